Background: an optimization exercise with open tools, aiming at small area, a short achievable clock period and few clock cycles. Do not read the settings as production practice. Where RTL was checked, it was by simulation tests only, not by an equivalence proof against the original. The runs stand in the order in which they began. Some may have run side by side, so a run need not build on the results above it, and the first need not be the original design. Some runs may be left out. An edit can pass the tests and still lose a function that they never use. Only the layout flow was run in runs 2, 3, 7 to 14 and 19; the RTL was not checked for function there.

==> flow/design.v <==
module PE(
    clk,
    rst_n,
    state,
    in_west,  
    in_north,  
    out_east,  
    out_south,
    psum  
);  
    input clk , rst_n;
    input [1:0] state;
    input signed [7:0]  in_west , in_north;
    output reg [7:0] out_east , out_south;
    output wire [31:0] psum;
    reg [31:0] maccout;
    reg [31:0] west_c , north_c;  
    wire signed [31:0] product;
    localparam IDLE = 2'd0;
    localparam READ = 2'd1;
    assign psum = maccout;
    assign product = in_west * in_north;
    always @(posedge clk or negedge rst_n) begin
        if (!rst_n) begin
            maccout <= 0;
            out_east <= 0;
            out_south <= 0;
        end else if (state == READ) begin
            maccout <= maccout + product;
            out_east <= in_west;
            out_south <= in_north;
        end else if (state == IDLE) begin
            maccout <= 0;
        end
    end
endmodule
module systolic_array(
    clk,
    rst_n,
    state,
    datain_h,
    datain_v,
    psum_1,
    psum_2,
    psum_3,
    psum_4
);
    input clk;
    input rst_n;
    input [1:0] state;
    input [31:0] datain_h;
    input [31:0] datain_v;
    output wire [127:0] psum_1;
    output wire [127:0] psum_2;
    output wire [127:0] psum_3;
    output wire [127:0] psum_4;
    wire [31:0] psum [0:15];  
    wire [95:0] dataout_h;
    wire [95:0] dataout_v;
    parameter WRITE = 2'd2;
    assign psum_1 = (state == WRITE)?{psum[0], psum[1], psum[2], psum[3]} : 128'b0;
    assign psum_2 = (state == WRITE)?{psum[4], psum[5], psum[6], psum[7]} : 128'b0;
    assign psum_3 = (state == WRITE)?{psum[8], psum[9], psum[10], psum[11]} : 128'b0;
    assign psum_4 = (state == WRITE)?{psum[12], psum[13], psum[14], psum[15]} : 128'b0;
    PE pe1(
        .clk (clk),
        .rst_n (rst_n),
        .state (state),
        .in_west (datain_h[31:24]),
        .in_north (datain_v[31:24]),
        .out_east (dataout_h[7:0]),
        .out_south (dataout_v[7:0]),
        .psum (psum[0])
    );
    PE pe2(
        .clk (clk),
        .rst_n (rst_n),
        .state (state),
        .in_west (dataout_h[7:0]),
        .in_north (datain_v[23:16]),
        .out_east (dataout_h[15:8]),
        .out_south (dataout_v[15:8]),
        .psum (psum[1])
    );
    PE pe3(
        .clk (clk),
        .rst_n (rst_n),
        .state (state),
        .in_west (dataout_h[15:8]),
        .in_north (datain_v[15:8]),
        .out_east (dataout_h[23:16]),
        .out_south (dataout_v[23:16]),
        .psum (psum[2])
    );
    PE pe4(
        .clk (clk),
        .rst_n (rst_n),
        .state (state),
        .in_west (dataout_h[23:16]),
        .in_north (datain_v[7:0]),
        .out_east (),  
        .out_south (dataout_v[31:24]),
        .psum (psum[3])
    );
    PE pe5(
        .clk (clk),
        .rst_n (rst_n),
        .state (state),
        .in_west (datain_h[23:16]),
        .in_north (dataout_v[7:0]),
        .out_east (dataout_h[31:24]),
        .out_south (dataout_v[39:32]),
        .psum (psum[4])
    );
    PE pe6(
        .clk (clk),
        .rst_n (rst_n),
        .state (state),
        .in_west (dataout_h[31:24]),
        .in_north (dataout_v[15:8]),
        .out_east (dataout_h[39:32]),
        .out_south (dataout_v[47:40]),
        .psum (psum[5])
    );
    PE pe7(
        .clk (clk),
        .rst_n (rst_n),
        .state (state),
        .in_west (dataout_h[39:32]),
        .in_north (dataout_v[23:16]),
        .out_east (dataout_h[47:40]),
        .out_south (dataout_v[55:48]),
        .psum (psum[6])
    );
    PE pe8(
        .clk (clk),
        .rst_n (rst_n),
        .state (state),
        .in_west (dataout_h[47:40]),
        .in_north (dataout_v[31:24]),
        .out_east (),
        .out_south (dataout_v[63:56]),
        .psum (psum[7])
    );
    PE pe9(
        .clk (clk),
        .rst_n (rst_n),
        .state (state),
        .in_west (datain_h[15:8]),
        .in_north (dataout_v[39:32]),
        .out_east (dataout_h[55:48]),
        .out_south (dataout_v[71:64]),
        .psum (psum[8])
    );
    PE pe10(
        .clk (clk),
        .rst_n (rst_n),
        .state (state),
        .in_west (dataout_h[55:48]),
        .in_north (dataout_v[47:40]),
        .out_east (dataout_h[63:56]),
        .out_south (dataout_v[79:72]),
        .psum (psum[9])
    );
    PE pe11(
        .clk (clk),
        .rst_n (rst_n),
        .state (state),
        .in_west (dataout_h[63:56]),
        .in_north (dataout_v[55:48]),
        .out_east (dataout_h[71:64]),
        .out_south (dataout_v[87:80]),
        .psum (psum[10])
    );
    PE pe12(
        .clk (clk),
        .rst_n (rst_n),
        .state (state),
        .in_west (dataout_h[71:64]),
        .in_north (dataout_v[63:56]),
        .out_east (),
        .out_south (dataout_v[95:88]),
        .psum (psum[11])
    );
    PE pe13(
        .clk (clk),
        .rst_n (rst_n),
        .state (state),
        .in_west (datain_h[7:0]),
        .in_north (dataout_v[71:64]),
        .out_east (dataout_h[79:72]),
        .out_south (),
        .psum (psum[12])
    );
    PE pe14(
        .clk (clk),
        .rst_n (rst_n),
        .state (state),
        .in_west (dataout_h[79:72]),
        .in_north (dataout_v[79:72]),
        .out_east (dataout_h[87:80]),
        .out_south (),
        .psum (psum[13])
    );
    PE pe15(
        .clk (clk),
        .rst_n (rst_n),
        .state (state),
        .in_west (dataout_h[87:80]),
        .in_north (dataout_v[87:80]),
        .out_east (dataout_h[95:88]),
        .out_south (),
        .psum (psum[14])
    );
    PE pe16(
        .clk (clk),
        .rst_n (rst_n),
        .state (state),
        .in_west (dataout_h[95:88]),
        .in_north (dataout_v[95:88]),
        .out_east (),
        .out_south (),
        .psum (psum[15])
    );
endmodule
module TPU 
#(
    parameter ADDR_BITS=12
)
(
    clk,
    rst_n,
    in_valid,
    K,
    M,
    N,
    busy,
    A_wr_en,
    A_index,
    A_data_in,
    A_data_out,
    B_wr_en,
    B_index,
    B_data_in,
    B_data_out,
    C_wr_en,
    C_index,
    C_data_in,
    C_data_out
);
input clk;
input rst_n;
input            in_valid;
input [7:0]      K;
input [7:0]      M;
input [7:0]      N;
output  reg      busy;
output           A_wr_en;
output [ADDR_BITS-1:0]    A_index;
output [31:0]    A_data_in;
input  [31:0]    A_data_out;
output           B_wr_en;
output [ADDR_BITS-1:0]    B_index;
output [31:0]    B_data_in;
input  [31:0]    B_data_out;
output           C_wr_en;
output [ADDR_BITS-1:0]    C_index;
output [127:0]   C_data_in;
input  [127:0]   C_data_out;
reg [7:0] K_reg, M_reg, N_reg;
wire [1:0] state, n_state;
wire [31:0] counter;
wire [31:0] datain_h, datain_v;
wire [127:0] psum_1, psum_2, psum_3, psum_4;
parameter IDLE = 2'd0;
parameter READ = 2'd1;
parameter WRITE = 2'd2;
parameter FINISH = 2'd3;
always @(posedge clk or negedge rst_n) begin
    if (!rst_n) begin
        busy <= 0;
    end else if (in_valid) begin
        busy <= 1;
    end else if (n_state == FINISH) begin
        busy <= 0;
    end
end
always @(posedge clk) begin
    if(K > 0) begin  
        K_reg <= K;
        M_reg <= M;
        N_reg <= N;
    end
end
data_loader A_loader(
    .clk(clk),
    .rst_n(rst_n),
    .state(state),
    .in_data(A_data_out),
    .K_reg(K_reg), 
    .counter(counter),
    .out_wire(datain_h)
);
data_loader B_loader(
    .clk(clk),
    .rst_n(rst_n),
    .state(state),
    .in_data(B_data_out),
    .K_reg(K_reg),
    .counter(counter),
    .out_wire(datain_v)
);
systolic_array systolic(
    .clk(clk),
    .rst_n(rst_n),
    .state(state),
    .datain_h(datain_h),  
    .datain_v(datain_v),  
    .psum_1(psum_1),
    .psum_2(psum_2),
    .psum_3(psum_3),
    .psum_4(psum_4)
);
controller ctrl(
    .clk(clk),
    .rst_n(rst_n),
    .in_valid(in_valid),
    .busy(busy),
    .K_reg(K_reg),
    .M_reg(M_reg),
    .N_reg(N_reg),
    .psum_1(psum_1),
    .psum_2(psum_2),
    .psum_3(psum_3),
    .psum_4(psum_4),
    .state_wire(state),
    .n_state_wire(n_state),
    .A_wr_en(A_wr_en),
    .B_wr_en(B_wr_en),
    .C_wr_en(C_wr_en),
    .A_data_in(A_data_in),
    .B_data_in(B_data_in),
    .C_data_in(C_data_in),
    .A_index(A_index),
    .B_index(B_index),
    .C_index(C_index),
    .counter_wire(counter)
);
endmodule
module data_loader(
    clk,
    rst_n,
    state,
    in_data,
    K_reg, 
    counter, 
    out_wire
);
    input clk;
    input rst_n;
    input [1:0] state;
    input [31:0] in_data;
    input [7:0] K_reg;
    input [31:0] counter;
    output wire [31:0] out_wire;
    localparam IDLE = 2'b0;
    localparam READ = 2'b1;
    reg [31:0] out;
    reg [7:0] temp_out1;
    reg [15:0] temp_out2;
    reg [23:0] temp_out3;
    reg [31:0] temp_out4;
    assign out_wire = (state==READ)? out : 32'b0;
    always @(posedge clk or negedge rst_n) begin
        if(!rst_n) begin
            temp_out1 <= 0;
            temp_out2 <= 0;
            temp_out3 <= 0;
            temp_out4 <= 0;
            out <= 0;
        end else if(state == IDLE) begin
            temp_out1 <= 0;
            temp_out2 <= 0;
            temp_out3 <= 0;
            temp_out4 <= 0;
            out <= 0;
        end  else if(state == READ) begin
            if(counter < K_reg) begin
                temp_out1 <= in_data[31:24];
                temp_out2 <= {temp_out2[7:0] , in_data[23:16]};  
                temp_out3 <= {temp_out3[15:0] , in_data[15:8]};
                temp_out4 <= {temp_out4[23:0] , in_data[7:0]};
                out <= {in_data[31:24], temp_out2[7:0], temp_out3[15:8], temp_out4[23:16]};  
            end
            else begin
                temp_out1 <= temp_out1 << 8;
                temp_out2 <= temp_out2 << 8;
                temp_out3 <= temp_out3 << 8;
                temp_out4 <= temp_out4 << 8;
                out <= {8'b0, temp_out2[7:0], temp_out3[15:8], temp_out4[23:16]}; 
            end
        end
    end
endmodule
module controller
#(
    parameter ADDR_BITS=12
)
(
    clk,
    rst_n,
    in_valid,
    busy,
    K_reg,
    M_reg,
    N_reg,
    psum_1,
    psum_2,
    psum_3,
    psum_4,
    state_wire,
    n_state_wire,
    A_wr_en,
    B_wr_en,
    C_wr_en,
    A_data_in,
    B_data_in,
    C_data_in,
    A_index,
    B_index,
    C_index,
    counter_wire
);
    input clk;
    input rst_n;
    input in_valid;
    input [7:0] K_reg;
    input [7:0] M_reg;
    input [7:0] N_reg;
    input [127:0] psum_1;
    input [127:0] psum_2;
    input [127:0] psum_3;
    input [127:0] psum_4;
    input busy;
    output wire [1:0] state_wire;
    output wire [1:0] n_state_wire;
    output A_wr_en;
    output B_wr_en;
    output C_wr_en;
    output [31:0] A_data_in;
    output [31:0] B_data_in;
    output [127:0] C_data_in;
    output [ADDR_BITS-1:0] A_index;
    output [ADDR_BITS-1:0] B_index;
    output [ADDR_BITS-1:0] C_index;
    output wire [31:0] counter_wire;
    reg [1:0] state;
    reg [1:0] n_state;
    reg [2:0] out_cycle;  
    reg [7:0] a_offset;
    reg [7:0] b_offset;
    reg [7:0] counter_a;
    reg [7:0] counter_b;
    reg [31:0] counter;
    reg [31:0] counter_out;  
    reg [15:0] idx_a;
    reg [15:0] idx_b;
    reg [15:0] idx_c;
    parameter IDLE = 2'd0;
    parameter READ = 2'd1;
    parameter WRITE = 2'd2;
    parameter FINISH = 2'd3;
    assign state_wire = state;
    assign n_state_wire = n_state;
    assign counter_wire = counter;
    assign A_index = (state==READ)? idx_a : 0;
    assign B_index = (state==READ)?idx_b : 0;
    assign C_index = idx_c;
    always @(posedge clk or negedge rst_n) begin
        if(!rst_n) 
            state <= IDLE;
        else 
            state <= n_state;
    end
    always @(*) begin
        case (state)
            IDLE: 
                n_state = (in_valid || busy) ? READ : IDLE;
            READ: 
                n_state = (counter <= (K_reg + 6)) ? READ : WRITE; 
            WRITE: 
                n_state = (counter_out < out_cycle) ? WRITE : (counter_b == b_offset) ? FINISH : IDLE;
            FINISH: 
                n_state = IDLE;
            default: 
                n_state = IDLE;
        endcase
    end
    always @(*) begin
        a_offset = ((M_reg+3)/4);  
        b_offset = ((N_reg+3)/4);  
    end
    assign A_wr_en = 0;
    assign B_wr_en = 0;
    assign C_wr_en = (n_state == WRITE) ? 1 : 0;
    always @(posedge clk or negedge rst_n) begin
        if(!rst_n) out_cycle <= 0;
        else if(state == busy)
            out_cycle <= ((counter_a == (a_offset - 1) || a_offset == 8'd1) && M_reg[1:0] != 2'b00 ) ? M_reg[1:0] : 4;  
        else
            out_cycle <= out_cycle;
    end
    always @(posedge clk or negedge rst_n) begin
        if(!rst_n) counter <= 0;
        else begin
            if(state == READ)
                counter <= counter + 1;
            else
                counter <= 0;
        end
    end
    always @(posedge clk or negedge rst_n) begin
        if(!rst_n) counter_a <= 0;
        else begin
            if(counter_out == out_cycle-1 && state == WRITE) begin
                if(counter_a < a_offset)
                    counter_a <= counter_a + 1;
                else
                    counter_a <= 1;
            end
        else if(state == FINISH)
            counter_a <= 0;
        end
    end
    always @(posedge clk or negedge rst_n) begin
        if(!rst_n) counter_b <= 0;
        else begin
            if(n_state == IDLE && counter_a == a_offset && busy)
                counter_b <= counter_b + 1;
            else if(state == FINISH)
                counter_b <= 0;
        end
    end
    always @(posedge clk or negedge rst_n) begin
        if(!rst_n) counter_out <= 0;
        else if(state == WRITE)
            counter_out <= counter_out + 1;
        else
            counter_out <= 0;
    end
    always @(posedge clk or negedge rst_n) begin
        if(!rst_n) idx_a <= 15'd0;
        else begin
        if(state == WRITE) begin
            if(n_state==IDLE) begin  
                idx_a <= idx_a + 15'd1;
            end
            else
              idx_a <= idx_a;
        end
        else if(state == IDLE && counter_a == a_offset)begin
            idx_a <= 0;
        end
        else if(state == FINISH)begin
            idx_a <= 15'd0;
        end
        else if(state == READ) begin
            if(counter < K_reg - 1)  
            idx_a <= idx_a + 15'd1;
        end
        else begin
            idx_a <= idx_a;
        end
        end
    end
    always @(posedge clk or negedge rst_n) begin
        if(!rst_n) idx_b <= 0;
        else begin
            if(state == IDLE && busy) begin
                idx_b <= K_reg * counter_b;  
            end
            else if(state == FINISH)begin
                idx_b <= 15'd0;
            end
            else if(state == READ) begin
                if(counter < K_reg )  
                    idx_b <= idx_b + 1;
            end
        end
    end
    always @(posedge clk or negedge rst_n) begin
        if(!rst_n) idx_c <= 0;
        else begin
            if(state == FINISH)
                idx_c <= 0;
            else if(state == WRITE && n_state == WRITE)
                idx_c <= idx_c + 1;
            else
                idx_c <= idx_c;
        end
    end
    assign A_data_in = 0;
    assign B_data_in = 0;
    assign C_data_in = (!rst_n) ? 0 :
                   (counter_out == 2'd0) ? psum_1 :
                   (counter_out == 2'd1) ? psum_2 :
                   (counter_out == 2'd2) ? psum_3 :
                   (counter_out == 2'd3) ? psum_4 : 0;
endmodule
==> flow/run.sh <==
#!/bin/bash
# synth_recipe.tcl (not shown) runs the flow's synth.tcl, then flattens the netlist and writes it again
# the make line also repeats each setting of config.mk as NAME=value (left out here)
make -C /OpenROAD-flow-scripts/flow DESIGN_CONFIG=/design/flow/config.mk WORK_HOME=/design/flow/orfs CLKGATE_MAP_FILE= SYNTH_SCRIPT=/design/flow/synth_recipe.tcl finish
==> flow/config.mk <==
export PLATFORM = sky130hd
export DESIGN_NAME = TPU
export DESIGN_NICKNAME = TPU
export VERILOG_FILES = /design/flow/design.v
export SDC_FILE = /design/flow/constraint.sdc
export NUM_CORES = 4
export LEC_CHECK = 0
export CAP_MARGIN = 20
export CORE_MARGIN = 2
export CORE_UTILIZATION = 40
export SLEW_MARGIN = 20
==> flow/constraint.sdc <==
create_clock -name core_clock -period 10.0 [get_ports {clk}]
set_input_delay 2.0000 -clock core_clock [delete_from_list [all_inputs] [get_ports {clk}]]
set_output_delay 2.0000 -clock core_clock [all_outputs]
set_load 0.01 [all_outputs]
==> metrics.log, run 1 <==
INFO  metric run_status = no timing/DRC/antenna violations
INFO  metric dp_hpwl = 224.1 mm
INFO  metric rows = 191
INFO  metric floorplan.initialDensity = 40.23%
INFO  metric worstRegToRegCells = 30
INFO  metric layout_net_count = 14.62k
INFO  metric timing.reg2reg.setup_slack = 1.29 ns
INFO  metric slew_headroom = 25.94%
INFO  metric worst_path_max_delay_cell = xnor2_1
INFO  metric synth-edff-count = 24
INFO  metric clkSlewWorstSetupHoldPaths = 0.06 ns
INFO  metric grt_max_degree = 180
INFO  metric drt_iter0_drc = 5341
INFO  metric fp.dieW = 526.0 um
INFO  metric ys_ff_latch = 1010
INFO  metric num-fill-cells = 26.62k
INFO  metric cts.path.max_buffers = 4
INFO  metric timing.critical_path.required = 10.73 ns
INFO  metric fmax = 114.8 MHz
INFO  metric ctsResizeCount = 0
INFO  metric crit_buf_inv = 3
INFO  metric synth_top_area_share = 22.63%
INFO  metric grt_pass1_wl = 480.2 mm
INFO  metric cap_viol_max_count = 0
INFO  metric synth_top_flop_cell = dfrtp_1
INFO  metric core = 271000 sq um
INFO  metric worst_setup_path_end_kind = flop
INFO  metric postPlaceCellArea = 114800 sq um
INFO  metric timing.critical_path.from_type = flop
INFO  metric path_class = reg2reg
INFO  metric ioPinCount = 451
INFO  metric post-synth-top-count-cell = nand2_1
INFO  metric post_synth_num_cell_types = 91
INFO  metric grt_use_total = 21.50%
INFO  metric synth_async_sr_flop_share = 97.62%
INFO  metric crit_arrival = 9.44 ns
INFO  metric syn-instance-count = 12.45k
INFO  metric vias = 85.40k
INFO  metric global_route.overflow_total = 0
INFO  metric grt_pass1_vias = 84.66k
INFO  metric hold_violations = 0
INFO  metric areaGrowthSynthToFinish = 9.675%
INFO  metric path_delay_family = compound AO/OA/AOI/OAI gates
INFO  metric tns = 0 ns
INFO  metric netlist_top_cells_count = nand2_1 (1581), inv_1 (1523), ha_1 (1071)
INFO  metric worstHoldPathCells = 1
INFO  metric viasPerCell = 5.314
INFO  metric report.final.slew_viol_count = 0
INFO  metric synth.largest_area_cell = dfrtp_1
INFO  metric postCtsSetupRepairBufs = 0
INFO  metric layout-drive-gt1-share = 3.097%
INFO  metric route.antenna.remaining_nets = 0
INFO  metric cts.sinks = 1010
INFO  metric ctsHoldBuffers = 0
INFO  metric clock-root-buffer = clkbuf_16
INFO  metric finalCriticalPeriod = 8.712 ns
INFO  metric finClkSkew = 0.06512 ns
INFO  metric syn_area = 109000 sq um
INFO  metric routed_wirelength = 299.3 mm
INFO  metric critPathMaxStageDelay = 0.74 ns
INFO  metric grt_antenna_before_repair = 10
INFO  metric remaining_drc_errors = 0
INFO  metric design.die.area = 276700 sq um
INFO  metric hold_path_end = A_loader.out[16]
INFO  metric worst_r2r_endpoint = systolic.pe2.maccout[29]
INFO  metric dp.cells = 15.83k
INFO  metric setup_repair_after_global_routing_missed_its_margin = no
INFO  metric startpoint = ctrl.state[1]
INFO  metric max_slew.worst_pin.slew = 1.111 ns
INFO  metric hold_sp = A_loader.temp_out2[0]
INFO  metric final_cell_area = 119600 sq um
INFO  metric port-buffer-count = 256
INFO  metric finish.cell_count_without_fillers = 16.07k
INFO  metric critical_path.max_fanout = 12
INFO  metric finalSetupViolations = 0
INFO  metric cts_tree = done
INFO  metric clock_insertion_delay_worst_skew = 0.84 ns
INFO  metric dieHeight = 526.0 um
INFO  metric syn_area_per_cell = 8.759 sq um
INFO  metric part_of_the_yosys_area_used_for_sequential_elements = 23.29%
INFO  metric wl_per_cell = 18.63 um
INFO  metric drt-pass1-iter-count = 5
INFO  metric synth.area.top_cells = dfrtp_1 (23%), fa_1 (17%), ha_1 (12%)
INFO  metric multi_input_comb_area = 75700 sq um
INFO  metric min-delay-path-class = reg2reg
INFO  metric portion_of_the_clock_cycle_consumed_by_the_worst_path_in_the_final_layout = 87.12%
INFO  metric post-route-util = 44.12%
INFO  metric synth.yosys.warnings = 5
INFO  metric rr_startpoint = ctrl.state[1]
INFO  metric numCtsBuffers = 140
INFO  metric gpl.final_weighted_congestion = 0.8869
INFO  metric total_area_of_sequential_cells = 25400 sq um
INFO  metric cts_h_tree_lvls = 4
-- worst max path at each step --
stage / to / slack [ns] / cells past startpoint
after floorplan: systolic.pe5.maccout[30] / 1.54 / 30
after global placement: systolic.pe1.maccout[30] / 1.29 / 27
after detailed placement: systolic.pe2.maccout[29] / 1.30 / 30
after CTS: systolic.pe2.maccout[29] / 1.22 / 30
after global routing: systolic.pe4.maccout[31] / 0.77 / 29
final: systolic.pe2.maccout[29] / 1.29 / 30
-- layout make-up --
class | instances | area share [%]
Antenna cell | 6 | 0.01256
Clock buffer | 192 | 3.406
Clock inverter | 46 | 0.5777
Inverter | 1524 | 4.786
Multi-Input combinational cell | 9375 | 63.31
Sequential cell | 1010 | 21.24
Tap cell | 3570 | 3.736
Timing Repair Buffer | 349 | 2.923
-- per-layer routing --
metal  track usage, %  routed length (um)
met2            35.28              140000
met5                0                   0
met4            5.859                8502
met1            30.05              138400
met3            2.229               12500
-- placed cells by master, fill, tap and decap left out, types with 23 or more instances in the layout --
master and n:
o21ai_0 768, nand3_1 229, xnor2_1 498, a21o_1 309, and4_1 23, a221o_1 70
edfxtp_1 24, nand2b_1 122, or2_2 25, nor3_1 84, a31oi_1 60, or3_1 43
ha_1 1071, clkdlybuf4s50_1 255, o31ai_1 119, nor2_1 402, o211ai_1 96, a21boi_0 77
a211oi_1 56, and3_1 372, and2_1 484, nor2b_1 170, a22o_1 201, conb_1 66
nand2_1 1579, buf_4 74, a22oi_1 136, nor4_1 26, clkbuf_8 31, xor2_1 266
clkbuf_16 143, nand4_1 65, dfrtp_1 984, o21a_1 75, fa_1 927, inv_1 1522
a21oi_1 580, o21bai_1 112
-- metrics by stage --
step | hold slack [ns] | setup slack, ns
global route | 0.5049 | 0.7703
detailed placement | 0.4717 | 1.301
global placement | 0.4758 | 1.294
floorplan | 0.4472 | 1.538
finish | 0.4811 | 1.288
CTS | 0.4833 | 1.223
-- logic make-up (layout without fill, tap and decap cells) --
| kind of cell | count (synthesis) | count (layout) | synth area share, % |
|---|---|---|---|
| xor gates and xnor gates | 779 | 779 | 6.259 |
| other | 1 | 72 | 0.003440 |
| adders and majority gates | 1998 | 1998 | 29.32 |
| and+or+nand+nor | 3682 | 3682 | 16.35 |
| DFF | 1010 | 1010 | 23.29 |
| AOI/OAI and AO/OA | 2840 | 2840 | 17.03 |
| buffers and inverters | 2126 | 2111 | 7.647 |
| muxes | 10 | 10 | 0.1010 |
Testbench counts, summed over its fixed seeds: cycles 102,343.
Power of run 1 is not shown: default switching activity piles up to over one toggle a cycle in this logic, so the estimate is an artifact.
==> run 2, diff against run 1 <==
==> flow/design.v (replaced) <==
module PE (
    input  wire               clk,
    input  wire signed [7:0]  a,
    input  wire signed [7:0]  b,
    input  wire               acc_en,    
    input  wire               first,     
    output wire [22:0]        acc_out
);
    reg signed [15:0] prod;
    reg signed [22:0] acc;
    always @(posedge clk) begin
        prod <= a * b;
        if (acc_en)
            acc <= (first ? 23'sd0 : acc) + prod;
    end
    assign acc_out = acc;
endmodule
module systolic_array (
    input  wire         clk,
    input  wire [31:0]  a_word,     
    input  wire [31:0]  b_word,     
    input  wire         acc_en,
    input  wire         first,
    input  wire [1:0]   row_sel,    
    output wire [127:0] row_out     
);
    wire [22:0] acc [0:15];
    genvar r, c;
    generate
        for (r = 0; r < 4; r = r + 1) begin : g_row
            for (c = 0; c < 4; c = c + 1) begin : g_col
                PE pe (
                    .clk    (clk),
                    .a      (a_word[31-8*r -: 8]),
                    .b      (b_word[31-8*c -: 8]),
                    .acc_en (acc_en),
                    .first  (first),
                    .acc_out(acc[4*r+c])
                );
            end
        end
        for (c = 0; c < 4; c = c + 1) begin : g_out
            wire [22:0] v = acc[4*row_sel+c];
            assign row_out[127-32*c -: 32] = {{9{v[22]}}, v};
        end
    endgenerate
endmodule
module TPU
#(
    parameter ADDR_BITS = 12
)
(
    input  wire                  clk,
    input  wire                  rst_n,
    input  wire                  in_valid,
    input  wire [7:0]            K,
    input  wire [7:0]            M,
    input  wire [7:0]            N,
    output reg                   busy,
    output wire                  A_wr_en,
    output reg  [ADDR_BITS-1:0]  A_index,
    output wire [31:0]           A_data_in,
    input  wire [31:0]           A_data_out,
    output wire                  B_wr_en,
    output reg  [ADDR_BITS-1:0]  B_index,
    output wire [31:0]           B_data_in,
    input  wire [31:0]           B_data_out,
    output reg                   C_wr_en,
    output reg  [ADDR_BITS-1:0]  C_index,
    output wire [127:0]          C_data_in,
    input  wire [127:0]          C_data_out
);
    assign A_wr_en   = 1'b0;
    assign B_wr_en   = 1'b0;
    assign A_data_in = 32'd0;
    assign B_data_in = 32'd0;
    reg [7:0] k_m1;      
    reg [5:0] ab_m1;     
    reg [1:0] mrow_m1;   
    reg        issuing;      
    reg [1:0]  gap;          
    reg        draining;     
    reg [7:0]  krem;         
    reg [5:0]  arem;         
    reg [5:0]  brem;         
    reg [ADDR_BITS-1:0] bbase;   
    wire start = in_valid & ~busy;
    wire issue = start | (busy & issuing);
    wire [7:0] cur_krem = busy ? krem : K - 8'd1;
    wire [5:0] cur_arem = busy ? arem : (M - 8'd1) >> 2;
    wire [5:0] cur_brem = busy ? brem : (N - 8'd1) >> 2;
    wire [1:0] cur_mrow = busy ? mrow_m1 : (M[1:0] - 2'd1);
    wire last_k = (cur_krem == 8'd0);
    wire last_a = (cur_arem == 6'd0);
    wire last_b = (cur_brem == 6'd0);
    wire fin    = last_k & last_a & last_b;
    wire [1:0] rows_m1 = last_a ? cur_mrow : 2'd3;
    wire first_k = start | (krem == k_m1);
    always @(posedge clk or negedge rst_n) begin
        if (!rst_n) begin
            k_m1     <= 8'd0;
            ab_m1    <= 6'd0;
            mrow_m1  <= 2'd0;
            issuing  <= 1'b0;
            gap      <= 2'd0;
            draining <= 1'b0;
            krem     <= 8'd0;
            arem     <= 6'd0;
            brem     <= 6'd0;
            bbase    <= {ADDR_BITS{1'b0}};
            A_index  <= {ADDR_BITS{1'b0}};
            B_index  <= {ADDR_BITS{1'b0}};
        end else begin
            if (start) begin
                k_m1    <= K - 8'd1;
                ab_m1   <= (M - 8'd1) >> 2;
                mrow_m1 <= M[1:0] - 2'd1;
                arem    <= cur_arem;
                brem    <= cur_brem;
                issuing <= 1'b1;
            end
            if (issue) begin
                if (!last_k) begin
                    krem    <= cur_krem - 8'd1;
                    A_index <= A_index + 1'b1;
                    B_index <= B_index + 1'b1;
                end else begin
                    krem <= start ? K - 8'd1 : k_m1;
                    if (fin) begin
                        issuing  <= 1'b0;
                        draining <= 1'b1;
                        A_index  <= {ADDR_BITS{1'b0}};
                        B_index  <= {ADDR_BITS{1'b0}};
                        bbase    <= {ADDR_BITS{1'b0}};
                    end else begin
                        issuing <= (rows_m1 == 2'd0);
                        gap     <= rows_m1;
                        if (last_a) begin
                            arem    <= start ? (M - 8'd1) >> 2 : ab_m1;
                            brem    <= cur_brem - 6'd1;
                            A_index <= {ADDR_BITS{1'b0}};
                            B_index <= B_index + 1'b1;
                            bbase   <= B_index + 1'b1;
                        end else begin
                            arem    <= cur_arem - 6'd1;
                            brem    <= cur_brem;
                            A_index <= A_index + 1'b1;
                            B_index <= bbase;
                        end
                    end
                end
            end else if (gap != 2'd0) begin
                gap <= gap - 2'd1;
                if (gap == 2'd1)
                    issuing <= 1'b1;
            end
            if (draining & ~busy)
                draining <= 1'b0;
        end
    end
    reg [31:0] a_word, b_word;
    always @(posedge clk) begin
        a_word <= A_data_out;
        b_word <= B_data_out;
    end
    reg       v0, f0, l0, z0;
    reg [1:0] r0;
    reg       v1, f1, l1, z1;
    reg [1:0] r1;
    always @(posedge clk or negedge rst_n) begin
        if (!rst_n) begin
            v0 <= 1'b0; f0 <= 1'b0; l0 <= 1'b0; z0 <= 1'b0; r0 <= 2'd0;
            v1 <= 1'b0; f1 <= 1'b0; l1 <= 1'b0; z1 <= 1'b0; r1 <= 2'd0;
        end else begin
            v0 <= issue; f0 <= first_k; l0 <= last_k; z0 <= fin; r0 <= rows_m1;
            v1 <= v0;    f1 <= f0;      l1 <= l0;     z1 <= z0;  r1 <= r0;
        end
    end
    reg [1:0] wrow;      
    reg [1:0] wlast;     
    reg       wfin;      
    systolic_array array (
        .clk    (clk),
        .a_word (a_word),
        .b_word (b_word),
        .acc_en (v1),
        .first  (f1),
        .row_sel(wrow),
        .row_out(C_data_in)
    );
    always @(posedge clk or negedge rst_n) begin
        if (!rst_n) begin
            busy    <= 1'b0;
            C_wr_en <= 1'b0;
            C_index <= {ADDR_BITS{1'b0}};
            wrow    <= 2'd0;
            wlast   <= 2'd0;
            wfin    <= 1'b0;
        end else begin
            if (start)
                busy <= 1'b1;
            if (C_wr_en) begin
                C_index <= C_index + 1'b1;
                wrow    <= wrow + 2'd1;
                if (wrow == wlast) begin
                    C_wr_en <= 1'b0;
                    if (wfin) begin
                        busy    <= 1'b0;
                        C_index <= {ADDR_BITS{1'b0}};
                    end
                end
            end
            if (v1 & l1) begin
                C_wr_en <= 1'b1;
                wrow    <= 2'd0;
                wlast   <= r1;
                wfin    <= z1;
            end
        end
    end
endmodule
==> run 2 against run 1 <==
  * Hold slack got worse by 0.14 ns
  * Global-route usage is essentially flat
  * Sequential share of layout area grew 0.21 points
  * Still clean
==> metrics.log, run 2 <==
INFO  metric run_status = no timing/DRC/antenna violations
INFO  metric cts_tree = done
INFO  metric fp.dieW = 465.4 um
INFO  metric grt_pass1_wl = 366.0 mm
INFO  metric postCtsSetupRepairBufs = 0
INFO  metric areaGrowthSynthToFinish = 10.13%
INFO  metric grt_max_degree = 153
INFO  metric layout_common_cells = inv_1 (1523), fa_1 (896), ha_1 (825)
INFO  metric part_of_the_yosys_area_used_for_sequential_elements = 23.62%
INFO  metric timing.critical_path.from_type = flop
INFO  metric netlist_top_cells_count = inv_1 (1523), fa_1 (896), ha_1 (829)
INFO  metric slew_headroom = 27.39%
INFO  metric numCtsBuffers = 102
INFO  metric viasPerCell = 5.212
INFO  metric finalCriticalPeriod = 6.625 ns
INFO  metric synth-edff-count = 368
INFO  metric syn_area = 85150 sq um
INFO  metric report.final.slew_viol_count = 0
INFO  metric layout.cells.most_common = inv_1
INFO  metric crit_arrival = 4.63 ns
INFO  metric max_slew.worst_pin.slew = 1.075 ns
INFO  metric post-synth-top-count-cell = inv_1
INFO  metric largest_register = array.g_row.g_col.pe.acc
INFO  metric top_regs = array.g_row.g_col.pe.acc x368, array.g_row.g_col.pe.prod x256
INFO  metric synth_top_flop_cell = edfxtp_1
INFO  metric clkSlewWorstSetupHoldPaths = 0.06 ns
INFO  metric route.antenna.remaining_nets = 0
INFO  metric grt_antenna_before_repair = 40
INFO  metric ctsHoldBuffers = 0
INFO  metric finClkSkew = 0.02838 ns
INFO  metric vias = 63.44k
INFO  metric remaining_drc_errors = 0
INFO  metric post_synth_num_cell_types = 88
INFO  metric dp_hpwl = 176.2 mm
INFO  metric setup_repair_after_global_routing_missed_its_margin = no
INFO  metric drt-pass1-iter-count = 9
INFO  metric port-buffer-count = 256
INFO  metric floorplan.initialDensity = 40.19%
INFO  metric cts.path.max_buffers = 3
INFO  metric tns = 0 ns
INFO  metric layout-drive-gt1-share = 3.689%
INFO  metric cts.sinks = 794
INFO  metric synth.largest_area_cell = fa_1
INFO  metric grt_pass1_vias = 64.72k
INFO  metric routed_wirelength = 232.6 mm
INFO  metric design.die.area = 216600 sq um
INFO  metric ctsResizeCount = 0
INFO  metric ys_ff_latch = 794
INFO  metric layout_net_count = 11.21k
INFO  metric drt_iter0_drc = 4684
INFO  metric syn-instance-count = 9158
INFO  metric dieHeight = 465.4 um
INFO  metric synth.yosys.warnings = 3
INFO  metric synth.area.top_cells = fa_1 (21%), edfxtp_1 (13%), ha_1 (12%)
INFO  metric critical_path.max_fanout = 38
INFO  metric hold_violations = 0
INFO  metric path_class = reg2out
INFO  metric global_route.overflow_total = 0
INFO  metric grt_use_total = 21.55%
INFO  metric largest_register_ffs = 368
INFO  metric synth_async_sr_flop_share = 13.35%
INFO  metric worst_setup_path_end_kind = output pin
INFO  metric cap_viol_max_count = 0
INFO  metric wl_per_cell = 19.11 um
INFO  metric fmax = 150.9 MHz
INFO  metric finalSetupViolations = 0
INFO  metric ioPinCount = 451
INFO  metric timing.critical_path.required = 8.00 ns
INFO  metric cts_h_tree_lvls = 3
INFO  metric core = 211900 sq um
INFO  metric portion_of_the_clock_cycle_consumed_by_the_worst_path_in_the_final_layout = 66.25%
INFO  metric clock-root-buffer = clkbuf_16
INFO  metric clock_insertion_delay_worst_skew = 0.77 ns
INFO  metric min-delay-path-class = reg2reg
INFO  metric syn_area_per_cell = 9.298 sq um
INFO  metric rows = 169
INFO  metric gpl.final_weighted_congestion = 0.8781
INFO  metric synth_top_area_share = 21.07%
-- run 2: cell types whose count changed after synthesis, moves of 205 or more --
cell	delta
nor2b_1	+252
o21ai_0	-481
dfxtp_1	+320
ha_1	-242
dfrtp_1	-880
a21oi_1	-242
and3_1	-323
edfxtp_1	+344
and2_1	+205
nand2_1	-1022
-- run 2: metrics by stage --
stage                     hold slack, ns  std cells  util (%)  setup WS [ns]  instance area (sq um)
after floorplan                   0.3312       9223         -         0.4375                  85390
after global placement            0.3322      11979     42.63          4.143                  90320
after detailed placement          0.3347      11979     42.63          4.102                  90320
after CTS                         0.3451      12171     44.25          3.252                  93750
after global routing              0.3490      12172     44.26          3.137                  93770
final                             0.3388      12173     44.26          3.375                  93770
-- run 2: cell type report --
class | instances | area [sq um]
multi-input cells | 6492 | 57690
clock buffers | 133 | 2840
flip-flops and latches | 794 | 20120
inverters | 1524 | 5720
diodes | 1 | 2.502
fillers | 20444 | 118100
repair buffers | 349 | 3283
clock inverters | 59 | 584.3
well taps | 2821 | 3530
-- run 2: cells by family (layout without fill, tap and decap cells) --
| kind of cell | count (synthesis) | after routing | synth area share (%) |
|---|---|---|---|
| AOI/OAI and AO/OA | 1421 | 1421 | 11.04 |
| DFF | 794 | 794 | 23.62 |
| and+or+nand+nor | 2642 | 2642 | 16.42 |
| adders and majority gates | 1725 | 1725 | 33.25 |
| other | 1 | 67 | 0.004404 |
| xor gates and xnor gates | 583 | 583 | 5.997 |
| muxes | 55 | 55 | 0.6657 |
| buffers and inverters | 1937 | 2065 | 9.011 |
-- run 2: critical path, cell delays in order, from the launching register on --
cell and delay, ns:
dfrtp_1 0.57, inv_1 0.25, ha_4 0.56, buf_4 0.42, buf_4 0.48, a222oi_1 0.22
mux2i_1 0.58, clkdlybuf4s50_1 0.67
-- run 2: routing by layer --
metal / vias up / part of all wire, % / track usage, %
li1: 29916 / - / -
met3: 319 / 7.8 / 4.550
met5: - / 0.12 / 0
met4: 44 / 2.8 / 6.169
met1: 31379 / 47 / 31.28
met2: 1785 / 42 / 32.16
-- run 2: worst paths after layout --
path	startpoint	endpoint	slack, ns	cells after the start
max	wrow[0]	C_data_in[121]	3.37	7
min	v0	v1	0.34	0
max reg2reg	b_word[23]	array.g_row[1].g_col[1].pe.prod[15]	4.28	15
min reg2reg	v0	v1	0.34	0
max in group asynchronous	rst_n	f1	7.41	2
min in group asynchronous	rst_n	brem[5]	1.18	1
Power of run 2 is not shown: the default activity estimate is doubtful for this run.
==> run 3, diff against run 2 <==
==> flow/design.v (replaced) <==
module PE (
    input  wire        clk,
    input  wire [7:0]  a,
    input  wire [7:0]  b,
    input  wire        first,
    input  wire [7:0]  kc,
    output wire [22:0] acc_out
);
    reg  [22:0] acc;
    wire [22:0] acc_g = first ? {kc, 15'd0} : acc;
    wire pp0_0;
    wire pp0_1;
    wire pp0_2;
    wire pp0_3;
    wire pp0_4;
    wire pp0_5;
    wire pp0_6;
    wire pp0_7;
    wire pp1_0;
    wire pp1_1;
    wire pp1_2;
    wire pp1_3;
    wire pp1_4;
    wire pp1_5;
    wire pp1_6;
    wire pp1_7;
    wire pp2_0;
    wire pp2_1;
    wire pp2_2;
    wire pp2_3;
    wire pp2_4;
    wire pp2_5;
    wire pp2_6;
    wire pp2_7;
    wire pp3_0;
    wire pp3_1;
    wire pp3_2;
    wire pp3_3;
    wire pp3_4;
    wire pp3_5;
    wire pp3_6;
    wire pp3_7;
    wire pp4_0;
    wire pp4_1;
    wire pp4_2;
    wire pp4_3;
    wire pp4_4;
    wire pp4_5;
    wire pp4_6;
    wire pp4_7;
    wire pp5_0;
    wire pp5_1;
    wire pp5_2;
    wire pp5_3;
    wire pp5_4;
    wire pp5_5;
    wire pp5_6;
    wire pp5_7;
    wire pp6_0;
    wire pp6_1;
    wire pp6_2;
    wire pp6_3;
    wire pp6_4;
    wire pp6_5;
    wire pp6_6;
    wire pp6_7;
    wire pp7_0;
    wire pp7_1;
    wire pp7_2;
    wire pp7_3;
    wire pp7_4;
    wire pp7_5;
    wire pp7_6;
    wire pp7_7;
    wire s1;
    wire c2;
    wire s3;
    wire c4;
    wire s5;
    wire c6;
    wire s7;
    wire c8;
    wire s9;
    wire c10;
    wire s11;
    wire c12;
    wire s13;
    wire c14;
    wire s15;
    wire c16;
    wire s17;
    wire c18;
    wire s19;
    wire c20;
    wire s21;
    wire c22;
    wire s23;
    wire c24;
    wire s25;
    wire c26;
    wire s27;
    wire c28;
    wire s29;
    wire c30;
    wire s31;
    wire c32;
    wire s33;
    wire c34;
    wire s35;
    wire c36;
    wire s37;
    wire c38;
    wire s39;
    wire c40;
    wire s41;
    wire c42;
    wire s43;
    wire c44;
    wire s45;
    wire c46;
    wire s47;
    wire c48;
    wire s49;
    wire c50;
    wire s51;
    wire c52;
    wire s53;
    wire c54;
    wire s55;
    wire c56;
    wire s57;
    wire c58;
    wire s59;
    wire c60;
    wire s61;
    wire c62;
    wire s63;
    wire c64;
    wire s65;
    wire c66;
    wire s67;
    wire c68;
    wire s69;
    wire c70;
    wire s71;
    wire c72;
    wire s73;
    wire c74;
    wire s75;
    wire c76;
    wire s77;
    wire c78;
    wire s79;
    wire c80;
    wire s81;
    wire c82;
    wire s83;
    wire c84;
    wire s85;
    wire c86;
    wire s87;
    wire c88;
    wire s89;
    wire c90;
    wire s91;
    wire c92;
    wire s93;
    wire c94;
    wire s95;
    wire c96;
    wire s97;
    wire c98;
    wire s99;
    wire c100;
    wire s101;
    wire c102;
    wire s103;
    wire c104;
    wire s105;
    wire c106;
    wire s107;
    wire c108;
    wire s109;
    wire c110;
    wire s111;
    wire c112;
    assign pp0_0 = a[0] & b[0];
    assign pp0_1 = a[0] & b[1];
    assign pp0_2 = a[0] & b[2];
    assign pp0_3 = a[0] & b[3];
    assign pp0_4 = a[0] & b[4];
    assign pp0_5 = a[0] & b[5];
    assign pp0_6 = a[0] & b[6];
    assign pp0_7 = ~(a[0] & b[7]);
    assign pp1_0 = a[1] & b[0];
    assign pp1_1 = a[1] & b[1];
    assign pp1_2 = a[1] & b[2];
    assign pp1_3 = a[1] & b[3];
    assign pp1_4 = a[1] & b[4];
    assign pp1_5 = a[1] & b[5];
    assign pp1_6 = a[1] & b[6];
    assign pp1_7 = ~(a[1] & b[7]);
    assign pp2_0 = a[2] & b[0];
    assign pp2_1 = a[2] & b[1];
    assign pp2_2 = a[2] & b[2];
    assign pp2_3 = a[2] & b[3];
    assign pp2_4 = a[2] & b[4];
    assign pp2_5 = a[2] & b[5];
    assign pp2_6 = a[2] & b[6];
    assign pp2_7 = ~(a[2] & b[7]);
    assign pp3_0 = a[3] & b[0];
    assign pp3_1 = a[3] & b[1];
    assign pp3_2 = a[3] & b[2];
    assign pp3_3 = a[3] & b[3];
    assign pp3_4 = a[3] & b[4];
    assign pp3_5 = a[3] & b[5];
    assign pp3_6 = a[3] & b[6];
    assign pp3_7 = ~(a[3] & b[7]);
    assign pp4_0 = a[4] & b[0];
    assign pp4_1 = a[4] & b[1];
    assign pp4_2 = a[4] & b[2];
    assign pp4_3 = a[4] & b[3];
    assign pp4_4 = a[4] & b[4];
    assign pp4_5 = a[4] & b[5];
    assign pp4_6 = a[4] & b[6];
    assign pp4_7 = ~(a[4] & b[7]);
    assign pp5_0 = a[5] & b[0];
    assign pp5_1 = a[5] & b[1];
    assign pp5_2 = a[5] & b[2];
    assign pp5_3 = a[5] & b[3];
    assign pp5_4 = a[5] & b[4];
    assign pp5_5 = a[5] & b[5];
    assign pp5_6 = a[5] & b[6];
    assign pp5_7 = ~(a[5] & b[7]);
    assign pp6_0 = a[6] & b[0];
    assign pp6_1 = a[6] & b[1];
    assign pp6_2 = a[6] & b[2];
    assign pp6_3 = a[6] & b[3];
    assign pp6_4 = a[6] & b[4];
    assign pp6_5 = a[6] & b[5];
    assign pp6_6 = a[6] & b[6];
    assign pp6_7 = ~(a[6] & b[7]);
    assign pp7_0 = ~(a[7] & b[0]);
    assign pp7_1 = ~(a[7] & b[1]);
    assign pp7_2 = ~(a[7] & b[2]);
    assign pp7_3 = ~(a[7] & b[3]);
    assign pp7_4 = ~(a[7] & b[4]);
    assign pp7_5 = ~(a[7] & b[5]);
    assign pp7_6 = ~(a[7] & b[6]);
    assign pp7_7 = a[7] & b[7];
    HA ha1 (.a(pp0_6), .b(pp1_5), .s(s1), .co(c2));
    FA fa1 (.a(pp0_7), .b(pp1_6), .ci(pp2_5), .s(s3), .co(c4));
    HA ha2 (.a(pp3_4), .b(pp4_3), .s(s5), .co(c6));
    FA fa2 (.a(pp1_7), .b(pp2_6), .ci(pp3_5), .s(s7), .co(c8));
    FA fa3 (.a(pp4_4), .b(pp5_3), .ci(pp6_2), .s(s9), .co(c10));
    FA fa4 (.a(pp2_7), .b(pp3_6), .ci(pp4_5), .s(s11), .co(c12));
    HA ha3 (.a(pp0_4), .b(pp1_3), .s(s13), .co(c14));
    FA fa5 (.a(pp0_5), .b(pp1_4), .ci(pp2_3), .s(s15), .co(c16));
    HA ha4 (.a(pp3_2), .b(pp4_1), .s(s17), .co(c18));
    FA fa6 (.a(s1), .b(pp2_4), .ci(pp3_3), .s(s19), .co(c20));
    FA fa7 (.a(pp4_2), .b(pp5_1), .ci(pp6_0), .s(s21), .co(c22));
    FA fa8 (.a(s3), .b(s5), .ci(pp5_2), .s(s23), .co(c24));
    FA fa9 (.a(pp6_1), .b(pp7_0), .ci(c2), .s(s25), .co(c26));
    FA fa10 (.a(s7), .b(s9), .ci(pp7_1), .s(s27), .co(c28));
    assign s29 = ~(c6 ^ c4);
    assign c30 = c6 | c4;
    FA fa11 (.a(s11), .b(pp5_4), .ci(pp6_3), .s(s31), .co(c32));
    FA fa12 (.a(pp7_2), .b(c8), .ci(c10), .s(s33), .co(c34));
    FA fa13 (.a(pp3_7), .b(pp4_6), .ci(pp5_5), .s(s35), .co(c36));
    FA fa14 (.a(pp6_4), .b(pp7_3), .ci(c12), .s(s37), .co(c38));
    FA fa15 (.a(pp4_7), .b(pp5_6), .ci(pp6_5), .s(s39), .co(c40));
    HA ha5 (.a(pp0_3), .b(pp1_2), .s(s41), .co(c42));
    FA fa16 (.a(s13), .b(pp2_2), .ci(pp3_1), .s(s43), .co(c44));
    FA fa17 (.a(s15), .b(s17), .ci(pp5_0), .s(s45), .co(c46));
    FA fa18 (.a(s19), .b(s21), .ci(c16), .s(s47), .co(c48));
    FA fa19 (.a(s23), .b(s25), .ci(c20), .s(s49), .co(c50));
    FA fa20 (.a(s27), .b(s29), .ci(c24), .s(s51), .co(c52));
    FA fa21 (.a(s31), .b(s33), .ci(c28), .s(s53), .co(c54));
    FA fa22 (.a(s35), .b(s37), .ci(c32), .s(s55), .co(c56));
    FA fa23 (.a(s39), .b(pp7_4), .ci(c36), .s(s57), .co(c58));
    FA fa24 (.a(pp5_7), .b(pp6_6), .ci(pp7_5), .s(s59), .co(c60));
    HA ha6 (.a(pp0_2), .b(pp1_1), .s(s61), .co(c62));
    FA fa25 (.a(s41), .b(pp2_1), .ci(pp3_0), .s(s63), .co(c64));
    FA fa26 (.a(s43), .b(pp4_0), .ci(c42), .s(s65), .co(c66));
    FA fa27 (.a(s45), .b(c14), .ci(c44), .s(s67), .co(c68));
    FA fa28 (.a(s47), .b(c18), .ci(c46), .s(s69), .co(c70));
    FA fa29 (.a(s49), .b(c22), .ci(c48), .s(s71), .co(c72));
    FA fa30 (.a(s51), .b(c26), .ci(c50), .s(s73), .co(c74));
    FA fa31 (.a(s53), .b(c30), .ci(c52), .s(s75), .co(c76));
    FA fa32 (.a(s55), .b(c34), .ci(c54), .s(s77), .co(c78));
    FA fa33 (.a(s57), .b(c38), .ci(c56), .s(s79), .co(c80));
    FA fa34 (.a(s59), .b(c40), .ci(c58), .s(s81), .co(c82));
    FA fa35 (.a(pp6_7), .b(pp7_6), .ci(c60), .s(s83), .co(c84));
    HA ha7 (.a(acc_g[1]), .b(x0[1]), .s(s85), .co(c86));
    FA fa36 (.a(acc_g[2]), .b(x0[2]), .ci(x1[2]), .s(s87), .co(c88));
    FA fa37 (.a(acc_g[3]), .b(x0[3]), .ci(x1[3]), .s(s89), .co(c90));
    FA fa38 (.a(acc_g[4]), .b(x0[4]), .ci(x1[4]), .s(s91), .co(c92));
    FA fa39 (.a(acc_g[5]), .b(x0[5]), .ci(x1[5]), .s(s93), .co(c94));
    FA fa40 (.a(acc_g[6]), .b(x0[6]), .ci(x1[6]), .s(s95), .co(c96));
    FA fa41 (.a(acc_g[7]), .b(x0[7]), .ci(x1[7]), .s(s97), .co(c98));
    FA fa42 (.a(acc_g[8]), .b(x0[8]), .ci(x1[8]), .s(s99), .co(c100));
    FA fa43 (.a(acc_g[9]), .b(x0[9]), .ci(x1[9]), .s(s101), .co(c102));
    FA fa44 (.a(acc_g[10]), .b(x0[10]), .ci(x1[10]), .s(s103), .co(c104));
    FA fa45 (.a(acc_g[11]), .b(x0[11]), .ci(x1[11]), .s(s105), .co(c106));
    FA fa46 (.a(acc_g[12]), .b(x0[12]), .ci(x1[12]), .s(s107), .co(c108));
    FA fa47 (.a(acc_g[13]), .b(x0[13]), .ci(x1[13]), .s(s109), .co(c110));
    FA fa48 (.a(acc_g[14]), .b(x0[14]), .ci(x1[14]), .s(s111), .co(c112));
    reg [14:0] x0, x1;
    always @(posedge clk) begin
        x0 <= {pp7_7, s83, s81, s79, s77, s75, s73, s71, s69, s67, s65, s63, s61, pp0_1, pp0_0};
        x1 <= {c84, c82, c80, c78, c76, c74, c72, c70, c68, c66, c64, c62, pp2_0, pp1_0, 1'b0};
    end
    wire [22:0] sa = {acc_g[22], acc_g[21], acc_g[20], acc_g[19], acc_g[18], acc_g[17], acc_g[16], acc_g[15], s111, s109, s107, s105, s103, s101, s99, s97, s95, s93, s91, s89, s87, s85, acc_g[0]};
    wire [22:0] sb = {1'b0, 1'b0, 1'b0, 1'b0, 1'b0, 1'b0, 1'b0, c112, c110, c108, c106, c104, c102, c100, c98, c96, c94, c92, c90, c88, c86, x1[1], x0[0]};
    always @(posedge clk)
        acc <= sa + sb;
    assign acc_out = acc;
endmodule
module FA (input wire a, input wire b, input wire ci, output wire s, output wire co);
    assign s  = a ^ b ^ ci;
    assign co = (a & b) | (ci & (a ^ b));
endmodule
module HA (input wire a, input wire b, output wire s, output wire co);
    assign s  = a ^ b;
    assign co = a & b;
endmodule
module systolic_array (
    input  wire         clk,
    input  wire [31:0]  a_word,     
    input  wire [31:0]  b_word,     
    input  wire         first,      
    input  wire [31:0]  kc,         
    input  wire [1:0]   row_sel,    
    output wire [91:0]  row_out     
);
    wire [22:0] acc [0:15];
    genvar r, c;
    generate
        for (r = 0; r < 4; r = r + 1) begin : g_row
            for (c = 0; c < 4; c = c + 1) begin : g_col
                PE pe (
                    .clk    (clk),
                    .a      (a_word[31-8*r -: 8]),
                    .b      (b_word[31-8*c -: 8]),
                    .first  (first),
                    .kc     (kc[31-8*r -: 8]),
                    .acc_out(acc[4*r+c])
                );
            end
        end
        for (c = 0; c < 4; c = c + 1) begin : g_out
            assign row_out[91-23*c -: 23] = acc[4*row_sel+c];
        end
    endgenerate
endmodule
module TPU
#(
    parameter ADDR_BITS = 12
)
(
    input  wire                  clk,
    input  wire                  rst_n,
    input  wire                  in_valid,
    input  wire [7:0]            K,
    input  wire [7:0]            M,
    input  wire [7:0]            N,
    output reg                   busy,
    output wire                  A_wr_en,
    output reg  [ADDR_BITS-1:0]  A_index,
    output wire [31:0]           A_data_in,
    input  wire [31:0]           A_data_out,
    output wire                  B_wr_en,
    output reg  [ADDR_BITS-1:0]  B_index,
    output wire [31:0]           B_data_in,
    input  wire [31:0]           B_data_out,
    output reg                   C_wr_en,
    output reg  [ADDR_BITS-1:0]  C_index,
    output wire [127:0]          C_data_in,
    input  wire [127:0]          C_data_out
);
    assign A_wr_en   = 1'b0;
    assign B_wr_en   = 1'b0;
    assign A_data_in = 32'd0;
    assign B_data_in = 32'd0;
    reg [7:0] k_reg, m_reg;
    reg [31:0] kc;           
    reg        issuing;      
    reg [1:0]  gap;          
    reg [7:0]  kp1;          
    reg [7:0]  mrem;         
    reg [7:0]  nrem;         
    reg [ADDR_BITS-1:0] bbase;   
    wire start = in_valid & ~busy;
    wire issue = start | (busy & issuing);
    wire [7:0] cur_m = busy ? mrem : M;
    wire [7:0] cur_n = busy ? nrem : N;
    wire last_k = busy ? (kp1 == k_reg) : (K == 8'd1);
    wire last_a = (cur_m <= 8'd4);
    wire last_b = (cur_n <= 8'd4);
    wire fin    = last_k & last_a & last_b;
    wire [1:0] rows_m1 = last_a ? cur_m[1:0] - 2'd1 : 2'd3;
    wire first_k = start | (kp1 == 8'd1);
    always @(posedge clk or negedge rst_n) begin
        if (!rst_n) begin
            k_reg    <= 8'd0;
            m_reg    <= 8'd0;
            issuing  <= 1'b0;
            gap      <= 2'd0;
            kp1      <= 8'd0;
            mrem     <= 8'd0;
            nrem     <= 8'd0;
            bbase    <= {ADDR_BITS{1'b0}};
            A_index  <= {ADDR_BITS{1'b0}};
            B_index  <= {ADDR_BITS{1'b0}};
        end else begin
            if (start) begin
                k_reg   <= K;
                m_reg   <= M;
                mrem    <= M;
                nrem    <= N;
                issuing <= 1'b1;
            end
            if (issue) begin
                if (!last_k) begin
                    kp1     <= (start ? 8'd1 : kp1) + 8'd1;
                    A_index <= A_index + 1'b1;
                    B_index <= B_index + 1'b1;
                end else begin
                    kp1 <= 8'd1;
                    if (fin) begin
                        issuing  <= 1'b0;
                        A_index  <= {ADDR_BITS{1'b0}};
                        B_index  <= {ADDR_BITS{1'b0}};
                        bbase    <= {ADDR_BITS{1'b0}};
                    end else begin
                        issuing <= (rows_m1 == 2'd0);
                        gap     <= rows_m1;
                        if (last_a) begin
                            mrem    <= start ? M : m_reg;
                            nrem    <= cur_n - 8'd4;
                            A_index <= {ADDR_BITS{1'b0}};
                            B_index <= B_index + 1'b1;
                            bbase   <= B_index + 1'b1;
                        end else begin
                            mrem    <= cur_m - 8'd4;
                            A_index <= A_index + 1'b1;
                            B_index <= bbase;
                        end
                    end
                end
            end else if (gap != 2'd0) begin
                gap <= gap - 2'd1;
                if (gap == 2'd1)
                    issuing <= 1'b1;
            end
        end
    end
    always @(posedge clk) begin
        kc[31:24] <= 8'd0 - k_reg;
        kc[23:16] <= 8'd255 - k_reg;
        kc[15:8]  <= 8'd254 - k_reg;
        kc[7:0]   <= 8'd253 - k_reg;
    end
    reg [31:0] a_word, b_word;
    always @(posedge clk) begin
        a_word <= issue ? A_data_out : 32'd0;
        b_word <= B_data_out;
    end
    reg       v0, f0, l0, z0;
    reg [1:0] r0;
    reg       v1, f1, l1, z1;
    reg [1:0] r1;
    always @(posedge clk or negedge rst_n) begin
        if (!rst_n) begin
            v0 <= 1'b0; f0 <= 1'b0; l0 <= 1'b0; z0 <= 1'b0; r0 <= 2'd0;
            v1 <= 1'b0; f1 <= 1'b0; l1 <= 1'b0; z1 <= 1'b0; r1 <= 2'd0;
        end else begin
            v0 <= issue;    f0 <= issue & first_k;
            l0 <= last_k;   z0 <= fin;  r0 <= rows_m1;
            v1 <= v0;       f1 <= f0;   l1 <= v0 & l0;  z1 <= z0;  r1 <= r0;
        end
    end
    reg        ld;         
    reg [1:0]  ld_row;     
    reg [1:0]  ld_last;    
    reg        ld_fin;     
    reg        c_fin;      
    reg [91:0] c_data;
    wire [91:0] row_out;
    systolic_array array (
        .clk    (clk),
        .a_word (a_word),
        .b_word (b_word),
        .first  (f1),
        .kc     (kc),
        .row_sel(ld_row),
        .row_out(row_out)
    );
    always @(posedge clk)
        c_data <= row_out;
    genvar c;
    generate
        for (c = 0; c < 4; c = c + 1) begin : g_lane
            assign C_data_in[127-32*c -: 32] = {{9{c_data[91-23*c]}}, c_data[91-23*c -: 23]};
        end
    endgenerate
    always @(posedge clk or negedge rst_n) begin
        if (!rst_n) begin
            busy    <= 1'b0;
            ld      <= 1'b0;
            ld_row  <= 2'd0;
            ld_last <= 2'd0;
            ld_fin  <= 1'b0;
            c_fin   <= 1'b0;
            C_wr_en <= 1'b0;
            C_index <= {ADDR_BITS{1'b0}};
        end else begin
            if (start)
                busy <= 1'b1;
            if (C_wr_en) begin
                C_index <= C_index + 1'b1;
                if (c_fin) begin
                    busy    <= 1'b0;
                    C_index <= {ADDR_BITS{1'b0}};
                end
            end
            C_wr_en <= ld;
            c_fin   <= ld & ld_fin & (ld_row == ld_last);
            if (ld) begin
                ld_row <= ld_row + 2'd1;
                if (ld_row == ld_last)
                    ld <= 1'b0;
            end
            if (l1) begin
                ld      <= 1'b1;
                ld_row  <= 2'd0;
                ld_last <= r1;
                ld_fin  <= z1;
            end
        end
    end
endmodule
--- a/flow/config.mk
+++ b/flow/config.mk
@@ -9,3 +9,4 @@
 export CORE_MARGIN = 2
 export CORE_UTILIZATION = 40
 export SLEW_MARGIN = 20
+export SYNTH_HIERARCHICAL = 1
==> run 3 against run 2 <==
  * Utilization grew 1.5 points
  * Critical endpoint is now array.g_row[2].g_col[1].pe.acc[19]
  * Still clean
  * Via count shrank 23%
  * Clock skew grew 0.0029 ns
==> metrics.log, run 3 <==
INFO  metric vias = 48.68k
INFO  metric run_status = no timing/DRC/antenna violations
INFO  metric wl_per_cell = 20.44 um
INFO  metric hold_violations = 0
INFO  metric min-delay-path-class = reg2reg
INFO  metric timing.critical_path.from_type = flop
INFO  metric post-synth-top-count-cell = dfxtp_1
INFO  metric floorplan.initialDensity = 40.26%
INFO  metric gpl.final_weighted_congestion = 0.8869
INFO  metric synth_async_sr_flop_share = 9.832%
INFO  metric grt_pass1_vias = 50.52k
INFO  metric clock-root-buffer = clkbuf_16
INFO  metric synth_top_area_share = 28.71%
INFO  metric cts.sinks = 1129
INFO  metric routed_wirelength = 187.7 mm
INFO  metric setup_repair_after_global_routing_missed_its_margin = no
INFO  metric cts_h_tree_lvls = 4
INFO  metric worst_setup_path_end_kind = flop
INFO  metric synth-edff-count = 0
INFO  metric rows = 154
INFO  metric synth.area.top_cells = dfxtp_1 (29%), fa_1 (22%), and2_1 (7.4%)
INFO  metric cts_tree = done
INFO  metric finClkSkew = 0.03127 ns
INFO  metric ioPinCount = 451
INFO  metric layout.cells.most_common = dfxtp_1
INFO  metric grt_antenna_before_repair = 11
INFO  metric clkSlewWorstSetupHoldPaths = 0.06 ns
INFO  metric syn_area_per_cell = 11.01 sq um
INFO  metric port-buffer-count = 256
INFO  metric crit_arrival = 5.51 ns
INFO  metric largest_register_ffs = 368
INFO  metric top_regs = array.g_row.g_col.pe.acc x368, array.g_row.g_col.pe.x0 x240, array.g_row.g_col.pe.x1 x224
INFO  metric core = 176300 sq um
INFO  metric part_of_the_yosys_area_used_for_sequential_elements = 32.62%
INFO  metric critical_path.max_fanout = 116
INFO  metric syn_area = 70980 sq um
INFO  metric timing.critical_path.required = 10.66 ns
INFO  metric ys_ff_latch = 1129
INFO  metric areaGrowthSynthToFinish = 13.67%
INFO  metric largest_register = array.g_row.g_col.pe.acc
INFO  metric portion_of_the_clock_cycle_consumed_by_the_worst_path_in_the_final_layout = 48.55%
INFO  metric clock_insertion_delay_worst_skew = 0.79 ns
INFO  metric grt_use_total = 20.92%
INFO  metric post-route-util = 45.76%
INFO  metric max_slew.worst_pin.slew = 1.201 ns
INFO  metric drt_iter0_drc = 3282
INFO  metric path_class = reg2reg
INFO  metric finalCriticalPeriod = 4.855 ns
INFO  metric route.antenna.remaining_nets = 0
INFO  metric layout_common_cells = dfxtp_1 (1006), and2_1 (839), fa_1 (784)
INFO  metric fmax = 206.0 MHz
INFO  metric design.die.area = 180800 sq um
INFO  metric grt_max_degree = 122
INFO  metric finalSetupViolations = 0
INFO  metric drt-pass1-iter-count = 5
INFO  metric dieHeight = 425.3 um
INFO  metric netlist_top_cells_count = dfxtp_1 (1018), and2_1 (839), fa_1 (784)
INFO  metric fp.dieW = 425.3 um
INFO  metric synth.largest_area_cell = dfxtp_1
INFO  metric syn-instance-count = 6449
INFO  metric postCtsSetupRepairBufs = 0
INFO  metric ctsResizeCount = 0
INFO  metric post_synth_num_cell_types = 84
INFO  metric cts.path.max_buffers = 3
INFO  metric cap_viol_max_count = 0
INFO  metric global_route.overflow_total = 0
INFO  metric tns = 0 ns
INFO  metric layout_net_count = 8125
INFO  metric report.final.slew_viol_count = 0
INFO  metric slew_headroom = 19.93%
INFO  metric synth_top_flop_cell = dfxtp_1
INFO  metric remaining_drc_errors = 0
INFO  metric dp_hpwl = 131.9 mm
INFO  metric numCtsBuffers = 138
INFO  metric viasPerCell = 5.301
INFO  metric synth.yosys.warnings = 9
INFO  metric layout-drive-gt1-share = 8.516%
INFO  metric ctsHoldBuffers = 0
INFO  metric grt_pass1_wl = 293.2 mm
[run 3: changes by cell type after synthesis, moves of 142 or more]
cell	before	now
o21ai_0	287	120
dfxtp_1	320	1018
ha_1	829	399
xnor2_1	476	185
clkbuf_1	301	97
a22oi_1	144	2
and2_1	691	839
inv_1	1523	85
edfxtp_1	368	0
nor2_1	381	133
[run 3: metrics by stage]
step	instance area [sq um]	std cells	hold WS (ns)	worst slack [ns]
floorplan	71220	6514	0.3312	6.001
global placement	75830	8922	0.3347	5.140
detailed placement	75830	8922	0.3393	5.099
CTS	80630	9173	0.3545	5.214
global route	80660	9174	0.3570	4.989
finish	80680	9183	0.3450	5.145
[run 3: path summary, 6_finish.rpt]
path	startpoint	endpoint	slack [ns]	cells past startpoint
hold / removal	f0	f1	0.34	0
max in group asynchronous	rst_n	ld_row[1]	7.34	2
setup reg to reg	f1	array.g_row[2].g_col[1].pe.acc[19]	5.14	11
hold reg to reg	f0	f1	0.34	0
setup / recovery	f1	array.g_row[2].g_col[1].pe.acc[19]	5.14	11
min in group asynchronous	rst_n	A_index[11]	1.31	1
[run 3: area by class of cell]
| cell class | count | area (sq um) |
|---|---|---|
| antenna | 9 | 22.52 |
| clock buffer | 197 | 4094 |
| clock inverter | 54 | 710.7 |
| fill | 16173 | 95620 |
| inverter | 88 | 330.3 |
| multi-input combinational | 5026 | 46170 |
| sequential | 1129 | 23190 |
| tap | 2340 | 2928 |
| timing repair buffer | 340 | 3248 |
[run 3: layer usage]
metal | routed length, um | part of all wire, % | vias to the layer above | track usage (%)
met3 | 10520 | 5.6 | 297 | 3.080
met5 | 0 | 0 | - | 0
met4 | 7413 | 4.0 | 0 | 8.209
met1 | 81850 | 44 | 24675 | 28.01
li1 | - | - | 22398 | -
met2 | 87870 | 47 | 1306 | 34.09
[run 3: cell families (layout without fill, tap and decap cells)]
| group | count (synthesis) | count (layout) | synth area share [%] |
|---|---|---|---|
| buffers and inverters | 359 | 679 | 2.688 |
| muxes | 260 | 260 | 5.385 |
| and+or+nand+nor | 2283 | 2283 | 17.74 |
| DFF | 1129 | 1129 | 32.62 |
| adders and majority gates | 1183 | 1183 | 29.15 |
| other | 1 | 75 | 0.005283 |
| xor gates and xnor gates | 380 | 380 | 4.699 |
| AOI/OAI and AO/OA | 854 | 854 | 7.714 |
[run 3: worst max-delay path, cell delays in order, from the launching register on]
cell	delay (ns)
dfrtp_4	0.93
buf_12	0.56
nor2b_1	0.15
fa_1	0.51
ha_1	0.40
a21o_1	0.14
a21oi_1	0.09
a21oi_1	0.30
nor4_1	0.16
o31ai_1	0.96
nand2_1	0.17
xor2_1	0.22
[run 3: modules after synthesis (local to each module, per instance)]
| module | cells inside | times used | flip-flops and latches | area (sq um) |
|---|---|---|---|---|
| PE | 280 | 16 | 52 | 2549 |
| TPU | 977 | 1 | 297 | 11180 |
| FA | 1 | 768 | 0 | 20.02 |
| systolic_array | 112 | 1 | 0 | 2241 |
| HA | 1 | 112 | 0 | 12.51 |
Power of run 3 is not shown: the default activity estimate is doubtful for this run.
==> run 4, diff against run 3 <==
--- a/flow/design.v
+++ b/flow/design.v
@@ -2,11 +2,12 @@
     input  wire        clk,
     input  wire [7:0]  a,
     input  wire [7:0]  b,
-    input  wire        first,
+    input  wire        first_in,  
     input  wire [7:0]  kc,
     output wire [22:0] acc_out
 );
     reg  [22:0] acc;
+    reg         first;
     wire [22:0] acc_g = first ? {kc, 15'd0} : acc;
     wire pp0_0;
     wire pp0_1;
@@ -307,6 +308,7 @@
     FA fa48 (.a(acc_g[14]), .b(x0[14]), .ci(x1[14]), .s(s111), .co(c112));
     reg [14:0] x0, x1;
     always @(posedge clk) begin
+        first <= first_in;
         x0 <= {pp7_7, s83, s81, s79, s77, s75, s73, s71, s69, s67, s65, s63, s61, pp0_1, pp0_0};
         x1 <= {c84, c82, c80, c78, c76, c74, c72, c70, c68, c66, c64, c62, pp2_0, pp1_0, 1'b0};
     end
@@ -342,7 +344,7 @@
                     .clk    (clk),
                     .a      (a_word[31-8*r -: 8]),
                     .b      (b_word[31-8*c -: 8]),
-                    .first  (first),
+                    .first_in(first),
                     .kc     (kc[31-8*r -: 8]),
                     .acc_out(acc[4*r+c])
                 );
@@ -391,15 +393,13 @@
     reg [7:0]  nrem;         
     reg [ADDR_BITS-1:0] bbase;   
     wire start = in_valid & ~busy;
-    wire issue = start | (busy & issuing);
-    wire [7:0] cur_m = busy ? mrem : M;
-    wire [7:0] cur_n = busy ? nrem : N;
-    wire last_k = busy ? (kp1 == k_reg) : (K == 8'd1);
-    wire last_a = (cur_m <= 8'd4);
-    wire last_b = (cur_n <= 8'd4);
+    wire issue = busy & issuing;
+    wire last_k = (kp1 == k_reg);
+    wire last_a = (mrem <= 8'd4);
+    wire last_b = (nrem <= 8'd4);
     wire fin    = last_k & last_a & last_b;
-    wire [1:0] rows_m1 = last_a ? cur_m[1:0] - 2'd1 : 2'd3;
-    wire first_k = start | (kp1 == 8'd1);
+    wire [1:0] rows_m1 = last_a ? mrem[1:0] - 2'd1 : 2'd3;
+    wire first_k = (kp1 == 8'd1);
     always @(posedge clk or negedge rst_n) begin
         if (!rst_n) begin
             k_reg    <= 8'd0;
@@ -412,47 +412,45 @@
             bbase    <= {ADDR_BITS{1'b0}};
             A_index  <= {ADDR_BITS{1'b0}};
             B_index  <= {ADDR_BITS{1'b0}};
-        end else begin
-            if (start) begin
-                k_reg   <= K;
-                m_reg   <= M;
-                mrem    <= M;
-                nrem    <= N;
-                issuing <= 1'b1;
-            end
-            if (issue) begin
-                if (!last_k) begin
-                    kp1     <= (start ? 8'd1 : kp1) + 8'd1;
-                    A_index <= A_index + 1'b1;
-                    B_index <= B_index + 1'b1;
+        end else if (start) begin
+            k_reg   <= K;
+            m_reg   <= M;
+            mrem    <= M;
+            nrem    <= N;
+            kp1     <= 8'd1;
+            issuing <= 1'b1;
+        end else if (issue) begin
+            if (!last_k) begin
+                kp1     <= kp1 + 8'd1;
+                A_index <= A_index + 1'b1;
+                B_index <= B_index + 1'b1;
+            end else begin
+                kp1 <= 8'd1;
+                if (fin) begin
+                    issuing  <= 1'b0;
+                    A_index  <= {ADDR_BITS{1'b0}};
+                    B_index  <= {ADDR_BITS{1'b0}};
+                    bbase    <= {ADDR_BITS{1'b0}};
                 end else begin
-                    kp1 <= 8'd1;
-                    if (fin) begin
-                        issuing  <= 1'b0;
-                        A_index  <= {ADDR_BITS{1'b0}};
-                        B_index  <= {ADDR_BITS{1'b0}};
-                        bbase    <= {ADDR_BITS{1'b0}};
+                    issuing <= (rows_m1 == 2'd0);
+                    gap     <= rows_m1;
+                    if (last_a) begin
+                        mrem    <= m_reg;
+                        nrem    <= nrem - 8'd4;
+                        A_index <= {ADDR_BITS{1'b0}};
+                        B_index <= B_index + 1'b1;
+                        bbase   <= B_index + 1'b1;
                     end else begin
-                        issuing <= (rows_m1 == 2'd0);
-                        gap     <= rows_m1;
-                        if (last_a) begin
-                            mrem    <= start ? M : m_reg;
-                            nrem    <= cur_n - 8'd4;
-                            A_index <= {ADDR_BITS{1'b0}};
-                            B_index <= B_index + 1'b1;
-                            bbase   <= B_index + 1'b1;
-                        end else begin
-                            mrem    <= cur_m - 8'd4;
-                            A_index <= A_index + 1'b1;
-                            B_index <= bbase;
-                        end
+                        mrem    <= mrem - 8'd4;
+                        A_index <= A_index + 1'b1;
+                        B_index <= bbase;
                     end
                 end
-            end else if (gap != 2'd0) begin
-                gap <= gap - 2'd1;
-                if (gap == 2'd1)
-                    issuing <= 1'b1;
             end
+        end else if (gap != 2'd0) begin
+            gap <= gap - 2'd1;
+            if (gap == 2'd1)
+                issuing <= 1'b1;
         end
     end
     always @(posedge clk) begin
@@ -466,18 +464,18 @@
         a_word <= issue ? A_data_out : 32'd0;
         b_word <= B_data_out;
     end
-    reg       v0, f0, l0, z0;
+    reg       f0, l0, z0;
     reg [1:0] r0;
-    reg       v1, f1, l1, z1;
+    reg       l1, z1;
     reg [1:0] r1;
     always @(posedge clk or negedge rst_n) begin
         if (!rst_n) begin
-            v0 <= 1'b0; f0 <= 1'b0; l0 <= 1'b0; z0 <= 1'b0; r0 <= 2'd0;
-            v1 <= 1'b0; f1 <= 1'b0; l1 <= 1'b0; z1 <= 1'b0; r1 <= 2'd0;
+            f0 <= 1'b0; l0 <= 1'b0; z0 <= 1'b0; r0 <= 2'd0;
+            l1 <= 1'b0; z1 <= 1'b0; r1 <= 2'd0;
         end else begin
-            v0 <= issue;    f0 <= issue & first_k;
-            l0 <= last_k;   z0 <= fin;  r0 <= rows_m1;
-            v1 <= v0;       f1 <= f0;   l1 <= v0 & l0;  z1 <= z0;  r1 <= r0;
+            f0 <= issue & first_k;
+            l0 <= issue & last_k;   z0 <= fin;  r0 <= rows_m1;
+            l1 <= l0;               z1 <= z0;   r1 <= r0;
         end
     end
     reg        ld;         
@@ -491,7 +489,7 @@
         .clk    (clk),
         .a_word (a_word),
         .b_word (b_word),
-        .first  (f1),
+        .first  (f0),
         .kc     (kc),
         .row_sel(ld_row),
         .row_out(row_out)
==> run 4 against run 3 <==
  * Area after synthesis decreased by 0.45%
  * First-iteration DRC count rose by 4.8%
  * Sequential cell count increased by 14
  * Critical path depth is 10 lower
  * Utilization fell by 0.11 points
  * Count of clock-buffer cells in the layout up 5
  * Worst setup slack improved by 0.49 ns
  * Largest cell class unchanged
  * Global-route usage up 0.23 points
==> metrics.log, run 4 <==
INFO  metric run_status = no timing/DRC/antenna violations
INFO  metric muxShareOfSynthArea = 4.700%
INFO  metric largest_register = array.g_row.g_col.pe.acc
INFO  metric cap_viol_max_count = 0
INFO  metric clock-root-buffer = clkbuf_16
INFO  metric tns = 0 ns
INFO  metric ctsHoldBuffers = 0
INFO  metric drt-pass1-iter-count = 6
INFO  metric cts.sinks = 1143
INFO  metric syn_area = 70660 sq um
INFO  metric grt_use_total = 21.15%
INFO  metric critical_path.max_fanout = 10
INFO  metric min-delay-path-class = reg2reg
INFO  metric fmax = 228.8 MHz
INFO  metric cts_tree = done
INFO  metric synth_async_sr_flop_share = 9.536%
INFO  metric grt_pass1_wl = 295.2 mm
INFO  metric ioPinCount = 451
INFO  metric wl_per_cell = 20.55 um
INFO  metric design.die.area = 180000 sq um
INFO  metric timing.critical_path.required = 8.00 ns
INFO  metric worst_setup_path_end_kind = output pin
INFO  metric part_of_the_yosys_area_used_for_sequential_elements = 33.16%
INFO  metric layout-drive-gt1-share = 8.230%
INFO  metric post_synth_num_cell_types = 73
INFO  metric viasPerCell = 5.311
INFO  metric synth-compound-area-share = 7.811%
INFO  metric finalCriticalPeriod = 4.370 ns
INFO  metric layout_common_cells = dfxtp_1 (1025), and2_1 (802), fa_1 (784)
INFO  metric areaGrowthSynthToFinish = 13.65%
INFO  metric grt_pass1_vias = 50.47k
INFO  metric clkSlewWorstSetupHoldPaths = 0.06 ns
INFO  metric syn_area_per_cell = 10.95 sq um
INFO  metric final.hold.worst_slack = 0.3452 ns
INFO  metric layout.cells.most_common = dfxtp_1
INFO  metric dp_hpwl = 134.4 mm
INFO  metric critPathMaxStageDelay = 0.87 ns
INFO  metric cts.path.max_buffers = 3
INFO  metric largest_register_ffs = 368
INFO  metric global_route.overflow_total = 0
INFO  metric crit_path_cell_trace = clkdlybuf4s50_1
INFO  metric synth_xor_xnor_area_share = 4.549%
INFO  metric finClkSkew = 0.03324 ns
INFO  metric path_class = reg2out
INFO  metric grt_max_degree = 76
INFO  metric crit_buf_inv = 1
INFO  metric max_slew.worst_pin.slew = 1.147 ns
INFO  metric netlist_top_cells_count = dfxtp_1 (1034), and2_1 (802), fa_1 (784)
INFO  metric slew_headroom = 23.53%
INFO  metric vias = 48.79k
INFO  metric floorplan.initialDensity = 40.17%
INFO  metric path_delay_family = flip-flops
INFO  metric ys_ff_latch = 1143
INFO  metric drt_iter0_drc = 3438
INFO  metric hold_violations = 0
INFO  metric portion_of_the_clock_cycle_consumed_by_the_worst_path_in_the_final_layout = 43.70%
INFO  metric remaining_drc_errors = 0
INFO  metric post-synth-top-count-cell = dfxtp_1
INFO  metric port-buffer-count = 256
INFO  metric cts_h_tree_lvls = 4
INFO  metric route.antenna.remaining_nets = 0
INFO  metric syn-instance-count = 6450
INFO  metric timing.critical_path.from_type = flop
INFO  metric finalSetupViolations = 0
INFO  metric routed_wirelength = 188.8 mm
INFO  metric crit_arrival = 2.37 ns
INFO  metric top_regs = array.g_row.g_col.pe.acc x368, array.g_row.g_col.pe.x0 x240, array.g_row.g_col.pe.x1 x224
INFO  metric post_synthesis_adder_cell_area_fraction = 29.31%
INFO  metric synth_top_family_by_area = adder cells
INFO  metric clock_insertion_delay_worst_skew = 0.81 ns
INFO  metric synth.yosys.warnings = 9
INFO  metric gpl.final_weighted_congestion = 0.9048
INFO  metric synth_top_area_share = 29.30%
INFO  metric rows = 154
INFO  metric ctsResizeCount = 0
INFO  metric yosys.area_share.simple = 17.74%
INFO  metric core = 175900 sq um
INFO  metric fp.dieW = 424.3 um
INFO  metric synth_top_flop_cell = dfxtp_1
INFO  metric synth-edff-count = 0
INFO  metric numCtsBuffers = 140
INFO  metric postCtsSetupRepairBufs = 0
INFO  metric worst_path_max_delay_cell = dfxtp_1
INFO  metric setup_repair_after_global_routing_missed_its_margin = no
INFO  metric synth.largest_area_cell = dfxtp_1
INFO  metric synth.area.top_cells = dfxtp_1 (29%), fa_1 (22%), and2_1 (7.1%)
INFO  metric layout_net_count = 8132
INFO  metric dieHeight = 424.3 um
INFO  metric report.final.slew_viol_count = 0
INFO  metric grt_antenna_before_repair = 21
## run 4: kinds of logic (layout without fill, tap and decap cells)
group	after synthesis	count (layout)
muxes	212	212
other	1	72
DFF	1143	1143
adders and majority gates	1185	1185
xor gates and xnor gates	367	367
AOI/OAI and AO/OA	871	871
buffers and inverters	376	702
and+or+nand+nor	2295	2295
## run 4: stage by stage
step | instance area (sq um) | util [%] | instances | setup WS [ns]
2_1_floorplan | 70900 | - | 6515 | 6.752
3_3_place_gp | 75530 | 42.94 | 8926 | 6.091
3_5_place_dp | 75530 | 42.94 | 8926 | 6.118
4_1_cts | 80290 | 45.64 | 9181 | 5.536
5_1_grt | 80290 | 45.64 | 9181 | 5.604
6_report | 80310 | 45.65 | 9187 | 5.630
## run 4: path summary, 6_finish.rpt
path / start / endpoint / slack, ns / depth (start not counted)
max reg2reg: array.g_row[3].g_col[1].pe.first / array.g_row[3].g_col[1].pe.acc[19] / 6.18 / 11
max in group asynchronous: rst_n / ld_row[1] / 7.39 / 2
max: c_data[68] / C_data_in[90] / 5.63 / 1
min: l0 / l1 / 0.35 / 0
min reg2reg: l0 / l1 / 0.35 / 0
min in group asynchronous: rst_n / A_index[1] / 1.13 / 1
## run 4: final cells by class
class                   count  area (sq um)
diodes                      6         15.01
clock buffers             202          4111
clock inverters            53         641.9
fillers                 16207         95610
inverters                 103         386.6
multi-input cells        4996         45550
flip-flops and latches   1143         23450
well taps                2340          2928
repair buffers            344          3224
## run 4: routing by layer
layer / global-route usage (%) / part of all wire [%] / routed length [um]
met3: 3.437 / 5.3 / 10020
met1: 28.14 / 44 / 82690
met4: 8.304 / 4.1 / 7822
met2: 34.46 / 47 / 88160
met5: 0 / 0.042 / 80
## run 4: per-module statistics from Yosys (local to each module, per instance)
module          copies in the design  cell area, sq um
TPU                                1             10540
PE                                16              2569
systolic_array                     1              2241
FA                               768             20.02
HA                               112             12.51
Testbench counts for the RTL of run 4, summed over its fixed seeds: cycles 76,170.
Power of run 4 is not shown: the default activity estimate is doubtful for this run.
==> run 5, diff against run 4 <==
==> flow/flow/run.sh (new file) <==
#!/bin/bash
# Layout: the standard ORFS flow, with timing repair asked to aim for a
# shorter period than the clock the design is constrained and signed off at,
# and the ports buffered with plain buffers.
set -euo pipefail
bash standard.sh \
    SETUP_SLACK_MARGIN=6.5 \
    "BUFFER_PORTS_ARGS=-buffer_cell sky130_fd_sc_hd__buf_4" \
    finish > standard_flow.log 2>&1
==> flow/standard.sh (new file) <==
#!/bin/bash
# synth_recipe.tcl (not shown) runs the flow's synth.tcl, then flattens the netlist and writes it again
# the make line also repeats each setting of config.mk as NAME=value (left out here)
make -C /OpenROAD-flow-scripts/flow DESIGN_CONFIG=/design/flow/config.mk WORK_HOME=/design/flow/orfs CLKGATE_MAP_FILE= SYNTH_SCRIPT=/design/flow/synth_recipe.tcl "${@:-finish}"
removed: flow/run.sh
==> run 5 against run 4 <==
  * Utilization about the same
  * Critical path depth up 1
  * Global-route usage up 0.086 points
  * Still clean
  * Highest routed layer unchanged
==> metrics.log, run 5 <==
INFO  metric post_synth_num_cell_types = 73
INFO  metric postPlaceCellArea = 74920 sq um
INFO  metric fp.dieW = 424.3 um
INFO  metric yosys.area_share.simple = 17.74%
INFO  metric muxShareOfSynthArea = 4.700%
INFO  metric finalCriticalPeriod = 3.453 ns
INFO  metric crit_arrival = 1.45 ns
INFO  metric layout.cells.most_common = dfxtp_1
INFO  metric cap_viol_max_count = 0
INFO  metric cts.sinks = 1143
INFO  metric synth-compound-area-share = 7.811%
INFO  metric path_class = reg2out
INFO  metric critical_path.max_fanout = 5
INFO  metric dp_hpwl = 134.9 mm
INFO  metric ctsHoldBuffers = 0
INFO  metric worst_path_max_delay_cell = dfxtp_4
INFO  metric grt_pass1_wl = 295.6 mm
INFO  metric gpl.final_weighted_congestion = 0.9131
INFO  metric design.die.area = 180000 sq um
INFO  metric synth.area.top_cells = dfxtp_1 (29%), fa_1 (22%), and2_1 (7.1%)
INFO  metric final.hold.worst_slack = 0.3468 ns
INFO  metric slew_headroom = 23.97%
INFO  metric post_synthesis_adder_cell_area_fraction = 29.31%
INFO  metric post-synth-top-count-cell = dfxtp_1
INFO  metric cts.path.max_buffers = 3
INFO  metric vias = 49.12k
INFO  metric rows = 154
INFO  metric synth-edff-count = 0
INFO  metric max_slew.worst_pin.slew = 1.140 ns
INFO  metric port-buffer-count = 256
INFO  metric routed_wirelength = 190.8 mm
INFO  metric floorplan.initialDensity = 40.17%
INFO  metric cts_tree = done
INFO  metric final_cell_area = 80360 sq um
INFO  metric clock_insertion_delay_worst_skew = 0.81 ns
INFO  metric fin_ws = 6.547 ns
INFO  metric crit_path_cell_trace = buf_12, buf_6
INFO  metric grt_antenna_before_repair = 21
INFO  metric min-delay-path-class = reg2reg
INFO  metric synth_xor_xnor_area_share = 4.549%
INFO  metric dieHeight = 424.3 um
INFO  metric areaGrowthSynthToFinish = 13.73%
INFO  metric clock-root-buffer = clkbuf_16
INFO  metric ioPinCount = 451
INFO  metric remaining_drc_errors = 0
INFO  metric layout_net_count = 8150
INFO  metric wl_per_cell = 20.72 um
INFO  metric place_ws = 6.201 ns
INFO  metric worst_setup_path_end_kind = output pin
INFO  metric syn_area_per_cell = 10.95 sq um
INFO  metric timing.critical_path.from_type = flop
INFO  metric netlist_top_cells_count = dfxtp_1 (1034), and2_1 (802), fa_1 (784)
INFO  metric layout_common_cells = dfxtp_1 (1015), and2_1 (802), fa_1 (784)
INFO  metric ys_ff_latch = 1143
INFO  metric drt_iter0_drc = 3253
INFO  metric viasPerCell = 5.336
INFO  metric synth.yosys.warnings = 9
INFO  metric grt_max_degree = 78
INFO  metric synth_async_sr_flop_share = 9.536%
INFO  metric hold_violations = 0
INFO  metric core = 175900 sq um
INFO  metric grt_use_total = 21.24%
INFO  metric grt_pass1_vias = 50.80k
INFO  metric report.final.slew_viol_count = 0
INFO  metric global_route.overflow_total = 0
INFO  metric synth_top_area_share = 29.30%
INFO  metric syn_area = 70660 sq um
INFO  metric tns = 0 ns
INFO  metric drt-pass1-iter-count = 6
INFO  metric setup_repair_after_global_routing_missed_its_margin = yes
INFO  metric finalSetupViolations = 0
INFO  metric syn-instance-count = 6450
INFO  metric finClkSkew = 0.03236 ns
INFO  metric timing.reg2reg.setup_slack = 6.62 ns
INFO  metric route.antenna.remaining_nets = 0
INFO  metric critPathMaxStageDelay = 0.38 ns
INFO  metric largest_register = array.g_row.g_col.pe.acc
INFO  metric synth_top_family_by_area = adder cells
INFO  metric fmax = 289.6 MHz
INFO  metric top_regs = array.g_row.g_col.pe.acc x368, array.g_row.g_col.pe.x0 x240, array.g_row.g_col.pe.x1 x224
INFO  metric timing.critical_path.required = 8.00 ns
INFO  metric numCtsBuffers = 138
INFO  metric cts_h_tree_lvls = 4
INFO  metric run_status = no timing/DRC/antenna violations
INFO  metric clkSlewWorstSetupHoldPaths = 0.06 ns
INFO  metric synth.largest_area_cell = dfxtp_1
INFO  metric synth_top_flop_cell = dfxtp_1
INFO  metric largest_register_ffs = 368
INFO  metric part_of_the_yosys_area_used_for_sequential_elements = 33.16%
INFO  metric portion_of_the_clock_cycle_consumed_by_the_worst_path_in_the_final_layout = 34.53%
INFO  metric layout-drive-gt1-share = 13.11%
run 5: cell types whose count changed in the layout (fill, tap and decap cells not counted), moves of 11 or more:
cell             change
nor4_1              -13
buf_4              +249
clkdlybuf4s50_1    -255
a211oi_4            +11
a211oi_2            -11
buf_6               +11
run 5: routing by layer:
| metal | global-route usage [%] | up-vias | share of wire, % |
|---|---|---|---|
| met1 | 27.71 | 24860 | 43 |
| met4 | 9.603 | 16 | 5.0 |
| li1 | - | 22432 | - |
| met2 | 34.54 | 1431 | 47 |
| met3 | 3.612 | 376 | 5.7 |
| met5 | 0 | - | 0.049 |
run 5: critical path: cells and delay by family, from the launching register on:
family | cells | cell delay, ns
flops | 1 | 0.38
buf+inv | 2 | 0.29
run 5: modules after synthesis (local to each module, per instance):
module | copies in the design | area [sq um] | flip-flops and latches
systolic_array | 1 | 2241 | 0
HA | 112 | 12.51 | 0
TPU | 1 | 10540 | 295
FA | 768 | 20.02 | 0
PE | 16 | 2569 | 53
run 5: final timing paths:
check                                                      start                                  to  cells after the start
worst max-delay path                                  c_data[68]                       C_data_in[93]                      2
worst min-delay path                                       r0[1]                               r1[1]                      0
worst max register to register  array.g_row[2].g_col[1].pe.first  array.g_row[2].g_col[1].pe.acc[20]                     11
worst min register to register                             r0[1]                               r1[1]                      0
max in group asynchronous                                  rst_n                           ld_row[0]                      2
min in group asynchronous                                  rst_n                            bbase[9]                      1
run 5: area by class of cell:
cell class / count / area, sq um
fill: 16204 / 95560
multi-input combinational: 4996 / 45960
sequential: 1143 / 23480
clock buffer: 207 / 4124
timing repair buffer: 364 / 2955
tap: 2340 / 2928
clock inverter: 43 / 501.7
inverter: 103 / 386.6
antenna: 9 / 22.52
run 5: per-stage QoR:
| stage | util (%) | std cells |
|---|---|---|
| after global routing | 45.67 | 9198 |
| after floorplan | - | 6515 |
| after CTS | 45.35 | 9188 |
| final | 45.68 | 9205 |
| after detailed placement | 42.59 | 8929 |
| after global placement | 42.59 | 8929 |
run 5: cells by family after synthesis:
| kind of cell | after synthesis |
|---|---|
| AOI/OAI and AO/OA | 871 |
| xor gates and xnor gates | 367 |
| adders and majority gates | 1185 |
| buffers and inverters | 376 |
| DFF | 1143 |
| muxes | 212 |
| other | 1 |
| and+or+nand+nor | 2295 |
run 5: repair_timing:
| action | 4_1_cts | 5_1_grt |
|---|---|---|
| setup buffers | 9 | 6 |
| setup endpoints to repair | 78 | 99 |
| cloned | 0 | 2 |
| pin swaps | 0 | 6 |
| gates resized for setup | 38 | 89 |
Power of run 5 is not shown: the default activity estimate is doubtful for this run.
==> run 6, diff against run 5 <==
--- a/flow/flow/run.sh
+++ b/flow/flow/run.sh
@@ -4,6 +4,6 @@
 # and the ports buffered with plain buffers.
 set -euo pipefail
 bash standard.sh \
-    SETUP_SLACK_MARGIN=6.5 \
+    SETUP_SLACK_MARGIN=7.5 \
     "BUFFER_PORTS_ARGS=-buffer_cell sky130_fd_sc_hd__buf_4" \
     finish > standard_flow.log 2>&1
--- a/flow/config.mk
+++ b/flow/config.mk
@@ -7,6 +7,7 @@
 export LEC_CHECK = 0
 export CAP_MARGIN = 20
 export CORE_MARGIN = 2
-export CORE_UTILIZATION = 40
+export CORE_UTILIZATION = 60
+export PLACE_DENSITY = 0.72
 export SLEW_MARGIN = 20
 export SYNTH_HIERARCHICAL = 1
==> run 6 against run 5 <==
  * Still clean on timing, DRC and antenna
  * Clock skew fell by 0.0028 ns
  * Die area fell by 33%
  * Hold slack improved by 0.00060 ns
  * Sequential cell count did not move
  * Global-route usage rose by 19 points
  * Via count rose by 17%
  * Utilization rose by 37 points
  * Cell count fell by 0.76%
  * Final area rose by 20%
==> metrics.log, run 6 <==
INFO  metric run_status = no timing/DRC/antenna violations
INFO  metric design.die.area = 120500 sq um
INFO  metric met3WireLength = 31.66 mm
INFO  metric wl_per_cell = 28.00 um
INFO  metric cap_viol_max_count = 0
INFO  metric timing.critical_path.required = 8.00 ns
INFO  metric hold_violations = 0
INFO  metric crit_arrival = 1.42 ns
INFO  metric floorplan.initialDensity = 60.64%
INFO  metric layout-drive-gt1-share = 40.83%
INFO  metric timing.critical_path.from_type = flop
INFO  metric remaining_drc_errors = 0
INFO  metric global_route.overflow_total = 0
INFO  metric finalCriticalPeriod = 3.421 ns
INFO  metric critical_path.max_fanout = 2
INFO  metric max_slew.worst_pin.slew = 1.106 ns
INFO  metric met2_wirelength = 112.7 mm
INFO  metric syn_area_per_cell = 10.95 sq um
INFO  metric cts_h_tree_lvls = 4
INFO  metric drt_iter0_drc = 6385
INFO  metric post-synth-top-count-cell = dfxtp_1
INFO  metric grt_pass1_vias = 58.13k
INFO  metric clock_insertion_delay_worst_skew = 0.77 ns
INFO  metric gpl.final_weighted_congestion = 0.9432
INFO  metric clock-root-buffer = clkbuf_16
INFO  metric finClkSkew = 0.02955 ns
INFO  metric fin_ws = 6.579 ns
INFO  metric place_ws = 6.546 ns
INFO  metric grt_antenna_before_repair = 37
INFO  metric postPlaceCellArea = 75700 sq um
INFO  metric core = 116500 sq um
INFO  metric vias = 57.69k
INFO  metric dr.max_layer_used = met5
INFO  metric layout_net_count = 8886
INFO  metric worst_setup_path_end_kind = output pin
INFO  metric routed_wirelength = 255.8 mm
INFO  metric wirelength_met1 = 91.71 mm
INFO  metric portion_of_the_clock_cycle_consumed_by_the_worst_path_in_the_final_layout = 34.21%
INFO  metric grt_max_degree = 71
INFO  metric drt-pass1-iter-count = 9
INFO  metric ctsHoldBuffers = 0
INFO  metric cts_tree = done
INFO  metric clkSlewWorstSetupHoldPaths = 0.06 ns
INFO  metric grt_use_total = 40.36%
INFO  metric path_class = reg2out
INFO  metric hold_sp = z0
INFO  metric dieHeight = 347.2 um
INFO  metric final_cell_area = 96280 sq um
INFO  metric viasPerCell = 6.315
INFO  metric largest_register_ffs = 368
INFO  metric synth_async_sr_flop_share = 9.536%
INFO  metric num-fill-cells = 5982
INFO  metric min-delay-path-class = reg2reg
INFO  metric port-buffer-count = 256
INFO  metric grt_pass1_wl = 360.4 mm
INFO  metric startpoint = busy
INFO  metric post_synth_num_cell_types = 73
INFO  metric report.final.slew_viol_count = 0
INFO  metric rows = 125
INFO  metric finalSetupViolations = 0
INFO  metric cts.path.max_buffers = 3
INFO  metric layout.cells.most_common = dfxtp_1
INFO  metric layout_common_cells = dfxtp_1 (869), and2_1 (611), buf_4 (593)
INFO  metric netlist_top_cells_count = dfxtp_1 (1034), and2_1 (802), fa_1 (784)
INFO  metric ioPinCount = 451
INFO  metric rr_startpoint = array.g_row[3].g_col[0].pe.first
INFO  metric syn-instance-count = 6450
INFO  metric synth_top_flop_cell = dfxtp_1
INFO  metric setup_repair_after_global_routing_missed_its_margin = yes
INFO  metric part_of_the_yosys_area_used_for_sequential_elements = 33.16%
INFO  metric dp_hpwl = 130.2 mm
INFO  metric tns = 0 ns
INFO  metric synth.area.top_cells = dfxtp_1 (29%), fa_1 (22%), and2_1 (7.1%)
INFO  metric final.hold.worst_slack = 0.3474 ns
INFO  metric syn_area = 70660 sq um
INFO  metric synth.yosys.warnings = 9
INFO  metric areaGrowthSynthToFinish = 36.26%
INFO  metric synth_top_area_share = 29.30%
INFO  metric ys_ff_latch = 1143
INFO  metric largest_register = array.g_row.g_col.pe.acc
INFO  metric cts.sinks = 1143
INFO  metric slew_headroom = 26.14%
INFO  metric synth-edff-count = 0
INFO  metric top_regs = array.g_row.g_col.pe.acc x368, array.g_row.g_col.pe.x0 x240, array.g_row.g_col.pe.x1 x224
INFO  metric numCtsBuffers = 133
INFO  metric route.antenna.remaining_nets = 0
INFO  metric fmax = 292.3 MHz
INFO  metric synth.largest_area_cell = dfxtp_1
INFO  metric fp.dieW = 347.2 um
==> run 6: worst max-delay path, stage by stage (launching register included) <==
cell	delay, ns
dfrtp_2	0.43
buf_8	0.12
buf_6	0.11
==> run 6: cell families (layout without fill, tap and decap cells) <==
kind of cell / Yosys count / after routing / synth area share [%]
AND/OR/NAND/NOR: 2295 / 2295 / 17.74
adder cells (fa/ha/maj): 1185 / 1185 / 29.31
flip-flops: 1143 / 1143 / 33.16
AO/OA/AOI/OAI: 871 / 871 / 7.811
buffers and inverters: 376 / 1448 / 2.729
XOR/XNOR: 367 / 367 / 4.549
multiplexers: 212 / 212 / 4.700
other: 1 / 90 / 0.005307
==> run 6: final timing paths <==
| kind | endpoint | slack [ns] | cells after the start |
|---|---|---|---|
| worst max-delay path | busy | 6.58 | 2 |
| worst min-delay path | z1 | 0.35 | 0 |
| worst max register to register | array.g_row[3].g_col[0].pe.acc[20] | 6.93 | 11 |
| worst min register to register | z1 | 0.35 | 0 |
| max in group asynchronous | C_wr_en | 7.70 | 2 |
| min in group asynchronous | A_index[7] | 1.21 | 1 |
==> run 6: modules after synthesis, one instance, submodules excluded <==
module | area (sq um) | times used | flip-flops and latches
FA | 20.02 | 768 | 0
TPU | 10540 | 1 | 295
PE | 2569 | 16 | 53
HA | 12.51 | 112 | 0
systolic_array | 2241 | 1 | 0
==> run 6: final cells by class <==
type                       instances  area [sq um]  area share [%]
clock inverter                    49         544.3          0.5653
tap                             1524          1907           1.980
antenna                           24         60.06         0.06238
sequential                      1143         23860           24.78
inverter                         103         386.6          0.4015
clock buffer                     191          3914           4.065
timing repair buffer            1105         11720           12.18
multi-input combinational       4996         53890           55.97
==> run 6: per-layer routing <==
metal / vias to the layer above / global-route usage (%)
li1: 23983 / -
met1: 28892 / 50.70
met2: 3725 / 61.03
met3: 1069 / 12.39
met4: 16 / 25.12
met5: - / 0
==> run 6: per-stage QoR <==
stage	std cells	util, %
after floorplan	6515	-
after global placement	8051	64.97
after detailed placement	8051	64.97
after CTS	8920	79.23
after global routing	9114	82.59
final	9135	82.63
==> run 6: repair_timing <==
action,4_1_cts,5_1_grt
gates cloned,9,2
gates resized for setup,1371,569
hold endpoints to repair,0,0
buffers inserted,620,189
endpoints found under the setup margin,819,661
pin swaps,596,422
Power of run 6 is not shown: default switching activity piles up to over one toggle a cycle in this logic, so the estimate is an artifact.
==> run 7, diff against run 6 <==
--- a/flow/design.v
+++ b/flow/design.v
@@ -4,11 +4,13 @@
     input  wire [7:0]  b,
     input  wire        first_in,  
     input  wire [7:0]  kc,
-    output wire [22:0] acc_out
+    output wire [22:0] acc_s_out,
+    output wire [22:0] acc_c_out
 );
-    reg  [22:0] acc;
-    reg         first;
-    wire [22:0] acc_g = first ? {kc, 15'd0} : acc;
+    reg  [22:0] acc_s, acc_c;
+    reg         first;           
+    wire [22:0] s_g = first ? {kc, 15'd0} : acc_s;
+    wire [22:0] c_g = first ? 23'd0 : acc_c;
     wire pp0_0;
     wire pp0_1;
     wire pp0_2;
@@ -185,6 +187,52 @@
     wire c110;
     wire s111;
     wire c112;
+    wire s113;
+    wire c114;
+    wire s115;
+    wire c116;
+    wire s117;
+    wire c118;
+    wire s119;
+    wire c120;
+    wire s121;
+    wire c122;
+    wire s123;
+    wire c124;
+    wire s125;
+    wire c126;
+    wire s127;
+    wire c128;
+    wire s129;
+    wire c130;
+    wire s131;
+    wire c132;
+    wire s133;
+    wire c134;
+    wire s135;
+    wire c136;
+    wire s137;
+    wire c138;
+    wire s139;
+    wire c140;
+    wire s141;
+    wire c142;
+    wire s143;
+    wire c144;
+    wire s145;
+    wire c146;
+    wire s147;
+    wire c148;
+    wire s149;
+    wire c150;
+    wire s151;
+    wire c152;
+    wire s153;
+    wire c154;
+    wire s155;
+    wire c156;
+    wire s157;
+    wire c158;
     assign pp0_0 = a[0] & b[0];
     assign pp0_1 = a[0] & b[1];
     assign pp0_2 = a[0] & b[2];
@@ -249,74 +297,93 @@
     assign pp7_5 = ~(a[7] & b[5]);
     assign pp7_6 = ~(a[7] & b[6]);
     assign pp7_7 = a[7] & b[7];
-    HA ha1 (.a(pp0_6), .b(pp1_5), .s(s1), .co(c2));
-    FA fa1 (.a(pp0_7), .b(pp1_6), .ci(pp2_5), .s(s3), .co(c4));
-    HA ha2 (.a(pp3_4), .b(pp4_3), .s(s5), .co(c6));
-    FA fa2 (.a(pp1_7), .b(pp2_6), .ci(pp3_5), .s(s7), .co(c8));
-    FA fa3 (.a(pp4_4), .b(pp5_3), .ci(pp6_2), .s(s9), .co(c10));
-    FA fa4 (.a(pp2_7), .b(pp3_6), .ci(pp4_5), .s(s11), .co(c12));
-    HA ha3 (.a(pp0_4), .b(pp1_3), .s(s13), .co(c14));
-    FA fa5 (.a(pp0_5), .b(pp1_4), .ci(pp2_3), .s(s15), .co(c16));
-    HA ha4 (.a(pp3_2), .b(pp4_1), .s(s17), .co(c18));
-    FA fa6 (.a(s1), .b(pp2_4), .ci(pp3_3), .s(s19), .co(c20));
-    FA fa7 (.a(pp4_2), .b(pp5_1), .ci(pp6_0), .s(s21), .co(c22));
-    FA fa8 (.a(s3), .b(s5), .ci(pp5_2), .s(s23), .co(c24));
-    FA fa9 (.a(pp6_1), .b(pp7_0), .ci(c2), .s(s25), .co(c26));
-    FA fa10 (.a(s7), .b(s9), .ci(pp7_1), .s(s27), .co(c28));
-    assign s29 = ~(c6 ^ c4);
-    assign c30 = c6 | c4;
-    FA fa11 (.a(s11), .b(pp5_4), .ci(pp6_3), .s(s31), .co(c32));
-    FA fa12 (.a(pp7_2), .b(c8), .ci(c10), .s(s33), .co(c34));
-    FA fa13 (.a(pp3_7), .b(pp4_6), .ci(pp5_5), .s(s35), .co(c36));
-    FA fa14 (.a(pp6_4), .b(pp7_3), .ci(c12), .s(s37), .co(c38));
-    FA fa15 (.a(pp4_7), .b(pp5_6), .ci(pp6_5), .s(s39), .co(c40));
-    HA ha5 (.a(pp0_3), .b(pp1_2), .s(s41), .co(c42));
-    FA fa16 (.a(s13), .b(pp2_2), .ci(pp3_1), .s(s43), .co(c44));
-    FA fa17 (.a(s15), .b(s17), .ci(pp5_0), .s(s45), .co(c46));
-    FA fa18 (.a(s19), .b(s21), .ci(c16), .s(s47), .co(c48));
-    FA fa19 (.a(s23), .b(s25), .ci(c20), .s(s49), .co(c50));
-    FA fa20 (.a(s27), .b(s29), .ci(c24), .s(s51), .co(c52));
-    FA fa21 (.a(s31), .b(s33), .ci(c28), .s(s53), .co(c54));
-    FA fa22 (.a(s35), .b(s37), .ci(c32), .s(s55), .co(c56));
-    FA fa23 (.a(s39), .b(pp7_4), .ci(c36), .s(s57), .co(c58));
-    FA fa24 (.a(pp5_7), .b(pp6_6), .ci(pp7_5), .s(s59), .co(c60));
-    HA ha6 (.a(pp0_2), .b(pp1_1), .s(s61), .co(c62));
-    FA fa25 (.a(s41), .b(pp2_1), .ci(pp3_0), .s(s63), .co(c64));
-    FA fa26 (.a(s43), .b(pp4_0), .ci(c42), .s(s65), .co(c66));
-    FA fa27 (.a(s45), .b(c14), .ci(c44), .s(s67), .co(c68));
-    FA fa28 (.a(s47), .b(c18), .ci(c46), .s(s69), .co(c70));
-    FA fa29 (.a(s49), .b(c22), .ci(c48), .s(s71), .co(c72));
-    FA fa30 (.a(s51), .b(c26), .ci(c50), .s(s73), .co(c74));
-    FA fa31 (.a(s53), .b(c30), .ci(c52), .s(s75), .co(c76));
-    FA fa32 (.a(s55), .b(c34), .ci(c54), .s(s77), .co(c78));
-    FA fa33 (.a(s57), .b(c38), .ci(c56), .s(s79), .co(c80));
-    FA fa34 (.a(s59), .b(c40), .ci(c58), .s(s81), .co(c82));
-    FA fa35 (.a(pp6_7), .b(pp7_6), .ci(c60), .s(s83), .co(c84));
-    HA ha7 (.a(acc_g[1]), .b(x0[1]), .s(s85), .co(c86));
-    FA fa36 (.a(acc_g[2]), .b(x0[2]), .ci(x1[2]), .s(s87), .co(c88));
-    FA fa37 (.a(acc_g[3]), .b(x0[3]), .ci(x1[3]), .s(s89), .co(c90));
-    FA fa38 (.a(acc_g[4]), .b(x0[4]), .ci(x1[4]), .s(s91), .co(c92));
-    FA fa39 (.a(acc_g[5]), .b(x0[5]), .ci(x1[5]), .s(s93), .co(c94));
-    FA fa40 (.a(acc_g[6]), .b(x0[6]), .ci(x1[6]), .s(s95), .co(c96));
-    FA fa41 (.a(acc_g[7]), .b(x0[7]), .ci(x1[7]), .s(s97), .co(c98));
-    FA fa42 (.a(acc_g[8]), .b(x0[8]), .ci(x1[8]), .s(s99), .co(c100));
-    FA fa43 (.a(acc_g[9]), .b(x0[9]), .ci(x1[9]), .s(s101), .co(c102));
-    FA fa44 (.a(acc_g[10]), .b(x0[10]), .ci(x1[10]), .s(s103), .co(c104));
-    FA fa45 (.a(acc_g[11]), .b(x0[11]), .ci(x1[11]), .s(s105), .co(c106));
-    FA fa46 (.a(acc_g[12]), .b(x0[12]), .ci(x1[12]), .s(s107), .co(c108));
-    FA fa47 (.a(acc_g[13]), .b(x0[13]), .ci(x1[13]), .s(s109), .co(c110));
-    FA fa48 (.a(acc_g[14]), .b(x0[14]), .ci(x1[14]), .s(s111), .co(c112));
-    reg [14:0] x0, x1;
+    HA ha1 (.a(s_g[7]), .b(c_g[7]), .s(s1), .co(c2));
+    FA fa1 (.a(s_g[8]), .b(c_g[8]), .ci(pp1_7), .s(s3), .co(c4));
+    HA ha2 (.a(s_g[4]), .b(c_g[4]), .s(s5), .co(c6));
+    FA fa2 (.a(s_g[5]), .b(c_g[5]), .ci(pp0_5), .s(s7), .co(c8));
+    HA ha3 (.a(pp1_4), .b(pp2_3), .s(s9), .co(c10));
+    FA fa3 (.a(s_g[6]), .b(c_g[6]), .ci(pp0_6), .s(s11), .co(c12));
+    FA fa4 (.a(pp1_5), .b(pp2_4), .ci(pp3_3), .s(s13), .co(c14));
+    HA ha4 (.a(pp4_2), .b(pp5_1), .s(s15), .co(c16));
+    FA fa5 (.a(pp0_7), .b(pp1_6), .ci(pp2_5), .s(s17), .co(c18));
+    FA fa6 (.a(pp3_4), .b(pp4_3), .ci(pp5_2), .s(s19), .co(c20));
+    FA fa7 (.a(pp6_1), .b(pp7_0), .ci(s1), .s(s21), .co(c22));
+    FA fa8 (.a(pp2_6), .b(pp3_5), .ci(pp4_4), .s(s23), .co(c24));
+    FA fa9 (.a(pp5_3), .b(pp6_2), .ci(pp7_1), .s(s25), .co(c26));
+    assign s27 = ~(c2 ^ s3);
+    assign c28 = c2 | s3;
+    FA fa10 (.a(s_g[9]), .b(c_g[9]), .ci(pp2_7), .s(s29), .co(c30));
+    FA fa11 (.a(pp3_6), .b(pp4_5), .ci(pp5_4), .s(s31), .co(c32));
+    FA fa12 (.a(pp6_3), .b(pp7_2), .ci(c4), .s(s33), .co(c34));
+    FA fa13 (.a(s_g[10]), .b(c_g[10]), .ci(pp3_7), .s(s35), .co(c36));
+    FA fa14 (.a(pp4_6), .b(pp5_5), .ci(pp6_4), .s(s37), .co(c38));
+    FA fa15 (.a(s_g[11]), .b(c_g[11]), .ci(pp4_7), .s(s39), .co(c40));
+    HA ha5 (.a(s_g[2]), .b(c_g[2]), .s(s41), .co(c42));
+    FA fa16 (.a(s_g[3]), .b(c_g[3]), .ci(pp0_3), .s(s43), .co(c44));
+    HA ha6 (.a(pp1_2), .b(pp2_1), .s(s45), .co(c46));
+    FA fa17 (.a(pp0_4), .b(pp1_3), .ci(pp2_2), .s(s47), .co(c48));
+    FA fa18 (.a(pp3_1), .b(pp4_0), .ci(s5), .s(s49), .co(c50));
+    FA fa19 (.a(pp3_2), .b(pp4_1), .ci(pp5_0), .s(s51), .co(c52));
+    FA fa20 (.a(s7), .b(s9), .ci(c6), .s(s53), .co(c54));
+    FA fa21 (.a(pp6_0), .b(s11), .ci(s13), .s(s55), .co(c56));
+    FA fa22 (.a(s15), .b(c8), .ci(c10), .s(s57), .co(c58));
+    FA fa23 (.a(s17), .b(s19), .ci(s21), .s(s59), .co(c60));
+    FA fa24 (.a(c12), .b(c14), .ci(c16), .s(s61), .co(c62));
+    FA fa25 (.a(s23), .b(s25), .ci(s27), .s(s63), .co(c64));
+    FA fa26 (.a(c18), .b(c20), .ci(c22), .s(s65), .co(c66));
+    FA fa27 (.a(s29), .b(s31), .ci(s33), .s(s67), .co(c68));
+    FA fa28 (.a(c24), .b(c26), .ci(c28), .s(s69), .co(c70));
+    FA fa29 (.a(pp7_3), .b(s35), .ci(s37), .s(s71), .co(c72));
+    FA fa30 (.a(c30), .b(c32), .ci(c34), .s(s73), .co(c74));
+    FA fa31 (.a(pp5_6), .b(pp6_5), .ci(pp7_4), .s(s75), .co(c76));
+    FA fa32 (.a(s39), .b(c36), .ci(c38), .s(s77), .co(c78));
+    FA fa33 (.a(s_g[12]), .b(c_g[12]), .ci(pp5_7), .s(s79), .co(c80));
+    FA fa34 (.a(pp6_6), .b(pp7_5), .ci(c40), .s(s81), .co(c82));
+    FA fa35 (.a(s_g[13]), .b(c_g[13]), .ci(pp6_7), .s(s83), .co(c84));
+    HA ha7 (.a(s_g[1]), .b(c_g[1]), .s(s85), .co(c86));
+    FA fa36 (.a(pp0_2), .b(pp1_1), .ci(pp2_0), .s(s87), .co(c88));
+    FA fa37 (.a(pp3_0), .b(s43), .ci(s45), .s(s89), .co(c90));
+    FA fa38 (.a(s47), .b(s49), .ci(c44), .s(s91), .co(c92));
+    FA fa39 (.a(s51), .b(s53), .ci(c48), .s(s93), .co(c94));
+    FA fa40 (.a(s55), .b(s57), .ci(c52), .s(s95), .co(c96));
+    FA fa41 (.a(s59), .b(s61), .ci(c56), .s(s97), .co(c98));
+    FA fa42 (.a(s63), .b(s65), .ci(c60), .s(s99), .co(c100));
+    FA fa43 (.a(s67), .b(s69), .ci(c64), .s(s101), .co(c102));
+    FA fa44 (.a(s71), .b(s73), .ci(c68), .s(s103), .co(c104));
+    FA fa45 (.a(s75), .b(s77), .ci(c72), .s(s105), .co(c106));
+    FA fa46 (.a(s79), .b(s81), .ci(c76), .s(s107), .co(c108));
+    FA fa47 (.a(pp7_6), .b(s83), .ci(c80), .s(s109), .co(c110));
+    FA fa48 (.a(s_g[14]), .b(c_g[14]), .ci(pp7_7), .s(s111), .co(c112));
+    HA ha8 (.a(s_g[0]), .b(c_g[0]), .s(s113), .co(c114));
+    FA fa49 (.a(pp0_1), .b(pp1_0), .ci(s85), .s(s115), .co(c116));
+    FA fa50 (.a(s41), .b(s87), .ci(c86), .s(s117), .co(c118));
+    FA fa51 (.a(c42), .b(s89), .ci(c88), .s(s119), .co(c120));
+    FA fa52 (.a(c46), .b(s91), .ci(c90), .s(s121), .co(c122));
+    FA fa53 (.a(c50), .b(s93), .ci(c92), .s(s123), .co(c124));
+    FA fa54 (.a(c54), .b(s95), .ci(c94), .s(s125), .co(c126));
+    FA fa55 (.a(c58), .b(s97), .ci(c96), .s(s127), .co(c128));
+    FA fa56 (.a(c62), .b(s99), .ci(c98), .s(s129), .co(c130));
+    FA fa57 (.a(c66), .b(s101), .ci(c100), .s(s131), .co(c132));
+    FA fa58 (.a(c70), .b(s103), .ci(c102), .s(s133), .co(c134));
+    FA fa59 (.a(c74), .b(s105), .ci(c104), .s(s135), .co(c136));
+    FA fa60 (.a(c78), .b(s107), .ci(c106), .s(s137), .co(c138));
+    FA fa61 (.a(c82), .b(s109), .ci(c108), .s(s139), .co(c140));
+    FA fa62 (.a(c84), .b(s111), .ci(c110), .s(s141), .co(c142));
+    FA fa63 (.a(s_g[15]), .b(c_g[15]), .ci(c112), .s(s143), .co(c144));
+    HA ha9 (.a(s_g[16]), .b(c_g[16]), .s(s145), .co(c146));
+    HA ha10 (.a(s_g[17]), .b(c_g[17]), .s(s147), .co(c148));
+    HA ha11 (.a(s_g[18]), .b(c_g[18]), .s(s149), .co(c150));
+    HA ha12 (.a(s_g[19]), .b(c_g[19]), .s(s151), .co(c152));
+    HA ha13 (.a(s_g[20]), .b(c_g[20]), .s(s153), .co(c154));
+    HA ha14 (.a(s_g[21]), .b(c_g[21]), .s(s155), .co(c156));
+    HA ha15 (.a(s_g[22]), .b(c_g[22]), .s(s157), .co(c158));
     always @(posedge clk) begin
         first <= first_in;
-        x0 <= {pp7_7, s83, s81, s79, s77, s75, s73, s71, s69, s67, s65, s63, s61, pp0_1, pp0_0};
-        x1 <= {c84, c82, c80, c78, c76, c74, c72, c70, c68, c66, c64, c62, pp2_0, pp1_0, 1'b0};
+        acc_s <= {s157, s155, s153, s151, s149, s147, s145, s143, s141, s139, s137, s135, s133, s131, s129, s127, s125, s123, s121, s119, s117, s115, pp0_0};
+        acc_c <= {c156, c154, c152, c150, c148, c146, c144, c142, c140, c138, c136, c134, c132, c130, c128, c126, c124, c122, c120, c118, c116, c114, s113};
     end
-    wire [22:0] sa = {acc_g[22], acc_g[21], acc_g[20], acc_g[19], acc_g[18], acc_g[17], acc_g[16], acc_g[15], s111, s109, s107, s105, s103, s101, s99, s97, s95, s93, s91, s89, s87, s85, acc_g[0]};
-    wire [22:0] sb = {1'b0, 1'b0, 1'b0, 1'b0, 1'b0, 1'b0, 1'b0, c112, c110, c108, c106, c104, c102, c100, c98, c96, c94, c92, c90, c88, c86, x1[1], x0[0]};
-    always @(posedge clk)
-        acc <= sa + sb;
-    assign acc_out = acc;
+    assign acc_s_out = acc_s;
+    assign acc_c_out = acc_c;
 endmodule
 module FA (input wire a, input wire b, input wire ci, output wire s, output wire co);
     assign s  = a ^ b ^ ci;
@@ -333,25 +400,27 @@
     input  wire         first,      
     input  wire [31:0]  kc,         
     input  wire [1:0]   row_sel,    
-    output wire [91:0]  row_out     
+    output wire [183:0] row_out     
 );
-    wire [22:0] acc [0:15];
+    wire [22:0] acc_s [0:15];
+    wire [22:0] acc_c [0:15];
     genvar r, c;
     generate
         for (r = 0; r < 4; r = r + 1) begin : g_row
             for (c = 0; c < 4; c = c + 1) begin : g_col
                 PE pe (
-                    .clk    (clk),
-                    .a      (a_word[31-8*r -: 8]),
-                    .b      (b_word[31-8*c -: 8]),
-                    .first_in(first),
-                    .kc     (kc[31-8*r -: 8]),
-                    .acc_out(acc[4*r+c])
+                    .clk      (clk),
+                    .a        (a_word[31-8*r -: 8]),
+                    .b        (b_word[31-8*c -: 8]),
+                    .first_in (first),
+                    .kc       (kc[31-8*r -: 8]),
+                    .acc_s_out(acc_s[4*r+c]),
+                    .acc_c_out(acc_c[4*r+c])
                 );
             end
         end
         for (c = 0; c < 4; c = c + 1) begin : g_out
-            assign row_out[91-23*c -: 23] = acc[4*row_sel+c];
+            assign row_out[183-46*c -: 46] = {acc_s[4*row_sel+c], acc_c[4*row_sel+c]};
         end
     endgenerate
 endmodule
@@ -464,18 +533,13 @@
         a_word <= issue ? A_data_out : 32'd0;
         b_word <= B_data_out;
     end
-    reg       f0, l0, z0;
+    reg       l0, z0;
     reg [1:0] r0;
-    reg       l1, z1;
-    reg [1:0] r1;
     always @(posedge clk or negedge rst_n) begin
         if (!rst_n) begin
-            f0 <= 1'b0; l0 <= 1'b0; z0 <= 1'b0; r0 <= 2'd0;
-            l1 <= 1'b0; z1 <= 1'b0; r1 <= 2'd0;
+            l0 <= 1'b0; z0 <= 1'b0; r0 <= 2'd0;
         end else begin
-            f0 <= issue & first_k;
             l0 <= issue & last_k;   z0 <= fin;  r0 <= rows_m1;
-            l1 <= l0;               z1 <= z0;   r1 <= r0;
         end
     end
     reg        ld;         
@@ -484,20 +548,24 @@
     reg        ld_fin;     
     reg        c_fin;      
     reg [91:0] c_data;
-    wire [91:0] row_out;
+    wire [183:0] row_out;
     systolic_array array (
         .clk    (clk),
         .a_word (a_word),
         .b_word (b_word),
-        .first  (f0),
+        .first  (issue & first_k),
         .kc     (kc),
         .row_sel(ld_row),
         .row_out(row_out)
     );
-    always @(posedge clk)
-        c_data <= row_out;
     genvar c;
     generate
+        for (c = 0; c < 4; c = c + 1) begin : g_sum
+            always @(posedge clk)
+                c_data[91-23*c -: 23] <= row_out[183-46*c -: 23] + row_out[160-46*c -: 23];
+        end
+    endgenerate
+    generate
         for (c = 0; c < 4; c = c + 1) begin : g_lane
             assign C_data_in[127-32*c -: 32] = {{9{c_data[91-23*c]}}, c_data[91-23*c -: 23]};
         end
@@ -529,11 +597,11 @@
                 if (ld_row == ld_last)
                     ld <= 1'b0;
             end
-            if (l1) begin
+            if (l0) begin
                 ld      <= 1'b1;
                 ld_row  <= 2'd0;
-                ld_last <= r1;
-                ld_fin  <= z1;
+                ld_last <= r0;
+                ld_fin  <= z0;
             end
         end
     end
--- a/flow/flow/run.sh
+++ b/flow/flow/run.sh
@@ -4,6 +4,6 @@
 # and the ports buffered with plain buffers.
 set -euo pipefail
 bash standard.sh \
-    SETUP_SLACK_MARGIN=7.5 \
+    SETUP_SLACK_MARGIN=6.5 \
     "BUFFER_PORTS_ARGS=-buffer_cell sky130_fd_sc_hd__buf_4" \
     finish > standard_flow.log 2>&1
--- a/flow/config.mk
+++ b/flow/config.mk
@@ -7,7 +7,6 @@
 export LEC_CHECK = 0
 export CAP_MARGIN = 20
 export CORE_MARGIN = 2
-export CORE_UTILIZATION = 60
-export PLACE_DENSITY = 0.72
+export CORE_UTILIZATION = 40
 export SLEW_MARGIN = 20
 export SYNTH_HIERARCHICAL = 1
==> run 7 against run 6 <==
  * Critical path type is now reg2reg
  * Final area decreased by 18%
  * Still clean
  * Fmax shrank 1.7%
  * Highest routed layer unchanged
  * Global-route usage decreased by 18 points
  * Clock skew increased by 0.015 ns
  * Worst setup slack got worse by 0.059 ns
  * Register-to-register slack worse by 0.41 ns
==> metrics.log, run 7 <==
INFO  metric final.hold.worst_slack = 0.4673 ns
INFO  metric grt_antenna_before_repair = 23
INFO  metric place_ws = 5.037 ns
INFO  metric synth_top_flop_cell = dfxtp_1
INFO  metric timing.reg2reg.setup_slack = 6.52 ns
INFO  metric synth.area.top_cells = fa_1 (29%), dfxtp_1 (27%), and2_1 (7.2%)
INFO  metric grt_pass1_wl = 300.6 mm
INFO  metric areaGrowthSynthToFinish = 13.35%
INFO  metric layout_net_count = 7582
INFO  metric clock-root-buffer = clkbuf_16
INFO  metric grtUsageMet2 = 36.01%
INFO  metric design.die.area = 177800 sq um
INFO  metric routed_wirelength = 193.1 mm
INFO  metric global_route.overflow_total = 0
INFO  metric synth-edff-count = 0
INFO  metric layout-drive-gt1-share = 16.99%
INFO  metric syn-instance-count = 5712
INFO  metric drt-pass1-iter-count = 6
INFO  metric critPathMaxStageDelay = 0.49 ns
INFO  metric portion_of_the_clock_cycle_consumed_by_the_worst_path_in_the_final_layout = 34.80%
INFO  metric crit_path_cell_trace = buf_12, buf_4, buf_12, buf_4, mux4_2, ha_2, nand2_1, a211oi_4, buf_4, o21ai_1, nor2b_1, xnor2_2
INFO  metric grt-busiest-layer = met2
INFO  metric path_class = reg2reg
INFO  metric ys_ff_latch = 1042
INFO  metric synth_async_sr_flop_share = 9.981%
INFO  metric fp.dieW = 421.7 um
INFO  metric post_synth_num_cell_types = 77
INFO  metric setup_repair_after_global_routing_missed_its_margin = yes
INFO  metric grt_use_total = 22.22%
INFO  metric netlist_top_cells_count = fa_1 (1012), dfxtp_1 (938), and2_1 (804)
INFO  metric run_status = no timing/DRC/antenna violations
INFO  metric worst_path_max_delay_cell = mux4_2
INFO  metric timing.critical_path.required = 10.63 ns
INFO  metric remaining_drc_errors = 0
INFO  metric dp_hpwl = 131.4 mm
INFO  metric gpl.final_weighted_congestion = 0.8547
INFO  metric cts_h_tree_lvls = 3
INFO  metric tns = 0 ns
INFO  metric dieHeight = 421.7 um
INFO  metric grt_met1_usage = 30.25%
INFO  metric clkSlewWorstSetupHoldPaths = 0.06 ns
INFO  metric post-route-util = 45.55%
INFO  metric cts.sinks = 1042
INFO  metric port-buffer-count = 256
INFO  metric synth.largest_area_cell = fa_1
INFO  metric rows = 153
INFO  metric clock_insertion_delay_worst_skew = 0.76 ns
INFO  metric ioPinCount = 451
INFO  metric syn_area = 69780 sq um
INFO  metric cpMostUsedCell = buf_4
INFO  metric grt_max_degree = 81
INFO  metric vias = 43.50k
INFO  metric grt_util_met3 = 3.550%
INFO  metric crit_arrival = 4.11 ns
INFO  metric wl_per_cell = 22.91 um
INFO  metric syn_area_per_cell = 12.22 sq um
INFO  metric drt_iter0_drc = 3013
INFO  metric report.final.slew_viol_count = 0
INFO  metric timing.critical_path.from_type = flop
INFO  metric top_regs = array.g_row.g_col.pe.acc_c x368, array.g_row.g_col.pe.acc_s x368, c_data x92
INFO  metric worst_setup_path_end_kind = flop
INFO  metric slew_headroom = 46.48%
INFO  metric max_slew.worst_pin.slew = 0.8028 ns
INFO  metric finClkSkew = 0.04502 ns
INFO  metric post-synth-top-count-cell = fa_1
INFO  metric fmax = 287.4 MHz
INFO  metric numCtsBuffers = 121
INFO  metric critical_path.max_fanout = 15
INFO  metric cts.path.max_buffers = 3
INFO  metric core = 173600 sq um
INFO  metric route.antenna.remaining_nets = 0
INFO  metric viasPerCell = 5.162
INFO  metric hold_violations = 0
INFO  metric cap_viol_max_count = 0
INFO  metric finalSetupViolations = 0
INFO  metric synth_top_area_share = 29.03%
INFO  metric layout.cells.most_common = fa_1
INFO  metric min-delay-path-class = reg2reg
INFO  metric floorplan.initialDensity = 40.19%
INFO  metric layout_common_cells = fa_1 (1008), dfxtp_1 (888), and2_1 (804)
INFO  metric synth.yosys.warnings = 9
INFO  metric fin_ws = 6.521 ns
INFO  metric finalCriticalPeriod = 3.480 ns
INFO  metric grt_pass1_vias = 48.46k
INFO  metric part_of_the_yosys_area_used_for_sequential_elements = 30.64%
INFO  metric cts_tree = done
[run 7: cell count changes after synthesis, sizes merged, moves of 73 or more]
cell	previous run	this run
nand3	141	32
and2b	0	128
mux4	92	184
nor2b	291	497
mux2	38	134
xor2	187	49
dfxtp	1034	938
nor3	102	29
fa	784	1012
xnor2	180	86
a21oi	384	103
nand2	533	372
mux2i	82	2
[run 7: layout make-up]
class                   instances  area (sq um)
diodes                          6         15.01
clock buffers                 183          3665
clock inverters                46         646.9
fillers                     15848         94540
inverters                     127         476.7
multi-input cells            4326         46690
flip-flops and latches       1042         21490
well taps                    2325          2909
repair buffers                372          3202
[run 7: cells by family after synthesis]
kind of cell	Yosys count	share of synthesized area (%)
xor gates and xnor gates	135	1.695
DFF	1042	30.64
and+or+nand+nor	2078	17.19
buffers and inverters	409	3.518
AOI/OAI and AO/OA	354	3.145
muxes	320	8.302
other	1	0.005374
adders and majority gates	1373	35.51
[run 7: final timing paths]
| path | from | endpoint | cells after the start |
|---|---|---|---|
| worst max-delay path | ld_row[0] | c_data[10] | 12 |
| worst min-delay path | m_reg[4] | m_reg[4] | 2 |
| worst max register to register | ld_row[0] | c_data[10] | 12 |
| worst min register to register | m_reg[4] | m_reg[4] | 2 |
| max in group asynchronous | rst_n | C_wr_en | 2 |
| min in group asynchronous | rst_n | A_index[5] | 1 |
[run 7: worst max-delay path, delay by kind of cell, from the launching register on]
kind,cells,cell delay [ns]
buf+inv,5,0.91
fa+ha+maj,1,0.40
xor+xnor,1,0.31
flops,1,0.42
mux,1,0.49
compound gates,2,0.41
simple gates,2,0.35
[run 7: modules after synthesis (local to each module, per instance)]
module          cells  area, sq um
FA                  1        20.02
HA                  1        12.51
PE                168         1724
TPU              1550        14550
systolic_array    226         4461
[run 7: layer usage]
metal  share of wire [%]  up-vias
met5               0.050        -
met4                 3.5       14
met3                 5.8      317
met2                  48     1323
met1                  43    22673
li1                    -    19175
[run 7: metrics by stage]
stage               area, sq um  instances
finish                    79090       8427
global route              79070       8421
CTS                       78590       8408
detailed placement        73600       8161
global placement          73600       8161
floorplan                 70020       5777
[run 7: what timing repair did]
item,4_1_cts,5_1_grt
gates resized for setup,106,92
gates cloned,2,3
setup endpoints to repair,155,85
hold buffers,0,0
buffers inserted,16,10
pin swaps,6,18
Power of run 7 is not shown: the default activity estimate is doubtful for this run.
==> run 8, diff against run 7 <==
--- a/flow/design.v
+++ b/flow/design.v
@@ -399,7 +399,7 @@
     input  wire [31:0]  b_word,     
     input  wire         first,      
     input  wire [31:0]  kc,         
-    input  wire [1:0]   row_sel,    
+    input  wire [1:0]   row_sel_nx,  
     output wire [183:0] row_out     
 );
     wire [22:0] acc_s [0:15];
@@ -420,6 +420,8 @@
             end
         end
         for (c = 0; c < 4; c = c + 1) begin : g_out
+            wire [1:0] row_sel;
+            OREG #(.W(2)) sel (.clk(clk), .d(row_sel_nx), .q(row_sel));
             assign row_out[183-46*c -: 46] = {acc_s[4*row_sel+c], acc_c[4*row_sel+c]};
         end
     endgenerate
@@ -435,17 +437,17 @@
     input  wire [7:0]            K,
     input  wire [7:0]            M,
     input  wire [7:0]            N,
-    output reg                   busy,
+    output wire                  busy,
     output wire                  A_wr_en,
-    output reg  [ADDR_BITS-1:0]  A_index,
+    output wire [ADDR_BITS-1:0]  A_index,
     output wire [31:0]           A_data_in,
     input  wire [31:0]           A_data_out,
     output wire                  B_wr_en,
-    output reg  [ADDR_BITS-1:0]  B_index,
+    output wire [ADDR_BITS-1:0]  B_index,
     output wire [31:0]           B_data_in,
     input  wire [31:0]           B_data_out,
-    output reg                   C_wr_en,
-    output reg  [ADDR_BITS-1:0]  C_index,
+    output wire                  C_wr_en,
+    output wire [ADDR_BITS-1:0]  C_index,
     output wire [127:0]          C_data_in,
     input  wire [127:0]          C_data_out
 );
@@ -453,73 +455,86 @@
     assign B_wr_en   = 1'b0;
     assign A_data_in = 32'd0;
     assign B_data_in = 32'd0;
-    reg [7:0] k_reg, m_reg;
-    reg [31:0] kc;           
+    reg        busy_q;
     reg        issuing;      
     reg [1:0]  gap;          
+    reg [7:0]  k_reg, m_reg;
     reg [7:0]  kp1;          
     reg [7:0]  mrem;         
     reg [7:0]  nrem;         
-    reg [ADDR_BITS-1:0] bbase;   
-    wire start = in_valid & ~busy;
-    wire issue = busy & issuing;
+    reg [ADDR_BITS-1:0] a_idx, b_idx, bbase, c_idx;
+    reg [31:0] kc;           
+    wire start = in_valid & ~busy_q;
+    wire issue = busy_q & issuing;
     wire last_k = (kp1 == k_reg);
     wire last_a = (mrem <= 8'd4);
     wire last_b = (nrem <= 8'd4);
     wire fin    = last_k & last_a & last_b;
     wire [1:0] rows_m1 = last_a ? mrem[1:0] - 2'd1 : 2'd3;
     wire first_k = (kp1 == 8'd1);
+    reg [ADDR_BITS-1:0] a_nx, b_nx;
+    always @(*) begin
+        a_nx = a_idx;
+        b_nx = b_idx;
+        if (start) begin
+            a_nx = {ADDR_BITS{1'b0}};
+            b_nx = {ADDR_BITS{1'b0}};
+        end else if (issue) begin
+            if (!last_k || (!fin && !last_a))
+                a_nx = a_idx + 1'b1;
+            else
+                a_nx = {ADDR_BITS{1'b0}};
+            if (!last_k || (!fin && last_a))
+                b_nx = b_idx + 1'b1;
+            else if (!fin)
+                b_nx = bbase;
+            else
+                b_nx = {ADDR_BITS{1'b0}};
+        end
+    end
     always @(posedge clk or negedge rst_n) begin
         if (!rst_n) begin
-            k_reg    <= 8'd0;
-            m_reg    <= 8'd0;
-            issuing  <= 1'b0;
-            gap      <= 2'd0;
-            kp1      <= 8'd0;
-            mrem     <= 8'd0;
-            nrem     <= 8'd0;
-            bbase    <= {ADDR_BITS{1'b0}};
-            A_index  <= {ADDR_BITS{1'b0}};
-            B_index  <= {ADDR_BITS{1'b0}};
+            busy_q  <= 1'b0;
+            issuing <= 1'b0;
         end else if (start) begin
-            k_reg   <= K;
-            m_reg   <= M;
-            mrem    <= M;
-            nrem    <= N;
-            kp1     <= 8'd1;
+            busy_q  <= 1'b1;
             issuing <= 1'b1;
+        end else begin
+            if (C_wr_en_q & c_fin)
+                busy_q <= 1'b0;
+            if (issue & last_k)
+                issuing <= ~fin & (rows_m1 == 2'd0);
+            else if (~issue & (gap == 2'd1))
+                issuing <= 1'b1;
+        end
+    end
+    always @(posedge clk) begin
+        a_idx <= a_nx;
+        b_idx <= b_nx;
+        if (start) begin
+            k_reg <= K;
+            m_reg <= M;
+            mrem  <= M;
+            nrem  <= N;
+            kp1   <= 8'd1;
+            gap   <= 2'd0;
+            bbase <= {ADDR_BITS{1'b0}};
         end else if (issue) begin
             if (!last_k) begin
-                kp1     <= kp1 + 8'd1;
-                A_index <= A_index + 1'b1;
-                B_index <= B_index + 1'b1;
+                kp1 <= kp1 + 8'd1;
             end else begin
                 kp1 <= 8'd1;
-                if (fin) begin
-                    issuing  <= 1'b0;
-                    A_index  <= {ADDR_BITS{1'b0}};
-                    B_index  <= {ADDR_BITS{1'b0}};
-                    bbase    <= {ADDR_BITS{1'b0}};
+                gap <= fin ? 2'd0 : rows_m1;
+                if (last_a) begin
+                    mrem  <= m_reg;
+                    nrem  <= nrem - 8'd4;
+                    bbase <= b_idx + 1'b1;
                 end else begin
-                    issuing <= (rows_m1 == 2'd0);
-                    gap     <= rows_m1;
-                    if (last_a) begin
-                        mrem    <= m_reg;
-                        nrem    <= nrem - 8'd4;
-                        A_index <= {ADDR_BITS{1'b0}};
-                        B_index <= B_index + 1'b1;
-                        bbase   <= B_index + 1'b1;
-                    end else begin
-                        mrem    <= mrem - 8'd4;
-                        A_index <= A_index + 1'b1;
-                        B_index <= bbase;
-                    end
+                    mrem  <= mrem - 8'd4;
                 end
             end
         end else if (gap != 2'd0) begin
             gap <= gap - 2'd1;
-            if (gap == 2'd1)
-                issuing <= 1'b1;
         end
     end
     always @(posedge clk) begin
@@ -536,73 +551,93 @@
     reg       l0, z0;
     reg [1:0] r0;
     always @(posedge clk or negedge rst_n) begin
-        if (!rst_n) begin
-            l0 <= 1'b0; z0 <= 1'b0; r0 <= 2'd0;
-        end else begin
-            l0 <= issue & last_k;   z0 <= fin;  r0 <= rows_m1;
-        end
+        if (!rst_n)
+            l0 <= 1'b0;
+        else
+            l0 <= issue & last_k;
+    end
+    always @(posedge clk) begin
+        z0 <= fin;
+        r0 <= rows_m1;
     end
     reg        ld;         
     reg [1:0]  ld_row;     
     reg [1:0]  ld_last;    
     reg        ld_fin;     
     reg        c_fin;      
-    reg [91:0] c_data;
+    reg        C_wr_en_q;
     wire [183:0] row_out;
+    wire [1:0]   ld_row_nx;
     systolic_array array (
         .clk    (clk),
         .a_word (a_word),
         .b_word (b_word),
         .first  (issue & first_k),
         .kc     (kc),
-        .row_sel(ld_row),
+        .row_sel_nx(ld_row_nx),
         .row_out(row_out)
     );
-    genvar c;
-    generate
-        for (c = 0; c < 4; c = c + 1) begin : g_sum
-            always @(posedge clk)
-                c_data[91-23*c -: 23] <= row_out[183-46*c -: 23] + row_out[160-46*c -: 23];
-        end
-    endgenerate
-    generate
-        for (c = 0; c < 4; c = c + 1) begin : g_lane
-            assign C_data_in[127-32*c -: 32] = {{9{c_data[91-23*c]}}, c_data[91-23*c -: 23]};
-        end
-    endgenerate
     always @(posedge clk or negedge rst_n) begin
         if (!rst_n) begin
-            busy    <= 1'b0;
-            ld      <= 1'b0;
-            ld_row  <= 2'd0;
-            ld_last <= 2'd0;
-            ld_fin  <= 1'b0;
-            c_fin   <= 1'b0;
-            C_wr_en <= 1'b0;
-            C_index <= {ADDR_BITS{1'b0}};
+            ld        <= 1'b0;
+            C_wr_en_q <= 1'b0;
         end else begin
-            if (start)
-                busy <= 1'b1;
-            if (C_wr_en) begin
-                C_index <= C_index + 1'b1;
-                if (c_fin) begin
-                    busy    <= 1'b0;
-                    C_index <= {ADDR_BITS{1'b0}};
-                end
-            end
-            C_wr_en <= ld;
-            c_fin   <= ld & ld_fin & (ld_row == ld_last);
-            if (ld) begin
-                ld_row <= ld_row + 2'd1;
-                if (ld_row == ld_last)
-                    ld <= 1'b0;
-            end
-            if (l0) begin
-                ld      <= 1'b1;
-                ld_row  <= 2'd0;
-                ld_last <= r0;
-                ld_fin  <= z0;
-            end
+            C_wr_en_q <= ld;
+            if (l0)
+                ld <= 1'b1;
+            else if (ld_row == ld_last)
+                ld <= 1'b0;
+        end
+    end
+    assign ld_row_nx = l0 ? 2'd0 : ld ? ld_row + 2'd1 : ld_row;
+    always @(posedge clk) begin
+        c_fin  <= ld & ld_fin & (ld_row == ld_last);
+        ld_row <= ld_row_nx;
+        if (l0) begin
+            ld_last <= r0;
+            ld_fin  <= z0;
         end
     end
+    wire [ADDR_BITS-1:0] c_nx = start ? {ADDR_BITS{1'b0}} :
+                                C_wr_en_q ? c_idx + 1'b1 : c_idx;
+    always @(posedge clk)
+        c_idx <= c_nx;
+    OREG_R o_busy (.clk(clk), .rst_n(rst_n),
+                   .d(start | (busy_q & ~(C_wr_en_q & c_fin))), .q(busy));
+    OREG_R o_cwe  (.clk(clk), .rst_n(rst_n), .d(ld), .q(C_wr_en));
+    OREG #(.W(ADDR_BITS)) o_a (.clk(clk), .d(a_nx), .q(A_index));
+    OREG #(.W(ADDR_BITS)) o_b (.clk(clk), .d(b_nx), .q(B_index));
+    OREG #(.W(ADDR_BITS)) o_c (.clk(clk), .d(c_nx), .q(C_index));
+    genvar c, i;
+    generate
+        for (c = 0; c < 4; c = c + 1) begin : g_lane
+            wire [22:0] sum = row_out[183-46*c -: 23] + row_out[160-46*c -: 23];
+            OREG #(.W(23)) o_lo (.clk(clk), .d(sum), .q(C_data_in[127-32*c-9 -: 23]));
+            for (i = 0; i < 9; i = i + 1) begin : g_sign
+                OREG #(.W(1)) o_s (.clk(clk), .d(sum[22]), .q(C_data_in[127-32*c-i]));
+            end
+        end
+    endgenerate
+endmodule
+module OREG #(
+    parameter W = 1
+) (
+    input  wire         clk,
+    input  wire [W-1:0] d,
+    output reg  [W-1:0] q
+);
+    always @(posedge clk)
+        q <= d;
+endmodule
+module OREG_R (
+    input  wire clk,
+    input  wire rst_n,
+    input  wire d,
+    output reg  q
+);
+    always @(posedge clk or negedge rst_n)
+        if (!rst_n)
+            q <= 1'b0;
+        else
+            q <= d;
 endmodule
--- a/flow/flow/run.sh
+++ b/flow/flow/run.sh
@@ -4,6 +4,6 @@
 # and the ports buffered with plain buffers.
 set -euo pipefail
 bash standard.sh \
-    SETUP_SLACK_MARGIN=6.5 \
+    SETUP_SLACK_MARGIN=6.7 \
     "BUFFER_PORTS_ARGS=-buffer_cell sky130_fd_sc_hd__buf_4" \
     finish > standard_flow.log 2>&1
==> run 8 against run 7 <==
  * Die area increased by 1.5%
  * Cell count increased by 1.6%
  * Clock skew decreased by 0.012 ns
  * Critical path type unchanged
  * Critical endpoint is now g_lane[1].g_sign[2].o_s.q
==> metrics.log, run 8 <==
INFO  metric drt_iter0_drc = 2456
INFO  metric synth.area.top_cells = dfxtp_1 (31%), fa_1 (29%), and2_1 (7.1%)
INFO  metric portion_of_the_clock_cycle_consumed_by_the_worst_path_in_the_final_layout = 33.97%
INFO  metric clock-root-buffer = clkbuf_16
INFO  metric tns = 0 ns
INFO  metric critPathMaxStageDelay = 0.54 ns
INFO  metric netlist_top_cells_count = dfxtp_1 (1082), fa_1 (1012), and2_1 (807)
INFO  metric hold_violations = 0
INFO  metric cap_viol_max_count = 0
INFO  metric viasPerCell = 5.125
INFO  metric syn-instance-count = 5657
INFO  metric finalCriticalPeriod = 3.397 ns
INFO  metric grt_max_degree = 60
INFO  metric setup_repair_after_global_routing_missed_its_margin = yes
INFO  metric synth_top_area_share = 30.59%
INFO  metric wl_per_cell = 23.34 um
INFO  metric crit_path_cell_trace = buf_12, mux4_2, ha_4, inv_2, fa_2, nor2b_2, o31a_1, nor3_2, o21ai_2, a311o_2, a21oi_4, o311ai_4, xnor2_4, buf_12
INFO  metric synth.yosys.warnings = 14
INFO  metric core = 176100 sq um
INFO  metric report.final.slew_viol_count = 0
INFO  metric areaGrowthSynthToFinish = 17.69%
INFO  metric worst_setup_path_end_kind = flop
INFO  metric min-delay-path-class = reg2reg
INFO  metric layout_net_count = 7702
INFO  metric dp_hpwl = 128.8 mm
INFO  metric layout.cells.most_common = fa_1
INFO  metric cts_tree = done
INFO  metric floorplan.initialDensity = 40.21%
INFO  metric layout-drive-gt1-share = 19.85%
INFO  metric ioPinCount = 451
INFO  metric max_slew.worst_pin.slew = 1.017 ns
INFO  metric numCtsBuffers = 137
INFO  metric cts.sinks = 1124
INFO  metric worst_path_max_delay_cell = mux4_2
INFO  metric critical_path.max_fanout = 10
INFO  metric synth_top_flop_cell = dfxtp_1
INFO  metric port-buffer-count = 256
INFO  metric cts.path.max_buffers = 3
INFO  metric top_regs = array.g_row.g_col.pe.acc_c x368, array.g_row.g_col.pe.acc_s x368, g_lane.o_lo.q x92
INFO  metric rows = 154
INFO  metric gpl.final_weighted_congestion = 0.8436
INFO  metric grt_antenna_before_repair = 16
INFO  metric part_of_the_yosys_area_used_for_sequential_elements = 32.32%
INFO  metric route.antenna.remaining_nets = 0
INFO  metric run_status = no timing/DRC/antenna violations
INFO  metric finalSetupViolations = 0
INFO  metric layout_common_cells = fa_1 (1008), dfxtp_1 (994), and2_1 (807)
INFO  metric synth_async_sr_flop_share = 0.6228%
INFO  metric fmax = 294.4 MHz
INFO  metric clock_insertion_delay_worst_skew = 0.80 ns
INFO  metric path_class = reg2reg
INFO  metric global_route.overflow_total = 0
INFO  metric post-synth-top-count-cell = dfxtp_1
INFO  metric finClkSkew = 0.03285 ns
INFO  metric timing.critical_path.required = 10.69 ns
INFO  metric clkSlewWorstSetupHoldPaths = 0.06 ns
INFO  metric crit_arrival = 4.09 ns
INFO  metric syn_area_per_cell = 12.52 sq um
INFO  metric syn_area = 70810 sq um
INFO  metric vias = 43.90k
INFO  metric grt_use_total = 22.09%
INFO  metric timing.critical_path.from_type = flop
INFO  metric routed_wirelength = 200.0 mm
INFO  metric grt_pass1_wl = 300.5 mm
INFO  metric design.die.area = 180400 sq um
INFO  metric grt_pass1_vias = 48.69k
INFO  metric slew_headroom = 31.80%
INFO  metric ys_ff_latch = 1124
INFO  metric drt-pass1-iter-count = 5
INFO  metric cpMostUsedCell = buf_12
INFO  metric remaining_drc_errors = 0
INFO  metric fp.dieW = 424.8 um
INFO  metric post_synth_num_cell_types = 81
INFO  metric synth-edff-count = 35
INFO  metric dieHeight = 424.8 um
INFO  metric synth.largest_area_cell = dfxtp_1
INFO  metric cts_h_tree_lvls = 4
-- run 8: path summary, 6_finish.rpt --
path,start,end,slack [ns],depth (start not counted)
min,r0[1],ld_last[1],0.40,0
max reg2reg,array.g_out[1].sel.q[0],g_lane[1].g_sign[2].o_s.q,6.60,14
max in group asynchronous,rst_n,issuing,8.85,1
min reg2reg,r0[1],ld_last[1],0.40,0
max,array.g_out[1].sel.q[0],g_lane[1].g_sign[2].o_s.q,6.60,14
min in group asynchronous,rst_n,ld,1.01,1
-- run 8: worst max-delay path, delay by kind of cell, from the launching register on --
| kind | cells | cell delay [ns] |
|---|---|---|
| XOR/XNOR | 1 | 0.18 |
| multiplexers | 1 | 0.54 |
| adder cells (fa/ha/maj) | 2 | 0.41 |
| buffers and inverters | 3 | 0.34 |
| AO/OA/AOI/OAI | 5 | 1.23 |
| AND/OR/NAND/NOR | 2 | 0.20 |
| flip-flops | 1 | 0.37 |
-- run 8: Yosys stat by module (local to each module, per instance), a selection --
module,flip-flops and latches,area (sq um)
FA,0,20.02
HA,0,12.51
OREG_R,1,25.02
PE,47,1724
TPU,198,11860
systolic_array,0,4688
-- run 8: routing by layer --
metal | up-vias | global-route usage [%] | part of all wire, %
met4 | 6 | 8.144 | 3.8
met5 | - | 0 | 0.020
li1 | 19426 | - | -
met3 | 342 | 3.552 | 6.1
met1 | 22896 | 28.97 | 42
met2 | 1231 | 36.83 | 48
-- run 8: cell families after synthesis --
family	synth area share, %
simple gates	16.56
flops	32.32
compound gates	2.817
other cells	0.005296
mux	8.227
buf+inv	3.211
xor+xnor	1.868
fa+ha+maj	34.99
-- run 8: area by class of cell --
| cell class | count | area, sq um |
|---|---|---|
| fill | 15749 | 92780 |
| multi-input combinational | 4238 | 46840 |
| tap | 2340 | 2928 |
| antenna | 3 | 7.507 |
| sequential | 1124 | 23100 |
| timing repair buffer | 489 | 5151 |
| clock buffer | 190 | 3961 |
| clock inverter | 62 | 904.6 |
| inverter | 120 | 450.4 |
-- run 8: what timing repair did --
| item | 4_1_cts | 5_1_grt |
|---|---|---|
| resized for setup | 285 | 138 |
| cloned | 13 | 18 |
| pin swaps | 27 | 41 |
| setup endpoints to repair | 291 | 153 |
| buffers inserted | 65 | 51 |
| hold buffers | 0 | 0 |
-- run 8: stage by stage --
step / std cells / setup WS [ns] / hold slack (ns) / instance area [sq um] / utilization [%]
global placement: 8164 / 4.910 / 0.3904 / 74830 / 42.49
global route: 8563 / 6.480 / 0.4090 / 83330 / 47.32
finish: 8566 / 6.603 / 0.3965 / 83340 / 47.32
floorplan: 5722 / 6.714 / 0.3855 / 71080 / -
detailed placement: 8164 / 4.851 / 0.3921 / 74830 / 42.49
CTS: 8494 / 6.477 / 0.4108 / 81890 / 46.50
Power of run 8 is not shown: the default activity estimate is doubtful for this run.
==> run 9, diff against run 8 <==
--- a/flow/config.mk
+++ b/flow/config.mk
@@ -7,6 +7,8 @@
 export LEC_CHECK = 0
 export CAP_MARGIN = 20
 export CORE_MARGIN = 2
-export CORE_UTILIZATION = 40
+export CORE_UTILIZATION = 50
+export CTS_CLUSTER_DIAMETER = 80
+export CTS_CLUSTER_SIZE = 40
 export SLEW_MARGIN = 20
 export SYNTH_HIERARCHICAL = 1
==> run 9 against run 8 <==
  * Utilization grew 9.5 points
  * Register-to-register slack improved by 0.02 ns
  * Die area decreased by 20%
  * Final area decreased by 3.8%
  * Critical endpoint is now g_lane[1].g_sign[3].o_s.q
  * Worst setup slack better by 0.018 ns
  * Clock skew is 0.015 ns higher
==> metrics.log, run 9 <==
INFO  metric run_status = no timing/DRC/antenna violations
INFO  metric cts_tree = done
INFO  metric post_synth_num_cell_types = 81
INFO  metric synth.area.top_cells = dfxtp_1 (31%), fa_1 (29%), and2_1 (7.1%)
INFO  metric syn-instance-count = 5657
INFO  metric floorplan.initialDensity = 50.20%
INFO  metric synth-edff-count = 35
INFO  metric crit_arrival = 3.99 ns
INFO  metric slew_headroom = 27.18%
INFO  metric max_slew.worst_pin.slew = 1.086 ns
INFO  metric global_route.overflow_total = 0
INFO  metric remaining_drc_errors = 0
INFO  metric core = 141100 sq um
INFO  metric ctsHoldBuffers = 0
INFO  metric tns = 0 ns
INFO  metric grt_use_total = 27.21%
INFO  metric clock_insertion_delay_worst_skew = 0.73 ns
INFO  metric drt-pass1-iter-count = 5
INFO  metric rows = 138
INFO  metric synth.yosys.warnings = 14
INFO  metric drt_iter0_drc = 2569
INFO  metric grt_pass1_wl = 296.6 mm
INFO  metric netlist_top_cells_count = dfxtp_1 (1082), fa_1 (1012), and2_1 (807)
INFO  metric vias = 43.70k
INFO  metric place_ws = 5.087 ns
INFO  metric critical_path.max_fanout = 10
INFO  metric dp_hpwl = 128.4 mm
INFO  metric dieHeight = 380.3 um
INFO  metric layout-drive-gt1-share = 17.71%
INFO  metric timing.critical_path.from_type = flop
INFO  metric synth_async_sr_flop_share = 0.6228%
INFO  metric ys_ff_latch = 1124
INFO  metric design.die.area = 144700 sq um
INFO  metric cts_h_tree_lvls = 3
INFO  metric report.final.slew_viol_count = 0
INFO  metric min-delay-path-class = reg2reg
INFO  metric portion_of_the_clock_cycle_consumed_by_the_worst_path_in_the_final_layout = 33.79%
INFO  metric fp.dieW = 380.3 um
INFO  metric grt_antenna_before_repair = 19
INFO  metric viasPerCell = 5.478
INFO  metric syn_area_per_cell = 12.52 sq um
INFO  metric clock-root-buffer = clkbuf_16
INFO  metric finClkSkew = 0.04811 ns
INFO  metric wl_per_cell = 24.41 um
INFO  metric areaGrowthSynthToFinish = 13.23%
INFO  metric cts.sinks = 1124
INFO  metric top_regs = array.g_row.g_col.pe.acc_c x368, array.g_row.g_col.pe.acc_s x368, g_lane.o_lo.q x92
INFO  metric clkSlewWorstSetupHoldPaths = 0.11 ns
INFO  metric path_class = reg2reg
INFO  metric synth_top_area_share = 30.59%
INFO  metric finish.cell_count_without_fillers = 7978
INFO  metric cap_viol_max_count = 0
INFO  metric finalSetupViolations = 0
INFO  metric dp.cells = 7720
INFO  metric fmax = 295.9 MHz
INFO  metric layout.cells.most_common = dfxtp_1
INFO  metric synth.largest_area_cell = dfxtp_1
INFO  metric synth_top_flop_cell = dfxtp_1
INFO  metric finalCriticalPeriod = 3.379 ns
INFO  metric part_of_the_yosys_area_used_for_sequential_elements = 32.32%
INFO  metric cts.path.max_buffers = 3
INFO  metric hold_violations = 0
INFO  metric routed_wirelength = 194.8 mm
INFO  metric port-buffer-count = 256
INFO  metric gpl.final_weighted_congestion = 0.8491
INFO  metric numCtsBuffers = 78
INFO  metric post-synth-top-count-cell = dfxtp_1
INFO  metric syn_area = 70810 sq um
INFO  metric grt_pass1_vias = 48.02k
INFO  metric layout_net_count = 7610
INFO  metric fin_ws = 6.621 ns
INFO  metric layout_common_cells = dfxtp_1 (1025), fa_1 (1007), and2_1 (807)
INFO  metric grt_max_degree = 47
INFO  metric route.antenna.remaining_nets = 0
INFO  metric worst_setup_path_end_kind = flop
INFO  metric num-fill-cells = 11.81k
INFO  metric setup_repair_after_global_routing_missed_its_margin = yes
INFO  metric timing.critical_path.required = 10.61 ns
INFO  metric ioPinCount = 451
run 9: cells by family (layout without fill, tap and decap cells):
kind of cell	Yosys count	count (layout)	synth area share, %
AND/OR/NAND/NOR	2015	2015	16.56
adder cells (fa/ha/maj)	1373	1373	34.99
flip-flops	1124	1124	32.32
buffers and inverters	361	721	3.211
AO/OA/AOI/OAI	317	317	2.817
multiplexers	315	315	8.227
XOR/XNOR	151	152	1.868
other	1	71	0.005296
run 9: per-layer routing:
layer,vias to the layer above,global-route usage (%),share of wire (%)
li1,19190,-,-
met1,22925,36.53,42
met2,1311,46.20,49
met3,274,3.828,5.8
met4,4,7.496,3.1
met5,-,0,0.014
run 9: layout make-up:
cell class / instances / area [sq um] / share of cell area [%]
Antenna cell: 5 / 12.51 / 0.01560
Clock buffer: 85 / 2082 / 2.597
Clock inverter: 60 / 1002 / 1.250
Inverter: 120 / 452.9 / 0.5649
Multi-Input combinational cell: 4238 / 46630 / 58.16
Sequential cell: 1124 / 23040 / 28.73
Tap cell: 1890 / 2365 / 2.949
Timing Repair Buffer: 456 / 4593 / 5.729
run 9: final timing paths:
| path | start | endpoint | slack [ns] | cells past startpoint |
|---|---|---|---|---|
| worst min-delay path | r0[0] | ld_last[0] | 0.42 | 0 |
| worst min register to register | r0[0] | ld_last[0] | 0.42 | 0 |
| worst max-delay path | array.g_out[1].sel.q[0] | g_lane[1].g_sign[3].o_s.q | 6.62 | 12 |
| max in group asynchronous | rst_n | issuing | 8.76 | 1 |
| worst max register to register | array.g_out[1].sel.q[0] | g_lane[1].g_sign[3].o_s.q | 6.62 | 12 |
| min in group asynchronous | rst_n | busy_q | 1.08 | 1 |
run 9: modules after synthesis, one instance, submodules excluded, a selection:
module	cells	flops+latches	times used
PE	168	47	16
OREG_R	1	1	2
systolic_array	224	0	1
HA	1	0	240
TPU	1323	198	1
FA	1	0	1008
run 9: what timing repair did:
item | CTS | global route
resized for setup | 211 | 106
endpoints found under the hold margin | 0 | 0
pin swaps | 22 | 39
gates cloned | 17 | 12
buffers inserted | 50 | 28
endpoints found under the setup margin | 314 | 148
run 9: worst max-delay path, cell delays in order, from the launching register on:
cell	delay (ns)
dfxtp_4	0.40
buf_12	0.15
mux4_1	0.60
ha_4	0.32
o21a_1	0.11
o31a_1	0.25
nor3_2	0.08
o21ai_2	0.22
a311o_1	0.32
a21oi_4	0.10
o311ai_4	0.41
xnor2_4	0.13
buf_12	0.15
run 9: metrics by stage:
stage / util (%) / cell area [sq um] / hold slack (ns)
after floorplan: - / 71080 / 0.3855
after global placement: 52.68 / 74320 / 0.3889
after detailed placement: 52.69 / 74330 / 0.3911
after CTS: 56.13 / 79170 / 0.4188
after global routing: 56.83 / 80170 / 0.4299
final: 56.84 / 80180 / 0.4157
Power of run 9 is not shown: the default activity estimate is doubtful for this run.
==> run 10, diff against run 9 <==
==> flow/config.mk (replaced) <==
export PLATFORM = sky130hd
export DESIGN_NAME = TPU
export DESIGN_NICKNAME = TPU
export VERILOG_FILES = /design/flow/design.v
export SDC_FILE = /design/flow/constraint.sdc
export NUM_CORES = 4
export LEC_CHECK = 0
export ABC_CLOCK_PERIOD_IN_PS = 2500
export CAP_MARGIN = 20
export CORE_MARGIN = 2
export CORE_UTILIZATION = 50
export SLEW_MARGIN = 20
export SYNTH_HIERARCHICAL = 1
==> run 10 against run 9 <==
  * Critical path type unchanged
  * Cell count rose by 1.6%
  * Highest routed layer unchanged
  * Final area rose by 2.6%
  * Worst setup slack worse by 0.034 ns
  * Non-clock buffer count rose by 27
  * Critical path depth unchanged
  * First-iteration DRC count shrank 4.7%
==> metrics.log, run 10 <==
INFO  metric timing.critical_path.required = 10.70 ns
INFO  metric crit_arrival = 4.12 ns
INFO  metric max_slew.worst_pin.slew = 1.116 ns
INFO  metric hold_violations = 0
INFO  metric grt_pass1_vias = 48.96k
INFO  metric clock_insertion_delay_worst_skew = 0.77 ns
INFO  metric synth_async_sr_flop_share = 0.6228%
INFO  metric critPathMaxStageDelay = 0.54 ns
INFO  metric drt-pass1-iter-count = 7
INFO  metric portion_of_the_clock_cycle_consumed_by_the_worst_path_in_the_final_layout = 34.13%
INFO  metric fmax = 293.0 MHz
INFO  metric cts.path.max_buffers = 3
INFO  metric global_route.overflow_total = 0
INFO  metric grt_pass1_wl = 299.5 mm
INFO  metric route.antenna.remaining_nets = 0
INFO  metric tns = 0 ns
INFO  metric grt_use_total = 27.50%
INFO  metric synth_top_flop_cell = dfxtp_1
INFO  metric hold_path_end = ld_last[0]
INFO  metric netlist_top_cells_count = dfxtp_1 (1082), fa_1 (1012), and2_1 (807)
INFO  metric ys_ff_latch = 1124
INFO  metric syn_area_per_cell = 12.52 sq um
INFO  metric worstHoldPathCells = 0
INFO  metric post_synthesis_adder_cell_area_fraction = 34.99%
INFO  metric hold_sp = r0[0]
INFO  metric yosys.area_share.simple = 16.56%
INFO  metric port-buffer-count = 256
INFO  metric drt_iter0_drc = 2448
INFO  metric ctsHoldBuffers = 0
INFO  metric min-delay-path-class = reg2reg
INFO  metric layout_net_count = 7693
INFO  metric synth-compound-area-share = 2.817%
INFO  metric viasPerCell = 5.444
INFO  metric worstRegToRegCells = 12
INFO  metric finalCriticalPeriod = 3.413 ns
INFO  metric wl_per_cell = 24.47 um
INFO  metric synth_xor_xnor_area_share = 1.868%
INFO  metric dieHeight = 380.3 um
INFO  metric clock-root-buffer = clkbuf_16
INFO  metric finClkSkew = 0.01982 ns
INFO  metric syn-instance-count = 5657
INFO  metric layout_common_cells = dfxtp_1 (1017), fa_1 (1005), and2_1 (807)
INFO  metric fp.dieW = 380.3 um
INFO  metric run_status = no timing/DRC/antenna violations
INFO  metric numCtsBuffers = 134
INFO  metric synth_top_area_share = 30.59%
INFO  metric post_synth_num_cell_types = 81
INFO  metric synth_top_family_by_area = adder cells
INFO  metric dp_hpwl = 128.4 mm
INFO  metric post-synth-top-count-cell = dfxtp_1
INFO  metric grt_antenna_before_repair = 15
INFO  metric clkSlewWorstSetupHoldPaths = 0.06 ns
INFO  metric muxShareOfSynthArea = 8.227%
INFO  metric synth.area.top_cells = dfxtp_1 (31%), fa_1 (29%), and2_1 (7.1%)
INFO  metric areaGrowthSynthToFinish = 16.19%
INFO  metric timing.reg2reg.setup_slack = 6.59 ns
INFO  metric gpl.final_weighted_congestion = 0.8491
INFO  metric vias = 44.14k
INFO  metric rows = 138
INFO  metric cts_tree = done
INFO  metric cts.sinks = 1124
INFO  metric routed_wirelength = 198.5 mm
INFO  metric setup_repair_after_global_routing_missed_its_margin = yes
INFO  metric remaining_drc_errors = 0
INFO  metric synth-edff-count = 35
INFO  metric worst_setup_path_end_kind = flop
INFO  metric syn_area = 70810 sq um
INFO  metric floorplan.initialDensity = 50.20%
INFO  metric part_of_the_yosys_area_used_for_sequential_elements = 32.32%
INFO  metric core = 141100 sq um
INFO  metric slew_headroom = 25.21%
INFO  metric worst_path_max_delay_cell = mux4_2
INFO  metric critical_path.max_fanout = 10
INFO  metric timing.critical_path.from_type = flop
INFO  metric worst_r2r_endpoint = g_lane[1].g_sign[5].o_s.q
INFO  metric synth.yosys.warnings = 14
INFO  metric layout.cells.most_common = dfxtp_1
INFO  metric finalSetupViolations = 0
INFO  metric top_regs = array.g_row.g_col.pe.acc_c x368, array.g_row.g_col.pe.acc_s x368, g_lane.o_lo.q x92
INFO  metric layout-drive-gt1-share = 19.02%
INFO  metric cts_h_tree_lvls = 4
INFO  metric path_class = reg2reg
INFO  metric ioPinCount = 451
INFO  metric design.die.area = 144700 sq um
INFO  metric report.final.slew_viol_count = 0
INFO  metric rr_startpoint = array.g_out[1].sel.q[0]
INFO  metric synth.largest_area_cell = dfxtp_1
INFO  metric cap_viol_max_count = 0
INFO  metric grt_max_degree = 47
INFO  metric crit_path_cell_trace = bufbuf_16, mux4_2, ha_4, o21a_1, o31a_1, nor3_2, o21ai_2, a311o_1, a21oi_4, o311ai_4, xnor2_4, buf_12
==> run 10: worst max-delay path: cells and delay by family, from the launching register on <==
family                   cells  cell delay [ns]
AO/OA/AOI/OAI                6             1.41
multiplexers                 1             0.54
buffers and inverters        2             0.43
AND/OR/NAND/NOR              1             0.07
XOR/XNOR                     1             0.17
flip-flops                   1             0.41
adder cells (fa/ha/maj)      1             0.31
==> run 10: worst max path at each step <==
stage | start | end | slack [ns] | depth (start not counted)
2_1_floorplan | in_valid | k_reg[0] | 6.71 | 3
3_3_place_gp | array.g_out[1].sel.q[0] | g_lane[1].g_sign[0].o_s.q | 5.17 | 10
3_5_place_dp | array.g_out[1].sel.q[0] | g_lane[1].g_sign[0].o_s.q | 5.09 | 10
4_1_cts | array.g_out[3].sel.q[0] | g_lane[3].g_sign[0].o_s.q | 6.52 | 14
5_1_grt | array.g_out[3].sel.q[0] | g_lane[3].g_sign[2].o_s.q | 6.53 | 14
6_report | array.g_out[1].sel.q[0] | g_lane[1].g_sign[5].o_s.q | 6.59 | 12
==> run 10: routing by layer <==
metal  GRT usage, %  routed length (um)  vias up
met3          4.232               11300      330
met2          46.00               96850     1268
met1          36.52               83370    23116
met5              0                  53        -
li1               -                   -    19420
met4          9.509                6875        8
==> run 10: stage by stage <==
step / cells / setup WS, ns / area, sq um / util [%] / hold WS, ns
floorplan: 5722 / 6.714 / 71080 / - / 0.3855
global placement: 7720 / 5.174 / 74320 / 52.68 / 0.3889
finish: 8109 / 6.587 / 82270 / 58.32 / 0.4028
global route: 8098 / 6.527 / 82250 / 58.30 / 0.4174
detailed placement: 7720 / 5.087 / 74330 / 52.69 / 0.3911
CTS: 8035 / 6.516 / 81010 / 57.43 / 0.4053
==> run 10: final cells by class <==
| type | count | area, sq um |
|---|---|---|
| fillers | 11555 | 58800 |
| flip-flops and latches | 1124 | 23070 |
| diodes | 11 | 27.53 |
| clock inverters | 62 | 924.6 |
| well taps | 1890 | 2365 |
| repair buffers | 483 | 4931 |
| multi-input cells | 4238 | 46650 |
| clock buffers | 181 | 3855 |
| inverters | 120 | 452.9 |
==> run 10: cell families after synthesis <==
| logic type | count (synthesis) |
|---|---|
| compound gates | 317 |
| xor+xnor | 151 |
| fa+ha+maj | 1373 |
| buf+inv | 361 |
| flops | 1124 |
| mux | 315 |
| other cells | 1 |
| simple gates | 2015 |
==> run 10: Yosys stat by module (local to each module, per instance), a selection <==
module | area (sq um) | cells inside | flops+latches | times used
FA | 20.02 | 1 | 0 | 1008
OREG_R | 25.02 | 1 | 1 | 2
TPU | 11860 | 1323 | 198 | 1
HA | 12.51 | 1 | 0 | 240
systolic_array | 4688 | 224 | 0 | 1
PE | 1724 | 168 | 47 | 16
==> run 10: what timing repair did <==
item | in CTS | in global routing
endpoints found under the setup margin | 320 | 146
pin swaps | 26 | 50
setup buffers | 57 | 50
resized for setup | 233 | 114
cloned | 15 | 13
Power of run 10 is not shown: the default activity estimate is doubtful for this run.
==> run 11, diff against run 10 <==
==> flow/design.v (replaced) <==
module PE (
    input  wire        clk,
    input  wire [7:0]  a,
    input  wire [3:0]  bo,        
    input  wire [3:0]  bt,        
    input  wire [3:0]  bn,        
    input  wire        first_in,  
    input  wire [7:0]  kc,
    output wire [22:0] acc_s_out,
    output wire [22:0] acc_c_out
);
    reg  [22:0] acc_s, acc_c;
    reg         first;           
    wire [22:0] s_g = first ? {kc, 15'd0} : acc_s;
    wire [22:0] c_g = first ? 23'd0 : acc_c;
    wire pp0_0;
    wire pp0_1;
    wire pp0_2;
    wire pp0_3;
    wire pp0_4;
    wire pp0_5;
    wire pp0_6;
    wire pp0_7;
    wire pp0_8;
    wire pp1_0;
    wire pp1_1;
    wire pp1_2;
    wire pp1_3;
    wire pp1_4;
    wire pp1_5;
    wire pp1_6;
    wire pp1_7;
    wire pp1_8;
    wire pp2_0;
    wire pp2_1;
    wire pp2_2;
    wire pp2_3;
    wire pp2_4;
    wire pp2_5;
    wire pp2_6;
    wire pp2_7;
    wire pp2_8;
    wire pp3_0;
    wire pp3_1;
    wire pp3_2;
    wire pp3_3;
    wire pp3_4;
    wire pp3_5;
    wire pp3_6;
    wire pp3_7;
    wire pp3_8;
    wire s1;
    wire c2;
    wire s3;
    wire c4;
    wire s5;
    wire c6;
    wire s7;
    wire c8;
    wire s9;
    wire c10;
    wire s11;
    wire c12;
    wire s13;
    wire c14;
    wire s15;
    wire c16;
    wire s17;
    wire c18;
    wire s19;
    wire c20;
    wire s21;
    wire c22;
    wire s23;
    wire c24;
    wire s25;
    wire c26;
    wire s27;
    wire c28;
    wire s29;
    wire c30;
    wire s31;
    wire c32;
    wire s33;
    wire c34;
    wire s35;
    wire c36;
    wire s37;
    wire c38;
    wire s39;
    wire c40;
    wire s41;
    wire c42;
    wire s43;
    wire s44;
    wire c45;
    wire s46;
    wire c47;
    wire s48;
    wire c49;
    wire s50;
    wire c51;
    wire s52;
    wire c53;
    wire s54;
    wire c55;
    wire s56;
    wire c57;
    wire s58;
    wire c59;
    wire s60;
    wire c61;
    wire s62;
    wire c63;
    wire s64;
    wire c65;
    wire s66;
    wire c67;
    wire s68;
    wire c69;
    wire s70;
    wire c71;
    wire s72;
    wire c73;
    wire s74;
    wire c75;
    wire s76;
    wire c77;
    wire s78;
    wire c79;
    wire s80;
    wire c81;
    wire s82;
    wire c83;
    wire s84;
    wire c85;
    wire s86;
    wire c87;
    wire s88;
    wire c89;
    wire s90;
    wire c91;
    wire s92;
    wire c93;
    wire s94;
    wire c95;
    wire s96;
    wire c97;
    wire s98;
    wire c99;
    wire s100;
    wire c101;
    wire s102;
    wire c103;
    wire s104;
    wire c105;
    wire s106;
    wire c107;
    wire s108;
    wire c109;
    wire s110;
    wire c111;
    wire s112;
    wire c113;
    wire s114;
    wire c115;
    wire s116;
    wire c117;
    wire s118;
    wire c119;
    wire s120;
    wire c121;
    wire s122;
    wire c123;
    assign pp0_0 = (bo[0] & a[0]) ^ bn[0];
    assign pp0_1 = ((bo[0] & a[1]) | (bt[0] & a[0])) ^ bn[0];
    assign pp0_2 = ((bo[0] & a[2]) | (bt[0] & a[1])) ^ bn[0];
    assign pp0_3 = ((bo[0] & a[3]) | (bt[0] & a[2])) ^ bn[0];
    assign pp0_4 = ((bo[0] & a[4]) | (bt[0] & a[3])) ^ bn[0];
    assign pp0_5 = ((bo[0] & a[5]) | (bt[0] & a[4])) ^ bn[0];
    assign pp0_6 = ((bo[0] & a[6]) | (bt[0] & a[5])) ^ bn[0];
    assign pp0_7 = ((bo[0] & a[7]) | (bt[0] & a[6])) ^ bn[0];
    assign pp0_8 = ~(((bo[0] & a[7]) | (bt[0] & a[7])) ^ bn[0]);
    assign pp1_0 = (bo[1] & a[0]) ^ bn[1];
    assign pp1_1 = ((bo[1] & a[1]) | (bt[1] & a[0])) ^ bn[1];
    assign pp1_2 = ((bo[1] & a[2]) | (bt[1] & a[1])) ^ bn[1];
    assign pp1_3 = ((bo[1] & a[3]) | (bt[1] & a[2])) ^ bn[1];
    assign pp1_4 = ((bo[1] & a[4]) | (bt[1] & a[3])) ^ bn[1];
    assign pp1_5 = ((bo[1] & a[5]) | (bt[1] & a[4])) ^ bn[1];
    assign pp1_6 = ((bo[1] & a[6]) | (bt[1] & a[5])) ^ bn[1];
    assign pp1_7 = ((bo[1] & a[7]) | (bt[1] & a[6])) ^ bn[1];
    assign pp1_8 = ~(((bo[1] & a[7]) | (bt[1] & a[7])) ^ bn[1]);
    assign pp2_0 = (bo[2] & a[0]) ^ bn[2];
    assign pp2_1 = ((bo[2] & a[1]) | (bt[2] & a[0])) ^ bn[2];
    assign pp2_2 = ((bo[2] & a[2]) | (bt[2] & a[1])) ^ bn[2];
    assign pp2_3 = ((bo[2] & a[3]) | (bt[2] & a[2])) ^ bn[2];
    assign pp2_4 = ((bo[2] & a[4]) | (bt[2] & a[3])) ^ bn[2];
    assign pp2_5 = ((bo[2] & a[5]) | (bt[2] & a[4])) ^ bn[2];
    assign pp2_6 = ((bo[2] & a[6]) | (bt[2] & a[5])) ^ bn[2];
    assign pp2_7 = ((bo[2] & a[7]) | (bt[2] & a[6])) ^ bn[2];
    assign pp2_8 = ~(((bo[2] & a[7]) | (bt[2] & a[7])) ^ bn[2]);
    assign pp3_0 = (bo[3] & a[0]) ^ bn[3];
    assign pp3_1 = ((bo[3] & a[1]) | (bt[3] & a[0])) ^ bn[3];
    assign pp3_2 = ((bo[3] & a[2]) | (bt[3] & a[1])) ^ bn[3];
    assign pp3_3 = ((bo[3] & a[3]) | (bt[3] & a[2])) ^ bn[3];
    assign pp3_4 = ((bo[3] & a[4]) | (bt[3] & a[3])) ^ bn[3];
    assign pp3_5 = ((bo[3] & a[5]) | (bt[3] & a[4])) ^ bn[3];
    assign pp3_6 = ((bo[3] & a[6]) | (bt[3] & a[5])) ^ bn[3];
    assign pp3_7 = ((bo[3] & a[7]) | (bt[3] & a[6])) ^ bn[3];
    assign pp3_8 = ~(((bo[3] & a[7]) | (bt[3] & a[7])) ^ bn[3]);
    HA ha1 (.a(s_g[6]), .b(c_g[6]), .s(s1), .co(c2));
    HA ha2 (.a(s_g[7]), .b(c_g[7]), .s(s3), .co(c4));
    FA fa1 (.a(s_g[8]), .b(c_g[8]), .ci(pp0_8), .s(s5), .co(c6));
    HA ha3 (.a(s_g[9]), .b(c_g[9]), .s(s7), .co(c8));
    HA ha4 (.a(s_g[2]), .b(c_g[2]), .s(s9), .co(c10));
    HA ha5 (.a(s_g[3]), .b(c_g[3]), .s(s11), .co(c12));
    FA fa2 (.a(s_g[4]), .b(c_g[4]), .ci(pp0_4), .s(s13), .co(c14));
    HA ha6 (.a(pp1_2), .b(pp2_0), .s(s15), .co(c16));
    FA fa3 (.a(s_g[5]), .b(c_g[5]), .ci(pp0_5), .s(s17), .co(c18));
    HA ha7 (.a(pp1_3), .b(pp2_1), .s(s19), .co(c20));
    FA fa4 (.a(pp0_6), .b(pp1_4), .ci(pp2_2), .s(s21), .co(c22));
    FA fa5 (.a(pp3_0), .b(bn[3]), .ci(s1), .s(s23), .co(c24));
    FA fa6 (.a(pp0_7), .b(pp1_5), .ci(pp2_3), .s(s25), .co(c26));
    FA fa7 (.a(pp3_1), .b(s3), .ci(c2), .s(s27), .co(c28));
    FA fa8 (.a(pp1_6), .b(pp2_4), .ci(pp3_2), .s(s29), .co(c30));
    assign s31 = ~(c4 ^ s5);
    assign c32 = c4 | s5;
    FA fa9 (.a(pp1_7), .b(pp2_5), .ci(pp3_3), .s(s33), .co(c34));
    assign s35 = ~(c6 ^ s7);
    assign c36 = c6 | s7;
    FA fa10 (.a(s_g[10]), .b(c_g[10]), .ci(pp1_8), .s(s37), .co(c38));
    FA fa11 (.a(pp2_6), .b(pp3_4), .ci(c8), .s(s39), .co(c40));
    FA fa12 (.a(s_g[11]), .b(c_g[11]), .ci(pp2_7), .s(s41), .co(c42));
    assign s43 = ~pp3_5;
    FA fa13 (.a(s_g[12]), .b(c_g[12]), .ci(pp2_8), .s(s44), .co(c45));
    HA ha8 (.a(s_g[13]), .b(c_g[13]), .s(s46), .co(c47));
    HA ha9 (.a(s_g[0]), .b(c_g[0]), .s(s48), .co(c49));
    HA ha10 (.a(s_g[1]), .b(c_g[1]), .s(s50), .co(c51));
    FA fa14 (.a(pp0_2), .b(pp1_0), .ci(bn[1]), .s(s52), .co(c53));
    FA fa15 (.a(pp0_3), .b(pp1_1), .ci(s11), .s(s54), .co(c55));
    FA fa16 (.a(bn[2]), .b(s13), .ci(s15), .s(s56), .co(c57));
    FA fa17 (.a(s17), .b(s19), .ci(c14), .s(s58), .co(c59));
    FA fa18 (.a(s21), .b(s23), .ci(c18), .s(s60), .co(c61));
    FA fa19 (.a(s25), .b(s27), .ci(c22), .s(s62), .co(c63));
    FA fa20 (.a(s29), .b(s31), .ci(c26), .s(s64), .co(c65));
    FA fa21 (.a(s33), .b(s35), .ci(c30), .s(s66), .co(c67));
    FA fa22 (.a(s37), .b(s39), .ci(c34), .s(s68), .co(c69));
    FA fa23 (.a(s41), .b(s43), .ci(c38), .s(s70), .co(c71));
    FA fa24 (.a(pp3_6), .b(s44), .ci(c42), .s(s72), .co(c73));
    assign s74 = ~(s46 ^ pp3_7);
    assign c75 = s46 | pp3_7;
    FA fa25 (.a(s_g[14]), .b(c_g[14]), .ci(pp3_8), .s(s76), .co(c77));
    HA ha11 (.a(pp0_0), .b(bn[0]), .s(s78), .co(c79));
    FA fa26 (.a(pp0_1), .b(s50), .ci(c49), .s(s80), .co(c81));
    FA fa27 (.a(s9), .b(s52), .ci(c51), .s(s82), .co(c83));
    FA fa28 (.a(c10), .b(s54), .ci(c53), .s(s84), .co(c85));
    FA fa29 (.a(c12), .b(s56), .ci(c55), .s(s86), .co(c87));
    FA fa30 (.a(c16), .b(s58), .ci(c57), .s(s88), .co(c89));
    FA fa31 (.a(c20), .b(s60), .ci(c59), .s(s90), .co(c91));
    FA fa32 (.a(c24), .b(s62), .ci(c61), .s(s92), .co(c93));
    FA fa33 (.a(c28), .b(s64), .ci(c63), .s(s94), .co(c95));
    FA fa34 (.a(c32), .b(s66), .ci(c65), .s(s96), .co(c97));
    FA fa35 (.a(c36), .b(s68), .ci(c67), .s(s98), .co(c99));
    FA fa36 (.a(c40), .b(s70), .ci(c69), .s(s100), .co(c101));
    FA fa37 (.a(pp3_5), .b(s72), .ci(c71), .s(s102), .co(c103));
    FA fa38 (.a(c45), .b(s74), .ci(c73), .s(s104), .co(c105));
    FA fa39 (.a(c47), .b(s76), .ci(c75), .s(s106), .co(c107));
    FA fa40 (.a(s_g[15]), .b(c_g[15]), .ci(c77), .s(s108), .co(c109));
    HA ha12 (.a(s_g[16]), .b(c_g[16]), .s(s110), .co(c111));
    HA ha13 (.a(s_g[17]), .b(c_g[17]), .s(s112), .co(c113));
    HA ha14 (.a(s_g[18]), .b(c_g[18]), .s(s114), .co(c115));
    HA ha15 (.a(s_g[19]), .b(c_g[19]), .s(s116), .co(c117));
    HA ha16 (.a(s_g[20]), .b(c_g[20]), .s(s118), .co(c119));
    HA ha17 (.a(s_g[21]), .b(c_g[21]), .s(s120), .co(c121));
    HA ha18 (.a(s_g[22]), .b(c_g[22]), .s(s122), .co(c123));
    always @(posedge clk) begin
        first <= first_in;
        acc_s <= {s122, s120, s118, s116, s114, s112, s110, s108, s106, s104, s102, s100, s98, s96, s94, s92, s90, s88, s86, s84, s82, s80, s48};
        acc_c <= {c121, c119, c117, c115, c113, c111, c109, c107, c105, c103, c101, c99, c97, c95, c93, c91, c89, c87, c85, c83, c81, c79, s78};
    end
    assign acc_s_out = acc_s;
    assign acc_c_out = acc_c;
endmodule
module FA (input wire a, input wire b, input wire ci, output wire s, output wire co);
    assign s  = a ^ b ^ ci;
    assign co = (a & b) | (ci & (a ^ b));
endmodule
module HA (input wire a, input wire b, output wire s, output wire co);
    assign s  = a ^ b;
    assign co = a & b;
endmodule
module systolic_array (
    input  wire         clk,
    input  wire [31:0]  a_word,     
    input  wire [15:0]  b_one,      
    input  wire [15:0]  b_two,      
    input  wire [15:0]  b_neg,      
    input  wire         first,      
    input  wire [31:0]  kc,         
    input  wire [1:0]   row_sel_nx,  
    output wire [183:0] row_out     
);
    wire [22:0] acc_s [0:15];
    wire [22:0] acc_c [0:15];
    genvar r, c;
    generate
        for (r = 0; r < 4; r = r + 1) begin : g_row
            for (c = 0; c < 4; c = c + 1) begin : g_col
                PE pe (
                    .clk      (clk),
                    .a        (a_word[31-8*r -: 8]),
                    .bo       (b_one[15-4*c -: 4]),
                    .bt       (b_two[15-4*c -: 4]),
                    .bn       (b_neg[15-4*c -: 4]),
                    .first_in (first),
                    .kc       (kc[31-8*r -: 8]),
                    .acc_s_out(acc_s[4*r+c]),
                    .acc_c_out(acc_c[4*r+c])
                );
            end
        end
        for (c = 0; c < 4; c = c + 1) begin : g_out
            wire [1:0] row_sel;
            OREG #(.W(2)) sel (.clk(clk), .d(row_sel_nx), .q(row_sel));
            assign row_out[183-46*c -: 46] = {acc_s[4*row_sel+c], acc_c[4*row_sel+c]};
        end
    endgenerate
endmodule
module TPU
#(
    parameter ADDR_BITS = 12
)
(
    input  wire                  clk,
    input  wire                  rst_n,
    input  wire                  in_valid,
    input  wire [7:0]            K,
    input  wire [7:0]            M,
    input  wire [7:0]            N,
    output wire                  busy,
    output wire                  A_wr_en,
    output wire [ADDR_BITS-1:0]  A_index,
    output wire [31:0]           A_data_in,
    input  wire [31:0]           A_data_out,
    output wire                  B_wr_en,
    output wire [ADDR_BITS-1:0]  B_index,
    output wire [31:0]           B_data_in,
    input  wire [31:0]           B_data_out,
    output wire                  C_wr_en,
    output wire [ADDR_BITS-1:0]  C_index,
    output wire [127:0]          C_data_in,
    input  wire [127:0]          C_data_out
);
    assign A_wr_en   = 1'b0;
    assign B_wr_en   = 1'b0;
    assign A_data_in = 32'd0;
    assign B_data_in = 32'd0;
    reg        busy_q;
    reg        issuing;      
    reg [1:0]  gap;          
    reg [7:0]  k_reg, m_reg;
    reg [7:0]  kp1;          
    reg [7:0]  mrem;         
    reg [7:0]  nrem;         
    reg [ADDR_BITS-1:0] a_idx, b_idx, bbase, c_idx;
    reg [31:0] kc;           
    wire start = in_valid & ~busy_q;
    wire issue = busy_q & issuing;
    wire last_k = (kp1 == k_reg);
    wire last_a = (mrem <= 8'd4);
    wire last_b = (nrem <= 8'd4);
    wire fin    = last_k & last_a & last_b;
    wire [1:0] rows_m1 = last_a ? mrem[1:0] - 2'd1 : 2'd3;
    wire first_k = (kp1 == 8'd1);
    reg [ADDR_BITS-1:0] a_nx, b_nx;
    always @(*) begin
        a_nx = a_idx;
        b_nx = b_idx;
        if (start) begin
            a_nx = {ADDR_BITS{1'b0}};
            b_nx = {ADDR_BITS{1'b0}};
        end else if (issue) begin
            if (!last_k || (!fin && !last_a))
                a_nx = a_idx + 1'b1;
            else
                a_nx = {ADDR_BITS{1'b0}};
            if (!last_k || (!fin && last_a))
                b_nx = b_idx + 1'b1;
            else if (!fin)
                b_nx = bbase;
            else
                b_nx = {ADDR_BITS{1'b0}};
        end
    end
    always @(posedge clk or negedge rst_n) begin
        if (!rst_n) begin
            busy_q  <= 1'b0;
            issuing <= 1'b0;
        end else if (start) begin
            busy_q  <= 1'b1;
            issuing <= 1'b1;
        end else begin
            if (C_wr_en_q & c_fin)
                busy_q <= 1'b0;
            if (issue & last_k)
                issuing <= ~fin & (rows_m1 == 2'd0);
            else if (~issue & (gap == 2'd1))
                issuing <= 1'b1;
        end
    end
    always @(posedge clk) begin
        a_idx <= a_nx;
        b_idx <= b_nx;
        if (start) begin
            k_reg <= K;
            m_reg <= M;
            mrem  <= M;
            nrem  <= N;
            kp1   <= 8'd1;
            gap   <= 2'd0;
            bbase <= {ADDR_BITS{1'b0}};
        end else if (issue) begin
            if (!last_k) begin
                kp1 <= kp1 + 8'd1;
            end else begin
                kp1 <= 8'd1;
                gap <= fin ? 2'd0 : rows_m1;
                if (last_a) begin
                    mrem  <= m_reg;
                    nrem  <= nrem - 8'd4;
                    bbase <= b_idx + 1'b1;
                end else begin
                    mrem  <= mrem - 8'd4;
                end
            end
        end else if (gap != 2'd0) begin
            gap <= gap - 2'd1;
        end
    end
    always @(posedge clk) begin
        kc[31:24] <= 8'd0 - k_reg;
        kc[23:16] <= 8'd255 - k_reg;
        kc[15:8]  <= 8'd254 - k_reg;
        kc[7:0]   <= 8'd253 - k_reg;
    end
    reg [31:0] a_word;
    reg [15:0] b_one, b_two, b_neg;
    always @(posedge clk)
        a_word <= issue ? A_data_out : 32'd0;
    genvar c, i, k;
    generate
        for (c = 0; c < 4; c = c + 1) begin : g_benc
            wire [8:0] bb = {B_data_out[31-8*c -: 8], 1'b0};
            for (k = 0; k < 4; k = k + 1) begin : g_dig
                wire hi = bb[2*k+2], mid = bb[2*k+1], lo = bb[2*k];
                always @(posedge clk) begin
                    b_one[15-4*c-3+k] <= mid ^ lo;
                    b_two[15-4*c-3+k] <= (hi & ~mid & ~lo) | (~hi & mid & lo);
                    b_neg[15-4*c-3+k] <= hi;
                end
            end
        end
    endgenerate
    reg       l0, z0;
    reg [1:0] r0;
    always @(posedge clk or negedge rst_n) begin
        if (!rst_n)
            l0 <= 1'b0;
        else
            l0 <= issue & last_k;
    end
    always @(posedge clk) begin
        z0 <= fin;
        r0 <= rows_m1;
    end
    reg        ld;         
    reg [1:0]  ld_row;     
    reg [1:0]  ld_last;    
    reg        ld_fin;     
    reg        c_fin;      
    reg        C_wr_en_q;
    wire [183:0] row_out;
    wire [1:0]   ld_row_nx;
    systolic_array array (
        .clk    (clk),
        .a_word (a_word),
        .b_one  (b_one),
        .b_two  (b_two),
        .b_neg  (b_neg),
        .first  (issue & first_k),
        .kc     (kc),
        .row_sel_nx(ld_row_nx),
        .row_out(row_out)
    );
    always @(posedge clk or negedge rst_n) begin
        if (!rst_n) begin
            ld        <= 1'b0;
            C_wr_en_q <= 1'b0;
        end else begin
            C_wr_en_q <= ld;
            if (l0)
                ld <= 1'b1;
            else if (ld_row == ld_last)
                ld <= 1'b0;
        end
    end
    assign ld_row_nx = l0 ? 2'd0 : ld ? ld_row + 2'd1 : ld_row;
    always @(posedge clk) begin
        c_fin  <= ld & ld_fin & (ld_row == ld_last);
        ld_row <= ld_row_nx;
        if (l0) begin
            ld_last <= r0;
            ld_fin  <= z0;
        end
    end
    wire [ADDR_BITS-1:0] c_nx = start ? {ADDR_BITS{1'b0}} :
                                C_wr_en_q ? c_idx + 1'b1 : c_idx;
    always @(posedge clk)
        c_idx <= c_nx;
    OREG_R o_busy (.clk(clk), .rst_n(rst_n),
                   .d(start | (busy_q & ~(C_wr_en_q & c_fin))), .q(busy));
    OREG_R o_cwe  (.clk(clk), .rst_n(rst_n), .d(ld), .q(C_wr_en));
    OREG #(.W(ADDR_BITS)) o_a (.clk(clk), .d(a_nx), .q(A_index));
    OREG #(.W(ADDR_BITS)) o_b (.clk(clk), .d(b_nx), .q(B_index));
    OREG #(.W(ADDR_BITS)) o_c (.clk(clk), .d(c_nx), .q(C_index));
    generate
        for (c = 0; c < 4; c = c + 1) begin : g_lane
            wire [22:0] sum = row_out[183-46*c -: 23] + row_out[160-46*c -: 23];
            OREG #(.W(23)) o_lo (.clk(clk), .d(sum), .q(C_data_in[127-32*c-9 -: 23]));
            for (i = 0; i < 9; i = i + 1) begin : g_sign
                OREG #(.W(1)) o_s (.clk(clk), .d(sum[22]), .q(C_data_in[127-32*c-i]));
            end
        end
    endgenerate
endmodule
module OREG #(
    parameter W = 1
) (
    input  wire         clk,
    input  wire [W-1:0] d,
    output reg  [W-1:0] q
);
    always @(posedge clk)
        q <= d;
endmodule
module OREG_R (
    input  wire clk,
    input  wire rst_n,
    input  wire d,
    output reg  q
);
    always @(posedge clk or negedge rst_n)
        if (!rst_n)
            q <= 1'b0;
        else
            q <= d;
endmodule
==> run 11 against run 10 <==
  * Fmax is 0.18% lower
  * Global-route usage is 1.2 points lower
  * Synthesized cell count is 6.2% higher
  * Clock skew is 0.0061 ns higher
  * Worst setup slack worse by 0.0061 ns
  * Register-to-register slack hardly changed
  * Via count is 3.3% higher
  * Highest routed layer unchanged
==> metrics.log, run 11 <==
INFO  metric min-delay-path-class = reg2reg
INFO  metric floorplan.initialDensity = 50.33%
INFO  metric hold_violations = 0
INFO  metric syn_area = 71180 sq um
INFO  metric port-buffer-count = 256
INFO  metric layout.cells.most_common = dfxtp_1
INFO  metric wl_per_cell = 23.43 um
INFO  metric portion_of_the_clock_cycle_consumed_by_the_worst_path_in_the_final_layout = 34.19%
INFO  metric critical_path.max_fanout = 10
INFO  metric crit_buf_inv = 3
INFO  metric drt-pass1-iter-count = 6
INFO  metric muxShareOfSynthArea = 8.229%
INFO  metric dieHeight = 381.3 um
INFO  metric synth-edff-count = 35
INFO  metric remaining_drc_errors = 0
INFO  metric finalCriticalPeriod = 3.419 ns
INFO  metric syn-instance-count = 6005
INFO  metric run_status = no timing/DRC/antenna violations
INFO  metric slew_headroom = 37.47%
INFO  metric synth_top_family_by_area = adder cells
INFO  metric clock-root-buffer = clkbuf_16
INFO  metric fp.dieW = 381.3 um
INFO  metric post_synth_num_cell_types = 85
INFO  metric clock_insertion_delay_worst_skew = 0.78 ns
INFO  metric netlist_top_cells_count = dfxtp_1 (1098), fa_1 (644), xnor2_1 (577)
INFO  metric areaGrowthSynthToFinish = 12.03%
INFO  metric critPathMaxStageDelay = 0.50 ns
INFO  metric synth_async_sr_flop_share = 0.6140%
INFO  metric routed_wirelength = 191.2 mm
INFO  metric cts_h_tree_lvls = 4
INFO  metric synth-compound-area-share = 8.313%
INFO  metric grt_antenna_before_repair = 7
INFO  metric timing.critical_path.from_type = flop
INFO  metric grt_pass1_vias = 48.30k
INFO  metric synth_xor_xnor_area_share = 9.229%
INFO  metric numCtsBuffers = 134
INFO  metric gpl.final_weighted_congestion = 0.8302
INFO  metric finalSetupViolations = 0
INFO  metric grt_max_degree = 54
INFO  metric synth_top_area_share = 30.88%
INFO  metric global_route.overflow_total = 0
INFO  metric cts.path.max_buffers = 3
INFO  metric cts.sinks = 1140
INFO  metric tns = 0 ns
INFO  metric ys_ff_latch = 1140
INFO  metric ioPinCount = 451
INFO  metric layout_net_count = 7465
INFO  metric drt_iter0_drc = 3157
INFO  metric yosys.area_share.simple = 9.064%
INFO  metric vias = 45.60k
INFO  metric part_of_the_yosys_area_used_for_sequential_elements = 32.60%
INFO  metric synth.area.top_cells = dfxtp_1 (31%), fa_1 (18%), ha_1 (7.8%)
INFO  metric finClkSkew = 0.02589 ns
INFO  metric path_delay_family = compound AO/OA/AOI/OAI gates
INFO  metric post_synthesis_adder_cell_area_fraction = 25.87%
INFO  metric path_class = reg2reg
INFO  metric synth.yosys.warnings = 14
INFO  metric viasPerCell = 5.587
INFO  metric design.die.area = 145400 sq um
INFO  metric synth_top_flop_cell = dfxtp_1
INFO  metric synth.largest_area_cell = dfxtp_1
INFO  metric worst_setup_path_end_kind = flop
INFO  metric syn_area_per_cell = 11.85 sq um
INFO  metric max_slew.worst_pin.slew = 0.9380 ns
INFO  metric ctsHoldBuffers = 0
INFO  metric timing.critical_path.required = 10.70 ns
INFO  metric grt_pass1_wl = 292.6 mm
INFO  metric route.antenna.remaining_nets = 0
INFO  metric post-synth-top-count-cell = dfxtp_1
INFO  metric grt_use_total = 26.34%
INFO  metric layout_common_cells = dfxtp_1 (1004), fa_1 (640), xnor2_1 (565)
INFO  metric fmax = 292.5 MHz
INFO  metric top_regs = array.g_row.g_col.pe.acc_c x368, array.g_row.g_col.pe.acc_s x368, g_lane.o_lo.q x92
INFO  metric dp_hpwl = 124.9 mm
INFO  metric worst_path_max_delay_cell = mux4_2
INFO  metric core = 141400 sq um
INFO  metric cap_viol_max_count = 0
INFO  metric crit_arrival = 4.12 ns
INFO  metric cts_tree = done
INFO  metric report.final.slew_viol_count = 0
INFO  metric crit_path_cell_trace = buf_16, buf_4, mux4_2, ha_2, o21a_1, o31a_1, nor3_2, o21ai_2, a311o_1, a21oi_2, o311ai_4, xnor2_2, buf_12
INFO  metric layout-drive-gt1-share = 19.75%
INFO  metric setup_repair_after_global_routing_missed_its_margin = yes
INFO  metric clkSlewWorstSetupHoldPaths = 0.06 ns
INFO  metric rows = 138
[run 11: changes by cell type after synthesis, sizes merged, moves of 16 or more]
cell / delta
dfxtp: +16
o21ai: +85
xnor2: +486
fa: -368
nand2: -158
and2: -795
buf: +251
inv: +115
ha: +80
xor2: +113
clkbuf: +37
a22oi: +448
[run 11: cell type report]
| cell class | count | area (sq um) |
|---|---|---|
| multi-input cells | 4166 | 44370 |
| well taps | 1890 | 2365 |
| inverters | 235 | 882.1 |
| flip-flops and latches | 1140 | 23370 |
| repair buffers | 484 | 4199 |
| clock inverters | 39 | 491.7 |
| clock buffers | 203 | 4053 |
| fillers | 11903 | 61670 |
| diodes | 5 | 12.51 |
[run 11: per-module statistics from Yosys (local to each module, per instance), a selection]
module,cells,area [sq um]
PE,204,2122
systolic_array,224,4688
TPU,1415,12630
FA,1,20.02
HA,1,12.51
OREG_R,1,25.02
[run 11: worst paths after layout]
path / from / end / slack, ns / depth (start not counted)
setup reg to reg: array.g_out[1].sel.q[0] / g_lane[1].g_sign[2].o_s.q / 6.58 / 13
setup / recovery: array.g_out[1].sel.q[0] / g_lane[1].g_sign[2].o_s.q / 6.58 / 13
max in group asynchronous: rst_n / issuing / 8.83 / 1
hold reg to reg: r0[1] / ld_last[1] / 0.41 / 0
hold / removal: r0[1] / ld_last[1] / 0.41 / 0
min in group asynchronous: rst_n / o_cwe.q / 1.04 / 1
[run 11: through the flow]
step / setup slack (ns) / hold WS [ns] / utilization, % / cell area (sq um) / cells
3_3_place_gp: 5.050 / 0.3925 / 51.42 / 72720 / 7785
5_1_grt: 6.450 / 0.4182 / 56.38 / 79730 / 8158
4_1_cts: 6.494 / 0.4032 / 55.73 / 78810 / 8110
2_1_floorplan: 6.725 / 0.3855 / - / 71450 / 6070
3_5_place_dp: 4.961 / 0.3895 / 51.43 / 72730 / 7786
6_report: 6.581 / 0.4055 / 56.39 / 79740 / 8162
[run 11: metal layers]
metal,global-route usage (%),up-vias,routed length (um)
met1,37.46,23237,86840
met4,8.681,4,5796
met5,0,-,20
met2,40.26,1512,85220
li1,-,20516,-
met3,5.270,329,13360
[run 11: repair_timing]
| item | 4_1_cts | 5_1_grt |
|---|---|---|
| gates resized for setup | 160 | 91 |
| pin swaps | 51 | 51 |
| setup buffers | 76 | 43 |
| endpoints found under the setup margin | 141 | 112 |
| hold endpoints to repair | 0 | 0 |
| gates cloned | 6 | 4 |
[run 11: cells by family after synthesis]
kind of cell / after synthesis
buffers and inverters: 764
DFF: 1140
xor gates and xnor gates: 750
AOI/OAI and AO/OA: 837
other: 1
muxes: 318
and+or+nand+nor: 1110
adders and majority gates: 1085
Power of run 11 is not shown: the default activity estimate is doubtful for this run.
==> run 12, diff against run 11 <==
--- a/flow/config.mk
+++ b/flow/config.mk
@@ -5,7 +5,7 @@
 export SDC_FILE = /design/flow/constraint.sdc
 export NUM_CORES = 4
 export LEC_CHECK = 0
-export ABC_CLOCK_PERIOD_IN_PS = 2500
+export ABC_CLOCK_PERIOD_IN_PS = 1200
 export CAP_MARGIN = 20
 export CORE_MARGIN = 2
 export CORE_UTILIZATION = 50
==> run 12 against run 11 <==
  * Synthesized cell count stayed put
  * Global-route usage stayed put
  * Die area stayed put
  * Cell count stayed put
  * Sequential share of layout area stayed put
  * Fmax stayed put
  * Count of clock-buffer cells in the layout stayed put
  * Register-to-register slack hardly changed
  * Final area stayed put
==> metrics.log, run 12 <==
INFO  metric fmax = 292.5 MHz
INFO  metric final.hold.worst_slack = 0.4055 ns
INFO  metric report.final.slew_viol_count = 0
INFO  metric grt_pass1_wl = 292.6 mm
INFO  metric grt-busiest-layer = met2
INFO  metric timing.critical_path.from_type = flop
INFO  metric syn_area_per_cell = 11.85 sq um
INFO  metric multi_input_comb_area = 44370 sq um
INFO  metric layout.cells.most_common = dfxtp_1
INFO  metric finClkSkew = 0.02589 ns
INFO  metric synth.largest_area_cell = dfxtp_1
INFO  metric routed_wirelength = 191.2 mm
INFO  metric grt_use_total = 26.34%
INFO  metric slew_headroom = 37.47%
INFO  metric fin_ws = 6.581 ns
INFO  metric vias = 45.60k
INFO  metric finalSetupViolations = 0
INFO  metric crit_path_cell_trace = buf_16, buf_4, mux4_2, ha_2, o21a_1, o31a_1, nor3_2, o21ai_2, a311o_1, a21oi_2, o311ai_4, xnor2_2, buf_12
INFO  metric viasPerCell = 5.587
INFO  metric dp_hpwl = 124.9 mm
INFO  metric grt_pass1_vias = 48.30k
INFO  metric total_area_of_sequential_cells = 23370 sq um
INFO  metric run_status = no timing/DRC/antenna violations
INFO  metric numCtsBuffers = 134
INFO  metric num-fill-cells = 11.90k
INFO  metric clock-root-buffer = clkbuf_16
INFO  metric max_slew.worst_pin.slew = 0.9380 ns
INFO  metric worst_path_max_delay_cell = mux4_2
INFO  metric finish.cell_count_without_fillers = 8162
INFO  metric wl_per_cell = 23.43 um
INFO  metric cap_viol_max_count = 0
INFO  metric place_ws = 4.961 ns
INFO  metric dp.cells = 7786
INFO  metric cts.sinks = 1140
INFO  metric design.die.area = 145400 sq um
INFO  metric gpl.final_weighted_congestion = 0.8302
INFO  metric min-delay-path-class = reg2reg
INFO  metric finalCriticalPeriod = 3.419 ns
INFO  metric cts_tree = done
INFO  metric areaGrowthSynthToFinish = 12.03%
INFO  metric synth_top_flop_cell = dfxtp_1
INFO  metric crit_arrival = 4.12 ns
INFO  metric worst_setup_path_end_kind = flop
INFO  metric grt_util_met3 = 5.270%
INFO  metric fp.dieW = 381.3 um
INFO  metric netlist_top_cells_count = dfxtp_1 (1098), fa_1 (644), xnor2_1 (577)
INFO  metric cts.path.max_buffers = 3
INFO  metric grt_met1_usage = 37.46%
INFO  metric syn_area = 71180 sq um
INFO  metric ys_ff_latch = 1140
INFO  metric cts_h_tree_lvls = 4
INFO  metric drt-pass1-iter-count = 6
INFO  metric path_class = reg2reg
INFO  metric syn-instance-count = 6005
INFO  metric synth_async_sr_flop_share = 0.6140%
INFO  metric tns = 0 ns
INFO  metric synth.area.top_cells = dfxtp_1 (31%), fa_1 (18%), ha_1 (7.8%)
INFO  metric critical_path.max_fanout = 10
INFO  metric layout_common_cells = dfxtp_1 (1004), fa_1 (640), xnor2_1 (565)
INFO  metric clkSlewWorstSetupHoldPaths = 0.06 ns
INFO  metric critPathMaxStageDelay = 0.50 ns
INFO  metric floorplan.initialDensity = 50.33%
INFO  metric portion_of_the_clock_cycle_consumed_by_the_worst_path_in_the_final_layout = 34.19%
INFO  metric drt_iter0_drc = 3157
INFO  metric layout-drive-gt1-share = 19.75%
INFO  metric timing.critical_path.required = 10.70 ns
INFO  metric layout_net_count = 7465
INFO  metric post_synth_num_cell_types = 85
INFO  metric port-buffer-count = 256
INFO  metric grt_max_degree = 54
INFO  metric synth_top_area_share = 30.88%
INFO  metric setup_repair_after_global_routing_missed_its_margin = yes
INFO  metric ctsHoldBuffers = 0
INFO  metric post-synth-top-count-cell = dfxtp_1
INFO  metric dieHeight = 381.3 um
INFO  metric top_regs = array.g_row.g_col.pe.acc_c x368, array.g_row.g_col.pe.acc_s x368, g_lane.o_lo.q x92
INFO  metric rows = 138
INFO  metric ioPinCount = 451
INFO  metric remaining_drc_errors = 0
INFO  metric hold_violations = 0
INFO  metric core = 141400 sq um
INFO  metric global_route.overflow_total = 0
INFO  metric route.antenna.remaining_nets = 0
INFO  metric grtUsageMet2 = 40.26%
INFO  metric clock_insertion_delay_worst_skew = 0.78 ns
INFO  metric grt_antenna_before_repair = 7
INFO  metric part_of_the_yosys_area_used_for_sequential_elements = 32.60%
INFO  metric synth.yosys.warnings = 14
INFO  metric synth-edff-count = 35
## run 12: what timing repair did
item / CTS / global route
setup buffers: 76 / 43
resized for setup: 160 / 91
cloned: 6 / 4
endpoints found under the setup margin: 141 / 112
pin swaps: 51 / 51
## run 12: per-module statistics from Yosys (local to each module, per instance), excerpt
module          times used  cell area, sq um
OREG_R                   2             25.02
FA                     640             20.02
PE                      16              2122
TPU                      1             12630
HA                     288             12.51
systolic_array           1              4688
## run 12: worst max-delay path, delay by kind of cell, from the launching register on
| kind | cells | cell delay [ns] |
|---|---|---|
| AOI/OAI and AO/OA | 6 | 1.32 |
| xor gates and xnor gates | 1 | 0.18 |
| adders and majority gates | 1 | 0.40 |
| buffers and inverters | 3 | 0.45 |
| DFF | 1 | 0.41 |
| muxes | 1 | 0.50 |
| and+or+nand+nor | 1 | 0.07 |
## run 12: final cells by class
class                   instances  area share [%]
diodes                          5         0.01569
clock buffers                 203           5.082
clock inverters                39          0.6167
inverters                     235           1.106
multi-input cells            4166           55.64
flip-flops and latches       1140           29.31
well taps                    1890           2.966
repair buffers                484           5.266
## run 12: path summary, 6_finish.rpt
path                                    startpoint                   endpoint  slack (ns)  cells past startpoint
max                        array.g_out[1].sel.q[0]  g_lane[1].g_sign[2].o_s.q        6.58                     13
min                                          r0[1]                 ld_last[1]        0.41                      0
max reg2reg                array.g_out[1].sel.q[0]  g_lane[1].g_sign[2].o_s.q        6.58                     13
min reg2reg                                  r0[1]                 ld_last[1]        0.41                      0
max in group asynchronous                    rst_n                    issuing        8.83                      1
min in group asynchronous                    rst_n                    o_cwe.q        1.04                      1
## run 12: cells by family (layout without fill, tap and decap cells)
group / count (synthesis) / in the layout / synth area share (%)
DFF: 1140 / 1140 / 32.60
and+or+nand+nor: 1110 / 1110 / 9.064
adders and majority gates: 1085 / 1085 / 25.87
AOI/OAI and AO/OA: 837 / 837 / 8.313
buffers and inverters: 764 / 961 / 6.690
xor gates and xnor gates: 750 / 750 / 9.229
muxes: 318 / 318 / 8.229
other: 1 / 71 / 0.005269
## run 12: layer usage
metal	part of all wire, %	vias to the layer above
li1	-	20516
met1	45	23237
met2	45	1512
met3	7.0	329
met4	3.0	4
met5	0.010	-
## run 12: metrics by stage
| stage | util [%] | area (sq um) |
|---|---|---|
| final | 56.39 | 79740 |
| after global routing | 56.38 | 79730 |
| after CTS | 55.73 | 78810 |
| after detailed placement | 51.43 | 72730 |
| after global placement | 51.42 | 72720 |
| after floorplan | - | 71450 |
Power of run 12 is not shown: the default activity estimate is doubtful for this run.
==> run 13, diff against run 12 <==
--- a/flow/config.mk
+++ b/flow/config.mk
@@ -5,9 +5,10 @@
 export SDC_FILE = /design/flow/constraint.sdc
 export NUM_CORES = 4
 export LEC_CHECK = 0
-export ABC_CLOCK_PERIOD_IN_PS = 1200
 export CAP_MARGIN = 20
 export CORE_MARGIN = 2
 export CORE_UTILIZATION = 50
+export CTS_CLUSTER_DIAMETER = 60
+export CTS_CLUSTER_SIZE = 30
 export SLEW_MARGIN = 20
 export SYNTH_HIERARCHICAL = 1
==> run 13 against run 12 <==
  * Hold slack better by 0.0024 ns
  * Routed wire length is 0.75% lower
  * Die area stayed put
  * Fmax is 1.7% lower
  * Register-to-register slack worse by 0.06 ns
  * Area after synthesis stayed put
  * Critical path depth stayed put
  * Non-clock buffer count is 41 lower
  * Via count is 0.63% lower
  * First-iteration DRC count is 6.7% lower
  * Utilization is 0.48 points lower
  * Count of clock-buffer cells in the layout is 76 lower
  * Largest cell class unchanged
  * Highest routed layer unchanged
==> metrics.log, run 13 <==
INFO  metric path_delay_family = compound AO/OA/AOI/OAI gates
INFO  metric grt_pass1_vias = 48.05k
INFO  metric worst_setup_path_end_kind = flop
INFO  metric route.antenna.remaining_nets = 0
INFO  metric rr_startpoint = array.g_out[1].sel.q[0]
INFO  metric post_synthesis_adder_cell_area_fraction = 25.87%
INFO  metric port-buffer-count = 256
INFO  metric fmax = 287.5 MHz
INFO  metric top_regs = array.g_row.g_col.pe.acc_c x368, array.g_row.g_col.pe.acc_s x368, g_lane.o_lo.q x92
INFO  metric timing.critical_path.from_type = flop
INFO  metric yosys.area_share.simple = 9.064%
INFO  metric syn-instance-count = 6005
INFO  metric cap_viol_max_count = 0
INFO  metric worst-path-stages = 13
INFO  metric rows = 138
INFO  metric hold_violations = 0
INFO  metric synth_top_family_by_area = adder cells
INFO  metric cts.path.max_buffers = 3
INFO  metric routed_wirelength = 189.8 mm
INFO  metric synth_async_sr_flop_share = 0.6140%
INFO  metric worst_r2r_endpoint = g_lane[1].o_lo.q[22]
INFO  metric synth_xor_xnor_area_share = 9.229%
INFO  metric worstHoldPathCells = 0
INFO  metric timing.critical_path.required = 10.68 ns
INFO  metric worstRegToRegCells = 13
INFO  metric post-route-util = 55.91%
INFO  metric crit_buf_inv = 3
INFO  metric grt_max_degree = 54
INFO  metric synth_top_flop_cell = dfxtp_1
INFO  metric syn_area = 71180 sq um
INFO  metric min-delay-path-class = reg2reg
INFO  metric grt-busiest-layer = met2
INFO  metric ys_ff_latch = 1140
INFO  metric drt-pass1-iter-count = 5
INFO  metric timing.reg2reg.setup_slack = 6.52 ns
INFO  metric finalCriticalPeriod = 3.479 ns
INFO  metric post-synth-top-count-cell = dfxtp_1
INFO  metric dieHeight = 381.3 um
INFO  metric portion_of_the_clock_cycle_consumed_by_the_worst_path_in_the_final_layout = 34.79%
INFO  metric remaining_drc_errors = 0
INFO  metric syn_area_per_cell = 11.85 sq um
INFO  metric grt_use_total = 26.11%
INFO  metric clock-root-buffer = clkbuf_16
INFO  metric netlist_top_cells_count = dfxtp_1 (1098), fa_1 (644), xnor2_1 (577)
INFO  metric areaGrowthSynthToFinish = 11.08%
INFO  metric grtUsageMet2 = 40.06%
INFO  metric critical_path.max_fanout = 10
INFO  metric report.final.slew_viol_count = 0
INFO  metric layout.cells.most_common = dfxtp_1
INFO  metric slew_headroom = 36.69%
INFO  metric wl_per_cell = 23.43 um
INFO  metric cts_h_tree_lvls = 3
INFO  metric viasPerCell = 5.594
INFO  metric place_ws = 4.961 ns
INFO  metric synth.yosys.warnings = 14
INFO  metric floorplan.initialDensity = 50.33%
INFO  metric worst_path_max_delay_cell = mux4_2
INFO  metric grt_pass1_wl = 291.4 mm
INFO  metric clock_insertion_delay_worst_skew = 0.77 ns
INFO  metric part_of_the_yosys_area_used_for_sequential_elements = 32.60%
INFO  metric dp_hpwl = 124.9 mm
INFO  metric synth-compound-area-share = 8.313%
INFO  metric synth.area.top_cells = dfxtp_1 (31%), fa_1 (18%), ha_1 (7.8%)
INFO  metric numCtsBuffers = 116
INFO  metric vias = 45.31k
INFO  metric cts.sinks = 1140
INFO  metric crit_arrival = 4.16 ns
INFO  metric tns = 0 ns
INFO  metric muxShareOfSynthArea = 8.229%
INFO  metric post_synth_num_cell_types = 85
INFO  metric fin_ws = 6.521 ns
INFO  metric gpl.final_weighted_congestion = 0.8302
INFO  metric crit_path_cell_trace = buf_16, buf_4, mux4_2, ha_2, o21a_1, o31a_1, nor3_2, o21ai_2, a311o_1, a21oi_2, o311ai_4, xnor2_2, buf_12
INFO  metric path_class = reg2reg
INFO  metric synth_top_area_share = 30.88%
INFO  metric layout-drive-gt1-share = 19.19%
INFO  metric synth.largest_area_cell = dfxtp_1
INFO  metric finalSetupViolations = 0
INFO  metric global_route.overflow_total = 0
INFO  metric drt_iter0_drc = 2945
INFO  metric hold_sp = z0
INFO  metric finish.cell_count_without_fillers = 8101
INFO  metric grt_met1_usage = 37.31%
INFO  metric hold_path_end = ld_fin
INFO  metric clkSlewWorstSetupHoldPaths = 0.08 ns
INFO  metric fp.dieW = 381.3 um
INFO  metric synth-edff-count = 35
INFO  metric total_area_of_sequential_cells = 23360 sq um
INFO  metric multi_input_comb_area = 44230 sq um
INFO  metric core = 141400 sq um
INFO  metric critPathMaxStageDelay = 0.50 ns
INFO  metric max_slew.worst_pin.slew = 0.9497 ns
INFO  metric grt_util_met3 = 4.841%
INFO  metric num-fill-cells = 11.96k
INFO  metric ioPinCount = 451
INFO  metric layout_common_cells = dfxtp_1 (1008), fa_1 (640), xnor2_1 (568)
INFO  metric dp.cells = 7786
INFO  metric setup_repair_after_global_routing_missed_its_margin = yes
INFO  metric design.die.area = 145400 sq um
INFO  metric layout_net_count = 7406
INFO  metric run_status = no timing/DRC/antenna violations
INFO  metric ctsHoldBuffers = 0
INFO  metric cts_tree = done
INFO  metric finClkSkew = 0.03443 ns
INFO  metric grt_antenna_before_repair = 5
-- run 13: cell counts after synthesis --
No cell type changed its count.
-- run 13: final cells by class --
cell class,instances,area share (%)
multi-input cells,4166,55.94
flip-flops and latches,1140,29.55
repair buffers,443,4.776
clock buffers,127,3.921
well taps,1890,2.991
clock inverters,95,1.687
inverters,235,1.116
diodes,5,0.01583
-- run 13: cell families after synthesis --
group	count (synthesis)
AO/OA/AOI/OAI	837
XOR/XNOR	750
adder cells (fa/ha/maj)	1085
buffers and inverters	764
flip-flops	1140
multiplexers	318
other	1
AND/OR/NAND/NOR	1110
-- run 13: how the worst max path moves through the flow --
stage / start / endpoint / slack (ns)
after floorplan: array.g_out[3].sel.q[0] / g_lane[3].g_sign[0].o_s.q / 6.72
after global placement: array.g_out[1].sel.q[0] / g_lane[1].g_sign[1].o_s.q / 5.05
after detailed placement: array.g_out[1].sel.q[0] / g_lane[1].g_sign[1].o_s.q / 4.96
after CTS: array.g_out[1].sel.q[0] / g_lane[1].o_lo.q[22] / 6.46
after global routing: array.g_out[3].sel.q[0] / g_lane[3].g_sign[1].o_s.q / 6.45
final: array.g_out[1].sel.q[0] / g_lane[1].o_lo.q[22] / 6.52
-- run 13: modules after synthesis (local to each module, per instance), a selection --
| module | flops+latches | copies in the design | cells | area [sq um] |
|---|---|---|---|---|
| PE | 47 | 16 | 204 | 2122 |
| OREG_R | 1 | 2 | 1 | 25.02 |
| systolic_array | 0 | 1 | 224 | 4688 |
| FA | 0 | 640 | 1 | 20.02 |
| HA | 0 | 288 | 1 | 12.51 |
| TPU | 214 | 1 | 1415 | 12630 |
-- run 13: what timing repair did --
| action | in CTS | in global routing |
|---|---|---|
| cloned | 7 | 1 |
| buffers inserted | 50 | 30 |
| gates resized for setup | 133 | 87 |
| pin swaps | 40 | 46 |
| endpoints found under the setup margin | 139 | 122 |
-- run 13: per-layer routing --
| metal | wire, um | vias to the layer above |
|---|---|---|
| met5 | 13 | - |
| met4 | 5531 | 2 |
| met3 | 13730 | 322 |
| met2 | 84420 | 1536 |
| met1 | 86120 | 23024 |
| li1 | - | 20429 |
-- run 13: worst register-to-register path, cell delays in order (launching register included) --
cell      delay (ns)
dfxtp_4         0.42
buf_16          0.15
buf_4           0.15
mux4_2          0.51
ha_2            0.41
o21a_1          0.14
o31a_1          0.24
nor3_2          0.07
o21ai_2         0.20
a311o_1         0.34
a21oi_2         0.13
o311ai_4        0.30
xnor2_2         0.18
buf_12          0.16
-- run 13: per-stage QoR --
step | area, sq um | hold WS [ns]
6_report | 79060 | 0.4078
5_1_grt | 79050 | 0.4254
4_1_cts | 78400 | 0.4091
3_5_place_dp | 72730 | 0.3895
3_3_place_gp | 72720 | 0.3925
2_1_floorplan | 71450 | 0.3855
Power of run 13 is not shown: the default activity estimate is doubtful for this run.
==> run 14, diff against run 13 <==
--- a/flow/config.mk
+++ b/flow/config.mk
@@ -8,7 +8,7 @@
 export CAP_MARGIN = 20
 export CORE_MARGIN = 2
 export CORE_UTILIZATION = 50
-export CTS_CLUSTER_DIAMETER = 60
-export CTS_CLUSTER_SIZE = 30
+export CTS_CLUSTER_DIAMETER = 45
+export CTS_CLUSTER_SIZE = 24
 export SLEW_MARGIN = 20
 export SYNTH_HIERARCHICAL = 1
==> run 14 against run 13 <==
  * Final area up 1.8%
  * Cell count is 1.2% higher
  * Global-route usage rose by 0.26 points
  * First-iteration DRC count up 1.2%
  * Highest routed layer unchanged
==> metrics.log, run 14 <==
INFO  metric run_status = no timing/DRC/antenna violations
INFO  metric max_slew.worst_pin.slew = 0.9630 ns
INFO  metric grt_pass1_wl = 293.4 mm
INFO  metric layout.cells.most_common = dfxtp_1
INFO  metric ioPinCount = 451
INFO  metric portion_of_the_clock_cycle_consumed_by_the_worst_path_in_the_final_layout = 34.87%
INFO  metric critPathMaxStageDelay = 0.51 ns
INFO  metric syn_area_per_cell = 11.85 sq um
INFO  metric post-synth-top-count-cell = dfxtp_1
INFO  metric grt_use_total = 26.37%
INFO  metric final_cell_area = 80510 sq um
INFO  metric part_of_the_yosys_area_used_for_sequential_elements = 32.60%
INFO  metric grt_antenna_before_repair = 5
INFO  metric gpl.final_weighted_congestion = 0.8302
INFO  metric syn_area = 71180 sq um
INFO  metric min-delay-path-class = reg2reg
INFO  metric layout_common_cells = dfxtp_1 (979), fa_1 (640), xnor2_1 (568)
INFO  metric path_class = reg2reg
INFO  metric drt_iter0_drc = 2981
INFO  metric report.final.slew_viol_count = 0
INFO  metric synth.largest_area_cell = dfxtp_1
INFO  metric global_route.overflow_total = 0
INFO  metric core = 141400 sq um
INFO  metric layout_net_count = 7476
INFO  metric dieHeight = 381.3 um
INFO  metric syn-instance-count = 6005
INFO  metric vias = 45.65k
INFO  metric port-buffer-count = 256
INFO  metric netlist_top_cells_count = dfxtp_1 (1098), fa_1 (644), xnor2_1 (577)
INFO  metric finalSetupViolations = 0
INFO  metric cap_viol_max_count = 0
INFO  metric ctsHoldBuffers = 0
INFO  metric numCtsBuffers = 157
INFO  metric timing.critical_path.required = 10.72 ns
INFO  metric top_regs = array.g_row.g_col.pe.acc_c x368, array.g_row.g_col.pe.acc_s x368, g_lane.o_lo.q x92
INFO  metric route.antenna.remaining_nets = 0
INFO  metric viasPerCell = 5.570
INFO  metric synth.area.top_cells = dfxtp_1 (31%), fa_1 (18%), ha_1 (7.8%)
INFO  metric synth_async_sr_flop_share = 0.6140%
INFO  metric synth-edff-count = 35
INFO  metric synth.yosys.warnings = 14
INFO  metric finClkSkew = 0.03696 ns
INFO  metric timing.critical_path.from_type = flop
INFO  metric post-route-util = 56.93%
INFO  metric grt_pass1_vias = 48.51k
INFO  metric crit_path_cell_trace = buf_16, buf_4, mux4_2, ha_2, o21a_1, o31a_1, nor3_2, o21ai_2, a311o_1, a21oi_2, o311ai_4, xnor2_2, buf_12
INFO  metric worst_setup_path_end_kind = flop
INFO  metric remaining_drc_errors = 0
INFO  metric cts.sinks = 1140
INFO  metric clock_insertion_delay_worst_skew = 0.81 ns
INFO  metric crit_buf_inv = 3
INFO  metric grt_max_degree = 54
INFO  metric cts.path.max_buffers = 3
INFO  metric areaGrowthSynthToFinish = 13.11%
INFO  metric worst_path_max_delay_cell = mux4_2
INFO  metric synth_top_flop_cell = dfxtp_1
INFO  metric dp_hpwl = 124.9 mm
INFO  metric path_delay_family = compound AO/OA/AOI/OAI gates
INFO  metric finalCriticalPeriod = 3.487 ns
INFO  metric drt-pass1-iter-count = 6
INFO  metric routed_wirelength = 191.1 mm
INFO  metric slew_headroom = 35.80%
INFO  metric fmax = 286.8 MHz
INFO  metric setup_repair_after_global_routing_missed_its_margin = yes
INFO  metric rows = 138
INFO  metric cts_h_tree_lvls = 4
INFO  metric post_synth_num_cell_types = 85
INFO  metric ys_ff_latch = 1140
INFO  metric clkSlewWorstSetupHoldPaths = 0.07 ns
INFO  metric wl_per_cell = 23.31 um
INFO  metric cts_tree = done
INFO  metric clock-root-buffer = clkbuf_16
INFO  metric synth_top_area_share = 30.88%
INFO  metric fp.dieW = 381.3 um
INFO  metric design.die.area = 145400 sq um
INFO  metric hold_violations = 0
INFO  metric critical_path.max_fanout = 11
INFO  metric postPlaceCellArea = 72730 sq um
INFO  metric floorplan.initialDensity = 50.33%
INFO  metric crit_arrival = 4.20 ns
INFO  metric layout-drive-gt1-share = 20.71%
INFO  metric tns = 0 ns
## run 14: cell counts after synthesis
No cell type changed its count.
## run 14: per-stage QoR
step                      setup slack, ns  hold slack, ns  instances
after floorplan                     6.725          0.3855       6070
after global placement              5.050          0.3925       7785
after detailed placement            4.961          0.3895       7786
after CTS                           6.455          0.4055       8148
after global routing                6.421          0.4203       8192
final                               6.513          0.4049       8196
## run 14: Yosys stat by module (local to each module, per instance), excerpt
module          area [sq um]  times used  flops+latches
TPU                    12630           1            214
systolic_array          4688           1              0
PE                      2122          16             47
OREG_R                 25.02           2              1
FA                     20.02         640              0
HA                     12.51         288              0
## run 14: path summary, 6_finish.rpt
kind / from / to / slack (ns) / depth (start not counted)
max: array.g_out[1].sel.q[0] / g_lane[1].g_sign[4].o_s.q / 6.51 / 13
min: z0 / ld_fin / 0.40 / 0
max reg2reg: array.g_out[1].sel.q[0] / g_lane[1].g_sign[4].o_s.q / 6.51 / 13
min reg2reg: z0 / ld_fin / 0.40 / 0
max in group asynchronous: rst_n / issuing / 8.86 / 1
min in group asynchronous: rst_n / o_cwe.q / 1.01 / 1
## run 14: logic make-up after synthesis
group	Yosys count	synth area share, %
simple gates	1110	9.064
fa+ha+maj	1085	25.87
compound gates	837	8.313
flops	1140	32.60
buf+inv	764	6.690
mux	318	8.229
other cells	1	0.005269
xor+xnor	750	9.229
## run 14: per-layer routing
metal	track usage (%)	up-vias	wire, um
met3	5.443	327	14270
met1	37.32	23207	85950
met2	40.05	1529	84920
met5	0	-	20
met4	9.376	4	5904
li1	-	20582	-
## run 14: area by class of cell
cell class / count / area (sq um)
inverters: 235 / 882.1
clock inverters: 109 / 1336
multi-input cells: 4166 / 44250
clock buffers: 178 / 4119
well taps: 1890 / 2365
repair buffers: 472 / 4136
flip-flops and latches: 1140 / 23400
fillers: 11871 / 60910
diodes: 6 / 15.01
## run 14: timing repair
action | CTS | global route
cloned | 5 | 2
setup endpoints to repair | 182 | 126
buffers inserted | 70 | 40
pin swaps | 43 | 45
resized for setup | 207 | 91
Power of run 14 is not shown: the default activity estimate is doubtful for this run.
==> run 15, diff against run 14 <==
--- a/flow/design.v
+++ b/flow/design.v
@@ -520,16 +520,20 @@
     OREG_R o_busy (.clk(clk), .rst_n(rst_n),
                    .d(start | (busy_q & ~(C_wr_en_q & c_fin))), .q(busy));
     OREG_R o_cwe  (.clk(clk), .rst_n(rst_n), .d(ld), .q(C_wr_en));
-    OREG #(.W(ADDR_BITS)) o_a (.clk(clk), .d(a_nx), .q(A_index));
-    OREG #(.W(ADDR_BITS)) o_b (.clk(clk), .d(b_nx), .q(B_index));
-    OREG #(.W(ADDR_BITS)) o_c (.clk(clk), .d(c_nx), .q(C_index));
+    assign A_index = a_idx;
+    assign B_index = b_idx;
+    assign C_index = c_idx;
     generate
         for (c = 0; c < 4; c = c + 1) begin : g_lane
             wire [22:0] sum = row_out[183-46*c -: 23] + row_out[160-46*c -: 23];
+            wire [2:0]  sgn;
             OREG #(.W(23)) o_lo (.clk(clk), .d(sum), .q(C_data_in[127-32*c-9 -: 23]));
-            for (i = 0; i < 9; i = i + 1) begin : g_sign
-                OREG #(.W(1)) o_s (.clk(clk), .d(sum[22]), .q(C_data_in[127-32*c-i]));
+            for (i = 0; i < 3; i = i + 1) begin : g_sign
+                OREG #(.W(1)) o_s (.clk(clk), .d(sum[22]), .q(sgn[i]));
             end
+            assign C_data_in[127-32*c -: 9] = {sgn[0], sgn[0], sgn[0],
+                                               sgn[1], sgn[1], sgn[1],
+                                               sgn[2], sgn[2], sgn[2]};
         end
     endgenerate
 endmodule
==> flow/config.mk (replaced) <==
export PLATFORM = sky130hd
export DESIGN_NAME = TPU
export DESIGN_NICKNAME = TPU
export VERILOG_FILES = /design/flow/design.v
export SDC_FILE = /design/flow/constraint.sdc
export NUM_CORES = 4
export LEC_CHECK = 0
export ABC_CLOCK_PERIOD_IN_PS = 2500
export CAP_MARGIN = 20
export CORE_MARGIN = 2
export CORE_UTILIZATION = 50
export SLEW_MARGIN = 20
export SYNTH_HIERARCHICAL = 1
==> run 15 against run 14 <==
  * Still clean on timing, DRC and antenna
  * Synthesized cell count barely moved
  * Routed wire length rose by 1.1%
  * Area after synthesis fell by 1.2%
  * Non-clock buffer count fell by 59
  * Critical path depth fell by 12
  * Global-route usage rose by 0.80 points
  * Register-to-register slack improved by 0.24 ns
  * Utilization fell by 1.5 points
  * Sequential cell count fell by 60
  * Largest cell class unchanged
==> metrics.log, run 15 <==
INFO  metric worstRegToRegCells = 6
INFO  metric grt_antenna_before_repair = 6
INFO  metric run_status = no timing/DRC/antenna violations
INFO  metric design.die.area = 143600 sq um
INFO  metric post_synth_num_cell_types = 77
INFO  metric total_area_of_sequential_cells = 22260 sq um
INFO  metric wl_per_cell = 24.02 um
INFO  metric crit_arrival = 1.37 ns
INFO  metric route.antenna.remaining_nets = 0
INFO  metric path_class = reg2out
INFO  metric cts_h_tree_lvls = 4
INFO  metric portion_of_the_clock_cycle_consumed_by_the_worst_path_in_the_final_layout = 33.67%
INFO  metric worst_path_max_delay_cell = dfxtp_4
INFO  metric fmax = 297.0 MHz
INFO  metric hold_path_end = ld_last[1]
INFO  metric rr_startpoint = a_word[16]
INFO  metric num-fill-cells = 11.93k
INFO  metric slew_headroom = 32.43%
INFO  metric rows = 137
INFO  metric worst_setup_path_end_kind = output pin
INFO  metric top_regs = array.g_row.g_col.pe.acc_c x368, array.g_row.g_col.pe.acc_s x368, g_lane.o_lo.q x92
INFO  metric post-synth-top-count-cell = dfxtp_1
INFO  metric floorplan.initialDensity = 50.38%
INFO  metric hold_sp = r0[1]
INFO  metric critical_path.max_fanout = 3
INFO  metric clock_insertion_delay_worst_skew = 0.79 ns
INFO  metric synth_top_flop_cell = dfxtp_1
INFO  metric drt_iter0_drc = 3464
INFO  metric clkSlewWorstSetupHoldPaths = 0.06 ns
INFO  metric part_of_the_yosys_area_used_for_sequential_elements = 31.31%
INFO  metric dp_hpwl = 125.8 mm
INFO  metric layout_common_cells = dfxtp_1 (905), fa_1 (643), xnor2_1 (591)
INFO  metric synth.yosys.warnings = 13
INFO  metric grt_max_degree = 57
INFO  metric syn_area = 70290 sq um
INFO  metric synth-edff-count = 35
INFO  metric ctsHoldBuffers = 0
INFO  metric cts_tree = done
INFO  metric timing.critical_path.from_type = flop
INFO  metric crit_path_cell_trace = buf_6
INFO  metric layout_net_count = 7367
INFO  metric worst_r2r_endpoint = array.g_row[1].g_col[1].pe.acc_s[7]
INFO  metric remaining_drc_errors = 0
INFO  metric gpl.final_weighted_congestion = 0.8530
INFO  metric areaGrowthSynthToFinish = 10.09%
INFO  metric finalSetupViolations = 0
INFO  metric drt-pass1-iter-count = 5
INFO  metric synth.area.top_cells = dfxtp_1 (30%), fa_1 (18%), ha_1 (7.9%)
INFO  metric grt_use_total = 27.17%
INFO  metric critPathMaxStageDelay = 0.45 ns
INFO  metric setup_repair_after_global_routing_missed_its_margin = yes
INFO  metric finalCriticalPeriod = 3.367 ns
INFO  metric layout.cells.most_common = dfxtp_1
INFO  metric path_delay_family = flip-flops
INFO  metric grt_pass1_vias = 47.99k
INFO  metric viasPerCell = 5.692
INFO  metric cts.sinks = 1080
INFO  metric dieHeight = 378.9 um
INFO  metric worstHoldPathCells = 0
INFO  metric syn_area_per_cell = 11.70 sq um
INFO  metric synth.largest_area_cell = dfxtp_1
INFO  metric timing.reg2reg.setup_slack = 6.75 ns
INFO  metric final_cell_area = 77380 sq um
INFO  metric crit_buf_inv = 1
INFO  metric finClkSkew = 0.02355 ns
INFO  metric synth_async_sr_flop_share = 0.6481%
INFO  metric hold_violations = 0
INFO  metric global_route.overflow_total = 0
INFO  metric timing.critical_path.required = 8.00 ns
INFO  metric vias = 45.78k
INFO  metric clock-root-buffer = clkbuf_16
INFO  metric cts.path.max_buffers = 3
INFO  metric port-buffer-count = 256
INFO  metric grt_pass1_wl = 294.8 mm
INFO  metric multi_input_comb_area = 43930 sq um
INFO  metric numCtsBuffers = 131
INFO  metric max_slew.worst_pin.slew = 1.012 ns
INFO  metric core = 139500 sq um
INFO  metric fp.dieW = 378.9 um
INFO  metric tns = 0 ns
INFO  metric ys_ff_latch = 1080
INFO  metric syn-instance-count = 6007
INFO  metric ioPinCount = 451
INFO  metric postPlaceCellArea = 71590 sq um
INFO  metric synth_top_area_share = 29.56%
INFO  metric netlist_top_cells_count = dfxtp_1 (1038), fa_1 (644), xnor2_1 (594)
INFO  metric routed_wirelength = 193.1 mm
INFO  metric cap_viol_max_count = 0
INFO  metric report.final.slew_viol_count = 0
INFO  metric min-delay-path-class = reg2reg
INFO  metric layout-drive-gt1-share = 18.14%
INFO  metric post-route-util = 55.46%
## run 15: cell types whose count changed in the layout (fill, tap and decap cells not counted), moves of 23 or more
cell / delta
xnor2_1: +23
ha_1: +25
a21o_1: -28
inv_6: -24
nor2_1: +31
buf_6: -25
buf_4: -29
clkbuf_16: -23
nand2_1: +27
dfxtp_1: -74
## run 15: kinds of logic (layout without fill, tap and decap cells)
group / after synthesis / in the layout / share of synthesized area [%]
and+or+nand+nor: 1162 / 1162 / 9.416
adders and majority gates: 1085 / 1085 / 26.19
DFF: 1080 / 1080 / 31.31
AOI/OAI and AO/OA: 825 / 825 / 8.277
buffers and inverters: 773 / 864 / 6.956
xor gates and xnor gates: 759 / 759 / 9.457
muxes: 322 / 322 / 8.388
other: 1 / 69 / 0.005335
## run 15: what timing repair did
action                                  in CTS  in global routing
resized for setup                          154                 50
buffers inserted                            39                 14
cloned                                       3                  4
pin swaps                                    5                 11
endpoints found under the setup margin     181                 78
## run 15: metrics by stage
stage | hold WS (ns) | instances | setup slack (ns)
after global routing | 0.4057 | 8039 | 6.590
after detailed placement | 0.3887 | 7746 | 5.750
final | 0.4024 | 8042 | 6.633
after floorplan | 0.3855 | 6072 | 6.721
after global placement | 0.3886 | 7746 | 5.750
after CTS | 0.4023 | 8021 | 6.570
## run 15: how the worst max path moves through the flow
stage / start / endpoint / slack (ns) / depth (start not counted)
floorplan: in_valid / k_reg[0] / 6.72 / 5
global placement: array.g_out[3].sel.q[0] / g_lane[3].g_sign[0].o_s.q / 5.75 / 10
detailed placement: in_valid / b_idx[2] / 5.75 / 7
CTS: g_lane[3].g_sign[0].o_s.q / C_data_in[30] / 6.57 / 1
global route: g_lane[3].g_sign[1].o_s.q / C_data_in[28] / 6.59 / 1
finish: g_lane[3].g_sign[2].o_s.q / C_data_in[25] / 6.63 / 1
## run 15: per-module statistics from Yosys, one instance, submodules excluded, excerpt
module	flops+latches	copies in the design	cells inside	area [sq um]
OREG_R	1	2	1	25.02
systolic_array	0	1	224	4688
TPU	214	1	1477	12940
PE	47	16	204	2122
FA	0	640	1	20.02
HA	0	288	1	12.51
## run 15: cell type report
cell class                 count  share of cell area (%)
multi-input combinational   4219                   56.77
inverter                     218                   1.057
clock inverter                58                   1.017
timing repair buffer         413                   4.616
clock buffer                 175                   4.736
sequential                  1080                   28.76
antenna                        3                0.009702
tap                         1876                   3.033
## run 15: metal layers
layer	up-vias	track usage [%]	wire length, um
li1	20338	-	-
met1	23352	38.67	86290
met2	1727	41.67	85940
met3	356	5.210	14620
met4	4	8.813	6255
met5	-	0	30
Testbench counts for the RTL of run 15, summed over its fixed seeds: cycles 75,978.
Power of run 15 is not shown: the default activity estimate is doubtful for this run.
==> run 16, diff against run 15 <==
--- a/flow/config.mk
+++ b/flow/config.mk
@@ -5,9 +5,10 @@
 export SDC_FILE = /design/flow/constraint.sdc
 export NUM_CORES = 4
 export LEC_CHECK = 0
-export ABC_CLOCK_PERIOD_IN_PS = 2500
 export CAP_MARGIN = 20
 export CORE_MARGIN = 2
 export CORE_UTILIZATION = 50
+export CTS_CLUSTER_DIAMETER = 60
+export CTS_CLUSTER_SIZE = 30
 export SLEW_MARGIN = 20
 export SYNTH_HIERARCHICAL = 1
==> run 16 against run 15 <==
  * Via count decreased by 0.34%
  * Die area unchanged
  * Register-to-register slack improved by 0.02 ns
  * Global-route usage decreased by 0.17 points
  * Still clean
==> metrics.log, run 16 <==
INFO  metric run_status = no timing/DRC/antenna violations
INFO  metric timing.critical_path.required = 8.00 ns
INFO  metric crit_path_cell_trace = buf_6
INFO  metric drt_iter0_drc = 3539
INFO  metric crit_arrival = 1.35 ns
INFO  metric synth.largest_area_cell = dfxtp_1
INFO  metric grt_pass1_vias = 47.79k
INFO  metric remaining_drc_errors = 0
INFO  metric ys_ff_latch = 1080
INFO  metric floorplan.initialDensity = 50.38%
INFO  metric path_class = reg2out
INFO  metric layout-drive-gt1-share = 17.99%
INFO  metric clkSlewWorstSetupHoldPaths = 0.10 ns
INFO  metric viasPerCell = 5.689
INFO  metric worst_setup_path_end_kind = output pin
INFO  metric drt-pass1-iter-count = 6
INFO  metric core = 139500 sq um
INFO  metric synth.area.top_cells = dfxtp_1 (30%), fa_1 (18%), ha_1 (7.9%)
INFO  metric worst_path_max_delay_cell = dfxtp_4
INFO  metric ioPinCount = 451
INFO  metric syn_area = 70290 sq um
INFO  metric dp_hpwl = 125.8 mm
INFO  metric design.die.area = 143600 sq um
INFO  metric grt_max_degree = 57
INFO  metric cap_viol_max_count = 0
INFO  metric rows = 137
INFO  metric synth_top_flop_cell = dfxtp_1
INFO  metric syn-instance-count = 6007
INFO  metric syn_area_per_cell = 11.70 sq um
INFO  metric cts_tree = done
INFO  metric cts_h_tree_lvls = 3
INFO  metric min-delay-path-class = reg2reg
INFO  metric areaGrowthSynthToFinish = 9.614%
INFO  metric wl_per_cell = 24.03 um
INFO  metric top_regs = array.g_row.g_col.pe.acc_c x368, array.g_row.g_col.pe.acc_s x368, g_lane.o_lo.q x92
INFO  metric cts.sinks = 1080
INFO  metric synth_top_area_share = 29.56%
INFO  metric numCtsBuffers = 114
INFO  metric clock-root-buffer = clkbuf_16
INFO  metric layout.cells.most_common = dfxtp_1
INFO  metric grt_use_total = 27.01%
INFO  metric layout_net_count = 7342
INFO  metric part_of_the_yosys_area_used_for_sequential_elements = 31.31%
INFO  metric finClkSkew = 0.04435 ns
INFO  metric vias = 45.62k
INFO  metric gpl.final_weighted_congestion = 0.8530
INFO  metric finalSetupViolations = 0
INFO  metric global_route.overflow_total = 0
INFO  metric synth-edff-count = 35
INFO  metric grt_pass1_wl = 293.9 mm
INFO  metric layout_common_cells = dfxtp_1 (918), fa_1 (643), xnor2_1 (591)
INFO  metric cts.path.max_buffers = 3
INFO  metric port-buffer-count = 256
INFO  metric fmax = 298.3 MHz
INFO  metric post_synth_num_cell_types = 77
INFO  metric dieHeight = 378.9 um
INFO  metric synth_async_sr_flop_share = 0.6481%
INFO  metric tns = 0 ns
INFO  metric route.antenna.remaining_nets = 0
INFO  metric finalCriticalPeriod = 3.353 ns
INFO  metric clock_insertion_delay_worst_skew = 0.75 ns
INFO  metric report.final.slew_viol_count = 0
INFO  metric hold_violations = 0
INFO  metric num-fill-cells = 11.95k
INFO  metric grt_antenna_before_repair = 6
INFO  metric critPathMaxStageDelay = 0.46 ns
INFO  metric synth.yosys.warnings = 13
INFO  metric routed_wirelength = 192.8 mm
INFO  metric setup_repair_after_global_routing_missed_its_margin = yes
INFO  metric max_slew.worst_pin.slew = 0.9854 ns
INFO  metric timing.critical_path.from_type = flop
INFO  metric slew_headroom = 34.31%
INFO  metric post-synth-top-count-cell = dfxtp_1
INFO  metric critical_path.max_fanout = 3
INFO  metric netlist_top_cells_count = dfxtp_1 (1038), fa_1 (644), xnor2_1 (594)
INFO  metric path_delay_family = flip-flops
INFO  metric portion_of_the_clock_cycle_consumed_by_the_worst_path_in_the_final_layout = 33.53%
INFO  metric fp.dieW = 378.9 um
INFO  metric crit_buf_inv = 1
## run 16: Yosys stat by module (local to each module, per instance), a selection
module	flops+latches	cells
TPU	214	1477
HA	0	1
PE	47	204
systolic_array	0	224
OREG_R	1	1
FA	0	1
## run 16: path summary, 6_finish.rpt
check,start,end,slack (ns),depth (start not counted)
setup / recovery,g_lane[3].g_sign[2].o_s.q,C_data_in[25],6.65,1
hold / removal,r0[1],ld_last[1],0.41,0
setup reg to reg,array.g_out[1].sel.q[0],g_lane[1].o_lo.q[20],6.77,10
hold reg to reg,r0[1],ld_last[1],0.41,0
max in group asynchronous,rst_n,ld,8.81,1
min in group asynchronous,rst_n,l0,1.05,1
## run 16: stage by stage
stage / util (%) / area (sq um) / worst slack [ns] / std cells / hold slack, ns
floorplan: - / 70540 / 6.721 / 6072 / 0.3855
global placement: 51.31 / 71590 / 5.750 / 7746 / 0.3886
detailed placement: 51.31 / 71590 / 5.750 / 7746 / 0.3887
CTS: 54.94 / 76650 / 6.592 / 7995 / 0.4120
global route: 55.21 / 77030 / 6.595 / 8013 / 0.4159
finish: 55.22 / 77050 / 6.647 / 8020 / 0.4121
## run 16: cell families (layout without fill, tap and decap cells)
kind of cell	after synthesis	after routing	synth area share, %
AOI/OAI and AO/OA	825	825	8.277
buffers and inverters	773	838	6.956
adders and majority gates	1085	1085	26.19
and+or+nand+nor	1162	1162	9.416
DFF	1080	1080	31.31
xor gates and xnor gates	759	759	9.457
other	1	73	0.005335
muxes	322	322	8.388
## run 16: repair_timing
action                     CTS  global route
gates cloned                 4             3
gates resized for setup    125            51
hold endpoints to repair     0             0
hold buffers                 0             0
setup endpoints to repair  166            80
pin swaps                    5            11
buffers inserted            30            15
## run 16: layer usage
| layer | part of all wire, % | routed length [um] | global-route usage (%) |
|---|---|---|---|
| met5 | 0.0073 | 14 | 0 |
| met4 | 3.2 | 6259 | 8.730 |
| met3 | 7.6 | 14710 | 4.671 |
| met2 | 44 | 85740 | 41.65 |
| met1 | 45 | 86030 | 38.58 |
## run 16: area by class of cell
type                    instances  area, sq um  area share [%]
well taps                    1876         2347           3.046
repair buffers                405         3471           4.505
clock inverters                96         1313           1.704
flip-flops and latches       1080        22230           28.85
multi-input cells            4219        43910           57.00
inverters                     218        820.8           1.065
diodes                          7        17.52         0.02274
clock buffers                 119         2934           3.808
Power of run 16 is not shown: the default activity estimate is doubtful for this run.
==> run 17, diff against run 16 <==
--- a/flow/config.mk
+++ b/flow/config.mk
@@ -7,8 +7,9 @@
 export LEC_CHECK = 0
 export CAP_MARGIN = 20
 export CORE_MARGIN = 2
-export CORE_UTILIZATION = 50
+export CORE_UTILIZATION = 70
 export CTS_CLUSTER_DIAMETER = 60
 export CTS_CLUSTER_SIZE = 30
+export PLACE_DENSITY = 0.8
 export SLEW_MARGIN = 20
 export SYNTH_HIERARCHICAL = 1
==> run 17 against run 16 <==
  * Critical endpoint is now g_lane[3].o_lo.q[20]
  * Register-to-register slack got worse by 0.14 ns
  * Sequential share of layout area grew 0.56 points
  * Highest routed layer unchanged
  * Still clean on timing, DRC and antenna
  * Via count up 1.7%
  * Utilization increased by 20 points
  * Synthesized cell count unchanged
  * Die area down 28%
  * First-iteration DRC count is 24% higher
==> metrics.log, run 17 <==
INFO  metric run_status = no timing/DRC/antenna violations
INFO  metric synth.area.top_cells = dfxtp_1 (30%), fa_1 (18%), ha_1 (7.9%)
INFO  metric timing.reg2reg.setup_slack = 6.63 ns
INFO  metric critPathMaxStageDelay = 0.57 ns
INFO  metric post-synth-top-count-cell = dfxtp_1
INFO  metric grt_max_degree = 57
INFO  metric dieHeight = 320.9 um
INFO  metric grt_pass1_wl = 281.4 mm
INFO  metric rr_startpoint = array.g_out[3].sel.q[0]
INFO  metric worstRegToRegCells = 11
INFO  metric clock_insertion_delay_worst_skew = 0.72 ns
INFO  metric synth.largest_area_cell = dfxtp_1
INFO  metric rows = 116
INFO  metric finalCriticalPeriod = 3.370 ns
INFO  metric critical_path.max_fanout = 11
INFO  metric synth_top_area_share = 29.56%
INFO  metric grt_pass1_vias = 49.37k
INFO  metric timing.critical_path.required = 10.53 ns
INFO  metric drt_iter0_drc = 4390
INFO  metric syn_area_per_cell = 11.70 sq um
INFO  metric core = 99860 sq um
INFO  metric path_class = reg2reg
INFO  metric design.die.area = 103000 sq um
INFO  metric dp_hpwl = 117.4 mm
INFO  metric tns = 0 ns
INFO  metric clock-root-buffer = clkbuf_16
INFO  metric part_of_the_yosys_area_used_for_sequential_elements = 31.31%
INFO  metric synth_top_flop_cell = dfxtp_1
INFO  metric cts_h_tree_lvls = 3
INFO  metric layout_common_cells = dfxtp_1 (963), fa_1 (643), xnor2_1 (590)
INFO  metric worst_setup_path_end_kind = flop
INFO  metric finClkSkew = 0.04669 ns
INFO  metric worst_path_max_delay_cell = o41ai_1
INFO  metric worst_r2r_endpoint = g_lane[3].o_lo.q[20]
INFO  metric synth.yosys.warnings = 13
INFO  metric hold_sp = r0[0]
INFO  metric cts_tree = done
INFO  metric numCtsBuffers = 94
INFO  metric route.antenna.remaining_nets = 0
INFO  metric cts.path.max_buffers = 3
INFO  metric drt-pass1-iter-count = 6
INFO  metric report.final.slew_viol_count = 0
INFO  metric finalSetupViolations = 0
INFO  metric synth-edff-count = 35
INFO  metric min-delay-path-class = reg2reg
INFO  metric vias = 46.40k
INFO  metric remaining_drc_errors = 0
INFO  metric grt_use_total = 35.44%
INFO  metric top_regs = array.g_row.g_col.pe.acc_c x368, array.g_row.g_col.pe.acc_s x368, g_lane.o_lo.q x92
INFO  metric hold_path_end = ld_last[0]
INFO  metric syn-instance-count = 6007
INFO  metric wl_per_cell = 24.55 um
INFO  metric timing.critical_path.from_type = flop
INFO  metric netlist_top_cells_count = dfxtp_1 (1038), fa_1 (644), xnor2_1 (594)
INFO  metric multi_input_comb_area = 43860 sq um
INFO  metric viasPerCell = 6.288
INFO  metric num-fill-cells = 6400
INFO  metric crit_arrival = 3.90 ns
INFO  metric setup_repair_after_global_routing_missed_its_margin = yes
INFO  metric portion_of_the_clock_cycle_consumed_by_the_worst_path_in_the_final_layout = 33.70%
INFO  metric worstHoldPathCells = 0
INFO  metric layout-drive-gt1-share = 16.33%
INFO  metric hold_violations = 0
INFO  metric slew_headroom = 36.92%
INFO  metric total_area_of_sequential_cells = 22120 sq um
INFO  metric syn_area = 70290 sq um
INFO  metric grt_antenna_before_repair = 7
INFO  metric fp.dieW = 320.9 um
INFO  metric layout.cells.most_common = dfxtp_1
INFO  metric post_synth_num_cell_types = 77
INFO  metric synth_async_sr_flop_share = 0.6481%
INFO  metric crit_path_cell_trace = buf_12, mux4_1, ha_1, inv_1, fa_1, nand2b_1, a21oi_1, o41ai_1, o21ai_0, nor2_1, xnor2_1
INFO  metric layout_net_count = 7302
INFO  metric gpl.final_weighted_congestion = 0.9006
INFO  metric port-buffer-count = 256
INFO  metric max_slew.worst_pin.slew = 0.9462 ns
INFO  metric cts.sinks = 1080
INFO  metric global_route.overflow_total = 0
INFO  metric areaGrowthSynthToFinish = 6.996%
INFO  metric ys_ff_latch = 1080
INFO  metric cap_viol_max_count = 0
INFO  metric ioPinCount = 451
INFO  metric floorplan.initialDensity = 70.39%
INFO  metric fmax = 296.7 MHz
INFO  metric clkSlewWorstSetupHoldPaths = 0.10 ns
INFO  metric routed_wirelength = 181.1 mm
[run 17: cell type report]
cell class | instances | area share (%)
diodes | 2 | 0.006655
repair buffers | 385 | 4.251
multi-input cells | 4219 | 58.32
clock buffers | 99 | 3.251
well taps | 1298 | 2.159
clock inverters | 78 | 1.507
inverters | 218 | 1.091
flip-flops and latches | 1080 | 29.41
[run 17: kinds of logic after synthesis]
logic type               Yosys count  synth area share, %
AND/OR/NAND/NOR                 1162                9.416
adder cells (fa/ha/maj)         1085                26.19
flip-flops                      1080                31.31
AO/OA/AOI/OAI                    825                8.277
buffers and inverters            773                6.956
XOR/XNOR                         759                9.457
multiplexers                     322                8.388
other                              1             0.005335
[run 17: metrics by stage]
step | util, % | setup WS (ns) | area [sq um] | hold WS (ns) | std cells
3_3_place_gp | 70.99 | 5.894 | 70890 | 0.3886 | 7176
5_1_grt | 75.31 | 6.530 | 75200 | 0.4087 | 7377
3_5_place_dp | 70.99 | 5.867 | 70890 | 0.3947 | 7176
6_report | 75.32 | 6.630 | 75210 | 0.4044 | 7379
2_1_floorplan | - | 6.721 | 70540 | 0.3855 | 6072
4_1_cts | 74.98 | 6.691 | 74870 | 0.4031 | 7366
[run 17: how the worst max path moves through the flow]
stage / start / end / cells after the start
final: array.g_out[3].sel.q[0] / g_lane[3].o_lo.q[20] / 11
after global placement: in_valid / b_idx[2] / 7
after CTS: array.g_out[0].sel.q[0] / g_lane[0].g_sign[1].o_s.q / 11
after global routing: array.g_out[3].sel.q[0] / g_lane[3].o_lo.q[20] / 11
after detailed placement: in_valid / b_idx[2] / 7
after floorplan: in_valid / k_reg[0] / 5
[run 17: layer usage]
layer	track usage, %	share of wire (%)	up-vias	wire length (um)
li1	-	-	20220	-
met1	47.52	39	23260	70540
met2	54.88	45	2441	82180
met3	9.520	11	473	20590
met4	14.65	4.3	8	7774
met5	0	0.026	-	47
[run 17: critical path, delay by kind of cell (launching register included)]
family / cells / cell delay, ns
DFF: 1 / 0.42
AOI/OAI and AO/OA: 3 / 0.88
xor gates and xnor gates: 1 / 0.31
adders and majority gates: 2 / 0.47
and+or+nand+nor: 2 / 0.29
muxes: 1 / 0.56
buffers and inverters: 2 / 0.26
[run 17: what timing repair did]
item                                    CTS  global route
buffers inserted                         12             6
gates cloned                              1             5
endpoints found under the setup margin  102            80
resized for setup                        56            45
pin swaps                                 1            10
endpoints found under the hold margin     0             0
hold buffers                              0             0
[run 17: Yosys stat by module, one instance, submodules excluded, a selection]
module	cell area, sq um	times used	flip-flops and latches
FA	20.02	640	0
HA	12.51	288	0
OREG_R	25.02	2	1
PE	2122	16	47
TPU	12940	1	214
systolic_array	4688	1	0
Power of run 17 is not shown: the default activity estimate is doubtful for this run.
==> run 18, diff against run 17 <==
--- a/flow/flow/run.sh
+++ b/flow/flow/run.sh
@@ -4,6 +4,6 @@
 # and the ports buffered with plain buffers.
 set -euo pipefail
 bash standard.sh \
-    SETUP_SLACK_MARGIN=6.7 \
+    SETUP_SLACK_MARGIN=6.9 \
     "BUFFER_PORTS_ARGS=-buffer_cell sky130_fd_sc_hd__buf_4" \
     finish > standard_flow.log 2>&1
--- a/flow/config.mk
+++ b/flow/config.mk
@@ -7,9 +7,9 @@
 export LEC_CHECK = 0
 export CAP_MARGIN = 20
 export CORE_MARGIN = 2
-export CORE_UTILIZATION = 70
+export CORE_UTILIZATION = 60
 export CTS_CLUSTER_DIAMETER = 60
 export CTS_CLUSTER_SIZE = 30
-export PLACE_DENSITY = 0.8
+export PLACE_DENSITY = 0.7
 export SLEW_MARGIN = 20
 export SYNTH_HIERARCHICAL = 1
==> run 18 against run 17 <==
  * Via count fell by 0.10%
  * Count of clock-buffer cells in the layout rose by 8
  * Non-clock buffer count up 68
  * Synthesized cell count is the same
  * Final area up 3.8%
  * Sequential share of layout area is 0.73 points lower
  * Clock skew fell by 0.0098 ns
  * Die area is 16% higher
  * Cell count is 4.2% higher
  * Routed wire length up 3.3%
  * Sequential cell count unchanged
  * Largest cell class unchanged
==> metrics.log, run 18 <==
INFO  metric run_status = no timing/DRC/antenna violations
INFO  metric layout-drive-gt1-share = 21.03%
INFO  metric path_class = reg2out
INFO  metric ctsHoldBuffers = 0
INFO  metric finClkSkew = 0.03687 ns
INFO  metric drt-pass1-iter-count = 6
INFO  metric dp_hpwl = 120.1 mm
INFO  metric worst_path_max_delay_cell = dfrtp_1
INFO  metric rows = 125
INFO  metric cts.path.max_buffers = 3
INFO  metric syn-instance-count = 6007
INFO  metric viasPerCell = 6.027
INFO  metric fmax = 306.9 MHz
INFO  metric hold_violations = 0
INFO  metric multi_input_comb_area = 44440 sq um
INFO  metric clkSlewWorstSetupHoldPaths = 0.09 ns
INFO  metric finalSetupViolations = 0
INFO  metric wl_per_cell = 24.32 um
INFO  metric vias = 46.35k
INFO  metric cts_h_tree_lvls = 3
INFO  metric clock_insertion_delay_worst_skew = 0.74 ns
INFO  metric worst-path-stages = 1
INFO  metric cap_viol_max_count = 0
INFO  metric port-buffer-count = 256
INFO  metric layout_common_cells = dfxtp_1 (831), fa_1 (641), xnor2_1 (587)
INFO  metric part_of_the_yosys_area_used_for_sequential_elements = 31.31%
INFO  metric grt_pass1_vias = 48.88k
INFO  metric rr_startpoint = array.g_out[3].sel.q[0]
INFO  metric fp.dieW = 346.3 um
INFO  metric top_regs = array.g_row.g_col.pe.acc_c x368, array.g_row.g_col.pe.acc_s x368, g_lane.o_lo.q x92
INFO  metric slew_headroom = 28.40%
INFO  metric drt_iter0_drc = 4030
INFO  metric grt_antenna_before_repair = 4
INFO  metric grt_max_degree = 57
INFO  metric netlist_top_cells_count = dfxtp_1 (1038), fa_1 (644), xnor2_1 (594)
INFO  metric synth.largest_area_cell = dfxtp_1
INFO  metric total_area_of_sequential_cells = 22390 sq um
INFO  metric timing.reg2reg.setup_slack = 6.76 ns
INFO  metric grt_pass1_wl = 288.6 mm
INFO  metric num-fill-cells = 8545
INFO  metric startpoint = o_busy.q
INFO  metric global_route.overflow_total = 0
INFO  metric synth.area.top_cells = dfxtp_1 (30%), fa_1 (18%), ha_1 (7.9%)
INFO  metric setup_repair_after_global_routing_missed_its_margin = yes
INFO  metric synth_top_area_share = 29.56%
INFO  metric areaGrowthSynthToFinish = 11.06%
INFO  metric layout.cells.most_common = dfxtp_1
INFO  metric portion_of_the_clock_cycle_consumed_by_the_worst_path_in_the_final_layout = 32.58%
INFO  metric worst_r2r_endpoint = g_lane[3].g_sign[1].o_s.q
INFO  metric syn_area_per_cell = 11.70 sq um
INFO  metric synth_top_flop_cell = dfxtp_1
INFO  metric design.die.area = 119900 sq um
INFO  metric clock-root-buffer = clkbuf_16
INFO  metric timing.critical_path.from_type = flop
INFO  metric core = 116200 sq um
INFO  metric synth.yosys.warnings = 13
INFO  metric syn_area = 70290 sq um
INFO  metric max_slew.worst_pin.slew = 1.070 ns
INFO  metric grt_use_total = 31.26%
INFO  metric ys_ff_latch = 1080
INFO  metric report.final.slew_viol_count = 0
INFO  metric route.antenna.remaining_nets = 0
INFO  metric crit_path_cell_trace = buf_6
INFO  metric worst_setup_path_endpoint = busy
INFO  metric floorplan.initialDensity = 60.49%
INFO  metric finalCriticalPeriod = 3.258 ns
INFO  metric cts_tree = done
INFO  metric cts.sinks = 1080
INFO  metric dieHeight = 346.3 um
INFO  metric post_synth_num_cell_types = 77
INFO  metric min-delay-path-class = reg2reg
INFO  metric post-synth-top-count-cell = dfxtp_1
INFO  metric numCtsBuffers = 105
INFO  metric tns = 0 ns
INFO  metric critical_path.max_fanout = 1
INFO  metric worst_setup_path_end_kind = output pin
INFO  metric critPathMaxStageDelay = 0.40 ns
INFO  metric crit_arrival = 1.26 ns
INFO  metric remaining_drc_errors = 0
INFO  metric synth-edff-count = 35
INFO  metric ioPinCount = 451
INFO  metric path_delay_family = flip-flops
INFO  metric routed_wirelength = 187.0 mm
INFO  metric gpl.final_weighted_congestion = 0.8896
INFO  metric layout_net_count = 7381
INFO  metric crit_buf_inv = 1
INFO  metric timing.critical_path.required = 8.00 ns
INFO  metric worstRegToRegCells = 11
INFO  metric synth_async_sr_flop_share = 0.6481%
-- run 18: cell type report --
type	instances	area share, %
well taps	1524	2.443
flip-flops and latches	1080	28.68
diodes	1	0.003205
clock buffers	107	3.375
clock inverters	89	1.571
repair buffers	453	5.949
inverters	218	1.051
multi-input cells	4219	56.93
-- run 18: per-stage QoR --
stage               instance area [sq um]  worst slack [ns]  hold slack, ns  utilization [%]  cells
floorplan                           70550             6.914          0.3855                -   6072
global placement                    71160             5.739          0.3870            61.23   7395
detailed placement                  71160             5.698          0.3904            61.23   7395
CTS                                 77050             6.696          0.4086            66.31   7655
global route                        78060             6.688          0.4248            67.18   7690
finish                              78070             6.742          0.4116            67.18   7691
-- run 18: logic make-up (layout without fill, tap and decap cells) --
kind of cell / after synthesis / after routing / synth area share (%)
buffers and inverters: 773 / 867 / 6.956
muxes: 322 / 322 / 8.388
and+or+nand+nor: 1162 / 1162 / 9.416
adders and majority gates: 1085 / 1085 / 26.19
xor gates and xnor gates: 759 / 759 / 9.457
other: 1 / 67 / 0.005335
DFF: 1080 / 1080 / 31.31
AOI/OAI and AO/OA: 825 / 825 / 8.277
-- run 18: how the worst min path moves through the flow --
stage          start    endpoint  slack [ns]  cells past startpoint
6_report       r0[0]  ld_last[0]        0.41                      0
5_1_grt        r0[1]  ld_last[1]        0.42                      0
4_1_cts        r0[0]  ld_last[0]        0.41                      0
3_5_place_dp   r0[0]  ld_last[0]        0.39                      0
3_3_place_gp   r0[1]  ld_last[1]        0.39                      0
2_1_floorplan     z0      ld_fin        0.39                      0
-- run 18: per-module statistics from Yosys (local to each module, per instance), excerpt --
module          area [sq um]  flops+latches
systolic_array          4688              0
PE                      2122             47
TPU                    12940            214
OREG_R                 25.02              1
FA                     20.02              0
HA                     12.51              0
-- run 18: timing repair --
action                                  4_1_cts  5_1_grt
buffers inserted                             56       35
resized for setup                           392      198
cloned                                        8        0
endpoints found under the hold margin         0        0
pin swaps                                    18       29
endpoints found under the setup margin      425      319
-- run 18: routing by layer --
metal  up-vias  share of wire (%)  GRT usage (%)
li1      20374                  -              -
met1     23553                 42          42.78
met2      2014                 45          48.48
met3       411                9.2          7.482
met4         2                3.8          11.45
met5         -             0.0064              0
Power of run 18 is not shown: the default activity estimate is doubtful for this run.
==> run 19, diff against run 18 <==
--- a/flow/design.v
+++ b/flow/design.v
@@ -320,9 +320,11 @@
             end
         end
         for (c = 0; c < 4; c = c + 1) begin : g_out
-            wire [1:0] row_sel;
-            OREG #(.W(2)) sel (.clk(clk), .d(row_sel_nx), .q(row_sel));
-            assign row_out[183-46*c -: 46] = {acc_s[4*row_sel+c], acc_c[4*row_sel+c]};
+            wire [1:0] sel_s, sel_c;
+            OREG #(.W(2)) sel_sq (.clk(clk), .d(row_sel_nx), .q(sel_s));
+            OREG #(.W(2)) sel_cq (.clk(clk), .d(row_sel_nx), .q(sel_c));
+            assign row_out[183-46*c -: 23] = acc_s[4*sel_s+c];
+            assign row_out[160-46*c -: 23] = acc_c[4*sel_c+c];
         end
     endgenerate
 endmodule
--- a/flow/flow/run.sh
+++ b/flow/flow/run.sh
@@ -4,6 +4,6 @@
 # and the ports buffered with plain buffers.
 set -euo pipefail
 bash standard.sh \
-    SETUP_SLACK_MARGIN=6.9 \
+    SETUP_SLACK_MARGIN=6.7 \
     "BUFFER_PORTS_ARGS=-buffer_cell sky130_fd_sc_hd__buf_4" \
     finish > standard_flow.log 2>&1
==> run 19 against run 18 <==
  * Routed wire length down 3.2%
  * Sequential cell count up 8
  * Still clean
  * Clock skew up 0.0081 ns
  * Critical endpoint is now g_lane[2].g_sign[0].o_s.q
  * Largest cell class unchanged
  * Highest routed layer unchanged
==> metrics.log, run 19 <==
INFO  metric run_status = no timing/DRC/antenna violations
INFO  metric timing.critical_path.required = 10.60 ns
INFO  metric numCtsBuffers = 100
INFO  metric dieHeight = 345.9 um
INFO  metric hold_path_end = ld_fin
INFO  metric finClkSkew = 0.04496 ns
INFO  metric min-delay-path-class = reg2reg
INFO  metric timing.critical_path.from_type = flop
INFO  metric crit_arrival = 4.06 ns
INFO  metric remaining_drc_errors = 0
INFO  metric clock_insertion_delay_worst_skew = 0.73 ns
INFO  metric core = 116000 sq um
INFO  metric layout_common_cells = dfxtp_1 (952), fa_1 (642), xnor2_1 (583)
INFO  metric viasPerCell = 5.939
INFO  metric cts.path.max_buffers = 3
INFO  metric cap_viol_max_count = 0
INFO  metric grt_use_total = 30.51%
INFO  metric final_cell_area = 75960 sq um
INFO  metric wl_per_cell = 23.89 um
INFO  metric vias = 45.01k
INFO  metric ys_ff_latch = 1088
INFO  metric floorplan.initialDensity = 60.43%
INFO  metric tns = 0 ns
INFO  metric top_regs = array.g_row.g_col.pe.acc_c x368, array.g_row.g_col.pe.acc_s x368, g_lane.o_lo.q x92
INFO  metric worst_r2r_endpoint = g_lane[2].g_sign[0].o_s.q
INFO  metric max_slew.worst_pin.slew = 1.138 ns
INFO  metric postPlaceCellArea = 71060 sq um
INFO  metric layout-drive-gt1-share = 18.01%
INFO  metric syn_area = 70130 sq um
INFO  metric dp.cells = 7339
INFO  metric grt_max_degree = 60
INFO  metric synth_top_flop_cell = dfxtp_1
INFO  metric finalCriticalPeriod = 3.460 ns
INFO  metric crit_path_cell_trace = buf_12, mux4_2, ha_4, fa_2, a21oi_2, o21ai_2, a211o_1, a211o_1, a211oi_2, o21bai_2, xnor2_2, buf_6
INFO  metric gpl.final_weighted_congestion = 0.8848
INFO  metric areaGrowthSynthToFinish = 8.305%
INFO  metric dp_hpwl = 119.0 mm
INFO  metric portion_of_the_clock_cycle_consumed_by_the_worst_path_in_the_final_layout = 34.60%
INFO  metric layout.cells.most_common = dfxtp_1
INFO  metric hold_violations = 0
INFO  metric routed_wirelength = 181.0 mm
INFO  metric drt_iter0_drc = 3458
INFO  metric critPathMaxStageDelay = 0.54 ns
INFO  metric wirelength_met1 = 77.61 mm
INFO  metric syn_area_per_cell = 11.83 sq um
INFO  metric rows = 125
INFO  metric synth.area.top_cells = dfxtp_1 (30%), fa_1 (18%), ha_1 (7.9%)
INFO  metric part_of_the_yosys_area_used_for_sequential_elements = 31.61%
INFO  metric route.antenna.remaining_nets = 0
INFO  metric met2_wirelength = 80.58 mm
INFO  metric timing.reg2reg.setup_slack = 6.54 ns
INFO  metric worst_setup_path_end_kind = flop
INFO  metric port-buffer-count = 256
INFO  metric dr.max_layer_used = met5
INFO  metric report.final.slew_viol_count = 0
INFO  metric post-synth-top-count-cell = dfxtp_1
INFO  metric synth.yosys.warnings = 13
INFO  metric hold_sp = z0
INFO  metric clkSlewWorstSetupHoldPaths = 0.09 ns
INFO  metric grt_pass1_vias = 47.22k
INFO  metric path_class = reg2reg
INFO  metric synth.largest_area_cell = dfxtp_1
INFO  metric drt-pass1-iter-count = 5
INFO  metric synth_async_sr_flop_share = 0.6434%
INFO  metric synth_top_area_share = 29.86%
INFO  metric path_delay_family = compound AO/OA/AOI/OAI gates
INFO  metric rr_startpoint = array.g_out[2].sel_cq.q[0]
INFO  metric post_synth_num_cell_types = 79
INFO  metric cpMostUsedCell = a211o_1
INFO  metric met3WireLength = 17.39 mm
INFO  metric grt_pass1_wl = 281.8 mm
INFO  metric cts.sinks = 1088
INFO  metric finalSetupViolations = 0
INFO  metric slew_headroom = 23.88%
INFO  metric worst_path_max_delay_cell = mux4_2
INFO  metric worstRegToRegCells = 12
INFO  metric grt_antenna_before_repair = 6
INFO  metric finish.cell_count_without_fillers = 7579
INFO  metric fmax = 289.0 MHz
INFO  metric cts_tree = done
INFO  metric synth-edff-count = 35
INFO  metric crit_buf_inv = 2
INFO  metric clock-root-buffer = clkbuf_16
INFO  metric design.die.area = 119600 sq um
INFO  metric setup_repair_after_global_routing_missed_its_margin = yes
INFO  metric critical_path.max_fanout = 4
INFO  metric ioPinCount = 451
INFO  metric syn-instance-count = 5929
INFO  metric global_route.overflow_total = 0
INFO  metric netlist_top_cells_count = dfxtp_1 (1046), fa_1 (644), xnor2_1 (588)
INFO  metric fp.dieW = 345.9 um
INFO  metric worstHoldPathCells = 0
INFO  metric cts_h_tree_lvls = 3
INFO  metric layout_net_count = 7268
[run 19: worst max-delay path by stage]
stage,startpoint,end,slack [ns],cells past startpoint
finish,array.g_out[2].sel_cq.q[0],g_lane[2].g_sign[0].o_s.q,6.54,12
global route,array.g_out[2].sel_sq.q[0],g_lane[2].g_sign[1].o_s.q,6.47,13
CTS,array.g_out[1].sel_sq.q[0],g_lane[1].g_sign[1].o_s.q,6.59,11
detailed placement,array.g_out[2].sel_sq.q[0],g_lane[2].g_sign[2].o_s.q,5.55,11
global placement,array.g_out[2].sel_sq.q[0],g_lane[2].g_sign[2].o_s.q,5.60,11
floorplan,in_valid,k_reg[0],6.73,3
[run 19: cell families (layout without fill, tap and decap cells)]
logic type / after synthesis / after routing / synth area share, %
xor+xnor: 762 / 762 / 9.516
compound gates: 823 / 823 / 8.380
buf+inv: 772 / 830 / 7.029
fa+ha+maj: 1085 / 1085 / 26.25
flops: 1088 / 1088 / 31.61
simple gates: 1085 / 1085 / 8.933
other cells: 1 / 69 / 0.005347
mux: 313 / 313 / 8.278
[run 19: per-module statistics from Yosys, one instance, submodules excluded, a selection]
| module | flops+latches | area, sq um |
|---|---|---|
| OREG_R | 1 | 25.02 |
| FA | 0 | 20.02 |
| HA | 0 | 12.51 |
| TPU | 214 | 12590 |
| PE | 47 | 2122 |
| systolic_array | 0 | 4725 |
[run 19: metal layers]
metal,track usage [%],vias up
met5,0,-
met4,9.803,2
met3,7.299,299
met2,46.94,1873
met1,42.64,22841
li1,-,19995
[run 19: cell type report]
type                       instances  area, sq um
multi-input combinational       4134        43660
clock buffer                     112         2673
timing repair buffer             416         3466
inverter                         224        840.8
antenna                            3        7.507
sequential                      1088        22320
tap                             1524         1907
fill                            8892        40090
clock inverter                    78         1079
[run 19: through the flow]
stage          hold slack [ns]  utilization, %  setup WS (ns)
3_5_place_dp            0.3887           61.23          5.550
3_3_place_gp            0.3886           61.23          5.600
4_1_cts                 0.4101           65.16          6.588
5_1_grt                 0.4176           65.44          6.473
6_report                0.4106           65.45          6.540
2_1_floorplan           0.3855               -          6.731
[run 19: worst reg2reg max path: cells and delay by family, from the launching register on]
family                   cells  cell delay (ns)
buffers and inverters        2             0.26
adder cells (fa/ha/maj)      2             0.57
AO/OA/AOI/OAI                6             1.44
flip-flops                   1             0.37
XOR/XNOR                     1             0.15
multiplexers                 1             0.55
[run 19: repair_timing]
| item | in CTS | in global routing |
|---|---|---|
| endpoints found under the setup margin | 87 | 56 |
| hold buffers | 0 | 0 |
| setup buffers | 29 | 11 |
| endpoints found under the hold margin | 0 | 0 |
| gates cloned | 6 | 1 |
| pin swaps | 24 | 24 |
| gates resized for setup | 122 | 52 |
Power of run 19 is not shown: the default activity estimate is doubtful for this run.
==> run 20, diff against run 19 <==
--- a/flow/design.v
+++ b/flow/design.v
@@ -320,11 +320,9 @@
             end
         end
         for (c = 0; c < 4; c = c + 1) begin : g_out
-            wire [1:0] sel_s, sel_c;
-            OREG #(.W(2)) sel_sq (.clk(clk), .d(row_sel_nx), .q(sel_s));
-            OREG #(.W(2)) sel_cq (.clk(clk), .d(row_sel_nx), .q(sel_c));
-            assign row_out[183-46*c -: 23] = acc_s[4*sel_s+c];
-            assign row_out[160-46*c -: 23] = acc_c[4*sel_c+c];
+            wire [1:0] row_sel;
+            OREG #(.W(2)) sel (.clk(clk), .d(row_sel_nx), .q(row_sel));
+            assign row_out[183-46*c -: 46] = {acc_s[4*row_sel+c], acc_c[4*row_sel+c]};
         end
     endgenerate
 endmodule
==> run 20 against run 19 <==
  * Still clean on timing, DRC and antenna
  * Register-to-register slack better by 0.23 ns
  * Area after synthesis up 0.23%
  * Non-clock buffer count down 29
  * Sequential share of layout area down 0.13 points
  * Sequential cell count down 8
  * Via count up 0.99%
==> metrics.log, run 20 <==
INFO  metric run_status = no timing/DRC/antenna violations
INFO  metric grt_pass1_vias = 48.22k
INFO  metric min-delay-path-class = reg2reg
INFO  metric timing.critical_path.from_type = flop
INFO  metric dp_hpwl = 120.2 mm
INFO  metric layout-drive-gt1-share = 16.97%
INFO  metric portion_of_the_clock_cycle_consumed_by_the_worst_path_in_the_final_layout = 32.93%
INFO  metric ys_ff_latch = 1080
INFO  metric multi_input_comb_area = 43900 sq um
INFO  metric cts.path.max_buffers = 3
INFO  metric grt_use_total = 30.53%
INFO  metric gpl.final_weighted_congestion = 0.8787
INFO  metric post_synthesis_adder_cell_area_fraction = 26.19%
INFO  metric syn_area_per_cell = 11.70 sq um
INFO  metric syn_area = 70290 sq um
INFO  metric top_regs = array.g_row.g_col.pe.acc_c x368, array.g_row.g_col.pe.acc_s x368, g_lane.o_lo.q x92
INFO  metric dieHeight = 346.3 um
INFO  metric max_slew.worst_pin.slew = 1.010 ns
INFO  metric rr_startpoint = array.g_out[2].sel.q[0]
INFO  metric ioPinCount = 451
INFO  metric design.die.area = 119900 sq um
INFO  metric clock-root-buffer = clkbuf_16
INFO  metric layout.cells.most_common = dfxtp_1
INFO  metric muxShareOfSynthArea = 8.388%
INFO  metric fmax = 303.7 MHz
INFO  metric synth_top_area_share = 29.56%
INFO  metric core = 116200 sq um
INFO  metric fin_ws = 6.707 ns
INFO  metric layout_net_count = 7310
INFO  metric routed_wirelength = 182.5 mm
INFO  metric path_delay_family = flip-flops
INFO  metric worst_setup_path_endpoint = busy
INFO  metric critical_path.max_fanout = 1
INFO  metric crit_buf_inv = 1
INFO  metric worst_path_max_delay_cell = dfrtp_1
INFO  metric report.final.slew_viol_count = 0
INFO  metric remaining_drc_errors = 0
INFO  metric global_route.overflow_total = 0
INFO  metric finClkSkew = 0.04261 ns
INFO  metric synth.yosys.warnings = 13
INFO  metric worstRegToRegCells = 9
INFO  metric port-buffer-count = 256
INFO  metric synth_top_flop_cell = dfxtp_1
INFO  metric drt-pass1-iter-count = 5
INFO  metric cts_h_tree_lvls = 3
INFO  metric viasPerCell = 5.966
INFO  metric synth_async_sr_flop_share = 0.6481%
INFO  metric grt_pass1_wl = 282.1 mm
INFO  metric post-synth-top-count-cell = dfxtp_1
INFO  metric slew_headroom = 32.44%
INFO  metric tns = 0 ns
INFO  metric synth-edff-count = 35
INFO  metric layout_common_cells = dfxtp_1 (937), fa_1 (643), xnor2_1 (592)
INFO  metric worst_r2r_endpoint = g_lane[2].o_lo.q[20]
INFO  metric floorplan.initialDensity = 60.49%
INFO  metric rows = 125
INFO  metric vias = 45.46k
INFO  metric numCtsBuffers = 100
INFO  metric areaGrowthSynthToFinish = 7.708%
INFO  metric fp.dieW = 346.3 um
INFO  metric yosys.area_share.simple = 9.416%
INFO  metric num-fill-cells = 8835
INFO  metric cts.sinks = 1080
INFO  metric synth-compound-area-share = 8.277%
INFO  metric grt_max_degree = 56
INFO  metric timing.reg2reg.setup_slack = 6.77 ns
INFO  metric setup_repair_after_global_routing_missed_its_margin = yes
INFO  metric netlist_top_cells_count = dfxtp_1 (1038), fa_1 (644), xnor2_1 (594)
INFO  metric synth.largest_area_cell = dfxtp_1
INFO  metric grt_antenna_before_repair = 15
INFO  metric clock_insertion_delay_worst_skew = 0.72 ns
INFO  metric ctsHoldBuffers = 0
INFO  metric cap_viol_max_count = 0
INFO  metric synth.area.top_cells = dfxtp_1 (30%), fa_1 (18%), ha_1 (7.9%)
INFO  metric finalSetupViolations = 0
INFO  metric startpoint = o_busy.q
INFO  metric post_synth_num_cell_types = 77
INFO  metric worst_setup_path_end_kind = output pin
INFO  metric synth_top_family_by_area = adder cells
INFO  metric total_area_of_sequential_cells = 22160 sq um
INFO  metric part_of_the_yosys_area_used_for_sequential_elements = 31.31%
INFO  metric hold_violations = 0
INFO  metric path_class = reg2out
INFO  metric crit_arrival = 1.29 ns
INFO  metric syn-instance-count = 6007
INFO  metric wl_per_cell = 23.95 um
INFO  metric drt_iter0_drc = 3353
INFO  metric place_ws = 5.706 ns
INFO  metric route.antenna.remaining_nets = 0
INFO  metric cts_tree = done
INFO  metric worst-path-stages = 1
INFO  metric critPathMaxStageDelay = 0.43 ns
INFO  metric finalCriticalPeriod = 3.293 ns
INFO  metric timing.critical_path.required = 8.00 ns
INFO  metric synth_xor_xnor_area_share = 9.457%
INFO  metric crit_path_cell_trace = buf_6
INFO  metric clkSlewWorstSetupHoldPaths = 0.08 ns
## run 20: what timing repair did
item	CTS	global route
setup buffers	16	4
resized for setup	60	52
endpoints found under the hold margin	0	0
pin swaps	3	8
setup endpoints to repair	103	74
cloned	0	4
## run 20: per-layer routing
layer | vias to the layer above | track usage, % | share of wire (%)
met3 | 381 | 9.255 | 10
met1 | 22862 | 41.33 | 42
met2 | 1958 | 46.35 | 44
met4 | 16 | 11.26 | 3.8
li1 | 20240 | - | -
met5 | - | 0 | 0.050
## run 20: kinds of logic after synthesis
group | after synthesis
AO/OA/AOI/OAI | 825
XOR/XNOR | 759
adder cells (fa/ha/maj) | 1085
buffers and inverters | 773
flip-flops | 1080
multiplexers | 322
other | 1
AND/OR/NAND/NOR | 1162
## run 20: modules after synthesis (local to each module, per instance), a selection
| module | flip-flops and latches | times used | cell area [sq um] |
|---|---|---|---|
| FA | 0 | 640 | 20.02 |
| PE | 47 | 16 | 2122 |
| OREG_R | 1 | 2 | 25.02 |
| HA | 0 | 288 | 12.51 |
| TPU | 214 | 1 | 12940 |
| systolic_array | 0 | 1 | 4688 |
## run 20: how the worst min path moves through the flow
| stage | startpoint | end | slack [ns] | depth (start not counted) |
|---|---|---|---|---|
| after floorplan | z0 | ld_fin | 0.39 | 0 |
| after global placement | z0 | ld_fin | 0.39 | 0 |
| after detailed placement | r0[1] | ld_last[1] | 0.40 | 0 |
| after CTS | r0[1] | ld_last[1] | 0.42 | 0 |
| after global routing | z0 | ld_fin | 0.42 | 0 |
| final | z0 | ld_fin | 0.42 | 0 |
## run 20: stage by stage
stage	cells	instance area, sq um	utilization, %	hold WS (ns)
finish	7619	75710	65.15	0.4168
detailed placement	7404	71220	61.29	0.3963
global route	7618	75710	65.15	0.4209
floorplan	6072	70540	-	0.3855
CTS	7610	75350	64.84	0.4156
global placement	7403	71200	61.27	0.3897
## run 20: layout make-up
| cell class | instances | area share (%) |
|---|---|---|
| repair buffers | 387 | 4.266 |
| well taps | 1524 | 2.519 |
| clock inverters | 85 | 1.438 |
| clock buffers | 105 | 3.441 |
| flip-flops and latches | 1080 | 29.26 |
| inverters | 218 | 1.081 |
| diodes | 1 | 0.003305 |
| multi-input cells | 4219 | 57.99 |
Testbench counts for the RTL of run 20, summed over its fixed seeds: cycles 75,978.
Power of run 20 is not shown: the default activity estimate is doubtful for this run.
==> run 21, diff against run 20 <==
--- a/flow/config.mk
+++ b/flow/config.mk
@@ -7,9 +7,9 @@
 export LEC_CHECK = 0
 export CAP_MARGIN = 20
 export CORE_MARGIN = 2
-export CORE_UTILIZATION = 60
+export CORE_UTILIZATION = 65
 export CTS_CLUSTER_DIAMETER = 60
 export CTS_CLUSTER_SIZE = 30
-export PLACE_DENSITY = 0.7
+export PLACE_DENSITY = 0.75
 export SLEW_MARGIN = 20
 export SYNTH_HIERARCHICAL = 1
==> run 21 against run 20 <==
  * Global-route usage up 2.2 points
  * Fmax up 0.92%
  * Utilization grew 5.3 points
  * Cell count shrank 1.7%
  * First-iteration DRC count up 25%
  * Routed wire length is 0.79% lower
  * Worst setup slack improved by 0.030 ns
  * Final area shrank 0.21%
  * Largest cell class unchanged
  * Via count rose by 1.1%
==> metrics.log, run 21 <==
INFO  metric ys_ff_latch = 1080
INFO  metric fmax = 306.5 MHz
INFO  metric grt_use_total = 32.76%
INFO  metric netlist_top_cells_count = dfxtp_1 (1038), fa_1 (644), xnor2_1 (594)
INFO  metric timing.reg2reg.setup_slack = 6.74 ns
INFO  metric timing.critical_path.from_type = flop
INFO  metric worst-path-stages = 1
INFO  metric timing.critical_path.required = 8.00 ns
INFO  metric cts.path.max_buffers = 3
INFO  metric routed_wirelength = 181.1 mm
INFO  metric synth_async_sr_flop_share = 0.6481%
INFO  metric layout.cells.most_common = dfxtp_1
INFO  metric part_of_the_yosys_area_used_for_sequential_elements = 31.31%
INFO  metric wirelength_met1 = 73.82 mm
INFO  metric multi_input_comb_area = 43920 sq um
INFO  metric ctsHoldBuffers = 0
INFO  metric dr.max_layer_used = met5
INFO  metric drt-pass1-iter-count = 6
INFO  metric wl_per_cell = 24.18 um
INFO  metric critPathMaxStageDelay = 0.41 ns
INFO  metric worst_setup_path_end_kind = output pin
INFO  metric synth_top_flop_cell = dfxtp_1
INFO  metric drt_iter0_drc = 4205
INFO  metric fp.dieW = 332.8 um
INFO  metric layout_common_cells = dfxtp_1 (940), fa_1 (643), xnor2_1 (589)
INFO  metric max_slew.worst_pin.slew = 1.022 ns
INFO  metric cts_h_tree_lvls = 3
INFO  metric grt_max_degree = 57
INFO  metric num-fill-cells = 7644
INFO  metric syn_area = 70290 sq um
INFO  metric synth.yosys.warnings = 13
INFO  metric met3WireLength = 19.06 mm
INFO  metric total_area_of_sequential_cells = 22170 sq um
INFO  metric grt_pass1_vias = 48.34k
INFO  metric viasPerCell = 6.138
INFO  metric rr_startpoint = array.g_out[2].sel.q[0]
INFO  metric numCtsBuffers = 100
INFO  metric worstHoldPathCells = 0
INFO  metric layout_net_count = 7299
INFO  metric crit_arrival = 1.26 ns
INFO  metric portion_of_the_clock_cycle_consumed_by_the_worst_path_in_the_final_layout = 32.63%
INFO  metric remaining_drc_errors = 0
INFO  metric layout-drive-gt1-share = 16.83%
INFO  metric syn_area_per_cell = 11.70 sq um
INFO  metric setup_repair_after_global_routing_missed_its_margin = yes
INFO  metric finalCriticalPeriod = 3.263 ns
INFO  metric hold_violations = 0
INFO  metric vias = 45.97k
INFO  metric crit_buf_inv = 1
INFO  metric post-synth-top-count-cell = dfxtp_1
INFO  metric dp_hpwl = 119.1 mm
INFO  metric finalSetupViolations = 0
INFO  metric tns = 0 ns
INFO  metric run_status = no timing/DRC/antenna violations
INFO  metric areaGrowthSynthToFinish = 7.476%
INFO  metric synth-edff-count = 35
INFO  metric hold_sp = z0
INFO  metric cts.sinks = 1080
INFO  metric dieHeight = 332.8 um
INFO  metric worstRegToRegCells = 10
INFO  metric clock-root-buffer = clkbuf_16
INFO  metric ioPinCount = 451
INFO  metric cap_viol_max_count = 0
INFO  metric min-delay-path-class = reg2reg
INFO  metric route.antenna.remaining_nets = 0
INFO  metric clkSlewWorstSetupHoldPaths = 0.08 ns
INFO  metric path_class = reg2out
INFO  metric path_delay_family = flip-flops
INFO  metric post_synth_num_cell_types = 77
INFO  metric synth.largest_area_cell = dfxtp_1
INFO  metric place_ws = 5.884 ns
INFO  metric worst_path_max_delay_cell = dfxtp_2
INFO  metric worst_r2r_endpoint = g_lane[2].o_lo.q[16]
INFO  metric critical_path.max_fanout = 7
INFO  metric syn-instance-count = 6007
INFO  metric hold_path_end = ld_fin
INFO  metric core = 107200 sq um
INFO  metric top_regs = array.g_row.g_col.pe.acc_c x368, array.g_row.g_col.pe.acc_s x368, g_lane.o_lo.q x92
INFO  metric report.final.slew_viol_count = 0
INFO  metric design.die.area = 110800 sq um
INFO  metric fin_ws = 6.737 ns
INFO  metric cts_tree = done
INFO  metric synth.area.top_cells = dfxtp_1 (30%), fa_1 (18%), ha_1 (7.9%)
INFO  metric global_route.overflow_total = 0
INFO  metric gpl.final_weighted_congestion = 0.8944
INFO  metric grt_pass1_wl = 280.2 mm
INFO  metric clock_insertion_delay_worst_skew = 0.71 ns
INFO  metric crit_path_cell_trace = buf_4
INFO  metric grt_antenna_before_repair = 8
INFO  metric finClkSkew = 0.02892 ns
INFO  metric port-buffer-count = 256
INFO  metric synth_top_area_share = 29.56%
INFO  metric floorplan.initialDensity = 65.57%
INFO  metric rows = 120
INFO  metric slew_headroom = 31.75%
INFO  metric met2_wirelength = 81.21 mm
## run 21: cell counts after synthesis
Identical to the previous run, type by type.
## run 21: worst max-delay path by stage
stage | startpoint | end | slack, ns
2_1_floorplan | in_valid | k_reg[0] | 6.72
3_3_place_gp | array.g_out[2].sel.q[0] | g_lane[2].g_sign[0].o_s.q | 5.92
3_5_place_dp | array.g_out[2].sel.q[0] | g_lane[2].o_lo.q[22] | 5.88
4_1_cts | array.g_out[1].sel.q[0] | g_lane[1].o_lo.q[20] | 6.70
5_1_grt | array.g_out[3].sel.q[0] | g_lane[3].o_lo.q[19] | 6.67
6_report | b_idx[6] | B_index[6] | 6.74
## run 21: area by class of cell
class | count | area share [%]
multi-input cells | 4219 | 58.13
flip-flops and latches | 1080 | 29.34
repair buffers | 376 | 4.167
clock buffers | 108 | 3.450
well taps | 1403 | 2.324
clock inverters | 82 | 1.496
inverters | 218 | 1.083
diodes | 2 | 0.006625
## run 21: repair_timing
| action | 4_1_cts | 5_1_grt |
|---|---|---|
| setup buffers | 12 | 3 |
| cloned | 1 | 5 |
| pin swaps | 4 | 12 |
| endpoints found under the setup margin | 96 | 86 |
| hold endpoints to repair | 0 | 0 |
| resized for setup | 50 | 71 |
## run 21: metrics by stage
| step | area, sq um | hold slack, ns | util (%) | std cells |
|---|---|---|---|---|
| final | 75550 | 0.4072 | 70.47 | 7488 |
| after global placement | 71000 | 0.3885 | 66.23 | 7275 |
| after global routing | 75540 | 0.4112 | 70.46 | 7486 |
| after detailed placement | 71000 | 0.3895 | 66.23 | 7275 |
| after CTS | 75110 | 0.4071 | 70.06 | 7478 |
| after floorplan | 70540 | 0.3855 | - | 6072 |
## run 21: per-layer routing
layer,up-vias,GRT usage [%]
li1,20195,-
met1,23178,44.70
met2,2216,50.53
met3,366,8.081
met4,10,12.83
met5,-,0
## run 21: cell families after synthesis
| logic type | share of synthesized area [%] |
|---|---|
| AND/OR/NAND/NOR | 9.416 |
| multiplexers | 8.388 |
| AO/OA/AOI/OAI | 8.277 |
| buffers and inverters | 6.956 |
| other | 0.005335 |
| flip-flops | 31.31 |
| XOR/XNOR | 9.457 |
| adder cells (fa/ha/maj) | 26.19 |
## run 21: modules after synthesis (local to each module, per instance), a selection
module	area, sq um	times used	flip-flops and latches	cells
PE	2122	16	47	204
OREG_R	25.02	2	1	1
HA	12.51	288	0	1
TPU	12940	1	214	1477
FA	20.02	640	0	1
systolic_array	4688	1	0	224
Power of run 21 is not shown: the default activity estimate is doubtful for this run.
==> run 22, diff against run 21 <==
--- a/flow/config.mk
+++ b/flow/config.mk
@@ -7,9 +7,9 @@
 export LEC_CHECK = 0
 export CAP_MARGIN = 20
 export CORE_MARGIN = 2
-export CORE_UTILIZATION = 65
-export CTS_CLUSTER_DIAMETER = 60
-export CTS_CLUSTER_SIZE = 30
-export PLACE_DENSITY = 0.75
+export CORE_UTILIZATION = 60
+export CTS_CLUSTER_DIAMETER = 70
+export CTS_CLUSTER_SIZE = 40
+export PLACE_DENSITY = 0.7
 export SLEW_MARGIN = 20
 export SYNTH_HIERARCHICAL = 1
==> run 22 against run 21 <==
  * Register-to-register slack hardly changed
  * Hold slack better by 0.017 ns
  * Sequential share of layout area is 0.18 points higher
  * Area after synthesis stayed put
  * Clock skew is 0.012 ns higher
  * Via count is 1.4% lower
  * Fmax is 0.97% lower
  * Routed wire length is 0.18% higher
  * Global-route usage is 2.3 points lower
  * Critical path type unchanged
  * Largest cell class unchanged
==> metrics.log, run 22 <==
INFO  metric hold_violations = 0
INFO  metric setup_repair_after_global_routing_missed_its_margin = yes
INFO  metric dp_hpwl = 120.2 mm
INFO  metric path_delay_family = flip-flops
INFO  metric worst_path_max_delay_cell = dfxtp_1
INFO  metric worstHoldPathCells = 0
INFO  metric dieHeight = 346.3 um
INFO  metric synth.area.top_cells = dfxtp_1 (30%), fa_1 (18%), ha_1 (7.9%)
INFO  metric worst_r2r_endpoint = g_lane[1].o_lo.q[20]
INFO  metric clock_insertion_delay_worst_skew = 0.70 ns
INFO  metric finalCriticalPeriod = 3.295 ns
INFO  metric cts_h_tree_lvls = 3
INFO  metric rows = 125
INFO  metric hold_path_end = ld_last[1]
INFO  metric critical_path.max_fanout = 4
INFO  metric route.antenna.remaining_nets = 0
INFO  metric cts.sinks = 1080
INFO  metric layout.cells.most_common = dfxtp_1
INFO  metric path_class = reg2out
INFO  metric vias = 45.33k
INFO  metric ctsHoldBuffers = 0
INFO  metric drt-pass1-iter-count = 6
INFO  metric wl_per_cell = 23.97 um
INFO  metric synth_top_area_share = 29.56%
INFO  metric design.die.area = 119900 sq um
INFO  metric viasPerCell = 5.990
INFO  metric crit_buf_inv = 1
INFO  metric num-fill-cells = 8889
INFO  metric report.final.slew_viol_count = 0
INFO  metric tns = 0 ns
INFO  metric cts.path.max_buffers = 3
INFO  metric floorplan.initialDensity = 60.49%
INFO  metric global_route.overflow_total = 0
INFO  metric run_status = no timing/DRC/antenna violations
INFO  metric clock-root-buffer = clkbuf_16
INFO  metric synth_top_flop_cell = dfxtp_1
INFO  metric timing.critical_path.required = 8.00 ns
INFO  metric crit_arrival = 1.29 ns
INFO  metric min-delay-path-class = reg2reg
INFO  metric cts_tree = done
INFO  metric clkSlewWorstSetupHoldPaths = 0.12 ns
INFO  metric worstRegToRegCells = 9
INFO  metric port-buffer-count = 256
INFO  metric portion_of_the_clock_cycle_consumed_by_the_worst_path_in_the_final_layout = 32.95%
INFO  metric synth_async_sr_flop_share = 0.6481%
INFO  metric grt_antenna_before_repair = 15
INFO  metric critPathMaxStageDelay = 0.44 ns
INFO  metric grt_pass1_vias = 47.78k
INFO  metric layout_common_cells = dfxtp_1 (941), fa_1 (643), xnor2_1 (591)
INFO  metric grt_pass1_wl = 281.9 mm
INFO  metric finClkSkew = 0.04043 ns
INFO  metric numCtsBuffers = 77
INFO  metric slew_headroom = 33.56%
INFO  metric multi_input_comb_area = 43900 sq um
INFO  metric cap_viol_max_count = 0
INFO  metric areaGrowthSynthToFinish = 6.732%
INFO  metric gpl.final_weighted_congestion = 0.8787
INFO  metric hold_sp = r0[1]
INFO  metric grt_max_degree = 56
INFO  metric top_regs = array.g_row.g_col.pe.acc_c x368, array.g_row.g_col.pe.acc_s x368, g_lane.o_lo.q x92
INFO  metric routed_wirelength = 181.4 mm
INFO  metric total_area_of_sequential_cells = 22150 sq um
INFO  metric ioPinCount = 451
INFO  metric rr_startpoint = array.g_out[1].sel.q[0]
INFO  metric netlist_top_cells_count = dfxtp_1 (1038), fa_1 (644), xnor2_1 (594)
INFO  metric timing.reg2reg.setup_slack = 6.75 ns
INFO  metric max_slew.worst_pin.slew = 0.9929 ns
INFO  metric syn_area = 70290 sq um
INFO  metric syn-instance-count = 6007
INFO  metric ys_ff_latch = 1080
INFO  metric fmax = 303.5 MHz
INFO  metric synth.largest_area_cell = dfxtp_1
INFO  metric synth-edff-count = 35
INFO  metric core = 116200 sq um
INFO  metric remaining_drc_errors = 0
INFO  metric post_synth_num_cell_types = 77
INFO  metric part_of_the_yosys_area_used_for_sequential_elements = 31.31%
INFO  metric crit_path_cell_trace = buf_4
INFO  metric timing.critical_path.from_type = flop
INFO  metric synth.yosys.warnings = 13
INFO  metric grt_use_total = 30.47%
INFO  metric post-synth-top-count-cell = dfxtp_1
INFO  metric syn_area_per_cell = 11.70 sq um
INFO  metric layout_net_count = 7285
INFO  metric layout-drive-gt1-share = 16.19%
INFO  metric drt_iter0_drc = 3279
INFO  metric worst_setup_path_end_kind = output pin
INFO  metric fp.dieW = 346.3 um
INFO  metric finalSetupViolations = 0
run 22: changes by cell type in the layout (fill, tap and decap cells not counted), moves of 4 or more:
cell        before  now
bufinv_16        5    0
buf_12           5    9
inv_8           17    3
clkinv_4         7    1
dfxtp_4         15    7
clkbuf_1         4    0
clkinv_16        0   15
dfxtp_2         83   90
clkbuf_16      108   82
inv_12          13    9
buf_4          352  361
clkinvlp_4       6    2
run 22: what timing repair did:
| action | 4_1_cts | 5_1_grt |
|---|---|---|
| buffers inserted | 16 | 3 |
| cloned | 0 | 3 |
| pin swaps | 3 | 7 |
| gates resized for setup | 55 | 50 |
| setup endpoints to repair | 99 | 70 |
run 22: final cells by class:
cell class,instances,area share [%]
repair buffers,385,4.229
inverters,218,1.091
clock buffers,79,2.635
multi-input cells,4219,58.51
well taps,1524,2.542
flip-flops and latches,1080,29.52
diodes,3,0.01001
clock inverters,60,1.464
run 22: logic make-up after synthesis:
family / Yosys count / share of synthesized area, %
compound gates: 825 / 8.277
other cells: 1 / 0.005335
simple gates: 1162 / 9.416
buf+inv: 773 / 6.956
fa+ha+maj: 1085 / 26.19
mux: 322 / 8.388
xor+xnor: 759 / 9.457
flops: 1080 / 31.31
run 22: how the worst max path moves through the flow:
stage | startpoint | to | slack [ns] | cells past startpoint
global route | array.g_out[1].sel.q[1] | g_lane[1].o_lo.q[20] | 6.60 | 11
floorplan | in_valid | k_reg[0] | 6.72 | 5
detailed placement | array.g_out[0].sel.q[0] | g_lane[0].g_sign[0].o_s.q | 5.71 | 11
global placement | array.g_out[0].sel.q[0] | g_lane[0].g_sign[0].o_s.q | 5.77 | 11
CTS | c_idx[7] | C_index[7] | 6.70 | 1
finish | b_idx[1] | B_index[1] | 6.71 | 1
run 22: Yosys stat by module, one instance, submodules excluded, excerpt:
module,cell area [sq um],cells,flip-flops and latches,copies in the design
FA,20.02,1,0,640
TPU,12940,1477,214,1
HA,12.51,1,0,288
PE,2122,204,47,16
systolic_array,4688,224,0,1
OREG_R,25.02,1,1,2
run 22: metal layers:
| layer | track usage [%] | vias to the layer above | wire [um] |
|---|---|---|---|
| li1 | - | 20127 | - |
| met1 | 42.50 | 22907 | 77170 |
| met2 | 47.07 | 1931 | 81240 |
| met4 | 9.714 | 16 | 5671 |
| met5 | 0 | - | 94 |
| met3 | 7.219 | 350 | 17210 |
run 22: through the flow:
stage               utilization (%)  hold WS, ns  area (sq um)  setup slack (ns)  std cells
finish                        64.56       0.4238         75020             6.705       7568
detailed placement            61.29       0.3963         71220             5.706       7404
floorplan                         -       0.3855         70540             6.721       6072
global placement              61.27       0.3897         71200             5.768       7403
CTS                           64.30       0.4251         74720             6.701       7559
global route                  64.55       0.4304         75010             6.605       7565
Power of run 22 is not shown: the default activity estimate is doubtful for this run.

## what the ideal ports hide
In the flow no input, the clock included, has a driving cell. The finished layouts below were timed again as built, in two steps. Step 1: set_driving_cell puts a clkbuf_16 on clk and a buf_2 on each other input, an assumption about the parent block. Step 2 also shifts input and output timing later by t, the mid clock arrival at the registers, as if the neighbouring blocks saw the same clock. Three values: ideal ports, drivers, drivers and shift; two values: the first two.
run	shift t [ns]	slack for setup (ns)	worst setup path at the end	clock arrival spread, ns	slew at the worst register clock pin (ns)
run 1	0.910	1.288 / 1.288 / 1.288	register to register	0.069 / 0.068	0.07 / 0.07
run 2	0.850	3.375 / 3.280 / 4.001	input to register	0.034 / 0.034	0.07 / 0.07
run 3	0.860	5.145 / 5.145 / 5.119	input to register	0.035 / 0.034	0.07 / 0.07
run 4	0.881	5.630 / 5.544 / 6.125	input to register	0.036 / 0.036	0.06 / 0.06
run 5	0.873	6.547 / 6.467 / 6.500	input to register	0.036 / 0.036	0.06 / 0.06
run 6	0.835	6.579 / 6.495 / 6.803	input to register	0.031 / 0.031	0.07 / 0.07
run 7	0.822	6.521 / 6.478 / 6.495	input to register	0.049 / 0.049	0.07 / 0.07
run 8	0.868	6.603 / 6.603 / 6.083	input to register	0.040 / 0.040	0.06 / 0.06
run 9	0.781	6.621 / 6.621 / 6.188	input to register	0.051 / 0.052	0.12 / 0.12
run 10	0.847	6.587 / 6.587 / 6.073	input to register	0.022 / 0.022	0.06 / 0.06
run 11	0.848	6.581 / 6.581 / 6.386	input to register	0.026 / 0.026	0.06 / 0.06
run 12	0.848	6.581 / 6.581 / 6.386	input to register	0.026 / 0.026	0.06 / 0.06
run 13	0.828	6.521 / 6.521 / 6.395	input to register	0.037 / 0.037	0.09 / 0.09
run 14	0.869	6.513 / 6.513 / 6.386	input to register	0.041 / 0.041	0.07 / 0.07
run 15	0.853	6.633 / 6.552 / 6.146	input to register	0.027 / 0.027	0.07 / 0.07
run 16	0.809	6.647 / 6.567 / 6.256	input to register	0.047 / 0.047	0.10 / 0.10
run 17	0.774	6.630 / 6.630 / 6.281	input to register	0.047 / 0.047	0.10 / 0.10
run 18	0.798	6.742 / 6.664 / 6.358	input to register	0.040 / 0.040	0.09 / 0.09
run 19	0.784	6.540 / 6.540 / 6.208	input to register	0.045 / 0.045	0.10 / 0.10
run 20	0.782	6.707 / 6.627 / 6.283	input to register	0.044 / 0.044	0.09 / 0.09
run 21	0.772	6.737 / 6.663 / 6.247	input to register	0.033 / 0.033	0.09 / 0.09
run 22	0.762	6.705 / 6.625 / 6.319	input to register	0.051 / 0.051	0.12 / 0.12
After both steps every run listed still meets setup and hold. For run 8, which loses most, drivers alone change the setup slack by 0.000 ns; drivers and shift together by -0.520 ns.
